Context: an optimization exercise on an open-source flow, tuned for small area and a short achievable clock period. The choices shown serve that exercise and are no tape-out recipe. RTL that was checked went through simulation tests only; none was proved equivalent to the original. Runs are listed by start time; runs that overlapped did not see each other's results, and the first one shown may already differ from the original design. Not every run is shown, and edits may drop behaviour that the tests do not exercise. Function not checked in runs 2, 3, 14, 19, 21 to 28, 30 to 39, 42, 43, 45, 48, 56 to 60, 67, 68, 79, 81, 83 to 85, 91, 98 to 105, 112, 113, 120, 125 to 130 and 137: the RTL went through the layout flow alone.

$ cat design/flow/design.v
module full_adder (
    input wire a,
    input wire b,
    input wire cin,
    output wire sum,
    output wire cout
);
    assign sum = a ^ b ^ cin;
    assign cout = (a & b) | (a & cin) | (b & cin);
endmodule
module final_adder #(
    parameter WIDTH = 32
)(
    input  wire [WIDTH-1:0] a,
    input  wire [WIDTH-1:0] b,
    output wire [WIDTH:0] sum   
);
    wire [WIDTH:0] carry;
    wire [WIDTH-1:0] p;  
    wire [WIDTH-1:0] g;  
    assign carry[0] = 1'b0;
    genvar i;
    generate
        for (i=0; i<WIDTH; i=i+1) begin : adder
            assign p[i] = a[i] ^ b[i];       
            assign g[i] = a[i] & b[i];       
            assign sum[i] = p[i] ^ carry[i];
            assign carry[i+1] = g[i] | (p[i] & carry[i]);
        end
    endgenerate
    assign sum[WIDTH] = carry[WIDTH];
endmodule
module fp32_unpacker (
    input wire [32-1:0] fp_in,        
    output wire sign,                          
    output wire [8-1:0] exponent,     
    output wire [23-1:0] mantissa,    
    output wire is_zero,                       
    output wire is_inf,                        
    output wire is_nan                        
);
    assign sign = fp_in[32-1];
    assign exponent = fp_in[32-2 : 23];
    assign mantissa = fp_in[23-1 : 0];
    wire exp_all_zeros = (exponent == {8{1'b0}});
    wire exp_all_ones = (exponent == {8{1'b1}});
    wire mant_all_zeros = (mantissa == {23{1'b0}});
    assign is_zero = exp_all_zeros && mant_all_zeros;
    assign is_inf = exp_all_ones && mant_all_zeros;
    assign is_nan = exp_all_ones && !mant_all_zeros;
endmodule
module fp32_aligner #(
    parameter NUM_INPUTS = 8
) (
    input wire [NUM_INPUTS-1:0] signs,
    input wire [NUM_INPUTS*8-1:0] exponents_flat,   
    input wire [NUM_INPUTS*23-1:0] mantissas_flat,  
    input wire [NUM_INPUTS-1:0] is_zeros,
    input wire [NUM_INPUTS-1:0] is_infs,
    input wire [NUM_INPUTS-1:0] is_nans,
    output wire [8-1:0] max_exponent,
    output wire [NUM_INPUTS*(1+ 23 + 8)-1:0] aligned_mantissas_flat,  
    output wire [NUM_INPUTS-1:0] effective_signs
);
genvar i;
wire [NUM_INPUTS-1:0] valid_for_max_exp;
wire [8-1:0] max_exp_stages [0:NUM_INPUTS];
generate
    for (i = 0; i < NUM_INPUTS; i = i + 1) begin : gen_max_exp
        assign valid_for_max_exp[i] = !is_zeros[i] && !is_infs[i] && !is_nans[i];
    end
endgenerate
assign max_exp_stages[0] = 0;
generate
    for (i = 0; i < NUM_INPUTS; i = i + 1) begin : gen_max_exp_stages
        wire [8-1:0] current_exp_for_max = exponents_flat[(i+1)*8-1 : i*8];
        assign max_exp_stages[i+1] = valid_for_max_exp[i] && (current_exp_for_max > max_exp_stages[i]) ? 
                                    current_exp_for_max : max_exp_stages[i];
    end
endgenerate
assign max_exponent = max_exp_stages[NUM_INPUTS];
generate
    for (i = 0; i < NUM_INPUTS; i = i + 1) begin : align_gen
        wire [8-1:0] current_exp = exponents_flat[i*8 +: 8];
        wire [23-1:0] orig_mant = mantissas_flat[i*23 +: 23];
        wire [8-1:0] effective_biased_exp;
        assign effective_biased_exp = (current_exp == 0 && !is_zeros[i] && max_exponent != 0) ? 1'b1 : current_exp;
        wire [8:0] exp_diff = (effective_biased_exp < max_exponent) ? 
                                     (max_exponent - effective_biased_exp) : 
                                     {(8+1){1'b0}};  
        localparam SHIFT_LIMIT = (1+ 23 + 8);  
        wire [$clog2((1+ 23 + 8)+1)-1:0] shift_amount = 
            (exp_diff > SHIFT_LIMIT) ? SHIFT_LIMIT : exp_diff;
        wire has_implied_bit = !is_zeros[i] && (current_exp != 0);  
        wire [23:0] mant_with_implied = {has_implied_bit, orig_mant};  
        wire [(1+ 23 + 8)-1:0] extended_mant = {mant_with_implied, {8{1'b0}}};  
        wire [(1+ 23 + 8)-1:0] shifted_mant;
        wire sticky_bit;
        wire complete_shift = (shift_amount >= (1+ 23 + 8));
        assign shifted_mant = complete_shift ? 
                            {(1+ 23 + 8){1'b0}} : 
                            (extended_mant >> shift_amount);
        assign sticky_bit = complete_shift ? 
                          |extended_mant : 
                          |(extended_mant & ((1 << shift_amount) - 1));
        wire [(1+ 23 + 8)-1:0] aligned_mant;
        assign aligned_mant = (is_zeros[i] | is_infs[i] | is_nans[i]) ? 
                             {(1+ 23 + 8){1'b0}} : 
                             {shifted_mant[(1+ 23 + 8)-1:1],   
                              shifted_mant[0] | sticky_bit};           
        assign aligned_mantissas_flat[i*(1+ 23 + 8) +: (1+ 23 + 8)] = aligned_mant;
    end
endgenerate
assign effective_signs = signs;
endmodule
module wallace_tree_8_inputs #(
    parameter NUM_INPUTS = 8,                   
    parameter WIDTH = 34           
) (
    input  wire [NUM_INPUTS*WIDTH-1:0] data_in,   
    output wire [WIDTH+1:0] final_result          
);
    wire [WIDTH-1:0] inputs [0:NUM_INPUTS-1];
    genvar i;
    generate
        for (i = 0; i < NUM_INPUTS; i = i + 1) begin : unpack_inputs
            assign inputs[i] = data_in[(i+1)*WIDTH-1 : i*WIDTH];
        end
    endgenerate
    wire [WIDTH-1:0] layer1 [0:5];
    genvar b;
    generate
        for (b = 0; b < WIDTH; b = b + 1) begin : layer1_compress
            wire [7:0] input_bits = {
                inputs[7][b], inputs[6][b], inputs[5][b], inputs[4][b],
                inputs[3][b], inputs[2][b], inputs[1][b], inputs[0][b]
            };
            wire fa1_sum, fa1_carry;
            full_adder fa1 (
                .a(input_bits[0]), 
                .b(input_bits[1]), 
                .cin(input_bits[2]), 
                .sum(fa1_sum), 
                .cout(fa1_carry)
            );
            wire fa2_sum, fa2_carry;
            full_adder fa2 (
                .a(input_bits[3]), 
                .b(input_bits[4]), 
                .cin(input_bits[5]), 
                .sum(fa2_sum), 
                .cout(fa2_carry)
            );
            assign layer1[0][b] = fa1_sum;         
            assign layer1[1][b] = fa2_sum;         
            assign layer1[2][b] = input_bits[6];   
            assign layer1[3][b] = input_bits[7];   
            assign layer1[4][b] = fa1_carry;       
            assign layer1[5][b] = fa2_carry;       
        end
    endgenerate
    wire [WIDTH-1:0] layer2 [0:3];
    generate
        for (b = 0; b < WIDTH; b = b + 1) begin : layer2_compress
            wire carry1_from_prev;
            wire carry2_from_prev;
            if (b == 0) begin
                assign carry1_from_prev = 1'b0;
                assign carry2_from_prev = 1'b0;
            end else begin
                assign carry1_from_prev = layer1[4][b-1];
                assign carry2_from_prev = layer1[5][b-1];
            end
            wire [5:0] input_bits = {
                carry1_from_prev,      
                carry2_from_prev,      
                layer1[0][b],          
                layer1[1][b],          
                layer1[2][b],          
                layer1[3][b]           
            };
            wire fa1_sum, fa1_carry;
            full_adder fa1 (
                .a(input_bits[0]), 
                .b(input_bits[1]), 
                .cin(input_bits[2]), 
                .sum(fa1_sum), 
                .cout(fa1_carry)
            );
            wire fa2_sum, fa2_carry;
            full_adder fa2 (
                .a(input_bits[3]), 
                .b(input_bits[4]), 
                .cin(input_bits[5]), 
                .sum(fa2_sum), 
                .cout(fa2_carry)
            );
            assign layer2[0][b] = fa1_sum;     
            assign layer2[1][b] = fa2_sum;     
            assign layer2[2][b] = fa1_carry;   
            assign layer2[3][b] = fa2_carry;   
        end
    endgenerate
    wire [WIDTH-1:0] layer3 [0:2];
    generate
        for (b = 0; b < WIDTH; b = b + 1) begin : layer3_compress
            wire carry1_from_prev;
            wire carry2_from_prev;
            if (b == 0) begin
                assign carry1_from_prev = 1'b0;
                assign carry2_from_prev = 1'b0;
            end else begin
                assign carry1_from_prev = layer2[2][b-1];
                assign carry2_from_prev = layer2[3][b-1];
            end
            wire [3:0] input_bits = {
                carry1_from_prev,      
                carry2_from_prev,      
                layer2[0][b],          
                layer2[1][b]           
            };
            wire fa_sum, fa_carry;
            full_adder fa (
                .a(input_bits[0]), 
                .b(input_bits[1]), 
                .cin(input_bits[2]), 
                .sum(fa_sum), 
                .cout(fa_carry)
            );
            assign layer3[0][b] = fa_sum;         
            assign layer3[1][b] = input_bits[3];  
            assign layer3[2][b] = fa_carry;       
        end
    endgenerate
    wire [WIDTH-1:0] sum_out, carry_out;
    generate
        for (b = 0; b < WIDTH; b = b + 1) begin : layer4_compress
            wire carry_from_prev;
            if (b == 0) begin
                assign carry_from_prev = 1'b0;
            end else begin
                assign carry_from_prev = layer3[2][b-1];
            end
            wire [2:0] input_bits = {
                carry_from_prev,       
                layer3[0][b],          
                layer3[1][b]           
            };
            wire fa_sum, fa_carry;
            full_adder fa (
                .a(input_bits[0]), 
                .b(input_bits[1]), 
                .cin(input_bits[2]), 
                .sum(fa_sum), 
                .cout(fa_carry)
            );
            assign sum_out[b] = fa_sum;      
            assign carry_out[b] = fa_carry;  
        end
    endgenerate
    wire [WIDTH:0] sum_extended = {1'b0, sum_out};       
    wire [WIDTH:0] carry_extended = {carry_out, 1'b0};   
    final_adder #(
        .WIDTH(WIDTH + 1)   
    ) u_final_adder (
        .a(sum_extended),
        .b(carry_extended),
        .sum(final_result)
    );
endmodule
module fp32_normalizer_rounder #(
    parameter IN_WIDTH = 34 + 1  
) (
    input wire [IN_WIDTH-1:0] mant_raw,             
    input wire [8-1:0] exp_in,       
    input wire sign_in,                             
    output wire [32-1:0] fp_out,          
    output reg overflow,                            
    output reg underflow,                           
    output reg zero_out                             
);
localparam TARGET_POS        = 23 + 1;         
localparam NORM_MANT_WIDTH   = TARGET_POS + 8;     
localparam EXP_MAX           = ((1<<8) - 1);   
localparam ZERO_EXP          = {8{1'b0}};      
reg [32-1:0] fp_out_reg;
assign fp_out = fp_out_reg;
reg signed [8+1:0] adjusted_exp;            
reg [NORM_MANT_WIDTH-1:0] normalized_mant;              
reg [IN_WIDTH+8-1:0] extended_mant;           
integer current_msb_pos;                                
integer logical_shift;                                  
reg [23-1:0] rounded_mant;                
reg signed [8+1:0] final_exp;               
reg carry_out_rounding;                                 
reg g, r, s, lsb;                                       
reg round_up;                                           
reg [NORM_MANT_WIDTH-1:0] denorm_mant;                  
integer denorm_shift;                                   
reg [23:0] dn_mant24_pre;                
reg [23:0] dn_mant24_rounded;            
reg dn_g, dn_r, dn_s, dn_lsb, dn_round_up, dn_carry24;
reg temp_sticky;
reg sticky;                                             
reg is_denorm_input;                                    
reg [IN_WIDTH-1:0] denorm_shifted;                      
integer sticky_i;
always @(*) begin 
    zero_out = 1'b0;
    overflow = 1'b0;
    underflow = 1'b0;
    adjusted_exp = {(8+1){1'b0}};
    normalized_mant = {NORM_MANT_WIDTH{1'b0}};
    current_msb_pos = -1;
    sticky = 1'b0;
    is_denorm_input = (exp_in == 0 && mant_raw != 0);
    extended_mant = {mant_raw, {8{1'b0}}}; 
    if (mant_raw == 0) begin
        zero_out = 1'b1;
    end else begin
        current_msb_pos = -1;
        for (sticky_i = 0; sticky_i < IN_WIDTH; sticky_i = sticky_i + 1) begin
            if (mant_raw[sticky_i]) begin
                current_msb_pos = sticky_i;
            end
        end
        logical_shift = current_msb_pos - (TARGET_POS - 1); 
        if (logical_shift > 0) begin 
            temp_sticky = 1'b0;
            for (sticky_i = 0; sticky_i < (IN_WIDTH + 8); sticky_i = sticky_i + 1) begin
                if (sticky_i < logical_shift) begin
                    temp_sticky = temp_sticky | extended_mant[sticky_i];
                end
            end
            sticky = temp_sticky;
            normalized_mant = extended_mant >> logical_shift;
        end else if (logical_shift < 0) begin 
            normalized_mant = extended_mant << (-logical_shift);
        end else begin
            normalized_mant = extended_mant;
        end
        if (is_denorm_input) begin
            if (current_msb_pos < TARGET_POS - 1) begin
                adjusted_exp = 0;  
            end else begin
                adjusted_exp = 1 + logical_shift - 8;  
            end
        end else begin
            adjusted_exp = exp_in + logical_shift - 8;
        end
    end
end
always @(*) begin
    rounded_mant = normalized_mant[NORM_MANT_WIDTH-1:8];
    final_exp = adjusted_exp;
    carry_out_rounding = 1'b0;
    if (!zero_out) begin
        g   = normalized_mant[8-1];               
        r   = normalized_mant[8-2];               
        s   = |normalized_mant[8-3:0] | sticky;  
        lsb = rounded_mant[0];                              
        round_up = (g & (r | s)) | (g & ~r & ~s & lsb);
        if (round_up) begin
            {carry_out_rounding, rounded_mant} = rounded_mant + 1;
            if (carry_out_rounding) begin
                rounded_mant = {23{1'b0}};   
                final_exp = final_exp + 1;
            end
        end
    end
end
always @(*) begin
    if (zero_out) begin
        fp_out_reg = {sign_in, ZERO_EXP, {23{1'b0}}};
        underflow = 1'b0;
        overflow = 1'b0;
    end else if (final_exp >= EXP_MAX) begin
        fp_out_reg = {sign_in, {8{1'b1}}, {23{1'b0}}};
        overflow = 1'b1;
        underflow = 1'b0;
    end else if (final_exp <= 0) begin
        underflow = 1'b1;
        overflow = 1'b0;
        if (is_denorm_input && final_exp == 0) begin
            denorm_shifted = mant_raw >> 8;
            fp_out_reg = {sign_in, ZERO_EXP, denorm_shifted[23-1:0]};
        end else begin 
            denorm_shift = 1 - final_exp;
            denorm_mant = normalized_mant;
            temp_sticky = 1'b0;
            for (sticky_i = 0; sticky_i < NORM_MANT_WIDTH; sticky_i = sticky_i + 1) begin
                if (sticky_i < denorm_shift) begin
                    temp_sticky = temp_sticky | denorm_mant[sticky_i];
                end
            end
            denorm_mant = denorm_mant >> denorm_shift;
            dn_mant24_pre = denorm_mant[NORM_MANT_WIDTH-1:8];
            dn_g = denorm_mant[8-1];
            dn_r = denorm_mant[8-2];
            dn_s = (|denorm_mant[8-3:0]) | temp_sticky;
            dn_lsb = dn_mant24_pre[0];
            dn_round_up = (dn_g & (dn_r | dn_s)) | (dn_g & ~dn_r & ~dn_s & dn_lsb);
            {dn_carry24, dn_mant24_rounded} = dn_mant24_pre + (dn_round_up ? 1'b1 : 1'b0);
            if (dn_carry24) begin
                fp_out_reg = {sign_in, {8{1'b0}} | 8'd1, {23{1'b0}}};
            end else begin
                fp_out_reg = {sign_in, ZERO_EXP, dn_mant24_rounded[23-1:0]};
            end
        end
    end else begin
        fp_out_reg = {sign_in, final_exp[8-1:0], rounded_mant};
        underflow = 1'b0;
        overflow = 1'b0;
    end
end
endmodule
module fp32_packer (
    input wire final_sign,
    input wire [8-1:0] final_exponent, 
    input wire [23-1:0] final_mantissa, 
    input wire result_is_zero, 
    input wire result_is_inf,  
    input wire result_is_nan,  
    output wire [32-1:0] fp_out 
);
    localparam FP32_QNAN     = {1'b0, {8{1'b1}}, {1'b1, {(23-1){1'b0}}}};  
    localparam FP32_POS_INF  = {1'b0, {8{1'b1}}, {23{1'b0}}};
    localparam FP32_NEG_INF  = {1'b1, {8{1'b1}}, {23{1'b0}}};
    localparam FP32_POS_ZERO = {1'b0, {(8 + 23){1'b0}}};
    localparam FP32_NEG_ZERO = {1'b1, {(8 + 23){1'b0}}};
    assign fp_out = result_is_nan ? FP32_QNAN :
                    result_is_inf ? (final_sign ? FP32_NEG_INF : FP32_POS_INF) :
                    result_is_zero ? (final_sign ? FP32_NEG_ZERO : FP32_POS_ZERO) :
                    {final_sign, final_exponent, final_mantissa};  
endmodule
module fp32_adder_tree_8_inputs (
    input wire clk,                                       
    input wire rst_n,                                     
    input wire [127:0] dvr_fp32addtree8to1_s0,           
    input wire [127:0] dvr_fp32addtree8to1_s1,           
    input wire [2:0] cru_fp32addtree8to1,                
    output reg [127:0] dr_fp32addtree8to1_d               
);
    localparam NUM_INPUTS = 8;
    genvar i, j, k;
    wire cmd_valid;
    wire [1:0] dest_reg_idx;
    assign cmd_valid = cru_fp32addtree8to1[2];             
    assign dest_reg_idx = cru_fp32addtree8to1[1:0];        
    wire [15:0] s0_16bit_data [0:7];   
    wire [15:0] s1_16bit_data [0:7];   
    assign s0_16bit_data[0] = dvr_fp32addtree8to1_s0[15:0];
    assign s0_16bit_data[1] = dvr_fp32addtree8to1_s0[31:16];
    assign s0_16bit_data[2] = dvr_fp32addtree8to1_s0[47:32];
    assign s0_16bit_data[3] = dvr_fp32addtree8to1_s0[63:48];
    assign s0_16bit_data[4] = dvr_fp32addtree8to1_s0[79:64];
    assign s0_16bit_data[5] = dvr_fp32addtree8to1_s0[95:80];
    assign s0_16bit_data[6] = dvr_fp32addtree8to1_s0[111:96];
    assign s0_16bit_data[7] = dvr_fp32addtree8to1_s0[127:112];
    assign s1_16bit_data[0] = dvr_fp32addtree8to1_s1[15:0];
    assign s1_16bit_data[1] = dvr_fp32addtree8to1_s1[31:16];
    assign s1_16bit_data[2] = dvr_fp32addtree8to1_s1[47:32];
    assign s1_16bit_data[3] = dvr_fp32addtree8to1_s1[63:48];
    assign s1_16bit_data[4] = dvr_fp32addtree8to1_s1[79:64];
    assign s1_16bit_data[5] = dvr_fp32addtree8to1_s1[95:80];
    assign s1_16bit_data[6] = dvr_fp32addtree8to1_s1[111:96];
    assign s1_16bit_data[7] = dvr_fp32addtree8to1_s1[127:112];
    wire [32-1:0] current_fp_input [0:NUM_INPUTS-1];
    assign current_fp_input[0] = {s1_16bit_data[0], s0_16bit_data[0]};
    assign current_fp_input[1] = {s1_16bit_data[1], s0_16bit_data[1]};
    assign current_fp_input[2] = {s1_16bit_data[2], s0_16bit_data[2]};
    assign current_fp_input[3] = {s1_16bit_data[3], s0_16bit_data[3]};
    assign current_fp_input[4] = {s1_16bit_data[4], s0_16bit_data[4]};
    assign current_fp_input[5] = {s1_16bit_data[5], s0_16bit_data[5]};
    assign current_fp_input[6] = {s1_16bit_data[6], s0_16bit_data[6]};
    assign current_fp_input[7] = {s1_16bit_data[7], s0_16bit_data[7]};
    wire [8-1:0] temp_exponent [0:NUM_INPUTS-1];
    wire [23-1:0] temp_mantissa [0:NUM_INPUTS-1];
    wire [NUM_INPUTS-1:0] signs;
    wire [NUM_INPUTS*8-1:0] exponents_flat;
    wire [NUM_INPUTS*23-1:0] mantissas_flat;
    wire [NUM_INPUTS-1:0] is_zeros;
    wire [NUM_INPUTS-1:0] is_infs;
    wire [NUM_INPUTS-1:0] is_nans;
    wire any_valid_positive;
    wire no_positive_contribution_present;
    assign any_valid_positive = |(~is_nans & ~is_infs & ~signs);
    assign no_positive_contribution_present = ~any_valid_positive;
    generate
        for (i = 0; i < NUM_INPUTS; i = i + 1) begin : unpack_gen
            fp32_unpacker unpacker_inst (
                .fp_in(current_fp_input[i]),
                .sign(signs[i]),
                .exponent(temp_exponent[i]),
                .mantissa(temp_mantissa[i]),
                .is_zero(is_zeros[i]),
                .is_inf(is_infs[i]),
                .is_nan(is_nans[i])
            );
            assign exponents_flat[(i+1)*8-1 : i*8] = temp_exponent[i];
            assign mantissas_flat[(i+1)*23-1 : i*23] = temp_mantissa[i];
        end
    endgenerate
    wire any_nan_in;
    wire [NUM_INPUTS-1:0] is_pos_inf;
    wire [NUM_INPUTS-1:0] is_neg_inf;
    wire any_pos_inf;
    wire any_neg_inf;
    wire result_is_nan_condition;
    wire result_is_inf_condition;
    wire result_inf_sign;
    assign any_nan_in = |is_nans;
    assign is_pos_inf = is_infs & ~signs;
    assign is_neg_inf = is_infs & signs;
    assign any_pos_inf = |is_pos_inf;
    assign any_neg_inf = |is_neg_inf;
    assign result_is_nan_condition = any_nan_in || (any_pos_inf && any_neg_inf);
    assign result_is_inf_condition = !result_is_nan_condition && (any_pos_inf ^ any_neg_inf);
    assign result_inf_sign = any_neg_inf;
    wire [8-1:0] max_exponent;
    wire [NUM_INPUTS*(1+ 23 + 8)-1:0] aligned_mantissas_flat;
    wire [NUM_INPUTS-1:0] effective_signs;
    fp32_aligner #(
        .NUM_INPUTS(NUM_INPUTS)
    ) aligner_inst (
        .signs(signs),
        .exponents_flat(exponents_flat),
        .mantissas_flat(mantissas_flat),
        .is_zeros(is_zeros),
        .is_infs(is_infs),
        .is_nans(is_nans),
        .max_exponent(max_exponent),
        .aligned_mantissas_flat(aligned_mantissas_flat),
        .effective_signs(effective_signs)
    );
    wire [34-1:0] pos_mants [0:NUM_INPUTS-1];
    wire [34-1:0] neg_mants [0:NUM_INPUTS-1];
    generate
        for (j = 0; j < NUM_INPUTS; j = j + 1) begin : pos_neg_group
            wire [(1+ 23 + 8)-1:0] this_aligned_mantissa;
            wire [34-1:0] mantissa_ext;
            assign this_aligned_mantissa = aligned_mantissas_flat[(j+1)*(1+ 23 + 8)-1 : j*(1+ 23 + 8)];
            assign mantissa_ext = {1'b0, this_aligned_mantissa};
            assign pos_mants[j] = (effective_signs[j] == 1'b0) ? mantissa_ext : {34{1'b0}};
            assign neg_mants[j] = (effective_signs[j] == 1'b1) ? mantissa_ext : {34{1'b0}};
        end
    endgenerate
    wire [NUM_INPUTS*34-1:0] pos_mants_flat;
    wire [NUM_INPUTS*34-1:0] neg_mants_flat;
    generate
        for (k = 0; k < NUM_INPUTS; k = k + 1) begin : flatten_mants
            assign pos_mants_flat[(k+1)*34-1 : k*34] = pos_mants[k];
            assign neg_mants_flat[(k+1)*34-1 : k*34] = neg_mants[k];
        end
    endgenerate
    wire [34+1:0] pos_sum;
    wire [34+1:0] neg_sum;
    wallace_tree_8_inputs #(
        .NUM_INPUTS(NUM_INPUTS),
        .WIDTH(34)
    ) wallace_pos_sum_inst (
        .data_in(pos_mants_flat),
        .final_result(pos_sum)
    );
    wallace_tree_8_inputs #(
        .NUM_INPUTS(NUM_INPUTS),
        .WIDTH(34)
    ) wallace_neg_sum_inst (
        .data_in(neg_mants_flat),
        .final_result(neg_sum)
    );
    wire signed [34+1:0] wallace_final_result;
    assign wallace_final_result = $signed(pos_sum) - $signed(neg_sum);
    wire result_sign;
    wire [34+1:0] result_mant_raw;
    assign result_sign = (wallace_final_result == 0) ? no_positive_contribution_present : (wallace_final_result < 0);
    assign result_mant_raw = result_sign ? -wallace_final_result : wallace_final_result;
    wire [32-1:0] normalized_fp_out;
    wire norm_overflow;
    wire norm_underflow;
    wire norm_zero_out;
    fp32_normalizer_rounder #(
        .IN_WIDTH(34 + 2) 
    ) normalizer_rounder_inst (
        .mant_raw(result_mant_raw),   
        .exp_in(max_exponent),
        .sign_in(result_sign),
        .fp_out(normalized_fp_out),
        .overflow(norm_overflow),
        .underflow(norm_underflow),
        .zero_out(norm_zero_out)
    );
    wire packer_sign;
    wire [8-1:0] packer_exp;
    wire [23-1:0] packer_mant;
    wire is_zero_out;
    wire final_special_sign;
    wire [32-1:0] fp_sum_result;
    assign packer_sign = normalized_fp_out[32-1];
    assign packer_exp = normalized_fp_out[32-2 : 23];
    assign packer_mant = normalized_fp_out[23-1 : 0];
    assign is_zero_out = !result_is_nan_condition && !result_is_inf_condition && !norm_overflow && norm_zero_out;
    assign final_special_sign = (result_is_inf_condition || norm_overflow) ? (result_is_inf_condition ? result_inf_sign : result_sign)
                              : is_zero_out ? result_sign
                              : packer_sign;
    fp32_packer packer_inst (
        .final_sign(final_special_sign),
        .final_exponent(packer_exp),  
        .final_mantissa(packer_mant),
        .result_is_zero(is_zero_out),
        .result_is_inf(result_is_inf_condition || norm_overflow),
        .result_is_nan(result_is_nan_condition),
        .fp_out(fp_sum_result)
    );
    reg [127:0] dr_next;
    always @(*) begin
        dr_next = 128'b0;
        if (cmd_valid) begin
            case (dest_reg_idx)
                2'b00: dr_next[31:0]   = fp_sum_result;
                2'b01: dr_next[63:32]  = fp_sum_result;
                2'b10: dr_next[95:64]  = fp_sum_result;
                2'b11: dr_next[127:96] = fp_sum_result;
            endcase
        end
    end
    always @(posedge clk or negedge rst_n) begin
        if (!rst_n) begin
            dr_fp32addtree8to1_d <= 128'b0;
        end else begin
            dr_fp32addtree8to1_d <= dr_next;
        end
    end
endmodule
$ cat design/flow/run.sh
#!/bin/bash
# synth_recipe.tcl (not shown) runs the flow's synth.tcl, then flattens the netlist and writes it again
# the make line also repeats each setting of config.mk as NAME=value (left out here)
make -C /OpenROAD-flow-scripts/flow DESIGN_CONFIG=/design/flow/config.mk WORK_HOME=/design/flow/orfs CLKGATE_MAP_FILE= SYNTH_SCRIPT=/design/flow/synth_recipe.tcl finish
$ cat design/flow/config.mk
export PLATFORM = sky130hd
export DESIGN_NAME = fp32_adder_tree_8_inputs
export DESIGN_NICKNAME = fp32_adder_tree_8_inputs
export VERILOG_FILES = /design/flow/design.v
export SDC_FILE = /design/flow/constraint.sdc
export NUM_CORES = 8
export LEC_CHECK = 0
export CAP_MARGIN = 20
export CORE_MARGIN = 2
export CORE_UTILIZATION = 40
export SLEW_MARGIN = 20
$ cat design/flow/constraint.sdc
create_clock -name core_clock -period 64.0 [get_ports {clk}]
set_input_delay 12.8000 -clock core_clock [delete_from_list [all_inputs] [get_ports {clk}]]
set_output_delay 12.8000 -clock core_clock [all_outputs]
set_load 0.01 [all_outputs]
==> results.cfg, run 1 <==
[clock_network]
htreeDepth = 4
hold_buffers = 0
cts_tree = done
cts_sinks = 128
clockBufferDepth = 2
cts_made_buffers = 17
cts_root_buf = clkbuf_16
clkSlewWorstSetupHoldPaths_ns = 0.06

[run]
cap_violations = 0

[synthesis]
synth_top_family_by_area = simple AND/OR/NAND/NOR gates
syn_inst = 7827
syn_avg_cell_area_um2 = 7.13
synthAdderAreaFrac_pct = 20.6
synth_edf_count = 0
synth_ff_type = dfrtp_1
yosys-mux-area-fraction_pct = 12.8
yosys-top-cells-area = fa_1 (16%), mux2i_1 (9.9%), nand2_1 (5.9%)
syn_nets = 8733
synth-xor-area-share_pct = 2.94
async_flop_share_pct = 100
synth_most_common_cell = nand2_1
ys_types = 136
synth-seq-area-share_pct = 5.74
synth_compound_area_share_pct = 22.2
syn_area_um2 = 55800
synth_simple_gate_area_share_pct = 27.2
yosysWarningCount = 4
synth_area_leader_cell = fa_1
synth_common_cells = nand2_1 (885), nor2_1 (850), inv_1 (805), mux2i_1 (550), a21oi_1 (484)
synth_top_cell_area_share_pct = 16.2
ys_ff_latch = 128

[worst_setup_path]
cp-end-kind = register
path_class = input port to register
path_max_fanout = 28
crit_start = dvr_fp32addtree8to1_s1[12]
cp_common_cell = fa_1
path_buf_inv = 23
cp_data_arrival_time_ns = 61.51
crit_path_top_delay_cell = clkdlybuf4s50_1
cp-start-kind = input port
cpLargestDelayFamily = adder cells
slowest_delay_ns = 0.58
cp.required_ns = 64.26

[floorplanning]
dieArea_um2 = 143000
num_rows = 137
start_util_pct = 40.2
die_x_um = 378
ioPinCount = 389
die_h_um = 378
core-area_um2 = 139000

[sta]
fin_hold_ws_ns = 12.45
finalCriticalPeriod_ns = 61.24
final-setup-viol-count = 0
worstMarginPinSlew_ns = 1.22
max-slew-margin-rel_pct = 17.8
finalHoldViolCount = 0
slew_violations = 0
period_share_pct = 95.7
setup_ws_ns = 2.76
fmax_ghz = 0.0163

[route]
routed_via_density = 6.49
drtIter0Drc = 9165
firstDrtPassIters = 9
wl_per_cell_um = 30.8
routed-via-count = 66100
wl_mm = 314
drc = 0
ant_nets = 0

[place]
dpl.cell_count = 10100
dp_slack_ns = 0.952
port_buffers = 388
place_congestion = 1.08
dp_hpwl_mm = 267
placed_area_um2 = 63900

[final_layout]
nets = 9190
largest_reg_flops = 128
fillers = 14300
regMostFlops = dr_fp32addtree8to1_d
drive_above_1_share_pct = 10.0
multiInputGateArea_um2 = 48200
final_area_um2 = 64900
top_regs = dr_fp32addtree8to1_d x128
area_growth_pct = 16.2
fin_cells = 10200
final-seq-area_um2 = 3200

[global_route]
grt_use_total_pct = 42.7
overflow = 0
grt_max_degree = 69
grt_antenna_before_repair = 31
grt_pass1_vias = 62600
grt_first_pass_wirelength_mm = 449

[run_status]
run_status = no timing/DRC/antenna violations

[worst_hold_path]
hold_class = input port to async pin
==> layer usage <==
layer	global-route usage [%]	wire [um]	part of all wire, %
met1	60.2	133000	42
met2	62.2	129000	41
met3	12.3	39200	12
met4	13.4	12200	3.9
met5	0.789	564	0.18
==> layout by cell type, fill, tap and decap left out, drive strengths merged, types with 114 or more instances in the layout <==
cell	Yosys	routed
a21o	118	118
a21oi	493	493
and2	118	118
buf	120	462
clkdlybuf4s50	0	386
dfrtp	128	128
fa	452	452
ha	193	193
inv	809	815
mux2i	550	550
nand2	887	887
nand3	212	212
nand4	157	157
nor2	852	852
nor3	295	295
nor4	128	128
o21ai	359	359
xnor2	114	114
==> repair_timing <==
| action | in CTS | in global routing |
|---|---|---|
| setup buffers | 0 | 14 |
| hold endpoints to repair | 0 | 0 |
| resized for setup | 0 | 42 |
| setup endpoints to repair | 0 | 124 |
==> logic make-up (layout without fill, tap and decap cells) <==
group / Yosys count / count (layout)
buf+inv: 1225 / 1695
flops: 128 / 128
compound gates: 1848 / 1848
fa+ha+maj: 648 / 648
xor+xnor: 183 / 183
mux: 658 / 658
other cells: 0 / 11
simple gates: 3137 / 3137
==> cell type report <==
cell class	instances	share of cell area, %
timing repair buffer	848	11.4
sequential	128	4.94
inverter	815	4.72
tap	1876	3.62
clock inverter	13	0.266
clock buffer	19	0.683
antenna	11	0.0424
multi-input combinational	6474	74.4
==> worst max-delay path by stage <==
| stage | slack, ns | cells past startpoint | end |
|---|---|---|---|
| after floorplan | 1.55 | 207 | dr_fp32addtree8to1_d[18]$_DFF_PN0_ |
| after global placement | 1.46 | 194 | dr_fp32addtree8to1_d[82]$_DFF_PN0_ |
| after detailed placement | 0.95 | 196 | dr_fp32addtree8to1_d[82]$_DFF_PN0_ |
| after CTS | 1.35 | 196 | dr_fp32addtree8to1_d[82]$_DFF_PN0_ |
| after global routing | -0.05 | 200 | dr_fp32addtree8to1_d[18]$_DFF_PN0_ |
| final | 2.76 | 184 | dr_fp32addtree8to1_d[82]$_DFF_PN0_ |
==> stage by stage <==
step	setup TNS (ns)	utilization (%)
after CTS	0	46.4
after global routing	-0.241	46.7
after global placement	0	46.0
after detailed placement	0	46.0
after floorplan	0	-
final	0	46.7
Power of run 1 is not shown: default switching activity piles up to over one toggle a cycle in this logic, so the estimate is an artifact.
## Run 2: large edit since run 1, in outline
design/flow/design.v: 634 -> 1625 lines; modules unchanged: 1
  final_adder: edited, 22 -> 422 lines, not shown
  fp32_unpacker: edited, 19 -> 20 lines, not shown
  fp32_aligner: edited, 64 -> 18 lines, not shown
  wallace_tree_8_inputs: edited, 155 -> 505 lines, shown in part
  fp32_normalizer_rounder: edited, 146 -> 378 lines, not shown
  fp32_packer: edited, 19 -> 14 lines, not shown
  fp32_adder_tree_8_inputs: edited, 199 -> 258 lines, not shown
==> module wallace_tree_8_inputs, changes in run 2, first 13 of 659 lines <==
@@ -1,155 +1,505 @@
-module wallace_tree_8_inputs #(
-    parameter NUM_INPUTS = 8,                   
-    parameter WIDTH = 34           
-) (
-    input  wire [NUM_INPUTS*WIDTH-1:0] data_in,   
-    output wire [WIDTH+1:0] final_result          
+module wallace_tree_8_inputs (
+    input  wire [255:0] data_in,
+    input  wire [7:0]   sgn,
+    output wire [35:0]  row_a,
+    output wire [35:0]  row_b
 );
--- a/design/flow/config.mk
+++ b/design/flow/config.mk
@@ -7,2 +7,3 @@
 export LEC_CHECK = 0
+export ABC_AREA = 1
 export CAP_MARGIN = 20
==> results.cfg, run 2 <==
[route]
wl_per_cell_um = 19.9
firstDrtPassIters = 6
routed_via_density = 5.40
wl_mm = 149
routed.top_layer = met5

[clock_network]
clkSlewWorstSetupHoldPaths_ns = 0.05
cts_root_buf = clkbuf_16
cts_tree = done
hold_buffers = 0
cts_sinks = 35
clockBufferDepth = 2
htreeDepth = 2
cts_made_buffers = 5

[worst_setup_path]
slowest_delay_ns = 1.03
cp_common_cell = nand2_1
cp.required_ns = 64.19
cp_data_arrival_time_ns = 34.40
path_class = input port to register
crit_path_end = sum_q[1]$_DFF_PN0_
cp-start-kind = input port

[synthesis]
synth_most_common_cell = nand2_1
syn_area_um2 = 35300
synthAdderAreaFrac_pct = 18.7
ys_ff_latch = 35
ys_types = 58
syn_nets = 6819
synth_top_cell_area_share_pct = 16.7
synth-seq-area-share_pct = 2.48
synth-xor-area-share_pct = 9.31

[place]
port_buffers = 388

[final_layout]
fillers = 9665
multiInputGateArea_um2 = 30100
regMostFlops = sum_q
area_growth_pct = 13.5

[global_route]
overflow = 0
grt_max_degree = 42
grt_first_pass_wirelength_mm = 225
use_met1_pct = 43.1
grt_use_total_pct = 31.8

[floorplanning]
num_rows = 108
dieArea_um2 = 90600
ioPinCount = 389
start_util_pct = 40.5
core-area_um2 = 87200

[run_status]
run_status = no timing/DRC/antenna violations

[worst_hold_path]
hold_class = input port to async pin

[sta]
slew_violations = 0
max-slew-margin-rel_pct = 28.2
finalCriticalPeriod_ns = 34.21
run 2: critical path: cells and delay by family:
| kind | cells | cell delay [ns] |
|---|---|---|
| buffers and inverters | 16 | 2.84 |
| AOI/OAI and AO/OA | 13 | 3.22 |
| xor gates and xnor gates | 4 | 1.27 |
| adders and majority gates | 14 | 5.93 |
| and+or+nand+nor | 49 | 8.23 |
run 2: worst min path at each step:
| stage | from | end |
|---|---|---|
| detailed placement | rst_n | sum_q[1]$_DFF_PN0_ |
| CTS | rst_n | sum_q[1]$_DFF_PN0_ |
| global placement | rst_n | sum_q[3]$_DFF_PN0_ |
| floorplan | rst_n | seg_q[0]$_DFF_PN0_ |
| global route | rst_n | sum_q[1]$_DFF_PN0_ |
| finish | rst_n | sum_q[1]$_DFF_PN0_ |
run 2: cell type report:
cell class              count  area share [%]
inverters                 855            8.01
flip-flops and latches     35            2.19
clock inverters             3           0.109
diodes                      4          0.0250
multi-input cells        4990            75.0
repair buffers            443            10.7
clock buffers               5           0.312
well taps                1155            3.61
Power of run 2 is left out for the same reason.
==> run 3, diff against run 2 <==
==> design/flow/flow/run.sh (new file) <==
#!/bin/bash
# Layout flow: the standard flow, with timing repair aimed at a setup slack
# margin so that the (otherwise unconstrained) input-to-register paths are sized.
set -o pipefail
ls -la > ls.log
cat standard.sh > standard_copy.log
export SETUP_SLACK_MARGIN=${MARGIN:-30}
bash standard.sh > standard.log 2>&1
==> design/flow/standard.sh (new file) <==
#!/bin/bash
# synth_recipe.tcl (not shown) runs the flow's synth.tcl, then flattens the netlist and writes it again
# the make line also repeats each setting of config.mk as NAME=value (left out here)
make -C /OpenROAD-flow-scripts/flow DESIGN_CONFIG=/design/flow/config.mk WORK_HOME=/design/flow/orfs CLKGATE_MAP_FILE= SYNTH_SCRIPT=/design/flow/synth_recipe.tcl "${@:-finish}"
removed: design/flow/run.sh
==> results.cfg, run 3 <==
[sta]
fin_hold_ws_ns = 12.59
slew_violations = 0
max-slew-margin-rel_pct = 28.0
finalCriticalPeriod_ns = 32.50

[route]
firstDrtPassIters = 6
wl_mm = 150
ant_nets = 0
routed_via_density = 5.43
routed.top_layer = met5
wl_per_cell_um = 20.0

[synthesis]
synthAdderAreaFrac_pct = 18.7
synth-seq-area-share_pct = 2.48
synth_top_cell_area_share_pct = 16.7
syn_nets = 6819
ys_types = 58
syn_area_um2 = 35300
synth-xor-area-share_pct = 9.31
synth_simple_gate_area_share_pct = 37.0
synth_most_common_cell = nand2_1

[clock_network]
cts_sinks = 35
cts_made_buffers = 5
clkSlewWorstSetupHoldPaths_ns = 0.05
clockBufferDepth = 2
htreeDepth = 2
cts_tree = done
cts_root_buf = clkbuf_16
hold_buffers = 0

[final_layout]
fin_cells = 7507
regMostFlops = sum_q

[worst_hold_path]
hold_class = input port to async pin

[worst_setup_path]
crit_path_end = sum_q[1]$_DFF_PN0_
cp.required_ns = 64.19
path_class = input port to register
slowest_delay_ns = 0.68
cp_common_cell = nand2_1
cp-start-kind = input port
cp_data_arrival_time_ns = 32.69

[floorplanning]
start_util_pct = 40.5
num_rows = 108
dieArea_um2 = 90600
ioPinCount = 389

[global_route]
grt.busiest_layer = met2
grt_max_degree = 42
grt_first_pass_wirelength_mm = 225
grt_use_total_pct = 31.8
use_met1_pct = 43.1

[run_status]
run_status = no timing/DRC/antenna violations

[place]
place_congestion = 1.04
port_buffers = 388
run 3: timing repair:
item	in CTS	in global routing
endpoints found under the hold margin	0	0
gates resized for setup	1	48
endpoints found under the setup margin	22	31
pin swaps	0	4
buffers inserted	0	9
gates cloned	0	8
run 3: worst max-delay path, delay by kind of cell:
family | cells | cell delay (ns)
compound gates | 12 | 2.93
simple gates | 53 | 7.72
xor+xnor | 5 | 1.27
buf+inv | 15 | 3.10
fa+ha+maj | 13 | 4.78
run 3: area by class of cell:
class	instances	area, um^2
multi-input cells	4991	30200
repair buffers	452	4370
repair inverters	7	50.0
clock inverters	3	43.8
well taps	1155	1450
inverters	855	3270
diodes	4	10.0
clock buffers	5	125
flip-flops and latches	35	876
fillers	9659	46800
run 3: stage by stage:
stage,area (um^2),worst slack (ns)
detailed placement,39900,29.63
CTS,40000,30.17
finish,40300,31.50
floorplan,35300,35.67
global placement,39900,29.41
global route,40300,30.01
Power of run 3 is left out for the same reason.
==> run 4, diff against run 3 <==
--- a/design/flow/design.v
+++ b/design/flow/design.v
@@ -1392,9 +1392,19 @@
     wire all_neg = &sgn;
-    wire [7:0] m01 = (ex[0] > ex[1]) ? ex[0] : ex[1];
-    wire [7:0] m23 = (ex[2] > ex[3]) ? ex[2] : ex[3];
-    wire [7:0] m45 = (ex[4] > ex[5]) ? ex[4] : ex[5];
-    wire [7:0] m67 = (ex[6] > ex[7]) ? ex[6] : ex[7];
-    wire [7:0] m03 = (m01 > m23) ? m01 : m23;
-    wire [7:0] m47 = (m45 > m67) ? m45 : m67;
-    wire [7:0] emax = (m03 > m47) ? m03 : m47;
+    function [7:0] max2(input [7:0] a, input [7:0] b);
+        reg c;
+        integer k;
+        begin
+            c = 1'b1;
+            for (k = 0; k < 8; k = k + 1)
+                c = (a[k] & ~b[k]) | ((a[k] | ~b[k]) & c);
+            max2 = c ? a : b;
+        end
+    endfunction
+    wire [7:0] m01 = max2(ex[0], ex[1]);
+    wire [7:0] m23 = max2(ex[2], ex[3]);
+    wire [7:0] m45 = max2(ex[4], ex[5]);
+    wire [7:0] m67 = max2(ex[6], ex[7]);
+    wire [7:0] m03 = max2(m01, m23);
+    wire [7:0] m47 = max2(m45, m67);
+    wire [7:0] emax = max2(m03, m47);
     wire [255:0] aligned;
==> results.cfg, run 4 <==
[run_status]
run_status = no timing/DRC/antenna violations

[final_layout]
n_antenna_cell = 1
multiInputGateArea_um2 = 28800
largest_reg_flops = 32
nets = 6678
seq_share_pct = 2.24
buffers_excl_clock = 463
regMostFlops = sum_q
dominant_cells = multi-input gates
inverters = 870
nMultiInputCombCells = 4689
clkbuf_count = 5
design.seq.count = 35
fillers = 9141
buffer_area_share_pct = 11.5
fin_cells = 7200
clock_area_share_pct = 0.372
final-seq-area_um2 = 876
multi_input_area_share_pct = 73.8

[worst_setup_path]
cp-start-kind = input port
cpLargestDelayFamily = simple AND/OR/NAND/NOR gates
path_buf_inv = 16
path_class = input port to register
cp.required_ns = 64.16
crit_path_top_delay_cell = clkdlybuf4s50_1
cp_common_cell = nand2_1
slowest_delay_ns = 0.60
worstSetupPathDepth = 129
cp_data_arrival_time_ns = 32.24

[global_route]
grt_pass1_vias = 36100
grt_max_degree = 45
use_met1_pct = 41.5
grt_first_pass_wirelength_mm = 208
grt.busiest_layer = met2
grt_use_total_pct = 30.9

[floorplanning]
dieArea_um2 = 87000
ioPinCount = 389
num_rows = 106
taps = 1134
die_h_um = 295

[route]
routed_via_density = 5.35
wl_mm = 140
firstDrtPassIters = 9
wl_per_cell_um = 19.4
ant_nets = 0
drc = 0

[synthesis]
synth_top_cell_area_share_pct = 16.5
ys_types = 70
synth_most_common_cell = nand2_1
async_flop_share_pct = 100
synthAdderAreaFrac_pct = 17.6
synth_ff_type = dfrtp_1
synth_simple_gate_area_share_pct = 37.0
syn_nets = 6459
synth-seq-area-share_pct = 2.59
synth-xor-area-share_pct = 10.4
syn_area_um2 = 33900

[clock_network]
cts_made_buffers = 5
htreeDepth = 2
clkSlewWorstSetupHoldPaths_ns = 0.05
cts_sinks = 35
cts_root_buf = clkbuf_16
clockBufferDepth = 2
cts_tree = done
hold_buffers = 0

[place]
place_congestion = 1.04
port_buffers = 388

[sta]
max-slew-margin-rel_pct = 28.4
finalCriticalPeriod_ns = 32.07
slew_violations = 0
fin_hold_ws_ns = 12.93
## run 4: metal layers
layer  up-vias  part of all wire (%)
met3       208                   8.8
li1      19100                     -
met1     17700                    44
met4         0                   3.4
met5         -                     0
met2      1487                    44
## run 4: stage by stage
step	setup slack (ns)	instance area [um^2]
2_1_floorplan	35.04	33900
3_3_place_gp	29.72	38500
3_5_place_dp	29.33	38500
4_1_cts	30.09	38700
5_1_grt	30.04	39000
6_report	31.93	39000
## run 4: final timing paths
kind	start	endpoint	slack [ns]
min in group core_clock	cru_fp32addtree8to1[2]	valid_q$_DFF_PN0_	12.96
min	rst_n	sum_q[13]$_DFF_PN0_	12.93
max in group asynchronous	rst_n	sum_q[22]$_DFF_PN0_	50.76
max	dvr_fp32addtree8to1_s1[8]	sum_q[18]$_DFF_PN0_	31.93
## run 4: timing repair
action / CTS / global route
resized for setup: 4 / 31
cloned: 0 / 8
buffers inserted: 0 / 13
setup endpoints to repair: 25 / 31
pin swaps: 0 / 5
Power of run 4 is left out for the same reason.
==> run 5, diff against run 4 <==
--- a/design/flow/config.mk
+++ b/design/flow/config.mk
@@ -10,3 +10,3 @@
 export CORE_MARGIN = 2
-export CORE_UTILIZATION = 40
+export CORE_UTILIZATION = 65
 export SLEW_MARGIN = 20
==> results.cfg, run 5 <==
[worst_setup_path]
path_class = input port to register
crit_path_end = sum_q[20]$_DFF_PN0_
crit_start = dvr_fp32addtree8to1_s1[40]
path_buf_inv = 16
cp_data_arrival_time_ns = 32.68
cp-end-kind = register
cp_common_cell = nand2_1
cp.required_ns = 64.16
crit_path_top_delay_cell = clkdlybuf4s50_1
cpLargestDelayFamily = simple AND/OR/NAND/NOR gates
cp-start-kind = input port
worstSetupPathDepth = 125

[global_route]
grt_pass1_vias = 36800
grt_first_pass_wirelength_mm = 200
grt_max_degree = 45

[place]
port_buffers = 388
placed_area_um2 = 37900
dp_slack_ns = 30.15
place_congestion = 1.13

[clock_network]
cts_sinks = 35
clockBufferDepth = 2
cts_made_buffers = 5
clkSlewWorstSetupHoldPaths_ns = 0.06

[sta]
fin_hold_ws_ns = 12.94
finalCriticalPeriod_ns = 32.52
rsz0062_at_grt = false
max-slew-margin-rel_pct = 19.1
setup_ws_ns = 31.48
slew_violations = 0

[synthesis]
syn_area_um2 = 33900
synth_most_common_cell = nand2_1
synth_ff_type = dfrtp_1
async_flop_share_pct = 100
ys_types = 70
synth-seq-area-share_pct = 2.59
synth_top_cell_area_share_pct = 16.5

[route]
routed_via_density = 6.06
wl_mm = 132
drc = 0
ant_nets = 0
firstDrtPassIters = 9

[final_layout]
final_area_um2 = 38300
regMostFlops = sum_q
largest_reg_flops = 32
nets = 6661
fin_cells = 6734

[floorplanning]
num_rows = 83
ioPinCount = 389

[run_status]
run_status = no timing/DRC/antenna violations
run 5: cell counts after synthesis:
No cell type changed its count.
run 5: cell type report:
cell class,instances,area [um^2]
repair buffers,446,4320
multi-input cells,4688,28800
clock inverters,3,20.0
inverters,866,3280
diodes,6,15.0
repair inverters,5,25.0
flip-flops and latches,35,876
clock buffers,5,125
fillers,4450,13100
well taps,680,851
run 5: cells by family (layout without fill, tap and decap cells):
family	after synthesis	after routing	share of synthesized area, %
other cells	0	6	0
flops	35	35	2.59
mux	144	144	4.26
buf+inv	1125	1325	13.2
simple gates	2862	2865	37.0
fa+ha+maj	353	353	17.6
compound gates	926	926	15.0
xor+xnor	400	400	10.4
run 5: metal layers:
layer / up-vias / track usage [%] / share of wire, %
met5: - / 0 / 0
met4: 0 / 29.9 / 7.4
met3: 523 / 9.65 / 13
met2: 2817 / 73.1 / 42
met1: 18400 / 59.6 / 37
li1: 19100 / - / -
run 5: what timing repair did:
item	in CTS	in global routing
gates resized for setup	0	28
setup buffers	0	4
endpoints found under the setup margin	0	31
Power of run 5 is left out for the same reason.
==> run 6, diff against run 5 <==
--- a/design/flow/config.mk
+++ b/design/flow/config.mk
@@ -11,2 +11,3 @@
 export CORE_UTILIZATION = 65
+export PLACE_DENSITY = 0.8
 export SLEW_MARGIN = 20
==> results.cfg, run 6 <==
[synthesis]
synth_top_cell_area_share_pct = 16.5
synth-xor-area-share_pct = 10.4
ys_types = 70
synth_simple_gate_area_share_pct = 37.0
synthAdderAreaFrac_pct = 17.6
synth_most_common_cell = nand2_1
async_flop_share_pct = 100
synth_top_family_by_area = simple AND/OR/NAND/NOR gates
syn_area_um2 = 33900
synth-seq-area-share_pct = 2.59
yosys-mux-area-fraction_pct = 4.26
synth_compound_area_share_pct = 15.0

[global_route]
grt_max_degree = 45
grt_pass1_vias = 36800
grt_first_pass_wirelength_mm = 200

[clock_network]
clockBufferDepth = 2
cts_setup_buffers = 0
cts_resized = 0
cts_made_buffers = 5
clkSlewWorstSetupHoldPaths_ns = 0.05

[place]
port_buffers = 388
place_congestion = 1.12
placed_area_um2 = 37900
dp_slack_ns = 30.12

[sta]
max-slew-margin-rel_pct = 25.4
setup_ws_ns = 31.61
rsz0062_at_grt = false
fin_hold_ws_ns = 12.98
finalCriticalPeriod_ns = 32.39

[route]
routed_via_density = 6.04
ant_nets = 0
wl_mm = 134
drc = 0

[worst_setup_path]
cp_data_arrival_time_ns = 32.55
cpLargestDelayFamily = simple AND/OR/NAND/NOR gates
cp-start-kind = input port
crit_path_top_delay_cell = clkdlybuf4s50_1
cp_common_cell = nand2_1
cp-end-kind = register
worstSetupPathDepth = 130
path_buf_inv = 21

[final_layout]
nets = 6674
largest_reg_flops = 32
regMostFlops = sum_q
post-route-util_pct = 74.7

[floorplanning]
ioPinCount = 389
die_x_um = 232
num_rows = 83

[run_status]
run_status = no timing/DRC/antenna violations
## run 6: layer usage
metal	track usage [%]	part of all wire, %	wire, um	vias up
met5	0	0.028	38	-
met4	31.2	7.9	10500	6
met3	11.3	13	17600	613
met2	72.7	42	56400	2777
met1	59.0	37	49000	18300
li1	-	-	-	19100
## run 6: path summary, 6_finish.rpt
kind,from,end,slack (ns)
worst max-delay path,dvr_fp32addtree8to1_s1[40],sum_q[19]$_DFF_PN0_,31.61
worst min-delay path,cru_fp32addtree8to1[2],valid_q$_DFF_PN0_,12.98
max in group asynchronous,rst_n,sum_q[23]$_DFF_PN0_,50.69
min in group asynchronous,rst_n,sum_q[0]$_DFF_PN0_,12.99
## run 6: layout make-up
class | count | area, um^2
antenna | 7 | 17.5
clock buffer | 7 | 133
clock inverter | 1 | 5.00
fill | 4437 | 13000
inverter | 866 | 3300
multi-input combinational | 4688 | 28700
sequential | 35 | 876
tap | 680 | 851
timing repair buffer | 458 | 4460
timing repair inverter | 6 | 30.0
Power of run 6 is left out for the same reason.
==> run 7, diff against run 6 <==
==> design/flow/flow/run.sh (replaced) <==
#!/bin/bash
# Layout flow: ORFS, with two changes to its synthesis script and a setup
# margin for timing repair.
#  - synthesis: Yosys's generic synth step runs without its quick ABC pass, so
#    the full adders written in the RTL reach extract_fa as written (no
#    inverters around them); the final ABC mapping uses flow/abc.script.
#  - layout: standard steps; repair_timing aims at SETUP_SLACK_MARGIN.
# Each tool's output goes to ORFS's own logs (orfs/logs/...); make's output to flow.log.
set -euo pipefail
HERE=$(pwd)
FL=$HERE/flow
source $FL/params.sh
sed -e 's#^source \$::env(SCRIPTS_DIR)/synth_preamble.tcl#&\nset abc_args [lreplace $abc_args 1 1 '"$FL"'/abc.script]#' \
    -e 's#synth -top \$::env(DESIGN_NAME) -run fine: {\*}\$synth_full_args#& -noabc#' \
    $FLOW_HOME/scripts/synth.tcl > $HERE/my_synth.tcl
grep -q -- '-noabc' $HERE/my_synth.tcl
grep -q 'abc.script\]' $HERE/my_synth.tcl
sed -e "s#source \$::env(SCRIPTS_DIR)/synth.tcl#source $HERE/my_synth.tcl#" synth_recipe.tcl > my_synth_recipe.tcl
grep -q my_synth.tcl my_synth_recipe.tcl
sed -e "s#SYNTH_SCRIPT=[^ ]*#SYNTH_SCRIPT=$HERE/my_synth_recipe.tcl#" standard.sh > my_standard.sh
grep -q my_synth_recipe.tcl my_standard.sh
export SETUP_SLACK_MARGIN=$MARGIN
bash my_standard.sh finish > flow.log 2>&1
==> design/flow/flow/abc.script (new file) <==
strash
dch
amap
topo
stime -c
buffer -c
upsize -c
dnsize -c
==> design/flow/flow/params.sh (new file) <==
MARGIN=30
--- a/design/flow/config.mk
+++ b/design/flow/config.mk
@@ -10,4 +10,3 @@
 export CORE_MARGIN = 2
-export CORE_UTILIZATION = 65
-export PLACE_DENSITY = 0.8
+export CORE_UTILIZATION = 40
 export SLEW_MARGIN = 20
==> results.cfg, run 7 <==
[place]
dp_slack_ns = 21.61
place_congestion = 1.01
placed_area_um2 = 33000
port_buffers = 388
dp_hpwl_mm = 104

[synthesis]
synthAdderAreaFrac_pct = 21.3
synth-seq-area-share_pct = 3.12
synth-xor-area-share_pct = 0.187
synth_compound_area_share_pct = 42.6
synth_simple_gate_area_share_pct = 23.6
synth_top_family_by_area = compound AO/OA/AOI/OAI gates
syn_area_um2 = 28100
yosys-mux-area-fraction_pct = 0
synth_most_common_cell = nor2_1

[sta]
finalCriticalPeriod_ns = 37.38
rsz0062_at_grt = true
fmax_ghz = 0.0268
max-slew-margin-rel_pct = 18.2
setup_ws_ns = 26.62
fin_hold_ws_ns = 12.61

[route]
routedLengthMet1_mm = 57.2
wl_mm = 137
wl_met2_mm = 61.7
ant_nets = 0
drc = 0
wl_met3_mm = 11.9
routed.top_layer = met5

[floorplanning]
ioPinCount = 389
num_rows = 97

[final_layout]
nets = 5457
regMostFlops = sum_q
largest_reg_flops = 32
post-route-util_pct = 56.0

[global_route]
grtUsageMet2_pct = 57.7
gr-usage-met3_pct = 5.25
grt.busiest_layer = met2
grt_first_pass_wirelength_mm = 199
grt_max_degree = 69
use_met1_pct = 47.9

[clock_network]
clkSlewWorstSetupHoldPaths_ns = 0.05
cts_made_buffers = 5
clockBufferDepth = 2

[worst_setup_path]
crit_path_top_delay_cell = fa_2
cp-start-kind = input port
cp_common_cell = buf_4
cp_data_arrival_time_ns = 37.53
path_max_fanout = 25
crit_start = dvr_fp32addtree8to1_s1[103]

[run_status]
run_status = no timing/DRC/antenna violations
run 7: final timing paths:
| path | endpoint | slack, ns | depth (start not counted) |
|---|---|---|---|
| max in group asynchronous | sum_q[31]$_DFF_PN0_ | 50.90 | 1 |
| worst min-delay path | sum_q[6]$_DFF_PN0_ | 12.61 | 1 |
| min in group core_clock | seg_q[0]$_DFF_PN0_ | 12.97 | 1 |
| worst max-delay path | sum_q[22]$_DFF_PN0_ | 26.62 | 168 |
run 7: repair_timing:
item | 4_1_cts | 5_1_grt
pin swaps | 115 | 87
endpoints found under the setup margin | 32 | 31
resized for setup | 475 | 207
gates cloned | 38 | 8
setup buffers | 306 | 100
endpoints found under the hold margin | 0 | 0
run 7: area by class of cell:
cell class	instances	area (um^2)	share of cell area [%]
sequential	35	876	2.24
antenna	5	12.5	0.0320
timing repair inverter	16	98.8	0.253
timing repair buffer	878	8340	21.3
inverter	355	1610	4.11
multi-input combinational	3550	26800	68.6
tap	940	1180	3.01
clock buffer	8	156	0.400
Power of run 7 is left out for the same reason.
==> run 8, diff against run 7 <==
==> design/flow/flow/params.sh (replaced) <==
MARGIN=0
==> results.cfg, run 8 <==
[global_route]
grt_max_degree = 69
use_met1_pct = 43.3
grtUsageMet2_pct = 50.8
grt.busiest_layer = met2
gr-usage-met3_pct = 3.24
grt_first_pass_wirelength_mm = 176

[route]
wl_per_cell_um = 22.2
ant_nets = 0
wl_mm = 118
routed.top_layer = met5
wl_met3_mm = 8.72
drc = 0
routedLengthMet1_mm = 51.5
wl_met2_mm = 53.3

[synthesis]
yosys-mux-area-fraction_pct = 0
synth_most_common_cell = nor2_1
synth_compound_area_share_pct = 42.6
syn_area_um2 = 28100
synth-seq-area-share_pct = 3.12
synth-xor-area-share_pct = 0.187
synthAdderAreaFrac_pct = 21.3
synth_top_family_by_area = compound AO/OA/AOI/OAI gates

[final_layout]
largest_reg_flops = 32
area_growth_pct = 16.2
regMostFlops = sum_q
post-route-util_pct = 46.8
multiInputGateArea_um2 = 24800
final-seq-area_um2 = 876
nets = 5004

[place]
dp_hpwl_mm = 100
dp_slack_ns = 20.93
port_buffers = 388
place_congestion = 1.04

[sta]
max-slew-margin-rel_pct = 23.9
setup_ws_ns = 21.03
fmax_ghz = 0.0233
finalCriticalPeriod_ns = 42.97
rsz0062_at_grt = false

[clock_network]
cts_resized = 0
clockBufferDepth = 2
clkSlewWorstSetupHoldPaths_ns = 0.05
cts_made_buffers = 5

[worst_setup_path]
crit_path_top_delay_cell = clkinv_1
cp-start-kind = input port
cp_data_arrival_time_ns = 43.13
path_max_fanout = 44
cp_common_cell = inv_2

[floorplanning]
ioPinCount = 389

[run_status]
run_status = no timing/DRC/antenna violations
## run 8: worst paths after layout
path	startpoint	to	slack (ns)
max	dvr_fp32addtree8to1_s1[40]	sum_q[5]$_DFF_PN0_	21.03
min	rst_n	sum_q[22]$_DFF_PN0_	12.62
max in group asynchronous	rst_n	sum_q[0]$_DFF_PN0_	50.85
min in group core_clock	cru_fp32addtree8to1[1]	seg_q[1]$_DFF_PN0_	12.96
## run 8: stage by stage
stage               std cells  cell area, um^2
floorplan                4250            28100
global placement         5321            32400
detailed placement       5321            32400
CTS                      5329            32600
global route             5330            32600
finish                   5331            32600
## run 8: critical path, delay by kind of cell
family / cells / cell delay [ns]
and+or+nand+nor: 54 / 6.75
adders and majority gates: 8 / 3.86
buffers and inverters: 40 / 6.77
AOI/OAI and AO/OA: 62 / 12.86
## run 8: cell type report
class	instances	area share, %
antenna	2	0.0153
clock buffer	5	0.383
clock inverter	3	0.134
inverter	355	4.09
multi-input combinational	3542	75.9
sequential	35	2.68
tap	940	3.60
timing repair buffer	449	13.2
Power of run 8 is left out for the same reason.
==> run 9, diff against run 8 <==
==> design/flow/flow/params.sh (replaced) <==
MARGIN=24
==> results.cfg, run 9 <==
[place]
port_buffers = 388
dp_hpwl_mm = 100
dpl.cell_count = 5321
placed_area_um2 = 32400

[final_layout]
regMostFlops = sum_q
multi_input_area_share_pct = 72.5
buffer_area_share_pct = 16.7
final-seq-area_um2 = 876
n_antenna_cell = 1
final_area_um2 = 35400
post-route-util_pct = 50.8
fin_cells = 5508
area_growth_pct = 26.1
nMultiInputCombCells = 3548
design.seq.count = 35
buffers_excl_clock = 604
multiInputGateArea_um2 = 25700
largest_reg_flops = 32
clkbuf_count = 5
clock_area_share_pct = 0.477

[global_route]
grt.busiest_layer = met2
grtUsageMet2_pct = 50.9
use_met1_pct = 43.5
grt_first_pass_wirelength_mm = 177
grt_max_degree = 69

[sta]
max-slew-margin-rel_pct = 20.5
rsz0062_at_grt = false
finalCriticalPeriod_ns = 38.32

[worst_setup_path]
cp_data_arrival_time_ns = 38.49
path_buf_inv = 42
cp-start-kind = input port
cp_common_cell = inv_2
worstSetupPathDepth = 173
cpLargestDelayFamily = compound AO/OA/AOI/OAI gates
path_max_fanout = 11

[route]
wl_met2_mm = 56.2
drc = 0
wl_mm = 125
routedLengthMet1_mm = 52.7
wl_met3_mm = 10.9
wl_per_cell_um = 22.8
ant_nets = 0
routed.top_layer = met5

[clock_network]
cts_made_buffers = 5

[synthesis]
syn_area_um2 = 28100
synth-seq-area-share_pct = 3.12

[floorplanning]
taps = 940
ioPinCount = 389

[run_status]
run_status = no timing/DRC/antenna violations
==> run 9: cell families (layout without fill, tap and decap cells) <==
kind of cell,count (synthesis),count (layout),share of synthesized area [%]
xor+xnor,6,6,0.187
buf+inv,673,984,9.18
fa+ha+maj,355,355,21.3
compound gates,1745,1750,42.6
other cells,0,1,0
simple gates,1436,1437,23.6
flops,35,35,3.12
==> run 9: how the worst min path moves through the flow <==
stage,startpoint,to,slack [ns],cells past startpoint
5_1_grt,rst_n,sum_q[23]$_DFF_PN0_,12.70,1
3_5_place_dp,rst_n,sum_q[22]$_DFF_PN0_,12.94,1
3_3_place_gp,rst_n,sum_q[22]$_DFF_PN0_,12.94,1
6_report,rst_n,sum_q[22]$_DFF_PN0_,12.62,1
2_1_floorplan,rst_n,seg_q[0]$_DFF_PN0_,12.50,0
4_1_cts,rst_n,sum_q[22]$_DFF_PN0_,12.64,1
Power of run 9 is left out for the same reason.
==> run 10, diff against run 9 <==
==> design/flow/flow/abc.script (replaced) <==
strash
dch
map -B 0.9
topo
stime -c
buffer -c
upsize -c
dnsize -c
==> design/flow/flow/params.sh (replaced) <==
MARGIN=0
==> results.cfg, run 10 <==
[global_route]
grt_antenna_before_repair = 9
use_met1_pct = 41.4
overflow = 0
gr-usage-met3_pct = 2.39
grtUsageMet2_pct = 51.4
grt_first_pass_wirelength_mm = 205
grt.busiest_layer = met2
grt_max_degree = 40

[final_layout]
largest_reg_flops = 32
top_regs = sum_q x32, seg_q x2, valid_q x1
fin_cells = 6797
final_area_um2 = 37600
area_growth_pct = 14.3
post-route-util_pct = 46.0
final-seq-area_um2 = 876
regMostFlops = sum_q
multiInputGateArea_um2 = 28700

[sta]
fmax_ghz = 0.0295
finalCriticalPeriod_ns = 33.87
fin_hold_ws_ns = 12.60
rsz0062_at_grt = false
max-slew-margin-rel_pct = 28.7

[clock_network]
clkSlewWorstSetupHoldPaths_ns = 0.06
cts_made_buffers = 5
cts_tree = done

[worst_setup_path]
path_buf_inv = 13
path_max_fanout = 30
cp_common_cell = nand2_1
cp_data_arrival_time_ns = 34.06
cpLargestDelayFamily = simple AND/OR/NAND/NOR gates
cp-start-kind = input port
worstSetupPathDepth = 103

[run_status]
run_status = no timing/DRC/antenna violations

[place]
placed_area_um2 = 37400
dp_hpwl_mm = 117
port_buffers = 388
dpl.cell_count = 6782

[route]
routedLengthMet1_mm = 59.3
routed_via_density = 5.49
routed.top_layer = met5
ant_nets = 0
wl_per_cell_um = 19.9
wl_met3_mm = 7.56
drc = 0
wl_mm = 135
wl_met2_mm = 63.1

[synthesis]
synth-seq-area-share_pct = 2.66
syn_area_um2 = 32900

[floorplanning]
ioPinCount = 389
[run 10: area by class of cell]
class / count / share of cell area (%)
multi-input combinational: 4637 / 76.3
clock buffer: 5 / 0.333
tap: 1070 / 3.56
sequential: 35 / 2.33
clock inverter: 2 / 0.0999
timing repair buffer: 437 / 11.3
inverter: 603 / 6.03
antenna: 8 / 0.0533
[run 10: final timing paths]
| kind | from | to |
|---|---|---|
| max in group asynchronous | rst_n | sum_q[2]$_DFF_PN0_ |
| hold / removal | rst_n | sum_q[15]$_DFF_PN0_ |
| setup / recovery | dvr_fp32addtree8to1_s1[24] | sum_q[1]$_DFF_PN0_ |
| min in group core_clock | cru_fp32addtree8to1[0] | seg_q[0]$_DFF_PN0_ |
[run 10: kinds of logic after synthesis]
family	synth area share (%)
compound gates	16.5
xor+xnor	10.5
fa+ha+maj	18.2
buf+inv	10.5
flops	2.66
mux	4.29
simple gates	37.2
Power of run 10 is left out for the same reason.
==> run 11, diff against run 10 <==
==> design/flow/flow/params.sh (replaced) <==
MARGIN=25
==> results.cfg, run 11 <==
[global_route]
gr-usage-met3_pct = 2.39
grt_first_pass_wirelength_mm = 205
use_met1_pct = 41.4
overflow = 0
grt_max_degree = 40
grt.busiest_layer = met2
grt_antenna_before_repair = 9
grt_use_total_pct = 30.8
grtUsageMet2_pct = 51.4
grt_pass1_vias = 34700

[sta]
fmax_ghz = 0.0295
period_share_pct = 52.9
fin_tns_setup_ns = 0
fin_hold_ws_ns = 12.60
finalCriticalPeriod_ns = 33.87
max-slew-margin-rel_pct = 28.7
finalHoldViolCount = 0
rsz0062_at_grt = false

[final_layout]
final_common_cell = nand2_1
post-route-util_pct = 46.0
regMostFlops = sum_q
drive_above_1_share_pct = 5.02
top_regs = sum_q x32, seg_q x2, valid_q x1
final_area_um2 = 37600
fin_cells = 6797
area_growth_pct = 14.3
largest_reg_flops = 32

[worst_setup_path]
path_buf_inv = 13
cpLargestDelayFamily = simple AND/OR/NAND/NOR gates
crit_path_end = sum_q[1]$_DFF_PN0_
crit_start = dvr_fp32addtree8to1_s1[24]
worstSetupPathDepth = 103
path_max_fanout = 30
cp_common_cell = nand2_1
crit_path_top_delay_cell = fa_1
cp-start-kind = input port
cp_data_arrival_time_ns = 34.06
path_class = input port to register

[place]
dp_slack_ns = 30.19
place_congestion = 1.01
dp_hpwl_mm = 117
placed_area_um2 = 37400
port_buffers = 388
dpl.cell_count = 6782

[floorplanning]
die_h_um = 291
num_rows = 105
ioPinCount = 389
die_x_um = 291

[route]
wl_mm = 135
drc = 0
wl_per_cell_um = 19.9
ant_nets = 0
routed_via_density = 5.49

[run_status]
run_status = no timing/DRC/antenna violations

[synthesis]
ys_ff_latch = 35
synth_ff_type = dfrtp_1
async_flop_share_pct = 100
synth_most_common_cell = nand2_1
synth-seq-area-share_pct = 2.66
syn_inst = 5542
synth_edf_count = 0
synth_area_leader_cell = nand2_1
syn_area_um2 = 32900

[clock_network]
htreeDepth = 2
hold_buffers = 0
clkSlewWorstSetupHoldPaths_ns = 0.06
cts_tree = done
cts_setup_buffers = 0
cts_made_buffers = 5
cts_sinks = 35

[worst_hold_path]
hold_class = input port to async pin
-- run 11: cell type report --
class | instances | area (um^2)
clock inverter | 2 | 37.5
inverter | 603 | 2270
clock buffer | 5 | 125
antenna | 8 | 20.0
sequential | 35 | 876
timing repair buffer | 437 | 4250
multi-input combinational | 4637 | 28700
tap | 1070 | 1340
fill | 8950 | 44100
-- run 11: metal layers --
metal / part of all wire, % / vias to the layer above
met2: 47 / 1336
met4: 4.1 / 4
li1: - / 18500
met3: 5.6 / 214
met5: 0.014 / -
met1: 44 / 17300
-- run 11: cells by family (layout without fill, tap and decap cells) --
kind of cell	count (synthesis)	after routing	share of synthesized area, %
xor+xnor	395	395	10.5
simple gates	2787	2787	37.2
flops	35	35	2.66
buf+inv	870	1047	10.5
mux	141	141	4.29
other cells	0	8	0
compound gates	959	959	16.5
fa+ha+maj	355	355	18.2
Power of run 11 is left out for the same reason.
==> run 12, diff against run 11 <==
==> design/flow/flow/abc.script (replaced) <==
strash
dc2
dch
map -B 0.9
topo
stime -c
buffer -c
upsize -c
dnsize -c
==> results.cfg, run 12 <==
[run_status]
run_status = no timing/DRC/antenna violations

[sta]
fmax_ghz = 0.0279
finalHoldViolCount = 0
fin_tns_setup_ns = 0
fin_hold_ws_ns = 12.60
period_share_pct = 56.0

[worst_setup_path]
path_max_fanout = 31
cpLargestDelayFamily = simple AND/OR/NAND/NOR gates
crit_start = dvr_fp32addtree8to1_s1[104]
cp_data_arrival_time_ns = 36.00
crit_path_end = sum_q[0]$_DFF_PN0_
worstSetupPathDepth = 154
cp-start-kind = input port
path_buf_inv = 12

[place]
placed_area_um2 = 36600
dp_hpwl_mm = 112
place_congestion = 1.09
port_buffers = 388
dp_slack_ns = 28.41

[clock_network]
clkSlewWorstSetupHoldPaths_ns = 0.05
cts_tree = done
cts_sinks = 35
cts_setup_buffers = 0
htreeDepth = 2

[global_route]
grt_use_total_pct = 30.0
grt_max_degree = 39
grt_pass1_vias = 33300
gr-usage-met3_pct = 3.08
grt_first_pass_wirelength_mm = 194
grt.busiest_layer = met2
grtUsageMet2_pct = 51.6

[worst_hold_path]
hold_class = input port to async pin

[synthesis]
syn_area_um2 = 32200
synth-seq-area-share_pct = 2.72
synth_area_leader_cell = nand2_1
async_flop_share_pct = 100
synth_most_common_cell = nand2_1
ys_ff_latch = 35

[route]
routed.top_layer = met5
ant_nets = 0
wl_met2_mm = 60.0
wl_per_cell_um = 19.2
wl_met3_mm = 7.29
routed_via_density = 5.38

[final_layout]
fin_cells = 6699
area_growth_pct = 14.1
fillers = 8695
post-route-util_pct = 45.9

[floorplanning]
num_rows = 104
-- run 12: cell count changes after synthesis, moves of 38 or more --
cell / before / now
a21oi_1: 118 / 171
inv_1: 558 / 696
nand2_1: 1496 / 1381
nand3_1: 358 / 239
o211ai_1: 114 / 13
o21ai_0: 556 / 765
xor2_1: 354 / 316
-- run 12: final cells by class --
type | count | area, um^2 | area share (%)
flip-flops and latches | 35 | 876 | 2.38
multi-input cells | 4431 | 27500 | 74.6
well taps | 1060 | 1330 | 3.60
inverters | 727 | 2730 | 7.42
repair buffers | 436 | 4240 | 11.5
clock buffers | 5 | 125 | 0.340
clock inverters | 3 | 43.8 | 0.119
diodes | 2 | 5.00 | 0.0136
-- run 12: cell families after synthesis --
logic type,after synthesis,share of synthesized area (%)
AOI/OAI and AO/OA,1120,18.5
muxes,137,4.25
DFF,35,2.72
and+or+nand+nor,2469,33.8
buffers and inverters,1004,12.4
adders and majority gates,355,18.6
xor gates and xnor gates,350,9.75
Power of run 12 is left out for the same reason.
==> run 13, diff against run 12 <==
==> design/flow/flow/abc.script (replaced) <==
strash
dch
map -B 0.9
topo
stime -c
buffer -c
upsize -c
dnsize -c
==> design/flow/flow/params.sh (replaced) <==
MARGIN=31
==> results.cfg, run 13 <==
[place]
place_congestion = 1.01
port_buffers = 388
dpl.cell_count = 6782
dp_slack_ns = 30.19
placed_area_um2 = 37400
dp_hpwl_mm = 117

[clock_network]
htreeDepth = 2
cts_sinks = 35
cts_tree = done
clkSlewWorstSetupHoldPaths_ns = 0.06

[global_route]
grt_first_pass_wirelength_mm = 205
grt_use_total_pct = 30.8
grt_pass1_vias = 34700

[final_layout]
dominant_cells = multi-input gates
multi_input_area_share_pct = 76.1
post-route-util_pct = 46.3
inverters = 606
design.seq.count = 35
clock_area_share_pct = 0.430
buffers_excl_clock = 446
seq_share_pct = 2.32
multiInputGateArea_um2 = 28800
area_growth_pct = 15.1
n_antenna_cell = 8
final-seq-area_um2 = 876
nMultiInputCombCells = 4642

[floorplanning]
die_x_um = 291
num_rows = 105

[worst_setup_path]
crit_start = dvr_fp32addtree8to1_s1[24]
cp_data_arrival_time_ns = 31.66
crit_path_end = sum_q[16]$_DFF_PN0_
path_max_fanout = 30

[sta]
fin_tns_setup_ns = 0
fin_hold_ws_ns = 12.60
finalHoldViolCount = 0
fmax_ghz = 0.0318
final-setup-viol-count = 0
period_share_pct = 49.2

[synthesis]
synth-xor-area-share_pct = 10.5
yosys-mux-area-fraction_pct = 4.29
syn_area_um2 = 32900
synth-seq-area-share_pct = 2.66
synth_top_family_by_area = simple AND/OR/NAND/NOR gates
synthAdderAreaFrac_pct = 18.2
synth_compound_area_share_pct = 16.5
async_flop_share_pct = 100

[route]
wl_per_cell_um = 20.1
ant_nets = 0

[run_status]
run_status = no timing/DRC/antenna violations
==> run 13: changes by cell type in the layout (fill, tap and decap cells not counted), sizes merged, moves of 13 or more <==
| cell | before | now |
|---|---|---|
| and2 | 2 | 15 |
| nand3 | 249 | 369 |
| xor2 | 324 | 354 |
| o21ai | 811 | 603 |
| o211ai | 13 | 115 |
| inv | 717 | 584 |
| xnor2 | 26 | 41 |
| nor2 | 485 | 528 |
| nor4 | 42 | 79 |
| nand4 | 114 | 89 |
| a21oi | 172 | 125 |
| nand2 | 1417 | 1546 |
==> run 13: worst max-delay path: cells and delay by family <==
kind / cells / cell delay, ns
AOI/OAI and AO/OA: 11 / 1.97
xor gates and xnor gates: 4 / 0.68
buffers and inverters: 20 / 3.30
adders and majority gates: 10 / 4.15
and+or+nand+nor: 64 / 8.68
==> run 13: routing by layer <==
layer	track usage, %	vias to the layer above	share of wire [%]
li1	-	18500	-
met1	41.4	17300	44
met2	51.4	1358	47
met3	2.36	213	5.7
met4	11.3	4	4.2
met5	0	-	0.014
Power of run 13 is left out for the same reason.
--- run 14: outline of the changes from run 13 ---
design/flow/design.v: 1635 -> 1665 lines; modules unchanged: 7
  fp32_adder_tree_8_inputs: edited, 268 -> 298 lines, shown in part
==> module fp32_adder_tree_8_inputs, changes in run 14, first 22 of 56 lines <==
@@ -25,3 +25,3 @@
     wire all_neg = &sgn;
-    function [7:0] max2(input [7:0] a, input [7:0] b);
+    function cmp_ge(input [7:0] a, input [7:0] b);
         reg c;
@@ -32,12 +32,42 @@
                 c = (a[k] & ~b[k]) | ((a[k] | ~b[k]) & c);
-            max2 = c ? a : b;
+            cmp_ge = c;
         end
     endfunction
-    wire [7:0] m01 = max2(ex[0], ex[1]);
-    wire [7:0] m23 = max2(ex[2], ex[3]);
-    wire [7:0] m45 = max2(ex[4], ex[5]);
-    wire [7:0] m67 = max2(ex[6], ex[7]);
-    wire [7:0] m03 = max2(m01, m23);
-    wire [7:0] m47 = max2(m45, m67);
-    wire [7:0] emax = max2(m03, m47);
+    wire ge_0_1 = cmp_ge(ex[0], ex[1]);
+    wire ge_0_2 = cmp_ge(ex[0], ex[2]);
+    wire ge_0_3 = cmp_ge(ex[0], ex[3]);
+    wire ge_0_4 = cmp_ge(ex[0], ex[4]);
==> results.cfg, run 14 <==
[floorplanning]
die_x_um = 302
core-area_um2 = 88100
num_rows = 109

[worst_setup_path]
cp_data_arrival_time_ns = 31.86
cpLargestDelayFamily = simple AND/OR/NAND/NOR gates
crit_start = dvr_fp32addtree8to1_s1[57]
cp_common_cell = nand3_1
crit_path_end = sum_q[0]$_DFF_PN0_
worstSetupPathDepth = 84
path_buf_inv = 11
path_max_fanout = 29

[run]
cap_violations = 0

[run_status]
run_status = no timing/DRC/antenna violations

[place]
place_congestion = 1.12
dp_hpwl_mm = 148
placed_area_um2 = 40000
port_buffers = 388
dpl.cell_count = 7481
dp_slack_ns = 32.44

[clock_network]
cts_root_buf = clkbuf_16
clkSlewWorstSetupHoldPaths_ns = 0.05
cts_sinks = 35
htreeDepth = 2
hold_buffers = 0
cts_tree = done

[sta]
fin_tns_setup_ns = 0
period_share_pct = 49.5
worstMarginPinSlew_ns = 1.17
fin_hold_ws_ns = 12.58
fmax_ghz = 0.0315
finalHoldViolCount = 0
final-setup-viol-count = 0
max-slew-margin-rel_pct = 21.9

[synthesis]
async_flop_share_pct = 100
synth-seq-area-share_pct = 2.47
syn_area_um2 = 35500
syn_nets = 6799

[final_layout]
final_area_um2 = 40200
post-route-util_pct = 45.6
nets = 6939
area_growth_pct = 13.3

[route]
routed-via-count = 42100
wl_per_cell_um = 23.1
drc = 0
ant_nets = 0

[global_route]
grt_pass1_vias = 38900
overflow = 0
grt_use_total_pct = 36.7
grt_first_pass_wirelength_mm = 252
[run 14: area by class of cell]
class	count	area [um^2]
tap	1165	1460
fill	9843	47900
antenna	14	35.0
timing repair buffer	459	4410
sequential	35	876
multi-input combinational	5144	30700
inverter	678	2540
clock buffer	6	139
clock inverter	1	5.00
[run 14: kinds of logic after synthesis]
| kind of cell | synth area share (%) |
|---|---|
| mux | 4.23 |
| fa+ha+maj | 16.9 |
| flops | 2.47 |
| buf+inv | 11.2 |
| compound gates | 15.7 |
| xor+xnor | 9.89 |
| simple gates | 39.6 |
[run 14: routing by layer]
layer | vias up | part of all wire, % | global-route usage (%)
met2 | 1853 | 46 | 60.3
met3 | 321 | 7.6 | 4.99
li1 | 20500 | - | -
met1 | 19500 | 42 | 47.6
met5 | - | 0.0075 | 0
met4 | 2 | 4.9 | 16.9
Power of run 14 is left out for the same reason.
==> run 15, diff against run 14 <==
==> design/flow/design.v: back to that of run 4 <==
==> design/flow/flow/params.sh (replaced) <==
MARGIN=35
==> results.cfg, run 15 <==
[worst_setup_path]
cp_data_arrival_time_ns = 28.52
crit_start = dvr_fp32addtree8to1_s1[87]
path_max_fanout = 7
cpLargestDelayFamily = simple AND/OR/NAND/NOR gates

[global_route]
grt_first_pass_wirelength_mm = 213
grt_pass1_vias = 35900
grt_use_total_pct = 31.9

[sta]
finalHoldViolCount = 0
fin_hold_ws_ns = 12.61
fin_tns_setup_ns = 0

[final_layout]
buffer_area_share_pct = 14.9
seq_share_pct = 2.05
area_growth_pct = 30.0
post-route-util_pct = 52.3
n_antenna_cell = 6
dominant_cells = multi-input gates
fillers = 8513
clkbuf_count = 5
inverters = 642
multi_input_area_share_pct = 73.2
final_area_um2 = 42700
design.seq.count = 35

[floorplanning]
core-area_um2 = 81700
die_x_um = 291
taps = 1070
num_rows = 105

[place]
dpl.cell_count = 6782
place_congestion = 1.01
dp_slack_ns = 30.19
port_buffers = 388
placed_area_um2 = 37400

[clock_network]
htreeDepth = 2
clkSlewWorstSetupHoldPaths_ns = 0.06
hold_buffers = 0
cts_sinks = 35
cts_tree = done

[route]
wl_per_cell_um = 20.8
ant_nets = 0
drc = 0

[synthesis]
synth_compound_area_share_pct = 16.5
syn_area_um2 = 32900
synthAdderAreaFrac_pct = 18.2
synth-seq-area-share_pct = 2.66
synth-xor-area-share_pct = 10.5
async_flop_share_pct = 100
yosys-mux-area-fraction_pct = 4.29
synth_simple_gate_area_share_pct = 37.2

[run]
cap_violations = 0

[run_status]
run_status = no timing/DRC/antenna violations
==> run 15: cell types whose count changed after synthesis, moves of 23 or more <==
cell | previous run | this run
o22ai_1 | 109 | 25
nor2_1 | 650 | 470
nor4_1 | 51 | 79
inv_1 | 589 | 558
buf_2 | 51 | 10
clkinv_1 | 54 | 18
xor2_1 | 326 | 354
nor3_1 | 116 | 88
nand2_1 | 1639 | 1496
nand3_1 | 528 | 358
o21ai_1 | 16 | 39
==> run 15: timing repair <==
action                                 in CTS  in global routing
setup buffers                              73                129
setup endpoints to repair                  31                 31
pin swaps                                  39                154
gates resized for setup                   279                523
endpoints found under the hold margin       0                  0
gates cloned                               33                 37
==> run 15: routing by layer <==
layer	track usage, %	up-vias	wire length (um)
li1	-	19100	-
met1	42.9	18500	62100
met2	53.8	1658	68300
met3	2.55	294	9630
met4	11.2	10	6660
met5	0	-	60
Power of run 15 is left out for the same reason.
==> run 16, diff against run 15 <==
==> design/flow/flow/params.sh (replaced) <==
MARGIN=37
==> results.cfg, run 16 <==
[run_status]
run_status = no timing/DRC/antenna violations

[synthesis]
yosys-mux-area-fraction_pct = 4.29
synthAdderAreaFrac_pct = 18.2
async_flop_share_pct = 100
synth-xor-area-share_pct = 10.5
syn_area_um2 = 32900
yosysWarningCount = 1
synth-seq-area-share_pct = 2.66
synth_simple_gate_area_share_pct = 37.2

[route]
ant_nets = 0
routedLengthMet1_mm = 62.3
wl_met3_mm = 10.9
drc = 0
routed.top_layer = met5
wl_per_cell_um = 21.0
wl_met2_mm = 72.1

[place]
place_congestion = 0.999
dpl.cell_count = 6783
dp_slack_ns = 31.80
placed_area_um2 = 37800
port_buffers = 388

[sta]
fin_hold_ws_ns = 12.94
fin_tns_setup_ns = 0
finalHoldViolCount = 0

[global_route]
grt_use_total_pct = 34.2
use_met1_pct = 43.1
grt_pass1_vias = 38800
overflow = 0
grtUsageMet2_pct = 58.1
grt_first_pass_wirelength_mm = 228
grt.busiest_layer = met2
gr-usage-met3_pct = 5.05

[floorplanning]
die_h_um = 291
num_rows = 105
start_util_pct = 40.2
core-area_um2 = 81700

[worst_setup_path]
path_max_fanout = 6
path_class = input port to register
crit_start = dvr_fp32addtree8to1_s1[56]
cpLargestDelayFamily = buffers and inverters

[clock_network]
htreeDepth = 2
cts_tree = done
clkSlewWorstSetupHoldPaths_ns = 0.05
cts_sinks = 35

[run]
cap_violations = 0

[final_layout]
area_growth_pct = 42.4
final_area_um2 = 46800
post-route-util_pct = 57.3
fillers = 7976
run 16: cell counts after synthesis:
Identical to the previous run, type by type.
run 16: cell families (layout without fill, tap and decap cells):
logic type / after synthesis / count (layout)
AOI/OAI and AO/OA: 959 / 961
adders and majority gates: 355 / 355
muxes: 141 / 141
other: 0 / 3
DFF: 35 / 35
xor gates and xnor gates: 395 / 396
and+or+nand+nor: 2787 / 2805
buffers and inverters: 870 / 1569
run 16: area by class of cell:
cell class | instances | area [um^2] | area share [%]
Multi-Input combinational cell | 4658 | 33100 | 70.8
Antenna cell | 3 | 7.51 | 0.0160
Timing Repair inverter | 37 | 268 | 0.572
Inverter | 603 | 2500 | 5.34
Timing Repair Buffer | 921 | 8520 | 18.2
Clock buffer | 8 | 156 | 0.334
Tap cell | 1070 | 1340 | 2.86
Sequential cell | 35 | 876 | 1.87
run 16: timing repair:
item | CTS | global route
hold buffers | 0 | 0
setup buffers | 353 | 108
resized for setup | 972 | 498
cloned | 70 | 10
endpoints found under the setup margin | 31 | 31
pin swaps | 258 | 263
Power of run 16 is left out for the same reason.
==> run 17, diff against run 16 <==
==> design/flow/flow/params.sh (replaced) <==
MARGIN=40
==> results.cfg, run 17 <==
[run_status]
run_status = no timing/DRC/antenna violations

[sta]
fin_hold_ws_ns = 12.94
fmax_ghz = 0.0360
finalHoldViolCount = 0
fin_tns_setup_ns = 0

[clock_network]
clkSlewWorstSetupHoldPaths_ns = 0.05
cts_sinks = 35
htreeDepth = 2
cts_tree = done

[synthesis]
yosysWarningCount = 1
syn_area_um2 = 32900
synth-seq-area-share_pct = 2.66
syn_inst = 5542
async_flop_share_pct = 100
yosys-mux-area-fraction_pct = 4.29
synthAdderAreaFrac_pct = 18.2
synth-xor-area-share_pct = 10.5
synth_simple_gate_area_share_pct = 37.2

[global_route]
grt_max_degree = 40
grt_use_total_pct = 33.4
overflow = 0
grt.busiest_layer = met2
gr-usage-met3_pct = 2.56
grt_first_pass_wirelength_mm = 223
grt_pass1_vias = 37300
grtUsageMet2_pct = 56.3
use_met1_pct = 44.7

[final_layout]
multiInputGateArea_um2 = 32600
post-route-util_pct = 54.9
area_growth_pct = 36.4
final_area_um2 = 44800
fillers = 8201

[route]
routed.top_layer = met5
drc = 0
ant_nets = 0
wl_per_cell_um = 21.0
routedLengthMet1_mm = 63.4

[place]
port_buffers = 388
dpl.cell_count = 6773
dp_slack_ns = 31.62
place_congestion = 1.02
placed_area_um2 = 38000

[run]
cap_violations = 0

[floorplanning]
num_rows = 105
start_util_pct = 40.2
die_h_um = 291

[worst_setup_path]
cpLargestDelayFamily = simple AND/OR/NAND/NOR gates
path_class = input port to register
path_max_fanout = 11
[run 17: cell counts after synthesis]
No cell type changed its count.
[run 17: path summary, 6_finish.rpt]
path / start / to / cells past startpoint
hold / removal: rst_n / sum_q[26]$_DFF_PN0_ / 2
max in group asynchronous: rst_n / sum_q[12]$_DFF_PN0_ / 2
setup / recovery: dvr_fp32addtree8to1_s1[122] / sum_q[6]$_DFF_PN0_ / 105
min in group core_clock: cru_fp32addtree8to1[2] / valid_q$_DFF_PN0_ / 1
[run 17: what timing repair did]
action / in CTS / in global routing
endpoints found under the setup margin: 32 / 32
hold endpoints to repair: 0 / 0
gates cloned: 61 / 14
resized for setup: 662 / 505
pin swaps: 182 / 281
buffers inserted: 213 / 95
[run 17: layout make-up]
type / instances / share of cell area, %
Clock buffer: 6 / 0.287
Antenna cell: 4 / 0.0223
Multi-Input combinational cell: 4659 / 72.6
Timing Repair inverter: 39 / 0.642
Tap cell: 1070 / 2.99
Sequential cell: 35 / 1.95
Timing Repair Buffer: 750 / 15.9
Inverter: 603 / 5.56
Power of run 17 is left out for the same reason.
==> run 18, diff against run 17 <==
==> design/flow/flow/params.sh (replaced) <==
MARGIN=33
==> results.cfg, run 18 <==
[run_status]
run_status = no timing/DRC/antenna violations

[clock_network]
clkSlewWorstSetupHoldPaths_ns = 0.06
cts_sinks = 35
htreeDepth = 2
clockBufferDepth = 2

[global_route]
grt_use_total_pct = 31.1
grt_max_degree = 40
grt_pass1_vias = 35000
use_met1_pct = 41.7
grt.busiest_layer = met2
grt_first_pass_wirelength_mm = 207
grtUsageMet2_pct = 52.0
gr-usage-met3_pct = 2.57

[final_layout]
fillers = 8845
clock_area_share_pct = 0.416
seq_share_pct = 2.24
nMultiInputCombCells = 4643
buffer_area_share_pct = 12.4
area_growth_pct = 19.1
inverters = 624
final_area_um2 = 39100
multiInputGateArea_um2 = 29400
multi_input_area_share_pct = 75.0
dominant_cells = multi-input gates

[run]
cap_violations = 0

[route]
ant_nets = 0
wl_per_cell_um = 20.3
drc = 0
routedLengthMet1_mm = 61.1
routed.top_layer = met5

[sta]
fmax_ghz = 0.0336
fin_hold_ws_ns = 12.60
finalHoldViolCount = 0
fin_tns_setup_ns = 0

[place]
place_congestion = 1.01
dp_slack_ns = 30.19
port_buffers = 388

[floorplanning]
die_h_um = 291
taps = 1070
num_rows = 105
start_util_pct = 40.2

[synthesis]
syn_inst = 5542
async_flop_share_pct = 100
yosysWarningCount = 1

[worst_setup_path]
path_class = input port to register
cpLargestDelayFamily = simple AND/OR/NAND/NOR gates
crit_path_end = sum_q[13]$_DFF_PN0_
path_max_fanout = 17
worstSetupPathDepth = 111
-- run 18: cell counts after synthesis --
No cell type changed its count.
-- run 18: kinds of logic after synthesis --
| logic type | Yosys count | share of synthesized area, % |
|---|---|---|
| mux | 141 | 4.29 |
| buf+inv | 870 | 10.5 |
| fa+ha+maj | 355 | 18.2 |
| flops | 35 | 2.66 |
| xor+xnor | 395 | 10.5 |
| compound gates | 959 | 16.5 |
| simple gates | 2787 | 37.2 |
-- run 18: what timing repair did --
item / in CTS / in global routing
setup buffers: 11 / 51
endpoints found under the setup margin: 31 / 31
endpoints found under the hold margin: 0 / 0
pin swaps: 8 / 19
gates cloned: 7 / 24
resized for setup: 61 / 176
hold buffers: 0 / 0
-- run 18: metrics by stage --
step / util (%) / instances
floorplan: - / 5542
detailed placement: 45.7 / 6782
CTS: 46.3 / 6807
finish: 47.9 / 6890
global route: 47.9 / 6888
global placement: 45.7 / 6782
Power of run 18 is left out for the same reason.
==> run 19: too many edits to list; what changed since run 18 <==
design/flow/design.v: 1635 -> 1557 lines; modules unchanged: 4
  final_adder: edited, 422 -> 575 lines, not shown
  wallace_tree_8_inputs: edited, 505 -> 507 lines, not shown
  fp32_normalizer_rounder: edited, 378 -> 329 lines, shown in part
  fp32_adder_tree_8_inputs: edited, 268 -> 84 lines, not shown
==> module fp32_normalizer_rounder as of run 19, first 4 of 329 lines <==
module fp32_normalizer_rounder (
    input  wire [34:0] mag,
    input  wire [7:0]  exp_in,      
    output wire [30:0] res,         
--- a/design/flow/flow/run.sh
+++ b/design/flow/flow/run.sh
@@ -6,3 +6,4 @@
 #    inverters around them); the final ABC mapping uses flow/abc.script.
-#  - layout: standard steps; repair_timing aims at SETUP_SLACK_MARGIN.
+#  - layout: standard steps; repair_timing aims at SETUP_SLACK_MARGIN; the
+#    port buffers are the platform's smallest buffer.
 # Each tool's output goes to ORFS's own logs (orfs/logs/...); make's output to flow.log.
@@ -22,2 +23,4 @@
 export SETUP_SLACK_MARGIN=$MARGIN
+# every port still gets a buffer, the smallest one
+export BUFFER_PORTS_ARGS="${PORTBUF:--buffer_cell sky130_fd_sc_hd__buf_1}"
 bash my_standard.sh finish > flow.log 2>&1
==> results.cfg, run 19 <==
[floorplanning]
start_util_pct = 40.2
die_h_um = 290
num_rows = 105

[synthesis]
ys_types = 68
yosysWarningCount = 1
async_flop_share_pct = 100
synth_top_cell_area_share_pct = 16.8
synth_ff_type = dfrtp_1
syn_inst = 5494

[sta]
finalHoldViolCount = 0
fin_hold_ws_ns = 12.61
fmax_ghz = 0.0335
worstMarginPinSlew_ns = 1.28

[clock_network]
cts_setup_buffers = 0
hold_buffers = 0
cts_resized = 11
cts_sinks = 35
clockBufferDepth = 2
clkSlewWorstSetupHoldPaths_ns = 0.06
htreeDepth = 2

[global_route]
gr-usage-met3_pct = 3.10
grt_first_pass_wirelength_mm = 208
use_met1_pct = 41.2
grt.busiest_layer = met2
grt_pass1_vias = 34700
grt_use_total_pct = 31.8
grt_max_degree = 48

[worst_setup_path]
cp.required_ns = 64.16
crit_path_end = sum_q[0]$_DFF_PN0_
path_class = input port to register
cpLargestDelayFamily = simple AND/OR/NAND/NOR gates
path_buf_inv = 11
worstSetupPathDepth = 98
path_max_fanout = 35

[route]
drc = 0
wl_per_cell_um = 20.8
ant_nets = 0
routed.top_layer = met5
routedLengthMet1_mm = 59.3

[final_layout]
fin_cells = 6782
fillers = 9017
area_growth_pct = 8.77
mostFrequentLayoutCells = nand2_1 (1,468), o21ai_0 (567), inv_1 (550), nor2_1 (409), nand3_1 (391)
final_area_um2 = 35700

[run]
cap_violations = 0

[run_status]
run_status = no timing/DRC/antenna violations

[place]
port_buffers = 388
place_congestion = 1.08
dpl.cell_count = 6731
run 19: changes by cell type after synthesis, sizes merged, moves of 9 or more:
cell / change
nor2: -70
o21ai: +24
nand2: -18
nand3: +32
nor4: -15
mux2i: +18
xnor2: -20
inv: +9
run 19: through the flow:
stage	setup WS, ns	util (%)
floorplan	36.75	-
global placement	32.32	42.7
detailed placement	32.06	42.7
CTS	33.05	43.0
global route	32.97	43.7
finish	34.18	43.7
run 19: kinds of logic after synthesis:
kind of cell | synth area share [%]
AO/OA/AOI/OAI | 16.8
multiplexers | 4.85
adder cells (fa/ha/maj) | 18.4
buffers and inverters | 10.8
flip-flops | 2.67
AND/OR/NAND/NOR | 36.5
XOR/XNOR | 10.0
run 19: cell type report:
type                    count  area (um^2)  area share (%)
inverters                 613         2400            6.71
clock buffers               6          139           0.389
clock inverters             2         35.0          0.0982
well taps                1070         1340            3.75
repair buffers            466         2090            5.85
repair inverters            8         52.6           0.147
flip-flops and latches     35          876            2.45
diodes                      4         10.0          0.0280
multi-input cells        4578        28800            80.6
Power of run 19 is left out for the same reason.
==> run 20, diff against run 19 <==
==> design/flow/design.v: back to that of run 4 <==
==> results.cfg, run 20 <==
[clock_network]
cts_setup_buffers = 4
cts_resized = 37
htreeDepth = 2
cts_sinks = 35
clkSlewWorstSetupHoldPaths_ns = 0.06
clockBufferDepth = 2
hold_buffers = 0

[worst_setup_path]
cp.required_ns = 64.16
path_max_fanout = 30
path_buf_inv = 17
cpLargestDelayFamily = simple AND/OR/NAND/NOR gates
path_class = input port to register

[floorplanning]
num_rows = 105
taps = 1070
start_util_pct = 40.2
die_x_um = 291
die_h_um = 291

[global_route]
grt_max_degree = 40
grt.busiest_layer = met2
gr-usage-met3_pct = 2.90
use_met1_pct = 40.3
grt_use_total_pct = 30.3
grt_pass1_vias = 34400
grt_first_pass_wirelength_mm = 203

[run_status]
run_status = no timing/DRC/antenna violations

[sta]
fin_hold_ws_ns = 12.62
worstMarginPinSlew_ns = 1.05
period_share_pct = 46.6
finalHoldViolCount = 0
final-setup-viol-count = 0
fmax_ghz = 0.0336
setup_ws_ns = 34.20

[final_layout]
design.seq.count = 35
seq_share_pct = 2.39
fillers = 9054
nets = 6430
clock_area_share_pct = 0.471
fin_cells = 6897
nMultiInputCombCells = 4643
mostFrequentLayoutCells = nand2_1 (1,488), inv_1 (541), o21ai_0 (533), nor2_1 (469), buf_1 (384)
inverters = 625
dominant_cells = multi-input gates
area_growth_pct = 11.4
final_area_um2 = 36600
n_antenna_cell = 12
multi_input_area_share_pct = 79.8
clkbuf_count = 5
post-route-util_pct = 44.8
buffers_excl_clock = 504
multiInputGateArea_um2 = 29200
final-seq-area_um2 = 876

[synthesis]
synth_edf_count = 0
yosysWarningCount = 1
async_flop_share_pct = 100
ys_ff_latch = 35
yosys-top-cells-area = nand2_1 (17%), fa_1 (13%), xor2_1 (9.4%)
synth_top_cell_area_share_pct = 17.1
ys_types = 62
synth_ff_type = dfrtp_1
syn_inst = 5542

[place]
place_congestion = 1.03
dpl.cell_count = 6780
dp_slack_ns = 30.57
port_buffers = 388

[route]
wl_per_cell_um = 19.7
routedLengthMet1_mm = 58.9
ant_nets = 0
routed.top_layer = met5
wl_mm = 136
drc = 0

[run]
cap_violations = 0
## run 20: cell families (layout without fill, tap and decap cells)
| kind of cell | count (synthesis) | in the layout | share of synthesized area [%] |
|---|---|---|---|
| simple gates | 2787 | 2791 | 37.2 |
| compound gates | 959 | 961 | 16.5 |
| buf+inv | 870 | 1137 | 10.5 |
| xor+xnor | 395 | 395 | 10.5 |
| fa+ha+maj | 355 | 355 | 18.2 |
| mux | 141 | 141 | 4.29 |
| flops | 35 | 35 | 2.66 |
| other cells | 0 | 12 | 0 |
## run 20: worst paths after layout
check                                 endpoint  slack, ns  cells after the start
worst max-delay path       sum_q[13]$_DFF_PN0_      34.20                    102
worst min-delay path        sum_q[9]$_DFF_PN0_      12.62                      1
max in group asynchronous   sum_q[6]$_DFF_PN0_      50.86                      1
min in group core_clock     seg_q[0]$_DFF_PN0_      12.62                      1
Power of run 20 is left out for the same reason.
==> run 21: too many edits to list; what changed since run 20 <==
design/flow/design.v: 1635 -> 1226 lines; modules unchanged: 4
  final_adder: edited, 422 -> 244 lines, not shown
  wallace_tree_8_inputs: edited, 505 -> 507 lines, not shown
  fp32_normalizer_rounder: edited, 378 -> 329 lines, shown in part
  fp32_adder_tree_8_inputs: edited, 268 -> 84 lines, not shown
==> module fp32_normalizer_rounder as of run 21, first 18 of 329 lines <==
module fp32_normalizer_rounder (
    input  wire [34:0] mag,
    input  wire [7:0]  exp_in,      
    output wire [30:0] res,         
    output wire        overflow
);
    wire [31:0] lim = (exp_in <= 8'd32) ? (32'd1 << (6'd32 - exp_in[5:0])) : 32'd0;
    wire [63:0] lzv = {mag | {3'b000, lim}, 1'b1, 28'b0};
    wire lz_z0_0 = ~lzv[63];
    wire lz_z0_1 = ~lzv[62];
    wire lz_z0_2 = ~lzv[61];
    wire lz_z0_3 = ~lzv[60];
    wire lz_z0_4 = ~lzv[59];
    wire lz_z0_5 = ~lzv[58];
    wire lz_z0_6 = ~lzv[57];
    wire lz_z0_7 = ~lzv[56];
    wire lz_z0_8 = ~lzv[55];
    wire lz_z0_9 = ~lzv[54];
==> design/flow/flow/params.sh (replaced) <==
MARGIN=35
==> results.cfg, run 21 <==
[sta]
worstMarginPinSlew_ns = 1.20
fin_hold_ws_ns = 12.61
fmax_ghz = 0.0357
period_share_pct = 43.8
finalHoldViolCount = 0
final-setup-viol-count = 0
setup_ws_ns = 35.97

[final_layout]
final_area_um2 = 36600
post-route-util_pct = 45.6
fin_cells = 6824
nets = 6379
fillers = 8822
mostFrequentLayoutCells = nand2_1 (1,445), o21ai_0 (558), inv_1 (557), nor2_1 (420), nand3_1 (403)
area_growth_pct = 12.9

[synthesis]
ys_types = 62
synth_compound_area_share_pct = 16.0
yosysWarningCount = 1
synth_ff_type = dfrtp_1
yosys-top-cells-area = nand2_1 (17%), fa_1 (13%), o21ai_0 (8.9%)
synthAdderAreaFrac_pct = 18.6
async_flop_share_pct = 100
ys_ff_latch = 35
synth_top_family_by_area = simple AND/OR/NAND/NOR gates
syn_inst = 5470

[clock_network]
clkSlewWorstSetupHoldPaths_ns = 0.05
clockBufferDepth = 2
htreeDepth = 2
hold_buffers = 0

[route]
wl_per_cell_um = 20.8
wl_mm = 142
ant_nets = 0

[place]
place_congestion = 1.01
port_buffers = 388
dpl.cell_count = 6695
dp_slack_ns = 32.57

[run_status]
run_status = no timing/DRC/antenna violations

[floorplanning]
die_x_um = 289
die_h_um = 289
num_rows = 104

[global_route]
grt_pass1_vias = 33700
grt_max_degree = 47
grt_first_pass_wirelength_mm = 204
grt_use_total_pct = 31.8

[worst_setup_path]
cpLargestDelayFamily = simple AND/OR/NAND/NOR gates
worstSetupPathDepth = 106
path_class = input port to register
crit_path_end = sum_q[18]$_DFF_PN0_
path_max_fanout = 20

[run]
cap_violations = 0
==> run 21: metal layers <==
metal | track usage, % | routed length [um] | up-vias | part of all wire (%)
met2 | 52.8 | 64300 | 1644 | 45
li1 | - | - | 18500 | -
met4 | 15.5 | 8200 | 4 | 5.8
met5 | 0 | 25 | - | 0.018
met3 | 2.90 | 10200 | 256 | 7.2
met1 | 41.5 | 59400 | 17300 | 42
==> run 21: final cells by class <==
type | instances | area (um^2) | share of cell area [%]
repair buffers | 523 | 2640 | 7.20
clock inverters | 3 | 43.8 | 0.119
flip-flops and latches | 35 | 876 | 2.39
inverters | 618 | 2460 | 6.71
clock buffers | 5 | 125 | 0.341
multi-input cells | 4549 | 29000 | 79.1
diodes | 3 | 7.51 | 0.0205
well taps | 1060 | 1330 | 3.62
repair inverters | 28 | 179 | 0.488
==> run 21: timing repair <==
action,in CTS,in global routing
buffers inserted,16,63
endpoints found under the setup margin,31,31
cloned,13,26
endpoints found under the hold margin,0,0
pin swaps,7,36
gates resized for setup,65,184
Power of run 21 is left out for the same reason.
==> run 22, diff against run 21 <==
==> design/flow/flow/params.sh (replaced) <==
MARGIN=31
==> results.cfg, run 22 <==
[synthesis]
synth_compound_area_share_pct = 16.0
ys_types = 62
synthAdderAreaFrac_pct = 18.6
synth_ff_type = dfrtp_1
ys_ff_latch = 35
yosysWarningCount = 1

[global_route]
grt_first_pass_wirelength_mm = 201
gr-usage-met3_pct = 2.06
grt_use_total_pct = 31.4
grt.busiest_layer = met2
use_met1_pct = 41.3
grtUsageMet2_pct = 52.0
grt_max_degree = 47

[place]
dpl.cell_count = 6695
place_congestion = 1.01
dp_slack_ns = 32.57

[final_layout]
nets = 6261
design.seq.count = 35
clkbuf_count = 5
buffer_area_share_pct = 5.36
area_growth_pct = 7.12
multi_input_area_share_pct = 81.1
n_antenna_cell = 3
mostFrequentLayoutCells = nand2_1 (1,454), inv_1 (584), o21ai_0 (580), nor2_1 (423), nand3_1 (404)
final_area_um2 = 34800
multiInputGateArea_um2 = 28200
clock_area_share_pct = 0.486

[route]
ant_nets = 0
wl_per_cell_um = 20.3
wl_mm = 136
wl_met3_mm = 7.44

[sta]
worstMarginPinSlew_ns = 1.14
fin_hold_ws_ns = 12.61
final-setup-viol-count = 0

[floorplanning]
die_h_um = 289
die_x_um = 289
num_rows = 104
taps = 1060

[worst_setup_path]
path_class = input port to register
crit_path_end = sum_q[11]$_DFF_PN0_
worstSetupPathDepth = 97
cpLargestDelayFamily = simple AND/OR/NAND/NOR gates

[run]
cap_violations = 0

[clock_network]
clkSlewWorstSetupHoldPaths_ns = 0.05
clockBufferDepth = 2
htreeDepth = 2
cts_setup_buffers = 0
hold_buffers = 0

[run_status]
run_status = no timing/DRC/antenna violations
[run 22: changes by cell type in the layout (fill, tap and decap cells not counted), moves of 10 or more]
cell	before	now
buf_6	13	2
nand2_8	13	0
inv_1	557	584
buf_4	106	51
clkinvlp_2	13	0
o21ai_2	24	10
clkinvlp_4	43	2
clkbuf_2	11	1
buf_1	377	387
o21ai_0	558	580
[run 22: worst min-delay path by stage]
stage | cells past startpoint | end | start
2_1_floorplan | 0 | seg_q[0]$_DFF_PN0_ | rst_n
3_3_place_gp | 1 | seg_q[1]$_DFF_PN0_ | cru_fp32addtree8to1[1]
3_5_place_dp | 1 | seg_q[1]$_DFF_PN0_ | cru_fp32addtree8to1[1]
4_1_cts | 1 | seg_q[1]$_DFF_PN0_ | cru_fp32addtree8to1[1]
5_1_grt | 1 | seg_q[1]$_DFF_PN0_ | cru_fp32addtree8to1[1]
6_report | 1 | seg_q[0]$_DFF_PN0_ | rst_n
Power of run 22 is left out for the same reason.
==> run 23, diff against run 22 <==
==> design/flow/flow/params.sh (replaced) <==
MARGIN=33
==> results.cfg, run 23 <==
[run_status]
run_status = no timing/DRC/antenna violations

[global_route]
gr-usage-met3_pct = 2.06
grt_first_pass_wirelength_mm = 201
grt_use_total_pct = 31.4
grt_antenna_before_repair = 6
grt_max_degree = 47
grt.busiest_layer = met2
use_met1_pct = 41.3
grtUsageMet2_pct = 52.0
grt_pass1_vias = 33300

[sta]
period_share_pct = 46.4
final-setup-viol-count = 0
finalHoldViolCount = 0
worstMarginPinSlew_ns = 1.13
fin_hold_ws_ns = 12.61

[synthesis]
synth-seq-area-share_pct = 2.70
syn_area_um2 = 32500
ys_types = 62
synth_edf_count = 0
synth_most_common_cell = nand2_1
ys_ff_latch = 35
yosysWarningCount = 1

[route]
wl_met3_mm = 7.55
routed_via_density = 5.46
wl_per_cell_um = 20.4
ant_nets = 0
wl_mm = 137

[final_layout]
final_area_um2 = 35100
area_growth_pct = 8.25
mostFrequentLayoutCells = nand2_1 (1,452), o21ai_0 (576), inv_1 (573), nor2_1 (422), nand3_1 (404)
nets = 6290

[floorplanning]
die_h_um = 289
die_x_um = 289
num_rows = 104

[place]
dp_slack_ns = 32.57
dpl.cell_count = 6695
place_congestion = 1.01

[clock_network]
hold_buffers = 0
htreeDepth = 2
cts_root_buf = clkbuf_16
clkSlewWorstSetupHoldPaths_ns = 0.05
clockBufferDepth = 2
cts_tree = done

[worst_setup_path]
worstSetupPathDepth = 102
path_class = input port to register
cp-end-kind = register
cpLargestDelayFamily = simple AND/OR/NAND/NOR gates
crit_path_end = sum_q[10]$_DFF_PN0_

[run]
cap_violations = 0
[run 23: logic make-up (layout without fill, tap and decap cells)]
logic type,Yosys count,in the layout,share of synthesized area (%)
and+or+nand+nor,2710,2711,36.6
AOI/OAI and AO/OA,931,931,16.0
buffers and inverters,894,1095,10.9
xor gates and xnor gates,386,386,10.4
adders and majority gates,358,358,18.6
muxes,156,156,4.81
DFF,35,35,2.70
other,0,3,0
[run 23: final cells by class]
class,instances,area (um^2),area share (%)
Multi-Input combinational cell,4542,28300,80.6
Inverter,618,2380,6.76
Timing Repair Buffer,457,2000,5.69
Tap cell,1060,1330,3.78
Sequential cell,35,876,2.49
Clock buffer,5,125,0.356
Timing Repair inverter,12,65.1,0.185
Clock inverter,3,43.8,0.125
Antenna cell,3,7.51,0.0214
[run 23: what timing repair did]
item	CTS	global route
setup endpoints to repair	22	31
resized for setup	3	45
setup buffers	0	16
pin swaps	0	5
gates cloned	0	13
Power of run 23 is left out for the same reason.
==> run 24, diff against run 23 <==
==> design/flow/flow/abc.script (replaced) <==
&get -n
&st
&dch
&nf
&st
&syn2
&if -g -K 6
&synch2
&nf
&st
&syn2
&if -g -K 6
&synch2
&nf
&st
&syn2
&if -g -K 6
&synch2
&nf
&st
&syn2
&if -g -K 6
&synch2
&nf
&st
&syn2
&if -g -K 6
&synch2
&nf
&put
buffer -c
topo
stime -c
upsize -c
dnsize -c
==> results.cfg, run 24 <==
[worst_setup_path]
worstSetupPathDepth = 71
path_max_fanout = 34
crit_path_end = sum_q[4]$_DFF_PN0_
path_class = input port to register
cpLargestDelayFamily = compound AO/OA/AOI/OAI gates

[synthesis]
synth_edf_count = 0
yosysWarningCount = 1
synth-xor-area-share_pct = 11.4
synth-seq-area-share_pct = 2.65
synth_top_family_by_area = simple AND/OR/NAND/NOR gates
synth_compound_area_share_pct = 21.1
ys_ff_latch = 35
yosys-mux-area-fraction_pct = 15.5
synth_common_cells = nand2_1 (526), nor2_1 (524), a21oi_1 (294), xnor2_1 (291), mux2i_1 (269)
synthAdderAreaFrac_pct = 18.5
ys_types = 122
synth_most_common_cell = nand2_1
synth_simple_gate_area_share_pct = 26.2
syn_area_um2 = 33100

[route]
wl_per_cell_um = 23.9
ant_nets = 0
routed_via_density = 6.13

[sta]
worstMarginPinSlew_ns = 1.17
finalCriticalPeriod_ns = 30.49
fin_hold_ws_ns = 12.60
period_share_pct = 47.6

[place]
dp_slack_ns = 30.26
place_congestion = 1.02

[run_status]
run_status = no timing/DRC/antenna violations

[global_route]
grtUsageMet2_pct = 49.3
grt.busiest_layer = met2
grt_pass1_vias = 33000
gr-usage-met3_pct = 2.90
grt_use_total_pct = 31.0
grt_antenna_before_repair = 2
use_met1_pct = 42.8
grt_max_degree = 43
grt_first_pass_wirelength_mm = 206

[final_layout]
nets = 5399
regMostFlops = sum_q
final_area_um2 = 37100
area_growth_pct = 12.2

[clock_network]
cts_root_buf = clkbuf_16
htreeDepth = 2
cts_tree = done

[run]
cap_violations = 0

[floorplanning]
die_x_um = 292
die_h_um = 292
num_rows = 105
==> run 24: changes by cell type in the layout (fill, tap and decap cells not counted), sizes merged, moves of 118 or more <==
cell   change
mux2i    +118
nand2    -976
nand3    -322
inv      -481
xnor2    +233
a21oi    +188
and2     +145
xor2     -190
o21ai    -342
==> run 24: final cells by class <==
class,count,area (um^2),area share [%]
timing repair inverter,2,17.5,0.0472
clock buffer,6,129,0.347
antenna,1,2.50,0.00674
multi-input combinational,4092,31600,85.0
clock inverter,2,12.5,0.0337
timing repair buffer,523,2680,7.22
sequential,35,876,2.36
inverter,121,502,1.35
tap,1070,1340,3.60
==> run 24: what timing repair did <==
item | 4_1_cts | 5_1_grt
pin swaps | 4 | 29
gates resized for setup | 82 | 111
buffers inserted | 13 | 31
setup endpoints to repair | 31 | 31
gates cloned | 0 | 7
Power of run 24 is left out for the same reason.
==> run 25, diff against run 24 <==
==> design/flow/flow/abc.script (replaced) <==
strash
dch
map -B 0.5
topo
stime -c
buffer -c
upsize -c
dnsize -c
==> results.cfg, run 25 <==
[run_status]
run_status = no timing/DRC/antenna violations

[place]
placed_area_um2 = 34100
dp_slack_ns = 31.34
place_congestion = 1.04

[worst_setup_path]
crit_path_end = sum_q[22]$_DFF_PN0_
worstSetupPathDepth = 93
path_class = input port to register
path_max_fanout = 31
cpLargestDelayFamily = simple AND/OR/NAND/NOR gates

[synthesis]
ys_ff_latch = 35
synth-seq-area-share_pct = 2.72
yosysWarningCount = 1
ys_types = 57
syn_area_um2 = 32200
synth_edf_count = 0

[floorplanning]
die_x_um = 288
num_rows = 103
die_h_um = 288

[run]
cap_violations = 0

[global_route]
grt_max_degree = 49
grt_pass1_vias = 33700
grt.busiest_layer = met2
use_met1_pct = 43.0
grt_antenna_before_repair = 8
grt_first_pass_wirelength_mm = 199
grt_use_total_pct = 30.8

[final_layout]
nMultiInputCombCells = 4516
inverters = 613
dominant_cells = multi-input gates
multi_input_area_share_pct = 80.5
fin_cells = 6690
seq_share_pct = 2.52
area_growth_pct = 8.08
final_area_um2 = 34800
n_antenna_cell = 7
design.seq.count = 35
buffer_area_share_pct = 5.83
multiInputGateArea_um2 = 28000
final-seq-area_um2 = 876
buffers_excl_clock = 462
nets = 6252

[sta]
fin_hold_ws_ns = 12.62
finalCriticalPeriod_ns = 29.72
max-slew-margin-rel_pct = 28.4
period_share_pct = 46.4

[clock_network]
cts_tree = done
htreeDepth = 2
cts_root_buf = clkbuf_16

[route]
ant_nets = 0
[run 25: cell count changes in the layout (fill, tap and decap cells not counted), sizes merged, moves of 75 or more]
cell / change
nand2: +839
inv: +467
nand3: +401
o21ai: +387
xnor2: -222
mux2i: -203
xor2: +170
a21oi: -158
and2: -144
a211oi: -78
o211ai: +75
[run 25: what timing repair did]
item / in CTS / in global routing
cloned: 1 / 11
pin swaps: 4 / 12
hold endpoints to repair: 0 / 0
buffers inserted: 2 / 24
setup endpoints to repair: 31 / 31
gates resized for setup: 23 / 31
[run 25: kinds of logic (layout without fill, tap and decap cells)]
group / after synthesis / count (layout) / share of synthesized area, %
compound gates: 1035 / 1035 / 18.0
xor+xnor: 376 / 377 / 10.2
fa+ha+maj: 358 / 358 / 18.8
buf+inv: 910 / 1082 / 11.1
flops: 35 / 35 / 2.72
mux: 71 / 71 / 2.21
other cells: 0 / 7 / 0
simple gates: 2673 / 2675 / 37.0
Power of run 25 is left out for the same reason.
## Run 26: large edit since run 25, in outline
design/flow/design.v: 1226 -> 1404 lines; modules unchanged: 7
  final_adder: edited, 244 -> 422 lines, shown in part
==> module final_adder as of run 26, first 23 of 422 lines <==
module final_adder (
    input  wire [35:0] a,
    input  wire [35:0] b,
    output wire [35:0] sum
);
    wire [35:0] s;
    wire fa_1 = a[0] & b[0];
    wire fa_2 = a[1] & b[1];
    wire fa_3 = a[2] & b[2];
    wire fa_4 = a[3] & b[3];
    wire fa_5 = a[4] & b[4];
    wire fa_6 = a[5] & b[5];
    wire fa_7 = a[6] & b[6];
    wire fa_8 = a[7] & b[7];
    wire fa_9 = a[8] & b[8];
    wire fa_10 = a[9] & b[9];
    wire fa_11 = a[10] & b[10];
    wire fa_12 = a[11] & b[11];
    wire fa_13 = a[12] & b[12];
    wire fa_14 = a[13] & b[13];
    wire fa_15 = a[14] & b[14];
    wire fa_16 = a[15] & b[15];
    wire fa_17 = a[16] & b[16];
==> design/flow/flow/abc.script (replaced) <==
strash
dch
map -B 0.9
topo
stime -c
buffer -c
upsize -c
dnsize -c
==> design/flow/flow/params.sh (replaced) <==
MARGIN=35
==> results.cfg, run 26 <==
[run_status]
run_status = no timing/DRC/antenna violations

[final_layout]
final_area_um2 = 38200
seq_share_pct = 2.29
area_growth_pct = 17.5
multi_input_area_share_pct = 78.4
clock_area_share_pct = 0.406
dominant_cells = multi-input gates
buffer_area_share_pct = 8.77
fin_cells = 6879
nMultiInputCombCells = 4558
buffers_excl_clock = 602
post-route-util_pct = 47.5
design.seq.count = 35
n_antenna_cell = 9

[place]
place_congestion = 1.06
dp_slack_ns = 32.27
placed_area_um2 = 34600

[clock_network]
cts_resized = 139
cts_root_buf = clkbuf_16
htreeDepth = 2
cts_setup_buffers = 23
cts_tree = done

[synthesis]
yosys-mux-area-fraction_pct = 4.28
synth_top_family_by_area = simple AND/OR/NAND/NOR gates
synth_area_leader_cell = nand2_1
synth_edf_count = 0
syn_area_um2 = 32500
ys_types = 65
synth-seq-area-share_pct = 2.69
synth_compound_area_share_pct = 17.7
synthAdderAreaFrac_pct = 18.6
ys_ff_latch = 35
synth-xor-area-share_pct = 10.3

[global_route]
grt_use_total_pct = 32.5
grt_max_degree = 40
grt_antenna_before_repair = 14
grt_pass1_vias = 34600
grt_first_pass_wirelength_mm = 208

[floorplanning]
die_x_um = 289
die_h_um = 289
num_rows = 104

[worst_setup_path]
crit_path_end = sum_q[7]$_DFF_PN0_
path_max_fanout = 31

[route]
ant_nets = 0

[sta]
fin_tns_setup_ns = 0
fin_hold_ws_ns = 12.62
finalCriticalPeriod_ns = 28.17
max-slew-margin-rel_pct = 23.1

[run]
cap_violations = 0
## run 26: changes by cell type after synthesis, sizes merged, moves of 24 or more
| cell | change |
|---|---|
| xor2 | +55 |
| xnor2 | -49 |
| clkbuf | -43 |
| mux2i | +68 |
| nand2 | +149 |
| inv | -24 |
| nand4 | -52 |
| nand3 | -123 |
## run 26: metal layers
metal | track usage, % | vias up | wire length (um) | share of wire, %
met2 | 53.5 | 1662 | 65100 | 45
met3 | 4.57 | 337 | 10900 | 7.5
met1 | 41.8 | 18000 | 60400 | 42
met4 | 15.2 | 10 | 8720 | 6.0
li1 | - | 18600 | - | -
met5 | 0 | - | 69 | 0.048
## run 26: critical path: cells and delay by family
kind | cells | cell delay, ns
AO/OA/AOI/OAI | 21 | 3.32
multiplexers | 1 | 0.21
AND/OR/NAND/NOR | 48 | 5.33
buffers and inverters | 17 | 1.92
XOR/XNOR | 2 | 0.57
adder cells (fa/ha/maj) | 10 | 4.08
Power of run 26 is left out for the same reason.
==> run 27, diff against run 26 <==
==> design/flow/design.v: back to that of run 21 <==
==> design/flow/flow/params.sh (replaced) <==
MARGIN=37
==> results.cfg, run 27 <==
[global_route]
grt_use_total_pct = 33.4
grt_max_degree = 47
grt_antenna_before_repair = 9
grt_pass1_vias = 35300
grt_first_pass_wirelength_mm = 214

[synthesis]
synth_compound_area_share_pct = 16.0
synth-seq-area-share_pct = 2.70
synth_edf_count = 0
synth-xor-area-share_pct = 10.4
synth_ff_type = dfrtp_1
synth_top_family_by_area = simple AND/OR/NAND/NOR gates
syn_area_um2 = 32500
syn_avg_cell_area_um2 = 5.93
yosys-mux-area-fraction_pct = 4.81
ys_types = 62

[final_layout]
top_regs = sum_q x32, seg_q x2, valid_q x1
nMultiInputCombCells = 4561
buffers_excl_clock = 738
final_area_um2 = 41500
clock_area_share_pct = 0.407
n_antenna_cell = 5
seq_share_pct = 2.11
buffer_area_share_pct = 11.6
dominant_cells = multi-input gates
design.seq.count = 35
fin_cells = 7061
multi_input_area_share_pct = 76.1
area_growth_pct = 28.0
post-route-util_pct = 51.7

[floorplanning]
num_rows = 104
die_x_um = 289
die_h_um = 289

[route]
ant_nets = 0

[clock_network]
htreeDepth = 2
cts_tree = done
cts_root_buf = clkbuf_16

[run_status]
run_status = no timing/DRC/antenna violations

[run]
cap_violations = 0

[worst_setup_path]
cpLargestDelayFamily = simple AND/OR/NAND/NOR gates
path_max_fanout = 16

[sta]
finalCriticalPeriod_ns = 26.91
rsz0062_at_grt = true
max-slew-margin-rel_pct = 27.6
fin_hold_ws_ns = 12.61
fin_tns_setup_ns = 0

[place]
dpl.cell_count = 6695
placed_area_um2 = 34600
dp_slack_ns = 32.57
place_congestion = 1.01
## run 27: worst paths after layout
path | start | to | slack (ns) | cells after the start
min in group core_clock | cru_fp32addtree8to1[1] | seg_q[1]$_DFF_PN0_ | 12.64 | 1
setup / recovery | dvr_fp32addtree8to1_s1[104] | sum_q[16]$_DFF_PN0_ | 37.09 | 102
hold / removal | rst_n | seg_q[0]$_DFF_PN0_ | 12.61 | 1
max in group asynchronous | rst_n | sum_q[27]$_DFF_PN0_ | 50.85 | 1
## run 27: metal layers
metal  vias to the layer above  part of all wire, %  global-route usage (%)
met4                         8                  6.6                    18.6
li1                      19000                    -                       -
met5                         -                0.037                       0
met3                       349                  7.3                    3.68
met1                     18400                   41                    42.5
met2                      1813                   45                    55.0
## run 27: timing repair
action	4_1_cts	5_1_grt
setup buffers	131	149
endpoints found under the setup margin	32	31
resized for setup	401	603
hold buffers	0	0
endpoints found under the hold margin	0	0
pin swaps	84	208
gates cloned	51	21
Power of run 27 is left out for the same reason.
--- run 28: outline of the changes from run 27 ---
design/flow/design.v: 1226 -> 1797 lines; modules unchanged: 5
  final_adder: edited, 244 -> 422 lines, not shown
  fp32_normalizer_rounder: edited, 329 -> 333 lines, not shown
  fp32_adder_tree_8_inputs: edited, 84 -> 473 lines, shown in part
==> module fp32_adder_tree_8_inputs, changes in run 28, first 20 of 431 lines <==
@@ -25,19 +25,408 @@
     wire all_neg = &sgn;
-    function [7:0] max2(input [7:0] a, input [7:0] b);
-        reg c;
-        integer k;
-        begin
-            c = 1'b1;
-            for (k = 0; k < 8; k = k + 1)
-                c = (a[k] & ~b[k]) | ((a[k] | ~b[k]) & c);
-            max2 = c ? a : b;
-        end
-    endfunction
-    wire [7:0] m01 = max2(ex[0], ex[1]);
-    wire [7:0] m23 = max2(ex[2], ex[3]);
-    wire [7:0] m45 = max2(ex[4], ex[5]);
-    wire [7:0] m67 = max2(ex[6], ex[7]);
-    wire [7:0] m03 = max2(m01, m23);
-    wire [7:0] m47 = max2(m45, m67);
-    wire [7:0] emax = max2(m03, m47);
+    wire [7:0] x0 = ex[0];
==> design/flow/flow/params.sh (replaced) <==
MARGIN=35
==> results.cfg, run 28 <==
[place]
place_congestion = 1.07

[synthesis]
synth_ff_type = dfrtp_1
syn_avg_cell_area_um2 = 5.94
ys_types = 66
syn_area_um2 = 33200
synth_compound_area_share_pct = 15.9
yosys-mux-area-fraction_pct = 5.12
synth_top_family_by_area = simple AND/OR/NAND/NOR gates
synth_edf_count = 0
synth-xor-area-share_pct = 9.75
synth-seq-area-share_pct = 2.64
synth_most_common_cell = nand2_1

[global_route]
grt_max_degree = 44
grt_first_pass_wirelength_mm = 216
grt.busiest_layer = met2
use_met1_pct = 43.4
grt_antenna_before_repair = 5
grt_use_total_pct = 32.8
grt_pass1_vias = 35600
gr-usage-met3_pct = 3.03
grtUsageMet2_pct = 54.7

[clock_network]
cts_made_buffers = 5
hold_buffers = 0
cts_tree = done
cts_setup_buffers = 12
cts_root_buf = clkbuf_16
cts_resized = 61
htreeDepth = 2

[run_status]
run_status = no timing/DRC/antenna violations

[worst_hold_path]
hold_depth = 1
min_to = seg_q[1]$_DFF_PN0_

[route]
ant_nets = 0
wl_met2_mm = 66.6
wl_met3_mm = 10.7
routedLengthMet1_mm = 62.5
routed.top_layer = met5

[worst_setup_path]
path_max_fanout = 27
cpLargestDelayFamily = simple AND/OR/NAND/NOR gates
crit_path_end = sum_q[26]$_DFF_PN0_
worstSetupPathDepth = 75
cp.required_ns = 64.09

[final_layout]
area_growth_pct = 10.2
mostFrequentLayoutCells = nand2_1 (1,426), o21ai_0 (591), nor2_1 (576), inv_1 (497), buf_1 (380)

[floorplanning]
die_h_um = 292
die_x_um = 292

[run]
cap_violations = 0

[sta]
max-slew-margin-rel_pct = 21.7
finalCriticalPeriod_ns = 28.07
rsz0062_at_grt = false
run 28: final cells by class:
type / instances / area [um^2] / area share, %
multi-input combinational: 4713 / 29600 / 80.9
clock buffer: 6 / 139 / 0.380
timing repair inverter: 21 / 150 / 0.410
inverter: 574 / 2290 / 6.27
antenna: 3 / 7.51 / 0.0205
clock inverter: 1 / 5.00 / 0.0137
sequential: 35 / 876 / 2.39
tap: 1070 / 1340 / 3.66
timing repair buffer: 471 / 2160 / 5.91
run 28: metrics by stage:
stage / instances / cell area, um^2 / utilization [%] / worst slack, ns / hold slack, ns
after global placement: 6819 / 35200 / 42.8 / 32.89 / 12.90
final: 6894 / 36600 / 44.6 / 35.93 / 12.62
after global routing: 6892 / 36600 / 44.5 / 34.91 / 12.62
after CTS: 6850 / 35800 / 43.6 / 35.01 / 12.61
after floorplan: 5586 / 33200 / - / 37.38 / 12.50
after detailed placement: 6819 / 35200 / 42.9 / 32.86 / 12.90
Power of run 28 is left out for the same reason.
==> run 29: too many edits to list; what changed since run 28 <==
design/flow/design.v: 1797 -> 1263 lines; modules unchanged: 6
  final_adder: edited, 422 -> 244 lines, shown in part
  fp32_adder_tree_8_inputs: edited, 473 -> 117 lines, not shown
==> module final_adder as of run 29, first 26 of 244 lines <==
module final_adder (
    input  wire [35:0] a,
    input  wire [35:0] b,
    output wire [35:0] sum
);
    wire [35:0] s;
    wire fa_1 = a[0] & b[0];
    wire fa_2 = a[1] & b[1];
    wire fa_3 = a[2] & b[2];
    wire fa_4 = a[3] & b[3];
    wire fa_5 = a[4] & b[4];
    wire fa_6 = a[5] & b[5];
    wire fa_7 = a[6] & b[6];
    wire fa_8 = a[7] & b[7];
    wire fa_9 = a[8] & b[8];
    wire fa_10 = a[9] & b[9];
    wire fa_11 = a[10] & b[10];
    wire fa_12 = a[11] & b[11];
    wire fa_13 = a[12] & b[12];
    wire fa_14 = a[13] & b[13];
    wire fa_15 = a[14] & b[14];
    wire fa_16 = a[15] & b[15];
    wire fa_17 = a[16] & b[16];
    wire fa_18 = a[17] & b[17];
    wire fa_19 = a[18] & b[18];
    wire fa_20 = a[19] & b[19];
==> results.cfg, run 29 <==
[synthesis]
syn_avg_cell_area_um2 = 5.95
synth_most_common_cell = nand2_1
yosys-mux-area-fraction_pct = 4.25
synth_top_family_by_area = simple AND/OR/NAND/NOR gates
synthAdderAreaFrac_pct = 18.8
synth_ff_type = dfrtp_1
ys_types = 62
syn_area_um2 = 32000
synth_compound_area_share_pct = 16.7
synth_edf_count = 0
synth-xor-area-share_pct = 10.5
synth-seq-area-share_pct = 2.73

[clock_network]
cts_made_buffers = 5
hold_buffers = 0
cts_tree = done
cts_resized = 73
cts_setup_buffers = 16
cts_root_buf = clkbuf_16
htreeDepth = 2

[sta]
rsz0062_at_grt = false
setup_ws_ns = 35.77
max-slew-margin-rel_pct = 24.9
fin_hold_ws_ns = 12.62

[route]
routedLengthMet1_mm = 57.6
ant_nets = 0
routed.top_layer = met5
wl_met3_mm = 9.19

[worst_setup_path]
cp.required_ns = 64.16
cpLargestDelayFamily = simple AND/OR/NAND/NOR gates
path_max_fanout = 32
cp-end-kind = register

[global_route]
grt_max_degree = 45
use_met1_pct = 40.7
grtUsageMet2_pct = 51.1
grt_antenna_before_repair = 4
grt.busiest_layer = met2
gr-usage-met3_pct = 3.39
grt_pass1_vias = 33400
grt_use_total_pct = 30.5

[floorplanning]
die_x_um = 287
die_h_um = 287

[place]
placed_area_um2 = 34100
dp_slack_ns = 32.51
place_congestion = 1.04

[final_layout]
post-route-util_pct = 45.9

[worst_hold_path]
hold_depth = 1
min_to = valid_q$_DFF_PN0_

[run_status]
run_status = no timing/DRC/antenna violations

[run]
cap_violations = 0
run 29: final cells by class:
class,instances,area (um^2)
Timing Repair inverter,10,65.1
Inverter,601,2360
Antenna cell,2,5.00
Multi-Input combinational cell,4488,28800
Sequential cell,35,876
Clock inverter,3,20.0
Fill cell,8670,42800
Timing Repair Buffer,536,2760
Clock buffer,5,125
Tap cell,1050,1310
run 29: how the worst max path moves through the flow:
stage,from,to,cells past startpoint
floorplan,dvr_fp32addtree8to1_s1[125],sum_q[18]$_DFF_PN0_,93
global placement,dvr_fp32addtree8to1_s1[41],sum_q[1]$_DFF_PN0_,97
detailed placement,dvr_fp32addtree8to1_s1[41],sum_q[1]$_DFF_PN0_,97
CTS,dvr_fp32addtree8to1_s1[41],sum_q[0]$_DFF_PN0_,101
global route,dvr_fp32addtree8to1_s1[126],sum_q[1]$_DFF_PN0_,95
finish,dvr_fp32addtree8to1_s1[45],sum_q[15]$_DFF_PN0_,92
Power of run 29 is left out for the same reason.
==> run 30: too many edits to list; what changed since run 29 <==
design/flow/design.v: 1263 -> 2125 lines; modules unchanged: 6
  fp32_normalizer_rounder: edited, 333 -> 471 lines, not shown
  fp32_adder_tree_8_inputs: edited, 117 -> 841 lines, shown in part
==> module fp32_adder_tree_8_inputs, changes in run 30, first 23 of 801 lines <==
@@ -25,19 +25,375 @@
     wire all_neg = &sgn;
-    function [7:0] max2(input [7:0] a, input [7:0] b);
-        reg c;
-        integer k;
-        begin
-            c = 1'b1;
-            for (k = 0; k < 8; k = k + 1)
-                c = (a[k] & ~b[k]) | ((a[k] | ~b[k]) & c);
-            max2 = c ? a : b;
-        end
-    endfunction
-    wire [7:0] m01 = max2(ex[0], ex[1]);
-    wire [7:0] m23 = max2(ex[2], ex[3]);
-    wire [7:0] m45 = max2(ex[4], ex[5]);
-    wire [7:0] m67 = max2(ex[6], ex[7]);
-    wire [7:0] m03 = max2(m01, m23);
-    wire [7:0] m47 = max2(m45, m67);
-    wire [7:0] emax = max2(m03, m47);
+    wire [7:0] x0 = ex[0];
+    wire [7:0] x1 = ex[1];
+    wire [7:0] x2 = ex[2];
+    wire [7:0] x3 = ex[3];
==> results.cfg, run 30 <==
[run_status]
run_status = no timing/DRC/antenna violations

[synthesis]
syn_avg_cell_area_um2 = 5.97
synth-seq-area-share_pct = 2.74
synth_top_family_by_area = simple AND/OR/NAND/NOR gates
synthAdderAreaFrac_pct = 19.7
synth_ff_type = dfrtp_1
synth_edf_count = 0
synth_most_common_cell = nand2_1
ys_types = 62
syn_area_um2 = 32000
synth_compound_area_share_pct = 16.3
synth_top_cell_area_share_pct = 17.9
yosys-mux-area-fraction_pct = 5.06

[sta]
worstMarginPinSlew_ns = 1.04
rsz0062_at_grt = false
fin_hold_ws_ns = 12.62
setup_ws_ns = 36.09
max-slew-margin-rel_pct = 30.7

[final_layout]
dominant_cells = multi-input gates
post-route-util_pct = 44.6
largest_reg_flops = 32
design.seq.count = 35
multi_input_area_share_pct = 81.0
nMultiInputCombCells = 4553
final-seq-area_um2 = 876
inverters = 512
seq_share_pct = 2.48
buffers_excl_clock = 495
clock_area_share_pct = 0.450
fillers = 8884
n_antenna_cell = 4

[floorplanning]
die_x_um = 287

[clock_network]
htreeDepth = 2
cts_setup_buffers = 16
hold_buffers = 0
cts_made_buffers = 5
cts_tree = done
cts_root_buf = clkbuf_16

[route]
ant_nets = 0

[global_route]
grt_pass1_vias = 34700
grt_use_total_pct = 31.4
grt_max_degree = 49
grt_antenna_before_repair = 15

[worst_setup_path]
crit_start = dvr_fp32addtree8to1_s1[91]
cpLargestDelayFamily = simple AND/OR/NAND/NOR gates
cp-end-kind = register
cp.required_ns = 64.16

[place]
place_congestion = 1.04
placed_area_um2 = 34000
run 30: changes by cell type in the layout (fill, tap and decap cells not counted), moves of 13 or more:
cell	previous run	this run
a211oi_1	2	19
buf_4	123	98
fa_1	199	229
inv_1	534	457
inv_2	34	13
mux2i_1	136	162
nand2_1	1466	1522
nand3_1	352	381
nand4_1	73	93
nor2_1	383	494
nor3_1	86	43
o21bai_1	21	8
or2_2	44	18
xnor2_1	43	16
run 30: path summary, 6_finish.rpt:
check	depth (start not counted)	slack, ns	to
setup / recovery	84	36.09	sum_q[13]$_DFF_PN0_
max in group asynchronous	1	50.85	seg_q[1]$_DFF_PN0_
min in group core_clock	1	12.63	seg_q[0]$_DFF_PN0_
hold / removal	1	12.62	sum_q[26]$_DFF_PN0_
run 30: metal layers:
| layer | part of all wire (%) | global-route usage, % |
|---|---|---|
| met1 | 42 | 40.1 |
| met2 | 46 | 53.2 |
| met3 | 7.0 | 5.42 |
| met4 | 4.4 | 11.1 |
| met5 | 0.11 | 0 |
Power of run 30 is left out for the same reason.
## Run 31: large edit since run 30, in outline
design/flow/design.v: 2125 -> 1757 lines; modules unchanged: 7
  fp32_adder_tree_8_inputs: edited, 841 -> 473 lines, shown in part
==> module fp32_adder_tree_8_inputs as of run 31, first 22 of 473 lines <==
module fp32_adder_tree_8_inputs (
    input wire clk,
    input wire rst_n,
    input wire [127:0] dvr_fp32addtree8to1_s0,
    input wire [127:0] dvr_fp32addtree8to1_s1,
    input wire [2:0] cru_fp32addtree8to1,
    output wire [127:0] dr_fp32addtree8to1_d
);
    genvar i;
    wire [7:0] sgn, hid, inf, nan;
    wire [7:0] ex [0:7];
    wire [22:0] man [0:7];
    generate
        for (i = 0; i < 8; i = i + 1) begin : unpack_gen
            fp32_unpacker u (
                .fp_in({dvr_fp32addtree8to1_s1[16*i +: 16], dvr_fp32addtree8to1_s0[16*i +: 16]}),
                .sign(sgn[i]), .exponent(ex[i]), .hidden(hid[i]), .mantissa(man[i]),
                .is_inf(inf[i]), .is_nan(nan[i]));
        end
    endgenerate
    wire pinf = |(inf & ~sgn);
    wire ninf = |(inf & sgn);
==> results.cfg, run 31 <==
[run_status]
run_status = no timing/DRC/antenna violations

[sta]
final-setup-viol-count = 0
rsz0062_at_grt = false
fin_hold_ws_ns = 12.61
setup_ws_ns = 35.96
max-slew-margin-rel_pct = 20.4

[synthesis]
synthAdderAreaFrac_pct = 18.2
synth_most_common_cell = nand2_1
yosys-top-cells-area = nand2_1 (16%), fa_1 (13%), xor2_1 (9.1%)
yosys-mux-area-fraction_pct = 4.62
ys_types = 64
syn_area_um2 = 33200
yosysWarningCount = 1
synth_ff_type = dfrtp_1
synth-seq-area-share_pct = 2.64
synth_edf_count = 0
synth_compound_area_share_pct = 15.2
synth_top_cell_area_share_pct = 16.2
syn_avg_cell_area_um2 = 5.95
synth_top_family_by_area = simple AND/OR/NAND/NOR gates

[final_layout]
clock_area_share_pct = 0.441
inverters = 541
post-route-util_pct = 44.2
design.seq.count = 35
fillers = 8922
seq_share_pct = 2.41
n_antenna_cell = 5
final-seq-area_um2 = 876
dominant_cells = multi-input gates
largest_reg_flops = 32
buffers_excl_clock = 487
multi_input_area_share_pct = 81.2
nMultiInputCombCells = 4736

[worst_setup_path]
cp-start-kind = input port
cp-end-kind = register

[route]
routed_via_density = 5.58
wl_mm = 142
ant_nets = 0

[place]
placed_area_um2 = 35100
dp_slack_ns = 32.73

[floorplanning]
die_x_um = 292

[clock_network]
cts_root_buf = clkbuf_16
cts_tree = done
htreeDepth = 2
cts_made_buffers = 5
hold_buffers = 0

[global_route]
grt_use_total_pct = 31.6
grt_pass1_vias = 35100
grt_max_degree = 47
run 31: worst paths after layout:
path	from	end	depth (start not counted)
min	rst_n	sum_q[9]$_DFF_PN0_	1
min in group core_clock	cru_fp32addtree8to1[1]	seg_q[1]$_DFF_PN0_	1
max in group asynchronous	rst_n	valid_q$_DFF_PN0_	1
max	dvr_fp32addtree8to1_s1[120]	sum_q[11]$_DFF_PN0_	82
run 31: metal layers:
metal	global-route usage, %	share of wire, %	wire (um)
met1	40.7	43	60500
met2	53.1	46	65600
met3	3.25	6.3	8990
met4	14.7	5.1	7210
met5	0	0.015	22
run 31: critical path, delay by kind of cell:
kind	cells	cell delay [ns]
buffers and inverters	7	1.05
AOI/OAI and AO/OA	16	2.77
and+or+nand+nor	47	7.02
adders and majority gates	8	3.61
xor gates and xnor gates	4	0.92
run 31: repair_timing:
action | 4_1_cts | 5_1_grt
pin swaps | 2 | 11
gates resized for setup | 36 | 88
setup buffers | 4 | 50
cloned | 7 | 18
endpoints found under the setup margin | 31 | 31
Power of run 31 is left out for the same reason.
==> run 32, diff against run 31 <==
==> design/flow/design.v: back to that of run 30 <==
==> design/flow/flow/params.sh (replaced) <==
MARGIN=36.5
==> results.cfg, run 32 <==
[final_layout]
n_antenna_cell = 5
inverters = 532
mostFrequentLayoutCells = nand2_1 (1,491), o21ai_0 (513), nor2_1 (477), inv_1 (438), nand3_1 (375)
final-seq-area_um2 = 876
largest_reg_flops = 32
buffers_excl_clock = 628
dominant_cells = multi-input gates
design.seq.count = 35
fillers = 8590
clock_area_share_pct = 0.416
multi_input_area_share_pct = 78.3

[route]
routed.top_layer = met5
routedLengthMet1_mm = 57.9
wl_met2_mm = 65.1
ant_nets = 0
wl_mm = 140
wl_met3_mm = 10.2
routed_via_density = 5.59

[synthesis]
synth_most_common_cell = nand2_1
synth_ff_type = dfrtp_1
ys_types = 62
synth-seq-area-share_pct = 2.74
synth_edf_count = 0
synth_top_cell_area_share_pct = 17.9
syn_area_um2 = 32000
yosysWarningCount = 1
syn_avg_cell_area_um2 = 5.97
yosys-top-cells-area = nand2_1 (18%), fa_1 (15%), xor2_1 (9.2%)

[worst_setup_path]
cp-start-kind = input port
cp-end-kind = register
cpLargestDelayFamily = simple AND/OR/NAND/NOR gates
path_buf_inv = 10

[clock_network]
cts_setup_buffers = 43
htreeDepth = 2
hold_buffers = 0
cts_resized = 165
cts_root_buf = clkbuf_16
cts_tree = done

[global_route]
gr-usage-met3_pct = 5.40
grt.busiest_layer = met2
grt_pass1_vias = 35100
grt_use_total_pct = 31.8
grt_max_degree = 49

[sta]
final-setup-viol-count = 0
max-slew-margin-rel_pct = 29.9
setup_ws_ns = 37.10

[place]
dp_slack_ns = 32.31

[floorplanning]
die_x_um = 287

[run_status]
run_status = no timing/DRC/antenna violations
-- run 32: changes by cell type after synthesis, moves of 28 or more --
cell	delta
nand3_1	-152
nand2_1	+99
nor3_1	-69
a21oi_1	-40
or2_2	-28
-- run 32: per-stage QoR --
stage	utilization [%]	hold WS (ns)
after CTS	44.5	12.61
after global routing	48.3	12.62
final	48.3	12.62
after global placement	42.9	12.90
after detailed placement	42.9	12.90
after floorplan	-	12.50
-- run 32: final timing paths --
path,startpoint,end,slack (ns),cells past startpoint
min in group core_clock,cru_fp32addtree8to1[0],seg_q[0]$_DFF_PN0_,12.63,1
max,dvr_fp32addtree8to1_s1[59],sum_q[20]$_DFF_PN0_,37.10,85
min,rst_n,sum_q[26]$_DFF_PN0_,12.62,1
max in group asynchronous,rst_n,seg_q[1]$_DFF_PN0_,50.85,1
-- run 32: kinds of logic after synthesis --
group | synth area share (%)
simple gates | 36.6
compound gates | 16.3
buf+inv | 9.65
fa+ha+maj | 19.7
xor+xnor | 9.97
mux | 5.06
flops | 2.74
Power of run 32 is left out for the same reason.
==> run 33, diff against run 32 <==
==> design/flow/flow/params.sh (replaced) <==
MARGIN=34
==> results.cfg, run 33 <==
[synthesis]
syn_inst = 5368
ys_ff_latch = 35
yosys-mux-area-fraction_pct = 5.06
synth-seq-area-share_pct = 2.74
synth_simple_gate_area_share_pct = 36.6
syn_area_um2 = 32000
synthAdderAreaFrac_pct = 19.7
synth_ff_type = dfrtp_1
yosysWarningCount = 1
synth_compound_area_share_pct = 16.3
yosys-top-cells-area = nand2_1 (18%), fa_1 (15%), xor2_1 (9.2%)
synth_most_common_cell = nand2_1
syn_nets = 5994
synth_top_cell_area_share_pct = 17.9
synth_edf_count = 0
ys_types = 62
synth_top_family_by_area = simple AND/OR/NAND/NOR gates

[clock_network]
cts_root_buf = clkbuf_16
htreeDepth = 2
cts_tree = done

[route]
ant_nets = 0
wl_mm = 134
routed_via_density = 5.50

[worst_setup_path]
crit_path_end = sum_q[26]$_DFF_PN0_
cp.required_ns = 64.16
crit_start = dvr_fp32addtree8to1_s1[45]
cp-end-kind = register
path_buf_inv = 10
slowest_delay_ns = 0.55
cp-start-kind = input port
cpLargestDelayFamily = simple AND/OR/NAND/NOR gates

[final_layout]
largest_reg_flops = 32
area_growth_pct = 8.70
fin_cells = 6627
post-route-util_pct = 44.0
mostFrequentLayoutCells = nand2_1 (1,529), o21ai_0 (565), nor2_1 (499), inv_1 (462), buf_1 (387)
fillers = 8895

[sta]
fmax_ghz = 0.0347
fin_hold_ws_ns = 12.62
setup_ws_ns = 35.19
max-slew-margin-rel_pct = 30.7
final-setup-viol-count = 0

[global_route]
grt_max_degree = 49
grt_use_total_pct = 31.3
grt_pass1_vias = 34400

[place]
dp_slack_ns = 32.31
place_congestion = 1.04

[run_status]
run_status = no timing/DRC/antenna violations

[floorplanning]
die_x_um = 287
[run 33: cell counts after synthesis]
No cell type changed its count.
[run 33: area by class of cell]
type / instances / area (um^2) / area share [%]
Timing Repair inverter: 10 / 55.1 / 0.158
Inverter: 501 / 1940 / 5.57
Clock inverter: 1 / 30.0 / 0.0863
Antenna cell: 4 / 10.0 / 0.0288
Multi-Input combinational cell: 4553 / 28400 / 81.6
Sequential cell: 35 / 876 / 2.52
Timing Repair Buffer: 467 / 2060 / 5.92
Tap cell: 1050 / 1310 / 3.77
Clock buffer: 6 / 129 / 0.370
[run 33: logic make-up after synthesis]
| logic type | count (synthesis) |
|---|---|
| simple gates | 2737 |
| compound gates | 923 |
| buf+inv | 783 |
| fa+ha+maj | 365 |
| xor+xnor | 363 |
| mux | 162 |
| flops | 35 |
[run 33: routing by layer]
layer	vias up	track usage (%)	wire length, um
li1	18000	-	-
met2	1187	53.0	62000
met1	16900	40.1	57000
met3	232	5.32	8900
met5	-	0	136
met4	22	10.5	5850
Power of run 33 is left out for the same reason.
==> run 34, diff against run 33 <==
==> design/flow/flow/params.sh (replaced) <==
MARGIN=35
--- a/design/flow/config.mk
+++ b/design/flow/config.mk
@@ -10,3 +10,3 @@
 export CORE_MARGIN = 2
-export CORE_UTILIZATION = 40
+export CORE_UTILIZATION = 55
 export SLEW_MARGIN = 20
==> results.cfg, run 34 <==
[run_status]
run_status = no timing/DRC/antenna violations

[final_layout]
area_growth_pct = 9.21
fillers = 5922
fin_cells = 6388
mostFrequentLayoutCells = nand2_1 (1,525), o21ai_0 (542), nor2_1 (495), inv_1 (448), nand3_1 (382)
largest_reg_flops = 32
final_common_cell = nand2_1
regMostFlops = sum_q
post-route-util_pct = 60.7

[clock_network]
htreeDepth = 2
cts_tree = done
cts_root_buf = clkbuf_16

[sta]
max-slew-margin-rel_pct = 32.0
fin_hold_ws_ns = 12.62
setup_ws_ns = 35.74
final-setup-viol-count = 0

[synthesis]
yosysWarningCount = 1
synth-seq-area-share_pct = 2.74
synth_most_common_cell = nand2_1
ys_types = 62
yosys-top-cells-area = nand2_1 (18%), fa_1 (15%), xor2_1 (9.2%)
synth_edf_count = 0
syn_nets = 5994
ys_ff_latch = 35
synth_top_cell_area_share_pct = 17.9
syn_inst = 5368
synth_area_leader_cell = nand2_1
syn_area_um2 = 32000

[worst_setup_path]
path_buf_inv = 7
cp-start-kind = input port
cp-end-kind = register
crit_start = dvr_fp32addtree8to1_s1[43]
slowest_delay_ns = 0.60
cpLargestDelayFamily = simple AND/OR/NAND/NOR gates

[place]
place_congestion = 1.09
placed_area_um2 = 33600
dp_slack_ns = 32.32
dpl.cell_count = 6282

[global_route]
grt_antenna_before_repair = 3
grt_pass1_vias = 33800
grt_use_total_pct = 41.2
grt_max_degree = 49

[floorplanning]
start_util_pct = 55.6
die_x_um = 245

[route]
wl_met2_mm = 58.7
wl_met3_mm = 11.1
routed_via_density = 5.95
routedLengthMet1_mm = 52.0
ant_nets = 0
-- run 34: cell count changes in the layout (fill, tap and decap cells not counted), sizes merged --
cell,previous run,this run
clkinvlp,22,50
buf,465,492
bufinv,1,0
diode,4,3
clkbuf,8,15
inv,480,466
-- run 34: per-layer routing --
layer	track usage [%]	up-vias
met5	0	-
met4	25.2	6
met3	5.23	493
met2	66.5	2077
met1	52.3	17300
li1	-	18100
-- run 34: layout make-up --
cell class,count,area [um^2],share of cell area (%)
sequential,35,876,2.50
timing repair buffer,501,2390,6.85
antenna,3,7.51,0.0215
tap,765,957,2.74
multi-input combinational,4553,28500,81.4
clock buffer,6,129,0.369
timing repair inverter,24,150,0.429
inverter,501,2000,5.72
-- run 34: cells by family (layout without fill, tap and decap cells) --
kind of cell	Yosys count	after routing	share of synthesized area [%]
other cells	0	3	0
compound gates	923	924	16.3
simple gates	2737	2739	36.6
buf+inv	783	1032	9.65
mux	162	162	5.06
flops	35	35	2.74
fa+ha+maj	365	365	19.7
xor+xnor	363	363	9.97
Power of run 34 is left out for the same reason.
==> run 35, diff against run 34 <==
--- a/design/flow/config.mk
+++ b/design/flow/config.mk
@@ -10,3 +10,4 @@
 export CORE_MARGIN = 2
-export CORE_UTILIZATION = 55
+export CORE_UTILIZATION = 40
+export PLACE_DENSITY_LB_ADDON = 0.2
 export SLEW_MARGIN = 20
==> results.cfg, run 35 <==
[place]
dpl.cell_count = 6569
placed_area_um2 = 34000
dp_slack_ns = 32.26
place_congestion = 1.04

[global_route]
gr-usage-met3_pct = 5.61
grtUsageMet2_pct = 52.6
use_met1_pct = 40.4
grt.busiest_layer = met2
grt_use_total_pct = 31.3
grt_pass1_vias = 34400
grt_antenna_before_repair = 20

[synthesis]
syn_inst = 5368
syn_nets = 5994
synth_top_cell_area_share_pct = 17.9
synth_top_family_by_area = simple AND/OR/NAND/NOR gates
synth_edf_count = 0
yosys-mux-area-fraction_pct = 5.06
synthAdderAreaFrac_pct = 19.7
ys_types = 62
yosys-top-cells-area = nand2_1 (18%), fa_1 (15%), xor2_1 (9.2%)
synth_area_leader_cell = nand2_1
synth-xor-area-share_pct = 9.97
synth-seq-area-share_pct = 2.74
yosysWarningCount = 1
synth_compound_area_share_pct = 16.3

[final_layout]
area_growth_pct = 11.0
post-route-util_pct = 44.9
fin_cells = 6676
mostFrequentLayoutCells = nand2_1 (1,521), o21ai_0 (553), nor2_1 (495), inv_1 (450), nand3_1 (383)
fillers = 8712
regMostFlops = sum_q
largest_reg_flops = 32

[route]
routed_via_density = 5.55
routedLengthMet1_mm = 56.8
wl_met3_mm = 9.57
ant_nets = 0
wl_mm = 135

[run]
cap_violations = 0

[clock_network]
cts_root_buf = clkbuf_16
htreeDepth = 2
cts_tree = done

[sta]
final-setup-viol-count = 0
max-slew-margin-rel_pct = 12.8
fin_hold_ws_ns = 12.62

[worst_setup_path]
cp-end-kind = register
crit_start = dvr_fp32addtree8to1_s1[46]
cp-start-kind = input port

[floorplanning]
die_x_um = 287

[run_status]
run_status = no timing/DRC/antenna violations
==> run 35: changes by cell type in the layout (fill, tap and decap cells not counted), moves of 8 or more <==
cell     change
o21ai_1     -13
o21ai_0     +11
xor2_1      -10
xor2_2       +9
fa_1         +8
fa_2         -8
nor2_2       -8
nor2_4       +8
==> run 35: critical path, delay by kind of cell <==
kind                     cells  cell delay (ns)
AO/OA/AOI/OAI               19             3.28
XOR/XNOR                     4             0.97
AND/OR/NAND/NOR             35             4.66
adder cells (fa/ha/maj)     10             4.02
multiplexers                 2             0.40
buffers and inverters       11             1.95
==> run 35: layout make-up <==
cell class	instances	area [um^2]	share of cell area, %
clock inverter	1	5.00	0.0141
sequential	35	876	2.46
clock buffer	6	139	0.391
antenna	4	10.0	0.0282
multi-input combinational	4553	28600	80.5
timing repair inverter	19	123	0.345
inverter	501	2000	5.62
tap	1050	1310	3.70
timing repair buffer	507	2460	6.92
Power of run 35 is left out for the same reason.
--- run 36: outline of the changes from run 35 ---
design/flow/design.v: 2125 -> 1941 lines; modules unchanged: 7
  fp32_normalizer_rounder: edited, 471 -> 287 lines, shown in part
==> module fp32_normalizer_rounder as of run 36, first 17 of 287 lines <==
module fp32_normalizer_rounder (
    input  wire [34:0] mag,
    input  wire [7:0]  exp_in,      
    output wire [30:0] res,         
    output wire        overflow
);
    wire [31:0] lim = (exp_in <= 8'd32) ? (32'd1 << (6'd32 - exp_in[5:0])) : 32'd0;
    wire [63:0] lzv = {mag | {3'b000, lim}, 1'b1, 28'b0};
    reg [5:0] sh;
    integer q;
    always @(*) begin
        sh = 6'd35;
        for (q = 0; q < 35; q = q + 1)
            if (lzv[q + 29]) sh = 34 - q;
    end
    wire [34:0] n1 = sh[5] ? {mag[2:0], 32'b0} : mag;
    wire [34:0] n2 = sh[4] ? {n1[18:0], 16'b0} : n1;
--- a/design/flow/config.mk
+++ b/design/flow/config.mk
@@ -11,3 +11,2 @@
 export CORE_UTILIZATION = 40
-export PLACE_DENSITY_LB_ADDON = 0.2
 export SLEW_MARGIN = 20
==> results.cfg, run 36 <==
[final_layout]
inverters = 549
fin_cells = 6556
final-seq-area_um2 = 876
clock_area_share_pct = 0.472
design.seq.count = 35
regMostFlops = sum_q
multiInputGateArea_um2 = 28400
nMultiInputCombCells = 4376
buffer_area_share_pct = 7.86
buffers_excl_clock = 545
seq_share_pct = 2.44
largest_reg_flops = 32
fillers = 8416
area_growth_pct = 13.7
n_antenna_cell = 3
multi_input_area_share_pct = 79.3

[run]
cap_violations = 0

[clock_network]
htreeDepth = 2
cts_tree = done
cts_root_buf = clkbuf_16

[synthesis]
yosys-top-cells-area = nand2_1 (17%), fa_1 (15%), o21ai_0 (9.7%)
syn_inst = 5214
synth_compound_area_share_pct = 18.0
synth_area_leader_cell = nand2_1
synth_edf_count = 0
ys_types = 66
synthAdderAreaFrac_pct = 20.0
yosysWarningCount = 2
synth_top_family_by_area = simple AND/OR/NAND/NOR gates
synth-seq-area-share_pct = 2.78
synth_top_cell_area_share_pct = 17.1
syn_nets = 5840

[global_route]
use_met1_pct = 41.5
grt_pass1_vias = 33400
grt.busiest_layer = met2
grt_use_total_pct = 31.3

[route]
ant_nets = 0
wl_met3_mm = 9.48
wl_mm = 135
routedLengthMet1_mm = 57.0
routed_via_density = 5.57

[place]
placed_area_um2 = 33600

[run_status]
run_status = no timing/DRC/antenna violations

[sta]
max-slew-margin-rel_pct = 18.6
final-setup-viol-count = 0

[worst_setup_path]
cp-end-kind = register
cp-start-kind = input port

[floorplanning]
taps = 1040
die_x_um = 285
## run 36: final timing paths
kind,startpoint,endpoint,depth (start not counted)
hold / removal,rst_n,sum_q[7]$_DFF_PN0_,1
setup / recovery,dvr_fp32addtree8to1_s1[59],sum_q[1]$_DFF_PN0_,85
max in group asynchronous,rst_n,sum_q[24]$_DFF_PN0_,1
min in group core_clock,cru_fp32addtree8to1[1],seg_q[1]$_DFF_PN0_,1
## run 36: through the flow
stage	hold WS [ns]	util, %	setup slack (ns)
finish	12.62	46.1	35.72
global route	12.61	46.1	34.80
global placement	12.91	43.2	32.18
floorplan	12.50	-	36.97
detailed placement	12.90	43.2	31.99
CTS	12.61	44.1	35.00
## run 36: worst max-delay path: cells and delay by family
family | cells | cell delay [ns]
compound gates | 24 | 4.04
xor+xnor | 4 | 1.24
fa+ha+maj | 9 | 3.84
buf+inv | 13 | 2.11
simple gates | 35 | 4.34
Power of run 36 is left out for the same reason.
==> run 37, diff against run 36 <==
==> design/flow/design.v: back to that of run 30 <==
==> design/flow/flow/abc.script (replaced) <==
strash
&get -n
&fraig -x
&put
scorr
dc2
dretime
strash
&get -n
&dch -f
&nf
&put
topo
stime -c
buffer -c
upsize -c
dnsize -c
==> results.cfg, run 37 <==
[sta]
final-setup-viol-count = 0
max-slew-margin-rel_pct = 19.7
fin_hold_ws_ns = 12.61
setup_ws_ns = 33.68

[worst_setup_path]
worstSetupPathDepth = 88
crit_start = dvr_fp32addtree8to1_s1[94]
cpLargestDelayFamily = compound AO/OA/AOI/OAI gates
crit_path_end = sum_q[15]$_DFF_PN0_
cp-end-kind = register
path_buf_inv = 28
cp-start-kind = input port

[final_layout]
largest_reg_flops = 32
fin_cells = 5619
area_growth_pct = 27.9
multiInputGateArea_um2 = 30900
fillers = 7304
post-route-util_pct = 51.4
regMostFlops = sum_q
final-seq-area_um2 = 876

[place]
dp_slack_ns = 29.82
port_buffers = 388
placed_area_um2 = 32500

[synthesis]
synth_area_leader_cell = fa_1
synth-seq-area-share_pct = 2.94
yosysWarningCount = 1
yosys-top-cells-area = fa_1 (16%), xnor2_1 (8.9%), a21oi_1 (8.5%)
synth_edf_count = 0
synth_top_cell_area_share_pct = 15.6
synth_most_common_cell = a21oi_1
syn_inst = 4225
syn_nets = 4851
ys_types = 109

[route]
ant_nets = 0
wl_mm = 130
wl_per_cell_um = 23.2
routed_via_density = 5.89

[run_status]
run_status = no timing/DRC/antenna violations

[floorplanning]
num_rows = 100
die_x_um = 277

[global_route]
grt_pass1_vias = 31400
grt_use_total_pct = 32.6
grt.busiest_layer = met2
overflow = 0
use_met1_pct = 41.4

[clock_network]
htreeDepth = 2
cts_tree = done
cts_root_buf = clkbuf_16

[run]
cap_violations = 0

[worst_hold_path]
hold_class = input port to async pin
[run 37: layout make-up]
class	instances	share of cell area [%]
Timing Repair inverter	3	0.0526
Tap cell	969	3.18
Timing Repair Buffer	687	11.6
Multi-Input combinational cell	3785	81.1
Antenna cell	1	0.00657
Inverter	131	1.37
Sequential cell	35	2.30
Clock buffer	8	0.411
[run 37: layer usage]
layer / vias up / part of all wire (%) / wire [um]
met5: - / 0.022 / 28
met4: 4 / 6.5 / 8470
met3: 342 / 7.6 / 9850
met2: 1466 / 45 / 59000
met1: 15500 / 41 / 52800
li1: 15700 / - / -
[run 37: cells by family (layout without fill, tap and decap cells)]
family / after synthesis / after routing / synth area share [%]
other: 0 / 1 / 0
DFF: 35 / 35 / 2.94
muxes: 349 / 349 / 12.4
buffers and inverters: 412 / 829 / 5.31
and+or+nand+nor: 1542 / 1544 / 24.6
AOI/OAI and AO/OA: 1137 / 1142 / 22.2
xor gates and xnor gates: 385 / 385 / 11.4
adders and majority gates: 365 / 365 / 21.2
Power of run 37 is left out for the same reason.
==> run 38, diff against run 37 <==
==> design/flow/flow/abc.script (replaced) <==
strash
dch
map -B 0.9
strash
dch
map -B 0.9
topo
stime -c
buffer -c
upsize -c
dnsize -c
==> results.cfg, run 38 <==
[sta]
final-setup-viol-count = 0
setup_ws_ns = 36.03
max-slew-margin-rel_pct = 22.1
rsz0062_at_grt = false
fmax_ghz = 0.0357

[worst_setup_path]
crit_path_end = sum_q[16]$_DFF_PN0_
path_buf_inv = 13
slowest_delay_ns = 0.61
cpLargestDelayFamily = simple AND/OR/NAND/NOR gates
cp-start-kind = input port
cp-end-kind = register
path_max_fanout = 45
worstSetupPathDepth = 84

[final_layout]
final-seq-area_um2 = 876
fin_cells = 6662
area_growth_pct = 9.82
fillers = 8659
multiInputGateArea_um2 = 28000
largest_reg_flops = 32
post-route-util_pct = 44.6
regMostFlops = sum_q

[place]
placed_area_um2 = 33500
port_buffers = 388
dp_slack_ns = 32.63

[route]
ant_nets = 0
routed_via_density = 5.53
wl_per_cell_um = 20.3
wl_mm = 136

[floorplanning]
dieArea_um2 = 81100
die_x_um = 285

[global_route]
grt_use_total_pct = 31.8
overflow = 0
grt_pass1_vias = 34000

[run_status]
run_status = no timing/DRC/antenna violations

[synthesis]
yosys-top-cells-area = nand2_1 (18%), fa_1 (15%), o21ai_0 (12%)
syn_nets = 6022
synth_area_leader_cell = nand2_1
syn_inst = 5396
synth_top_cell_area_share_pct = 18.0
yosysWarningCount = 1
synth_most_common_cell = nand2_1
synth-seq-area-share_pct = 2.78
synth_edf_count = 0
ys_types = 64

[clock_network]
cts_tree = done
htreeDepth = 2
cts_root_buf = clkbuf_16

[worst_hold_path]
hold_class = input port to async pin

[run]
cap_violations = 0
[run 38: routing by layer]
| layer | track usage (%) | up-vias | wire (um) |
|---|---|---|---|
| li1 | - | 18000 | - |
| met1 | 41.4 | 17100 | 56900 |
| met3 | 4.10 | 252 | 9260 |
| met2 | 52.7 | 1410 | 62100 |
| met5 | 0 | - | 105 |
| met4 | 13.8 | 16 | 7230 |
[run 38: area by class of cell]
type / count / area share, %
Clock inverter: 1 / 0.0867
Tap cell: 1040 / 3.76
Sequential cell: 35 / 2.53
Timing Repair Buffer: 469 / 6.30
Antenna cell: 3 / 0.0217
Clock buffer: 6 / 0.372
Timing Repair inverter: 11 / 0.188
Multi-Input combinational cell: 4571 / 80.8
Inverter: 526 / 5.91
[run 38: cells by family after synthesis]
logic type / Yosys count / synth area share, %
and+or+nand+nor: 2683 / 36.2
AOI/OAI and AO/OA: 1059 / 17.9
buffers and inverters: 793 / 9.87
adders and majority gates: 365 / 20.0
xor gates and xnor gates: 351 / 9.75
muxes: 110 / 3.49
DFF: 35 / 2.78
Power of run 38 is left out for the same reason.
==> run 39, diff against run 38 <==
==> design/flow/flow/abc.script (replaced) <==
strash
dch
map -B 0.9
topo
stime -c
==> results.cfg, run 39 <==
[sta]
final-setup-viol-count = 0
max-slew-margin-rel_pct = 33.4
setup_ws_ns = 35.92
fmax_ghz = 0.0356
rsz0062_at_grt = false

[final_layout]
multi_input_area_share_pct = 80.8
multiInputGateArea_um2 = 28500
dominant_cells = multi-input gates
final-seq-area_um2 = 876
n_antenna_cell = 3
seq_share_pct = 2.48
area_growth_pct = 16.5
post-route-util_pct = 47.2
clock_area_share_pct = 0.389
nMultiInputCombCells = 4557
largest_reg_flops = 32
clkbuf_count = 7
fillers = 8171
regMostFlops = sum_q
buffers_excl_clock = 510
fin_cells = 6586

[global_route]
grt_use_total_pct = 33.2
grt.busiest_layer = met2
grt_pass1_vias = 33900
overflow = 0

[synthesis]
synthAdderAreaFrac_pct = 20.8
syn_nets = 5712
synth_top_cell_area_share_pct = 19.4
synth_compound_area_share_pct = 17.0
yosys-mux-area-fraction_pct = 5.34
synth_edf_count = 0
synth_top_family_by_area = simple AND/OR/NAND/NOR gates
yosys-top-cells-area = nand2_1 (19%), fa_1 (15%), o21ai_0 (10%)
ys_types = 38
synth_most_common_cell = nand2_1

[worst_hold_path]
hold_class = input port to async pin

[place]
dp_slack_ns = 30.34
placed_area_um2 = 33500

[route]
ant_nets = 0
wl_met3_mm = 9.17
wl_per_cell_um = 20.9
wl_met2_mm = 65.0

[floorplanning]
dieArea_um2 = 78100
taps = 969

[worst_setup_path]
slowest_delay_ns = 0.58
path_max_fanout = 24

[run]
cap_violations = 0

[run_status]
run_status = no timing/DRC/antenna violations

[clock_network]
htreeDepth = 2
-- run 39: cell count changes in the layout (fill, tap and decap cells not counted), sizes merged, moves of 13 or more --
cell      delta
nor2        -15
clkinv     +468
nand4       +14
inv        -483
a21oi       -99
buf         +29
mux2i       +52
nand3       +39
clkinvlp    -17
clkbuf      +13
o211ai     +105
o21ai      -150
a211oi      +18
-- run 39: final timing paths --
kind                                       end  depth (start not counted)  slack (ns)
min in group core_clock      valid_q$_DFF_PN0_                          1       12.62
worst min-delay path        seg_q[0]$_DFF_PN0_                          1       12.62
worst max-delay path       sum_q[29]$_DFF_PN0_                         79       35.92
max in group asynchronous  sum_q[15]$_DFF_PN0_                          1       50.85
-- run 39: worst max-delay path: cells and delay by family --
| kind | cells | cell delay (ns) |
|---|---|---|
| simple gates | 42 | 6.03 |
| compound gates | 15 | 2.61 |
| xor+xnor | 4 | 1.32 |
| buf+inv | 9 | 1.27 |
| fa+ha+maj | 9 | 4.19 |
Power of run 39 is left out for the same reason.
==> run 40, diff against run 39 <==
--- a/design/flow/design.v
+++ b/design/flow/design.v
@@ -2105,3 +2105,3 @@
                     .overflow(overflow), .sign(sign), .res(res), .fp_out(fp_sum_result));
-    reg [31:0] sum_q;
+    reg [31:0] sum_qn;
     reg        valid_q;
@@ -2110,3 +2110,3 @@
         if (!rst_n) begin
-            sum_q   <= 32'b0;
+            sum_qn  <= 32'b0;
             valid_q <= 1'b0;
@@ -2114,3 +2114,3 @@
         end else begin
-            sum_q   <= fp_sum_result;
+            sum_qn  <= ~fp_sum_result;
             valid_q <= cru_fp32addtree8to1[2];
@@ -2120,6 +2120,6 @@
     assign dr_fp32addtree8to1_d = {
-        {32{valid_q & (seg_q == 2'b11)}} & sum_q,
-        {32{valid_q & (seg_q == 2'b10)}} & sum_q,
-        {32{valid_q & (seg_q == 2'b01)}} & sum_q,
-        {32{valid_q & (seg_q == 2'b00)}} & sum_q};
+        {32{valid_q & (seg_q == 2'b11)}} & ~sum_qn,
+        {32{valid_q & (seg_q == 2'b10)}} & ~sum_qn,
+        {32{valid_q & (seg_q == 2'b01)}} & ~sum_qn,
+        {32{valid_q & (seg_q == 2'b00)}} & ~sum_qn};
 endmodule
==> design/flow/flow/abc.script (replaced) <==
strash
dch
map -B 0.9
strash
dch
map -B 0.9
topo
stime -c
buffer -c
upsize -c
dnsize -c
==> design/flow/flow/params.sh (replaced) <==
MARGIN=34
==> results.cfg, run 40 <==
[synthesis]
synth_most_common_cell = nand2_1
synth_top_family_by_area = simple AND/OR/NAND/NOR gates
synth_edf_count = 0
yosys-mux-area-fraction_pct = 3.81
synth_top_cell_area_share_pct = 17.4
yosys-top-cells-area = nand2_1 (17%), fa_1 (15%), o21ai_0 (12%)
synthAdderAreaFrac_pct = 20.2
syn_avg_cell_area_um2 = 5.89
ys_types = 65
syn_nets = 5927

[final_layout]
multiInputGateArea_um2 = 27500
multi_input_area_share_pct = 80.5
regMostFlops = sum_qn
fillers = 8568
final-seq-area_um2 = 876
seq_share_pct = 2.57
dominant_cells = multi-input gates
n_antenna_cell = 3
largest_reg_flops = 32
buffers_excl_clock = 482
nMultiInputCombCells = 4498

[global_route]
gr-usage-met3_pct = 3.59
grt.busiest_layer = met2
use_met1_pct = 41.9
overflow = 0
grt_pass1_vias = 33100
grt_use_total_pct = 31.0

[route]
wl_per_cell_um = 20.2
ant_nets = 0
wl_met3_mm = 9.62
wl_met2_mm = 59.6

[worst_hold_path]
hold_class = input port to async pin

[worst_setup_path]
slowest_delay_ns = 0.58
crit_path_end = sum_qn[0]$_DFF_PN0_
path_max_fanout = 33
cpLargestDelayFamily = simple AND/OR/NAND/NOR gates
worstSetupPathDepth = 88
path_buf_inv = 10

[sta]
final-setup-viol-count = 0
rsz0062_at_grt = false
max-slew-margin-rel_pct = 29.0
setup_ws_ns = 35.23

[floorplanning]
dieArea_um2 = 80300
taps = 1040
num_rows = 102

[run_status]
run_status = no timing/DRC/antenna violations

[place]
dp_slack_ns = 32.98
placed_area_um2 = 33200

[clock_network]
htreeDepth = 2
-- run 40: changes by cell type after synthesis, moves of 108 or more --
cell      delta
clkbuf_1   +214
clkinv_1   -490
inv_1      +461
nand2_1    -115
o211ai_1   -108
o21ai_0    +117
-- run 40: worst min-delay path by stage --
stage	startpoint	end
floorplan	rst_n	seg_q[0]$_DFF_PN0_
global placement	cru_fp32addtree8to1[1]	seg_q[1]$_DFF_PN0_
detailed placement	cru_fp32addtree8to1[1]	seg_q[1]$_DFF_PN0_
CTS	cru_fp32addtree8to1[2]	valid_q$_DFF_PN0_
global route	cru_fp32addtree8to1[2]	valid_q$_DFF_PN0_
finish	rst_n	sum_qn[26]$_DFF_PN0_
-- run 40: through the flow --
step	instances	util, %	hold slack, ns
2_1_floorplan	5301	-	12.50
3_3_place_gp	6504	42.9	12.90
3_5_place_dp	6505	42.9	12.90
4_1_cts	6512	43.1	12.62
5_1_grt	6581	44.1	12.62
6_report	6583	44.1	12.62
Power of run 40 is left out for the same reason.
==> run 41, diff against run 40 <==
==> design/flow/flow/params.sh (replaced) <==
MARGIN=35
==> results.cfg, run 41 <==
[route]
drc = 0
wl_met3_mm = 9.74
wl_per_cell_um = 20.2
routedLengthMet1_mm = 57.3
wl_met2_mm = 60.5
routed-via-count = 36400
ant_nets = 0
routed_via_density = 5.53
firstDrtPassIters = 7

[sta]
final-setup-viol-count = 0
setup_ws_ns = 36.02
finalCriticalPeriod_ns = 27.98
fin_hold_ws_ns = 12.62
slew_violations = 0
max-slew-margin-rel_pct = 22.5
rsz0062_at_grt = false

[synthesis]
synth_most_common_cell = nand2_1
syn_avg_cell_area_um2 = 5.89
synth_area_leader_cell = nand2_1
synth_top_cell_area_share_pct = 17.4
yosys-top-cells-area = nand2_1 (17%), fa_1 (15%), o21ai_0 (12%)
syn_area_um2 = 31200
synth_edf_count = 0
yosysWarningCount = 1
synth_ff_type = dfrtp_1
syn_nets = 5927
ys_types = 65

[global_route]
gr-usage-met3_pct = 3.54
grt.busiest_layer = met2
overflow = 0
grt_antenna_before_repair = 7
grt_pass1_vias = 33400
grt_max_degree = 42
grt_use_total_pct = 31.3
use_met1_pct = 42.2

[final_layout]
fin_cells = 6587
top_regs = sum_qn x32, seg_q x2, valid_q x1
area_growth_pct = 10.1
largest_reg_flops = 32
final_area_um2 = 34400
regMostFlops = sum_qn
final_common_cell = nand2_1
post-route-util_pct = 44.5

[worst_setup_path]
path_class = input port to register
cp-end-kind = register
cp_data_arrival_time_ns = 28.13
slowest_delay_ns = 0.79
worstSetupPathDepth = 84
cpLargestDelayFamily = simple AND/OR/NAND/NOR gates
crit_path_end = sum_qn[0]$_DFF_PN0_
path_max_fanout = 30
path_buf_inv = 8
cp-start-kind = input port
crit_start = dvr_fp32addtree8to1_s1[121]

[run_status]
run_status = no timing/DRC/antenna violations

[clock_network]
cts_made_buffers = 5
cts_resized = 53
htreeDepth = 2
hold_buffers = 0
cts_root_buf = clkbuf_16
cts_setup_buffers = 13

[place]
placed_area_um2 = 33200
place_congestion = 1.03
dpl.cell_count = 6505
dp_slack_ns = 32.98

[floorplanning]
core-area_um2 = 77300
die_h_um = 283
num_rows = 102
dieArea_um2 = 80300
die_x_um = 283

[worst_hold_path]
hold_class = input port to async pin
==> run 41: kinds of logic (layout without fill, tap and decap cells) <==
logic type | after synthesis | in the layout | share of synthesized area (%)
AOI/OAI and AO/OA | 1069 | 1069 | 18.2
muxes | 119 | 119 | 3.81
adders and majority gates | 365 | 365 | 20.2
other | 0 | 1 | 0
xor gates and xnor gates | 355 | 355 | 9.95
buffers and inverters | 770 | 1013 | 9.84
DFF | 35 | 35 | 2.80
and+or+nand+nor | 2588 | 2590 | 35.2
==> run 41: area by class of cell <==
type / count / area, um^2
Clock inverter: 1 / 5.00
Sequential cell: 35 / 876
Clock buffer: 6 / 139
Timing Repair inverter: 18 / 120
Multi-Input combinational cell: 4498 / 27600
Timing Repair Buffer: 488 / 2280
Inverter: 500 / 2010
Antenna cell: 1 / 2.50
Fill cell: 8557 / 43000
Tap cell: 1040 / 1300
Power of run 41 is left out for the same reason.
==> run 42, diff against run 41 <==
--- a/design/flow/design.v
+++ b/design/flow/design.v
@@ -2105,3 +2105,3 @@
                     .overflow(overflow), .sign(sign), .res(res), .fp_out(fp_sum_result));
-    reg [31:0] sum_qn;
+    reg [31:0] sum_q;
     reg        valid_q;
@@ -2110,3 +2110,3 @@
         if (!rst_n) begin
-            sum_qn  <= 32'b0;
+            sum_q   <= 32'b0;
             valid_q <= 1'b0;
@@ -2114,3 +2114,3 @@
         end else begin
-            sum_qn  <= ~fp_sum_result;
+            sum_q   <= fp_sum_result;
             valid_q <= cru_fp32addtree8to1[2];
@@ -2120,6 +2120,6 @@
     assign dr_fp32addtree8to1_d = {
-        {32{valid_q & (seg_q == 2'b11)}} & ~sum_qn,
-        {32{valid_q & (seg_q == 2'b10)}} & ~sum_qn,
-        {32{valid_q & (seg_q == 2'b01)}} & ~sum_qn,
-        {32{valid_q & (seg_q == 2'b00)}} & ~sum_qn};
+        {32{valid_q & (seg_q == 2'b11)}} & sum_q,
+        {32{valid_q & (seg_q == 2'b10)}} & sum_q,
+        {32{valid_q & (seg_q == 2'b01)}} & sum_q,
+        {32{valid_q & (seg_q == 2'b00)}} & sum_q};
 endmodule
==> design/flow/flow/abc.script (replaced) <==
strash
dch
map -B 0.9
strash
dch
map -B 0.9
strash
dch
map -B 0.9
topo
stime -c
buffer -c
upsize -c
dnsize -c
==> results.cfg, run 42 <==
[run_status]
run_status = no timing/DRC/antenna violations

[synthesis]
synth_most_common_cell = nand2_1
yosys-mux-area-fraction_pct = 3.97
synth-xor-area-share_pct = 9.64
syn_area_um2 = 31500
synth_simple_gate_area_share_pct = 36.0
ys_types = 60
yosys-top-cells-area = nand2_1 (18%), fa_1 (15%), o21ai_0 (11%)
synth_area_leader_cell = nand2_1
synth_top_family_by_area = simple AND/OR/NAND/NOR gates
synthAdderAreaFrac_pct = 20.0
syn_avg_cell_area_um2 = 5.88

[worst_setup_path]
cpLargestDelayFamily = simple AND/OR/NAND/NOR gates
crit_start = dvr_fp32addtree8to1_s1[24]
crit_path_end = sum_q[26]$_DFF_PN0_
worstSetupPathDepth = 86
cp-start-kind = input port
cp-end-kind = register
path_class = input port to register
path_buf_inv = 7

[floorplanning]
dieArea_um2 = 81100
die_h_um = 285
core-area_um2 = 77700

[clock_network]
cts_root_buf = clkbuf_16
cts_made_buffers = 5

[sta]
setup_ws_ns = 35.83
slew_violations = 0
fin_hold_ws_ns = 12.61
rsz0062_at_grt = false

[global_route]
grt_antenna_before_repair = 4
gr-usage-met3_pct = 5.78
use_met1_pct = 42.4
grt_use_total_pct = 31.8
overflow = 0

[final_layout]
fillers = 8640
area_growth_pct = 10.4
top_regs = sum_q x32, seg_q x2, valid_q x1
final_common_cell = nand2_1
largest_reg_flops = 32
post-route-util_pct = 44.8
final_area_um2 = 34800

[route]
firstDrtPassIters = 6
wl_per_cell_um = 20.4
drc = 0
routed-via-count = 36600

[place]
placed_area_um2 = 33500
place_congestion = 1.07
dpl.cell_count = 6569
dp_slack_ns = 33.00
==> run 42: layer usage <==
metal  vias up  wire (um)
li1      18000          -
met1     17000      59000
met2      1388      60000
met3       217      10600
met4         6       6080
met5         -         37
==> run 42: area by class of cell <==
type	count	area (um^2)	share of cell area, %
inverters	495	1940	5.57
repair buffers	486	2290	6.57
repair inverters	13	80.1	0.230
diodes	1	2.50	0.00719
clock buffers	6	139	0.399
flip-flops and latches	35	876	2.52
clock inverters	2	35.0	0.101
well taps	1040	1300	3.74
multi-input cells	4566	28200	80.9
==> run 42: what timing repair did <==
| item | in CTS | in global routing |
|---|---|---|
| setup endpoints to repair | 31 | 31 |
| cloned | 10 | 11 |
| hold endpoints to repair | 0 | 0 |
| pin swaps | 6 | 18 |
| resized for setup | 65 | 98 |
| buffers inserted | 8 | 37 |
| hold buffers | 0 | 0 |
Power of run 42 is left out for the same reason.
--- run 43: outline of the changes from run 42 ---
design/flow/design.v: 2125 -> 2279 lines; modules unchanged: 7
  fp32_adder_tree_8_inputs: edited, 841 -> 995 lines, not shown
==> design/flow/flow/abc.script (replaced) <==
strash
dch
map -B 0.9
strash
dch
map -B 0.9
topo
stime -c
buffer -c
upsize -c
dnsize -c
==> design/flow/flow/params.sh (replaced) <==
MARGIN=36
==> results.cfg, run 43 <==
[final_layout]
multi_input_area_share_pct = 80.3
inverters = 540
fillers = 8751
nMultiInputCombCells = 4596
dominant_cells = multi-input gates
seq_share_pct = 2.47
multiInputGateArea_um2 = 28500
n_antenna_cell = 2
top_regs = sum_qn x32, seg_q x2, valid_q x1
clkbuf_count = 6
final_common_cell = nand2_1
design.seq.count = 35
area_growth_pct = 11.8
final-seq-area_um2 = 876
clock_area_share_pct = 0.363
buffer_area_share_pct = 6.87
final_area_um2 = 35500
post-route-util_pct = 45.1
fin_cells = 6727
largest_reg_flops = 32
nets = 6302
buffers_excl_clock = 498

[clock_network]
cts_made_buffers = 5
hold_buffers = 0
cts_tree = done
cts_root_buf = clkbuf_16

[floorplanning]
dieArea_um2 = 81600
die_x_um = 286
die_h_um = 286
core-area_um2 = 78700
taps = 1050

[synthesis]
synth_ff_type = dfrtp_1
syn_inst = 5413
yosys-top-cells-area = nand2_1 (18%), fa_1 (15%), o21ai_0 (12%)
ys_types = 67
synth_most_common_cell = nand2_1
synth_area_leader_cell = nand2_1
syn_area_um2 = 31700
syn_avg_cell_area_um2 = 5.86

[global_route]
grt_max_degree = 45
grt_antenna_before_repair = 7
overflow = 0
grt_use_total_pct = 31.3
grt_pass1_vias = 33900

[sta]
setup_ws_ns = 36.86
slew_violations = 0
max-slew-margin-rel_pct = 29.3
period_share_pct = 42.4
rsz0062_at_grt = false
final-setup-viol-count = 0
fin_hold_ws_ns = 12.62

[place]
placed_area_um2 = 33800
port_buffers = 388
dpl.cell_count = 6625
place_congestion = 1.05
dp_slack_ns = 33.86

[worst_setup_path]
crit_path_top_delay_cell = fa_1
cp-end-kind = register
path_class = input port to register
path_buf_inv = 16
crit_start = dvr_fp32addtree8to1_s1[43]
cpLargestDelayFamily = simple AND/OR/NAND/NOR gates
crit_path_end = sum_qn[7]$_DFF_PN0_
worstSetupPathDepth = 84
cp-start-kind = input port

[route]
routed-via-count = 37200
wl_per_cell_um = 20.2
drc = 0
firstDrtPassIters = 7

[run_status]
run_status = no timing/DRC/antenna violations

[run]
cap_violations = 0
[run 43: kinds of logic (layout without fill, tap and decap cells)]
kind of cell             Yosys count  in the layout  synth area share [%]
AO/OA/AOI/OAI                   1057           1057                  17.7
multiplexers                     109            109                  3.44
buffers and inverters            785           1044                  9.66
AND/OR/NAND/NOR                 2699           2701                  36.5
adder cells (fa/ha/maj)          365            365                  19.9
other                              0              2                     0
XOR/XNOR                         363            364                  10.1
flip-flops                        35             35                  2.76
[run 43: layer usage]
layer / vias up / share of wire [%] / global-route usage [%]
li1: 18200 / - / -
met1: 17400 / 42 / 40.1
met2: 1437 / 48 / 54.5
met3: 270 / 6.4 / 3.63
met4: 12 / 4.1 / 10.7
met5: - / 0.060 / 0
[run 43: what timing repair did]
item,4_1_cts,5_1_grt
gates resized for setup,78,193
endpoints found under the setup margin,31,31
cloned,11,19
setup buffers,8,55
pin swaps,8,19
Power of run 43 is left out for the same reason.
==> run 44, diff against run 43 <==
==> design/flow/design.v: back to that of run 40 <==
==> results.cfg, run 44 <==
[synthesis]
synth_compound_area_share_pct = 18.2
synth_top_family_by_area = simple AND/OR/NAND/NOR gates
yosys-mux-area-fraction_pct = 3.81
syn_avg_cell_area_um2 = 5.89
synth_ff_type = dfrtp_1
syn_inst = 5301
ys_types = 65
synth_most_common_cell = nand2_1

[final_layout]
clkbuf_count = 6
largest_reg_flops = 32
final-seq-area_um2 = 876
area_growth_pct = 12.6
seq_share_pct = 2.49
dominant_cells = multi-input gates
nMultiInputCombCells = 4502
fillers = 8495
multiInputGateArea_um2 = 28000
final_common_cell = nand2_1
post-route-util_pct = 45.5
buffer_area_share_pct = 7.53
inverters = 520
design.seq.count = 35

[global_route]
overflow = 0
grtUsageMet2_pct = 53.0
gr-usage-met3_pct = 3.31
grt_pass1_vias = 33700
use_met1_pct = 42.7
grt_max_degree = 42

[route]
firstDrtPassIters = 6
routed-via-count = 36700
routed.top_layer = met5
wl_met3_mm = 9.76
routedLengthMet1_mm = 57.8
drc = 0

[sta]
rsz0062_at_grt = false
setup_ws_ns = 36.77
final-setup-viol-count = 0
max-slew-margin-rel_pct = 21.5
slew_violations = 0

[place]
placed_area_um2 = 33200
place_congestion = 1.03
dp_slack_ns = 32.98

[run_status]
run_status = no timing/DRC/antenna violations

[clock_network]
cts_root_buf = clkbuf_16
hold_buffers = 0

[worst_setup_path]
path_buf_inv = 10
cp-start-kind = input port
crit_path_top_delay_cell = fa_2

[run]
cap_violations = 0
[run 44: path summary, 6_finish.rpt]
| path | endpoint | slack (ns) | startpoint | depth (start not counted) |
|---|---|---|---|---|
| max | sum_qn[3]$_DFF_PN0_ | 36.77 | dvr_fp32addtree8to1_s1[28] | 83 |
| min | sum_qn[26]$_DFF_PN0_ | 12.62 | rst_n | 1 |
| max in group asynchronous | sum_qn[3]$_DFF_PN0_ | 50.85 | rst_n | 1 |
| min in group core_clock | valid_q$_DFF_PN0_ | 12.63 | cru_fp32addtree8to1[2] | 1 |
[run 44: through the flow]
step                std cells  hold WS, ns
finish                   6632        12.62
global route             6631        12.62
CTS                      6558        12.62
detailed placement       6505        12.90
global placement         6504        12.90
floorplan                5301        12.50
[run 44: what timing repair did]
| action | in CTS | in global routing |
|---|---|---|
| resized for setup | 107 | 194 |
| setup buffers | 32 | 57 |
| cloned | 14 | 14 |
| setup endpoints to repair | 32 | 31 |
| pin swaps | 13 | 25 |
Power of run 44 is left out for the same reason.
==> run 45, diff against run 44 <==
==> design/flow/design.v: back to that of run 43 <==
==> design/flow/flow/params.sh (replaced) <==
MARGIN=35
==> results.cfg, run 45 <==
[synthesis]
synth_top_family_by_area = simple AND/OR/NAND/NOR gates
syn_avg_cell_area_um2 = 5.86
syn_inst = 5413
synth_compound_area_share_pct = 17.7
synth_most_common_cell = nand2_1
synth_ff_type = dfrtp_1
yosys-mux-area-fraction_pct = 3.44

[sta]
fin_hold_ws_ns = 12.62
final-setup-viol-count = 0
slew_violations = 0
max-slew-margin-rel_pct = 27.8

[place]
dpl.cell_count = 6625
place_congestion = 1.05
dp_slack_ns = 33.86
placed_area_um2 = 33800

[global_route]
gr-usage-met3_pct = 3.33
grtUsageMet2_pct = 54.2
overflow = 0
use_met1_pct = 40.0
grt_max_degree = 45
grt_pass1_vias = 33600

[final_layout]
fin_cells = 6675
area_growth_pct = 8.75
multiInputGateArea_um2 = 28000
buffers_excl_clock = 455
fillers = 8820
final-seq-area_um2 = 876
buffer_area_share_pct = 5.81
nMultiInputCombCells = 4593
inverters = 532
design.seq.count = 35
final_area_um2 = 34500
dominant_cells = multi-input gates
clkbuf_count = 6
final_common_cell = nand2_1
largest_reg_flops = 32

[worst_setup_path]
path_buf_inv = 14
crit_path_top_delay_cell = fa_1
cp-start-kind = input port

[clock_network]
cts_setup_buffers = 2
cts_root_buf = clkbuf_16
hold_buffers = 0

[floorplanning]
die_x_um = 286

[route]
routed.top_layer = met5
wl_met3_mm = 8.76
firstDrtPassIters = 6
drc = 0

[run_status]
run_status = no timing/DRC/antenna violations

[run]
cap_violations = 0
run 45: how the worst max path moves through the flow:
| stage | start | to | slack, ns | cells after the start |
|---|---|---|---|---|
| 3_3_place_gp | dvr_fp32addtree8to1_s1[11] | sum_qn[0]$_DFF_PN0_ | 33.96 | 89 |
| 3_5_place_dp | dvr_fp32addtree8to1_s1[11] | sum_qn[0]$_DFF_PN0_ | 33.86 | 89 |
| 6_report | dvr_fp32addtree8to1_s1[40] | sum_qn[1]$_DFF_PN0_ | 36.06 | 80 |
| 4_1_cts | dvr_fp32addtree8to1_s1[11] | sum_qn[1]$_DFF_PN0_ | 35.15 | 92 |
| 2_1_floorplan | dvr_fp32addtree8to1_s1[11] | sum_qn[14]$_DFF_PN0_ | 38.37 | 84 |
| 5_1_grt | dvr_fp32addtree8to1_s1[89] | sum_qn[15]$_DFF_PN0_ | 35.01 | 87 |
Power of run 45 is left out for the same reason.
==> run 46, diff against run 45 <==
==> design/flow/design.v: back to that of run 40 <==
==> design/flow/flow/params.sh (replaced) <==
MARGIN=36
export POST_GLOBAL_ROUTE_TCL=$FL/recover.tcl
==> design/flow/flow/recover.tcl (new file) <==
# Sourced by ORFS after global routing (POST_GLOBAL_ROUTE_TCL), with the
# global-route parasitics estimated.
# Area recovery: try each upsized cell at smaller drive strengths, keep the
# change if the worst setup slack and the slew/capacitance checks do not get worse.
proc rec_wns {} { return [sta::worst_slack_cmd max] }
set db [ord::get_db]
set block [ord::get_db_block]
set wns0 [rec_wns]
set viol0 [expr {[sta::max_slew_violation_count] + [sta::max_capacitance_violation_count]}]
puts "recover: start WNS $wns0 viol $viol0"
set masters {}
foreach lib [$db getLibs] { foreach m [$lib getMasters] { lappend masters [$m getName] } }
set tried 0; set changed 0
foreach inst [$block getInsts] {
  set mname [[$inst getMaster] getName]
  if {![regexp {^sky130_fd_sc_hd__(.+)_(\d+)$} $mname -> base drv]} continue
  if {$drv <= 1} continue
  if {[regexp {^(df|sdf|edf|dl|clk|tap|fill|decap|conb|lpflow|probe)} $base]} continue
  set cands {}
  foreach d {0 1 2 4 6 8 12 16} {
    if {$d >= $drv} break
    set c "sky130_fd_sc_hd__${base}_$d"
    if {[lsearch -exact $masters $c] >= 0} { lappend cands $c }
  }
  foreach c $cands {
    incr tried
    set iname [$inst getName]
    replace_cell $iname $c
    set w [rec_wns]
    set v [expr {[sta::max_slew_violation_count] + [sta::max_capacitance_violation_count]}]
    if {$w >= $wns0 - 1e-12 && $v <= $viol0} { incr changed; break }
    replace_cell $iname $mname
  }
}
puts "recover: tried $tried changed $changed WNS [rec_wns]"
==> results.cfg, run 46 <==
[clock_network]
cts_sinks = 35
clkSlewWorstSetupHoldPaths_ns = 0.05
clockBufferDepth = 2
cts_setup_buffers = 32
hold_buffers = 0
cts_root_buf = clkbuf_16

[global_route]
grt_use_total_pct = 31.6
overflow = 0
use_met1_pct = 42.7
gr-usage-met3_pct = 3.31
grtUsageMet2_pct = 53.0
grt_pass1_vias = 33700
grt_max_degree = 42

[final_layout]
fin_cells = 6633
area_growth_pct = 7.81
largest_reg_flops = 32
multiInputGateArea_um2 = 27100
final_common_cell = nand2_1
top_regs = sum_qn x32, seg_q x2, valid_q x1
fillers = 8775

[sta]
final-setup-viol-count = 0
fin_tns_setup_ns = 0
slew_violations = 98
max-slew-margin-rel_pct = -11.6
fin_hold_ws_ns = 12.62

[route]
drc = 0
routed.top_layer = met5
firstDrtPassIters = 7
routed-via-count = 36700
wl_met3_mm = 9.74
wl_per_cell_um = 20.2

[synthesis]
syn_inst = 5301
synth_ff_type = dfrtp_1
synth_most_common_cell = nand2_1
syn_avg_cell_area_um2 = 5.89

[floorplanning]
core-area_um2 = 77300
die_h_um = 283
die_x_um = 283

[run_status]
failed_checks = max-capacitance violations, max-slew violations
run_status = failed layout checks

[worst_setup_path]
crit_start = dvr_fp32addtree8to1_s1[45]
worstSetupPathDepth = 84
path_buf_inv = 11
crit_path_top_delay_cell = buf_1
cp-start-kind = input port
crit_path_end = sum_qn[0]$_DFF_PN0_

[run]
cap_violations = 6

[place]
place_congestion = 1.03
dpl.cell_count = 6505
-- run 46: metrics by stage --
stage | setup slack [ns] | cell area [um^2]
finish | 33.79 | 33700
global placement | 33.29 | 33200
CTS | 36.00 | 34000
floorplan | 37.59 | 31200
detailed placement | 32.98 | 33200
-- run 46: logic make-up (layout without fill, tap and decap cells) --
kind of cell | Yosys count | after routing | share of synthesized area (%)
buf+inv | 770 | 1052 | 9.84
mux | 119 | 119 | 3.81
simple gates | 2588 | 2594 | 35.2
compound gates | 1069 | 1069 | 18.2
other cells | 0 | 4 | 0
xor+xnor | 355 | 355 | 9.95
flops | 35 | 35 | 2.80
fa+ha+maj | 365 | 365 | 20.2
-- run 46: area by class of cell --
cell class,count,area share [%]
Multi-Input combinational cell,4502,80.5
Clock inverter,1,0.0149
Antenna cell,4,0.0297
Sequential cell,35,2.60
Timing Repair Buffer,525,6.23
Timing Repair inverter,20,0.394
Inverter,500,5.92
Clock buffer,6,0.412
Tap cell,1040,3.86
Power of run 46 is left out for the same reason.
==> run 47, diff against run 46 <==
==> design/flow/flow/params.sh (replaced) <==
MARGIN=35
export POST_GLOBAL_ROUTE_TCL=$FL/recover.tcl
==> results.cfg, run 47 <==
[synthesis]
syn_nets = 5927
syn_avg_cell_area_um2 = 5.89
synth_ff_type = dfrtp_1
syn_inst = 5301
ys_ff_latch = 35
synth_most_common_cell = nand2_1

[route]
firstDrtPassIters = 6
routed.top_layer = met5
routedLengthMet1_mm = 57.5
drc = 0
wl_per_cell_um = 20.1
wl_mm = 133
wl_met3_mm = 9.71
routed-via-count = 36300

[floorplanning]
taps = 1040
die_x_um = 283
die_h_um = 283
dieArea_um2 = 80300
core-area_um2 = 77300

[place]
place_congestion = 1.03
dpl.cell_count = 6505

[final_layout]
regMostFlops = sum_qn
n_antenna_cell = 2
inverters = 518
final_common_cell = nand2_1
dominant_cells = multi-input gates
largest_reg_flops = 32
clkbuf_count = 6
design.seq.count = 35
multi_input_area_share_pct = 81.1
fillers = 8758
nMultiInputCombCells = 4498
top_regs = sum_qn x32, seg_q x2, valid_q x1
area_growth_pct = 6.69
fin_cells = 6588
clock_area_share_pct = 0.432
buffers_excl_clock = 488
buffer_area_share_pct = 5.70
seq_share_pct = 2.63
multiInputGateArea_um2 = 27000

[clock_network]
clkSlewWorstSetupHoldPaths_ns = 0.05
cts_resized = 53
cts_tree = done
clockBufferDepth = 2
cts_sinks = 35
cts_root_buf = clkbuf_16
htreeDepth = 2
hold_buffers = 0
cts_setup_buffers = 13

[run_status]
run_status = failed layout checks
failed_checks = max-capacitance violations, max-slew violations

[worst_setup_path]
crit_start = dvr_fp32addtree8to1_s1[45]
cp_common_cell = nand2_1
cp-start-kind = input port
crit_path_top_delay_cell = buf_1
worstSetupPathDepth = 85
path_buf_inv = 9
crit_path_end = sum_qn[0]$_DFF_PN0_

[sta]
fin_tns_setup_ns = 0
slew_violations = 60
final-setup-viol-count = 0
max-slew-margin-rel_pct = -11.3
fin_hold_ws_ns = 12.62

[run]
cap_violations = 4

[global_route]
overflow = 0
grt_pass1_vias = 33400
grt_use_total_pct = 31.3
use_met1_pct = 42.2
grtUsageMet2_pct = 52.3
gr-usage-met3_pct = 3.54
grt_max_degree = 42
[run 47: logic make-up after synthesis]
family | after synthesis | share of synthesized area [%]
simple gates | 2588 | 35.2
compound gates | 1069 | 18.2
buf+inv | 770 | 9.84
fa+ha+maj | 365 | 20.2
xor+xnor | 355 | 9.95
mux | 119 | 3.81
flops | 35 | 2.80
[run 47: how the worst min path moves through the flow]
stage / cells after the start / slack (ns) / to
after floorplan: 0 / 12.50 / seg_q[0]$_DFF_PN0_
after global placement: 1 / 12.90 / seg_q[1]$_DFF_PN0_
after detailed placement: 1 / 12.90 / seg_q[1]$_DFF_PN0_
after CTS: 1 / 12.62 / valid_q$_DFF_PN0_
final: 1 / 12.62 / sum_qn[22]$_DFF_PN0_
[run 47: per-stage QoR]
stage               instance area [um^2]  util (%)  worst slack (ns)
finish                             33300      43.1             33.08
CTS                                33600      43.5             35.01
detailed placement                 33200      42.9             32.98
global placement                   33200      42.9             33.29
floorplan                          31200         -             37.59
Power of run 47 is left out for the same reason.
==> run 48, diff against run 47 <==
==> design/flow/design.v: back to that of run 43 <==
==> design/flow/flow/params.sh (replaced) <==
MARGIN=36
export POST_GLOBAL_ROUTE_TCL=$FL/recover.tcl
==> results.cfg, run 48 <==
[route]
drc = 0
wl_mm = 136
routed-via-count = 37200
routed.top_layer = met5
wl_met3_mm = 8.98
wl_per_cell_um = 20.2
routedLengthMet1_mm = 56.5
firstDrtPassIters = 6

[place]
place_congestion = 1.05
dp_slack_ns = 33.86
dpl.cell_count = 6625
placed_area_um2 = 33800

[sta]
final-setup-viol-count = 0
fin_tns_setup_ns = 0
fin_hold_ws_ns = 12.62
slew_violations = 141
max-slew-margin-rel_pct = -36.1

[floorplanning]
die_x_um = 286
dieArea_um2 = 81600
die_h_um = 286

[synthesis]
syn_avg_cell_area_um2 = 5.86
ys_ff_latch = 35
synth_most_common_cell = nand2_1
syn_nets = 6039
synth_ff_type = dfrtp_1
syn_inst = 5413

[global_route]
grt_use_total_pct = 31.3
overflow = 0
grt_max_degree = 45

[clock_network]
hold_buffers = 0
cts_tree = done
cts_sinks = 35
clockBufferDepth = 2
cts_resized = 78
clkSlewWorstSetupHoldPaths_ns = 0.05
cts_setup_buffers = 8
htreeDepth = 2

[final_layout]
fin_cells = 6727
post-route-util_pct = 43.3
top_regs = sum_qn x32, seg_q x2, valid_q x1
regMostFlops = sum_qn
final_area_um2 = 34100

[worst_setup_path]
crit_path_end = sum_qn[5]$_DFF_PN0_
crit_start = dvr_fp32addtree8to1_s1[126]
path_buf_inv = 16
crit_path_top_delay_cell = buf_1

[run_status]
run_status = failed layout checks
failed_checks = max-capacitance violations, max-slew violations

[run]
cap_violations = 6
## run 48: changes by cell type after synthesis, sizes merged, moves of 6 or more
cell,change
nand2,+55
nand3,+38
nor2,+32
inv,+16
mux2i,-10
xnor2,+10
nor3,-8
buf,-7
clkbuf,+7
a31oi,-6
nand4,+6
## run 48: cell families (layout without fill, tap and decap cells)
group,count (synthesis),after routing,share of synthesized area (%)
AO/OA/AOI/OAI,1057,1057,17.7
XOR/XNOR,363,364,10.1
adder cells (fa/ha/maj),365,365,19.9
buffers and inverters,785,1044,9.66
flip-flops,35,35,2.76
multiplexers,109,109,3.44
other,0,2,0
AND/OR/NAND/NOR,2699,2701,36.5
## run 48: final cells by class
cell class	instances	area [um^2]
Inverter	515	2020
Clock buffer	6	129
Multi-Input combinational cell	4596	27600
Timing Repair Buffer	498	1990
Tap cell	1050	1310
Antenna cell	2	5.00
Sequential cell	35	876
Fill cell	8971	44700
Timing Repair inverter	25	168
Power of run 48 is left out for the same reason.
--- run 49: outline of the changes from run 48 ---
changed, not shown: design/flow/flow/recover.tcl
==> design/flow/design.v: back to that of run 40 <==
==> design/flow/flow/abc.script (replaced) <==
strash
dch
map -B 0.9
strash
dch
map -B 0.9 -a
topo
stime -c
buffer -c
upsize -c
dnsize -c
==> design/flow/flow/params.sh (replaced) <==
MARGIN=36
==> results.cfg, run 49 <==
[worst_setup_path]
crit_start = dvr_fp32addtree8to1_s1[23]
path_buf_inv = 24
crit_path_end = sum_qn[2]$_DFF_PN0_

[route]
routedLengthMet1_mm = 57.6
wl_per_cell_um = 21.9
routed-via-count = 36500
ant_nets = 0
wl_met3_mm = 11.1
firstDrtPassIters = 6
wl_mm = 140
routed_via_density = 5.70
drc = 0
routed.top_layer = met5

[floorplanning]
dieArea_um2 = 76500
core-area_um2 = 73200
die_h_um = 277
die_x_um = 277

[synthesis]
syn_avg_cell_area_um2 = 6.12
syn_nets = 5480
async_flop_share_pct = 100
synth_ff_type = dfrtp_1
yosys-top-cells-area = fa_1 (16%), nand2_1 (14%), o21ai_0 (14%)
synth_common_cells = nand2_1 (1,110), o21ai_0 (803), nor2_1 (463), inv_1 (433), xor2_1 (321)
synth_most_common_cell = nand2_1
synth_top_cell_area_share_pct = 15.6
syn_inst = 4854
ys_ff_latch = 35
synth-seq-area-share_pct = 2.95

[place]
dp_slack_ns = 30.24
place_congestion = 1.04

[clock_network]
hold_buffers = 0
clkSlewWorstSetupHoldPaths_ns = 0.05
cts_resized = 580
htreeDepth = 2
cts_sinks = 35
cts_tree = done
clockBufferDepth = 2

[final_layout]
top_regs = sum_qn x32, seg_q x2, valid_q x1
post-route-util_pct = 52.1
regMostFlops = sum_qn

[run_status]
run_status = no timing/DRC/antenna violations

[sta]
final-setup-viol-count = 0
max-slew-margin-rel_pct = 24.0
slew_violations = 0
fin_tns_setup_ns = 0
fin_hold_ws_ns = 12.62

[global_route]
overflow = 0
grt_use_total_pct = 34.4
grt_max_degree = 45
-- run 49: cell type report --
cell class / instances / area (um^2)
diodes: 8 / 20.0
clock buffers: 8 / 156
fillers: 7477 / 35100
inverters: 509 / 2170
multi-input cells: 4059 / 28300
flip-flops and latches: 35 / 876
well taps: 959 / 1200
repair buffers: 785 / 5120
repair inverters: 34 / 270
-- run 49: layer usage --
metal  GRT usage [%]  vias up
li1                -    17200
met1            45.3    17200
met2            56.9     1667
met3            4.37      346
met4            14.0        4
met5               0        -
-- run 49: cell families (layout without fill, tap and decap cells) --
family          after synthesis  count (layout)  share of synthesized area (%)
xor+xnor                    373             374                           11.0
buf+inv                     773            1336                           10.4
mux                         109             109                           3.67
simple gates               1934            1941                           27.5
flops                        35              35                           2.95
compound gates             1265            1270                           23.3
other cells                   0               8                              0
fa+ha+maj                   365             365                           21.2
-- run 49: metrics by stage --
step                cell area [um^2]  std cells
floorplan                      29800       4854
global placement               31600       5975
detailed placement             31600       5976
CTS                            36300       6297
finish                         38100       6397
Power of run 49 is left out for the same reason.
==> run 50, diff against run 49 <==
==> design/flow/flow/abc.script (replaced) <==
strash
dch
map -B 0.9
strash
dc2
dch
map -B 0.9
topo
stime -c
buffer -c
upsize -c
dnsize -c
==> results.cfg, run 50 <==
[sta]
period_share_pct = 42.6
fin_tns_setup_ns = 0
max-slew-margin-rel_pct = 25.4
final-setup-viol-count = 0
fin_hold_ws_ns = 12.62

[worst_setup_path]
path_buf_inv = 10

[final_layout]
fillers = 8249
design.seq.count = 35
multi_input_area_share_pct = 78.8
largest_reg_flops = 32
multiInputGateArea_um2 = 28000
n_antenna_cell = 1
buffers_excl_clock = 560
inverters = 550
clkbuf_count = 5
seq_share_pct = 2.47
fin_cells = 6434
regMostFlops = sum_qn
clock_area_share_pct = 0.476
post-route-util_pct = 46.7
final-seq-area_um2 = 876
nMultiInputCombCells = 4250
top_regs = sum_qn x32, seg_q x2, valid_q x1
final_area_um2 = 35500

[route]
wl_per_cell_um = 20.3
ant_nets = 0
routedLengthMet1_mm = 54.4
wl_mm = 131
routed_via_density = 5.43
drc = 0
routed-via-count = 34900
firstDrtPassIters = 7
wl_met3_mm = 9.28
routed.top_layer = met5

[global_route]
grt.busiest_layer = met2
overflow = 0
grt_max_degree = 42
grt_use_total_pct = 31.0
use_met1_pct = 40.5
gr-usage-met3_pct = 4.40
grtUsageMet2_pct = 52.5

[synthesis]
synth_common_cells = nand2_1 (1,299), o21ai_0 (695), inv_1 (492), nor2_1 (472), xor2_1 (322)
synth_top_cell_area_share_pct = 15.9
synth_ff_type = dfrtp_1
synth-xor-area-share_pct = 10.3
synth-seq-area-share_pct = 2.85
syn_avg_cell_area_um2 = 6.06
ys_ff_latch = 35
syn_nets = 5694
synth_simple_gate_area_share_pct = 31.8
yosys-mux-area-fraction_pct = 5.02
synthAdderAreaFrac_pct = 20.5
async_flop_share_pct = 100
syn_inst = 5068
synth_top_family_by_area = simple AND/OR/NAND/NOR gates
synth_compound_area_share_pct = 19.3
synth_most_common_cell = nand2_1

[place]
dpl.cell_count = 6265
place_congestion = 1.05
dp_slack_ns = 33.70
placed_area_um2 = 32700

[clock_network]
cts_resized = 92
hold_buffers = 0
cts_sinks = 35
clkSlewWorstSetupHoldPaths_ns = 0.05
htreeDepth = 2
cts_tree = done

[floorplanning]
taps = 1030
core-area_um2 = 75900
die_x_um = 281

[run_status]
run_status = no timing/DRC/antenna violations
run 50: worst max path at each step:
stage	start	end	slack, ns	cells after the start
2_1_floorplan	dvr_fp32addtree8to1_s1[14]	sum_qn[10]$_DFF_PN0_	37.38	108
3_3_place_gp	dvr_fp32addtree8to1_s1[13]	sum_qn[1]$_DFF_PN0_	33.76	90
3_5_place_dp	dvr_fp32addtree8to1_s1[13]	sum_qn[1]$_DFF_PN0_	33.70	95
4_1_cts	dvr_fp32addtree8to1_s1[72]	sum_qn[1]$_DFF_PN0_	36.02	104
6_report	dvr_fp32addtree8to1_s1[30]	sum_qn[9]$_DFF_PN0_	36.75	94
run 50: cell families after synthesis:
kind of cell,after synthesis
fa+ha+maj,365
mux,154
simple gates,2264
flops,35
xor+xnor,362
compound gates,1091
buf+inv,797
Power of run 50 is left out for the same reason.
==> run 51, diff against run 50 <==
==> design/flow/flow/abc.script (replaced) <==
strash
dc2
dch
map -B 0.9
strash
dc2
dch
map -B 0.9
topo
stime -c
buffer -c
upsize -c
dnsize -c
==> results.cfg, run 51 <==
[route]
wl_per_cell_um = 19.7
ant_nets = 0
routed-via-count = 35700
routedLengthMet1_mm = 52.0
routed_via_density = 5.52
wl_mm = 128
firstDrtPassIters = 8
drc = 0

[sta]
fin_hold_ws_ns = 12.61
final-setup-viol-count = 0
fin_tns_setup_ns = 0

[global_route]
overflow = 0
use_met1_pct = 39.1
grt_use_total_pct = 30.6
gr-usage-met3_pct = 3.23
grt.busiest_layer = met2
grtUsageMet2_pct = 51.0
grt_max_degree = 45

[place]
place_congestion = 1.08
dpl.cell_count = 6242

[clock_network]
htreeDepth = 2
clkSlewWorstSetupHoldPaths_ns = 0.05
hold_buffers = 0
cts_tree = done
cts_sinks = 35
cts_resized = 348

[synthesis]
syn_avg_cell_area_um2 = 5.99
synth_top_cell_area_share_pct = 16.8
syn_inst = 5106
synth_ff_type = dfrtp_1
ys_ff_latch = 35
synth_common_cells = nand2_1 (1,372), o21ai_0 (736), inv_1 (514), nor2_1 (485), xor2_1 (324)
async_flop_share_pct = 100

[final_layout]
fillers = 8036
fin_cells = 6472
final_area_um2 = 36600
multiInputGateArea_um2 = 28500
largest_reg_flops = 32
final-seq-area_um2 = 876
regMostFlops = sum_qn

[run_status]
run_status = no timing/DRC/antenna violations

[worst_setup_path]
crit_path_end = sum_qn[8]$_DFF_PN0_
crit_start = dvr_fp32addtree8to1_s1[75]
path_max_fanout = 10
path_buf_inv = 14
worstSetupPathDepth = 129

[floorplanning]
die_x_um = 280
core-area_um2 = 75800

[worst_hold_path]
min_to = valid_q$_DFF_PN0_
run 51: cell types whose count changed after synthesis, moves of 15 or more:
| cell | previous run | this run |
|---|---|---|
| nand3_2 | 32 | 12 |
| a21oi_1 | 172 | 157 |
| a22oi_1 | 18 | 1 |
| o21ai_0 | 695 | 736 |
| clkbuf_1 | 194 | 216 |
| inv_1 | 492 | 514 |
| nand2_1 | 1299 | 1372 |
| nand4_1 | 84 | 66 |
run 51: logic make-up (layout without fill, tap and decap cells):
group,Yosys count,after routing,share of synthesized area [%]
other,0,4,0
adder cells (fa/ha/maj),365,365,20.6
flip-flops,35,35,2.86
buffers and inverters,834,1201,10.7
multiplexers,155,155,5.07
AND/OR/NAND/NOR,2265,2280,31.1
XOR/XNOR,362,364,10.4
AO/OA/AOI/OAI,1090,1090,19.2
run 51: area by class of cell:
class,instances,area share (%)
inverter,568,6.28
timing repair buffer,604,9.23
clock buffer,8,0.427
sequential,35,2.39
multi-input combinational,4254,77.9
timing repair inverter,21,0.427
antenna,4,0.0274
tap,978,3.34
Power of run 51 is left out for the same reason.
==> run 52, diff against run 51 <==
--- a/design/flow/flow/abc.script
+++ b/design/flow/flow/abc.script
@@ -1 +1,4 @@
+strash
+dch
+map -B 0.9
 strash
==> results.cfg, run 52 <==
[final_layout]
area_growth_pct = 25.0
final_area_um2 = 37900
regMostFlops = sum_qn
largest_reg_flops = 32
fillers = 7907
nets = 6107
fin_cells = 6460

[synthesis]
synth_top_cell_area_share_pct = 15.7
synth_ff_type = dfrtp_1
ys_ff_latch = 35
ys_types = 70
async_flop_share_pct = 100
synth_area_leader_cell = nand2_1
syn_avg_cell_area_um2 = 6.05
synth_common_cells = nand2_1 (1,270), o21ai_0 (728), inv_1 (527), nor2_1 (436), xor2_1 (337)
syn_inst = 5017

[route]
drc = 0
firstDrtPassIters = 8
routed-via-count = 36200
routed_via_density = 5.61
wl_mm = 134
ant_nets = 0
wl_per_cell_um = 20.7

[sta]
fin_tns_setup_ns = 0
finalCriticalPeriod_ns = 27.79
final-setup-viol-count = 0
fin_hold_ws_ns = 12.62

[clock_network]
hold_buffers = 0
cts_setup_buffers = 96
cts_tree = done
htreeDepth = 2
cts_sinks = 35
clockBufferDepth = 2
cts_resized = 318

[worst_setup_path]
cpLargestDelayFamily = simple AND/OR/NAND/NOR gates
crit_path_end = sum_qn[5]$_DFF_PN0_
path_max_fanout = 16
worstSetupPathDepth = 99
crit_start = dvr_fp32addtree8to1_s1[75]
path_buf_inv = 17

[global_route]
overflow = 0
grt_pass1_vias = 32500
grt_use_total_pct = 31.8
grt_max_degree = 43

[floorplanning]
core-area_um2 = 75600
die_x_um = 279

[place]
dpl.cell_count = 6184
place_congestion = 1.06

[run_status]
run_status = no timing/DRC/antenna violations
==> run 52: logic make-up after synthesis <==
family	Yosys count	share of synthesized area [%]
muxes	137	4.52
AOI/OAI and AO/OA	1132	20.2
xor gates and xnor gates	370	10.7
buffers and inverters	830	10.6
adders and majority gates	365	20.8
DFF	35	2.89
and+or+nand+nor	2148	30.3
==> run 52: final cells by class <==
class                      instances  area, um^2  area share, %
multi-input combinational       4167       29000           76.6
timing repair buffer             676        4130           10.9
inverter                         578        2350           6.20
tap                              978        1220           3.23
sequential                        35         876           2.31
timing repair inverter            18         139          0.366
clock buffer                       6         129          0.340
clock inverter                     1        30.0         0.0792
antenna                            1        2.50        0.00660
==> run 52: metal layers <==
metal | GRT usage (%) | vias up | part of all wire [%]
met5 | 0 | - | 0.062
met4 | 10.4 | 12 | 4.6
met3 | 3.62 | 279 | 6.6
met2 | 52.6 | 1507 | 46
met1 | 43.2 | 17100 | 43
li1 | - | 17300 | -
Power of run 52 is left out for the same reason.
==> run 53, diff against run 52 <==
==> design/flow/flow/abc.script (replaced) <==
strash
dch
map -B 0.9
mfs
strash
dch
map -B 0.9
topo
stime -c
buffer -c
upsize -c
dnsize -c
==> design/flow/flow/params.sh (replaced) <==
MARGIN=37
==> results.cfg, run 53 <==
[run_status]
run_status = no timing/DRC/antenna violations

[route]
wl_mm = 137
routed_via_density = 5.60
wl_met2_mm = 62.1
wl_per_cell_um = 20.6
wl_met3_mm = 10.4
ant_nets = 0
routed.top_layer = met5
firstDrtPassIters = 6
drc = 0
routedLengthMet1_mm = 55.0

[synthesis]
syn_inst = 5200
synth_area_leader_cell = nand2_1
synth_simple_gate_area_share_pct = 34.7
async_flop_share_pct = 100
synth_ff_type = dfrtp_1
ys_ff_latch = 35
synth_common_cells = nand2_1 (1,385), o21ai_0 (737), nor2_1 (508), inv_1 (450), xor2_1 (327)
synth-xor-area-share_pct = 10.5
synth_top_family_by_area = simple AND/OR/NAND/NOR gates
syn_avg_cell_area_um2 = 5.94

[global_route]
use_met1_pct = 41.0
overflow = 0
grt.busiest_layer = met2
grt_use_total_pct = 32.1
grtUsageMet2_pct = 53.4
grt_max_degree = 45
gr-usage-met3_pct = 4.78

[final_layout]
clock_area_share_pct = 0.469
nets = 6231
regMostFlops = sum_qn
n_antenna_cell = 2
multiInputGateArea_um2 = 29000
final_area_um2 = 37100
area_growth_pct = 20.0
fin_cells = 6638
fillers = 8031
buffers_excl_clock = 615

[floorplanning]
core-area_um2 = 76200
taps = 1030

[worst_setup_path]
crit_path_end = sum_qn[2]$_DFF_PN0_
path_max_fanout = 17

[place]
place_congestion = 1.08
dpl.cell_count = 6402

[clock_network]
cts_resized = 183
cts_tree = done
hold_buffers = 0
clockBufferDepth = 2

[sta]
final-setup-viol-count = 0
-- run 53: cell count changes after synthesis, sizes merged, moves of 12 or more --
cell,change
nand2,+127
o211ai,-12
o21ai,-21
mux2i,-23
inv,-87
nand3,+113
nor2,+83
a21oi,+33
o22ai,-31
-- run 53: worst min path at each step --
stage / start / to / slack (ns) / cells after the start
3_5_place_dp: cru_fp32addtree8to1[1] / seg_q[1]$_DFF_PN0_ / 12.91 / 1
2_1_floorplan: rst_n / seg_q[0]$_DFF_PN0_ / 12.50 / 0
4_1_cts: cru_fp32addtree8to1[1] / seg_q[1]$_DFF_PN0_ / 12.63 / 1
6_report: rst_n / sum_qn[29]$_DFF_PN0_ / 12.61 / 1
3_3_place_gp: cru_fp32addtree8to1[0] / seg_q[0]$_DFF_PN0_ / 12.91 / 1
-- run 53: worst max-delay path: cells and delay by family --
family	cells	cell delay, ns
buffers and inverters	9	0.98
and+or+nand+nor	48	5.04
adders and majority gates	10	4.31
AOI/OAI and AO/OA	13	2.69
xor gates and xnor gates	3	0.77
Power of run 53 is left out for the same reason.
==> run 54, diff against run 53 <==
==> design/flow/flow/params.sh (replaced) <==
MARGIN=36
==> results.cfg, run 54 <==
[clock_network]
hold_buffers = 0
cts_resized = 63
cts_tree = done
cts_made_buffers = 5
clockBufferDepth = 2
cts_root_buf = clkbuf_16

[synthesis]
ys_ff_latch = 35
syn_inst = 5200
synth_simple_gate_area_share_pct = 34.7
synth_top_family_by_area = simple AND/OR/NAND/NOR gates
syn_avg_cell_area_um2 = 5.94
synth_ff_type = dfrtp_1
synth_area_leader_cell = nand2_1
synth_common_cells = nand2_1 (1,385), o21ai_0 (737), nor2_1 (508), inv_1 (450), xor2_1 (327)
synth-xor-area-share_pct = 10.5
async_flop_share_pct = 100

[global_route]
grt_max_degree = 45
grt_use_total_pct = 31.6
overflow = 0

[final_layout]
nets = 6083
fin_cells = 6490
area_growth_pct = 11.9
fillers = 8294
multiInputGateArea_um2 = 27800
regMostFlops = sum_qn

[route]
routedLengthMet1_mm = 53.9
routed_via_density = 5.55
wl_met3_mm = 10.1
ant_nets = 0
drtIter0Drc = 3590
routed.top_layer = met5
wl_met2_mm = 60.7
drc = 0
wl_mm = 132
wl_per_cell_um = 20.4
firstDrtPassIters = 6

[worst_setup_path]
path_max_fanout = 30
path_buf_inv = 10
cpLargestDelayFamily = simple AND/OR/NAND/NOR gates
slowest_delay_ns = 0.68
worstSetupPathDepth = 80
path_class = input port to register
crit_path_end = sum_qn[2]$_DFF_PN0_

[place]
place_congestion = 1.08
dpl.cell_count = 6402

[worst_hold_path]
hold_class = input port to async pin

[floorplanning]
core-area_um2 = 76200

[run_status]
run_status = no timing/DRC/antenna violations

[sta]
final-setup-viol-count = 0
## run 54: cell counts after synthesis
No cell type changed its count.
## run 54: final cells by class
type / instances / share of cell area (%)
repair buffers: 484 / 6.65
flip-flops and latches: 35 / 2.53
multi-input cells: 4427 / 80.5
inverters: 484 / 5.69
clock buffers: 6 / 0.401
well taps: 1030 / 3.72
clock inverters: 2 / 0.101
diodes: 2 / 0.0145
repair inverters: 20 / 0.405
## run 54: routing by layer
| metal | vias up | track usage (%) |
|---|---|---|
| li1 | 17500 | - |
| met1 | 16600 | 40.6 |
| met2 | 1546 | 52.4 |
| met3 | 306 | 4.67 |
| met4 | 16 | 14.0 |
| met5 | - | 0 |
## run 54: metrics by stage
step / utilization, % / instance area (um^2)
after detailed placement: 43.2 / 32900
after CTS: 43.9 / 33400
after global placement: 43.2 / 32900
final: 45.4 / 34600
after floorplan: - / 30900
Power of run 54 is left out for the same reason.
==> run 55, diff against run 54 <==
==> design/flow/flow/params.sh (replaced) <==
MARGIN=35
==> results.cfg, run 55 <==
[run_status]
run_status = no timing/DRC/antenna violations

[final_layout]
nets = 6068
regMostFlops = sum_qn
final_area_um2 = 34000
area_growth_pct = 9.85

[synthesis]
synth_common_cells = nand2_1 (1,385), o21ai_0 (737), nor2_1 (508), inv_1 (450), xor2_1 (327)
synth-xor-area-share_pct = 10.5
synth_top_family_by_area = simple AND/OR/NAND/NOR gates
synth_ff_type = dfrtp_1
syn_avg_cell_area_um2 = 5.94
ys_ff_latch = 35
async_flop_share_pct = 100
synth_simple_gate_area_share_pct = 34.7

[route]
routedLengthMet1_mm = 54.9
ant_nets = 0
routed.top_layer = met5
wl_per_cell_um = 20.4
wl_met2_mm = 60.6
firstDrtPassIters = 6
wl_mm = 132
drtIter0Drc = 3879
wl_met3_mm = 9.24
routed_via_density = 5.53
drc = 0

[global_route]
grt_max_degree = 45
use_met1_pct = 40.6
grt.busiest_layer = met2
grt_use_total_pct = 31.3
grtUsageMet2_pct = 52.0
overflow = 0

[run]
cap_violations = 0

[worst_hold_path]
hold_class = input port to async pin

[clock_network]
clockBufferDepth = 2
cts_resized = 18
hold_buffers = 0
cts_root_buf = clkbuf_16
cts_made_buffers = 5
htreeDepth = 2
cts_tree = done

[worst_setup_path]
path_class = input port to register
worstSetupPathDepth = 81
slowest_delay_ns = 0.64
path_max_fanout = 26
crit_path_end = sum_qn[2]$_DFF_PN0_
path_buf_inv = 10

[floorplanning]
die_x_um = 282

[place]
place_congestion = 1.08
placed_area_um2 = 32900

[sta]
final-setup-viol-count = 0
-- run 55: cell counts after synthesis --
Identical to the previous run, type by type.
-- run 55: area by class of cell --
class | instances | area (um^2)
antenna | 2 | 5.00
inverter | 484 | 1930
fill | 8321 | 42200
clock buffer | 6 | 139
multi-input combinational | 4426 | 27400
tap | 1030 | 1290
timing repair inverter | 19 | 110
clock inverter | 2 | 35.0
sequential | 35 | 876
timing repair buffer | 471 | 2150
-- run 55: per-stage QoR --
| step | util [%] | worst slack [ns] | hold WS [ns] | instances |
|---|---|---|---|---|
| 3_3_place_gp | 43.2 | 34.05 | 12.91 | 6402 |
| 4_1_cts | 43.5 | 35.02 | 12.63 | 6410 |
| 3_5_place_dp | 43.2 | 33.69 | 12.91 | 6402 |
| 2_1_floorplan | - | 38.21 | 12.50 | 5200 |
| 6_report | 44.6 | 36.01 | 12.61 | 6475 |
Power of run 55 is left out for the same reason.
--- run 56: outline of the changes from run 55 ---
design/flow/design.v: 2125 -> 3197 lines; modules unchanged: 7
  fp32_adder_tree_8_inputs: edited, 841 -> 1913 lines, not shown
==> design/flow/flow/params.sh (replaced) <==
MARGIN=38
==> results.cfg, run 56 <==
[final_layout]
area_growth_pct = 19.0
regMostFlops = sum_qn
clkbuf_count = 6
seq_share_pct = 2.20
design.seq.count = 35
n_antenna_cell = 1
dominant_cells = multi-input gates
clock_area_share_pct = 0.399
buffer_area_share_pct = 9.28
nets = 6657
multiInputGateArea_um2 = 31500
post-route-util_pct = 47.8
final_area_um2 = 39800
fillers = 8998
buffers_excl_clock = 631

[clock_network]
cts_resized = 243
htreeDepth = 2
cts_made_buffers = 5
hold_buffers = 0
cts_tree = done
clockBufferDepth = 2

[route]
drtIter0Drc = 4518
wl_mm = 157
wl_met3_mm = 12.8
routed.top_layer = met4

[place]
placed_area_um2 = 35100
place_congestion = 1.06
dp_slack_ns = 33.99

[floorplanning]
taps = 1080
die_x_um = 293

[sta]
final-setup-viol-count = 0
fin_hold_ws_ns = 12.61
setup_ws_ns = 38.34

[synthesis]
syn_avg_cell_area_um2 = 5.89
synth-xor-area-share_pct = 9.21
synth_ff_type = dfrtp_1
ys_ff_latch = 35
async_flop_share_pct = 100
synth_simple_gate_area_share_pct = 34.5
synth_common_cells = nand2_1 (1,555), o21ai_0 (772), nor2_1 (544), inv_1 (431), xor2_1 (312)

[worst_setup_path]
worstSetupPathDepth = 76
path_max_fanout = 15
path_buf_inv = 13

[worst_hold_path]
hold_class = input port to async pin

[global_route]
grt.busiest_layer = met2
use_met1_pct = 44.8
grt_use_total_pct = 33.9
grt_max_degree = 41

[run_status]
run_status = no timing/DRC/antenna violations
[run 56: cell types whose count changed after synthesis, moves of 29 or more]
| cell | before | now |
|---|---|---|
| buf_2 | 12 | 49 |
| nand3_1 | 298 | 230 |
| a21oi_1 | 200 | 248 |
| nand2_1 | 1385 | 1555 |
| o21ai_1 | 23 | 52 |
| nor2_1 | 508 | 544 |
| inv_2 | 20 | 53 |
| o22ai_1 | 19 | 91 |
| o21ai_0 | 737 | 772 |
[run 56: how the worst max path moves through the flow]
stage,endpoint,startpoint
after detailed placement,sum_qn[10]$_DFF_PN0_,dvr_fp32addtree8to1_s1[45]
final,sum_qn[7]$_DFF_PN0_,dvr_fp32addtree8to1_s1[108]
after global placement,sum_qn[9]$_DFF_PN0_,dvr_fp32addtree8to1_s1[45]
after CTS,sum_qn[17]$_DFF_PN0_,dvr_fp32addtree8to1_s1[91]
after floorplan,sum_qn[10]$_DFF_PN0_,dvr_fp32addtree8to1_s1[57]
Power of run 56 is left out for the same reason.
==> run 57, diff against run 56 <==
==> design/flow/design.v: back to that of run 43 <==
==> design/flow/flow/params.sh (replaced) <==
MARGIN=36
==> results.cfg, run 57 <==
[final_layout]
design.seq.count = 35
fillers = 8754
area_growth_pct = 10.8
seq_share_pct = 2.49
buffer_area_share_pct = 6.63
regMostFlops = sum_qn
dominant_cells = multi-input gates
clkbuf_count = 6
clock_area_share_pct = 0.409
buffers_excl_clock = 494
final_area_um2 = 35200
nets = 6336
mostFrequentLayoutCells = nand2_1 (1,538), o21ai_0 (726), nor2_1 (580), inv_1 (417), buf_1 (383)
multiInputGateArea_um2 = 28500
post-route-util_pct = 44.7

[synthesis]
async_flop_share_pct = 100
synth-seq-area-share_pct = 2.76
yosysWarningCount = 1
synth_ff_type = dfrtp_1
ys_ff_latch = 35
synth_area_leader_cell = nand2_1
syn_avg_cell_area_um2 = 5.82
synth_common_cells = nand2_1 (1,552), o21ai_0 (745), nor2_1 (589), inv_1 (441), nand3_1 (334)

[worst_setup_path]
path_buf_inv = 10
crit_start = dvr_fp32addtree8to1_s1[61]
worstSetupPathDepth = 80
cp_data_arrival_time_ns = 27.22
path_max_fanout = 25
crit_path_end = sum_qn[5]$_DFF_PN0_

[floorplanning]
die_x_um = 286
core-area_um2 = 78700
taps = 1050

[route]
wl_mm = 133

[sta]
fin_hold_ws_ns = 12.63
final-setup-viol-count = 0
setup_ws_ns = 36.99

[clock_network]
cts_made_buffers = 5
cts_root_buf = clkbuf_16
cts_resized = 29
clockBufferDepth = 2
htreeDepth = 2
cts_tree = done

[place]
dpl.cell_count = 6663
dp_slack_ns = 34.05
place_congestion = 1.02
placed_area_um2 = 33700

[global_route]
grt_max_degree = 46

[run_status]
run_status = no timing/DRC/antenna violations

[worst_hold_path]
hold_class = input port to async pin
run 57: cell types whose count changed after synthesis, sizes merged, moves of 8 or more:
cell | previous run | this run
clkbuf | 216 | 228
inv | 487 | 470
nand4 | 84 | 94
o22ai | 91 | 18
o21ai | 837 | 764
a21oi | 254 | 188
a22oi | 24 | 12
nor3 | 58 | 43
o221ai | 8 | 0
nor2 | 606 | 620
a221oi | 23 | 4
nand3 | 241 | 342
buf | 107 | 40
run 57: routing by layer:
layer	global-route usage [%]	part of all wire, %	vias to the layer above
met4	10.5	4.1	6
met2	52.2	47	1510
met5	0	0.032	-
li1	-	-	18300
met3	3.00	6.6	249
met1	40.1	42	17500
run 57: logic make-up (layout without fill, tap and decap cells):
kind of cell	count (synthesis)	after routing	synth area share [%]
flops	35	35	2.76
simple gates	2790	2793	37.3
fa+ha+maj	365	365	19.9
xor+xnor	355	356	9.84
buf+inv	750	1001	9.41
compound gates	1069	1069	18.0
mux	91	91	2.87
Power of run 57 is left out for the same reason.
## Run 58: large edit since run 57, in outline
design/flow/design.v: 2279 -> 2318 lines; modules unchanged: 6
  fp32_normalizer_rounder: edited, 471 -> 664 lines, shown in part
  fp32_adder_tree_8_inputs: edited, 995 -> 841 lines, not shown
==> module fp32_normalizer_rounder as of run 58, first 21 of 664 lines <==
module fp32_normalizer_rounder (
    input  wire [34:0] raw,         
    input  wire        neg,         
    input  wire [7:0]  exp_in,      
    output wire [30:0] res,         
    output wire        overflow
);
    wire [31:0] lim = (exp_in <= 8'd32) ? (32'd1 << (6'd32 - exp_in[5:0])) : 32'd0;
    wire [34:0] mag = raw ^ {35{neg}};
    wire [63:0] lzp = {raw | {3'b000, lim}, 1'b1, 28'b0};
    wire [63:0] lzn = {~raw | {3'b000, lim}, 1'b1, 28'b0};
    wire lp_z0_0 = ~lzp[63];
    wire lp_z0_1 = ~lzp[62];
    wire lp_z0_2 = ~lzp[61];
    wire lp_z0_3 = ~lzp[60];
    wire lp_z0_4 = ~lzp[59];
    wire lp_z0_5 = ~lzp[58];
    wire lp_z0_6 = ~lzp[57];
    wire lp_z0_7 = ~lzp[56];
    wire lp_z0_8 = ~lzp[55];
    wire lp_z0_9 = ~lzp[54];
==> results.cfg, run 58 <==
[synthesis]
ys_ff_latch = 35
synth-seq-area-share_pct = 2.76
yosysWarningCount = 1
syn_avg_cell_area_um2 = 5.83
async_flop_share_pct = 100
synth_area_leader_cell = nand2_1
synth_ff_type = dfrtp_1
synth_common_cells = nand2_1 (1,528), o21ai_0 (722), nor2_1 (566), inv_1 (475), nand3_1 (355)

[clock_network]
clockBufferDepth = 2
cts_tree = done
htreeDepth = 2
cts_made_buffers = 5
cts_root_buf = clkbuf_16
cts_resized = 57

[final_layout]
mostFrequentLayoutCells = nand2_1 (1,511), o21ai_0 (680), nor2_1 (546), inv_1 (452), buf_1 (355)
area_growth_pct = 13.5
final_common_cell = nand2_1
final_area_um2 = 36100
nets = 6375
fillers = 8697
regMostFlops = sum_qn
multiInputGateArea_um2 = 28800
post-route-util_pct = 45.7

[global_route]
use_met1_pct = 41.2
grtUsageMet2_pct = 52.5
grt.busiest_layer = met2

[sta]
final-setup-viol-count = 0
slew_violations = 8
fin_hold_ws_ns = 12.62

[worst_hold_path]
hold_class = input port to async pin

[place]
dpl.cell_count = 6668
place_congestion = 1.04
placed_area_um2 = 33700

[route]
routed.top_layer = met4
wl_met2_mm = 62.6
wl_met3_mm = 8.62
wl_mm = 137
routed_via_density = 5.49
routedLengthMet1_mm = 57.7

[run_status]
failed_checks = max-capacitance violations, max-slew violations
run_status = failed layout checks

[worst_setup_path]
cp_data_arrival_time_ns = 27.15
crit_path_end = sum_qn[4]$_DFF_PN0_
crit_start = dvr_fp32addtree8to1_s1[109]
worstSetupPathDepth = 89
path_max_fanout = 16

[run]
cap_violations = 1

[floorplanning]
die_x_um = 286
core-area_um2 = 78900
-- run 58: cell types whose count changed after synthesis, sizes merged, moves of 10 or more --
cell | previous run | this run
xnor2 | 40 | 27
nand2 | 1613 | 1589
nand3 | 342 | 374
xor2 | 314 | 329
nand4 | 94 | 76
nor2 | 620 | 600
o21ai | 764 | 734
inv | 470 | 512
a21oi | 188 | 200
a31oi | 11 | 21
or2 | 12 | 26
clkbuf | 228 | 206
mux2i | 91 | 103
buf | 40 | 54
-- run 58: logic make-up after synthesis --
family,Yosys count,share of synthesized area [%]
adders and majority gates,365,19.9
DFF,35,2.76
buffers and inverters,783,9.74
AOI/OAI and AO/OA,1043,17.4
and+or+nand+nor,2767,37.2
xor gates and xnor gates,356,9.81
muxes,103,3.25
-- run 58: layout make-up --
cell class	count	share of cell area [%]
inverters	523	5.81
clock buffers	8	0.434
repair inverters	21	0.437
flip-flops and latches	35	2.43
repair buffers	523	7.40
multi-input cells	4640	79.8
well taps	1050	3.64
Power of run 58 is left out for the same reason.
==> run 59, diff against run 58 <==
==> design/flow/flow/params.sh (replaced) <==
MARGIN=37
==> results.cfg, run 59 <==
[route]
routedLengthMet1_mm = 58.1
routed_via_density = 5.53
wl_met3_mm = 9.55
wl_mm = 140
wl_met2_mm = 64.4
routed.top_layer = met4

[synthesis]
synth_top_family_by_area = simple AND/OR/NAND/NOR gates
ys_ff_latch = 35
synth_simple_gate_area_share_pct = 37.2
synth_ff_type = dfrtp_1
syn_avg_cell_area_um2 = 5.83
synth_compound_area_share_pct = 17.4
yosys-mux-area-fraction_pct = 3.25
async_flop_share_pct = 100
synthAdderAreaFrac_pct = 19.9
synth-xor-area-share_pct = 9.81
yosysWarningCount = 1
synth_area_leader_cell = nand2_1
synth-seq-area-share_pct = 2.76
synth_common_cells = nand2_1 (1,528), o21ai_0 (722), nor2_1 (566), inv_1 (475), nand3_1 (355)

[place]
place_congestion = 1.04
dpl.cell_count = 6668
placed_area_um2 = 33700

[run_status]
run_status = no timing/DRC/antenna violations

[sta]
slew_violations = 0

[global_route]
use_met1_pct = 41.4
grtUsageMet2_pct = 53.3
gr-usage-met3_pct = 2.40
grt.busiest_layer = met2

[clock_network]
cts_root_buf = clkbuf_16
htreeDepth = 2
cts_resized = 184
cts_tree = done
clockBufferDepth = 2
cts_made_buffers = 5

[worst_setup_path]
crit_start = dvr_fp32addtree8to1_s1[45]
crit_path_end = sum_qn[16]$_DFF_PN0_
path_max_fanout = 30
worstSetupPathDepth = 89
cpLargestDelayFamily = simple AND/OR/NAND/NOR gates
cp_data_arrival_time_ns = 26.54

[final_layout]
final_area_um2 = 38400
mostFrequentLayoutCells = nand2_1 (1,486), o21ai_0 (600), nor2_1 (512), inv_1 (447)
post-route-util_pct = 48.7
nets = 6473
regMostFlops = sum_qn

[worst_hold_path]
hold_class = input port to async pin

[run]
cap_violations = 0

[floorplanning]
die_x_um = 286
==> run 59: cell count changes in the layout (fill, tap and decap cells not counted), sizes merged <==
| cell | previous run | this run |
|---|---|---|
| inv | 500 | 494 |
| clkinv | 6 | 12 |
| nand3 | 376 | 375 |
| clkinvlp | 38 | 49 |
| nand2 | 1591 | 1595 |
| buf | 488 | 564 |
| clkbuf | 43 | 51 |
==> run 59: area by class of cell <==
class                      count  area (um^2)
timing repair buffer         607         3450
tap                         1050         1310
fill                        8430        40500
sequential                    35          876
multi-input combinational   4643        30200
clock buffer                   8          156
timing repair inverter        32          229
inverter                     523         2160
==> run 59: cell families (layout without fill, tap and decap cells) <==
| logic type | after synthesis | in the layout |
|---|---|---|
| muxes | 103 | 103 |
| AOI/OAI and AO/OA | 1043 | 1043 |
| and+or+nand+nor | 2767 | 2775 |
| adders and majority gates | 365 | 365 |
| xor gates and xnor gates | 356 | 357 |
| DFF | 35 | 35 |
| buffers and inverters | 783 | 1170 |
Power of run 59 is left out for the same reason.
==> run 60: too many edits to list; what changed since run 59 <==
design/flow/design.v: 2318 -> 2472 lines; modules unchanged: 7
  fp32_adder_tree_8_inputs: edited, 841 -> 995 lines, not shown
==> results.cfg, run 60 <==
[synthesis]
syn_avg_cell_area_um2 = 5.81
yosysWarningCount = 1
async_flop_share_pct = 100
synth_compound_area_share_pct = 17.5
synth-seq-area-share_pct = 2.69
ys_ff_latch = 35
synth_simple_gate_area_share_pct = 38.1
yosys-mux-area-fraction_pct = 3.01
synth_common_cells = nand2_1 (1,571), o21ai_0 (737), nor2_1 (586), inv_1 (466), nand3_1 (385)
synth_top_family_by_area = simple AND/OR/NAND/NOR gates
synth_ff_type = dfrtp_1
synth-xor-area-share_pct = 9.47
synthAdderAreaFrac_pct = 19.4

[worst_setup_path]
cpLargestDelayFamily = simple AND/OR/NAND/NOR gates
cp_data_arrival_time_ns = 26.50
worstSetupPathDepth = 88
path_max_fanout = 20

[sta]
slew_violations = 0

[final_layout]
regMostFlops = sum_qn
mostFrequentLayoutCells = nand2_1 (1,535), o21ai_0 (684), nor2_1 (558), inv_1 (436), nand3_1 (381)
inverters = 553
nets = 6587
multi_input_area_share_pct = 78.7
post-route-util_pct = 46.8
final-seq-area_um2 = 876
buffer_area_share_pct = 8.86
buffers_excl_clock = 593
multiInputGateArea_um2 = 29700
nMultiInputCombCells = 4773
dominant_cells = multi-input gates
design.seq.count = 35
clkbuf_count = 6

[clock_network]
clockBufferDepth = 2
cts_made_buffers = 5
htreeDepth = 2
cts_root_buf = clkbuf_16
cts_resized = 116
cts_tree = done

[run_status]
run_status = no timing/DRC/antenna violations

[run]
cap_violations = 0

[place]
placed_area_um2 = 34500
place_congestion = 1.07
dpl.cell_count = 6825

[route]
routed.top_layer = met5
wl_met2_mm = 66.2
wl_mm = 143
wl_met3_mm = 9.14

[floorplanning]
die_x_um = 289

[worst_hold_path]
hold_class = input port to async pin
## run 60: cell count changes after synthesis, sizes merged, moves of 8 or more
cell | before | now
o211ai | 10 | 18
nand3 | 374 | 410
a21oi | 200 | 192
nor4 | 39 | 48
xor2 | 329 | 321
nand2 | 1589 | 1627
nor2 | 600 | 628
or2 | 26 | 18
clkbuf | 206 | 221
clkinv | 11 | 20
o21ai | 734 | 753
nand4 | 76 | 93
## run 60: worst paths after layout
check | slack [ns] | to | start
min in group core_clock | 12.62 | seg_q[0]$_DFF_PN0_ | cru_fp32addtree8to1[0]
max | 37.64 | sum_qn[5]$_DFF_PN0_ | dvr_fp32addtree8to1_s1[122]
min | 12.62 | sum_qn[1]$_DFF_PN0_ | rst_n
max in group asynchronous | 50.86 | sum_qn[28]$_DFF_PN0_ | rst_n
## run 60: layer usage
layer,track usage (%),vias to the layer above
li1,-,19000
met1,41.0,18100
met2,54.0,1580
met3,2.90,336
met4,13.4,6
met5,0,-
Power of run 60 is left out for the same reason.
==> run 61, diff against run 60 <==
==> design/flow/design.v: back to that of run 40 <==
==> design/flow/flow/params.sh (replaced) <==
MARGIN=36
export SETUP_MOVE_SEQUENCE=unbuffer,sizeup,swap,buffer
removed: design/flow/flow/recover.tcl
==> results.cfg, run 61 <==
[worst_setup_path]
cpLargestDelayFamily = simple AND/OR/NAND/NOR gates
crit_path_end = sum_qn[28]$_DFF_PN0_
cp_data_arrival_time_ns = 27.53
cp-start-kind = input port
path_buf_inv = 9
worstSetupPathDepth = 80
path_max_fanout = 29

[synthesis]
synthAdderAreaFrac_pct = 20.4
synth_ff_type = dfrtp_1
syn_avg_cell_area_um2 = 5.94
synth_simple_gate_area_share_pct = 34.7
synth_top_family_by_area = simple AND/OR/NAND/NOR gates
async_flop_share_pct = 100
synth_compound_area_share_pct = 18.4
synth_common_cells = nand2_1 (1,385), o21ai_0 (737), nor2_1 (508), inv_1 (450), xor2_1 (327)
ys_ff_latch = 35
synth_most_common_cell = nand2_1
yosysWarningCount = 1
synth-xor-area-share_pct = 10.5
synth-seq-area-share_pct = 2.83

[place]
dpl.cell_count = 6402
place_congestion = 1.08
placed_area_um2 = 32900
dp_slack_ns = 33.69

[global_route]
grt_antenna_before_repair = 10
grt.busiest_layer = met2
grtUsageMet2_pct = 52.1
use_met1_pct = 40.6
gr-usage-met3_pct = 4.13

[route]
wl_mm = 130
routed-via-count = 35700

[clock_network]
cts_resized = 64
htreeDepth = 2
clockBufferDepth = 2
cts_root_buf = clkbuf_16
cts_made_buffers = 5
cts_tree = done

[final_layout]
nets = 6075
final_common_cell = nand2_1
regMostFlops = sum_qn
mostFrequentLayoutCells = nand2_1 (1,366), o21ai_0 (675), nor2_1 (489), inv_1 (429), buf_1 (351)
post-route-util_pct = 45.7

[worst_hold_path]
hold_class = input port to async pin

[sta]
finalCriticalPeriod_ns = 27.37
slew_violations = 0
finalHoldViolCount = 0

[run]
cap_violations = 0

[run_status]
run_status = no timing/DRC/antenna violations

[floorplanning]
die_x_um = 282
run 61: cell count changes after synthesis, sizes merged, moves of 8 or more:
cell	previous run	this run
nand2	1627	1431
a21oi	192	203
nor2	628	541
nand3	410	315
o21ai	753	763
nand3b	5	13
inv	511	472
or2	18	26
clkinv	20	12
nor4	48	37
mux2i	98	114
nand4	93	79
clkbuf	221	208
run 61: metal layers:
| layer | up-vias | wire [um] | part of all wire [%] |
|---|---|---|---|
| met5 | - | 104 | 0.080 |
| met3 | 278 | 8950 | 6.9 |
| met4 | 16 | 6750 | 5.2 |
| met1 | 16600 | 54300 | 42 |
| met2 | 1367 | 60400 | 46 |
| li1 | 17500 | - | - |
run 61: cell type report:
class                   instances  area, um^2  share of cell area (%)
clock inverters                 2        35.0                   0.101
clock buffers                   6         139                   0.399
repair buffers                499        2390                    6.87
well taps                    1030        1290                    3.70
inverters                     484        1960                    5.61
diodes                          2        5.00                  0.0144
flip-flops and latches         35         876                    2.51
multi-input cells            4424       28200                    80.8
Power of run 61 is left out for the same reason.
==> run 62, diff against run 61 <==
==> design/flow/flow/params.sh (replaced) <==
MARGIN=36
export SKIP_GATE_CLONING=1
==> results.cfg, run 62 <==
[route]
routed.top_layer = met5
wl_met3_mm = 9.65
wl_met2_mm = 60.6
routed-via-count = 36000
routedLengthMet1_mm = 54.4

[clock_network]
cts_root_buf = clkbuf_16
clockBufferDepth = 2
cts_resized = 64
htreeDepth = 2
cts_tree = done
cts_made_buffers = 5

[final_layout]
multiInputGateArea_um2 = 27700
design.seq.count = 35
dominant_cells = multi-input gates
nMultiInputCombCells = 4424
clock_area_share_pct = 0.502
regMostFlops = sum_qn
inverters = 484
final-seq-area_um2 = 876
final_common_cell = nand2_1
seq_share_pct = 2.53
mostFrequentLayoutCells = nand2_1 (1,374), o21ai_0 (710), nor2_1 (494), inv_1 (426), buf_1 (371)
buffer_area_share_pct = 7.41
post-route-util_pct = 45.4

[synthesis]
async_flop_share_pct = 100
synth-xor-area-share_pct = 10.5
synth_compound_area_share_pct = 18.4
synth_top_family_by_area = simple AND/OR/NAND/NOR gates
yosysWarningCount = 1
synth_common_cells = nand2_1 (1,385), o21ai_0 (737), nor2_1 (508), inv_1 (450), xor2_1 (327)
synthAdderAreaFrac_pct = 20.4
synth-seq-area-share_pct = 2.83
syn_avg_cell_area_um2 = 5.94
synth_simple_gate_area_share_pct = 34.7

[place]
dpl.cell_count = 6402
placed_area_um2 = 32900
dp_slack_ns = 33.69

[worst_setup_path]
path_buf_inv = 9
cp-start-kind = input port
cp_data_arrival_time_ns = 27.37

[worst_hold_path]
hold_class = input port to async pin

[sta]
slew_violations = 0
finalHoldViolCount = 0

[floorplanning]
die_x_um = 282
taps = 1030

[run_status]
run_status = no timing/DRC/antenna violations

[global_route]
grt.busiest_layer = met2
grt_antenna_before_repair = 9

[run]
cap_violations = 0
-- run 62: cell counts after synthesis --
Identical to the previous run, type by type.
-- run 62: worst max-delay path by stage --
stage                           startpoint                    to  slack (ns)  cells past startpoint
5_1_grt        dvr_fp32addtree8to1_s1[121]  sum_qn[12]$_DFF_PN0_       35.81                     88
3_3_place_gp    dvr_fp32addtree8to1_s1[73]   sum_qn[2]$_DFF_PN0_       34.05                     79
4_1_cts         dvr_fp32addtree8to1_s1[72]   sum_qn[2]$_DFF_PN0_       36.00                     90
2_1_floorplan   dvr_fp32addtree8to1_s1[89]  sum_qn[21]$_DFF_PN0_       38.21                     83
6_report        dvr_fp32addtree8to1_s1[93]   sum_qn[2]$_DFF_PN0_       36.84                     80
3_5_place_dp    dvr_fp32addtree8to1_s1[72]   sum_qn[2]$_DFF_PN0_       33.69                     79
Power of run 62 is left out for the same reason.
==> run 63, diff against run 62 <==
==> design/flow/flow/params.sh (replaced) <==
MARGIN=36
export TNS_END_PERCENT=50
==> results.cfg, run 63 <==
[worst_setup_path]
cp-end-kind = register
cp_data_arrival_time_ns = 27.35
path_buf_inv = 10
path_max_fanout = 30
cp-start-kind = input port

[route]
wl_met3_mm = 10.1
routed.top_layer = met5
wl_met2_mm = 60.7
routed-via-count = 36000
routedLengthMet1_mm = 53.9

[place]
placed_area_um2 = 32900
dp_slack_ns = 33.69

[clock_network]
cts_made_buffers = 5
cts_root_buf = clkbuf_16
cts_tree = done
htreeDepth = 2
clockBufferDepth = 2

[synthesis]
synth_top_cell_area_share_pct = 16.8
synth_simple_gate_area_share_pct = 34.7
synth_common_cells = nand2_1 (1,385), o21ai_0 (737), nor2_1 (508), inv_1 (450), xor2_1 (327)
synth_top_family_by_area = simple AND/OR/NAND/NOR gates
synth-seq-area-share_pct = 2.83
synth-xor-area-share_pct = 10.5
synthAdderAreaFrac_pct = 20.4
synth_compound_area_share_pct = 18.4
async_flop_share_pct = 100
synth_area_leader_cell = nand2_1
syn_nets = 5826
syn_avg_cell_area_um2 = 5.94
yosysWarningCount = 1

[floorplanning]
core-area_um2 = 76200
die_x_um = 282

[final_layout]
regMostFlops = sum_qn
multiInputGateArea_um2 = 27800
final-seq-area_um2 = 876
area_growth_pct = 11.9
mostFrequentLayoutCells = nand2_1 (1,373), o21ai_0 (705), nor2_1 (495), inv_1 (423), buf_1 (371)
post-route-util_pct = 45.4
nets = 6083
final_common_cell = nand2_1

[global_route]
grt.busiest_layer = met2
grt_antenna_before_repair = 9
gr-usage-met3_pct = 4.67

[sta]
finalHoldViolCount = 0
slew_violations = 0
setup_ws_ns = 36.85
fin_tns_setup_ns = 0

[worst_hold_path]
hold_class = input port to async pin

[run_status]
run_status = no timing/DRC/antenna violations
[run 63: cell counts after synthesis]
Identical to the previous run, type by type.
[run 63: area by class of cell]
cell class	instances	share of cell area [%]
Multi-Input combinational cell	4427	80.5
Timing Repair Buffer	484	6.65
Inverter	484	5.69
Tap cell	1030	3.72
Sequential cell	35	2.53
Timing Repair inverter	20	0.405
Clock buffer	6	0.401
Clock inverter	2	0.101
Antenna cell	2	0.0145
[run 63: path summary, 6_finish.rpt]
check	start	to	slack (ns)	cells past startpoint
max in group asynchronous	rst_n	sum_qn[1]$_DFF_PN0_	50.87	1
hold / removal	rst_n	sum_qn[29]$_DFF_PN0_	12.61	1
min in group core_clock	cru_fp32addtree8to1[1]	seg_q[1]$_DFF_PN0_	12.64	1
setup / recovery	dvr_fp32addtree8to1_s1[93]	sum_qn[2]$_DFF_PN0_	36.85	80
[run 63: repair_timing]
action	CTS	global route
gates resized for setup	63	213
buffers inserted	11	43
pin swaps	3	21
gates cloned	9	15
setup endpoints to repair	31	31
Power of run 63 is left out for the same reason.
==> run 64, diff against run 63 <==
==> design/flow/flow/params.sh (replaced) <==
MARGIN=35.5

==> results.cfg, run 64 <==
[run]
cap_violations = 0

[clock_network]
cts_root_buf = clkbuf_16
clockBufferDepth = 2
cts_tree = done
cts_setup_buffers = 3
htreeDepth = 2

[final_layout]
design.seq.count = 35
post-route-util_pct = 45.0
n_antenna_cell = 1
mostFrequentLayoutCells = nand2_1 (1,376), o21ai_0 (722), nor2_1 (497), inv_1 (427), buf_1 (375)
buffer_area_share_pct = 6.56
clock_area_share_pct = 0.508
seq_share_pct = 2.56
regMostFlops = sum_qn
inverters = 506
clkbuf_count = 6
final_common_cell = nand2_1
nMultiInputCombCells = 4427
dominant_cells = multi-input gates
area_growth_pct = 10.8
multiInputGateArea_um2 = 27600
buffers_excl_clock = 481
final-seq-area_um2 = 876

[worst_hold_path]
hold_class = input port to async pin

[synthesis]
synth_area_leader_cell = nand2_1
syn_avg_cell_area_um2 = 5.94
synthAdderAreaFrac_pct = 20.4
synth_top_family_by_area = simple AND/OR/NAND/NOR gates
synth-seq-area-share_pct = 2.83
synth_compound_area_share_pct = 18.4
synth_simple_gate_area_share_pct = 34.7
syn_nets = 5826
synth-xor-area-share_pct = 10.5
synth_ff_type = dfrtp_1

[run_status]
run_status = no timing/DRC/antenna violations

[route]
wl_mm = 132
routed-via-count = 36000

[floorplanning]
taps = 1030
core-area_um2 = 76200
die_x_um = 282

[sta]
finalHoldViolCount = 0
fin_tns_setup_ns = 0
slew_violations = 0

[worst_setup_path]
cp-start-kind = input port
crit_path_end = sum_qn[2]$_DFF_PN0_
crit_start = dvr_fp32addtree8to1_s1[7]
cp_data_arrival_time_ns = 27.79

[place]
placed_area_um2 = 32900

[global_route]
overflow = 0
==> run 64: routing by layer <==
| metal | global-route usage (%) | share of wire (%) | up-vias |
|---|---|---|---|
| met5 | 0 | 0.081 | - |
| met4 | 13.5 | 5.6 | 16 |
| met3 | 4.18 | 7.5 | 275 |
| met2 | 52.0 | 46 | 1554 |
| met1 | 40.7 | 41 | 16700 |
| li1 | - | - | 17500 |
==> run 64: through the flow <==
| step | std cells | worst slack, ns |
|---|---|---|
| floorplan | 5200 | 38.21 |
| global placement | 6402 | 34.05 |
| detailed placement | 6402 | 33.69 |
| CTS | 6415 | 35.53 |
| global route | 6488 | 35.42 |
| finish | 6488 | 36.36 |
==> run 64: critical path: cells and delay by family <==
family,cells,cell delay [ns]
AND/OR/NAND/NOR,52,6.09
buffers and inverters,8,1.50
adder cells (fa/ha/maj),9,4.25
XOR/XNOR,4,0.84
AO/OA/AOI/OAI,10,2.24
Power of run 64 is left out for the same reason.
==> run 65, diff against run 64 <==
==> design/flow/flow/abc.script (replaced) <==
strash
dch
map -B 0.9
mfs
strash
dc2
dch
map -B 0.9
topo
stime -c
buffer -c
upsize -c
dnsize -c
==> design/flow/flow/params.sh (replaced) <==
MARGIN=36

==> results.cfg, run 65 <==
[run_status]
run_status = no timing/DRC/antenna violations

[worst_setup_path]
path_buf_inv = 11
cp-start-kind = input port
worstSetupPathDepth = 98
crit_start = dvr_fp32addtree8to1_s1[90]
crit_path_end = sum_qn[3]$_DFF_PN0_
cp_data_arrival_time_ns = 27.51
cpLargestDelayFamily = simple AND/OR/NAND/NOR gates

[final_layout]
n_antenna_cell = 9
seq_share_pct = 2.46
post-route-util_pct = 46.8
inverters = 557
nMultiInputCombCells = 4285
final_common_cell = nand2_1
mostFrequentLayoutCells = nand2_1 (1,363), o21ai_0 (666), inv_1 (479), nor2_1 (404), buf_1 (345)
design.seq.count = 35
buffers_excl_clock = 540
area_growth_pct = 15.9
clock_area_share_pct = 0.450
final-seq-area_um2 = 876
clkbuf_count = 7
dominant_cells = multi-input gates
fin_cells = 6464
buffer_area_share_pct = 7.70
regMostFlops = sum_qn

[synthesis]
syn_nets = 5739
ys_ff_latch = 35
synth_ff_type = dfrtp_1
synth_area_leader_cell = nand2_1
syn_avg_cell_area_um2 = 6.00

[sta]
setup_ws_ns = 36.69
slew_violations = 0
fin_tns_setup_ns = 0

[clock_network]
cts_root_buf = clkbuf_16
cts_sinks = 35
cts_setup_buffers = 25
clockBufferDepth = 2
cts_tree = done
htreeDepth = 2

[place]
placed_area_um2 = 32800
dp_slack_ns = 32.74
dpl.cell_count = 6316

[floorplanning]
core-area_um2 = 75900
die_x_um = 281
taps = 1030
ioPinCount = 389

[route]
routed-via-count = 35700

[global_route]
overflow = 0

[run]
cap_violations = 0
-- run 65: changes by cell type in the layout (fill, tap and decap cells not counted), sizes merged, moves of 11 or more --
cell	delta
nand3	-62
clkbuf	+27
xnor2	-12
o22ai	+11
a21oi	-32
o21ai	-36
inv	+64
nand4	+11
buf	+33
mux2i	+28
nor2	-85
clkinvlp	-18
-- run 65: cell families after synthesis --
logic type               count (synthesis)  synth area share [%]
adder cells (fa/ha/maj)                365                  20.5
AND/OR/NAND/NOR                       2359                  32.9
multiplexers                           142                  4.63
buffers and inverters                  800                  10.1
AO/OA/AOI/OAI                         1052                  18.6
flip-flops                              35                  2.85
XOR/XNOR                               360                  10.3
-- run 65: layer usage --
layer | vias up | GRT usage, % | wire length (um)
li1 | 17300 | - | -
met1 | 16700 | 41.6 | 55100
met3 | 261 | 3.84 | 9470
met4 | 10 | 12.4 | 6560
met2 | 1453 | 52.1 | 60200
met5 | - | 0 | 49
Power of run 65 is left out for the same reason.
==> run 66, diff against run 65 <==
==> design/flow/flow/abc.script (replaced) <==
strash
dch
map -B 0.9
mfs
strash
dch
map -B 0.9
topo
stime -c
buffer -c
upsize -c
dnsize -c
==> design/flow/flow/params.sh (replaced) <==
MARGIN=36.5

==> results.cfg, run 66 <==
[run_status]
run_status = no timing/DRC/antenna violations

[floorplanning]
core-area_um2 = 76200
ioPinCount = 389
die_x_um = 282

[final_layout]
regMostFlops = sum_qn
fin_cells = 6549
area_growth_pct = 15.2
post-route-util_pct = 46.7
final-seq-area_um2 = 876
top_regs = sum_qn x32, seg_q x2, valid_q x1
fillers = 8192
final_common_cell = nand2_1
mostFrequentLayoutCells = nand2_1 (1,369), o21ai_0 (678), nor2_1 (487), inv_1 (420), buf_1 (362)

[synthesis]
yosys-top-cells-area = nand2_1 (17%), fa_1 (15%), o21ai_0 (12%)
ys_ff_latch = 35
synthAdderAreaFrac_pct = 20.4
synth_compound_area_share_pct = 18.4
synth_top_family_by_area = simple AND/OR/NAND/NOR gates
syn_nets = 5826
synth-xor-area-share_pct = 10.5
synth_ff_type = dfrtp_1
syn_avg_cell_area_um2 = 5.94
synth_simple_gate_area_share_pct = 34.7

[global_route]
grt.busiest_layer = met2
overflow = 0
grtUsageMet2_pct = 52.9
gr-usage-met3_pct = 4.81
use_met1_pct = 40.9

[route]
wl_met2_mm = 61.5
routed-via-count = 36500
routed.top_layer = met5
drtIter0Drc = 3935
wl_met3_mm = 10.1
routedLengthMet1_mm = 54.6

[worst_setup_path]
crit_start = dvr_fp32addtree8to1_s1[30]
cp-start-kind = input port
cp_data_arrival_time_ns = 27.09
crit_path_end = sum_qn[2]$_DFF_PN0_

[place]
dp_slack_ns = 33.69
placed_area_um2 = 32900
dpl.cell_count = 6402

[sta]
max-slew-margin-rel_pct = 23.9
setup_ws_ns = 37.12
fin_tns_setup_ns = 0

[clock_network]
clockBufferDepth = 2
cts_setup_buffers = 31
cts_root_buf = clkbuf_16
cts_sinks = 35

[run]
cap_violations = 0
run 66: changes by cell type after synthesis, moves of 12 or more:
cell	change
mux2i_1	-28
xnor2_1	+13
a21oi_1	+32
nand3_1	+71
nor2_1	+77
inv_1	-43
o21ai_0	+55
o21ai_1	-15
inv_2	-12
run 66: area by class of cell:
| cell class | count | share of cell area, % |
|---|---|---|
| Timing Repair Buffer | 540 | 7.87 |
| Tap cell | 1030 | 3.62 |
| Timing Repair inverter | 21 | 0.415 |
| Antenna cell | 1 | 0.00703 |
| Clock inverter | 2 | 0.0984 |
| Sequential cell | 35 | 2.46 |
| Clock buffer | 6 | 0.390 |
| Inverter | 484 | 5.66 |
| Multi-Input combinational cell | 4430 | 79.5 |
run 66: worst max-delay path, delay by kind of cell:
kind | cells | cell delay [ns]
AND/OR/NAND/NOR | 41 | 5.30
adder cells (fa/ha/maj) | 9 | 3.53
AO/OA/AOI/OAI | 15 | 2.55
buffers and inverters | 13 | 1.87
XOR/XNOR | 5 | 0.95
Power of run 66 is left out for the same reason.
--- run 67: outline of the changes from run 66 ---
design/flow/design.v: 2125 -> 2140 lines; modules unchanged: 7
  fp32_adder_tree_8_inputs: edited, 841 -> 856 lines, shown in part
==> module fp32_adder_tree_8_inputs, changes in run 67, first 21 of 69 lines <==
@@ -811,31 +811,46 @@
     final_adder cpa (.a(row_a), .b(row_b), .sum(sum));
-    wire neg = sum[35];
-    wire [34:0] mag = sum[34:0] ^ {35{neg}};
-    wire zero = ~|mag;
-    wire sign = zero ? all_neg : neg;
-    wire [30:0] res;
-    wire overflow;
-    fp32_normalizer_rounder nr (.mag(mag), .exp_in(emax), .res(res), .overflow(overflow));
-    wire [31:0] fp_sum_result;
-    fp32_packer pk (.res_nan(res_nan), .res_inf(res_inf), .inf_sign(ninf),
-                    .overflow(overflow), .sign(sign), .res(res), .fp_out(fp_sum_result));
-    reg [31:0] sum_qn;
-    reg        valid_q;
-    reg [1:0]  seg_q;
+    reg [35:0] sum_q;
+    reg [7:0] emax_q;
+    reg nan_q;
+    reg inf_q;
+    reg ninf_q;
+    reg allneg_q;
==> design/flow/flow/params.sh (replaced) <==
MARGIN=39

==> results.cfg, run 67 <==
[run_status]
run_status = aborted with a tool error
error_line = ERROR: ABC failed with status 6
stop_stage = synthesis (1_2_yosys)

[synthesis]
yosysWarningCount = 1
==> run 68, diff against run 67 <==
==> design/flow/flow/params.sh (replaced) <==
MARGIN=0

==> results.cfg, run 68 <==
[synthesis]
yosysWarningCount = 1

[run_status]
error_line = ERROR: ABC failed with status 6
run_status = aborted with a tool error
stop_stage = synthesis (1_2_yosys)
==> run 69, diff against run 68 <==
--- a/design/flow/design.v
+++ b/design/flow/design.v
@@ -2094,4 +2094,4 @@
     wallace_tree_8_inputs tree (.data_in(aligned), .sgn(sgn), .row_a(row_a), .row_b(row_b));
-    final_adder cpa (.a(row_a), .b(row_b), .sum(sum));
-    reg [35:0] sum_q;
+    reg [35:0] row_a_q;
+    reg [35:0] row_b_q;
     reg [7:0] emax_q;
@@ -2105,3 +2105,4 @@
         if (!rst_n) begin
-            sum_q <= 0;
+            row_a_q <= 0;
+            row_b_q <= 0;
             emax_q <= 0;
@@ -2114,3 +2115,4 @@
         end else begin
-            sum_q <= sum;
+            row_a_q <= row_a;
+            row_b_q <= row_b;
             emax_q <= emax;
@@ -2124,2 +2126,4 @@
     end
+    wire [35:0] sum_q;
+    final_adder cpa (.a(row_a_q), .b(row_b_q), .sum(sum_q));
     wire neg = sum_q[35];
==> design/flow/flow/params.sh (replaced) <==
MARGIN=43

==> results.cfg, run 69 <==
[global_route]
grtUsageMet2_pct = 52.4
grt_first_pass_wirelength_mm = 206
grt_max_degree = 72
use_met1_pct = 39.9
grt_antenna_before_repair = 18

[place]
dp_hpwl_mm = 114
dp_slack_ns = 39.69
dpl.cell_count = 6740

[final_layout]
regMostFlops = row_a_q
area_growth_pct = 22.5
top_regs = row_a_q x36, row_b_q x35, emax_q x8
drive_above_1_share_pct = 16.2
final_area_um2 = 40400
largest_reg_flops = 36

[sta]
rsz0062_at_grt = true
finalHoldViolCount = 0
fin_hold_ws_ns = 12.31
slew_violations = 0

[clock_network]
cts_root_buf = clkbuf_16
clockBufferDepth = 2

[route]
routed_via_density = 5.54
drc = 0
drtIter0Drc = 3397

[worst_setup_path]
cp-start-kind = input port
cp.required_ns = 64.21
slowest_delay_ns = 0.72
crit_path_end = row_a_q[28]$_DFF_PN0_
cp-end-kind = register

[synthesis]
async_flop_share_pct = 100
yosys-mux-area-fraction_pct = 2.64
synth-seq-area-share_pct = 6.52
synthAdderAreaFrac_pct = 19.2
syn_inst = 5496
ys_ff_latch = 86
synth_top_family_by_area = simple AND/OR/NAND/NOR gates
synth_compound_area_share_pct = 15.5
synth_most_common_cell = nand2_1
synth-xor-area-share_pct = 8.07
syn_nets = 6122
syn_avg_cell_area_um2 = 6.00
yosysWarningCount = 1
synth_simple_gate_area_share_pct = 37.8

[floorplanning]
start_util_pct = 40.3
core-area_um2 = 81800
die_h_um = 291
ioPinCount = 389

[run]
cap_violations = 0

[run_status]
run_status = no timing/DRC/antenna violations

[worst_hold_path]
hold_class = input port to async pin
## run 69: timing repair
action	CTS	global route
pin swaps	63	231
endpoints found under the setup margin	192	192
resized for setup	321	582
hold buffers	0	0
cloned	18	29
endpoints found under the hold margin	0	0
buffers inserted	93	110
## run 69: critical path, delay by kind of cell
| family | cells | cell delay, ns |
|---|---|---|
| AO/OA/AOI/OAI | 11 | 1.97 |
| XOR/XNOR | 1 | 0.17 |
| adder cells (fa/ha/maj) | 8 | 3.63 |
| buffers and inverters | 6 | 1.10 |
| AND/OR/NAND/NOR | 12 | 1.53 |
## run 69: layout make-up
cell class	count	area (um^2)
Fill cell	8621	41500
Multi-Input combinational cell	4564	30200
Timing Repair Buffer	639	3800
Inverter	602	2420
Sequential cell	86	2150
Tap cell	1070	1340
Clock buffer	9	225
Timing Repair inverter	29	193
Clock inverter	7	77.6
Antenna cell	8	20.0
Power of run 69 is left out for the same reason.
==> run 70, diff against run 69 <==
==> design/flow/flow/params.sh (replaced) <==
MARGIN=42

==> results.cfg, run 70 <==
[final_layout]
regMostFlops = row_a_q
n_antenna_cell = 2
fillers = 9094
clock_area_share_pct = 0.830
nMultiInputCombCells = 4558
final_area_um2 = 36200
final-seq-area_um2 = 2150
multiInputGateArea_um2 = 28000
area_growth_pct = 9.71
inverters = 611
multi_input_area_share_pct = 77.4
dominant_cells = multi-input gates
top_regs = row_a_q x36, row_b_q x35, emax_q x8
drive_above_1_share_pct = 6.08
seq_share_pct = 5.95
buffer_area_share_pct = 5.58
design.seq.count = 86

[synthesis]
synth_most_common_cell = nand2_1
synth-seq-area-share_pct = 6.52
syn_avg_cell_area_um2 = 6.00
syn_inst = 5496
yosysWarningCount = 1
syn_nets = 6122

[global_route]
grt_antenna_before_repair = 12
grt_first_pass_wirelength_mm = 204
use_met1_pct = 40.1
grtUsageMet2_pct = 52.2

[worst_hold_path]
hold_class = input port to async pin

[sta]
slew_violations = 0
fin_hold_ws_ns = 12.43
rsz0062_at_grt = false

[route]
drtIter0Drc = 3104
routed_via_density = 5.50

[clock_network]
cts_root_buf = clkbuf_16
clockBufferDepth = 2
cts_resized = 75
hold_buffers = 0

[floorplanning]
start_util_pct = 40.3
ioPinCount = 389
die_h_um = 291

[place]
dpl.cell_count = 6737
dp_hpwl_mm = 115

[worst_setup_path]
cpLargestDelayFamily = simple AND/OR/NAND/NOR gates
path_buf_inv = 7
slowest_delay_ns = 0.59
cp-start-kind = input port
cp.required_ns = 64.24
cp-end-kind = register

[run_status]
run_status = no timing/DRC/antenna violations
run 70: cell count changes in the layout (fill, tap and decap cells not counted), sizes merged:
cell      previous run  this run
buf                619       451
clkinvlp            54        23
clkbuf              29        15
inv                567       579
diode                8         2
nor2               466       462
nand2             1697      1695
clkinv              17        16
run 70: cells by family after synthesis:
logic type,share of synthesized area (%)
AOI/OAI and AO/OA,15.5
xor gates and xnor gates,8.07
adders and majority gates,19.2
buffers and inverters,10.3
DFF,6.52
muxes,2.64
and+or+nand+nor,37.8
run 70: worst paths after layout:
kind | slack, ns | depth (start not counted) | endpoint | start
setup / recovery | 42.41 | 41 | row_a_q[18]$_DFF_PN0_ | dvr_fp32addtree8to1_s1[121]
hold / removal | 12.43 | 1 | valid_q$_DFF_PN0_ | rst_n
max in group asynchronous | 50.46 | 2 | row_a_q[34]$_DFF_PN0_ | rst_n
min in group core_clock | 12.53 | 1 | valid_q$_DFF_PN0_ | cru_fp32addtree8to1[2]
Power of run 70 is left out for the same reason.
==> run 71, diff against run 70 <==
==> design/flow/flow/params.sh (replaced) <==
MARGIN=41

==> results.cfg, run 71 <==
[sta]
rsz0062_at_grt = true
slew_violations = 0
fin_hold_ws_ns = 12.43

[final_layout]
clock_area_share_pct = 0.846
buffers_excl_clock = 435
top_regs = row_a_q x36, row_b_q x35, emax_q x8
buffer_area_share_pct = 5.13
final-seq-area_um2 = 2150
area_growth_pct = 7.62
n_antenna_cell = 0
multi_input_area_share_pct = 77.8
regMostFlops = row_a_q
dominant_cells = multi-input gates
seq_share_pct = 6.06
fillers = 9154
nMultiInputCombCells = 4552
multiInputGateArea_um2 = 27600
design.seq.count = 86
final_area_um2 = 35500
inverters = 602

[run_status]
run_status = no timing/DRC/antenna violations

[synthesis]
synth-xor-area-share_pct = 8.07
synth_simple_gate_area_share_pct = 37.8
synth_most_common_cell = nand2_1
yosysWarningCount = 1
syn_avg_cell_area_um2 = 6.00
synth_top_family_by_area = simple AND/OR/NAND/NOR gates
syn_nets = 6122
yosys-mux-area-fraction_pct = 2.64
syn_inst = 5496
synth-seq-area-share_pct = 6.52

[floorplanning]
taps = 1070
ioPinCount = 389
die_h_um = 291

[worst_hold_path]
hold_class = input port to async pin

[clock_network]
clockBufferDepth = 2
hold_buffers = 0
cts_resized = 17

[place]
dp_hpwl_mm = 115
dpl.cell_count = 6737
place_congestion = 0.989

[global_route]
grt_antenna_before_repair = 13
grt_first_pass_wirelength_mm = 204

[worst_setup_path]
cp.required_ns = 64.25
cp-start-kind = input port
cp-end-kind = register
slowest_delay_ns = 0.77
path_buf_inv = 5

[route]
routed_via_density = 5.47
[run 71: cell counts after synthesis]
No cell type changed its count.
[run 71: routing by layer]
metal  GRT usage, %  part of all wire, %  up-vias
li1               -                    -    18300
met1           40.2                   43    17200
met2           52.3                   47     1278
met3           2.72                  5.5      237
met4           12.0                  4.4       22
met5              0                 0.11        -
[run 71: path summary, 6_finish.rpt]
| path | startpoint | to | cells past startpoint |
|---|---|---|---|
| setup / recovery | dvr_fp32addtree8to1_s1[41] | row_a_q[1]$_DFF_PN0_ | 42 |
| hold / removal | rst_n | valid_q$_DFF_PN0_ | 1 |
| max in group asynchronous | rst_n | row_a_q[34]$_DFF_PN0_ | 2 |
| min in group core_clock | cru_fp32addtree8to1[2] | valid_q$_DFF_PN0_ | 1 |
[run 71: cell families after synthesis]
family	Yosys count
AO/OA/AOI/OAI	933
XOR/XNOR	303
adder cells (fa/ha/maj)	366
buffers and inverters	858
flip-flops	86
multiplexers	87
AND/OR/NAND/NOR	2863
Power of run 71 is left out for the same reason.
==> run 72, diff against run 71 <==
==> design/flow/flow/abc.script (replaced) <==
strash
dch
map -B 0.9
strash
dch
map -B 0.9
topo
stime -c
buffer -c
upsize -c
dnsize -c
==> design/flow/flow/params.sh (replaced) <==
MARGIN=42

==> results.cfg, run 72 <==
[run_status]
run_status = no timing/DRC/antenna violations

[worst_setup_path]
cp-start-kind = input port
worstSetupPathDepth = 41
cp.required_ns = 64.21
path_buf_inv = 4
crit_path_end = row_a_q[12]$_DFF_PN0_
cp-end-kind = register
crit_start = dvr_fp32addtree8to1_s1[105]
slowest_delay_ns = 0.58

[place]
port_buffers = 388
place_congestion = 1.04
dpl.cell_count = 6803

[clock_network]
cts_resized = 108
hold_buffers = 0
clockBufferDepth = 2

[synthesis]
yosys-mux-area-fraction_pct = 3.94
synth_top_family_by_area = simple AND/OR/NAND/NOR gates
synth-seq-area-share_pct = 6.42
yosysWarningCount = 1
synth_simple_gate_area_share_pct = 36.6
syn_nets = 6197
synth-xor-area-share_pct = 8.02
syn_inst = 5571
syn_avg_cell_area_um2 = 6.02
synth_most_common_cell = nand2_1

[global_route]
grtUsageMet2_pct = 51.7
grt_antenna_before_repair = 12
grt.busiest_layer = met2
grt_first_pass_wirelength_mm = 203
gr-usage-met3_pct = 2.57
use_met1_pct = 39.0

[final_layout]
regMostFlops = row_a_q
top_regs = row_a_q x36, row_b_q x35, emax_q x8
final_area_um2 = 36800
area_growth_pct = 9.63
nets = 6407

[sta]
finalHoldViolCount = 0
final-setup-viol-count = 0
rsz0062_at_grt = true
finalCriticalPeriod_ns = 21.68
period_share_pct = 33.9
fin_hold_ws_ns = 12.34
fmax_ghz = 0.0461
slew_violations = 0

[worst_hold_path]
hold_class = input port to async pin

[route]
routed_via_density = 5.51

[floorplanning]
start_util_pct = 40.3
die_h_um = 294
ioPinCount = 389
-- run 72: cell types whose count changed in the layout (fill, tap and decap cells not counted), sizes merged, moves of 22 or more --
cell,before,now
a21oi,94,174
a22oi,58,0
o21ai,658,714
mux2i,87,132
nand3,439,406
buf,433,457
nand4,66,88
-- run 72: per-layer routing --
layer / up-vias / part of all wire (%)
met4: 14 / 4.9
met5: - / 0.067
met3: 273 / 5.5
li1: 18600 / -
met1: 17600 / 43
met2: 1350 / 47
-- run 72: cell type report --
type	instances	area, um^2
Timing Repair inverter	10	57.6
Inverter	583	2260
Clock inverter	6	97.6
Timing Repair Buffer	461	2070
Tap cell	1080	1350
Antenna cell	2	5.00
Multi-Input combinational cell	4630	28500
Fill cell	9197	46500
Clock buffer	10	239
Sequential cell	86	2150
-- run 72: kinds of logic after synthesis --
group | count (synthesis)
buffers and inverters | 858
AND/OR/NAND/NOR | 2810
XOR/XNOR | 306
AO/OA/AOI/OAI | 1013
flip-flops | 86
adder cells (fa/ha/maj) | 366
multiplexers | 132
Power of run 72 is left out for the same reason.
==> run 73, diff against run 72 <==
--- a/design/flow/design.v
+++ b/design/flow/design.v
@@ -2104,23 +2104,14 @@
     always @(posedge clk or negedge rst_n) begin
-        if (!rst_n) begin
-            row_a_q <= 0;
-            row_b_q <= 0;
-            emax_q <= 0;
-            nan_q <= 0;
-            inf_q <= 0;
-            ninf_q <= 0;
-            allneg_q <= 0;
-            valid_q <= 0;
-            seg_q <= 0;
-        end else begin
-            row_a_q <= row_a;
-            row_b_q <= row_b;
-            emax_q <= emax;
-            nan_q <= res_nan;
-            inf_q <= res_inf;
-            ninf_q <= ninf;
-            allneg_q <= all_neg;
-            valid_q <= cru_fp32addtree8to1[2];
-            seg_q <= cru_fp32addtree8to1[1:0];
-        end
+        if (!rst_n) valid_q <= 1'b0;
+        else valid_q <= cru_fp32addtree8to1[2];
+    end
+    always @(posedge clk) begin
+        row_a_q <= row_a;
+        row_b_q <= row_b;
+        emax_q <= emax;
+        nan_q <= res_nan;
+        inf_q <= res_inf;
+        ninf_q <= ninf;
+        allneg_q <= all_neg;
+        seg_q <= cru_fp32addtree8to1[1:0];
     end
==> design/flow/flow/abc.script (replaced) <==
strash
dch
map -B 0.9
mfs
strash
dch
map -B 0.9
topo
stime -c
buffer -c
upsize -c
dnsize -c
==> results.cfg, run 73 <==
[synthesis]
yosysWarningCount = 1

[run_status]
error_line = ERROR: ABC failed with status 6
stop_stage = synthesis (1_2_yosys)
run_status = aborted with a tool error
==> run 74, diff against run 73 <==
--- a/design/flow/design.v
+++ b/design/flow/design.v
@@ -2104,14 +2104,23 @@
     always @(posedge clk or negedge rst_n) begin
-        if (!rst_n) valid_q <= 1'b0;
-        else valid_q <= cru_fp32addtree8to1[2];
-    end
-    always @(posedge clk) begin
-        row_a_q <= row_a;
-        row_b_q <= row_b;
-        emax_q <= emax;
-        nan_q <= res_nan;
-        inf_q <= res_inf;
-        ninf_q <= ninf;
-        allneg_q <= all_neg;
-        seg_q <= cru_fp32addtree8to1[1:0];
+        if (!rst_n) begin
+            row_a_q <= 0;
+            row_b_q <= 0;
+            emax_q <= 0;
+            nan_q <= 0;
+            inf_q <= 0;
+            ninf_q <= 0;
+            allneg_q <= 0;
+            valid_q <= 0;
+            seg_q <= 0;
+        end else begin
+            row_a_q <= row_a;
+            row_b_q <= row_b;
+            emax_q <= emax;
+            nan_q <= res_nan;
+            inf_q <= res_inf;
+            ninf_q <= ninf;
+            allneg_q <= all_neg;
+            valid_q <= cru_fp32addtree8to1[2];
+            seg_q <= cru_fp32addtree8to1[1:0];
+        end
     end
==> design/flow/flow/abc.script (replaced) <==
strash
dch
map -B 0.9
topo
mfs
strash
dch
map -B 0.9
topo
stime -c
buffer -c
upsize -c
dnsize -c
==> results.cfg, run 74 <==
[global_route]
overflow = 0
grt_pass1_vias = 34600
grt_first_pass_wirelength_mm = 202
grt_max_degree = 77

[final_layout]
final_common_cell = nand2_1
largest_reg_flops = 36
multiInputGateArea_um2 = 28200
fillers = 9060

[run]
cap_violations = 0

[run_status]
run_status = no timing/DRC/antenna violations

[synthesis]
yosys-top-cells-area = nand2_1 (19%), fa_1 (14%), o21ai_0 (10%)
syn_avg_cell_area_um2 = 6.00
syn_area_um2 = 33100
synth-xor-area-share_pct = 8.13
syn_nets = 6136
ys_ff_latch = 86
synthAdderAreaFrac_pct = 19.1
synth_simple_gate_area_share_pct = 37.5
yosysWarningCount = 1
synth_most_common_cell = nand2_1
synth-seq-area-share_pct = 6.51

[clock_network]
cts_sinks = 86
clockBufferDepth = 2
hold_buffers = 0
cts_root_buf = clkbuf_16
cts_tree = done
htreeDepth = 3

[floorplanning]
die_x_um = 292
dieArea_um2 = 85000
die_h_um = 292
ioPinCount = 389

[place]
placed_area_um2 = 35100
dp_slack_ns = 39.13
port_buffers = 388

[route]
routed-via-count = 37700
routed_via_density = 5.53
wl_per_cell_um = 19.9
drtIter0Drc = 3613

[sta]
finalHoldViolCount = 0
rsz0062_at_grt = false
max-slew-margin-rel_pct = 29.0
fin_hold_ws_ns = 12.29
final-setup-viol-count = 0
finalCriticalPeriod_ns = 21.63
fmax_ghz = 0.0462
period_share_pct = 33.8

[worst_setup_path]
cp-end-kind = register
cp_common_cell = o21ai_0
crit_start = dvr_fp32addtree8to1_s1[27]
[run 74: layout make-up]
cell class	count	share of cell area (%)
Clock buffer	9	0.618
Timing Repair inverter	13	0.220
Clock inverter	7	0.199
Inverter	605	6.39
Multi-Input combinational cell	4558	77.3
Sequential cell	86	5.91
Tap cell	1070	3.68
Timing Repair Buffer	461	5.67
[run 74: layer usage]
layer	GRT usage (%)	part of all wire, %
met5	0	0.017
met4	11.9	4.6
met3	2.57	6.2
met1	39.5	42
met2	52.1	47
[run 74: critical path, delay by kind of cell]
| family | cells | cell delay (ns) |
|---|---|---|
| adders and majority gates | 7 | 3.38 |
| xor gates and xnor gates | 1 | 0.21 |
| AOI/OAI and AO/OA | 12 | 2.60 |
| and+or+nand+nor | 14 | 1.95 |
| buffers and inverters | 5 | 0.95 |
[run 74: timing repair]
action	in CTS	in global routing
endpoints found under the hold margin	0	0
gates resized for setup	72	138
endpoints found under the setup margin	68	68
gates cloned	3	12
pin swaps	6	19
buffers inserted	7	30
Power of run 74 is left out for the same reason.
==> run 75, diff against run 74 <==
--- a/design/flow/design.v
+++ b/design/flow/design.v
@@ -2104,23 +2104,14 @@
     always @(posedge clk or negedge rst_n) begin
-        if (!rst_n) begin
-            row_a_q <= 0;
-            row_b_q <= 0;
-            emax_q <= 0;
-            nan_q <= 0;
-            inf_q <= 0;
-            ninf_q <= 0;
-            allneg_q <= 0;
-            valid_q <= 0;
-            seg_q <= 0;
-        end else begin
-            row_a_q <= row_a;
-            row_b_q <= row_b;
-            emax_q <= emax;
-            nan_q <= res_nan;
-            inf_q <= res_inf;
-            ninf_q <= ninf;
-            allneg_q <= all_neg;
-            valid_q <= cru_fp32addtree8to1[2];
-            seg_q <= cru_fp32addtree8to1[1:0];
-        end
+        if (!rst_n) valid_q <= 1'b0;
+        else valid_q <= cru_fp32addtree8to1[2];
+    end
+    always @(posedge clk) begin
+        row_a_q <= row_a;
+        row_b_q <= row_b;
+        emax_q <= emax;
+        nan_q <= res_nan;
+        inf_q <= res_inf;
+        ninf_q <= ninf;
+        allneg_q <= all_neg;
+        seg_q <= cru_fp32addtree8to1[1:0];
     end
==> design/flow/flow/abc.script (replaced) <==
strash
dch
map -B 0.9
sweep
mfs
strash
dch
map -B 0.9
topo
stime -c
buffer -c
upsize -c
dnsize -c
==> results.cfg, run 75 <==
[run_status]
run_status = no timing/DRC/antenna violations

[final_layout]
clkbuf_count = 9
fillers = 8938
multiInputGateArea_um2 = 27900
post-route-util_pct = 44.4
multi_input_area_share_pct = 77.9
design.seq.count = 86
nets = 6470
clock_area_share_pct = 0.834
nMultiInputCombCells = 4623
dominant_cells = multi-input gates
seq_share_pct = 4.82
buffers_excl_clock = 459
inverters = 665
buffer_area_share_pct = 5.61

[synthesis]
yosysWarningCount = 1
synth_simple_gate_area_share_pct = 37.9
synth-xor-area-share_pct = 8.10
yosys-top-cells-area = nand2_1 (20%), fa_1 (14%), o21ai_0 (10%)
synth-seq-area-share_pct = 5.27
ys_ff_latch = 86
synth_most_common_cell = nand2_1
synthAdderAreaFrac_pct = 19.3
async_flop_share_pct = 1.16
syn_avg_cell_area_um2 = 5.82
syn_area_um2 = 32800

[route]
routedLengthMet1_mm = 57.6
drtIter0Drc = 3615
wl_mm = 133
wl_met3_mm = 8.07
routed-via-count = 37400
wl_met2_mm = 60.9
routed.top_layer = met5

[worst_setup_path]
cpLargestDelayFamily = adder cells
crit_start = dvr_fp32addtree8to1_s1[126]
cp_data_arrival_time_ns = 21.87
path_max_fanout = 13
crit_path_top_delay_cell = fa_2
path_buf_inv = 5
worstSetupPathDepth = 42
cp-end-kind = register
cp_common_cell = nand2_1

[clock_network]
cts_made_buffers = 9
cts_root_buf = clkbuf_16
clockBufferDepth = 2
hold_buffers = 0
cts_tree = done
htreeDepth = 3
cts_sinks = 86

[global_route]
use_met1_pct = 40.4
overflow = 0
grtUsageMet2_pct = 50.8
grt.busiest_layer = met2
grt_pass1_vias = 34500
gr-usage-met3_pct = 2.63
grt_max_degree = 40

[sta]
finalCriticalPeriod_ns = 21.61
finalHoldViolCount = 0
fin_hold_ws_ns = 12.18
fmax_ghz = 0.0463
rsz0062_at_grt = true
final-setup-viol-count = 0
period_share_pct = 33.8

[floorplanning]
ioPinCount = 389
dieArea_um2 = 84200
die_x_um = 290
die_h_um = 290
taps = 1060

[run]
cap_violations = 0

[place]
place_congestion = 1.03
port_buffers = 388
-- run 75: cell count changes in the layout (fill, tap and decap cells not counted), sizes merged, moves of 12 or more --
| cell | change |
|---|---|
| o21ai | -18 |
| clkinvlp | -12 |
| mux2i | -23 |
| nand2 | +94 |
| nor2 | +52 |
| nor3 | -20 |
| dfrtp | -85 |
| nand3 | -71 |
| dfxtp | +85 |
| a22oi | +14 |
| inv | +70 |
-- run 75: per-stage QoR --
step | instance area, um^2 | std cells | worst slack (ns)
CTS | 35300 | 6879 | 42.04
global placement | 34800 | 6856 | 39.15
finish | 35800 | 6911 | 42.39
global route | 35800 | 6911 | 41.92
detailed placement | 34800 | 6856 | 39.01
floorplan | 32800 | 5625 | 42.81
-- run 75: repair_timing --
item / in CTS / in global routing
pin swaps: 5 / 15
gates resized for setup: 75 / 100
gates cloned: 1 / 9
setup buffers: 6 / 21
endpoints found under the setup margin: 68 / 83
Power of run 75 is left out for the same reason.
==> run 76, diff against run 75 <==
==> design/flow/flow/abc.script (replaced) <==
strash
dch
map -B 0.9
topo
mfs
strash
dch
map -B 0.9
topo
stime -c
buffer -c
upsize -c
dnsize -c
--- a/design/flow/config.mk
+++ b/design/flow/config.mk
@@ -10,3 +10,3 @@
 export CORE_MARGIN = 2
-export CORE_UTILIZATION = 40
+export CORE_UTILIZATION = 55
 export SLEW_MARGIN = 20
==> results.cfg, run 76 <==
[run_status]
run_status = no timing/DRC/antenna violations

[global_route]
grt.busiest_layer = met2
grt_pass1_vias = 34200
grtUsageMet2_pct = 65.7
grt_max_degree = 41
overflow = 0
use_met1_pct = 53.2

[final_layout]
inverters = 625
seq_share_pct = 4.91
design.seq.count = 86
multiInputGateArea_um2 = 27800
nets = 6404
clock_area_share_pct = 0.871
fillers = 6059
post-route-util_pct = 59.9
nMultiInputCombCells = 4601
clkbuf_count = 9
buffers_excl_clock = 455
fin_cells = 6559
dominant_cells = multi-input gates
multi_input_area_share_pct = 79.0

[synthesis]
synthAdderAreaFrac_pct = 19.3
syn_avg_cell_area_um2 = 5.85
ys_ff_latch = 86
synth-seq-area-share_pct = 5.30
yosys-top-cells-area = nand2_1 (20%), fa_1 (14%), o21ai_0 (11%)
synth_simple_gate_area_share_pct = 37.4
synth-xor-area-share_pct = 7.98
synth_most_common_cell = nand2_1
syn_area_um2 = 32600
yosysWarningCount = 1

[floorplanning]
ioPinCount = 389
taps = 773
dieArea_um2 = 61200
die_h_um = 247
die_x_um = 247
start_util_pct = 55.5

[route]
drtIter0Drc = 4249
routedLengthMet1_mm = 52.0
routed-via-count = 38500
wl_mm = 133
routed.top_layer = met5
wl_met2_mm = 58.9

[place]
dpl.cell_count = 6505
port_buffers = 388
dp_slack_ns = 39.30
placed_area_um2 = 34200
place_congestion = 1.08

[clock_network]
hold_buffers = 0
cts_tree = done
cts_made_buffers = 9
clockBufferDepth = 2
htreeDepth = 3

[sta]
finalHoldViolCount = 0
finalCriticalPeriod_ns = 21.80
fmax_ghz = 0.0459
rsz0062_at_grt = true
period_share_pct = 34.1
final-setup-viol-count = 0
fin_hold_ws_ns = 12.18
setup_ws_ns = 42.20

[worst_setup_path]
cp_common_cell = nor2_1
cp-end-kind = register
cpLargestDelayFamily = adder cells
worstSetupPathDepth = 41
path_max_fanout = 26
path_buf_inv = 6
crit_path_top_delay_cell = ha_1
crit_start = dvr_fp32addtree8to1_s1[72]
cp_data_arrival_time_ns = 22.04

[run]
cap_violations = 0
run 76: changes by cell type in the layout (fill, tap and decap cells not counted), sizes merged, moves of 7 or more:
cell    before   now
inv        649   597
nand2     1790  1745
mux2i       68    82
o22ai       33    26
nor2       502   521
nand3      355   363
a21oi      102    92
nand3b      36    21
nand4       62    69
o21ai      678   696
run 76: worst min-delay path by stage:
| stage | cells after the start | slack [ns] | end |
|---|---|---|---|
| global placement | 1 | 12.56 | valid_q$_DFF_PN0_ |
| global route | 1 | 12.19 | valid_q$_DFF_PN0_ |
| CTS | 1 | 12.18 | valid_q$_DFF_PN0_ |
| floorplan | 0 | 12.50 | valid_q$_DFF_PN0_ |
| finish | 1 | 12.18 | valid_q$_DFF_PN0_ |
| detailed placement | 1 | 12.57 | valid_q$_DFF_PN0_ |
run 76: what timing repair did:
action,CTS,global route
gates resized for setup,65,113
pin swaps,3,22
buffers inserted,3,19
endpoints found under the setup margin,68,106
gates cloned,1,12
Power of run 76 is left out for the same reason.
==> run 77, diff against run 76 <==
==> design/flow/flow/params.sh (replaced) <==
MARGIN=43

--- a/design/flow/config.mk
+++ b/design/flow/config.mk
@@ -10,3 +10,3 @@
 export CORE_MARGIN = 2
-export CORE_UTILIZATION = 55
+export CORE_UTILIZATION = 40
 export SLEW_MARGIN = 20
==> results.cfg, run 77 <==
[run_status]
run_status = no timing/DRC/antenna violations

[sta]
finalCriticalPeriod_ns = 20.97
finalHoldViolCount = 0
rsz0062_at_grt = true
period_share_pct = 32.8
fmax_ghz = 0.0477
setup_ws_ns = 43.03
fin_hold_ws_ns = 12.18
final-setup-viol-count = 0

[place]
dp_slack_ns = 39.90
port_buffers = 388
dpl.cell_count = 6792
place_congestion = 1.03

[clock_network]
htreeDepth = 3
hold_buffers = 0
cts_resized = 286
cts_tree = done

[worst_setup_path]
path_buf_inv = 9
cp_data_arrival_time_ns = 21.30
cp-end-kind = register
crit_path_top_delay_cell = fa_2
path_max_fanout = 12
cpLargestDelayFamily = adder cells

[global_route]
grt_max_degree = 41
grt_pass1_vias = 35000
grt.busiest_layer = met2
grtUsageMet2_pct = 51.0
use_met1_pct = 39.9
overflow = 0

[synthesis]
synth-xor-area-share_pct = 7.98
yosysWarningCount = 1
synth-seq-area-share_pct = 5.30
syn_avg_cell_area_um2 = 5.85
synthAdderAreaFrac_pct = 19.3
synth_simple_gate_area_share_pct = 37.4
syn_area_um2 = 32600
yosys-top-cells-area = nand2_1 (20%), fa_1 (14%), o21ai_0 (11%)

[final_layout]
fillers = 8690
multiInputGateArea_um2 = 29800
post-route-util_pct = 48.6
nets = 6567
fin_cells = 7012

[route]
wl_met2_mm = 63.4
drtIter0Drc = 3516
wl_mm = 139
routed-via-count = 38800

[floorplanning]
die_h_um = 290
dieArea_um2 = 83800

[run]
cap_violations = 0
## run 77: cell counts after synthesis
No cell type changed its count.
## run 77: final cells by class
class,count,area share (%)
multi-input combinational,4609,76.0
timing repair buffer,604,8.86
inverter,619,6.29
sequential,86,4.41
tap,1060,3.38
clock buffer,9,0.575
timing repair inverter,12,0.223
clock inverter,7,0.201
antenna,6,0.0383
## run 77: worst max-delay path by stage
stage                          endpoint  depth (start not counted)  slack [ns]                        from
floorplan            row_a_q[3]$_DFF_P_                         47       43.01  dvr_fp32addtree8to1_s1[41]
detailed placement   row_a_q[1]$_DFF_P_                         42       39.90  dvr_fp32addtree8to1_s1[11]
global placement    row_a_q[10]$_DFF_P_                         42       40.12  dvr_fp32addtree8to1_s1[11]
finish               row_a_q[4]$_DFF_P_                         43       43.03  dvr_fp32addtree8to1_s1[89]
global route         row_a_q[2]$_DFF_P_                         46       42.69  dvr_fp32addtree8to1_s1[75]
CTS                  row_a_q[1]$_DFF_P_                         43       42.97  dvr_fp32addtree8to1_s1[58]
Power of run 77 is left out for the same reason.
==> run 78, diff against run 77 <==
==> design/flow/flow/params.sh (replaced) <==
MARGIN=41

==> results.cfg, run 78 <==
[place]
dp_slack_ns = 39.48
placed_area_um2 = 34600
port_buffers = 388
dpl.cell_count = 6796
place_congestion = 1.01

[sta]
fin_hold_ws_ns = 12.18
max-slew-margin-rel_pct = 28.0
period_share_pct = 35.0
fmax_ghz = 0.0446
setup_ws_ns = 41.59
final-setup-viol-count = 0
rsz0062_at_grt = false
finalCriticalPeriod_ns = 22.41
finalHoldViolCount = 0

[final_layout]
final_area_um2 = 35100
fillers = 9100
regMostFlops = row_a_q
fin_cells = 6818
largest_reg_flops = 36
post-route-util_pct = 43.5
nets = 6376

[synthesis]
async_flop_share_pct = 1.16
yosys-top-cells-area = nand2_1 (20%), fa_1 (14%), o21ai_0 (11%)
synth-seq-area-share_pct = 5.30
yosysWarningCount = 1
syn_area_um2 = 32600
syn_avg_cell_area_um2 = 5.85
synth_ff_type = dfxtp_1

[floorplanning]
start_util_pct = 40.4
dieArea_um2 = 83800
die_h_um = 290
num_rows = 104
core-area_um2 = 80700

[global_route]
grt.busiest_layer = met2
grt_max_degree = 41
grtUsageMet2_pct = 52.8
use_met1_pct = 41.1
grt_pass1_vias = 34300
overflow = 0
grt_first_pass_wirelength_mm = 203
grt_use_total_pct = 31.4

[route]
wl_per_cell_um = 20.0
drc = 0
routed_via_density = 5.46
firstDrtPassIters = 7
ant_nets = 0
drtIter0Drc = 3158
wl_met3_mm = 8.16
wl_mm = 137
wl_met2_mm = 64.0
routed-via-count = 37300

[clock_network]
cts_sinks = 86
cts_root_buf = clkbuf_16
cts_resized = 23
cts_tree = done
clkSlewWorstSetupHoldPaths_ns = 0.08
htreeDepth = 3
cts_made_buffers = 9
hold_buffers = 0

[worst_setup_path]
path_class = input port to register
crit_start = dvr_fp32addtree8to1_s1[25]
crit_path_end = row_a_q[2]$_DFF_P_
cp-end-kind = register
slowest_delay_ns = 0.61
path_max_fanout = 14
cp-start-kind = input port
crit_path_top_delay_cell = o21ai_0
cp_data_arrival_time_ns = 22.72

[run]
cap_violations = 0

[worst_hold_path]
hold_class = input port to async pin

[run_status]
run_status = no timing/DRC/antenna violations
## run 78: critical path, delay by kind of cell
family,cells,cell delay (ns)
AO/OA/AOI/OAI,15,3.16
XOR/XNOR,1,0.37
buffers and inverters,4,0.80
adder cells (fa/ha/maj),7,3.18
AND/OR/NAND/NOR,13,2.40
## run 78: cells by family after synthesis
| group | share of synthesized area [%] |
|---|---|
| buf+inv | 10.9 |
| xor+xnor | 7.98 |
| simple gates | 37.4 |
| compound gates | 16.5 |
| mux | 2.52 |
| flops | 5.30 |
| fa+ha+maj | 19.3 |
## run 78: area by class of cell
type                    instances  area (um^2)  area share, %
multi-input cells            4596        27500           78.5
inverters                     619         2350           6.71
clock inverters                 7         71.3          0.203
repair inverters                1         7.51         0.0214
well taps                    1060         1330           3.78
flip-flops and latches         86         1730           4.92
diodes                          3         7.51         0.0214
clock buffers                   9          225          0.642
repair buffers                437         1830           5.22
Power of run 78 is left out for the same reason.
--- run 79: outline of the changes from run 78 ---
design/flow/design.v: 2135 -> 2313 lines; modules unchanged: 7
  final_adder: edited, 244 -> 422 lines, shown in part
==> module final_adder as of run 79, first 26 of 422 lines <==
module final_adder (
    input  wire [35:0] a,
    input  wire [35:0] b,
    output wire [35:0] sum
);
    wire [35:0] s;
    wire fa_1 = a[0] & b[0];
    wire fa_2 = a[1] & b[1];
    wire fa_3 = a[2] & b[2];
    wire fa_4 = a[3] & b[3];
    wire fa_5 = a[4] & b[4];
    wire fa_6 = a[5] & b[5];
    wire fa_7 = a[6] & b[6];
    wire fa_8 = a[7] & b[7];
    wire fa_9 = a[8] & b[8];
    wire fa_10 = a[9] & b[9];
    wire fa_11 = a[10] & b[10];
    wire fa_12 = a[11] & b[11];
    wire fa_13 = a[12] & b[12];
    wire fa_14 = a[13] & b[13];
    wire fa_15 = a[14] & b[14];
    wire fa_16 = a[15] & b[15];
    wire fa_17 = a[16] & b[16];
    wire fa_18 = a[17] & b[17];
    wire fa_19 = a[18] & b[18];
    wire fa_20 = a[19] & b[19];
==> design/flow/flow/params.sh (replaced) <==
MARGIN=42

==> results.cfg, run 79 <==
[sta]
rsz0062_at_grt = true
finalCriticalPeriod_ns = 21.61
setup_ws_ns = 42.39
fmax_ghz = 0.0463
fin_hold_ws_ns = 12.18
period_share_pct = 33.8

[synthesis]
synth_simple_gate_area_share_pct = 39.0
synth-xor-area-share_pct = 7.85
async_flop_share_pct = 1.16
synth_top_family_by_area = simple AND/OR/NAND/NOR gates
yosysWarningCount = 1
syn_area_um2 = 33800
yosys-top-cells-area = nand2_1 (20%), fa_1 (14%), o21ai_0 (9.8%)
synth-seq-area-share_pct = 5.11
yosys-mux-area-fraction_pct = 2.87
synth_ff_type = dfxtp_1

[final_layout]
nMultiInputCombCells = 4790
design.seq.count = 86
buffer_area_share_pct = 5.63
clkbuf_count = 9
n_antenna_cell = 4
final-seq-area_um2 = 1730
fillers = 9285
multi_input_area_share_pct = 77.9
nets = 6665
clock_area_share_pct = 0.805

[route]
wl_per_cell_um = 19.3
routed_via_density = 5.45
firstDrtPassIters = 6
drc = 0

[clock_network]
cts_root_buf = clkbuf_16
clkSlewWorstSetupHoldPaths_ns = 0.07
hold_buffers = 0
cts_resized = 83

[run]
cap_violations = 0

[global_route]
grt_max_degree = 47
grt_pass1_vias = 35700

[floorplanning]
dieArea_um2 = 86800
taps = 1134
core-area_um2 = 83700
num_rows = 106
die_h_um = 295

[worst_setup_path]
cp-end-kind = register
crit_path_top_delay_cell = fa_2

[place]
placed_area_um2 = 35900
port_buffers = 388
place_congestion = 1.04

[worst_hold_path]
hold_class = input port to async pin

[run_status]
run_status = no timing/DRC/antenna violations
-- run 79: cell types whose count changed in the layout (fill, tap and decap cells not counted), sizes merged, moves of 11 or more --
cell,delta
nand2,+129
nand3,+55
o21ai,-22
a21oi,+19
buf,+27
clkinvlp,+15
clkinv,-12
nor2,-29
mux2i,+15
inv,+63
or2,+11
-- run 79: path summary, 6_finish.rpt --
check | from | cells past startpoint | slack [ns] | end
worst max-delay path | dvr_fp32addtree8to1_s1[25] | 47 | 42.39 | row_a_q[1]$_DFF_P_
worst min-delay path | rst_n | 1 | 12.18 | valid_q$_DFF_PN0_
max in group asynchronous | rst_n | 1 | 51.73 | valid_q$_DFF_PN0_
min in group core_clock | cru_fp32addtree8to1[0] | 1 | 12.52 | seg_q[0]$_DFF_P_
-- run 79: layer usage --
metal	vias up	track usage (%)	part of all wire, %
met3	248	2.99	6.4
li1	19300	-	-
met5	-	0	0.070
met1	18200	40.1	42
met2	1443	51.7	47
met4	14	11.5	4.4
Power of run 79 is left out for the same reason.
==> run 80, diff against run 79 <==
==> design/flow/design.v: back to that of run 73 <==
==> design/flow/flow/params.sh (replaced) <==
MARGIN=42.5

==> results.cfg, run 80 <==
[route]
routed_via_density = 5.52
wl_met2_mm = 65.6
routedLengthMet1_mm = 58.6
routed.top_layer = met5
firstDrtPassIters = 6
wl_met3_mm = 9.26
drc = 0

[floorplanning]
core-area_um2 = 80700
num_rows = 104
dieArea_um2 = 83800
die_h_um = 290

[synthesis]
synth_simple_gate_area_share_pct = 37.4
yosys-top-cells-area = nand2_1 (20%), fa_1 (14%), o21ai_0 (11%)
yosys-mux-area-fraction_pct = 2.52
synth_compound_area_share_pct = 16.5
syn_area_um2 = 32600
synth-xor-area-share_pct = 7.98
synth_common_cells = nand2_1 (1,705), o21ai_0 (690), inv_1 (575), nor2_1 (497), nand3_1 (344)
syn_inst = 5569
yosysWarningCount = 1
synth-seq-area-share_pct = 5.30
async_flop_share_pct = 1.16
synth_top_family_by_area = simple AND/OR/NAND/NOR gates

[sta]
finalHoldViolCount = 0
fin_tns_setup_ns = 0
fmax_ghz = 0.0472
setup_ws_ns = 42.79
period_share_pct = 33.1
fin_hold_ws_ns = 12.18
rsz0062_at_grt = true

[global_route]
grt.busiest_layer = met2
overflow = 0
grtUsageMet2_pct = 52.9
grt_max_degree = 41

[run]
cap_violations = 0

[run_status]
run_status = no timing/DRC/antenna violations

[worst_setup_path]
cp-end-kind = register

[final_layout]
top_regs = row_a_q x36, row_b_q x35, emax_q x8
final-seq-area_um2 = 1730
nets = 6468

[clock_network]
htreeDepth = 3
hold_buffers = 0
cts_resized = 138
clkSlewWorstSetupHoldPaths_ns = 0.08
cts_tree = done

[place]
place_congestion = 1.01
port_buffers = 388
placed_area_um2 = 34600

[worst_hold_path]
hold_class = input port to async pin
-- run 80: worst paths after layout --
| check | endpoint | start | slack (ns) | cells after the start |
|---|---|---|---|---|
| worst max-delay path | row_a_q[23]$_DFF_P_ | dvr_fp32addtree8to1_s1[88] | 42.79 | 38 |
| worst min-delay path | valid_q$_DFF_PN0_ | rst_n | 12.18 | 1 |
| max in group asynchronous | valid_q$_DFF_PN0_ | rst_n | 51.72 | 1 |
| min in group core_clock | seg_q[1]$_DFF_P_ | cru_fp32addtree8to1[1] | 12.52 | 1 |
-- run 80: final cells by class --
| type | instances | share of cell area [%] |
|---|---|---|
| multi-input cells | 4603 | 77.4 |
| repair buffers | 510 | 6.71 |
| inverters | 619 | 6.56 |
| flip-flops and latches | 86 | 4.67 |
| well taps | 1060 | 3.59 |
| clock buffers | 9 | 0.609 |
| repair inverters | 13 | 0.223 |
| clock inverters | 7 | 0.193 |
| diodes | 6 | 0.0406 |
Power of run 80 is left out for the same reason.
==> run 81: too many edits to list; what changed since run 80 <==
design/flow/design.v: 2135 -> 2289 lines; modules unchanged: 7
  fp32_adder_tree_8_inputs: edited, 851 -> 1005 lines, not shown
==> design/flow/flow/params.sh (replaced) <==
MARGIN=42

==> results.cfg, run 81 <==
[synthesis]
syn_area_um2 = 33700
synth_top_cell_area_share_pct = 21.7
synth-seq-area-share_pct = 5.12
synth_compound_area_share_pct = 16.4
yosys-top-cells-area = nand2_1 (22%), fa_1 (14%), o21ai_0 (11%)
yosysWarningCount = 1
synth_common_cells = nand2_1 (1,953), o21ai_0 (746), inv_1 (621), nor2_1 (428), nand3_1 (413)
synth_most_common_cell = nand2_1
async_flop_share_pct = 1.16
synth-xor-area-share_pct = 6.05

[final_layout]
final_common_cell = nand2_1
nets = 6743
top_regs = row_a_q x36, row_b_q x35, emax_q x8

[route]
wl_met3_mm = 8.19
routedLengthMet1_mm = 62.6
drc = 0
wl_met2_mm = 64.0
routed_via_density = 5.44
ant_nets = 0
firstDrtPassIters = 7

[floorplanning]
core-area_um2 = 83600
die_h_um = 294
num_rows = 106
dieArea_um2 = 86600

[sta]
final-setup-viol-count = 0
fin_hold_ws_ns = 12.21
fmax_ghz = 0.0463
rsz0062_at_grt = true
fin_tns_setup_ns = 0
finalHoldViolCount = 0

[worst_hold_path]
hold_class = input port to async pin

[worst_setup_path]
cp-end-kind = register
crit_path_end = row_a_q[1]$_DFF_P_
path_max_fanout = 23
crit_start = dvr_fp32addtree8to1_s1[89]

[place]
place_congestion = 1.02
placed_area_um2 = 35800
port_buffers = 388

[clock_network]
clkSlewWorstSetupHoldPaths_ns = 0.07
cts_tree = done
htreeDepth = 3

[global_route]
grtUsageMet2_pct = 51.5
overflow = 0
grt_max_degree = 46
grt.busiest_layer = met2
grt_pass1_vias = 35400
grt_use_total_pct = 31.4

[run]
cap_violations = 0

[run_status]
run_status = no timing/DRC/antenna violations
[run 81: final cells by class]
type                    count  area [um^2]
inverters                 660         2540
flip-flops and latches     86         1730
repair inverters            9         60.1
repair buffers            458         2030
multi-input cells        4893        28700
well taps                1080         1350
clock inverters             7         72.6
fillers                  9356        46800
clock buffers               9          225
diodes                      3         7.51
[run 81: worst max-delay path, delay by kind of cell]
kind,cells,cell delay (ns)
simple gates,17,2.38
compound gates,10,1.67
fa+ha+maj,7,3.03
buf+inv,9,1.89
[run 81: what timing repair did]
action	CTS	global route
hold buffers	0	0
gates cloned	3	6
setup buffers	5	11
setup endpoints to repair	68	68
pin swaps	2	7
gates resized for setup	47	98
[run 81: through the flow]
stage	utilization, %	setup WS, ns	instances
after floorplan	-	43.12	5919
after CTS	43.4	42.01	7185
after global routing	44.0	41.97	7204
after global placement	42.8	40.41	7161
final	44.0	42.42	7205
after detailed placement	42.8	40.39	7161
Power of run 81 is left out for the same reason.
==> run 82, diff against run 81 <==
==> design/flow/design.v: back to that of run 73 <==
==> results.cfg, run 82 <==
[clock_network]
htreeDepth = 3
cts_tree = done
clkSlewWorstSetupHoldPaths_ns = 0.08

[synthesis]
async_flop_share_pct = 1.16
synth_common_cells = nand2_1 (1,705), o21ai_0 (690), inv_1 (575), nor2_1 (497), nand3_1 (344)
yosys-top-cells-area = nand2_1 (20%), fa_1 (14%), o21ai_0 (11%)
synth_edf_count = 0
synth-seq-area-share_pct = 5.30
yosysWarningCount = 1
syn_area_um2 = 32600
ys_ff_latch = 86
synth_top_cell_area_share_pct = 19.6
syn_inst = 5569

[final_layout]
clock_area_share_pct = 0.828
buffer_area_share_pct = 5.91
regMostFlops = row_a_q
nMultiInputCombCells = 4599
final_common_cell = nand2_1
multiInputGateArea_um2 = 27900
fillers = 9059
clkbuf_count = 9
fin_cells = 6863
n_antenna_cell = 5
post-route-util_pct = 44.4
buffers_excl_clock = 470
inverters = 627
top_regs = row_a_q x36, row_b_q x35, emax_q x8
final-seq-area_um2 = 1730
multi_input_area_share_pct = 77.9
nets = 6419
seq_share_pct = 4.82
drive_above_1_share_pct = 6.17
dominant_cells = multi-input gates
design.seq.count = 86

[place]
dp_slack_ns = 39.48
port_buffers = 388
place_congestion = 1.01
placed_area_um2 = 34600
dpl.cell_count = 6796

[floorplanning]
core-area_um2 = 80700
taps = 1060
dieArea_um2 = 83800
die_h_um = 290
num_rows = 104

[sta]
fin_tns_setup_ns = 0
fmax_ghz = 0.0464
fin_hold_ws_ns = 12.18
rsz0062_at_grt = true
finalHoldViolCount = 0
setup_ws_ns = 42.44
slew_violations = 0
final-setup-viol-count = 0

[route]
drc = 0
ant_nets = 0
routed_via_density = 5.50
firstDrtPassIters = 6

[worst_setup_path]
worstSetupPathDepth = 47
crit_path_end = row_a_q[18]$_DFF_P_
cp-end-kind = register
crit_path_top_delay_cell = fa_1
cpLargestDelayFamily = adder cells
crit_start = dvr_fp32addtree8to1_s1[56]
path_max_fanout = 23
path_buf_inv = 7

[worst_hold_path]
hold_class = input port to async pin

[run]
cap_violations = 0

[run_status]
run_status = no timing/DRC/antenna violations

[global_route]
overflow = 0
grt_max_degree = 41
grt_use_total_pct = 31.4
grt_pass1_vias = 34400
## run 82: timing repair
action / CTS / global route
resized for setup: 84 / 127
gates cloned: 0 / 12
hold buffers: 0 / 0
buffers inserted: 3 / 31
endpoints found under the hold margin: 0 / 0
endpoints found under the setup margin: 68 / 134
pin swaps: 2 / 20
## run 82: kinds of logic after synthesis
kind of cell	share of synthesized area, %
compound gates	16.5
flops	5.30
buf+inv	10.9
mux	2.52
xor+xnor	7.98
fa+ha+maj	19.3
simple gates	37.4
## run 82: routing by layer
metal / global-route usage, % / wire length (um) / vias to the layer above / part of all wire, %
li1: - / - / 18500 / -
met1: 41.0 / 58200 / 17500 / 42
met3: 3.39 / 8590 / 310 / 6.2
met5: 0 / 165 / - / 0.12
met4: 13.5 / 6730 / 26 / 4.9
met2: 52.6 / 64400 / 1401 / 47
Power of run 82 is left out for the same reason.
## Run 83: large edit since run 82, in outline
design/flow/design.v: 2135 -> 2231 lines; modules unchanged: 7
  fp32_adder_tree_8_inputs: edited, 851 -> 947 lines, shown in part
==> module fp32_adder_tree_8_inputs, changes in run 83, first 21 of 831 lines <==
@@ -420,22 +420,34 @@
     wire df_19 = df_10 & df_9;
-    wire df_20 = df_4 | (df_12 & df_3);
-    wire df_21 = df_12 & df_11;
-    wire df_22 = df_6 | (df_14 & df_5);
-    wire df_23 = df_14 & df_13;
-    wire df_24 = df_8 | (df_16 & df_7);
-    wire df_25 = df_16 & df_15;
-    wire df_26 = df_20 | (df_21 & df_18);
-    wire df_27 = df_21 & df_19;
-    wire df_28 = df_24 | (df_25 & df_22);
-    wire df_29 = df_25 & df_23;
-    wire df_30 = df_28 | (df_29 & df_26);
-    wire df_31 = df_29 & df_27;
-    wire df_32 = df_22 | (df_23 & df_26);
-    wire df_33 = df_23 & df_27;
-    wire df_34 = df_3 | (df_11 & df_18);
-    wire df_35 = df_11 & df_19;
-    wire df_36 = df_5 | (df_13 & df_26);
-    wire df_37 = df_13 & df_27;
-    wire df_38 = df_7 | (df_15 & df_32);
==> results.cfg, run 83 <==
[floorplanning]
dieArea_um2 = 86200
num_rows = 106
core-area_um2 = 83300

[synthesis]
synth_top_family_by_area = simple AND/OR/NAND/NOR gates
ys_ff_latch = 86
yosys-mux-area-fraction_pct = 2.39
synth_simple_gate_area_share_pct = 39.4
synth_top_cell_area_share_pct = 21.1
yosysWarningCount = 1
synth-xor-area-share_pct = 8.38
synth_compound_area_share_pct = 15.9
syn_area_um2 = 33500
syn_inst = 5856

[sta]
finalHoldViolCount = 0
fmax_ghz = 0.0465
slew_violations = 0
fin_tns_setup_ns = 0
rsz0062_at_grt = true

[route]
drc = 0
wl_met2_mm = 65.1
routed.top_layer = met5
firstDrtPassIters = 6
routed_via_density = 5.46
wl_met3_mm = 8.23

[global_route]
grt_use_total_pct = 31.2
gr-usage-met3_pct = 3.09
use_met1_pct = 40.1

[final_layout]
buffer_area_share_pct = 6.02
multiInputGateArea_um2 = 28600
post-route-util_pct = 44.3
n_antenna_cell = 3
design.seq.count = 86
nMultiInputCombCells = 4861
buffers_excl_clock = 481
final_common_cell = nand2_1
dominant_cells = multi-input gates
clock_area_share_pct = 0.808
nets = 6720
drive_above_1_share_pct = 5.81
regMostFlops = row_a_q
inverters = 663

[worst_setup_path]
path_buf_inv = 5
cpLargestDelayFamily = simple AND/OR/NAND/NOR gates

[clock_network]
htreeDepth = 3
clkSlewWorstSetupHoldPaths_ns = 0.07
hold_buffers = 0
cts_tree = done

[run_status]
run_status = no timing/DRC/antenna violations

[worst_hold_path]
hold_class = input port to async pin
-- run 83: cell count changes after synthesis, sizes merged, moves of 9 or more --
| cell | previous run | this run |
|---|---|---|
| buf | 70 | 53 |
| nor2 | 520 | 494 |
| nand2 | 1743 | 1912 |
| o21a | 7 | 16 |
| fa | 232 | 208 |
| a22oi | 67 | 2 |
| o21ai | 695 | 740 |
| inv | 597 | 623 |
| clkbuf | 198 | 213 |
| xor2 | 281 | 303 |
| nand3 | 363 | 426 |
| a21oi | 92 | 131 |
| ha | 133 | 149 |
-- run 83: stage by stage --
step	std cells	setup WS [ns]	hold slack, ns	instance area (um^2)
6_report	7190	42.50	12.17	36900
3_3_place_gp	7102	39.66	12.56	35500
5_1_grt	7190	41.97	12.17	36900
4_1_cts	7135	42.01	12.16	36100
3_5_place_dp	7102	39.61	12.56	35500
2_1_floorplan	5856	42.92	12.50	33500
Power of run 83 is left out for the same reason.
## Run 84: large edit since run 83, in outline
design/flow/design.v: 2231 -> 2151 lines; modules unchanged: 7
  fp32_adder_tree_8_inputs: edited, 947 -> 867 lines, shown in part
==> module fp32_adder_tree_8_inputs, changes in run 84, first 20 of 847 lines <==
@@ -420,34 +420,24 @@
     wire df_19 = df_10 & df_9;
-    wire df_20 = df_3 | (df_11 & df_2);
-    wire df_21 = df_11 & df_10;
-    wire df_22 = df_4 | (df_12 & df_3);
-    wire df_23 = df_12 & df_11;
-    wire df_24 = df_5 | (df_13 & df_4);
-    wire df_25 = df_13 & df_12;
-    wire df_26 = df_6 | (df_14 & df_5);
-    wire df_27 = df_14 & df_13;
-    wire df_28 = df_7 | (df_15 & df_6);
-    wire df_29 = df_15 & df_14;
-    wire df_30 = df_8 | (df_16 & df_7);
-    wire df_31 = df_16 & df_15;
-    wire df_32 = df_20 | (df_21 & df_17);
-    wire df_33 = df_21 & df_9;
-    wire df_34 = df_22 | (df_23 & df_18);
-    wire df_35 = df_23 & df_19;
-    wire df_36 = df_24 | (df_25 & df_20);
-    wire df_37 = df_25 & df_21;
==> design/flow/flow/params.sh (replaced) <==
MARGIN=42.5

==> results.cfg, run 84 <==
[synthesis]
yosysWarningCount = 1
synth_area_leader_cell = nand2_1
async_flop_share_pct = 1.16
syn_area_um2 = 33800
syn_inst = 5687
synth_compound_area_share_pct = 15.4
ys_types = 69
synthAdderAreaFrac_pct = 18.5
synth-xor-area-share_pct = 8.16
synth_edf_count = 0
synth_top_family_by_area = simple AND/OR/NAND/NOR gates
syn_avg_cell_area_um2 = 5.95
synth_simple_gate_area_share_pct = 39.1
ys_ff_latch = 86
synth_top_cell_area_share_pct = 20.1
yosys-mux-area-fraction_pct = 3.43

[sta]
max-slew-margin-rel_pct = 26.5
rsz0062_at_grt = false
slew_violations = 0
fmax_ghz = 0.0472
period_share_pct = 33.1
finalHoldViolCount = 0
fin_tns_setup_ns = 0

[clock_network]
clockBufferDepth = 2
cts_tree = done
cts_resized = 116
htreeDepth = 3
cts_sinks = 86
clkSlewWorstSetupHoldPaths_ns = 0.08
hold_buffers = 0

[worst_setup_path]
cp-end-kind = register
cpLargestDelayFamily = adder cells
path_buf_inv = 8
crit_path_top_delay_cell = fa_2
cp_data_arrival_time_ns = 21.44
path_class = input port to register
crit_path_end = row_b_q[10]$_DFF_P_

[final_layout]
dominant_cells = multi-input gates
clkbuf_count = 9
largest_reg_flops = 36
nets = 6585
multiInputGateArea_um2 = 29200
n_antenna_cell = 6
drive_above_1_share_pct = 8.80
design.seq.count = 86
final-seq-area_um2 = 1730
nMultiInputCombCells = 4766
multi_input_area_share_pct = 77.7
buffer_area_share_pct = 6.75
inverters = 586
clock_area_share_pct = 0.809
buffers_excl_clock = 510
final_common_cell = nand2_1
regMostFlops = row_a_q

[worst_hold_path]
hold_class = input port to async pin

[route]
routed_via_density = 5.40
drc = 0
firstDrtPassIters = 9

[global_route]
grt_antenna_before_repair = 21
grt_max_degree = 45
overflow = 0
grt_use_total_pct = 30.3

[place]
port_buffers = 388

[floorplanning]
die_x_um = 295
dieArea_um2 = 86900
num_rows = 106
core-area_um2 = 83700
taps = 1134
ioPinCount = 389

[run]
cap_violations = 0

[run_status]
run_status = no timing/DRC/antenna violations
## run 84: cell count changes in the layout (fill, tap and decap cells not counted), moves of 38 or more
cell | previous run | this run
nand2_1 | 1874 | 1796
nor2_1 | 463 | 387
inv_1 | 584 | 509
nand3_1 | 380 | 321
nor2_2 | 12 | 67
a21oi_1 | 130 | 92
## run 84: through the flow
step	worst slack [ns]	hold slack, ns	utilization [%]	instances	area [um^2]
floorplan	42.55	12.50	-	5687	33800
global placement	39.72	12.57	42.6	6972	35700
detailed placement	39.59	12.57	42.6	6972	35700
CTS	42.50	12.18	43.6	7014	36500
global route	42.42	12.18	44.9	7104	37600
finish	42.81	12.18	44.9	7104	37600
## run 84: layer usage
metal | track usage [%] | wire length [um]
met2 | 50.5 | 63700
met1 | 39.6 | 59200
met5 | 0 | 119
met4 | 13.1 | 6960
met3 | 3.29 | 8530
Power of run 84 is left out for the same reason.
==> run 85, diff against run 84 <==
==> design/flow/design.v: back to that of run 83 <==
==> design/flow/flow/params.sh (replaced) <==
MARGIN=43

==> results.cfg, run 85 <==
[run_status]
run_status = no timing/DRC/antenna violations

[worst_setup_path]
cp-end-kind = register
path_class = input port to register
cpLargestDelayFamily = adder cells
crit_path_top_delay_cell = fa_1
crit_path_end = row_a_q[4]$_DFF_P_
cp_data_arrival_time_ns = 21.01
path_buf_inv = 8
cp.required_ns = 64.26

[final_layout]
regMostFlops = row_a_q
drive_above_1_share_pct = 11.3
final_area_um2 = 39400
nets = 6848
largest_reg_flops = 36
fin_cells = 7317
post-route-util_pct = 47.3
final_common_cell = nand2_1

[floorplanning]
die_x_um = 294
num_rows = 106
ioPinCount = 389
dieArea_um2 = 86200
core-area_um2 = 83300

[clock_network]
hold_buffers = 0
clockBufferDepth = 2
htreeDepth = 3
clkSlewWorstSetupHoldPaths_ns = 0.09
cts_sinks = 86
cts_tree = done

[place]
dp_slack_ns = 39.65
placed_area_um2 = 35500
port_buffers = 388
dpl.cell_count = 7096

[synthesis]
synth_area_leader_cell = nand2_1
synth_compound_area_share_pct = 15.9
synth_top_cell_area_share_pct = 21.1
yosysWarningCount = 1
synth_edf_count = 0
yosys-mux-area-fraction_pct = 2.39
async_flop_share_pct = 1.16
synth_top_family_by_area = simple AND/OR/NAND/NOR gates
ys_ff_latch = 86
ys_types = 66
syn_avg_cell_area_um2 = 5.73
syn_inst = 5856
synth_simple_gate_area_share_pct = 39.4

[route]
wl_met3_mm = 10.3
routed_via_density = 5.56
firstDrtPassIters = 9
routedLengthMet1_mm = 59.3
drc = 0
routed.top_layer = met5
ant_nets = 0

[sta]
setup_ws_ns = 43.25
fin_tns_setup_ns = 0
period_share_pct = 32.4
rsz0062_at_grt = true
slew_violations = 0
fin_hold_ws_ns = 12.20
fmax_ghz = 0.0482
finalHoldViolCount = 0
max-slew-margin-rel_pct = 23.7

[worst_hold_path]
hold_class = input port to async pin

[global_route]
grt_antenna_before_repair = 13
overflow = 0
grt_max_degree = 41
grtUsageMet2_pct = 54.1
gr-usage-met3_pct = 3.32
grt.busiest_layer = met2
grt_use_total_pct = 31.6
use_met1_pct = 40.5

[run]
cap_violations = 0
[run 85: cell count changes after synthesis, moves of 32 or more]
cell / delta
inv_1: +69
nand3_1: +65
mux2i_1: -36
nand2_2: -32
nand2_1: +75
nor2_1: +75
o21ai_0: -53
nor2_2: -54
a21oi_1: +35
[run 85: cell type report]
type | instances | area (um^2) | area share (%)
Antenna cell | 2 | 5.00 | 0.0127
Inverter | 646 | 2590 | 6.57
Multi-Input combinational cell | 4877 | 29900 | 75.9
Clock buffer | 9 | 225 | 0.572
Sequential cell | 86 | 1730 | 4.38
Clock inverter | 7 | 81.3 | 0.207
Timing Repair Buffer | 584 | 3320 | 8.43
Timing Repair inverter | 26 | 185 | 0.470
Tap cell | 1080 | 1350 | 3.43
[run 85: what timing repair did]
action | 4_1_cts | 5_1_grt
setup endpoints to repair | 192 | 192
resized for setup | 207 | 395
gates cloned | 30 | 20
buffers inserted | 49 | 104
pin swaps | 29 | 125
Power of run 85 is left out for the same reason.
==> run 86, diff against run 85 <==
==> design/flow/design.v: back to that of run 73 <==
--- a/design/flow/flow/abc.script
+++ b/design/flow/flow/abc.script
@@ -1 +1,6 @@
+strash
+dch
+map -B 0.9
+topo
+mfs
 strash
==> design/flow/flow/params.sh (replaced) <==
MARGIN=42

==> results.cfg, run 86 <==
[floorplanning]
ioPinCount = 389
start_util_pct = 40.4
num_rows = 104
core-area_um2 = 80500
die_x_um = 289
dieArea_um2 = 83600

[final_layout]
drive_above_1_share_pct = 5.79
final_common_cell = nand2_1
final_area_um2 = 35600
largest_reg_flops = 36
nets = 6340
n_antenna_cell = 0
regMostFlops = row_a_q

[clock_network]
hold_buffers = 0
clockBufferDepth = 2
htreeDepth = 3
cts_setup_buffers = 3
cts_resized = 44
clkSlewWorstSetupHoldPaths_ns = 0.08
cts_sinks = 86
cts_tree = done
cts_made_buffers = 9

[synthesis]
synth_area_leader_cell = nand2_1
synth_edf_count = 0
synth-seq-area-share_pct = 5.31
async_flop_share_pct = 1.16
ys_types = 68
yosysWarningCount = 1
syn_inst = 5483
syn_avg_cell_area_um2 = 5.93
ys_ff_latch = 86
synth_top_cell_area_share_pct = 18.7

[global_route]
overflow = 0
grt.busiest_layer = met2
use_met1_pct = 37.8
grt_pass1_vias = 33700
grt_use_total_pct = 30.0
grt_antenna_before_repair = 11
gr-usage-met3_pct = 3.83
grtUsageMet2_pct = 51.0
grt_max_degree = 46

[place]
port_buffers = 388
placed_area_um2 = 34600
dp_slack_ns = 39.83

[sta]
finalHoldViolCount = 0
fmax_ghz = 0.0466
rsz0062_at_grt = true
fin_tns_setup_ns = 0
period_share_pct = 33.6
fin_hold_ws_ns = 12.18
setup_ws_ns = 42.53
slew_violations = 0
max-slew-margin-rel_pct = 28.8

[route]
routed_via_density = 5.43
routed.top_layer = met5
wl_met3_mm = 8.13
firstDrtPassIters = 9
drc = 0
routedLengthMet1_mm = 55.0
ant_nets = 0

[worst_setup_path]
cp.required_ns = 64.23
path_class = input port to register
path_buf_inv = 5
cpLargestDelayFamily = adder cells
cp_data_arrival_time_ns = 21.71
cp-end-kind = register
crit_path_top_delay_cell = ha_1
crit_path_end = row_a_q[8]$_DFF_P_

[run]
cap_violations = 0

[worst_hold_path]
hold_class = input port to async pin

[run_status]
run_status = no timing/DRC/antenna violations
==> run 86: changes by cell type in the layout (fill, tap and decap cells not counted), sizes merged, moves of 21 or more <==
cell	delta
a21oi	-35
fa	+24
a22oi	+59
nor3	-21
xor2	-22
o21ai	-40
nand3	-58
clkinvlp	-33
buf	-115
nand2	-264
==> run 86: cell families after synthesis <==
group | share of synthesized area (%)
compound gates | 17.0
xor+xnor | 8.03
fa+ha+maj | 19.4
buf+inv | 10.7
flops | 5.31
mux | 2.55
simple gates | 36.9
==> run 86: cell type report <==
class,count,area (um^2)
clock inverters,7,76.3
well taps,1060,1330
repair inverters,8,45.0
repair buffers,464,2070
fillers,8889,45000
inverters,630,2420
multi-input cells,4515,27700
flip-flops and latches,86,1730
clock buffers,9,225
==> run 86: through the flow <==
stage               instances  utilization [%]
floorplan                5483                -
global placement         6720             42.9
detailed placement       6720             42.9
CTS                      6739             43.4
global route             6779             44.2
finish                   6779             44.2
Power of run 86 is left out for the same reason.
==> run 87, diff against run 86 <==
==> design/flow/flow/abc.script (replaced) <==
strash
dch
map -B 0.9
topo
mfs
strash
dc2
dch
map -B 0.9
topo
stime -c
buffer -c
upsize -c
dnsize -c
==> results.cfg, run 87 <==
[run_status]
run_status = no timing/DRC/antenna violations

[final_layout]
multi_input_area_share_pct = 74.9
fillers = 8276
regMostFlops = row_a_q
final_common_cell = nand2_1
design.seq.count = 86
final_area_um2 = 37100
nMultiInputCombCells = 4171
dominant_cells = multi-input gates
final-seq-area_um2 = 1730
drive_above_1_share_pct = 14.3
largest_reg_flops = 36
multiInputGateArea_um2 = 27800
clkbuf_count = 9
clock_area_share_pct = 0.954
inverters = 622
nets = 6129
buffers_excl_clock = 613
buffer_area_share_pct = 9.27
fin_cells = 6548
seq_share_pct = 4.65

[global_route]
grtUsageMet2_pct = 51.7
gr-usage-met3_pct = 2.44
grt_max_degree = 41
grt_antenna_before_repair = 2
grt.busiest_layer = met2
grt_pass1_vias = 32100
overflow = 0

[floorplanning]
num_rows = 102
core-area_um2 = 77500
taps = 1040
die_x_um = 284
dieArea_um2 = 80600
ioPinCount = 389
start_util_pct = 40.5

[worst_setup_path]
path_class = input port to register
crit_path_top_delay_cell = fa_2
cpLargestDelayFamily = adder cells
crit_path_end = row_a_q[1]$_DFF_P_
path_buf_inv = 9
cp.required_ns = 64.24

[clock_network]
hold_buffers = 0
cts_made_buffers = 9
htreeDepth = 3
cts_resized = 138
clkSlewWorstSetupHoldPaths_ns = 0.08
clockBufferDepth = 2
cts_setup_buffers = 24

[sta]
fin_tns_setup_ns = 0
setup_ws_ns = 42.23
slew_violations = 0
rsz0062_at_grt = true
period_share_pct = 34.0
max-slew-margin-rel_pct = 20.5
finalHoldViolCount = 0
fin_hold_ws_ns = 12.17

[route]
ant_nets = 0
routed.top_layer = met5
drc = 0
wl_met3_mm = 7.60
firstDrtPassIters = 6
routed_via_density = 5.48

[place]
placed_area_um2 = 33500
port_buffers = 388
dp_slack_ns = 39.22
dpl.cell_count = 6326

[synthesis]
ys_types = 68
synth_area_leader_cell = nand2_1
async_flop_share_pct = 1.16

[worst_hold_path]
hold_class = input port to async pin

[run]
cap_violations = 0
-- run 87: changes by cell type after synthesis, moves of 18 or more --
| cell | before | now |
|---|---|---|
| nand4_1 | 53 | 77 |
| inv_1 | 593 | 564 |
| nand3_1 | 352 | 186 |
| nor2_2 | 8 | 29 |
| nor2_1 | 462 | 365 |
| or2_2 | 22 | 41 |
| mux2i_1 | 83 | 115 |
| nand3_2 | 19 | 0 |
| nand2_1 | 1624 | 1422 |
| nor4_1 | 81 | 61 |
| buf_1 | 16 | 38 |
| nand4_2 | 0 | 24 |
| xor2_1 | 281 | 299 |
| a21oi_1 | 96 | 75 |
-- run 87: cell families (layout without fill, tap and decap cells) --
group | after synthesis | count (layout) | share of synthesized area [%]
and+or+nand+nor | 2322 | 2332 | 32.5
AOI/OAI and AO/OA | 1027 | 1031 | 18.3
buffers and inverters | 859 | 1251 | 10.6
adders and majority gates | 365 | 365 | 20.1
xor gates and xnor gates | 328 | 328 | 9.23
muxes | 115 | 115 | 3.67
DFF | 86 | 86 | 5.51
Power of run 87 is left out for the same reason.
==> run 88, diff against run 87 <==
==> design/flow/flow/params.sh (replaced) <==
MARGIN=41.5

==> results.cfg, run 88 <==
[run_status]
run_status = no timing/DRC/antenna violations

[sta]
fin_tns_setup_ns = 0
max-slew-margin-rel_pct = 17.3
period_share_pct = 34.4
setup_ws_ns = 41.96
finalHoldViolCount = 0
fin_hold_ws_ns = 12.19
slew_violations = 0
rsz0062_at_grt = false

[synthesis]
synth_compound_area_share_pct = 18.3
yosys-mux-area-fraction_pct = 3.67
ys_types = 68
async_flop_share_pct = 1.16
synth_top_family_by_area = simple AND/OR/NAND/NOR gates
synthAdderAreaFrac_pct = 20.1
synth_simple_gate_area_share_pct = 32.5
synth_area_leader_cell = nand2_1
syn_inst = 5102

[place]
dpl.cell_count = 6335
placed_area_um2 = 33500
dp_slack_ns = 39.05
port_buffers = 388

[worst_setup_path]
path_buf_inv = 10
crit_path_end = row_b_q[16]$_DFF_P_

[final_layout]
final_area_um2 = 35500
largest_reg_flops = 36
drive_above_1_share_pct = 9.35
regMostFlops = row_a_q
fin_cells = 6434
final_common_cell = nand2_1
nets = 6014

[global_route]
grt_max_degree = 41
grt_antenna_before_repair = 8
overflow = 0
grt_pass1_vias = 31900

[floorplanning]
core-area_um2 = 77500
ioPinCount = 389
dieArea_um2 = 80600
start_util_pct = 40.5

[route]
firstDrtPassIters = 6
routed_via_density = 5.45
ant_nets = 0
drc = 0

[run]
cap_violations = 0

[clock_network]
clockBufferDepth = 2
htreeDepth = 3
hold_buffers = 0
clkSlewWorstSetupHoldPaths_ns = 0.07

[worst_hold_path]
hold_class = input port to async pin
## run 88: kinds of logic after synthesis
| kind of cell | count (synthesis) |
|---|---|
| fa+ha+maj | 365 |
| xor+xnor | 328 |
| mux | 115 |
| buf+inv | 859 |
| compound gates | 1027 |
| simple gates | 2322 |
| flops | 86 |
## run 88: layout make-up
class,instances,area [um^2]
Fill cell,8416,41900
Multi-Input combinational cell,4162,27200
Timing Repair Buffer,509,2580
Inverter,608,2370
Sequential cell,86,1730
Tap cell,1040,1300
Clock buffer,9,225
Clock inverter,7,76.3
Timing Repair inverter,12,70.1
Antenna cell,1,2.50
## run 88: metal layers
metal,GRT usage [%],wire length (um),vias to the layer above
li1,-,-,17200
met1,39.5,54600,16200
met2,50.0,59400,1404
met3,2.11,7360,248
met4,13.9,7000,6
met5,0,39,-
## run 88: repair_timing
item,CTS,global route
setup endpoints to repair,68,192
pin swaps,2,63
resized for setup,65,259
cloned,2,24
setup buffers,2,50
Power of run 88 is left out for the same reason.
==> run 89, diff against run 88 <==
==> design/flow/flow/abc.script (replaced) <==
strash
dch
map -B 0.9
topo
mfs
strash
dch
map -B 0.9
topo
mfs
strash
dch
map -B 0.9
topo
stime -c
buffer -c
upsize -c
dnsize -c
==> design/flow/flow/params.sh (replaced) <==
MARGIN=42.5

==> results.cfg, run 89 <==
[run_status]
run_status = no timing/DRC/antenna violations

[worst_setup_path]
path_buf_inv = 7
crit_path_end = row_a_q[25]$_DFF_P_

[sta]
max-slew-margin-rel_pct = 25.2
fin_tns_setup_ns = 0
fin_hold_ws_ns = 12.18
rsz0062_at_grt = true
slew_violations = 0
period_share_pct = 32.9
finalCriticalPeriod_ns = 21.08

[global_route]
use_met1_pct = 37.7
grtUsageMet2_pct = 50.9
grt.busiest_layer = met2
grt_pass1_vias = 33800
gr-usage-met3_pct = 4.07
overflow = 0
grt_antenna_before_repair = 11

[place]
port_buffers = 388

[clock_network]
clkSlewWorstSetupHoldPaths_ns = 0.08
clockBufferDepth = 2
hold_buffers = 0
htreeDepth = 3

[synthesis]
synth_simple_gate_area_share_pct = 36.9
synthAdderAreaFrac_pct = 19.4
yosys-mux-area-fraction_pct = 2.55
async_flop_share_pct = 1.16
synth_compound_area_share_pct = 17.0
synth_area_leader_cell = nand2_1
synth_top_family_by_area = simple AND/OR/NAND/NOR gates
ys_types = 68
synth_top_cell_area_share_pct = 18.7
synth_edf_count = 0

[final_layout]
largest_reg_flops = 36
n_antenna_cell = 0
multiInputGateArea_um2 = 28200
regMostFlops = row_a_q
fillers = 8818
drive_above_1_share_pct = 8.46

[route]
wl_met3_mm = 8.69
routed.top_layer = met5
wl_met2_mm = 62.0
firstDrtPassIters = 6
ant_nets = 0
routed_via_density = 5.46
routedLengthMet1_mm = 55.0

[run]
cap_violations = 0

[floorplanning]
start_util_pct = 40.4
ioPinCount = 389

[worst_hold_path]
hold_class = input port to async pin
[run 89: cell types whose count changed in the layout (fill, tap and decap cells not counted), sizes merged, moves of 20 or more]
| cell | change |
|---|---|
| nand2 | +214 |
| nand3 | +187 |
| nor2 | +71 |
| nand4 | -40 |
| mux2i | -32 |
| o21ai | -23 |
| inv | +22 |
| or2 | -22 |
| nor4 | +20 |
[run 89: per-stage QoR]
stage          setup WS [ns]  std cells  instance area (um^2)
2_1_floorplan          42.71       5483                 32500
3_3_place_gp           39.83       6720                 34600
3_5_place_dp           39.83       6720                 34600
4_1_cts                42.51       6750                 35200
5_1_grt                42.40       6839                 36600
6_report               42.92       6839                 36600
[run 89: area by class of cell]
cell class	instances	area share [%]
clock inverters	7	0.208
clock buffers	9	0.615
repair buffers	519	6.89
inverters	630	6.68
repair inverters	11	0.184
multi-input cells	4517	77.1
flip-flops and latches	86	4.71
well taps	1060	3.62
Power of run 89 is left out for the same reason.
==> run 90, diff against run 89 <==
==> design/flow/flow/params.sh (replaced) <==
MARGIN=41.5

==> results.cfg, run 90 <==
[run_status]
run_status = no timing/DRC/antenna violations

[run]
cap_violations = 0

[final_layout]
regMostFlops = row_a_q
fillers = 8923
final_area_um2 = 35200
inverters = 632
dominant_cells = multi-input gates
nMultiInputCombCells = 4513
drive_above_1_share_pct = 4.55
multi_input_area_share_pct = 78.2
seq_share_pct = 4.91
design.seq.count = 86
largest_reg_flops = 36
buffer_area_share_pct = 5.41
fin_cells = 6751
buffers_excl_clock = 444
multiInputGateArea_um2 = 27500

[clock_network]
clockBufferDepth = 2
hold_buffers = 0
htreeDepth = 3

[global_route]
grt_antenna_before_repair = 11
gr-usage-met3_pct = 3.83
grtUsageMet2_pct = 50.9
overflow = 0

[synthesis]
synth_compound_area_share_pct = 17.0
yosys-mux-area-fraction_pct = 2.55
synth_simple_gate_area_share_pct = 36.9
synth_top_cell_area_share_pct = 18.7
synth_top_family_by_area = simple AND/OR/NAND/NOR gates
synthAdderAreaFrac_pct = 19.4
synth_edf_count = 0
ys_types = 68

[route]
ant_nets = 0
routed_via_density = 5.41
wl_met3_mm = 7.80
routed.top_layer = met5
wl_met2_mm = 61.1

[sta]
setup_ws_ns = 42.16
fin_hold_ws_ns = 12.18
max-slew-margin-rel_pct = 29.0
fin_tns_setup_ns = 0
period_share_pct = 34.1
rsz0062_at_grt = false
finalCriticalPeriod_ns = 21.84

[place]
placed_area_um2 = 34600
port_buffers = 388

[floorplanning]
start_util_pct = 40.4
ioPinCount = 389

[worst_hold_path]
hold_class = input port to async pin
==> run 90: cell counts after synthesis <==
No cell type changed its count.
==> run 90: final timing paths <==
check                                           from             endpoint  slack (ns)  cells past startpoint
worst min-delay path                           rst_n    valid_q$_DFF_PN0_       12.18                      1
min in group core_clock       cru_fp32addtree8to1[1]     seg_q[1]$_DFF_P_       12.52                      1
max in group asynchronous                      rst_n    valid_q$_DFF_PN0_       51.72                      1
worst max-delay path       dvr_fp32addtree8to1_s1[8]  row_a_q[13]$_DFF_P_       42.16                     45
==> run 90: worst max-delay path, delay by kind of cell <==
| kind | cells | cell delay (ns) |
|---|---|---|
| adder cells (fa/ha/maj) | 6 | 2.94 |
| AND/OR/NAND/NOR | 18 | 2.79 |
| AO/OA/AOI/OAI | 11 | 1.78 |
| buffers and inverters | 9 | 1.37 |
| XOR/XNOR | 1 | 0.36 |
Power of run 90 is left out for the same reason.
## Run 91: large edit since run 90, in outline
design/flow/design.v: 2135 -> 2328 lines; modules unchanged: 6
  fp32_normalizer_rounder: edited, 471 -> 664 lines, shown in part
  fp32_adder_tree_8_inputs: edited, 851 -> 851 lines
==> module fp32_normalizer_rounder as of run 91, first 10 of 664 lines <==
module fp32_normalizer_rounder (
    input  wire [34:0] raw,         
    input  wire        neg,         
    input  wire [7:0]  exp_in,      
    output wire [30:0] res,         
    output wire        overflow
);
    wire [31:0] lim = (exp_in <= 8'd32) ? (32'd1 << (6'd32 - exp_in[5:0])) : 32'd0;
    wire [34:0] mag = raw ^ {35{neg}};
    wire [63:0] lzp = {raw | {3'b000, lim}, 1'b1, 28'b0};
==> module fp32_adder_tree_8_inputs, changes in run 91 <==
@@ -841,3 +841,3 @@
     wire overflow;
-    fp32_normalizer_rounder nr (.mag(mag), .exp_in(emax_q), .res(res), .overflow(overflow));
+    fp32_normalizer_rounder nr (.raw(sum_q[34:0]), .neg(neg), .exp_in(emax_q), .res(res), .overflow(overflow));
     wire [31:0] fp_sum_result;
==> design/flow/flow/params.sh (replaced) <==
MARGIN=42

==> results.cfg, run 91 <==
[synthesis]
synth_compound_area_share_pct = 16.0
synth_simple_gate_area_share_pct = 37.9
yosys-mux-area-fraction_pct = 2.46
synth_top_family_by_area = simple AND/OR/NAND/NOR gates
synth_top_cell_area_share_pct = 19.1
synth_edf_count = 0
synthAdderAreaFrac_pct = 18.9
ys_types = 63

[final_layout]
fin_cells = 6977
inverters = 648
buffer_area_share_pct = 5.85
seq_share_pct = 4.72
fillers = 9110
dominant_cells = multi-input gates
clock_area_share_pct = 0.794
regMostFlops = row_a_q
buffers_excl_clock = 474
drive_above_1_share_pct = 6.71
largest_reg_flops = 36
multiInputGateArea_um2 = 28600
final_area_um2 = 36600

[route]
ant_nets = 0
routed_via_density = 5.44
wl_met3_mm = 7.65
routed.top_layer = met5
wl_met2_mm = 64.5

[worst_hold_path]
hold_class = input port to async pin

[global_route]
gr-usage-met3_pct = 2.62
grtUsageMet2_pct = 52.3
use_met1_pct = 40.4
grt_antenna_before_repair = 6

[run]
cap_violations = 0

[place]
placed_area_um2 = 35400
place_congestion = 1.04
port_buffers = 388

[clock_network]
htreeDepth = 3
clockBufferDepth = 2

[sta]
rsz0062_at_grt = true
fin_tns_setup_ns = 0
period_share_pct = 33.7
finalCriticalPeriod_ns = 21.57
max-slew-margin-rel_pct = 28.3

[worst_setup_path]
cpLargestDelayFamily = adder cells
path_buf_inv = 9

[floorplanning]
die_x_um = 293
ioPinCount = 389
start_util_pct = 40.5
core-area_um2 = 82400

[run_status]
run_status = no timing/DRC/antenna violations
[run 91: cell types whose count changed after synthesis, sizes merged, moves of 11 or more]
cell,change
nand2,+97
o21ai,-33
a21oi,+13
nand3b,-17
nor2,+36
inv,+15
nand4,+11
xor2,+22
nand3,+36
xnor2,+21
[run 91: worst paths after layout]
| path | startpoint | end | slack [ns] | depth (start not counted) |
|---|---|---|---|---|
| max in group asynchronous | rst_n | valid_q$_DFF_PN0_ | 51.73 | 1 |
| min | rst_n | valid_q$_DFF_PN0_ | 12.18 | 1 |
| min in group core_clock | cru_fp32addtree8to1[1] | seg_q[1]$_DFF_P_ | 12.52 | 1 |
| max | dvr_fp32addtree8to1_s1[42] | row_a_q[4]$_DFF_P_ | 42.43 | 50 |
[run 91: what timing repair did]
item | CTS | global route
endpoints found under the setup margin | 68 | 192
hold buffers | 0 | 0
setup buffers | 6 | 34
pin swaps | 3 | 21
gates resized for setup | 53 | 116
gates cloned | 0 | 10
Power of run 91 is left out for the same reason.
==> run 92, diff against run 91 <==
==> design/flow/design.v: back to that of run 73 <==
==> design/flow/flow/abc.script (replaced) <==
strash
dch
map -B 0.9
topo
mfs
strash
dch
map -B 0.9
topo
mfs
strash
dch
map -B 0.9
topo
stime -c
upsize -c
dnsize -c
==> results.cfg, run 92 <==
[final_layout]
mostFrequentLayoutCells = nand2_1 (1,630), o21ai_0 (668), clkinv_1 (545), nor2_1 (455), buf_1 (375)
largest_reg_flops = 36
regMostFlops = row_a_q
fin_cells = 6762
drive_above_1_share_pct = 4.97

[synthesis]
synth_edf_count = 0
yosys-mux-area-fraction_pct = 2.68
synthAdderAreaFrac_pct = 20.3
synth_compound_area_share_pct = 17.8
ys_types = 57
synth_most_common_cell = nand2_1
synth_top_family_by_area = simple AND/OR/NAND/NOR gates
synth_simple_gate_area_share_pct = 37.6
synth_top_cell_area_share_pct = 19.9

[sta]
fin_tns_setup_ns = 0
rsz0062_at_grt = false
max-slew-margin-rel_pct = 28.6
period_share_pct = 33.7
fmax_ghz = 0.0464
finalCriticalPeriod_ns = 21.56

[route]
wl_met3_mm = 9.05
wl_met2_mm = 64.9
routed_via_density = 5.51
routed.top_layer = met5
ant_nets = 0

[global_route]
grtUsageMet2_pct = 56.7
grt_antenna_before_repair = 11
grt.busiest_layer = met2
gr-usage-met3_pct = 4.41
use_met1_pct = 42.6

[worst_setup_path]
cpLargestDelayFamily = adder cells
crit_start = dvr_fp32addtree8to1_s1[109]
crit_path_end = row_a_q[13]$_DFF_P_
path_buf_inv = 5
path_class = input port to register
cp_common_cell = fa_1
worstSetupPathDepth = 37

[floorplanning]
core-area_um2 = 77100
start_util_pct = 40.3
die_x_um = 283
ioPinCount = 389

[place]
dp_hpwl_mm = 118
place_congestion = 1.03

[clock_network]
clockBufferDepth = 2
hold_buffers = 0
htreeDepth = 3

[worst_hold_path]
hold_class = input port to async pin

[run]
cap_violations = 0

[run_status]
run_status = no timing/DRC/antenna violations
==> run 92: stage by stage <==
step / worst slack, ns / instance area (um^2)
global route: 41.97 / 35300
detailed placement: 39.33 / 34200
floorplan: 42.03 / 31100
global placement: 39.33 / 34200
CTS: 42.00 / 34800
finish: 42.44 / 35300
==> run 92: cell families after synthesis <==
logic type / count (synthesis)
AND/OR/NAND/NOR: 2765
AO/OA/AOI/OAI: 1001
buffers and inverters: 630
adder cells (fa/ha/maj): 365
XOR/XNOR: 298
flip-flops: 86
multiplexers: 83
==> run 92: timing repair <==
item	in CTS	in global routing
cloned	1	3
buffers inserted	14	18
resized for setup	88	92
setup endpoints to repair	68	80
pin swaps	7	15
==> run 92: layout make-up <==
cell class,count,area [um^2]
clock buffers,9,225
repair buffers,471,2130
inverters,630,2470
fillers,8657,41800
repair inverters,1,5.00
diodes,3,7.51
flip-flops and latches,86,1730
clock inverters,7,75.1
well taps,1040,1300
multi-input cells,4515,27400
Power of run 92 is left out for the same reason.
==> run 93, diff against run 92 <==
==> design/flow/flow/abc.script (replaced) <==
strash
dch
map -B 0.9
topo
mfs
strash
dch
map -B 0.9
topo
mfs
strash
dch
map -B 0.9
topo
stime -c
==> design/flow/flow/params.sh (replaced) <==
MARGIN=43

==> results.cfg, run 93 <==
[run_status]
run_status = no timing/DRC/antenna violations

[place]
dp_slack_ns = 40.30
placed_area_um2 = 34200
dp_hpwl_mm = 114
place_congestion = 1.01

[synthesis]
synth_edf_count = 0
ys_ff_latch = 86
synth_top_cell_area_share_pct = 20.1
yosys-mux-area-fraction_pct = 2.69
synth_compound_area_share_pct = 17.9
synthAdderAreaFrac_pct = 20.4
syn_inst = 5228
ys_types = 46
synth_top_family_by_area = simple AND/OR/NAND/NOR gates
synth_simple_gate_area_share_pct = 37.3

[final_layout]
mostFrequentLayoutCells = nand2_1 (1,581), o21ai_0 (634), clkinv_1 (559), nor2_1 (434), nand3_1 (358)
top_regs = row_a_q x36, row_b_q x35, emax_q x8
drive_above_1_share_pct = 12.9
largest_reg_flops = 36
final_area_um2 = 38300
fin_cells = 6875
regMostFlops = row_a_q

[run]
cap_violations = 0

[worst_setup_path]
cpLargestDelayFamily = adder cells
crit_path_end = row_a_q[7]$_DFF_P_
crit_path_top_delay_cell = fa_2
path_class = input port to register
cp_common_cell = nand2_8
worstSetupPathDepth = 48
path_buf_inv = 10

[route]
ant_nets = 0
firstDrtPassIters = 6
routed_via_density = 5.53
drc = 0

[floorplanning]
die_x_um = 282
ioPinCount = 389
core-area_um2 = 76200

[sta]
finalHoldViolCount = 0
finalCriticalPeriod_ns = 21.03
max-slew-margin-rel_pct = 17.7
fmax_ghz = 0.0475
period_share_pct = 32.9
fin_tns_setup_ns = 0
rsz0062_at_grt = true
setup_ws_ns = 42.97

[worst_hold_path]
hold_class = input port to async pin

[clock_network]
htreeDepth = 3
clockBufferDepth = 2

[global_route]
grt_antenna_before_repair = 15
## run 93: layout make-up
cell class              count  area, um^2
repair inverters            1        7.51
fillers                  8268       37900
multi-input cells        4528       29100
repair buffers            583        3310
flip-flops and latches     86        1730
inverters                 630        2520
diodes                      1        2.50
clock inverters             7        75.1
clock buffers               9         225
well taps                1030        1290
## run 93: logic make-up after synthesis
logic type,count (synthesis)
AOI/OAI and AO/OA,1001
buffers and inverters,630
and+or+nand+nor,2765
xor gates and xnor gates,298
muxes,83
DFF,86
adders and majority gates,365
## run 93: what timing repair did
item,4_1_cts,5_1_grt
hold buffers,0,0
setup endpoints to repair,192,192
pin swaps,65,187
resized for setup,236,471
cloned,11,6
hold endpoints to repair,0,0
setup buffers,66,81
## run 93: per-layer routing
metal  wire length (um)  up-vias  global-route usage [%]
met5                 76        -                       0
met4               8420       12                    15.6
met3               8970      352                    2.91
met2              63700     1561                    55.4
met1              57100    17500                    42.4
li1                   -    18600                       -
Power of run 93 is left out for the same reason.
==> run 94, diff against run 93 <==
==> design/flow/flow/params.sh (replaced) <==
MARGIN=42

==> results.cfg, run 94 <==
[run_status]
run_status = no timing/DRC/antenna violations

[final_layout]
top_regs = row_a_q x36, row_b_q x35, emax_q x8
fin_cells = 6769
drive_above_1_share_pct = 5.26
fillers = 8554
mostFrequentLayoutCells = nand2_1 (1,634), o21ai_0 (669), clkinv_1 (589), nor2_1 (458), buf_1 (381)

[floorplanning]
start_util_pct = 40.5
ioPinCount = 389
core-area_um2 = 76200
die_x_um = 282

[sta]
finalHoldViolCount = 0
rsz0062_at_grt = true
fmax_ghz = 0.0463
fin_tns_setup_ns = 0
slew_violations = 0
period_share_pct = 33.8
setup_ws_ns = 42.38

[synthesis]
synth_edf_count = 0
ys_ff_latch = 86
ys_types = 46
synth_common_cells = nand2_1 (1,651), o21ai_0 (700), clkinv_1 (630), nor2_1 (479), nand3_1 (374)
syn_inst = 5228
synth_top_cell_area_share_pct = 20.1

[route]
wl_met2_mm = 64.5
routedLengthMet1_mm = 56.4
routed-via-count = 37300
drc = 0
ant_nets = 0
routed_via_density = 5.51
routed.top_layer = met5
wl_met3_mm = 9.01

[worst_setup_path]
worstSetupPathDepth = 46
path_buf_inv = 7
crit_path_end = row_a_q[16]$_DFF_P_
crit_path_top_delay_cell = fa_1
path_class = input port to register
cp_common_cell = nand2_1
cpLargestDelayFamily = adder cells
cp.required_ns = 64.31

[clock_network]
hold_buffers = 0
clockBufferDepth = 2
htreeDepth = 3
cts_resized = 79
cts_setup_buffers = 10

[place]
placed_area_um2 = 34100
place_congestion = 1.08
dp_hpwl_mm = 117

[worst_hold_path]
hold_class = input port to async pin

[global_route]
grt_antenna_before_repair = 8
[run 94: kinds of logic after synthesis]
| logic type | Yosys count | synth area share, % |
|---|---|---|
| adders and majority gates | 365 | 20.4 |
| DFF | 86 | 5.59 |
| muxes | 83 | 2.69 |
| AOI/OAI and AO/OA | 1001 | 17.9 |
| buffers and inverters | 630 | 7.66 |
| xor gates and xnor gates | 298 | 8.45 |
| and+or+nand+nor | 2765 | 37.3 |
[run 94: final cells by class]
type                    count  area share, %
diodes                      3         0.0213
clock buffers               9          0.638
clock inverters             7          0.209
inverters                 630           6.96
multi-input cells        4513           77.2
flip-flops and latches     86           4.89
well taps                1030           3.65
repair buffers            485           6.32
repair inverters            6         0.0850
[run 94: metal layers]
| layer | track usage [%] | vias to the layer above |
|---|---|---|
| met1 | 41.8 | 17200 |
| li1 | - | 18400 |
| met5 | 0 | - |
| met2 | 56.5 | 1410 |
| met4 | 16.1 | 6 |
| met3 | 4.18 | 293 |
Power of run 94 is left out for the same reason.
==> run 95, diff against run 94 <==
--- a/design/flow/flow/abc.script
+++ b/design/flow/flow/abc.script
@@ -15 +15,3 @@
 stime -c
+upsize -c
+dnsize -c
==> design/flow/flow/params.sh (replaced) <==
MARGIN=41.5

==> results.cfg, run 95 <==
[run_status]
run_status = no timing/DRC/antenna violations

[synthesis]
synth_simple_gate_area_share_pct = 37.6
synth_top_family_by_area = simple AND/OR/NAND/NOR gates
synth-xor-area-share_pct = 8.41
synth_top_cell_area_share_pct = 19.9
synth_edf_count = 0
ys_types = 57
synthAdderAreaFrac_pct = 20.3
ys_ff_latch = 86
synth_compound_area_share_pct = 17.8
yosysWarningCount = 1
syn_inst = 5228

[final_layout]
drive_above_1_share_pct = 4.30
top_regs = row_a_q x36, row_b_q x35, emax_q x8
fillers = 8571
mostFrequentLayoutCells = nand2_1 (1,632), o21ai_0 (673), clkinv_1 (557), nor2_1 (459), buf_1 (381)
fin_cells = 6761

[floorplanning]
core-area_um2 = 77100
die_x_um = 283
die_h_um = 283
start_util_pct = 40.3
ioPinCount = 389

[sta]
fin_tns_setup_ns = 0
fmax_ghz = 0.0454
period_share_pct = 34.4
rsz0062_at_grt = false
finalHoldViolCount = 0
slew_violations = 0
setup_ws_ns = 41.97

[clock_network]
cts_resized = 35
cts_setup_buffers = 3
hold_buffers = 0
clockBufferDepth = 2
htreeDepth = 3

[place]
placed_area_um2 = 34200
port_buffers = 388
dp_hpwl_mm = 116
place_congestion = 1.03

[route]
drc = 0
routed_via_density = 5.52
routed-via-count = 37300
ant_nets = 0

[worst_setup_path]
crit_path_top_delay_cell = xor2_1
cp.required_ns = 64.25
path_class = input port to register
cp_common_cell = nand2_1
crit_path_end = row_a_q[8]$_DFF_P_

[worst_hold_path]
hold_class = input port to async pin

[global_route]
grt_antenna_before_repair = 13
run 95: cell types whose count changed after synthesis, moves of 9 or more:
cell	before	now
nand2_1	1651	1642
a22o_2	9	0
a22o_1	0	9
inv_1	0	30
nor2_1	479	469
clkinv_1	630	584
inv_2	0	16
run 95: final cells by class:
cell class              instances  share of cell area (%)
clock inverters                 7                   0.214
inverters                     630                    6.93
multi-input cells            4513                    77.4
repair inverters                4                  0.0642
diodes                          1                 0.00713
well taps                    1040                    3.71
clock buffers                   9                   0.642
flip-flops and latches         86                    4.92
repair buffers                471                    6.16
run 95: critical path: cells and delay by family:
| family | cells | cell delay, ns |
|---|---|---|
| fa+ha+maj | 7 | 3.07 |
| compound gates | 11 | 2.40 |
| simple gates | 19 | 2.37 |
| buf+inv | 5 | 1.01 |
| xor+xnor | 1 | 0.64 |
run 95: layer usage:
layer	vias up	track usage [%]	routed length [um]
met2	1404	54.7	62800
met1	17200	41.9	56600
met5	-	0	138
met3	263	4.16	9410
met4	20	13.2	6340
li1	18400	-	-
Power of run 95 is left out for the same reason.
==> run 96, diff against run 95 <==
==> design/flow/flow/params.sh (replaced) <==
MARGIN=42.5

==> results.cfg, run 96 <==
[final_layout]
dominant_cells = multi-input gates
design.seq.count = 86
clock_area_share_pct = 0.842
buffers_excl_clock = 505
seq_share_pct = 4.78
n_antenna_cell = 2
top_regs = row_a_q x36, row_b_q x35, emax_q x8
buffer_area_share_pct = 6.75
nMultiInputCombCells = 4526
clkbuf_count = 9
drive_above_1_share_pct = 7.39
fin_cells = 6806

[global_route]
use_met1_pct = 43.2
grtUsageMet2_pct = 57.2
gr-usage-met3_pct = 3.44

[route]
routed.top_layer = met5
wl_met2_mm = 66.1
routedLengthMet1_mm = 58.8
wl_met3_mm = 8.09
drc = 0
routed_via_density = 5.51

[synthesis]
syn_nets = 5854
synth_top_cell_area_share_pct = 19.9
ys_ff_latch = 86
yosysWarningCount = 1
ys_types = 57
syn_inst = 5228

[sta]
finalHoldViolCount = 0
rsz0062_at_grt = true
slew_violations = 0
fin_tns_setup_ns = 0
setup_ws_ns = 42.89
period_share_pct = 33.0
fmax_ghz = 0.0474
worstMarginPinSlew_ns = 1.12

[worst_setup_path]
cp.required_ns = 64.26
crit_path_end = row_a_q[10]$_DFF_P_
crit_path_top_delay_cell = fa_1

[run_status]
run_status = no timing/DRC/antenna violations

[clock_network]
clockBufferDepth = 2
htreeDepth = 3
hold_buffers = 0

[place]
place_congestion = 1.03
port_buffers = 388
placed_area_um2 = 34200

[worst_hold_path]
hold_class = input port to async pin

[floorplanning]
taps = 1040
start_util_pct = 40.3
die_x_um = 283
==> run 96: cells by family (layout without fill, tap and decap cells) <==
| group | after synthesis | after routing | share of synthesized area, % |
|---|---|---|---|
| compound gates | 1001 | 1002 | 17.8 |
| flops | 86 | 86 | 5.56 |
| mux | 83 | 83 | 2.68 |
| other cells | 0 | 2 | 0 |
| simple gates | 2765 | 2778 | 37.6 |
| buf+inv | 630 | 1152 | 7.62 |
| fa+ha+maj | 365 | 365 | 20.3 |
| xor+xnor | 298 | 298 | 8.41 |
==> run 96: what timing repair did <==
item / 4_1_cts / 5_1_grt
setup buffers: 40 / 30
pin swaps: 22 / 63
gates resized for setup: 152 / 157
endpoints found under the setup margin: 68 / 192
gates cloned: 7 / 9
==> run 96: critical path: cells and delay by family <==
| family | cells | cell delay (ns) |
|---|---|---|
| and+or+nand+nor | 18 | 2.03 |
| xor gates and xnor gates | 1 | 0.32 |
| adders and majority gates | 7 | 2.96 |
| buffers and inverters | 10 | 1.34 |
| AOI/OAI and AO/OA | 15 | 1.88 |
Power of run 96 is left out for the same reason.
==> run 97, diff against run 96 <==
==> design/flow/flow/abc.script (replaced) <==
strash
dch
map -B 0.9
topo
mfs
strash
dch
map -B 0.9
topo
mfs
strash
dch
map -B 0.9
topo
stime -c
==> results.cfg, run 97 <==
[final_layout]
buffers_excl_clock = 498
design.seq.count = 86
fin_cells = 6787
nMultiInputCombCells = 4523
drive_above_1_share_pct = 7.07
seq_share_pct = 4.81
buffer_area_share_pct = 6.54
top_regs = row_a_q x36, row_b_q x35, emax_q x8
dominant_cells = multi-input gates
mostFrequentLayoutCells = nand2_1 (1,617), o21ai_0 (657), clkinv_1 (579), nor2_1 (450), buf_1 (368)
clkbuf_count = 9
clock_area_share_pct = 0.832

[synthesis]
ys_types = 46
synth_top_cell_area_share_pct = 20.1
syn_inst = 5228

[worst_setup_path]
path_buf_inv = 5
crit_path_top_delay_cell = fa_1
worstSetupPathDepth = 44
slowest_delay_ns = 0.60
cpLargestDelayFamily = adder cells
cp.required_ns = 64.25

[place]
port_buffers = 388
place_congestion = 1.04
placed_area_um2 = 34100

[clock_network]
cts_resized = 154
clockBufferDepth = 2
htreeDepth = 3
hold_buffers = 0
cts_setup_buffers = 40

[sta]
fin_tns_setup_ns = 0
setup_ws_ns = 42.86
fmax_ghz = 0.0473
final-setup-viol-count = 0
period_share_pct = 33.0
finalHoldViolCount = 0
worstMarginPinSlew_ns = 1.11
rsz0062_at_grt = true

[run_status]
run_status = no timing/DRC/antenna violations

[floorplanning]
start_util_pct = 40.5
die_x_um = 282
taps = 1030

[route]
wl_met3_mm = 8.07
routed.top_layer = met5
wl_met2_mm = 62.5
routedLengthMet1_mm = 56.8
drc = 0

[global_route]
use_met1_pct = 42.1
gr-usage-met3_pct = 3.26

[worst_hold_path]
hold_class = input port to async pin
==> run 97: cell types whose count changed after synthesis, sizes merged <==
cell | previous run | this run
inv | 46 | 0
clkinv | 584 | 630
==> run 97: how the worst min path moves through the flow <==
stage                              to  startpoint  slack, ns
floorplan           valid_q$_DFF_PN0_       rst_n      12.50
global placement    valid_q$_DFF_PN0_       rst_n      12.56
detailed placement  valid_q$_DFF_PN0_       rst_n      12.57
CTS                 valid_q$_DFF_PN0_       rst_n      12.17
global route        valid_q$_DFF_PN0_       rst_n      12.17
finish              valid_q$_DFF_PN0_       rst_n      12.17
==> run 97: logic make-up (layout without fill, tap and decap cells) <==
group	Yosys count	after routing	synth area share, %
AOI/OAI and AO/OA	1001	1002	17.9
xor gates and xnor gates	298	298	8.45
adders and majority gates	365	365	20.4
buffers and inverters	630	1144	7.66
DFF	86	86	5.59
muxes	83	83	2.69
other	0	4	0
and+or+nand+nor	2765	2775	37.3
Power of run 97 is left out for the same reason.
--- run 98: outline of the changes from run 97 ---
design/flow/design.v: 2135 -> 2003 lines; modules unchanged: 7
  fp32_normalizer_rounder: edited, 471 -> 339 lines, not shown
==> results.cfg, run 98 <==
[run_status]
run_status = no timing/DRC/antenna violations

[sta]
fmax_ghz = 0.0472
finalHoldViolCount = 0
fin_tns_setup_ns = 0
rsz0062_at_grt = true
setup_ws_ns = 42.84
final-setup-viol-count = 0
period_share_pct = 33.1
worstMarginPinSlew_ns = 1.15

[global_route]
gr-usage-met3_pct = 3.53
grt.busiest_layer = met2

[place]
dpl.cell_count = 6812
place_congestion = 1.06
dp_slack_ns = 39.85
port_buffers = 388
placed_area_um2 = 34700

[final_layout]
fin_cells = 6965
clock_area_share_pct = 0.786
seq_share_pct = 4.58
clkbuf_count = 9
nMultiInputCombCells = 4655
buffers_excl_clock = 548
dominant_cells = multi-input gates
design.seq.count = 86
regMostFlops = row_a_q
mostFrequentLayoutCells = nand2_1 (1,714), o21ai_0 (595), clkinv_1 (553), nand3_1 (435), nor2_1 (417)
top_regs = row_a_q x36, row_b_q x35, emax_q x8
buffer_area_share_pct = 7.69
drive_above_1_share_pct = 9.61

[route]
routedLengthMet1_mm = 60.6
drc = 0
wl_met2_mm = 65.3
wl_met3_mm = 9.45
routed.top_layer = met5

[floorplanning]
taps = 1040
die_x_um = 284
start_util_pct = 40.5

[worst_setup_path]
cp.required_ns = 64.25
crit_path_top_delay_cell = fa_2
worstSetupPathDepth = 47
path_buf_inv = 7
cpLargestDelayFamily = simple AND/OR/NAND/NOR gates
slowest_delay_ns = 0.80

[synthesis]
ys_types = 43
syn_inst = 5341
ys_ff_latch = 86
synth_top_cell_area_share_pct = 20.8

[worst_hold_path]
hold_class = input port to async pin

[clock_network]
clockBufferDepth = 2
run 98: repair_timing:
action	4_1_cts	5_1_grt
hold buffers	0	0
setup buffers	45	69
gates cloned	8	13
pin swaps	41	102
endpoints found under the setup margin	192	192
gates resized for setup	171	310
run 98: logic make-up after synthesis:
kind of cell | share of synthesized area, %
AO/OA/AOI/OAI | 17.0
XOR/XNOR | 8.27
adder cells (fa/ha/maj) | 20.7
buffers and inverters | 7.37
flip-flops | 5.49
multiplexers | 2.87
AND/OR/NAND/NOR | 38.4
run 98: worst paths after layout:
check	from	end	slack [ns]
worst max-delay path	dvr_fp32addtree8to1_s1[73]	row_a_q[1]$_DFF_P_	42.84
max in group asynchronous	rst_n	valid_q$_DFF_PN0_	51.75
worst min-delay path	rst_n	valid_q$_DFF_PN0_	12.16
min in group core_clock	cru_fp32addtree8to1[2]	valid_q$_DFF_PN0_	12.51
Power of run 98 is left out for the same reason.
==> run 99, diff against run 98 <==
==> design/flow/flow/params.sh (replaced) <==
MARGIN=43

==> results.cfg, run 99 <==
[final_layout]
buffer_area_share_pct = 9.41
design.seq.count = 86
regMostFlops = row_a_q
nMultiInputCombCells = 4658
area_growth_pct = 28.1
top_regs = row_a_q x36, row_b_q x35, emax_q x8
buffers_excl_clock = 641
dominant_cells = multi-input gates
mostFrequentLayoutCells = nand2_1 (1,676), o21ai_0 (558), clkinv_1 (537), nand3_1 (423), nor2_1 (406)
seq_share_pct = 4.29
drive_above_1_share_pct = 15.7
clock_area_share_pct = 0.742
fin_cells = 7066

[place]
place_congestion = 1.02
dpl.cell_count = 6808
placed_area_um2 = 34700
dp_slack_ns = 40.09
port_buffers = 388

[synthesis]
synth_simple_gate_area_share_pct = 38.4
synth_top_family_by_area = simple AND/OR/NAND/NOR gates
synthAdderAreaFrac_pct = 20.7
synth-xor-area-share_pct = 8.27
synth_top_cell_area_share_pct = 20.8
yosys-mux-area-fraction_pct = 2.87
syn_inst = 5341
synth_compound_area_share_pct = 17.0
ys_types = 43

[sta]
final-setup-viol-count = 0
fin_tns_setup_ns = 0
worstMarginPinSlew_ns = 1.22
finalHoldViolCount = 0
fmax_ghz = 0.0473
period_share_pct = 33.0
setup_ws_ns = 42.88
rsz0062_at_grt = true

[clock_network]
hold_buffers = 0
clockBufferDepth = 2
cts_setup_buffers = 87

[route]
drc = 0
routedLengthMet1_mm = 61.3
wl_met2_mm = 68.1
wl_met3_mm = 11.0

[worst_setup_path]
cp.required_ns = 64.25
slowest_delay_ns = 0.67

[global_route]
grt.busiest_layer = met2

[floorplanning]
start_util_pct = 40.5
taps = 1040

[run_status]
run_status = no timing/DRC/antenna violations

[worst_hold_path]
hold_class = input port to async pin
==> run 99: changes by cell type in the layout (fill, tap and decap cells not counted), sizes merged <==
cell      delta
bufinv       +1
nor2         +2
clkbuf       +1
inv          +3
clkinv       +1
diode        +2
clkinvlp     -2
a21oi        +1
buf         +92
==> run 99: worst paths after layout <==
check / startpoint / endpoint / slack (ns) / cells after the start
min: rst_n / valid_q$_DFF_PN0_ / 12.18 / 1
max in group asynchronous: rst_n / valid_q$_DFF_PN0_ / 51.72 / 1
max: dvr_fp32addtree8to1_s1[62] / row_a_q[29]$_DFF_P_ / 42.88 / 46
min in group core_clock: cru_fp32addtree8to1[0] / seg_q[0]$_DFF_P_ / 12.53 / 1
==> run 99: worst max-delay path, delay by kind of cell <==
kind | cells | cell delay (ns)
XOR/XNOR | 1 | 0.16
adder cells (fa/ha/maj) | 7 | 3.29
AO/OA/AOI/OAI | 12 | 1.54
buffers and inverters | 6 | 0.83
AND/OR/NAND/NOR | 20 | 2.70
Power of run 99 is left out for the same reason.
## Run 100: large edit since run 99, in outline
design/flow/design.v: 2003 -> 2647 lines; modules unchanged: 6
  fp32_normalizer_rounder: edited, 339 -> 471 lines, not shown
  fp32_adder_tree_8_inputs: edited, 851 -> 1363 lines, shown in part
==> module fp32_adder_tree_8_inputs as of run 100, first 18 of 1363 lines <==
module fp32_adder_tree_8_inputs (
    input wire clk,
    input wire rst_n,
    input wire [127:0] dvr_fp32addtree8to1_s0,
    input wire [127:0] dvr_fp32addtree8to1_s1,
    input wire [2:0] cru_fp32addtree8to1,
    output wire [127:0] dr_fp32addtree8to1_d
);
    genvar i;
    wire [7:0] sgn, hid, inf, nan;
    wire [7:0] ex [0:7];
    wire [22:0] man [0:7];
    generate
        for (i = 0; i < 8; i = i + 1) begin : unpack_gen
            fp32_unpacker u (
                .fp_in({dvr_fp32addtree8to1_s1[16*i +: 16], dvr_fp32addtree8to1_s0[16*i +: 16]}),
                .sign(sgn[i]), .exponent(ex[i]), .hidden(hid[i]), .mantissa(man[i]),
                .is_inf(inf[i]), .is_nan(nan[i]));
==> design/flow/flow/params.sh (replaced) <==
MARGIN=44.5

==> results.cfg, run 100 <==
[floorplanning]
start_util_pct = 40.6
die_x_um = 290

[sta]
fin_tns_setup_ns = 0
setup_ws_ns = 43.68
fin_hold_ws_ns = 12.19
fmax_ghz = 0.0492
period_share_pct = 31.8
worstMarginPinSlew_ns = 1.12
finalHoldViolCount = 0
rsz0062_at_grt = true

[worst_hold_path]
hold_class = input port to async pin

[global_route]
grtUsageMet2_pct = 60.8
grt.busiest_layer = met2

[synthesis]
synth_top_cell_area_share_pct = 22.2
synth-xor-area-share_pct = 7.83
syn_inst = 5601
synth_compound_area_share_pct = 19.6
yosys-mux-area-fraction_pct = 2.96
ys_types = 43
synth_common_cells = nand2_1 (1,935), o21ai_0 (695), clkinv_1 (562), nor2_1 (466), nand3_1 (422)
synth_simple_gate_area_share_pct = 38.6
syn_avg_cell_area_um2 = 5.85
synthAdderAreaFrac_pct = 19.2
synth_top_family_by_area = simple AND/OR/NAND/NOR gates

[worst_setup_path]
slowest_delay_ns = 0.64
cpLargestDelayFamily = adder cells
worstSetupPathDepth = 43
crit_start = dvr_fp32addtree8to1_s1[56]
path_buf_inv = 11
crit_path_end = row_a_q[5]$_DFF_P_
cp.required_ns = 64.23

[final_layout]
final_common_cell = nand2_1
area_growth_pct = 43.4
top_regs = row_a_q x36, row_b_q x35, emax_q x8
drive_above_1_share_pct = 23.7
regMostFlops = row_a_q
fin_cells = 7500
mostFrequentLayoutCells = nand2_1 (1,760), o21ai_0 (512), clkinv_1 (432), nor2_1 (385), nand3_1 (374)

[place]
port_buffers = 388
dpl.cell_count = 7106
place_congestion = 1.07

[route]
wl_met2_mm = 74.7
wl_met3_mm = 15.7
drtIter0Drc = 4816
routedLengthMet1_mm = 66.2
drc = 0

[clock_network]
hold_buffers = 0
clockBufferDepth = 2

[run_status]
run_status = no timing/DRC/antenna violations
[run 100: cell types whose count changed after synthesis, moves of 15 or more]
cell / before / now
nand2_1: 1744 / 1935
o221ai_1: 11 / 108
clkinv_1: 617 / 562
a21oi_1: 100 / 148
a22oi_1: 58 / 13
nand3_1: 446 / 422
o21ai_0: 672 / 695
o211ai_1: 9 / 31
o22ai_1: 31 / 51
ha_1: 148 / 133
[run 100: area by class of cell]
| cell class | count | area [um^2] |
|---|---|---|
| diodes | 1 | 2.50 |
| clock buffers | 9 | 225 |
| clock inverters | 7 | 80.1 |
| fillers | 7848 | 33800 |
| inverters | 562 | 3080 |
| multi-input cells | 4975 | 34600 |
| flip-flops and latches | 86 | 1740 |
| well taps | 1060 | 1330 |
| repair buffers | 789 | 5870 |
| repair inverters | 11 | 119 |
[run 100: repair_timing]
action	4_1_cts	5_1_grt
endpoints found under the setup margin	192	192
setup buffers	237	97
gates cloned	36	7
gates resized for setup	1163	445
pin swaps	297	157
Power of run 100 is not shown: the default activity estimate is doubtful for this run.
## Run 101: large edit since run 100, in outline
design/flow/design.v: 2647 -> 1995 lines; modules unchanged: 7
  fp32_adder_tree_8_inputs: edited, 1363 -> 711 lines, not shown
==> design/flow/flow/params.sh (replaced) <==
MARGIN=42.5

==> results.cfg, run 101 <==
[run_status]
run_status = no timing/DRC/antenna violations

[worst_setup_path]
slowest_delay_ns = 0.57
cp-end-kind = register
crit_path_end = row_a_q[6]$_DFF_P_
cp_data_arrival_time_ns = 21.53
cp.required_ns = 64.26

[clock_network]
clockBufferDepth = 2
cts_root_buf = clkbuf_16
cts_tree = done

[final_layout]
multiInputGateArea_um2 = 28100
fillers = 8283
final_common_cell = nand2_1
top_regs = row_a_q x36, row_b_q x35, emax_q x8
final-seq-area_um2 = 1730
fin_cells = 6757
mostFrequentLayoutCells = nand2_1 (1,619), o21ai_0 (639), clkinv_1 (523), nor2_1 (394), nand3_1 (386)
area_growth_pct = 18.5

[global_route]
grt_pass1_vias = 33900
overflow = 0
grt_first_pass_wirelength_mm = 199

[sta]
rsz0062_at_grt = true
fmax_ghz = 0.0470
finalHoldViolCount = 0
setup_ws_ns = 42.72
fin_hold_ws_ns = 12.17
fin_tns_setup_ns = 0
period_share_pct = 33.2

[synthesis]
synth_compound_area_share_pct = 17.8
synth-xor-area-share_pct = 8.70
synth_top_cell_area_share_pct = 20.1
synth_top_family_by_area = simple AND/OR/NAND/NOR gates
synthAdderAreaFrac_pct = 20.6
ys_types = 44
syn_avg_cell_area_um2 = 5.95
synth_common_cells = nand2_1 (1,644), o21ai_0 (697), clkinv_1 (581), nor2_1 (427), nand3_1 (396)
synth_simple_gate_area_share_pct = 37.4
syn_inst = 5159
yosys-mux-area-fraction_pct = 2.74

[floorplanning]
die_h_um = 281
start_util_pct = 40.4
die_x_um = 281

[place]
place_congestion = 1.04
port_buffers = 388
dpl.cell_count = 6622

[route]
drc = 0
drtIter0Drc = 3054
routed_via_density = 5.54

[run]
cap_violations = 0

[worst_hold_path]
hold_class = input port to async pin
## run 101: final cells by class
cell class,count,area share (%)
flip-flops and latches,86,4.75
clock buffers,9,0.619
multi-input cells,4510,77.2
well taps,1030,3.54
repair buffers,527,7.31
diodes,4,0.0275
inverters,581,6.32
clock inverters,7,0.220
repair inverters,3,0.0413
## run 101: timing repair
action,in CTS,in global routing
hold buffers,0,0
setup endpoints to repair,192,192
cloned,10,11
buffers inserted,31,63
gates resized for setup,129,248
pin swaps,32,98
## run 101: layer usage
| metal | up-vias | global-route usage, % | share of wire, % |
|---|---|---|---|
| li1 | 18400 | - | - |
| met1 | 17200 | 41.8 | 41 |
| met2 | 1491 | 55.3 | 46 |
| met3 | 315 | 3.52 | 6.7 |
| met4 | 8 | 15.2 | 5.7 |
| met5 | - | 0 | 0.042 |
## run 101: critical path: cells and delay by family
kind	cells	cell delay, ns
buf+inv	6	0.91
xor+xnor	1	0.35
compound gates	11	1.76
simple gates	19	2.64
fa+ha+maj	7	3.06
Power of run 101 is left out: the tool's default activity adds up to more than one toggle a clock period on the data nets, which glitch-free logic cannot reach.
==> run 102, diff against run 101 <==
==> design/flow/design.v: back to that of run 100 <==
==> design/flow/flow/params.sh (replaced) <==
MARGIN=43.5

==> results.cfg, run 102 <==
[final_layout]
area_growth_pct = 23.2
n_antenna_cell = 0
top_regs = row_a_q x36, row_b_q x35, emax_q x8
mostFrequentLayoutCells = nand2_1 (1,895), o21ai_0 (625), clkinv_1 (450), nor2_1 (422), nand3_1 (402)
final_common_cell = nand2_1
multiInputGateArea_um2 = 31000
final-seq-area_um2 = 1730
fillers = 8613

[sta]
finalHoldViolCount = 0
fin_tns_setup_ns = 0
period_share_pct = 31.8
rsz0062_at_grt = false
fin_hold_ws_ns = 12.19
setup_ws_ns = 43.62

[worst_setup_path]
path_buf_inv = 6
path_max_fanout = 16
cpLargestDelayFamily = adder cells
slowest_delay_ns = 0.60
cp.required_ns = 64.24
worstSetupPathDepth = 38
cp_data_arrival_time_ns = 20.62
crit_path_end = row_a_q[22]$_DFF_P_

[floorplanning]
die_x_um = 290
die_h_um = 290
start_util_pct = 40.6

[route]
routedLengthMet1_mm = 63.8
wl_met2_mm = 74.4
routed_via_density = 5.81
drc = 0
wl_met3_mm = 12.8
routed.top_layer = met5
drtIter0Drc = 4171

[global_route]
use_met1_pct = 44.8
grt_pass1_vias = 38900
grt_first_pass_wirelength_mm = 236
grt.busiest_layer = met2
overflow = 0
gr-usage-met3_pct = 4.73
grtUsageMet2_pct = 61.2

[synthesis]
syn_inst = 5601
ys_types = 43
syn_avg_cell_area_um2 = 5.85

[worst_hold_path]
hold_class = input port to async pin

[clock_network]
clockBufferDepth = 2
cts_root_buf = clkbuf_16
hold_buffers = 0

[place]
place_congestion = 1.10

[run]
cap_violations = 0

[run_status]
run_status = no timing/DRC/antenna violations
[run 102: stage by stage]
stage                     cell area, um^2  cells
after global routing                40400   7275
after global placement              36100   7110
after CTS                           38200   7165
after floorplan                     32900   5601
final                               40400   7275
after detailed placement            36200   7111
[run 102: kinds of logic (layout without fill, tap and decap cells)]
kind of cell	after synthesis	in the layout	synth area share, %
DFF	86	86	5.27
muxes	97	97	2.96
and+or+nand+nor	3070	3082	38.6
AOI/OAI and AO/OA	1128	1129	19.6
adders and majority gates	365	365	19.2
buffers and inverters	562	1162	6.44
xor gates and xnor gates	293	294	7.83
[run 102: final cells by class]
class	instances	share of cell area [%]
Clock inverter	7	0.180
Timing Repair Buffer	583	8.41
Sequential cell	86	4.28
Multi-Input combinational cell	4967	76.8
Clock buffer	9	0.558
Timing Repair inverter	1	0.0124
Tap cell	1060	3.28
Inverter	562	6.45
[run 102: repair_timing]
item                       CTS  global route
resized for setup          435           352
buffers inserted            35            94
setup endpoints to repair  192           192
pin swaps                   28            86
gates cloned                 3            16
Power of run 102 is not shown: the default activity estimate is doubtful for this run.
--- run 103: outline of the changes from run 102 ---
design/flow/design.v: 2647 -> 2515 lines; modules unchanged: 7
  fp32_normalizer_rounder: edited, 471 -> 339 lines, not shown
==> design/flow/flow/params.sh (replaced) <==
MARGIN=43

==> results.cfg, run 103 <==
[route]
wl_met2_mm = 72.1
routedLengthMet1_mm = 64.0
routed_via_density = 5.76
wl_met3_mm = 11.4
drtIter0Drc = 3885
routed.top_layer = met5

[synthesis]
synth-xor-area-share_pct = 8.28
synth_top_family_by_area = simple AND/OR/NAND/NOR gates
synthAdderAreaFrac_pct = 19.9
yosys-mux-area-fraction_pct = 3.19
synth_compound_area_share_pct = 19.9
syn_inst = 5501

[final_layout]
seq_share_pct = 4.52
final_common_cell = nand2_1
buffer_area_share_pct = 6.55
multi_input_area_share_pct = 78.6
clock_area_share_pct = 0.797
final_area_um2 = 38200
multiInputGateArea_um2 = 30000
final-seq-area_um2 = 1730
top_regs = row_a_q x36, row_b_q x35, emax_q x8
inverters = 535
fin_cells = 7085
nMultiInputCombCells = 4884
n_antenna_cell = 2

[clock_network]
cts_root_buf = clkbuf_16
clockBufferDepth = 2
cts_setup_buffers = 7

[sta]
period_share_pct = 32.5
setup_ws_ns = 43.19
fin_hold_ws_ns = 12.19
finalHoldViolCount = 0
rsz0062_at_grt = true

[floorplanning]
taps = 1060
start_util_pct = 40.5
die_h_um = 290
die_x_um = 290

[place]
place_congestion = 1.06
dpl.cell_count = 7030
placed_area_um2 = 36200

[run]
cap_violations = 0

[global_route]
grt_first_pass_wirelength_mm = 232
grt_pass1_vias = 38300
gr-usage-met3_pct = 4.27
use_met1_pct = 45.5
grtUsageMet2_pct = 59.3

[worst_hold_path]
hold_class = input port to async pin

[worst_setup_path]
path_max_fanout = 34

[run_status]
run_status = no timing/DRC/antenna violations
## run 103: cell count changes after synthesis, sizes merged, moves of 5 or more
cell,change
a21oi,-35
o21bai,+5
nor3,-6
ha,+16
o21ai,+31
nand4,-7
nand3,+6
mux2i,+6
nand3b,+7
nor2,-8
xor2,+20
clkinv,-29
nand2,-101
## run 103: path summary, 6_finish.rpt
kind	cells past startpoint	slack, ns	from	to
min in group core_clock	1	12.54	cru_fp32addtree8to1[1]	seg_q[1]$_DFF_P_
max	34	43.19	dvr_fp32addtree8to1_s1[41]	row_a_q[2]$_DFF_P_
max in group asynchronous	1	51.71	rst_n	valid_q$_DFF_PN0_
min	1	12.19	rst_n	valid_q$_DFF_PN0_
## run 103: critical path: cells and delay by family
| family | cells | cell delay, ns |
|---|---|---|
| AOI/OAI and AO/OA | 12 | 2.09 |
| xor gates and xnor gates | 1 | 0.33 |
| adders and majority gates | 7 | 3.33 |
| buffers and inverters | 7 | 1.16 |
| and+or+nand+nor | 7 | 1.30 |
Power of run 103 is not shown: the default activity estimate is doubtful for this run.
==> run 104, diff against run 103 <==
==> design/flow/design.v: back to that of run 100 <==
==> design/flow/flow/params.sh (replaced) <==
MARGIN=42.5

==> results.cfg, run 104 <==
[run_status]
run_status = no timing/DRC/antenna violations

[worst_setup_path]
path_buf_inv = 9
crit_path_end = row_a_q[23]$_DFF_P_
slowest_delay_ns = 0.56
cpLargestDelayFamily = adder cells
crit_start = dvr_fp32addtree8to1_s1[43]
path_max_fanout = 16
worstSetupPathDepth = 40

[global_route]
grtUsageMet2_pct = 60.2
grt_pass1_vias = 38900
gr-usage-met3_pct = 4.47
use_met1_pct = 45.5

[route]
drc = 0
wl_met3_mm = 11.5
wl_met2_mm = 72.5
drtIter0Drc = 4139
routed.top_layer = met5
routed_via_density = 5.77

[clock_network]
clockBufferDepth = 2

[floorplanning]
start_util_pct = 40.6
core-area_um2 = 80800
die_h_um = 290
taps = 1060
die_x_um = 290

[sta]
rsz0062_at_grt = false
fin_hold_ws_ns = 12.19
period_share_pct = 33.3
finalHoldViolCount = 0
setup_ws_ns = 42.68
slew_violations = 0

[run]
cap_violations = 0

[final_layout]
final_area_um2 = 37600
top_regs = row_a_q x36, row_b_q x35, emax_q x8
multi_input_area_share_pct = 78.6
n_antenna_cell = 1
multiInputGateArea_um2 = 29600
fin_cells = 7167
inverters = 563
clock_area_share_pct = 0.808
final_common_cell = nand2_1
nMultiInputCombCells = 4954
final-seq-area_um2 = 1730
buffer_area_share_pct = 6.23

[worst_hold_path]
hold_class = input port to async pin

[place]
place_congestion = 1.07
dpl.cell_count = 7120
placed_area_um2 = 36200

[synthesis]
syn_inst = 5601
async_flop_share_pct = 1.16
==> run 104: cell types whose count changed in the layout (fill, tap and decap cells not counted), sizes merged, moves of 7 or more <==
cell | before | now
a21oi | 113 | 148
o21ai | 726 | 695
nor2 | 459 | 466
nand4 | 73 | 80
xor2 | 292 | 272
clkinv | 486 | 509
nand2 | 1834 | 1936
buf | 493 | 480
ha | 149 | 133
nand3b | 25 | 18
==> run 104: repair_timing <==
| item | 4_1_cts | 5_1_grt |
|---|---|---|
| resized for setup | 173 | 147 |
| setup endpoints to repair | 192 | 192 |
| buffers inserted | 10 | 18 |
| gates cloned | 0 | 2 |
| pin swaps | 6 | 9 |
==> run 104: logic make-up after synthesis <==
group,after synthesis,share of synthesized area [%]
and+or+nand+nor,3070,38.6
AOI/OAI and AO/OA,1128,19.6
buffers and inverters,562,6.44
adders and majority gates,365,19.2
xor gates and xnor gates,293,7.83
muxes,97,2.96
DFF,86,5.27
Power of run 104 is not shown: the default activity estimate is doubtful for this run.
==> run 105, diff against run 104 <==
==> design/flow/design.v: back to that of run 101 <==
==> design/flow/flow/params.sh (replaced) <==
MARGIN=42

==> results.cfg, run 105 <==
[synthesis]
yosysWarningCount = 1
synth_compound_area_share_pct = 17.8
synthAdderAreaFrac_pct = 20.6
synth_top_family_by_area = simple AND/OR/NAND/NOR gates
synth-xor-area-share_pct = 8.70
synth_simple_gate_area_share_pct = 37.4
async_flop_share_pct = 1.16
yosys-mux-area-fraction_pct = 2.74
syn_inst = 5159

[route]
drc = 0
routed_via_density = 5.53
drtIter0Drc = 3250

[place]
place_congestion = 1.03

[final_layout]
nMultiInputCombCells = 4509
top_regs = row_a_q x36, row_b_q x35, emax_q x8
clock_area_share_pct = 0.835
buffer_area_share_pct = 6.99
final_common_cell = nand2_1
dominant_cells = multi-input gates
multiInputGateArea_um2 = 27600
multi_input_area_share_pct = 77.3
nets = 6323
final-seq-area_um2 = 1730
n_antenna_cell = 7
inverters = 582

[run_status]
run_status = no timing/DRC/antenna violations

[worst_setup_path]
slowest_delay_ns = 0.59
crit_start = dvr_fp32addtree8to1_s1[106]
worstSetupPathDepth = 43
cpLargestDelayFamily = adder cells
path_max_fanout = 9
crit_path_end = row_a_q[11]$_DFF_P_

[sta]
rsz0062_at_grt = false
setup_ws_ns = 42.39
worstMarginPinSlew_ns = 1.02
period_share_pct = 33.8
finalHoldViolCount = 0
slew_violations = 0

[floorplanning]
start_util_pct = 40.4
core-area_um2 = 75900
die_h_um = 281
taps = 1030

[global_route]
grt_pass1_vias = 33600
grt_use_total_pct = 32.2

[clock_network]
cts_resized = 94
cts_setup_buffers = 17
clockBufferDepth = 2

[run]
cap_violations = 0

[worst_hold_path]
hold_class = input port to async pin
==> run 105: cell types whose count changed after synthesis, sizes merged, moves of 26 or more <==
cell    delta
a22oi     +56
nand3     -26
nand2    -291
o22ai     -26
a21oi     -56
o221ai   -107
nor2      -39
==> run 105: routing by layer <==
| metal | part of all wire [%] | GRT usage, % | vias up |
|---|---|---|---|
| met3 | 6.1 | 3.15 | 303 |
| li1 | - | - | 18400 |
| met1 | 42 | 41.8 | 17100 |
| met2 | 46 | 53.4 | 1431 |
| met4 | 5.8 | 15.9 | 8 |
| met5 | 0.040 | 0 | - |
==> run 105: metrics by stage <==
stage,cell area [um^2],cells,hold slack [ns]
2_1_floorplan,30800,5159,12.50
4_1_cts,34600,6665,12.17
3_3_place_gp,33900,6624,12.57
5_1_grt,35600,6738,12.18
6_report,35700,6739,12.18
3_5_place_dp,33900,6624,12.57
Power of run 105 is not shown: default switching activity piles up to over one toggle a cycle in this logic, so the estimate is an artifact.
==> run 106, diff against run 105 <==
==> design/flow/design.v: back to that of run 73 <==
==> design/flow/flow/abc.script (replaced) <==
strash
dch
map -B 0.8
topo
mfs
strash
dch
map -B 0.8
topo
mfs
strash
dch
map -B 0.8
topo
stime -c
==> design/flow/flow/params.sh (replaced) <==
MARGIN=42.5

==> results.cfg, run 106 <==
[route]
routed_via_density = 5.53
drtIter0Drc = 3108
drc = 0
wl_mm = 137

[final_layout]
top_regs = row_a_q x36, row_b_q x35, emax_q x8
multi_input_area_share_pct = 76.8
multiInputGateArea_um2 = 28500
clock_area_share_pct = 0.804
fin_cells = 6839
n_antenna_cell = 0
dominant_cells = multi-input gates
inverters = 662
final_area_um2 = 37200
final-seq-area_um2 = 1730
nMultiInputCombCells = 4505
nets = 6420
buffer_area_share_pct = 7.17

[synthesis]
yosysWarningCount = 1
synth_common_cells = nand2_1 (1,609), o21ai_0 (701), clkinv_1 (660), nor2_1 (436), nand3_1 (401)
synth_top_family_by_area = simple AND/OR/NAND/NOR gates
async_flop_share_pct = 1.16
synthAdderAreaFrac_pct = 20.4
syn_inst = 5233
syn_avg_cell_area_um2 = 5.92
synth_simple_gate_area_share_pct = 37.3
yosys-mux-area-fraction_pct = 2.17

[floorplanning]
start_util_pct = 40.2
core-area_um2 = 77100
die_h_um = 282
dieArea_um2 = 79600
taps = 1040

[worst_setup_path]
path_max_fanout = 8
crit_path_top_delay_cell = fa_1
slowest_delay_ns = 0.59
crit_path_end = row_a_q[26]$_DFF_P_

[sta]
setup_ws_ns = 42.68
period_share_pct = 33.3
worstMarginPinSlew_ns = 1.10
fin_hold_ws_ns = 12.16
finalHoldViolCount = 0

[clock_network]
clkSlewWorstSetupHoldPaths_ns = 0.09

[run_status]
run_status = no timing/DRC/antenna violations

[global_route]
grt_pass1_vias = 34300
overflow = 0
grt_use_total_pct = 32.6

[run]
cap_violations = 0

[place]
dpl.cell_count = 6702
place_congestion = 1.03

[worst_hold_path]
hold_class = input port to async pin
[run 106: critical path: cells and delay by family]
kind | cells | cell delay [ns]
AOI/OAI and AO/OA | 12 | 2.24
xor gates and xnor gates | 1 | 0.22
adders and majority gates | 7 | 3.09
buffers and inverters | 7 | 0.91
and+or+nand+nor | 15 | 2.30
[run 106: metal layers]
layer / vias up / GRT usage [%] / wire length, um
met5: - / 0 / 0
li1: 18700 / - / -
met1: 17500 / 41.8 / 57000
met4: 0 / 14.7 / 7050
met2: 1358 / 56.0 / 64900
met3: 293 / 2.54 / 7760
[run 106: logic make-up after synthesis]
kind of cell,count (synthesis)
AO/OA/AOI/OAI,1005
XOR/XNOR,299
adder cells (fa/ha/maj),365
buffers and inverters,660
flip-flops,86
multiplexers,67
AND/OR/NAND/NOR,2751
[run 106: what timing repair did]
item / CTS / global route
setup buffers: 37 / 62
pin swaps: 32 / 100
hold buffers: 0 / 0
setup endpoints to repair: 192 / 192
cloned: 8 / 14
resized for setup: 166 / 363
Power of run 106 is left out for the same reason.
==> run 107, diff against run 106 <==
==> design/flow/flow/abc.script (replaced) <==
strash
dch
map -B 0.95
topo
mfs
strash
dch
map -B 0.95
topo
mfs
strash
dch
map -B 0.95
topo
stime -c
==> results.cfg, run 107 <==
[synthesis]
yosysWarningCount = 1
syn_avg_cell_area_um2 = 5.84
syn_inst = 5341
async_flop_share_pct = 1.16
synth_common_cells = nand2_1 (1,748), o21ai_0 (698), clkinv_1 (620), nor2_1 (514), nand3_1 (393)

[worst_setup_path]
cpLargestDelayFamily = adder cells
path_max_fanout = 8
path_buf_inv = 7
crit_path_top_delay_cell = fa_2

[global_route]
grtUsageMet2_pct = 55.3
use_met1_pct = 43.0
grt_pass1_vias = 35400
gr-usage-met3_pct = 3.64
overflow = 0
grt.busiest_layer = met2
grt_use_total_pct = 32.9

[final_layout]
n_antenna_cell = 0
area_growth_pct = 18.2
top_regs = row_a_q x36, row_b_q x35, emax_q x8
fin_cells = 6949
final_area_um2 = 36900
nets = 6530

[floorplanning]
num_rows = 102
dieArea_um2 = 80300
die_h_um = 283
start_util_pct = 40.4
core-area_um2 = 77300

[clock_network]
cts_setup_buffers = 39
clkSlewWorstSetupHoldPaths_ns = 0.07
cts_resized = 138
hold_buffers = 0

[sta]
worstMarginPinSlew_ns = 1.11
period_share_pct = 33.1
setup_ws_ns = 42.79

[worst_hold_path]
hold_class = input port to async pin

[route]
drc = 0
routed-via-count = 38300
routed_via_density = 5.51
wl_met2_mm = 64.1
routed.top_layer = met5
wl_mm = 139
drtIter0Drc = 3544
wl_met3_mm = 9.32
routedLengthMet1_mm = 58.9
ant_nets = 0

[run]
cap_violations = 0

[place]
dpl.cell_count = 6813
place_congestion = 1.01

[run_status]
run_status = no timing/DRC/antenna violations
-- run 107: cell type report --
class                   instances  area (um^2)
fillers                      8651        40500
repair inverters                1         5.00
clock buffers                   9          225
repair buffers                536         2740
inverters                     620         2430
well taps                    1040         1300
multi-input cells            4650        28400
clock inverters                 7         75.1
flip-flops and latches         86         1730
-- run 107: path summary, 6_finish.rpt --
check,slack (ns),end,from,depth (start not counted)
worst max-delay path,42.79,row_a_q[8]$_DFF_P_,dvr_fp32addtree8to1_s1[62],44
worst min-delay path,12.19,valid_q$_DFF_PN0_,rst_n,1
max in group asynchronous,51.71,valid_q$_DFF_PN0_,rst_n,1
min in group core_clock,12.53,seg_q[1]$_DFF_P_,cru_fp32addtree8to1[1],1
-- run 107: cell families after synthesis --
logic type	Yosys count	share of synthesized area, %
xor gates and xnor gates	303	8.50
and+or+nand+nor	2909	38.5
AOI/OAI and AO/OA	990	17.6
buffers and inverters	620	7.46
DFF	86	5.53
adders and majority gates	365	20.2
muxes	68	2.18
Power of run 107 is left out for the same reason.
==> run 108, diff against run 107 <==
==> design/flow/flow/abc.script (replaced) <==
strash
dch
map -B 0.9
topo
mfs
strash
dch
map -B 0.9
topo
mfs
strash
dch
map -B 0.9
topo
mfs
strash
dch
map -B 0.9
topo
stime -c
==> results.cfg, run 108 <==
[route]
ant_nets = 0
drtIter0Drc = 3000
drc = 0
routedLengthMet1_mm = 57.3
wl_met3_mm = 7.83
routed_via_density = 5.49
routed.top_layer = met5
routed-via-count = 37500

[synthesis]
synth_common_cells = nand2_1 (1,811), o21ai_0 (652), clkinv_1 (609), nor2_1 (460), nand3_1 (373)
yosysWarningCount = 1
async_flop_share_pct = 1.16
syn_avg_cell_area_um2 = 5.86

[final_layout]
n_antenna_cell = 1
nMultiInputCombCells = 4591
dominant_cells = multi-input gates
final_area_um2 = 36000
final-seq-area_um2 = 1730
buffers_excl_clock = 494
nets = 6417
seq_share_pct = 4.80
top_regs = row_a_q x36, row_b_q x35, emax_q x8
fillers = 8475
clkbuf_count = 9
area_growth_pct = 16.4
inverters = 609
design.seq.count = 86

[place]
place_congestion = 1.07
dpl.cell_count = 6744

[global_route]
use_met1_pct = 42.3
grt.busiest_layer = met2
overflow = 0
grt_pass1_vias = 34400
grt_use_total_pct = 32.7
grtUsageMet2_pct = 55.5

[worst_setup_path]
cpLargestDelayFamily = adder cells
path_max_fanout = 12
path_buf_inv = 6
crit_start = dvr_fp32addtree8to1_s1[57]
crit_path_top_delay_cell = fa_2

[floorplanning]
die_h_um = 282
taps = 1030
start_util_pct = 40.6
dieArea_um2 = 79500
num_rows = 101

[run_status]
run_status = no timing/DRC/antenna violations

[run]
cap_violations = 0

[clock_network]
clkSlewWorstSetupHoldPaths_ns = 0.09
cts_setup_buffers = 19

[sta]
worstMarginPinSlew_ns = 1.09
-- run 108: changes by cell type after synthesis, sizes merged, moves of 7 or more --
cell	delta
nand2	+63
a22oi	-12
nand3b	+7
a21oi	+13
clkinv	-11
nor3	-8
a31oi	-8
mux2i	+7
nor4	-7
o21ai	-46
nand3	-20
nor2	-54
-- run 108: kinds of logic after synthesis --
group / after synthesis / synth area share [%]
AND/OR/NAND/NOR: 2887 / 38.5
AO/OA/AOI/OAI: 952 / 17.2
buffers and inverters: 609 / 7.40
adder cells (fa/ha/maj): 365 / 20.4
XOR/XNOR: 301 / 8.53
flip-flops: 86 / 5.59
multiplexers: 75 / 2.43
-- run 108: final timing paths --
kind                                 endpoint  depth (start not counted)
min in group core_clock      seg_q[1]$_DFF_P_                          1
max in group asynchronous   valid_q$_DFF_PN0_                          1
max                        row_a_q[8]$_DFF_P_                         48
min                         valid_q$_DFF_PN0_                          1
Power of run 108 is left out for the same reason.
## Run 109: large edit since run 108, in outline
design/flow/design.v: 2135 -> 1791 lines; modules unchanged: 7
  fp32_adder_tree_8_inputs: edited, 851 -> 507 lines, shown in part
==> module fp32_adder_tree_8_inputs as of run 109, first 17 of 507 lines <==
module fp32_adder_tree_8_inputs (
    input wire clk,
    input wire rst_n,
    input wire [127:0] dvr_fp32addtree8to1_s0,
    input wire [127:0] dvr_fp32addtree8to1_s1,
    input wire [2:0] cru_fp32addtree8to1,
    output wire [127:0] dr_fp32addtree8to1_d
);
    genvar i;
    wire [7:0] sgn, hid, inf, nan;
    wire [7:0] ex [0:7];
    wire [22:0] man [0:7];
    generate
        for (i = 0; i < 8; i = i + 1) begin : unpack_gen
            fp32_unpacker u (
                .fp_in({dvr_fp32addtree8to1_s1[16*i +: 16], dvr_fp32addtree8to1_s0[16*i +: 16]}),
                .sign(sgn[i]), .exponent(ex[i]), .hidden(hid[i]), .mantissa(man[i]),
==> design/flow/flow/abc.script (replaced) <==
strash
dch
map -B 0.9
topo
mfs
strash
dch
map -B 0.9
topo
mfs
strash
dch
map -B 0.9
topo
stime -c
==> results.cfg, run 109 <==
[sta]
rsz0062_at_grt = false
slew_violations = 0
worstMarginPinSlew_ns = 1.01

[synthesis]
synth-xor-area-share_pct = 8.72
yosysWarningCount = 1
synthAdderAreaFrac_pct = 20.0
synth_top_family_by_area = simple AND/OR/NAND/NOR gates
synth-seq-area-share_pct = 5.58
async_flop_share_pct = 1.16
synth_ff_type = dfxtp_1
syn_avg_cell_area_um2 = 5.86
synth_compound_area_share_pct = 18.2
synth_common_cells = nand2_1 (1,760), o21ai_0 (682), clkinv_1 (561), nor2_1 (493), nand3_1 (402)
synth_top_cell_area_share_pct = 21.4
synth_simple_gate_area_share_pct = 38.8
yosys-mux-area-fraction_pct = 1.94

[route]
ant_nets = 0
drtIter0Drc = 3640
routed_via_density = 5.54
routed-via-count = 37800

[global_route]
grtUsageMet2_pct = 53.5
grt_use_total_pct = 32.6
grt_pass1_vias = 34100
use_met1_pct = 43.9
overflow = 0
grt.busiest_layer = met2
grt_max_degree = 45

[run_status]
run_status = no timing/DRC/antenna violations

[place]
placed_area_um2 = 34100
place_congestion = 1.04
dpl.cell_count = 6741

[final_layout]
fillers = 8423
n_antenna_cell = 0
final-seq-area_um2 = 1730
top_regs = row_a_q x36, row_b_q x35, emax_q x8
area_growth_pct = 15.7

[worst_setup_path]
worstSetupPathDepth = 43
path_buf_inv = 8
cpLargestDelayFamily = simple AND/OR/NAND/NOR gates
crit_start = dvr_fp32addtree8to1_s1[109]
cp_common_cell = nand2_1
crit_path_end = row_a_q[10]$_DFF_P_

[floorplanning]
num_rows = 101
dieArea_um2 = 79500
start_util_pct = 40.6
die_h_um = 282

[clock_network]
clkSlewWorstSetupHoldPaths_ns = 0.07

[run]
cap_violations = 0

[worst_hold_path]
hold_class = input port to async pin
==> run 109: cell types whose count changed in the layout (fill, tap and decap cells not counted), sizes merged, moves of 27 or more <==
cell / previous run / this run
o21ai: 653 / 682
nand3: 374 / 402
nor2: 463 / 493
clkbuf: 37 / 10
nand2: 1816 / 1762
clkinv: 572 / 533
==> run 109: per-layer routing <==
layer / part of all wire, % / vias up
li1: - / 18600
met1: 43 / 17400
met2: 46 / 1519
met3: 6.7 / 254
met4: 4.5 / 2
met5: 0.0096 / -
==> run 109: what timing repair did <==
action,4_1_cts,5_1_grt
endpoints found under the setup margin,192,192
setup buffers,11,42
gates resized for setup,122,175
pin swaps,12,32
cloned,3,3
==> run 109: area by class of cell <==
type                       count  share of cell area (%)
inverter                     561                    6.22
clock buffer                   9                   0.630
timing repair buffer         487                    6.50
multi-input combinational   4636                    78.0
tap                         1030                    3.60
sequential                    86                    4.83
clock inverter                 7                   0.206
Power of run 109 is left out for the same reason.
==> run 110, diff against run 109 <==
==> design/flow/flow/params.sh (replaced) <==
MARGIN=43

==> results.cfg, run 110 <==
[global_route]
grt.busiest_layer = met2
grt_use_total_pct = 34.2
grt_max_degree = 45
grtUsageMet2_pct = 56.0
grt_first_pass_wirelength_mm = 209
overflow = 0
use_met1_pct = 46.2
grt_pass1_vias = 34900

[run_status]
run_status = no timing/DRC/antenna violations

[run]
cap_violations = 0

[synthesis]
synth-seq-area-share_pct = 5.58
yosysWarningCount = 1
synth_top_cell_area_share_pct = 21.4
syn_area_um2 = 30900
synth_common_cells = nand2_1 (1,760), o21ai_0 (682), clkinv_1 (561), nor2_1 (493), nand3_1 (402)
ys_ff_latch = 86
syn_avg_cell_area_um2 = 5.86

[clock_network]
cts_resized = 212
cts_setup_buffers = 45

[place]
place_congestion = 1.06
placed_area_um2 = 34200
dpl.cell_count = 6734

[route]
routed.top_layer = met5
ant_nets = 0
wl_met2_mm = 65.8
routed_via_density = 5.61
routedLengthMet1_mm = 61.0
wl_met3_mm = 9.52

[sta]
fin_hold_ws_ns = 12.18
worstMarginPinSlew_ns = 1.11
rsz0062_at_grt = true

[worst_setup_path]
path_buf_inv = 10
crit_start = dvr_fp32addtree8to1_s1[106]
cp_common_cell = nand2_1
worstSetupPathDepth = 49
cpLargestDelayFamily = simple AND/OR/NAND/NOR gates
crit_path_end = row_a_q[7]$_DFF_P_

[floorplanning]
start_util_pct = 40.6
ioPinCount = 389
die_h_um = 282
num_rows = 101
dieArea_um2 = 79500

[final_layout]
fin_cells = 6897
area_growth_pct = 21.0
post-route-util_pct = 49.1
top_regs = row_a_q x36, row_b_q x35, emax_q x8
n_antenna_cell = 0
fillers = 8374

[worst_hold_path]
hold_class = input port to async pin
-- run 110: cell counts after synthesis --
Identical to the previous run, type by type.
-- run 110: layout make-up --
| cell class | count | area (um^2) | area share (%) |
|---|---|---|---|
| multi-input combinational | 4648 | 28800 | 76.9 |
| sequential | 86 | 1730 | 4.61 |
| clock inverter | 7 | 75.1 | 0.201 |
| tap | 1030 | 1290 | 3.44 |
| inverter | 561 | 2290 | 6.12 |
| timing repair inverter | 6 | 33.8 | 0.0903 |
| timing repair buffer | 550 | 3000 | 8.02 |
| clock buffer | 9 | 225 | 0.602 |
-- run 110: cell families (layout without fill, tap and decap cells) --
logic type      after synthesis  in the layout  share of synthesized area (%)
xor+xnor                    308            315                           8.72
compound gates              997            997                           18.2
buf+inv                     561           1133                           6.81
flops                        86             86                           5.58
mux                          60             60                           1.94
fa+ha+maj                   365            365                           20.0
simple gates               2900           2911                           38.8
Power of run 110 is left out for the same reason.
==> run 111, diff against run 110 <==
--- a/design/flow/flow/abc.script
+++ b/design/flow/flow/abc.script
@@ -1 +1,6 @@
+strash
+dch
+map -B 0.9
+topo
+mfs
 strash
==> design/flow/flow/params.sh (replaced) <==
MARGIN=42.5

==> results.cfg, run 111 <==
[place]
placed_area_um2 = 34100
dpl.cell_count = 6686
place_congestion = 1.04

[route]
routedLengthMet1_mm = 55.2
wl_met2_mm = 60.3
routed_via_density = 5.49
ant_nets = 0

[final_layout]
multi_input_area_share_pct = 78.0
clock_area_share_pct = 0.901
clkbuf_count = 9
dominant_cells = multi-input gates
post-route-util_pct = 46.7
multiInputGateArea_um2 = 27700
buffer_area_share_pct = 6.24
design.seq.count = 86
fillers = 8295
seq_share_pct = 4.86
inverters = 575
top_regs = row_a_q x36, row_b_q x35, emax_q x8
area_growth_pct = 15.2
final-seq-area_um2 = 1730
nMultiInputCombCells = 4571

[global_route]
grtUsageMet2_pct = 52.8
overflow = 0
grt_use_total_pct = 31.7
grt.busiest_layer = met2
grt_pass1_vias = 34100
grt_first_pass_wirelength_mm = 196

[floorplanning]
start_util_pct = 40.5
die_h_um = 282
dieArea_um2 = 79400
ioPinCount = 389
num_rows = 101

[sta]
worstMarginPinSlew_ns = 1.42
fin_hold_ws_ns = 12.18

[synthesis]
yosysWarningCount = 1
synth_common_cells = nand2_1 (1,724), o21ai_0 (678), clkinv_1 (575), nor2_1 (462), nand3_1 (368)
synth-seq-area-share_pct = 5.59
syn_avg_cell_area_um2 = 5.91
ys_ff_latch = 86
syn_area_um2 = 30900

[clock_network]
htreeDepth = 3
cts_setup_buffers = 24
cts_resized = 109

[run_status]
run_status = no timing/DRC/antenna violations

[run]
cap_violations = 0

[worst_hold_path]
hold_class = input port to async pin

[worst_setup_path]
cp_common_cell = o21ai_0
cp-end-kind = register
run 111: path summary, 6_finish.rpt:
check,to,start,slack (ns),depth (start not counted)
worst max-delay path,row_a_q[10]$_DFF_P_,dvr_fp32addtree8to1_s1[43],42.70,39
worst min-delay path,valid_q$_DFF_PN0_,rst_n,12.18,1
min in group core_clock,seg_q[0]$_DFF_P_,cru_fp32addtree8to1[0],12.52,1
max in group asynchronous,valid_q$_DFF_PN0_,rst_n,51.72,1
run 111: worst max-delay path, delay by kind of cell:
family	cells	cell delay, ns
buffers and inverters	7	1.13
XOR/XNOR	1	0.18
AO/OA/AOI/OAI	13	2.81
adder cells (fa/ha/maj)	6	3.04
AND/OR/NAND/NOR	12	1.53
run 111: kinds of logic after synthesis:
kind of cell	count (synthesis)	share of synthesized area, %
simple gates	2819	37.9
compound gates	976	17.7
buf+inv	575	6.99
fa+ha+maj	365	20.0
xor+xnor	310	8.79
mux	93	3.02
flops	86	5.59
Power of run 111 is left out for the same reason.
==> run 112, diff against run 111 <==
--- a/design/flow/design.v
+++ b/design/flow/design.v
@@ -287,6 +287,9 @@
     wire [31:0] s4 = diff[3] ? {8'b0,  s3[31:8]}   : s3;
-    wire [31:0] s5 = diff[4] ? {16'b0, s4[31:16]}  : s4;
     wire sticky = (diff[3] & |s3[7:1]) | (diff[4] & |s4[15:0]) | (big & (hidden | |mantissa));
-    wire [31:0] sh = big ? 32'b0 : s5;
-    assign aligned = {sh[31:1], sh[0] | sticky} ^ {32{sign}};
+    wire [31:0] s4x = s4 ^ {32{sign}};
+    wire hi_out = big | diff[4];
+    wire [31:0] s5;
+    assign s5[31:16] = hi_out ? {16{sign}} : s4x[31:16];
+    assign s5[15:0] = big ? {16{sign}} : (diff[4] ? s4x[31:16] : s4x[15:0]);
+    assign aligned = {s5[31:1], sticky ? ~sign : s5[0]};
 endmodule
==> design/flow/flow/abc.script (replaced) <==
strash
dch
map -B 0.9
topo
mfs
strash
dch
map -B 0.9
topo
mfs
strash
dch
map -B 0.9
topo
stime -c
==> design/flow/flow/params.sh (replaced) <==
MARGIN=43

==> results.cfg, run 112 <==
[final_layout]
post-route-util_pct = 48.3
area_growth_pct = 20.2
top_regs = row_a_q x36, row_b_q x35, emax_q x8

[synthesis]
syn_avg_cell_area_um2 = 5.79
synth_compound_area_share_pct = 20.0
synth-seq-area-share_pct = 5.45
synthAdderAreaFrac_pct = 19.5
synth-xor-area-share_pct = 7.77
yosys-mux-area-fraction_pct = 1.90
yosysWarningCount = 1
synth_common_cells = nand2_1 (1,791), o21ai_0 (772), clkinv_1 (612), nor2_1 (488), nand3_1 (408)
synth_simple_gate_area_share_pct = 38.1
ys_ff_latch = 86
synth_top_family_by_area = simple AND/OR/NAND/NOR gates
syn_area_um2 = 31700

[sta]
worstMarginPinSlew_ns = 1.04
fin_hold_ws_ns = 12.18

[worst_setup_path]
crit_path_top_delay_cell = fa_2
crit_start = dvr_fp32addtree8to1_s1[123]
cp-end-kind = register
cp_common_cell = nand2_2
crit_path_end = row_a_q[1]$_DFF_P_

[route]
routedLengthMet1_mm = 59.1
routed_via_density = 5.63
wl_mm = 142
wl_met2_mm = 65.3
ant_nets = 0
routed.top_layer = met5

[place]
placed_area_um2 = 34800

[global_route]
grt_use_total_pct = 32.7
overflow = 0
grtUsageMet2_pct = 54.6
grt_max_degree = 42
grt_first_pass_wirelength_mm = 209
grt_pass1_vias = 35300
grt.busiest_layer = met2

[worst_hold_path]
hold_class = input port to async pin

[clock_network]
clockBufferDepth = 2
cts_resized = 254
hold_buffers = 0
cts_setup_buffers = 41
htreeDepth = 3

[floorplanning]
dieArea_um2 = 81400
num_rows = 103
die_h_um = 285
ioPinCount = 389
start_util_pct = 40.2

[run_status]
run_status = no timing/DRC/antenna violations

[run]
cap_violations = 0
==> run 112: changes by cell type in the layout (fill, tap and decap cells not counted), moves of 31 or more <==
| cell | delta |
|---|---|
| o21ai_2 | +35 |
| o21ai_1 | +69 |
| o221ai_1 | +37 |
| a22o_2 | -31 |
| nand2_2 | +39 |
| nand3_1 | +40 |
| a22oi_1 | -48 |
| buf_4 | +41 |
| mux2i_1 | -35 |
| xor2_1 | -38 |
==> run 112: layout make-up <==
class	count	area (um^2)
Multi-Input combinational cell	4780	29400
Timing Repair Buffer	535	2800
Timing Repair inverter	2	15.0
Fill cell	8472	40700
Tap cell	1050	1310
Clock buffer	10	239
Sequential cell	86	1730
Clock inverter	6	75.1
Inverter	612	2490
==> run 112: critical path, delay by kind of cell <==
family          cells  cell delay [ns]
xor+xnor            1             0.26
compound gates      8             1.52
mux                 1             0.25
simple gates       18             2.21
buf+inv             9             1.38
fa+ha+maj           6             2.60
Power of run 112 is left out for the same reason.
==> run 113, diff against run 112 <==
==> design/flow/flow/params.sh (replaced) <==
MARGIN=42.5

==> results.cfg, run 113 <==
[run_status]
run_status = no timing/DRC/antenna violations

[synthesis]
syn_area_um2 = 31700
yosysWarningCount = 1
synth-seq-area-share_pct = 5.45
ys_ff_latch = 86
syn_avg_cell_area_um2 = 5.79

[global_route]
grt_first_pass_wirelength_mm = 206
grt_pass1_vias = 35300
overflow = 0
grt.busiest_layer = met2
grt_max_degree = 42

[final_layout]
fillers = 8749
largest_reg_flops = 36
nMultiInputCombCells = 4776
final-seq-area_um2 = 1730
dominant_cells = multi-input gates
design.seq.count = 86
area_growth_pct = 15.3
multiInputGateArea_um2 = 28400
seq_share_pct = 4.73
final_common_cell = nand2_1
buffer_area_share_pct = 6.25
post-route-util_pct = 46.4
top_regs = row_a_q x36, row_b_q x35, emax_q x8
clkbuf_count = 9
clock_area_share_pct = 0.819
multi_input_area_share_pct = 77.8

[floorplanning]
start_util_pct = 40.2
die_h_um = 285
dieArea_um2 = 81400
ioPinCount = 389
taps = 1050

[worst_setup_path]
cpLargestDelayFamily = compound AO/OA/AOI/OAI gates
worstSetupPathDepth = 42
cp-end-kind = register
crit_path_top_delay_cell = o31ai_1
cp_common_cell = nand2_1

[clock_network]
htreeDepth = 3
cts_resized = 123
hold_buffers = 0
clockBufferDepth = 2
cts_setup_buffers = 10

[worst_hold_path]
hold_class = input port to async pin

[route]
ant_nets = 0
routed_via_density = 5.54
wl_mm = 138

[sta]
finalCriticalPeriod_ns = 21.14
fin_hold_ws_ns = 12.20
period_share_pct = 33.0
## run 113: cell counts after synthesis
Identical to the previous run, type by type.
## run 113: final timing paths
path                                       startpoint  slack (ns)            endpoint
hold / removal                                  rst_n       12.20   valid_q$_DFF_PN0_
setup / recovery           dvr_fp32addtree8to1_s1[43]       42.86  row_a_q[6]$_DFF_P_
max in group asynchronous                       rst_n       51.69   valid_q$_DFF_PN0_
min in group core_clock        cru_fp32addtree8to1[0]       12.52    seg_q[0]$_DFF_P_
## run 113: cells by family (layout without fill, tap and decap cells)
family                     after synthesis  after routing  share of synthesized area (%)
AOI/OAI and AO/OA                     1133           1133                           20.0
xor gates and xnor gates               281            282                           7.77
adders and majority gates              365            365                           19.5
buffers and inverters                  612           1114                           7.25
DFF                                     86             86                           5.45
muxes                                   60             60                           1.90
and+or+nand+nor                       2929           2936                           38.1
## run 113: metal layers
layer | up-vias | wire (um)
met5 | - | 54
met4 | 8 | 6590
met3 | 268 | 8320
met2 | 1464 | 64500
met1 | 17800 | 58400
li1 | 19400 | -
Power of run 113 is left out for the same reason.
==> run 114, diff against run 113 <==
--- a/design/flow/design.v
+++ b/design/flow/design.v
@@ -287,9 +287,6 @@
     wire [31:0] s4 = diff[3] ? {8'b0,  s3[31:8]}   : s3;
+    wire [31:0] s5 = diff[4] ? {16'b0, s4[31:16]}  : s4;
     wire sticky = (diff[3] & |s3[7:1]) | (diff[4] & |s4[15:0]) | (big & (hidden | |mantissa));
-    wire [31:0] s4x = s4 ^ {32{sign}};
-    wire hi_out = big | diff[4];
-    wire [31:0] s5;
-    assign s5[31:16] = hi_out ? {16{sign}} : s4x[31:16];
-    assign s5[15:0] = big ? {16{sign}} : (diff[4] ? s4x[31:16] : s4x[15:0]);
-    assign aligned = {s5[31:1], sticky ? ~sign : s5[0]};
+    wire [31:0] sh = big ? 32'b0 : s5;
+    assign aligned = {sh[31:1], sh[0] | sticky} ^ {32{sign}};
 endmodule
==> design/flow/flow/abc.script (replaced) <==
strash
&get -n
&dch
&nf -p
&put
topo
mfs
strash
dch
map -B 0.9
topo
mfs
strash
dch
map -B 0.9
topo
stime -c
==> results.cfg, run 114 <==
[final_layout]
post-route-util_pct = 46.8
final_common_cell = nand2_1
area_growth_pct = 16.1
clkbuf_count = 9
multi_input_area_share_pct = 77.4
fillers = 8390
clock_area_share_pct = 0.857
largest_reg_flops = 36
buffer_area_share_pct = 6.58
multiInputGateArea_um2 = 27500
inverters = 612
dominant_cells = multi-input gates
nMultiInputCombCells = 4465
seq_share_pct = 4.86
design.seq.count = 86

[route]
routedLengthMet1_mm = 57.8
wl_mm = 135
routed.top_layer = met5
wl_met3_mm = 7.97
routed_via_density = 5.53

[global_route]
overflow = 0
grt.busiest_layer = met2
grt_max_degree = 44
grt_first_pass_wirelength_mm = 200

[run_status]
run_status = no timing/DRC/antenna violations

[worst_hold_path]
hold_class = input port to async pin

[synthesis]
synth_top_family_by_area = simple AND/OR/NAND/NOR gates
synthAdderAreaFrac_pct = 20.2
syn_area_um2 = 30600
synth_simple_gate_area_share_pct = 36.5
synth-seq-area-share_pct = 5.65
ys_ff_latch = 86
yosysWarningCount = 1
synth-xor-area-share_pct = 9.08
syn_avg_cell_area_um2 = 5.94
synth_compound_area_share_pct = 18.3
yosys-mux-area-fraction_pct = 2.82

[worst_setup_path]
cp_common_cell = nand2_1
cpLargestDelayFamily = adder cells
cp-end-kind = register
path_buf_inv = 10
crit_path_top_delay_cell = fa_2
worstSetupPathDepth = 50

[sta]
finalCriticalPeriod_ns = 21.05

[floorplanning]
die_h_um = 280
dieArea_um2 = 78700
ioPinCount = 389

[clock_network]
htreeDepth = 3
clockBufferDepth = 2
## run 114: cell count changes after synthesis, moves of 26 or more
cell / before / now
nand2_1: 1791 / 1632
o21ai_0: 772 / 662
nand3_1: 408 / 337
o221ai_1: 66 / 5
a22oi_1: 2 / 43
xor2_1: 260 / 294
o211ai_1: 35 / 5
o22ai_1: 20 / 48
mux2i_1: 60 / 86
nor3_1: 75 / 49
## run 114: timing repair
item | in CTS | in global routing
cloned | 4 | 8
pin swaps | 9 | 34
hold buffers | 0 | 0
buffers inserted | 8 | 39
endpoints found under the setup margin | 192 | 192
gates resized for setup | 117 | 213
## run 114: worst paths after layout
path,startpoint,to
worst min-delay path,rst_n,valid_q$_DFF_PN0_
min in group core_clock,cru_fp32addtree8to1[0],seg_q[0]$_DFF_P_
max in group asynchronous,rst_n,valid_q$_DFF_PN0_
worst max-delay path,dvr_fp32addtree8to1_s1[122],row_a_q[8]$_DFF_P_
Power of run 114 is left out for the same reason.
==> run 115, diff against run 114 <==
==> design/flow/flow/abc.script (replaced) <==
strash
dch
map -B 0.9
topo
mfs
strash
dch
map -B 0.9
topo
mfs
strash
dch
map -B 0.9
topo
mfs
strash
dch
map -B 0.9
topo
stime -c
==> design/flow/flow/params.sh (replaced) <==
MARGIN=42

==> results.cfg, run 115 <==
[synthesis]
syn_area_um2 = 30900
synthAdderAreaFrac_pct = 20.0
synth-xor-area-share_pct = 8.79
syn_avg_cell_area_um2 = 5.91
yosysWarningCount = 1
synth_compound_area_share_pct = 17.7
synth-seq-area-share_pct = 5.59
async_flop_share_pct = 1.16
synth_simple_gate_area_share_pct = 37.9
ys_ff_latch = 86
synth_top_family_by_area = simple AND/OR/NAND/NOR gates
yosys-mux-area-fraction_pct = 3.02

[global_route]
grt_max_degree = 45
overflow = 0
grt_first_pass_wirelength_mm = 203
grt.busiest_layer = met2
grt_antenna_before_repair = 7

[final_layout]
largest_reg_flops = 36
final_common_cell = nand2_1
area_growth_pct = 13.7
fillers = 8515
multiInputGateArea_um2 = 27500

[route]
routed_via_density = 5.50
wl_met2_mm = 62.5
wl_mm = 137
wl_met3_mm = 8.76
drc = 0
routed.top_layer = met5
drtIter0Drc = 3344
routedLengthMet1_mm = 58.8

[clock_network]
htreeDepth = 3
cts_root_buf = clkbuf_16
cts_setup_buffers = 9
clockBufferDepth = 2
cts_resized = 62

[worst_setup_path]
path_buf_inv = 7
cp-end-kind = register
cp_common_cell = nand2_1
cpLargestDelayFamily = adder cells

[floorplanning]
start_util_pct = 40.5
dieArea_um2 = 79400
die_h_um = 282
ioPinCount = 389

[place]
dp_slack_ns = 39.80
dpl.cell_count = 6688

[sta]
fmax_ghz = 0.0467
finalCriticalPeriod_ns = 21.43

[worst_hold_path]
hold_class = input port to async pin

[run_status]
run_status = no timing/DRC/antenna violations
-- run 115: layout make-up --
type,instances,area share (%)
flip-flops and latches,86,4.92
diodes,1,0.00713
well taps,1030,3.67
inverters,575,6.37
clock buffers,9,0.642
clock inverters,7,0.217
repair buffers,461,5.88
multi-input cells,4566,78.3
-- run 115: worst paths after layout --
check | start | depth (start not counted) | end
min in group core_clock | cru_fp32addtree8to1[1] | 1 | seg_q[1]$_DFF_P_
max | dvr_fp32addtree8to1_s1[24] | 40 | row_a_q[2]$_DFF_P_
min | rst_n | 1 | valid_q$_DFF_PN0_
max in group asynchronous | rst_n | 1 | valid_q$_DFF_PN0_
-- run 115: metrics by stage --
stage | hold WS, ns | cell area [um^2] | utilization (%)
4_1_cts | 12.19 | 34600 | 45.4
2_1_floorplan | 12.50 | 30900 | -
5_1_grt | 12.19 | 35100 | 46.1
3_3_place_gp | 12.58 | 34000 | 44.7
3_5_place_dp | 12.58 | 34000 | 44.7
6_report | 12.20 | 35100 | 46.1
Power of run 115 is left out for the same reason.
==> run 116, diff against run 115 <==
==> design/flow/flow/abc.script (replaced) <==
strash
dch
map -B 0.9 -a
topo
mfs
strash
dch
map -B 0.9
topo
mfs
strash
dch
map -B 0.9
topo
stime -c
==> design/flow/flow/params.sh (replaced) <==
MARGIN=42.5

==> results.cfg, run 116 <==
[run_status]
run_status = no timing/DRC/antenna violations

[worst_setup_path]
cp_common_cell = nand2_1
crit_path_end = row_a_q[1]$_DFF_P_
cp-end-kind = register

[global_route]
overflow = 0
grt.busiest_layer = met2
grt_antenna_before_repair = 5
grt_max_degree = 41
grt_first_pass_wirelength_mm = 195

[clock_network]
cts_root_buf = clkbuf_16
htreeDepth = 3
clockBufferDepth = 2

[sta]
fin_hold_ws_ns = 12.19
finalCriticalPeriod_ns = 21.21
worstMarginPinSlew_ns = 1.13
fin_tns_setup_ns = 0
period_share_pct = 33.1

[final_layout]
multiInputGateArea_um2 = 27400
final_common_cell = nand2_1
nets = 6213
post-route-util_pct = 47.1
fillers = 8155
largest_reg_flops = 36
area_growth_pct = 16.2

[synthesis]
synth-seq-area-share_pct = 5.70
synth_top_family_by_area = simple AND/OR/NAND/NOR gates
synth_simple_gate_area_share_pct = 37.7
synth-xor-area-share_pct = 9.34
synth_compound_area_share_pct = 17.7
syn_nets = 5705
syn_avg_cell_area_um2 = 5.96
yosysWarningCount = 1
ys_ff_latch = 86
async_flop_share_pct = 1.16
synthAdderAreaFrac_pct = 20.4
yosys-mux-area-fraction_pct = 2.61
synth_area_leader_cell = nand2_1
synth_ff_type = dfxtp_1

[place]
dpl.cell_count = 6482
placed_area_um2 = 33400
dp_slack_ns = 39.62

[floorplanning]
die_h_um = 279
ioPinCount = 389
start_util_pct = 40.6

[route]
wl_mm = 131
drtIter0Drc = 3073
wl_met3_mm = 8.16
routed_via_density = 5.53

[worst_hold_path]
hold_class = input port to async pin
[run 116: cell count changes in the layout (fill, tap and decap cells not counted), moves of 13 or more]
cell      previous run  this run
buf_4               63        82
o21ai_2              4        17
o21ai_1             24        46
clkinv_1           545       475
nor2_1             449       432
inv_2                0        17
buf_1              387       364
a21oi_1             93        72
nand2_1           1703      1638
mux2i_1             93        78
o21ai_0            650       597
clkbuf_2             1        21
[run 116: cell type report]
| cell class | instances | share of cell area [%] |
|---|---|---|
| multi-input combinational | 4471 | 78.0 |
| timing repair buffer | 489 | 6.77 |
| inverter | 530 | 6.06 |
| sequential | 86 | 4.91 |
| tap | 969 | 3.44 |
| clock buffer | 9 | 0.640 |
| clock inverter | 7 | 0.203 |
| antenna | 2 | 0.0142 |
[run 116: critical path, delay by kind of cell]
kind                     cells  cell delay, ns
AND/OR/NAND/NOR             26            3.49
adder cells (fa/ha/maj)      5            2.07
AO/OA/AOI/OAI               12            1.96
buffers and inverters        8            0.88
XOR/XNOR                     1            0.22
Power of run 116 is left out for the same reason.
==> run 117, diff against run 116 <==
==> design/flow/flow/params.sh (replaced) <==
MARGIN=43

==> results.cfg, run 117 <==
[synthesis]
ys_ff_latch = 86
async_flop_share_pct = 1.16
synth-seq-area-share_pct = 5.70
synth_ff_type = dfxtp_1
syn_area_um2 = 30300
yosysWarningCount = 1
syn_nets = 5705

[worst_setup_path]
crit_path_end = row_a_q[6]$_DFF_P_
cp_common_cell = nand2_1
cp-end-kind = register
worstSetupPathDepth = 50
path_buf_inv = 11
cpLargestDelayFamily = simple AND/OR/NAND/NOR gates

[clock_network]
htreeDepth = 3
clockBufferDepth = 2
cts_root_buf = clkbuf_16

[floorplanning]
ioPinCount = 389
num_rows = 100
die_h_um = 279
start_util_pct = 40.6

[global_route]
grt.busiest_layer = met2
grt_first_pass_wirelength_mm = 202
overflow = 0
use_met1_pct = 43.0
grt_antenna_before_repair = 9

[run_status]
run_status = no timing/DRC/antenna violations

[final_layout]
multiInputGateArea_um2 = 29200
fillers = 7905
nets = 6334
largest_reg_flops = 36
area_growth_pct = 25.5
final_common_cell = nand2_1
final-seq-area_um2 = 1730
top_regs = row_a_q x36, row_b_q x35, emax_q x8
fin_cells = 6684

[sta]
worstMarginPinSlew_ns = 1.18
fin_tns_setup_ns = 0
period_share_pct = 32.6
finalCriticalPeriod_ns = 20.86

[place]
dpl.cell_count = 6471
dp_hpwl_mm = 113
placed_area_um2 = 33400
dp_slack_ns = 40.12

[route]
wl_met3_mm = 9.27
drtIter0Drc = 3664
firstDrtPassIters = 6
wl_mm = 139
routed_via_density = 5.62

[worst_hold_path]
hold_class = input port to async pin
==> run 117: logic make-up (layout without fill, tap and decap cells) <==
logic type	Yosys count	count (layout)	share of synthesized area, %
buf+inv	530	1145	6.57
fa+ha+maj	365	365	20.4
mux	79	79	2.61
flops	86	86	5.70
other cells	0	2	0
compound gates	943	943	17.7
simple gates	2753	2767	37.7
xor+xnor	323	328	9.34
==> run 117: layout make-up <==
class | count | share of cell area [%]
multi-input cells | 4482 | 76.7
repair inverters | 4 | 0.0724
clock buffers | 9 | 0.592
diodes | 2 | 0.0132
well taps | 969 | 3.19
flip-flops and latches | 86 | 4.54
inverters | 530 | 5.76
repair buffers | 595 | 8.91
clock inverters | 7 | 0.244
==> run 117: repair_timing <==
item / in CTS / in global routing
resized for setup: 289 / 543
buffers inserted: 53 / 109
pin swaps: 50 / 151
cloned: 15 / 17
setup endpoints to repair: 192 / 192
Power of run 117 is left out for the same reason.
==> run 118, diff against run 117 <==
==> design/flow/flow/abc.script (replaced) <==
strash
dch
map -B 0.9 -a
topo
mfs
strash
dch
map -B 0.9 -a
topo
mfs
strash
dch
map -B 0.9
topo
stime -c
==> design/flow/flow/params.sh (replaced) <==
MARGIN=42.5

==> results.cfg, run 118 <==
[final_layout]
area_growth_pct = 17.7
top_regs = row_a_q x36, row_b_q x35, emax_q x8
fin_cells = 6512
fillers = 8086
final-seq-area_um2 = 1730
nets = 6164
largest_reg_flops = 36

[synthesis]
synth_edf_count = 0
syn_area_um2 = 30200
synth_top_family_by_area = simple AND/OR/NAND/NOR gates
yosys-mux-area-fraction_pct = 2.79
synth_simple_gate_area_share_pct = 36.4
async_flop_share_pct = 1.16
synth-seq-area-share_pct = 5.73
synth-xor-area-share_pct = 9.59
synthAdderAreaFrac_pct = 20.5
synth_compound_area_share_pct = 18.4
syn_nets = 5630
yosysWarningCount = 1
ys_ff_latch = 86

[place]
dpl.cell_count = 6411
placed_area_um2 = 33300
dp_slack_ns = 40.01

[floorplanning]
die_h_um = 279
start_util_pct = 40.4
ioPinCount = 389
num_rows = 100

[worst_setup_path]
path_buf_inv = 7
cp_common_cell = nand2_1
cp-end-kind = register
cpLargestDelayFamily = simple AND/OR/NAND/NOR gates
crit_path_top_delay_cell = fa_2

[clock_network]
cts_resized = 134
clockBufferDepth = 2
htreeDepth = 3
cts_tree = done
cts_setup_buffers = 18

[global_route]
use_met1_pct = 42.0
grt_antenna_before_repair = 9
grt_max_degree = 50
grt.busiest_layer = met2
grt_first_pass_wirelength_mm = 198

[sta]
fin_tns_setup_ns = 0
finalCriticalPeriod_ns = 21.13
worstMarginPinSlew_ns = 1.10

[run_status]
run_status = no timing/DRC/antenna violations

[route]
firstDrtPassIters = 6
wl_mm = 133
routed_via_density = 5.56
[run 118: cell count changes after synthesis, moves of 6 or more]
cell      before   now
nand2_1     1667  1580
nor3_1        60    66
o211ai_1       5    12
nand4_1       53    75
nand3b_1      21    10
xor2_1       292   299
a22oi_1       45    52
o21ai_0      660   650
nand3_1      377   336
a21oi_1       77    93
[run 118: how the worst max path moves through the flow]
stage                     depth (start not counted)                  endpoint
after floorplan                                  50        row_a_q[1]$_DFF_P_
after global placement                           50        row_a_q[1]$_DFF_P_
after detailed placement                         51        row_a_q[1]$_DFF_P_
after CTS                                        45  dr_fp32addtree8to1_d[91]
after global routing                             57        row_a_q[1]$_DFF_P_
final                                            46        row_a_q[1]$_DFF_P_
[run 118: layout make-up]
type                            count  share of cell area (%)
Clock buffer                        9                   0.635
Inverter                          525                    5.97
Clock inverter                      7                   0.208
Tap cell                          969                    3.42
Sequential cell                    86                    4.87
Timing Repair Buffer              512                    7.36
Timing Repair inverter              3                  0.0599
Multi-Input combinational cell   4401                    77.5
Power of run 118 is left out for the same reason.
==> run 119, diff against run 118 <==
==> design/flow/flow/abc.script (replaced) <==
strash
dch
map -B 0.9 -a
topo
mfs
strash
dch
map -B 0.9
topo
mfs
strash
dch
map -B 0.9
topo
stime -c
==> design/flow/flow/params.sh (replaced) <==
MARGIN=42

==> results.cfg, run 119 <==
[global_route]
grt.busiest_layer = met2
grt_first_pass_wirelength_mm = 193
grt_max_degree = 41
grt_antenna_before_repair = 8
use_met1_pct = 40.6

[worst_setup_path]
cp_common_cell = nand2_1
crit_path_top_delay_cell = fa_1
cp-end-kind = register
cpLargestDelayFamily = simple AND/OR/NAND/NOR gates
path_max_fanout = 27
crit_path_end = row_a_q[1]$_DFF_P_
path_buf_inv = 8
worstSetupPathDepth = 50

[sta]
worstMarginPinSlew_ns = 1.08
fin_tns_setup_ns = 0
finalCriticalPeriod_ns = 21.41

[route]
routed_via_density = 5.55
wl_met3_mm = 7.86
drtIter0Drc = 3153
wl_mm = 128
firstDrtPassIters = 6

[clock_network]
clockBufferDepth = 2
cts_resized = 69
cts_setup_buffers = 2
cts_tree = done
htreeDepth = 3

[synthesis]
synthAdderAreaFrac_pct = 20.4
synth-seq-area-share_pct = 5.70
ys_ff_latch = 86
synth_area_leader_cell = nand2_1
synth_top_family_by_area = simple AND/OR/NAND/NOR gates
syn_area_um2 = 30300
synth_ff_type = dfxtp_1
async_flop_share_pct = 1.16
syn_nets = 5705
synth-xor-area-share_pct = 9.34
synth_simple_gate_area_share_pct = 37.7
yosys-mux-area-fraction_pct = 2.61

[floorplanning]
num_rows = 100
start_util_pct = 40.6
ioPinCount = 389
die_h_um = 279

[place]
placed_area_um2 = 33400
dp_slack_ns = 39.85

[final_layout]
regMostFlops = row_a_q
largest_reg_flops = 36
nets = 6181
top_regs = row_a_q x36, row_b_q x35, emax_q x8

[run_status]
run_status = no timing/DRC/antenna violations
[run 119: cell types whose count changed after synthesis, sizes merged, moves of 10 or more]
| cell | before | now |
|---|---|---|
| nand4 | 75 | 53 |
| nand3b | 10 | 21 |
| nand3 | 336 | 377 |
| nand2 | 1580 | 1667 |
| a21oi | 93 | 77 |
| o21ai | 650 | 660 |
[run 119: per-stage QoR]
step | std cells | utilization (%)
floorplan | 5079 | -
global placement | 6483 | 44.7
detailed placement | 6483 | 44.7
CTS | 6501 | 45.3
global route | 6529 | 46.1
finish | 6530 | 46.1
[run 119: final cells by class]
type | instances | area [um^2]
multi-input cells | 4466 | 27000
repair inverters | 3 | 17.5
fillers | 8321 | 40300
inverters | 530 | 2080
repair buffers | 459 | 2050
diodes | 1 | 2.50
flip-flops and latches | 86 | 1730
clock buffers | 9 | 225
well taps | 969 | 1210
clock inverters | 7 | 75.1
Power of run 119 is left out for the same reason.
## Run 120: large edit since run 119, in outline
design/flow/design.v: 1791 -> 1651 lines; modules unchanged: 7
  fp32_adder_tree_8_inputs: edited, 507 -> 367 lines, shown in part
==> module fp32_adder_tree_8_inputs as of run 120, first 22 of 367 lines <==
module fp32_adder_tree_8_inputs (
    input wire clk,
    input wire rst_n,
    input wire [127:0] dvr_fp32addtree8to1_s0,
    input wire [127:0] dvr_fp32addtree8to1_s1,
    input wire [2:0] cru_fp32addtree8to1,
    output wire [127:0] dr_fp32addtree8to1_d
);
    genvar i;
    wire [7:0] sgn, hid, inf, nan;
    wire [7:0] ex [0:7];
    wire [22:0] man [0:7];
    generate
        for (i = 0; i < 8; i = i + 1) begin : unpack_gen
            fp32_unpacker u (
                .fp_in({dvr_fp32addtree8to1_s1[16*i +: 16], dvr_fp32addtree8to1_s0[16*i +: 16]}),
                .sign(sgn[i]), .exponent(ex[i]), .hidden(hid[i]), .mantissa(man[i]),
                .is_inf(inf[i]), .is_nan(nan[i]));
        end
    endgenerate
    wire pinf = |(inf & ~sgn);
    wire ninf = |(inf & sgn);
==> results.cfg, run 120 <==
[route]
firstDrtPassIters = 8
routed_via_density = 5.59
wl_met3_mm = 8.94
drtIter0Drc = 3390

[synthesis]
yosys-mux-area-fraction_pct = 3.18
synth_top_family_by_area = simple AND/OR/NAND/NOR gates
ys_ff_latch = 86
synth-seq-area-share_pct = 5.72
syn_nets = 5667
synth_area_leader_cell = nand2_1
synth_ff_type = dfxtp_1
synth-xor-area-share_pct = 9.38
synth_simple_gate_area_share_pct = 36.8
syn_area_um2 = 30200
async_flop_share_pct = 1.16
synthAdderAreaFrac_pct = 20.5

[floorplanning]
num_rows = 100
ioPinCount = 389
taps = 969
die_h_um = 279

[final_layout]
top_regs = row_a_q x36, row_b_q x35, emax_q x8
inverters = 583
fillers = 8167
seq_share_pct = 4.98
buffers_excl_clock = 463
buffer_area_share_pct = 6.22
n_antenna_cell = 2
clock_area_share_pct = 0.866
dominant_cells = multi-input gates
clkbuf_count = 9
largest_reg_flops = 36
final-seq-area_um2 = 1730
nets = 6147
regMostFlops = row_a_q

[global_route]
grt_first_pass_wirelength_mm = 194
grt_max_degree = 43

[worst_setup_path]
crit_path_top_delay_cell = nand2_1
crit_path_end = row_a_q[4]$_DFF_P_
worstSetupPathDepth = 52
cp_common_cell = nand2_1
path_buf_inv = 7
cpLargestDelayFamily = simple AND/OR/NAND/NOR gates
cp-end-kind = register

[sta]
worstMarginPinSlew_ns = 1.12
fin_tns_setup_ns = 0

[clock_network]
cts_tree = done
htreeDepth = 3
clockBufferDepth = 2

[run_status]
run_status = no timing/DRC/antenna violations
[run 120: changes by cell type in the layout (fill, tap and decap cells not counted), moves of 17 or more]
cell      delta
nor2_1      -79
o21ai_0     -78
a22oi_1     +64
clkinv_1    +47
a22o_2      -38
nand3_1     -31
nand4_1     +20
mux2i_1     +17
[run 120: through the flow]
stage          instances  utilization, %  cell area, um^2  hold slack (ns)
6_report            6497            46.5            34700            12.19
3_5_place_dp        6448            44.6            33300            12.57
4_1_cts             6467            45.5            33900            12.18
5_1_grt             6495            46.5            34700            12.20
2_1_floorplan       5041               -            30200            12.50
3_3_place_gp        6448            44.6            33300            12.56
[run 120: metal layers]
metal	GRT usage, %	vias up
li1	-	17800
met1	40.8	16700
met2	54.1	1475
met3	3.66	290
met4	14.6	2
met5	0	-
[run 120: timing repair]
item | 4_1_cts | 5_1_grt
endpoints found under the hold margin | 0 | 0
setup buffers | 2 | 23
hold buffers | 0 | 0
resized for setup | 100 | 183
setup endpoints to repair | 192 | 192
cloned | 1 | 5
pin swaps | 3 | 17
Power of run 120 is left out for the same reason.
==> run 121, diff against run 120 <==
==> design/flow/design.v: back to that of run 109 <==
==> design/flow/flow/params.sh (replaced) <==
MARGIN=41.5

==> results.cfg, run 121 <==
[run_status]
run_status = no timing/DRC/antenna violations

[final_layout]
largest_reg_flops = 36
nets = 6162
final_area_um2 = 34000
post-route-util_pct = 45.6
regMostFlops = row_a_q
top_regs = row_a_q x36, row_b_q x35, emax_q x8
fin_cells = 6514

[synthesis]
synthAdderAreaFrac_pct = 20.4
ys_ff_latch = 86
synth_ff_type = dfxtp_1
synth_simple_gate_area_share_pct = 37.7
synth_top_family_by_area = simple AND/OR/NAND/NOR gates
syn_area_um2 = 30300
synth-seq-area-share_pct = 5.70
synth-xor-area-share_pct = 9.34
syn_nets = 5705
yosys-top-cells-area = nand2_1 (21%), fa_1 (14%), o21ai_0 (11%)
synth_area_leader_cell = nand2_1
yosys-mux-area-fraction_pct = 2.61

[route]
drc = 0
firstDrtPassIters = 6
wl_met3_mm = 7.51
routed_via_density = 5.46

[clock_network]
cts_tree = done
cts_setup_buffers = 1
cts_resized = 30
htreeDepth = 3
hold_buffers = 0

[global_route]
grt_first_pass_wirelength_mm = 191
gr-usage-met3_pct = 3.33
grtUsageMet2_pct = 52.8
grt.busiest_layer = met2
grt_max_degree = 41
use_met1_pct = 40.5

[floorplanning]
num_rows = 100
die_h_um = 279
ioPinCount = 389
core-area_um2 = 74700

[place]
dpl.cell_count = 6488
placed_area_um2 = 33400

[sta]
final-setup-viol-count = 0
fin_tns_setup_ns = 0
fin_hold_ws_ns = 12.17

[worst_setup_path]
cp.required_ns = 64.26
crit_path_top_delay_cell = nor2_1
path_max_fanout = 14
cp-end-kind = register
slowest_delay_ns = 0.72
[run 121: cell type report]
type                    count  area [um^2]
diodes                      4         10.0
clock buffers               9          225
clock inverters             7         71.3
fillers                  8338        40600
inverters                 530         2070
multi-input cells        4465        26800
flip-flops and latches     86         1730
well taps                 969         1210
repair buffers            444         1890
[run 121: final timing paths]
check,startpoint,end,slack [ns],cells past startpoint
worst min-delay path,rst_n,valid_q$_DFF_PN0_,12.17,1
worst max-delay path,dvr_fp32addtree8to1_s1[123],row_a_q[1]$_DFF_P_,42.05,45
max in group asynchronous,rst_n,valid_q$_DFF_PN0_,51.73,1
min in group core_clock,cru_fp32addtree8to1[1],seg_q[1]$_DFF_P_,12.51,1
[run 121: worst max-delay path: cells and delay by family]
kind | cells | cell delay, ns
AND/OR/NAND/NOR | 18 | 2.86
adder cells (fa/ha/maj) | 5 | 2.41
AO/OA/AOI/OAI | 11 | 2.05
buffers and inverters | 9 | 1.43
XOR/XNOR | 2 | 0.62
Power of run 121 is left out for the same reason.
==> run 122, diff against run 121 <==
==> design/flow/flow/params.sh (replaced) <==
MARGIN=42

--- a/design/flow/config.mk
+++ b/design/flow/config.mk
@@ -11,2 +11,3 @@
 export CORE_UTILIZATION = 40
+export CTS_BUF_LIST = sky130_fd_sc_hd__clkbuf_4 sky130_fd_sc_hd__clkbuf_8
 export SLEW_MARGIN = 20
==> results.cfg, run 122 <==
[run_status]
run_status = no timing/DRC/antenna violations

[place]
dpl.cell_count = 6483
placed_area_um2 = 33400

[final_layout]
fin_cells = 6531
largest_reg_flops = 36
final_area_um2 = 34300
nets = 6181
regMostFlops = row_a_q
fillers = 8330
post-route-util_pct = 46.0
top_regs = row_a_q x36, row_b_q x35, emax_q x8

[synthesis]
synth_area_leader_cell = nand2_1
async_flop_share_pct = 1.16
ys_ff_latch = 86
synth-xor-area-share_pct = 9.34
syn_inst = 5079
synthAdderAreaFrac_pct = 20.4
syn_area_um2 = 30300
yosys-mux-area-fraction_pct = 2.61
synth_ff_type = dfxtp_1
synth_top_family_by_area = simple AND/OR/NAND/NOR gates
yosys-top-cells-area = nand2_1 (21%), fa_1 (14%), o21ai_0 (11%)
syn_nets = 5705
synth-seq-area-share_pct = 5.70

[route]
routed_via_density = 5.54
drtIter0Drc = 3073
firstDrtPassIters = 8
wl_met3_mm = 8.20
drc = 0

[floorplanning]
num_rows = 100
die_h_um = 279
core-area_um2 = 74700

[global_route]
use_met1_pct = 40.0
grt.busiest_layer = met2
gr-usage-met3_pct = 4.19
grt_first_pass_wirelength_mm = 192
grt_max_degree = 41

[sta]
fin_hold_ws_ns = 12.14
fin_tns_setup_ns = 0

[worst_setup_path]
crit_path_top_delay_cell = fa_1
cp.required_ns = 64.35
cpLargestDelayFamily = simple AND/OR/NAND/NOR gates
path_max_fanout = 29
cp-end-kind = register

[clock_network]
hold_buffers = 0
cts_resized = 70
cts_tree = done
htreeDepth = 3
cts_setup_buffers = 2
## run 122: cell counts after synthesis
No cell type changed its count.
## run 122: cell type report
class	instances	area (um^2)	area share (%)
repair buffers	459	2060	6.00
multi-input cells	4466	27000	78.7
clock inverters	7	75.1	0.219
diodes	2	5.00	0.0146
well taps	969	1210	3.53
flip-flops and latches	86	1730	5.03
inverters	530	2080	6.05
repair inverters	3	17.5	0.0510
clock buffers	9	124	0.361
## run 122: final timing paths
path | from | cells after the start | endpoint | slack (ns)
worst max-delay path | dvr_fp32addtree8to1_s1[73] | 42 | row_a_q[3]$_DFF_P_ | 42.48
worst min-delay path | rst_n | 1 | valid_q$_DFF_PN0_ | 12.14
max in group asynchronous | rst_n | 1 | valid_q$_DFF_PN0_ | 51.76
min in group core_clock | cru_fp32addtree8to1[1] | 1 | seg_q[1]$_DFF_P_ | 12.48
Power of run 122 is left out for the same reason.
==> run 123, diff against run 122 <==
--- a/design/flow/config.mk
+++ b/design/flow/config.mk
@@ -11,3 +11,3 @@
 export CORE_UTILIZATION = 40
-export CTS_BUF_LIST = sky130_fd_sc_hd__clkbuf_4 sky130_fd_sc_hd__clkbuf_8
+export PLACE_DENSITY = 0.7
 export SLEW_MARGIN = 20
==> results.cfg, run 123 <==
[synthesis]
synth_common_cells = nand2_1 (1,667), o21ai_0 (660), clkinv_1 (530), nor2_1 (457), nand3_1 (377)
syn_nets = 5705
ys_ff_latch = 86
syn_area_um2 = 30300
async_flop_share_pct = 1.16
yosys-top-cells-area = nand2_1 (21%), fa_1 (14%), o21ai_0 (11%)
synth_area_leader_cell = nand2_1
synth-seq-area-share_pct = 5.70
syn_inst = 5079
synth_ff_type = dfxtp_1

[clock_network]
cts_setup_buffers = 2
hold_buffers = 0
cts_tree = done
htreeDepth = 3
cts_resized = 90

[global_route]
grt_first_pass_wirelength_mm = 188
grt_max_degree = 41
use_met1_pct = 38.6
grt.busiest_layer = met2
gr-usage-met3_pct = 3.33

[final_layout]
fillers = 8060
nets = 6187
largest_reg_flops = 36
top_regs = row_a_q x36, row_b_q x35, emax_q x8
post-route-util_pct = 46.2
fin_cells = 6535
drive_above_1_share_pct = 5.70
regMostFlops = row_a_q

[route]
firstDrtPassIters = 6
drc = 0
routed_via_density = 5.56
drtIter0Drc = 3302
wl_met3_mm = 8.01

[worst_setup_path]
path_max_fanout = 14
cp.required_ns = 64.25
crit_path_top_delay_cell = fa_1
cpLargestDelayFamily = adder cells
crit_path_end = row_a_q[2]$_DFF_P_
crit_start = dvr_fp32addtree8to1_s1[108]
worstSetupPathDepth = 43

[sta]
fin_hold_ws_ns = 12.18
setup_ws_ns = 42.44
fin_tns_setup_ns = 0

[place]
placed_area_um2 = 33400
dpl.cell_count = 6484

[floorplanning]
core-area_um2 = 74700
num_rows = 100
die_h_um = 279

[run_status]
run_status = no timing/DRC/antenna violations
-- run 123: how the worst min path moves through the flow --
stage / startpoint / endpoint / cells past startpoint
final: rst_n / valid_q$_DFF_PN0_ / 1
after global placement: rst_n / valid_q$_DFF_PN0_ / 1
after global routing: rst_n / valid_q$_DFF_PN0_ / 1
after CTS: rst_n / valid_q$_DFF_PN0_ / 1
after detailed placement: rst_n / valid_q$_DFF_PN0_ / 1
after floorplan: rst_n / valid_q$_DFF_PN0_ / 0
-- run 123: kinds of logic after synthesis --
logic type	count (synthesis)	synth area share [%]
simple gates	2753	37.7
compound gates	943	17.7
buf+inv	530	6.57
fa+ha+maj	365	20.4
xor+xnor	323	9.34
flops	86	5.70
mux	79	2.61
-- run 123: area by class of cell --
class,count,area [um^2],share of cell area (%)
multi-input cells,4471,27100,78.5
inverters,530,2090,6.05
repair buffers,459,2040,5.91
flip-flops and latches,86,1730,5.01
well taps,969,1210,3.52
clock buffers,10,239,0.693
clock inverters,6,72.6,0.210
repair inverters,4,25.0,0.0726
Power of run 123 is left out for the same reason.
==> run 124, diff against run 123 <==
--- a/design/flow/config.mk
+++ b/design/flow/config.mk
@@ -10,4 +10,3 @@
 export CORE_MARGIN = 2
-export CORE_UTILIZATION = 40
-export PLACE_DENSITY = 0.7
+export CORE_UTILIZATION = 50
 export SLEW_MARGIN = 20
==> results.cfg, run 124 <==
[run_status]
run_status = no timing/DRC/antenna violations

[final_layout]
nMultiInputCombCells = 4467
seq_share_pct = 5.06
drive_above_1_share_pct = 5.16
largest_reg_flops = 36
fin_cells = 6354
dominant_cells = multi-input gates
buffer_area_share_pct = 5.97
fillers = 6424
multi_input_area_share_pct = 79.0
buffers_excl_clock = 461
inverters = 531
final-seq-area_um2 = 1730
regMostFlops = row_a_q
design.seq.count = 86
multiInputGateArea_um2 = 26900

[synthesis]
synth_compound_area_share_pct = 17.7
syn_nets = 5705
syn_inst = 5079
synth_ff_type = dfxtp_1
synth-xor-area-share_pct = 9.34
synth_simple_gate_area_share_pct = 37.7
syn_area_um2 = 30300
synth-seq-area-share_pct = 5.70
yosys-mux-area-fraction_pct = 2.61
synth_top_family_by_area = simple AND/OR/NAND/NOR gates

[global_route]
grt_first_pass_wirelength_mm = 191
gr-usage-met3_pct = 5.60
grt.busiest_layer = met2
grt_max_degree = 41

[sta]
fin_tns_setup_ns = 0
fin_hold_ws_ns = 12.16
setup_ws_ns = 42.48

[clock_network]
cts_tree = done
cts_resized = 60
hold_buffers = 0
htreeDepth = 3

[floorplanning]
taps = 782
die_h_um = 250

[place]
placed_area_um2 = 33200
dpl.cell_count = 6301

[route]
drc = 0
routed_via_density = 5.79
drtIter0Drc = 3758
firstDrtPassIters = 6

[worst_setup_path]
worstSetupPathDepth = 42
crit_start = dvr_fp32addtree8to1_s1[125]
cpLargestDelayFamily = adder cells
path_max_fanout = 28
[run 124: cell count changes in the layout (fill, tap and decap cells not counted), sizes merged]
cell and delta:
diode +11, buf +5, inv -5, clkbuf -4, clkinv +2, clkinvlp +2, nand2 -2, bufinv -1
nand3 -1, xnor2 -1
[run 124: how the worst min path moves through the flow]
stage	end	slack, ns
floorplan	valid_q$_DFF_PN0_	12.50
global placement	valid_q$_DFF_PN0_	12.56
detailed placement	valid_q$_DFF_PN0_	12.57
CTS	valid_q$_DFF_PN0_	12.15
global route	valid_q$_DFF_PN0_	12.16
finish	valid_q$_DFF_PN0_	12.16
[run 124: cells by family (layout without fill, tap and decap cells)]
kind of cell,after synthesis,after routing
simple gates,2753,2757
other cells,0,11
mux,79,79
fa+ha+maj,365,365
xor+xnor,323,323
compound gates,943,943
buf+inv,530,1008
flops,86,86
[run 124: per-layer routing]
layer	share of wire (%)	wire length [um]
met1	41	53300
met2	45	57500
met3	8.4	10700
met4	5.4	6930
met5	0.032	41
Power of run 124 is left out for the same reason.
--- run 125: outline of the changes from run 124 ---
design/flow/design.v: 1791 -> 1797 lines; modules unchanged: 6
  fp32_unpacker: edited, 20 -> 22 lines
  fp32_adder_tree_8_inputs: edited, 507 -> 511 lines, not shown
==> module fp32_unpacker, changes in run 125 <==
@@ -4,2 +4,3 @@
     output wire [7:0]  exponent,    
+    output wire [7:0]  raw_exponent,
     output wire        hidden,      
@@ -15,2 +16,3 @@
     assign exponent = {e[7:1], e[0] | e_zero};
+    assign raw_exponent = e;
     assign hidden = ~e_zero;
--- a/design/flow/config.mk
+++ b/design/flow/config.mk
@@ -10,3 +10,3 @@
 export CORE_MARGIN = 2
-export CORE_UTILIZATION = 50
+export CORE_UTILIZATION = 40
 export SLEW_MARGIN = 20
==> results.cfg, run 125 <==
[route]
routed_via_density = 5.47
wl_met2_mm = 62.6
wl_met3_mm = 7.98
firstDrtPassIters = 7
drc = 0
drtIter0Drc = 3251
routed.top_layer = met5
routedLengthMet1_mm = 61.0

[floorplanning]
die_h_um = 282
taps = 1030

[final_layout]
buffer_area_share_pct = 6.01
top_regs = row_a_q x36, row_b_q x35, emax_q x8
seq_share_pct = 4.86
nMultiInputCombCells = 4473
final_common_cell = nand2_1
regMostFlops = row_a_q
fin_cells = 6778
buffers_excl_clock = 470
final-seq-area_um2 = 1730
dominant_cells = multi-input gates
fillers = 8512
largest_reg_flops = 36
drive_above_1_share_pct = 6.75
inverters = 702
design.seq.count = 86
multi_input_area_share_pct = 76.8
multiInputGateArea_um2 = 27300

[place]
placed_area_um2 = 34000
dpl.cell_count = 6715

[worst_setup_path]
path_max_fanout = 32
crit_start = dvr_fp32addtree8to1_s1[87]

[run_status]
run_status = no timing/DRC/antenna violations

[clock_network]
hold_buffers = 0
clockBufferDepth = 2
cts_tree = done

[synthesis]
synth_common_cells = nand2_1 (1,562), o21ai_0 (794), clkinv_1 (699), nor2_1 (468), nand3_1 (344)
syn_inst = 5250
syn_nets = 5876
synth_ff_type = dfxtp_1
synth-seq-area-share_pct = 5.60
syn_area_um2 = 30800
ys_types = 44

[worst_hold_path]
hold_class = input port to async pin

[sta]
setup_ws_ns = 42.45
fin_hold_ws_ns = 12.21
fin_tns_setup_ns = 0

[global_route]
grt_max_degree = 38
grt.busiest_layer = met2
gr-usage-met3_pct = 3.21
-- run 125: cell types whose count changed after synthesis, sizes merged, moves of 11 or more --
cell	delta
a21oi	+19
a22o	-28
a22oi	-43
clkinv	+169
nand2	-105
nand3	-33
nor2	+11
o21a	-11
o21ai	+134
o22ai	+24
or2	+50
-- run 125: worst max-delay path: cells and delay by family --
kind | cells | cell delay, ns
xor+xnor | 2 | 0.63
compound gates | 14 | 2.31
simple gates | 15 | 2.06
buf+inv | 7 | 1.26
fa+ha+maj | 6 | 2.77
-- run 125: cell families (layout without fill, tap and decap cells) --
family / after synthesis / after routing / synth area share [%]
AND/OR/NAND/NOR: 2670 / 2676 / 36.3
AO/OA/AOI/OAI: 1043 / 1045 / 18.3
buffers and inverters: 699 / 1188 / 8.51
adder cells (fa/ha/maj): 365 / 365 / 20.1
XOR/XNOR: 314 / 314 / 8.92
flip-flops: 86 / 86 / 5.60
multiplexers: 73 / 73 / 2.37
other: 0 / 1 / 0
Power of run 125 is left out for the same reason.
==> run 126, diff against run 125 <==
==> design/flow/flow/params.sh (replaced) <==
MARGIN=42.5

==> results.cfg, run 126 <==
[clock_network]
clockBufferDepth = 2
hold_buffers = 0

[synthesis]
syn_inst = 5250
synth_common_cells = nand2_1 (1,562), o21ai_0 (794), clkinv_1 (699), nor2_1 (468), nand3_1 (344)
synthAdderAreaFrac_pct = 20.1
syn_nets = 5876
synth_compound_area_share_pct = 18.3
synth_top_family_by_area = simple AND/OR/NAND/NOR gates
synth_ff_type = dfxtp_1
synth_simple_gate_area_share_pct = 36.3
syn_area_um2 = 30800
synth-seq-area-share_pct = 5.60
ys_types = 44

[sta]
fin_tns_setup_ns = 0
max-slew-margin-rel_pct = 31.0

[floorplanning]
die_h_um = 282
taps = 1030

[worst_setup_path]
crit_start = dvr_fp32addtree8to1_s1[24]
cpLargestDelayFamily = adder cells
worstSetupPathDepth = 48
path_max_fanout = 34

[route]
firstDrtPassIters = 6
wl_met3_mm = 8.48
drc = 0
routedLengthMet1_mm = 60.7
routed.top_layer = met5
routed_via_density = 5.52
wl_met2_mm = 65.2

[final_layout]
multiInputGateArea_um2 = 27700
dominant_cells = multi-input gates
buffer_area_share_pct = 6.67
final_common_cell = nand2_1
inverters = 703
multi_input_area_share_pct = 76.4
nMultiInputCombCells = 4479
fin_cells = 6811
top_regs = row_a_q x36, row_b_q x35, emax_q x8
drive_above_1_share_pct = 8.75
seq_share_pct = 4.76
buffers_excl_clock = 496
final-seq-area_um2 = 1730
design.seq.count = 86
regMostFlops = row_a_q
fillers = 8474

[global_route]
grt.busiest_layer = met2
gr-usage-met3_pct = 2.61

[run_status]
run_status = no timing/DRC/antenna violations

[worst_hold_path]
hold_class = input port to async pin

[place]
dpl.cell_count = 6714
==> run 126: kinds of logic (layout without fill, tap and decap cells) <==
logic type	after synthesis	count (layout)
simple gates	2670	2681
fa+ha+maj	365	365
mux	73	73
compound gates	1043	1046
buf+inv	699	1215
flops	86	86
other cells	0	1
xor+xnor	314	314
==> run 126: per-stage QoR <==
step	worst slack [ns]	cell area (um^2)
after floorplan	42.44	30900
after global placement	40.18	34000
after detailed placement	39.98	34000
after CTS	42.50	35100
after global routing	42.43	36300
final	42.88	36300
==> run 126: worst max-delay path by stage <==
stage | endpoint
after detailed placement | row_a_q[1]$_DFF_P_
after floorplan | row_a_q[1]$_DFF_P_
after global routing | row_a_q[1]$_DFF_P_
final | row_a_q[1]$_DFF_P_
after CTS | row_a_q[1]$_DFF_P_
after global placement | row_a_q[1]$_DFF_P_
Power of run 126 is left out for the same reason.
==> run 127, diff against run 126 <==
==> design/flow/flow/params.sh (replaced) <==
MARGIN=41.5

==> results.cfg, run 127 <==
[synthesis]
async_flop_share_pct = 1.16
syn_inst = 5250
syn_area_um2 = 30800
synth_common_cells = nand2_1 (1,562), o21ai_0 (794), clkinv_1 (699), nor2_1 (468), nand3_1 (344)
syn_nets = 5876
ys_types = 44
synth-seq-area-share_pct = 5.60
synth_ff_type = dfxtp_1

[final_layout]
seq_share_pct = 4.93
design.seq.count = 86
largest_reg_flops = 36
multi_input_area_share_pct = 76.7
drive_above_1_share_pct = 5.61
nMultiInputCombCells = 4467
multiInputGateArea_um2 = 26900
top_regs = row_a_q x36, row_b_q x35, emax_q x8
dominant_cells = multi-input gates
buffer_area_share_pct = 5.86
fillers = 8593
inverters = 704
buffers_excl_clock = 465
clkbuf_count = 9
regMostFlops = row_a_q
final-seq-area_um2 = 1730

[route]
wl_met3_mm = 9.04
routed.top_layer = met5
wl_met2_mm = 57.8
firstDrtPassIters = 6
routedLengthMet1_mm = 56.5
drc = 0
routed_via_density = 5.45

[worst_setup_path]
crit_start = dvr_fp32addtree8to1_s1[119]
worstSetupPathDepth = 43
crit_path_end = row_a_q[1]$_DFF_P_
path_max_fanout = 33
cpLargestDelayFamily = simple AND/OR/NAND/NOR gates

[worst_hold_path]
hold_class = input port to async pin

[clock_network]
htreeDepth = 3
cts_sinks = 86
clockBufferDepth = 2

[floorplanning]
core-area_um2 = 76100
die_h_um = 282

[run_status]
run_status = no timing/DRC/antenna violations

[sta]
max-slew-margin-rel_pct = 36.1
fmax_ghz = 0.0457
fin_tns_setup_ns = 0

[global_route]
grt_pass1_vias = 33600
grt.busiest_layer = met2
gr-usage-met3_pct = 2.91
run 127: per-stage QoR:
step | instances | util, % | setup WS, ns | area (um^2)
after floorplan | 5250 | - | 41.65 | 30800
after global placement | 6714 | 44.6 | 40.03 | 33900
after detailed placement | 6714 | 44.6 | 39.87 | 33900
after CTS | 6730 | 45.3 | 41.53 | 34500
after global routing | 6768 | 46.1 | 41.48 | 35000
final | 6768 | 46.1 | 42.12 | 35000
run 127: cells by family (layout without fill, tap and decap cells):
kind of cell | Yosys count | after routing | share of synthesized area, %
AND/OR/NAND/NOR | 2670 | 2672 | 36.3
AO/OA/AOI/OAI | 1043 | 1043 | 18.3
buffers and inverters | 699 | 1185 | 8.51
adder cells (fa/ha/maj) | 365 | 365 | 20.1
XOR/XNOR | 314 | 314 | 8.92
flip-flops | 86 | 86 | 5.60
multiplexers | 73 | 73 | 2.37
Power of run 127 is left out for the same reason.
--- run 128: outline of the changes from run 127 ---
design/flow/design.v: 1797 -> 1665 lines; modules unchanged: 7
  fp32_normalizer_rounder: edited, 471 -> 339 lines, not shown
==> design/flow/flow/params.sh (replaced) <==
MARGIN=43

==> results.cfg, run 128 <==
[run_status]
run_status = no timing/DRC/antenna violations

[final_layout]
multiInputGateArea_um2 = 29700
drive_above_1_share_pct = 13.3
fillers = 8386
final-seq-area_um2 = 1730
buffers_excl_clock = 545
largest_reg_flops = 36
design.seq.count = 86
inverters = 719
dominant_cells = multi-input gates
top_regs = row_a_q x36, row_b_q x35, emax_q x8
nMultiInputCombCells = 4648
fin_cells = 7056
seq_share_pct = 4.44
post-route-util_pct = 50.1
clkbuf_count = 9

[sta]
setup_ws_ns = 43.08
fin_tns_setup_ns = 0
max-slew-margin-rel_pct = 18.2
fmax_ghz = 0.0478

[synthesis]
synthAdderAreaFrac_pct = 20.3
synth_simple_gate_area_share_pct = 37.5
syn_area_um2 = 31500
yosys-mux-area-fraction_pct = 1.37
synth_compound_area_share_pct = 18.1
synth-xor-area-share_pct = 8.74
synth_ff_type = dfxtp_1
synth_top_family_by_area = simple AND/OR/NAND/NOR gates
synth-seq-area-share_pct = 5.49
syn_nets = 6061
ys_types = 43

[clock_network]
clockBufferDepth = 2
cts_sinks = 86
htreeDepth = 3

[route]
drc = 0
firstDrtPassIters = 6
wl_met2_mm = 66.6
wl_met3_mm = 9.93
routed_via_density = 5.55
routedLengthMet1_mm = 59.5

[floorplanning]
die_h_um = 284
core-area_um2 = 77600

[global_route]
grt.busiest_layer = met2
gr-usage-met3_pct = 3.39
grt_pass1_vias = 35700

[place]
dp_slack_ns = 39.76
placed_area_um2 = 34600
dpl.cell_count = 6882

[worst_setup_path]
path_max_fanout = 17
==> run 128: critical path: cells and delay by family <==
family / cells / cell delay [ns]
compound gates: 8 / 1.86
xor+xnor: 1 / 0.39
simple gates: 14 / 1.73
buf+inv: 6 / 1.34
fa+ha+maj: 6 / 2.75
mux: 1 / 0.25
==> run 128: path summary, 6_finish.rpt <==
path | start | to | cells past startpoint
max | dvr_fp32addtree8to1_s1[110] | row_a_q[1]$_DFF_P_ | 36
min | rst_n | valid_q$_DFF_PN0_ | 1
max in group asynchronous | rst_n | valid_q$_DFF_PN0_ | 1
min in group core_clock | cru_fp32addtree8to1[0] | seg_q[0]$_DFF_P_ | 1
==> run 128: timing repair <==
item | 4_1_cts | 5_1_grt
pin swaps | 27 | 142
endpoints found under the hold margin | 0 | 0
endpoints found under the setup margin | 192 | 192
gates cloned | 8 | 30
buffers inserted | 25 | 93
gates resized for setup | 320 | 679
Power of run 128 is left out for the same reason.
--- run 129: outline of the changes from run 128 ---
design/flow/design.v: 1665 -> 1858 lines; modules unchanged: 6
  fp32_normalizer_rounder: edited, 339 -> 532 lines, shown in part
  fp32_adder_tree_8_inputs: edited, 511 -> 511 lines
==> module fp32_normalizer_rounder as of run 129, first 10 of 532 lines <==
module fp32_normalizer_rounder (
    input  wire [34:0] raw,         
    input  wire        neg,         
    input  wire [7:0]  exp_in,      
    output wire [30:0] res,         
    output wire        overflow
);
    wire [31:0] lim = (exp_in <= 8'd32) ? (32'd1 << (6'd32 - exp_in[5:0])) : 32'd0;
    wire [34:0] mag = raw ^ {35{neg}};
    wire [63:0] lzp = {raw | {3'b000, lim}, 1'b1, 28'b0};
==> module fp32_adder_tree_8_inputs, changes in run 129 <==
@@ -501,3 +501,3 @@
     wire overflow;
-    fp32_normalizer_rounder nr (.mag(mag), .exp_in(emax_q), .res(res), .overflow(overflow));
+    fp32_normalizer_rounder nr (.raw(sum_q[34:0]), .neg(neg), .exp_in(emax_q), .res(res), .overflow(overflow));
     wire [31:0] fp_sum_result;
==> design/flow/flow/params.sh (replaced) <==
MARGIN=42.5

==> results.cfg, run 129 <==
[worst_setup_path]
path_max_fanout = 9
path_buf_inv = 7
cp_data_arrival_time_ns = 21.45

[final_layout]
buffers_excl_clock = 503
buffer_area_share_pct = 6.80
fin_cells = 6922
drive_above_1_share_pct = 9.00
seq_share_pct = 4.63
clkbuf_count = 9
nets = 6515
final-seq-area_um2 = 1730
nMultiInputCombCells = 4566
design.seq.count = 86
inverters = 707
top_regs = row_a_q x36, row_b_q x35, emax_q x8
multiInputGateArea_um2 = 28500
dominant_cells = multi-input gates
fillers = 8583
post-route-util_pct = 47.9
largest_reg_flops = 36

[route]
firstDrtPassIters = 6
wl_met2_mm = 67.6
wl_met3_mm = 8.80
routed_via_density = 5.52
routedLengthMet1_mm = 60.2
drc = 0
routed-via-count = 38200

[sta]
period_share_pct = 33.1
setup_ws_ns = 42.79
fmax_ghz = 0.0472

[floorplanning]
num_rows = 102
die_h_um = 285
core-area_um2 = 77700

[clock_network]
cts_root_buf = clkbuf_16
clockBufferDepth = 2
cts_sinks = 86
htreeDepth = 3

[synthesis]
ys_types = 46
synth_top_cell_area_share_pct = 17.8
synth-seq-area-share_pct = 5.48
yosys-top-cells-area = nand2_1 (18%), fa_1 (14%), o21ai_0 (13%)
syn_area_um2 = 31500
synth_ff_type = dfxtp_1
syn_nets = 5994

[place]
dp_slack_ns = 39.50
placed_area_um2 = 34700
dpl.cell_count = 6819

[global_route]
grt_pass1_vias = 34600

[run_status]
run_status = no timing/DRC/antenna violations
[run 129: logic make-up after synthesis]
family	after synthesis	share of synthesized area (%)
multiplexers	62	1.97
XOR/XNOR	347	9.64
AND/OR/NAND/NOR	2651	35.0
adder cells (fa/ha/maj)	382	20.3
flip-flops	86	5.48
AO/OA/AOI/OAI	1121	19.3
buffers and inverters	703	8.37
[run 129: final timing paths]
path | to | from | cells past startpoint
max | row_a_q[1]$_DFF_P_ | dvr_fp32addtree8to1_s1[104] | 43
min in group core_clock | seg_q[0]$_DFF_P_ | cru_fp32addtree8to1[0] | 1
min | valid_q$_DFF_PN0_ | rst_n | 1
max in group asynchronous | valid_q$_DFF_PN0_ | rst_n | 1
[run 129: timing repair]
item / in CTS / in global routing
gates cloned: 2 / 7
pin swaps: 10 / 71
gates resized for setup: 227 / 440
setup buffers: 12 / 62
setup endpoints to repair: 192 / 192
[run 129: metal layers]
layer	vias to the layer above	track usage, %
met4	6	12.1
met1	17600	44.3
met5	-	0
met3	265	2.30
met2	1530	57.8
li1	18800	-
Power of run 129 is left out for the same reason.
==> run 130, diff against run 129 <==
==> design/flow/design.v: back to that of run 128 <==
==> results.cfg, run 130 <==
[final_layout]
drive_above_1_share_pct = 7.74
top_regs = row_a_q x36, row_b_q x35, emax_q x8
largest_reg_flops = 36
nets = 6556
regMostFlops = row_a_q
post-route-util_pct = 47.2

[synthesis]
syn_area_um2 = 31500
synth_top_cell_area_share_pct = 19.8
yosys-top-cells-area = nand2_1 (20%), fa_1 (14%), o21ai_0 (13%)
yosys-mux-area-fraction_pct = 1.37
synth-seq-area-share_pct = 5.49
synth_top_family_by_area = simple AND/OR/NAND/NOR gates
synth-xor-area-share_pct = 8.74
synth_compound_area_share_pct = 18.1
syn_nets = 6061
synth_ff_type = dfxtp_1
synthAdderAreaFrac_pct = 20.3
ys_types = 43
synth_simple_gate_area_share_pct = 37.5

[route]
wl_met3_mm = 9.95
routed_via_density = 5.51
firstDrtPassIters = 8
routed-via-count = 38300
drc = 0
routedLengthMet1_mm = 59.4

[sta]
fmax_ghz = 0.0473
fin_hold_ws_ns = 12.18
slew_violations = 0
setup_ws_ns = 42.84
period_share_pct = 33.1

[place]
dpl.cell_count = 6894
dp_slack_ns = 39.53
placed_area_um2 = 34600

[run_status]
run_status = no timing/DRC/antenna violations

[floorplanning]
die_h_um = 284
core-area_um2 = 77600
die_x_um = 284
num_rows = 102

[global_route]
grt_pass1_vias = 35600
grt_first_pass_wirelength_mm = 212

[worst_setup_path]
crit_path_end = row_a_q[7]$_DFF_P_
crit_path_top_delay_cell = fa_2
cp_data_arrival_time_ns = 21.47

[clock_network]
htreeDepth = 3
cts_sinks = 86
clockBufferDepth = 2
cts_made_buffers = 9
cts_resized = 208
cts_setup_buffers = 6
==> run 130: cell count changes in the layout (fill, tap and decap cells not counted), sizes merged, moves of 17 or more <==
cell   previous run  this run
nor2            561       488
buf             495       461
nand2          1495      1665
o21ai           836       816
nand3           289       374
mux2i            62        42
inv              53        36
xor2            329       293
==> run 130: cell type report <==
type / instances / area [um^2]
multi-input combinational: 4636 / 28200
timing repair inverter: 1 / 5.00
sequential: 86 / 1730
inverter: 706 / 2860
clock buffer: 9 / 225
timing repair buffer: 473 / 2170
antenna: 2 / 5.00
fill: 8689 / 41000
clock inverter: 7 / 110
tap: 1040 / 1300
==> run 130: per-layer routing <==
layer,vias up,track usage (%)
li1,18900,-
met2,1473,55.9
met1,17600,43.1
met5,-,0
met3,310,4.41
met4,6,15.3
==> run 130: critical path: cells and delay by family <==
kind,cells,cell delay [ns]
compound gates,16,2.59
xor+xnor,1,0.43
fa+ha+maj,6,2.97
buf+inv,4,0.67
simple gates,13,2.01
Power of run 130 is left out for the same reason.
==> run 131, diff against run 130 <==
==> design/flow/design.v: back to that of run 109 <==
==> design/flow/flow/params.sh (replaced) <==
MARGIN=42
export SKIP_LAST_GASP=1
==> results.cfg, run 131 <==
[synthesis]
yosys-top-cells-area = nand2_1 (21%), fa_1 (14%), o21ai_0 (11%)
synth_top_family_by_area = simple AND/OR/NAND/NOR gates
syn_area_um2 = 30300
synth_top_cell_area_share_pct = 20.7
synth-xor-area-share_pct = 9.34
yosys-mux-area-fraction_pct = 2.61
syn_nets = 5705
synth-seq-area-share_pct = 5.70
ys_types = 43

[global_route]
grt.busiest_layer = met2
gr-usage-met3_pct = 3.37
use_met1_pct = 40.6
grtUsageMet2_pct = 53.9
grt_first_pass_wirelength_mm = 193

[worst_setup_path]
path_buf_inv = 8
cpLargestDelayFamily = simple AND/OR/NAND/NOR gates
cp_data_arrival_time_ns = 21.67
crit_path_top_delay_cell = fa_1

[final_layout]
inverters = 533
nMultiInputCombCells = 4466
dominant_cells = multi-input gates
drive_above_1_share_pct = 5.40
design.seq.count = 86
final-seq-area_um2 = 1730
clkbuf_count = 9
regMostFlops = row_a_q
post-route-util_pct = 46.1
top_regs = row_a_q x36, row_b_q x35, emax_q x8
fillers = 8321
nets = 6181
multi_input_area_share_pct = 78.5
seq_share_pct = 5.01
largest_reg_flops = 36
clock_area_share_pct = 0.872

[route]
routedLengthMet1_mm = 54.3
wl_met3_mm = 7.86
routed_via_density = 5.55
firstDrtPassIters = 6
routed-via-count = 36300

[run_status]
run_status = no timing/DRC/antenna violations

[clock_network]
clockBufferDepth = 2
cts_resized = 69
cts_made_buffers = 9
htreeDepth = 3

[sta]
setup_ws_ns = 42.59
slew_violations = 0
fmax_ghz = 0.0467

[place]
dp_slack_ns = 39.85

[floorplanning]
taps = 969
run 131: changes by cell type after synthesis, sizes merged, moves of 10 or more:
cell / previous run / this run
o22ai: 51 / 14
o21a: 4 / 18
or2: 70 / 28
a22o: 8 / 39
a21oi: 90 / 77
xnor2: 21 / 31
nor2: 485 / 457
nand4: 63 / 53
ha: 166 / 149
clkinv: 706 / 530
o21ai: 815 / 660
a22oi: 1 / 45
mux2i: 42 / 79
run 131: how the worst min path moves through the flow:
| stage | start | to | slack (ns) | cells past startpoint |
|---|---|---|---|---|
| after global placement | rst_n | valid_q$_DFF_PN0_ | 12.57 | 1 |
| after detailed placement | rst_n | valid_q$_DFF_PN0_ | 12.57 | 1 |
| after CTS | rst_n | valid_q$_DFF_PN0_ | 12.16 | 1 |
| final | rst_n | valid_q$_DFF_PN0_ | 12.18 | 1 |
| after floorplan | rst_n | valid_q$_DFF_PN0_ | 12.50 | 0 |
| after global routing | rst_n | valid_q$_DFF_PN0_ | 12.17 | 1 |
Power of run 131 is left out for the same reason.
==> run 132, diff against run 131 <==
==> design/flow/flow/params.sh (replaced) <==
MARGIN=42
export REMOVE_ABC_BUFFERS=1
==> results.cfg, run 132 <==
[run_status]
run_status = no timing/DRC/antenna violations

[final_layout]
clock_area_share_pct = 0.861
seq_share_pct = 5.01
dominant_cells = multi-input gates
regMostFlops = row_a_q
design.seq.count = 86
drive_above_1_share_pct = 5.48
top_regs = row_a_q x36, row_b_q x35, emax_q x8
clkbuf_count = 9
post-route-util_pct = 46.1
multi_input_area_share_pct = 78.4
nMultiInputCombCells = 4466
fillers = 8280
largest_reg_flops = 36
nets = 6186
inverters = 534

[floorplanning]
taps = 969
ioPinCount = 389

[global_route]
overflow = 0
grtUsageMet2_pct = 52.9
grt_first_pass_wirelength_mm = 191
grt_pass1_vias = 33200

[clock_network]
cts_made_buffers = 9
clkSlewWorstSetupHoldPaths_ns = 0.07
cts_tree = done
htreeDepth = 3

[sta]
finalCriticalPeriod_ns = 21.51
fmax_ghz = 0.0465
slew_violations = 0

[synthesis]
syn_area_um2 = 30300
synth_top_family_by_area = simple AND/OR/NAND/NOR gates
syn_avg_cell_area_um2 = 5.96
ys_types = 43
synth-xor-area-share_pct = 9.34
yosys-top-cells-area = nand2_1 (21%), fa_1 (14%), o21ai_0 (11%)
synth_edf_count = 0
synth-seq-area-share_pct = 5.70
synth_ff_type = dfxtp_1
synth_top_cell_area_share_pct = 20.7

[route]
wl_mm = 128
routed_via_density = 5.48
routed-via-count = 35800
routedLengthMet1_mm = 55.2
firstDrtPassIters = 6
wl_met3_mm = 7.32

[place]
dp_slack_ns = 40.02
dp_hpwl_mm = 109

[worst_setup_path]
crit_path_top_delay_cell = o21ai_0
cp_data_arrival_time_ns = 21.77
run 132: worst max-delay path: cells and delay by family:
kind | cells | cell delay [ns]
fa+ha+maj | 6 | 2.59
buf+inv | 9 | 1.38
simple gates | 17 | 2.23
compound gates | 11 | 2.11
xor+xnor | 2 | 0.63
run 132: timing repair:
action,4_1_cts,5_1_grt
pin swaps,1,14
hold buffers,0,0
endpoints found under the setup margin,173,192
cloned,0,7
gates resized for setup,62,146
buffers inserted,1,22
run 132: path summary, 6_finish.rpt:
check | depth (start not counted) | start | end | slack, ns
setup / recovery | 45 | dvr_fp32addtree8to1_s1[124] | row_a_q[1]$_DFF_P_ | 42.49
hold / removal | 1 | rst_n | valid_q$_DFF_PN0_ | 12.17
max in group asynchronous | 1 | rst_n | valid_q$_DFF_PN0_ | 51.73
min in group core_clock | 1 | cru_fp32addtree8to1[1] | seg_q[1]$_DFF_P_ | 12.51
Power of run 132 is left out for the same reason.
==> run 133, diff against run 132 <==
==> design/flow/flow/params.sh (replaced) <==
MARGIN=42
export SKIP_CTS_REPAIR_TIMING=1
==> results.cfg, run 133 <==
[synthesis]
synth-xor-area-share_pct = 9.34
ys_types = 43
synth-seq-area-share_pct = 5.70
synth_top_cell_area_share_pct = 20.7
synth_top_family_by_area = simple AND/OR/NAND/NOR gates
yosys-top-cells-area = nand2_1 (21%), fa_1 (14%), o21ai_0 (11%)
syn_avg_cell_area_um2 = 5.96
synth_ff_type = dfxtp_1
synth_area_leader_cell = nand2_1
synth_edf_count = 0
syn_area_um2 = 30300

[worst_setup_path]
slowest_delay_ns = 0.78
cpLargestDelayFamily = simple AND/OR/NAND/NOR gates
crit_path_end = row_a_q[1]$_DFF_P_
crit_start = dvr_fp32addtree8to1_s1[40]
crit_path_top_delay_cell = fa_2
cp_data_arrival_time_ns = 21.78
worstSetupPathDepth = 49
cp_common_cell = nand2_1

[final_layout]
top_regs = row_a_q x36, row_b_q x35, emax_q x8
fillers = 8320
post-route-util_pct = 46.4
drive_above_1_share_pct = 6.09
nets = 6206
largest_reg_flops = 36
final_common_cell = nand2_1
regMostFlops = row_a_q

[sta]
setup_ws_ns = 42.54
fmax_ghz = 0.0466
slew_violations = 0
finalCriticalPeriod_ns = 21.46

[floorplanning]
dieArea_um2 = 78000
ioPinCount = 389

[run_status]
run_status = no timing/DRC/antenna violations

[route]
routed-via-count = 36500
wl_mm = 129
wl_met3_mm = 8.11
routed_via_density = 5.56
firstDrtPassIters = 6
routedLengthMet1_mm = 54.1

[global_route]
grt_pass1_vias = 33400
overflow = 0
grtUsageMet2_pct = 53.5
grt_first_pass_wirelength_mm = 192

[clock_network]
cts_made_buffers = 9
clkSlewWorstSetupHoldPaths_ns = 0.07
cts_tree = done

[worst_hold_path]
hold_class = input port to async pin

[place]
dp_hpwl_mm = 109
run 133: cell counts after synthesis:
Identical to the previous run, type by type.
run 133: area by class of cell:
| cell class | instances | area, um^2 | area share, % |
|---|---|---|---|
| Multi-Input combinational cell | 4467 | 27000 | 78.0 |
| Timing Repair Buffer | 472 | 2180 | 6.29 |
| Inverter | 530 | 2100 | 6.07 |
| Sequential cell | 86 | 1730 | 4.99 |
| Tap cell | 969 | 1210 | 3.50 |
| Clock buffer | 9 | 225 | 0.650 |
| Timing Repair inverter | 14 | 85.1 | 0.246 |
| Clock inverter | 7 | 75.1 | 0.217 |
run 133: how the worst min path moves through the flow:
stage	from	to	cells after the start
global route	rst_n	valid_q$_DFF_PN0_	1
global placement	rst_n	valid_q$_DFF_PN0_	1
detailed placement	rst_n	valid_q$_DFF_PN0_	1
CTS	rst_n	valid_q$_DFF_PN0_	1
floorplan	rst_n	valid_q$_DFF_PN0_	0
finish	rst_n	valid_q$_DFF_PN0_	1
Power of run 133 is left out for the same reason.
==> run 134, diff against run 133 <==
==> design/flow/flow/abc.script (replaced) <==
strash
dch
map -B 0.9 -a
topo
mfs
strash
dch
map -B 0.9 -D 9000
topo
mfs
strash
dch
map -B 0.9 -D 9000
topo
stime -c
==> design/flow/flow/params.sh (replaced) <==
MARGIN=42

==> results.cfg, run 134 <==
[run_status]
run_status = no timing/DRC/antenna violations

[route]
routed-via-count = 35500
firstDrtPassIters = 7
routed.top_layer = met5
routed_via_density = 5.54
routedLengthMet1_mm = 55.2

[final_layout]
nets = 6065
nMultiInputCombCells = 4313
post-route-util_pct = 47.1
clock_area_share_pct = 0.854
seq_share_pct = 4.95
multiInputGateArea_um2 = 27000
clkbuf_count = 9
top_regs = row_a_q x36, row_b_q x35, emax_q x8
inverters = 520
design.seq.count = 86
dominant_cells = multi-input gates
drive_above_1_share_pct = 7.99
multi_input_area_share_pct = 77.5
final_common_cell = nand2_1
buffers_excl_clock = 509
final-seq-area_um2 = 1730

[global_route]
overflow = 0
grtUsageMet2_pct = 54.6
grt_first_pass_wirelength_mm = 192
grt_pass1_vias = 32700

[synthesis]
synth_area_leader_cell = nand2_1
syn_avg_cell_area_um2 = 6.08
synth-seq-area-share_pct = 5.79
synth_top_cell_area_share_pct = 18.9
synth_edf_count = 0
ys_ff_latch = 86
syn_area_um2 = 29800
yosys-top-cells-area = nand2_1 (19%), fa_1 (14%), o21ai_0 (12%)

[floorplanning]
ioPinCount = 389
taps = 969
dieArea_um2 = 76800

[sta]
finalCriticalPeriod_ns = 21.82
setup_ws_ns = 42.18
fmax_ghz = 0.0458
slew_violations = 0

[worst_setup_path]
crit_path_top_delay_cell = or4_2
slowest_delay_ns = 0.64
worstSetupPathDepth = 46
cpLargestDelayFamily = compound AO/OA/AOI/OAI gates

[clock_network]
cts_tree = done
cts_made_buffers = 9
clkSlewWorstSetupHoldPaths_ns = 0.09

[place]
dp_hpwl_mm = 107
-- run 134: worst paths after layout --
path | start | end | slack, ns
max | dvr_fp32addtree8to1_s1[10] | row_a_q[1]$_DFF_P_ | 42.18
min | rst_n | valid_q$_DFF_PN0_ | 12.17
max in group asynchronous | rst_n | valid_q$_DFF_PN0_ | 51.74
min in group core_clock | cru_fp32addtree8to1[0] | seg_q[0]$_DFF_P_ | 12.51
-- run 134: cells by family (layout without fill, tap and decap cells) --
kind of cell             after synthesis  in the layout  share of synthesized area [%]
flip-flops                            86             86                           5.79
buffers and inverters                514           1045                           6.47
AO/OA/AOI/OAI                       1028           1030                           19.6
XOR/XNOR                             341            344                           10.0
adder cells (fa/ha/maj)              365            365                           20.8
other                                  0              2                              0
multiplexers                          84             84                           2.82
AND/OR/NAND/NOR                     2487           2490                           34.6
Power of run 134 is left out for the same reason.
==> run 135, diff against run 134 <==
==> design/flow/flow/abc.script (replaced) <==
strash
dch
map -B 0.9 -a
topo
mfs
strash
dch
map -B 0.9 -D 10000
topo
mfs
strash
dch
map -B 0.9 -D 10000
topo
stime -c
==> results.cfg, run 135 <==
[clock_network]
cts_made_buffers = 9
cts_tree = done
clkSlewWorstSetupHoldPaths_ns = 0.09

[synthesis]
ys_ff_latch = 86
synth_top_cell_area_share_pct = 18.2
syn_area_um2 = 29500
synth-seq-area-share_pct = 5.86
syn_avg_cell_area_um2 = 6.15
synth_compound_area_share_pct = 20.0
yosys-mux-area-fraction_pct = 2.72
synthAdderAreaFrac_pct = 21.0
yosys-top-cells-area = nand2_1 (18%), fa_1 (15%), o21ai_0 (12%)
synth_top_family_by_area = simple AND/OR/NAND/NOR gates
synth-xor-area-share_pct = 11.1
synth_edf_count = 0
synth_area_leader_cell = nand2_1
synth_simple_gate_area_share_pct = 33.3

[worst_setup_path]
slowest_delay_ns = 0.73
crit_path_end = row_a_q[1]$_DFF_P_
path_buf_inv = 9
worstSetupPathDepth = 48
path_max_fanout = 6
cp-start-kind = input port
cp.required_ns = 64.24
crit_start = dvr_fp32addtree8to1_s1[122]
cpLargestDelayFamily = compound AO/OA/AOI/OAI gates

[global_route]
grt_pass1_vias = 32000
grt_first_pass_wirelength_mm = 188
grt_use_total_pct = 32.3
overflow = 0

[sta]
fmax_ghz = 0.0458
finalCriticalPeriod_ns = 21.83
setup_ws_ns = 42.17

[place]
dp_hpwl_mm = 108
port_buffers = 388

[floorplanning]
start_util_pct = 40.4
num_rows = 99
dieArea_um2 = 75800
ioPinCount = 389

[route]
routed-via-count = 35200
firstDrtPassIters = 5
routed_via_density = 5.55

[run_status]
run_status = no timing/DRC/antenna violations

[final_layout]
post-route-util_pct = 48.8
nets = 6005
final_common_cell = nand2_1
drive_above_1_share_pct = 11.0
largest_reg_flops = 36
top_regs = row_a_q x36, row_b_q x35, emax_q x8
## run 135: cell types whose count changed after synthesis, sizes merged, moves of 6 or more
cell	before	now
nand3	309	229
xnor2	38	44
nor2	428	434
nand4	60	83
nor4	70	63
a21oi	97	83
xor2	303	328
o21ai	706	728
nand2	1504	1428
a21o	1	8
a22oi	46	37
a211oi	1	7
clkinv	514	481
nor3	56	70
## run 135: cell type report
| type | count | area (um^2) |
|---|---|---|
| repair buffers | 567 | 3040 |
| multi-input cells | 4229 | 27300 |
| flip-flops and latches | 86 | 1730 |
| fillers | 7901 | 37400 |
| inverters | 481 | 1950 |
| well taps | 959 | 1200 |
| clock inverters | 7 | 77.6 |
| repair inverters | 5 | 37.5 |
| clock buffers | 9 | 225 |
## run 135: per-layer routing
layer,track usage [%],share of wire [%]
met3,3.23,5.7
met4,12.4,4.7
met2,55.7,48
met1,41.5,42
met5,0,0.051
Power of run 135 is left out for the same reason.
==> run 136, diff against run 135 <==
==> design/flow/flow/abc.script (replaced) <==
strash
dch
map -B 0.9 -a
topo
mfs
strash
dch
map -B 0.9 -D 12000
topo
mfs
strash
dch
map -B 0.9 -D 12000
topo
stime -c
==> results.cfg, run 136 <==
[sta]
fmax_ghz = 0.0454
fin_hold_ws_ns = 12.19
finalCriticalPeriod_ns = 22.01
setup_ws_ns = 41.99

[worst_setup_path]
crit_start = dvr_fp32addtree8to1_s1[90]
worstSetupPathDepth = 52
cp.required_ns = 64.25
path_buf_inv = 7
cp-start-kind = input port
slowest_delay_ns = 0.55
cpLargestDelayFamily = compound AO/OA/AOI/OAI gates
crit_path_end = row_a_q[1]$_DFF_P_
path_max_fanout = 15

[route]
routed_via_density = 5.66
firstDrtPassIters = 6
routed-via-count = 35600

[global_route]
grt_first_pass_wirelength_mm = 190
grt_antenna_before_repair = 5
overflow = 0
grt_pass1_vias = 31700
grt_use_total_pct = 33.1

[final_layout]
largest_reg_flops = 36
nets = 5967
drive_above_1_share_pct = 19.2
regMostFlops = row_a_q
top_regs = row_a_q x36, row_b_q x35, emax_q x8
final_common_cell = nand2_1
area_growth_pct = 33.0
fillers = 7286
mostFrequentLayoutCells = nand2_1 (1,322), o21ai_0 (477), clkinv_1 (385), nor2_1 (357), buf_1 (339)

[clock_network]
clkSlewWorstSetupHoldPaths_ns = 0.07
cts_tree = done
cts_made_buffers = 9

[synthesis]
synth-seq-area-share_pct = 5.97
synth_edf_count = 0
syn_area_um2 = 28900
syn_avg_cell_area_um2 = 6.21
ys_ff_latch = 86
synth_top_cell_area_share_pct = 17.6
synth_area_leader_cell = nand2_1

[floorplanning]
die_h_um = 273
num_rows = 98
start_util_pct = 40.4
dieArea_um2 = 74400
ioPinCount = 389

[place]
dp_hpwl_mm = 107
port_buffers = 388
dpl.cell_count = 6027

[run_status]
run_status = no timing/DRC/antenna violations
run 136: cell type report:
cell class | count | area (um^2) | share of cell area (%)
Antenna cell | 2 | 5.00 | 0.0130
Clock buffer | 9 | 225 | 0.586
Clock inverter | 7 | 73.8 | 0.192
Inverter | 471 | 2040 | 5.31
Multi-Input combinational cell | 4114 | 29100 | 75.8
Sequential cell | 86 | 1730 | 4.50
Tap cell | 950 | 1190 | 3.09
Timing Repair Buffer | 652 | 3990 | 10.4
Timing Repair inverter | 7 | 42.5 | 0.111
run 136: cells by family after synthesis:
kind of cell	count (synthesis)	synth area share, %
fa+ha+maj	365	21.4
buf+inv	471	6.12
compound gates	1120	21.9
mux	82	2.84
flops	86	5.97
xor+xnor	369	11.2
simple gates	2161	30.6
run 136: per-layer routing:
metal / global-route usage [%] / part of all wire [%]
met5: 0 / 0.0083
met4: 12.2 / 4.6
met3: 5.06 / 8.1
met2: 54.4 / 46
met1: 43.7 / 41
Power of run 136 is left out for the same reason.
==> run 137, diff against run 136 <==
==> design/flow/design.v: back to that of run 101 <==
==> design/flow/flow/abc.script (replaced) <==
strash
dch
map -B 0.9 -a
topo
mfs
strash
dch
map -B 0.9
topo
mfs
strash
dch
map -B 0.9
topo
stime -c
==> results.cfg, run 137 <==
[run_status]
run_status = no timing/DRC/antenna violations

[synthesis]
synth-seq-area-share_pct = 5.74
synth_simple_gate_area_share_pct = 36.1
synth-xor-area-share_pct = 9.52
yosys-mux-area-fraction_pct = 2.90
yosysWarningCount = 1
synth_area_leader_cell = nand2_1
synth_top_cell_area_share_pct = 19.9
synthAdderAreaFrac_pct = 21.0
syn_avg_cell_area_um2 = 6.00
ys_types = 43

[clock_network]
clkSlewWorstSetupHoldPaths_ns = 0.08
cts_tree = done

[place]
dp_hpwl_mm = 113
dpl.cell_count = 6430
port_buffers = 388

[global_route]
grt.busiest_layer = met2
grt_first_pass_wirelength_mm = 197
grt_antenna_before_repair = 14
gr-usage-met3_pct = 3.33
grt_pass1_vias = 32900
use_met1_pct = 42.7
grtUsageMet2_pct = 55.3

[worst_setup_path]
path_buf_inv = 7
path_max_fanout = 12
slowest_delay_ns = 0.53
cp.required_ns = 64.26
crit_start = dvr_fp32addtree8to1_s1[77]
cpLargestDelayFamily = adder cells

[route]
routed_via_density = 5.51
firstDrtPassIters = 9
wl_met2_mm = 60.8
wl_met3_mm = 8.61
routed-via-count = 36000
routed.top_layer = met5

[sta]
fin_hold_ws_ns = 12.19
finalCriticalPeriod_ns = 21.59
setup_ws_ns = 42.41

[final_layout]
area_growth_pct = 16.1
fillers = 8184
nets = 6166
largest_reg_flops = 36
mostFrequentLayoutCells = nand2_1 (1,579), o21ai_0 (630), clkinv_1 (514), nor2_1 (405), buf_1 (367)
regMostFlops = row_a_q
drive_above_1_share_pct = 6.85
top_regs = row_a_q x36, row_b_q x35, emax_q x8
final_common_cell = nand2_1

[floorplanning]
die_h_um = 278
dieArea_um2 = 77400
==> run 137: final cells by class <==
class / instances / area [um^2] / share of cell area [%]
multi-input combinational: 4359 / 26900 / 77.1
timing repair buffer: 507 / 2430 / 6.97
inverter: 571 / 2280 / 6.53
sequential: 86 / 1730 / 4.94
tap: 969 / 1210 / 3.47
clock buffer: 9 / 225 / 0.645
clock inverter: 7 / 75.1 / 0.215
timing repair inverter: 6 / 35.0 / 0.100
antenna: 8 / 20.0 / 0.0573
==> run 137: final timing paths <==
| path | cells after the start | slack [ns] | end |
|---|---|---|---|
| setup / recovery | 52 | 42.41 | row_a_q[1]$_DFF_P_ |
| hold / removal | 1 | 12.19 | valid_q$_DFF_PN0_ |
| max in group asynchronous | 1 | 51.71 | valid_q$_DFF_PN0_ |
| min in group core_clock | 1 | 12.53 | valid_q$_DFF_PN0_ |
Power of run 137 is left out for the same reason.
==> run 138, diff against run 137 <==
==> design/flow/design.v: back to that of run 109 <==
==> design/flow/flow/abc.script (replaced) <==
strash
dch
map -B 0.9 -a
topo
mfs
strash
&get -n
&dch
&nf -p
&put
topo
mfs
strash
dch
map -B 0.9
topo
stime -c
==> results.cfg, run 138 <==
[route]
routed_via_density = 5.50
firstDrtPassIters = 8
routed.top_layer = met5
wl_met2_mm = 62.1

[clock_network]
clkSlewWorstSetupHoldPaths_ns = 0.07
htreeDepth = 3
cts_tree = done

[global_route]
grt_pass1_vias = 33800
gr-usage-met3_pct = 2.80
grt.busiest_layer = met2
use_met1_pct = 43.3
grt_antenna_before_repair = 8
grt_first_pass_wirelength_mm = 200
grtUsageMet2_pct = 55.1

[final_layout]
nets = 6298
nMultiInputCombCells = 4473
regMostFlops = row_a_q
clock_area_share_pct = 0.851
area_growth_pct = 14.9
design.seq.count = 86
mostFrequentLayoutCells = nand2_1 (1,603), o21ai_0 (626), clkinv_1 (577), nor2_1 (443), buf_1 (384)
dominant_cells = multi-input gates
top_regs = row_a_q x36, row_b_q x35, emax_q x8
largest_reg_flops = 36
fillers = 8370
buffer_area_share_pct = 6.40
clkbuf_count = 9
drive_above_1_share_pct = 5.83
seq_share_pct = 4.90
final-seq-area_um2 = 1730
n_antenna_cell = 1

[worst_setup_path]
cp_data_arrival_time_ns = 21.76
slowest_delay_ns = 0.62
cp.required_ns = 64.25
crit_start = dvr_fp32addtree8to1_s1[43]
path_max_fanout = 22

[synthesis]
synth-seq-area-share_pct = 5.62
synth_top_cell_area_share_pct = 19.8
yosysWarningCount = 1
syn_avg_cell_area_um2 = 5.94
ys_types = 42
synth_area_leader_cell = nand2_1

[run_status]
run_status = no timing/DRC/antenna violations

[place]
dp_hpwl_mm = 114
port_buffers = 388

[floorplanning]
dieArea_um2 = 79000
die_h_um = 281

[sta]
finalCriticalPeriod_ns = 21.51
fmax_ghz = 0.0465
-- run 138: through the flow --
step / util, % / std cells / hold slack, ns / setup slack (ns) / cell area [um^2]
finish: 46.4 / 6708 / 12.17 / 42.49 / 35300
detailed placement: 44.7 / 6638 / 12.57 / 39.42 / 33900
floorplan: - / 5170 / 12.50 / 41.98 / 30800
global placement: 44.7 / 6638 / 12.56 / 39.46 / 33900
CTS: 45.6 / 6664 / 12.16 / 42.03 / 34600
global route: 46.4 / 6708 / 12.17 / 41.94 / 35300
-- run 138: cells by family after synthesis --
family                   synth area share [%]
XOR/XNOR                                 9.18
AO/OA/AOI/OAI                            17.1
buffers and inverters                    7.50
AND/OR/NAND/NOR                          37.1
flip-flops                               5.62
adder cells (fa/ha/maj)                  20.2
multiplexers                             3.33
-- run 138: worst max-delay path, delay by kind of cell --
family	cells	cell delay, ns
adders and majority gates	5	2.64
xor gates and xnor gates	1	0.31
AOI/OAI and AO/OA	11	1.93
and+or+nand+nor	22	2.96
buffers and inverters	6	1.07
Power of run 138 is left out for the same reason.
==> run 139, diff against run 138 <==
==> design/flow/flow/abc.script (replaced) <==
strash
dch
map -B 0.9 -a
topo
mfs
strash
dch
map -B 0.9
topo
mfs
strash
dch
map -B 0.9
topo
mfs
strash
dch
map -B 0.9
topo
stime -c
==> results.cfg, run 139 <==
[run_status]
run_status = no timing/DRC/antenna violations

[place]
dp_hpwl_mm = 111
placed_area_um2 = 33400
port_buffers = 388

[final_layout]
top_regs = row_a_q x36, row_b_q x35, emax_q x8
clock_area_share_pct = 0.868
final-seq-area_um2 = 1730
seq_share_pct = 5.01
nets = 6211
mostFrequentLayoutCells = nand2_1 (1,677), o21ai_0 (615), clkinv_1 (505), nor2_1 (443), buf_1 (382)
final_area_um2 = 34400
drive_above_1_share_pct = 5.38
buffer_area_share_pct = 6.09
fillers = 8389
n_antenna_cell = 4
design.seq.count = 86
nMultiInputCombCells = 4473
dominant_cells = multi-input gates
clkbuf_count = 9

[synthesis]
synth-seq-area-share_pct = 5.69
synthAdderAreaFrac_pct = 20.4
synth_area_leader_cell = nand2_1
synth_top_family_by_area = simple AND/OR/NAND/NOR gates
syn_avg_cell_area_um2 = 5.95
yosys-mux-area-fraction_pct = 2.90
synth_simple_gate_area_share_pct = 37.6
ys_types = 44
synth_top_cell_area_share_pct = 21.0

[sta]
finalCriticalPeriod_ns = 21.42
fmax_ghz = 0.0467

[global_route]
grt.busiest_layer = met2
grt_antenna_before_repair = 8
gr-usage-met3_pct = 2.68
grt_pass1_vias = 32900
use_met1_pct = 42.0

[worst_setup_path]
crit_start = dvr_fp32addtree8to1_s1[89]
cpLargestDelayFamily = adder cells
worstSetupPathDepth = 43
path_buf_inv = 7
crit_path_end = row_b_q[5]$_DFF_P_
slowest_delay_ns = 0.71
cp_data_arrival_time_ns = 21.66

[route]
routed-via-count = 36000
firstDrtPassIters = 6
wl_met2_mm = 60.2
routed.top_layer = met5

[clock_network]
clkSlewWorstSetupHoldPaths_ns = 0.08
htreeDepth = 3

[floorplanning]
die_h_um = 279
[run 139: changes by cell type in the layout (fill, tap and decap cells not counted), sizes merged, moves of 18 or more]
cell	change
nand2	+76
clkinv	-75
a22oi	-25
buf	-22
nand4	-21
a21oi	-20
a22o	+18
o21ai	-18
[run 139: what timing repair did]
item                       CTS  global route
cloned                       4             2
gates resized for setup     81           105
setup endpoints to repair  192           192
pin swaps                   12             7
setup buffers               15            20
[run 139: through the flow]
stage | cells | utilization (%) | hold WS, ns | worst slack, ns
after global placement | 6511 | 44.2 | 12.56 | 39.94
after global routing | 6569 | 45.6 | 12.17 | 41.96
after detailed placement | 6511 | 44.2 | 12.56 | 39.65
after floorplan | 5100 | - | 12.50 | 42.00
after CTS | 6546 | 45.0 | 12.16 | 41.91
final | 6572 | 45.6 | 12.17 | 42.58
Power of run 139 is left out for the same reason.

[afterwards: timing with drivers on the ports]
The flow's constraints put no driver on any port. The routed layouts listed below were extracted and timed again, unchanged, in two steps. Step 1 assumes that a clkbuf_16 drives the clock port and a buf_2 every other input. Step 2 moves the port delays by t, midway between the first and last clock arrival at a register: inputs arrive t later, outputs are due t later. That takes back most of the time a late clock gives input paths. a / b / c = ideal / step 1 / step 2; a / b = the first two.
run | t (ns) | setup slack, ns | hold WS [ns] | latest minus earliest clock arrival (ns)
run 1 | 0.455 | 2.757 / 2.781 / 2.326 | 12.447 / 12.427 / 12.882 | 0.012 / 0.012
run 2 | 0.311 | 29.791 / 29.805 / 29.494 | 12.592 / 12.592 / 12.903 | 0.008 / 0.008
run 3 | 0.311 | 31.500 / 31.513 / 31.202 | 12.591 / 12.591 / 12.902 | 0.008 / 0.008
run 4 | 0.312 | 31.925 / 31.936 / 31.624 | 12.930 / 12.946 / 13.258 | 0.004 / 0.004
run 5 | 0.318 | 31.476 / 31.489 / 31.171 | 12.944 / 12.966 / 13.284 | 0.004 / 0.004
run 6 | 0.317 | 31.611 / 31.617 / 31.300 | 12.978 / 12.991 / 13.308 | 0.002 / 0.002
run 7 | 0.305 | 26.617 / 26.613 / 26.308 | 12.611 / 12.609 / 12.914 | 0.004 / 0.003
run 8 | 0.311 | 21.025 / 21.029 / 20.717 | 12.621 / 12.627 / 12.938 | 0.003 / 0.003
run 9 | 0.312 | 25.677 / 25.686 / 25.374 | 12.620 / 12.626 / 12.939 | 0.005 / 0.005
run 10 | 0.312 | 30.127 / 30.132 / 29.820 | 12.602 / 12.595 / 12.908 | 0.007 / 0.007
run 11 | 0.312 | 30.127 / 30.132 / 29.820 | 12.602 / 12.595 / 12.908 | 0.007 / 0.007
run 12 | 0.307 | 28.191 / 28.202 / 27.895 | 12.597 / 12.596 / 12.903 | 0.005 / 0.004
run 13 | 0.312 | 32.539 / 32.543 / 32.231 | 12.604 / 12.598 / 12.910 | 0.007 / 0.006
run 14 | 0.331 | 32.296 / 32.321 / 31.990 | 12.579 / 12.557 / 12.888 | 0.004 / 0.004
run 15 | 0.312 | 35.635 / 35.645 / 35.333 | 12.606 / 12.599 / 12.912 | 0.008 / 0.007
run 16 | 0.306 | 36.238 / 36.242 / 35.936 | 12.943 / 12.949 / 13.255 | 0.002 / 0.002
run 17 | 0.313 | 36.197 / 36.157 / 35.844 | 12.940 / 12.941 / 13.254 | 0.003 / 0.002
run 18 | 0.313 | 34.243 / 34.199 / 33.886 | 12.600 / 12.593 / 12.906 | 0.010 / 0.010
run 19 | 0.325 | 34.179 / 34.187 / 33.862 | 12.608 / 12.588 / 12.913 | 0.010 / 0.010
run 20 | 0.314 | 34.204 / 34.220 / 33.906 | 12.616 / 12.610 / 12.924 | 0.009 / 0.010
run 21 | 0.325 | 35.974 / 35.973 / 35.648 | 12.612 / 12.601 / 12.926 | 0.005 / 0.005
run 22 | 0.321 | 32.689 / 32.707 / 32.386 | 12.614 / 12.606 / 12.927 | 0.005 / 0.005
run 23 | 0.320 | 34.333 / 34.353 / 34.033 | 12.613 / 12.605 / 12.925 | 0.005 / 0.006
run 24 | 0.303 | 33.515 / 33.522 / 33.219 | 12.600 / 12.600 / 12.903 | 0.004 / 0.004
run 25 | 0.308 | 34.284 / 34.293 / 33.985 | 12.617 / 12.637 / 12.945 | 0.007 / 0.007
run 26 | 0.315 | 35.827 / 35.843 / 35.528 | 12.619 / 12.613 / 12.928 | 0.003 / 0.002
run 27 | 0.324 | 37.092 / 37.089 / 36.765 | 12.614 / 12.606 / 12.930 | 0.006 / 0.006
run 28 | 0.320 | 35.926 / 35.933 / 35.613 | 12.617 / 12.614 / 12.934 | 0.005 / 0.004
run 29 | 0.305 | 35.771 / 35.752 / 35.447 | 12.619 / 12.625 / 12.930 | 0.004 / 0.004
run 30 | 0.315 | 36.090 / 36.093 / 35.778 | 12.620 / 12.615 / 12.929 | 0.003 / 0.003
run 31 | 0.330 | 35.957 / 35.970 / 35.640 | 12.611 / 12.598 / 12.928 | 0.006 / 0.006
run 32 | 0.317 | 37.100 / 37.065 / 36.748 | 12.619 / 12.613 / 12.930 | 0.002 / 0.002
run 33 | 0.316 | 35.188 / 35.183 / 34.868 | 12.619 / 12.614 / 12.929 | 0.003 / 0.003
run 34 | 0.306 | 35.742 / 35.747 / 35.441 | 12.617 / 12.619 / 12.925 | 0.006 / 0.006
run 35 | 0.314 | 36.042 / 36.055 / 35.741 | 12.620 / 12.619 / 12.932 | 0.005 / 0.005
run 36 | 0.314 | 35.718 / 35.724 / 35.410 | 12.616 / 12.607 / 12.921 | 0.007 / 0.006
run 37 | 0.315 | 33.680 / 33.693 / 33.378 | 12.612 / 12.603 / 12.918 | 0.004 / 0.004
run 38 | 0.311 | 36.025 / 36.028 / 35.717 | 12.621 / 12.609 / 12.921 | 0.005 / 0.005
run 39 | 0.309 | 35.916 / 35.927 / 35.618 | 12.622 / 12.623 / 12.932 | 0.003 / 0.004
run 40 | 0.304 | 35.225 / 35.241 / 34.936 | 12.623 / 12.620 / 12.925 | 0.002 / 0.003
run 41 | 0.307 | 36.022 / 36.006 / 35.699 | 12.621 / 12.618 / 12.925 | 0.003 / 0.004
run 42 | 0.314 | 35.827 / 35.830 / 35.516 | 12.607 / 12.604 / 12.918 | 0.005 / 0.004
run 43 | 0.301 | 36.858 / 36.870 / 36.569 | 12.623 / 12.625 / 12.926 | 0.004 / 0.004
run 44 | 0.306 | 36.771 / 36.761 / 36.455 | 12.623 / 12.619 / 12.925 | 0.003 / 0.004
run 45 | 0.301 | 36.058 / 36.043 / 35.742 | 12.624 / 12.625 / 12.926 | 0.005 / 0.005
run 46 | 0.305 | 33.788 / 33.750 / 33.445 | 12.624 / 12.620 / 12.925 | 0.002 / 0.002
run 47 | 0.307 | 33.079 / 33.030 / 32.723 | 12.618 / 12.615 / 12.922 | 0.004 / 0.004
run 48 | 0.301 | 35.052 / 35.008 / 34.707 | 12.622 / 12.623 / 12.925 | 0.005 / 0.005
run 49 | 0.304 | 35.294 / 35.264 / 34.959 | 12.620 / 12.619 / 12.924 | 0.004 / 0.005
run 50 | 0.306 | 36.752 / 36.763 / 36.456 | 12.621 / 12.624 / 12.930 | 0.006 / 0.007
run 51 | 0.320 | 36.086 / 36.102 / 35.782 | 12.612 / 12.597 / 12.917 | 0.005 / 0.005
run 52 | 0.309 | 36.207 / 36.212 / 35.903 | 12.621 / 12.618 / 12.927 | 0.005 / 0.005
run 53 | 0.315 | 37.520 / 37.540 / 37.225 | 12.610 / 12.604 / 12.919 | 0.006 / 0.007
run 54 | 0.314 | 36.854 / 36.806 / 36.492 | 12.613 / 12.605 / 12.919 | 0.005 / 0.006
run 55 | 0.315 | 36.013 / 36.027 / 35.712 | 12.613 / 12.605 / 12.919 | 0.005 / 0.005
run 56 | 0.306 | 38.345 / 38.359 / 38.053 | 12.611 / 12.607 / 12.913 | 0.004 / 0.004
run 57 | 0.304 | 36.990 / 37.001 / 36.697 | 12.626 / 12.627 / 12.932 | 0.006 / 0.007
run 58 | 0.305 | 36.929 / 36.926 / 36.621 | 12.618 / 12.619 / 12.924 | 0.006 / 0.005
run 59 | 0.305 | 37.618 / 37.632 / 37.327 | 12.620 / 12.620 / 12.926 | 0.005 / 0.005
run 60 | 0.310 | 37.638 / 37.649 / 37.338 | 12.620 / 12.621 / 12.931 | 0.002 / 0.003
run 61 | 0.314 | 36.626 / 36.621 / 36.308 | 12.612 / 12.606 / 12.919 | 0.005 / 0.005
run 62 | 0.314 | 36.840 / 36.816 / 36.502 | 12.614 / 12.606 / 12.920 | 0.006 / 0.006
run 63 | 0.314 | 36.854 / 36.806 / 36.492 | 12.613 / 12.605 / 12.919 | 0.005 / 0.006
run 64 | 0.315 | 36.360 / 36.361 / 36.046 | 12.614 / 12.606 / 12.920 | 0.006 / 0.005
run 65 | 0.307 | 36.695 / 36.672 / 36.364 | 12.630 / 12.633 / 12.941 | 0.005 / 0.005
run 66 | 0.314 | 37.118 / 37.116 / 36.802 | 12.612 / 12.604 / 12.918 | 0.005 / 0.006
run 69 | 0.419 | 42.995 / 43.025 / 42.605 | 12.313 / 12.291 / 12.710 | 0.023 / 0.023
run 70 | 0.422 | 42.414 / 42.406 / 41.984 | 12.427 / 12.403 / 12.825 | 0.017 / 0.018
run 71 | 0.420 | 41.516 / 41.517 / 41.096 | 12.425 / 12.404 / 12.825 | 0.017 / 0.017
run 72 | 0.395 | 42.321 / 42.352 / 41.958 | 12.341 / 12.313 / 12.707 | 0.016 / 0.015
run 74 | 0.425 | 42.370 / 42.405 / 41.980 | 12.291 / 12.252 / 12.678 | 0.016 / 0.017
run 75 | 0.421 | 42.388 / 42.390 / 41.969 | 12.179 / 12.162 / 12.583 | 0.022 / 0.022
run 76 | 0.428 | 42.196 / 42.227 / 41.799 | 12.184 / 12.159 / 12.587 | 0.025 / 0.024
run 77 | 0.422 | 43.029 / 43.026 / 42.604 | 12.180 / 12.161 / 12.584 | 0.013 / 0.013
run 78 | 0.415 | 41.591 / 41.597 / 41.182 | 12.180 / 12.158 / 12.573 | 0.012 / 0.012
run 79 | 0.422 | 42.390 / 42.414 / 41.992 | 12.176 / 12.149 / 12.571 | 0.020 / 0.020
run 80 | 0.414 | 42.795 / 42.823 / 42.409 | 12.180 / 12.158 / 12.572 | 0.011 / 0.011
run 81 | 0.421 | 42.424 / 42.446 / 42.025 | 12.208 / 12.185 / 12.607 | 0.013 / 0.013
run 82 | 0.416 | 42.443 / 42.463 / 42.047 | 12.179 / 12.158 / 12.574 | 0.012 / 0.012
run 83 | 0.428 | 42.496 / 42.534 / 42.106 | 12.172 / 12.138 / 12.566 | 0.010 / 0.010
run 84 | 0.420 | 42.810 / 42.835 / 42.415 | 12.184 / 12.168 / 12.588 | 0.015 / 0.014
run 85 | 0.426 | 43.248 / 43.280 / 42.854 | 12.202 / 12.180 / 12.606 | 0.026 / 0.026
run 86 | 0.409 | 42.527 / 42.555 / 42.146 | 12.179 / 12.155 / 12.564 | 0.013 / 0.014
run 87 | 0.417 | 42.230 / 42.247 / 41.830 | 12.166 / 12.152 / 12.569 | 0.014 / 0.014
run 88 | 0.414 | 41.959 / 41.981 / 41.566 | 12.187 / 12.174 / 12.588 | 0.010 / 0.011
run 89 | 0.407 | 42.924 / 42.949 / 42.542 | 12.179 / 12.157 / 12.565 | 0.013 / 0.013
run 90 | 0.405 | 42.157 / 42.169 / 41.763 | 12.180 / 12.159 / 12.565 | 0.013 / 0.013
run 91 | 0.418 | 42.433 / 42.461 / 42.043 | 12.177 / 12.154 / 12.572 | 0.019 / 0.020
run 92 | 0.430 | 42.440 / 42.463 / 42.033 | 12.162 / 12.127 / 12.557 | 0.019 / 0.019
run 93 | 0.407 | 42.969 / 42.955 / 42.548 | 12.187 / 12.166 / 12.573 | 0.019 / 0.020
run 94 | 0.421 | 42.379 / 42.382 / 41.961 | 12.178 / 12.150 / 12.571 | 0.021 / 0.021
run 95 | 0.407 | 41.966 / 41.989 / 41.582 | 12.187 / 12.162 / 12.569 | 0.018 / 0.018
run 96 | 0.433 | 42.886 / 42.911 / 42.477 | 12.179 / 12.149 / 12.583 | 0.026 / 0.027
run 97 | 0.416 | 42.865 / 42.876 / 42.460 | 12.174 / 12.149 / 12.565 | 0.022 / 0.022
run 98 | 0.422 | 42.835 / 42.862 / 42.439 | 12.157 / 12.137 / 12.560 | 0.020 / 0.019
run 99 | 0.424 | 42.878 / 42.909 / 42.485 | 12.182 / 12.157 / 12.581 | 0.023 / 0.023
run 100 | 0.395 | 43.680 / 43.700 / 43.306 | 12.194 / 12.175 / 12.570 | 0.012 / 0.013
run 101 | 0.429 | 42.723 / 42.727 / 42.298 | 12.171 / 12.143 / 12.572 | 0.024 / 0.024
run 102 | 0.406 | 43.619 / 43.629 / 43.222 | 12.191 / 12.164 / 12.571 | 0.015 / 0.015
run 103 | 0.409 | 43.187 / 43.219 / 42.810 | 12.194 / 12.168 / 12.577 | 0.016 / 0.016
run 104 | 0.408 | 42.675 / 42.708 / 42.300 | 12.187 / 12.159 / 12.567 | 0.017 / 0.016
run 105 | 0.411 | 42.386 / 42.401 / 41.990 | 12.182 / 12.165 / 12.576 | 0.010 / 0.009
run 106 | 0.421 | 42.683 / 42.711 / 42.290 | 12.160 / 12.132 / 12.554 | 0.026 / 0.027
run 107 | 0.423 | 42.787 / 42.810 / 42.387 | 12.186 / 12.168 / 12.592 | 0.023 / 0.023
run 108 | 0.421 | 42.849 / 42.878 / 42.457 | 12.164 / 12.142 / 12.564 | 0.022 / 0.021
run 109 | 0.413 | 42.845 / 42.864 / 42.451 | 12.184 / 12.160 / 12.573 | 0.013 / 0.014
run 110 | 0.429 | 43.121 / 43.143 / 42.714 | 12.179 / 12.153 / 12.582 | 0.024 / 0.024
run 111 | 0.420 | 42.695 / 42.721 / 42.300 | 12.179 / 12.157 / 12.577 | 0.021 / 0.021
run 112 | 0.419 | 43.156 / 43.170 / 42.751 | 12.177 / 12.149 / 12.568 | 0.016 / 0.016
run 113 | 0.423 | 42.860 / 42.884 / 42.460 | 12.199 / 12.167 / 12.591 | 0.013 / 0.013
run 114 | 0.395 | 42.949 / 42.970 / 42.575 | 12.204 / 12.175 / 12.570 | 0.019 / 0.020
run 115 | 0.415 | 42.569 / 42.595 / 42.180 | 12.199 / 12.182 / 12.597 | 0.017 / 0.016
run 116 | 0.408 | 42.791 / 42.814 / 42.406 | 12.192 / 12.220 / 12.628 | 0.012 / 0.012
run 117 | 0.420 | 43.138 / 43.157 / 42.737 | 12.166 / 12.151 / 12.571 | 0.020 / 0.020
run 118 | 0.431 | 42.870 / 42.893 / 42.462 | 12.167 / 12.155 / 12.587 | 0.025 / 0.025
run 119 | 0.421 | 42.587 / 42.612 / 42.191 | 12.179 / 12.170 / 12.591 | 0.016 / 0.016
run 120 | 0.405 | 42.424 / 42.451 / 42.046 | 12.188 / 12.166 / 12.572 | 0.010 / 0.011
run 121 | 0.437 | 42.048 / 42.077 / 41.640 | 12.166 / 12.153 / 12.590 | 0.033 / 0.032
run 122 | 0.452 | 42.476 / 42.501 / 42.049 | 12.140 / 12.132 / 12.584 | 0.026 / 0.025
run 123 | 0.424 | 42.445 / 42.477 / 42.053 | 12.184 / 12.157 / 12.581 | 0.024 / 0.024
run 124 | 0.431 | 42.479 / 42.514 / 42.083 | 12.160 / 12.142 / 12.574 | 0.019 / 0.019
run 125 | 0.416 | 42.448 / 42.473 / 42.056 | 12.207 / 12.183 / 12.600 | 0.011 / 0.011
run 126 | 0.429 | 42.876 / 42.902 / 42.472 | 12.213 / 12.196 / 12.626 | 0.021 / 0.021
run 127 | 0.409 | 42.115 / 42.128 / 41.718 | 12.172 / 12.163 / 12.573 | 0.017 / 0.017
run 128 | 0.417 | 43.076 / 43.101 / 42.683 | 12.163 / 12.139 / 12.556 | 0.029 / 0.029
run 129 | 0.426 | 42.793 / 42.818 / 42.392 | 12.231 / 12.220 / 12.646 | 0.014 / 0.014
run 130 | 0.410 | 42.843 / 42.863 / 42.453 | 12.181 / 12.158 / 12.568 | 0.020 / 0.020
run 131 | 0.421 | 42.587 / 42.612 / 42.191 | 12.179 / 12.170 / 12.591 | 0.016 / 0.016
run 132 | 0.435 | 42.490 / 42.516 / 42.080 | 12.170 / 12.160 / 12.595 | 0.030 / 0.031
run 133 | 0.419 | 42.537 / 42.563 / 42.144 | 12.180 / 12.173 / 12.592 | 0.014 / 0.014
run 134 | 0.415 | 42.182 / 42.210 / 41.795 | 12.168 / 12.144 / 12.560 | 0.026 / 0.025
run 135 | 0.408 | 42.168 / 42.172 / 41.764 | 12.175 / 12.153 / 12.561 | 0.022 / 0.022
run 136 | 0.430 | 41.989 / 42.017 / 41.587 | 12.190 / 12.157 / 12.587 | 0.017 / 0.018
run 137 | 0.419 | 42.409 / 42.411 / 41.992 | 12.189 / 12.181 / 12.600 | 0.016 / 0.016
run 138 | 0.418 | 42.492 / 42.517 / 42.099 | 12.172 / 12.159 / 12.577 | 0.013 / 0.012
run 139 | 0.416 | 42.577 / 42.596 / 42.180 | 12.173 / 12.160 / 12.577 | 0.013 / 0.013
For run 1, which loses most, drivers alone change the setup slack by +0.024 ns; drivers and shift together by -0.431 ns.
